What follows belongs to an exercise in optimizing a design on an open flow for small area, a short achievable clock period and few clock cycles per item; a production flow would make more cautious choices.
RTL that was checked went through simulation tests only; none was proved equivalent to the original.
The runs stand in the order in which they began. Some may have run side by side, so a run need not build on the results above it, and the first need not be the original design.
Some runs may be left out. An edit can pass the tests and still lose a function that they never use.
Function not checked in runs 2 to 9, 13, 17, 22, 34 and 35: the RTL went through the layout flow alone.
Power figures rest on the tool's default switching activity, not on a simulated workload.

[design/flow/design.v]
module seq_multiplier #(parameter N = 32) (
    input  logic clk, rst_n, start,
    input  logic [N-1:0] a, b,
    output logic [(2*N)-1:0] prod,
    output logic ready
);
    logic [(2*N)-1:0] multiplicand;
    logic [N-1:0] multiplier;
    logic [$clog2(N):0] count;
    always_ff @(posedge clk or negedge rst_n) begin
        if (!rst_n) begin
            prod <= '0; ready <= 0; count <= '0;
        end else if (start) begin
            multiplicand <= { {N{1'b0}}, a };
            multiplier <= b;
            prod <= '0;
            count <= N;
            ready <= 0;
        end else if (count > 0) begin
            if (multiplier[0]) prod <= prod + multiplicand;
            multiplicand <= multiplicand << 1;
            multiplier <= multiplier >> 1;
            count <= count - 1;
        end else begin
            ready <= 1;
        end
    end
endmodule
[design/flow/run.sh]
#!/bin/bash
# synth_recipe.tcl (not shown) runs the flow's synth.tcl, then flattens the netlist and writes it again
# the make line also repeats each setting of config.mk as NAME=value (left out here)
make -C /OpenROAD-flow-scripts/flow DESIGN_CONFIG=/design/flow/config.mk WORK_HOME=/design/flow/orfs CLKGATE_MAP_FILE= SYNTH_SCRIPT=/design/flow/synth_recipe.tcl finish
[design/flow/config.mk]
export PLATFORM = sky130hd
export DESIGN_NAME = seq_multiplier
export DESIGN_NICKNAME = seq_multiplier
export VERILOG_FILES = /design/flow/design.v
export SDC_FILE = /design/flow/constraint.sdc
export NUM_CORES = 4
export LEC_CHECK = 0
export CAP_MARGIN = 20
export CORE_MARGIN = 2
export CORE_UTILIZATION = 40
export SLEW_MARGIN = 20
[design/flow/constraint.sdc]
create_clock -name core_clock -period 4.5 [get_ports {clk}]
set_input_delay 0.9000 -clock core_clock [delete_from_list [all_inputs] [get_ports {clk}]]
set_output_delay 0.9000 -clock core_clock [all_outputs]
set_load 0.01 [all_outputs]
==> results of run 1 <==
[through the flow]
| stage | cells | setup WS, ps |
|---|---|---|
| 2_1_floorplan | 1050 | 761.2 |
| 3_3_place_gp | 1465 | 868.8 |
| 3_5_place_dp | 1465 | 735.8 |
| 4_1_cts | 1497 | 641.9 |
| 5_1_grt | 1497 | 394.9 |
| 6_report | 1497 | 653.1 |
[power by group]
part	switching [mW]	total (mW)	leakage (nW)	internal [mW]
Combinational	1.66	2.95	2.93	1.29
Sequential	0.240	2.18	1.90	1.94
Clock	0.764	1.53	0.301	0.764
Total	2.66	6.66	5.13	4.00
[routing by layer]
| metal | global-route usage, % | vias up |
|---|---|---|
| met5 | 0 | - |
| met4 | 5.547 | 2 |
| met3 | 3.850 | 37 |
| li1 | - | 4059 |
| met2 | 30.51 | 193 |
| met1 | 27.39 | 3982 |
[final timing paths]
check	start	to	slack [ps]	cells past startpoint
setup / recovery	prod[0]$_DFFE_PN0P_	prod[60]$_DFFE_PN0P_	650	13
hold / removal	rst_n	prod[42]$_DFFE_PN0P_	380	1
setup reg to reg	prod[0]$_DFFE_PN0P_	prod[60]$_DFFE_PN0P_	650	13
hold reg to reg	ready$_DFFE_PN0P_	ready$_DFFE_PN0P_	520	2
max in group asynchronous	rst_n	count[3]$_DFFE_PN0P_	3100	2
min in group core_clock	ready$_DFFE_PN0P_	ready$_DFFE_PN0P_	520	2
[critical path, cell delays in order, from the launching register on]
cell       delay, ps
dfrtp_1          390
ha_1             190
inv_1             60
fa_1             380
and2b_1          260
o2111ai_2        180
a311oi_1         440
o21ai_1          180
a2111oi_4        430
o21ai_2          170
o31ai_4          320
a21oi_1          140
and4b_1          230
or3_1            350
[Yosys cell counts, drive strengths merged, types with 4 or more instances]
cell type    n  share of area (%)
edfxtp      96                 27
ha          64                7.5
and2         7               0.41
o211ai       4               0.28
a211o        4               0.33
o21a         6               0.42
nand4       22                1.3
nor2        59                2.1
nand3       12               0.57
or3          4               0.24
dfrtp       71                 17
a31oi       10               0.73
xnor2       28                2.3
inv         20               0.71
a21o        37                2.7
nor2b       36                2.1
a211oi      10               0.75
o21bai      21                1.5
xor2        24                2.0
nand3b       8               0.57
a21oi      127                6.0
mux2        62                6.6
o21ai       40                1.9
buf         25                1.8
nand2      134                4.7
nor3        15               0.71
and3         7               0.48
nand2b       8               0.47
nor4         6               0.35
clkbuf      31                1.3
[cells by family (layout without fill, tap and decap cells)]
| kind of cell | count (synthesis) | count (layout) |
|---|---|---|
| XOR/XNOR | 52 | 52 |
| buffers and inverters | 78 | 190 |
| AO/OA/AOI/OAI | 293 | 293 |
| AND/OR/NAND/NOR | 333 | 333 |
| multiplexers | 62 | 62 |
| adder cells (fa/ha/maj) | 65 | 65 |
| flip-flops | 167 | 167 |
[cell usage in the layout (no fill, tap or decap), types with 9 or more instances in the layout]
master	Yosys	final
mux2_2	62	62
a211oi_1	9	9
nor2_1	59	59
nand4_1	22	22
nand3_1	12	12
a31oi_1	9	9
ha_1	64	64
inv_1	20	20
nor3_1	15	15
nand2_1	134	133
a21o_1	34	34
o21bai_1	21	21
xnor2_1	28	28
nor2b_1	36	36
clkbuf_16	0	17
dfrtp_1	71	71
a21oi_1	126	126
o21ai_0	37	37
clkdlybuf4s50_1	0	129
xor2_1	24	24
edfxtp_1	96	96
[flip-flops by register name, summed over array words and instances (netlist names)]
| register | cells |
|---|---|
| count | 6 |
| multiplicand | 64 |
| multiplier | 32 |
| prod | 64 |
| ready | 1 |
[layout make-up]
| type | instances | area, sq um | area share (%) |
|---|---|---|---|
| clock inverter | 15 | 198.9 | 1.568 |
| sequential | 167 | 4659 | 36.73 |
| tap | 335 | 419.2 | 3.304 |
| clock buffer | 17 | 425.4 | 3.353 |
| inverter | 20 | 75.07 | 0.5918 |
| multi-input combinational | 805 | 5545 | 43.71 |
| timing repair buffer | 138 | 1363 | 10.74 |
==> results.ini, run 1 <==
[outcome]
status=complete, no violations

[timing]
maxSlewHeadroom_pct=33.57
setup-tns-final_ps=0
whs_ps=383.9
fmax_ghz=0.2599
drv_slew=0
worstMarginPinSlew_ps=996.4
finalSetupViolCount=0
rsz0062_at_grt=false
fin_crit_ps=3847
post-route-period-util_pct=85.49
fin_skew_ps=17.73
finalHoldViolCount=0

[synth]
ys_warn_count=1
avgSynthCellArea_sq_um=10.11
ys.flop_type=edfxtp_1
synth_area_sq_um=10610
synthSimpleGateAreaFrac_pct=15.21
synth-compound-area-share_pct=18.33
async_flop_share_pct=42.51
synth_mux_area_share_pct=6.578
netlist_instances=1050
ys_seq_area_share_pct=43.90
ys_ff_latch=167
synth_top_family_by_area=compound AO/OA/AOI/OAI gates
synth_xor_area_share_pct=4.291
syn-num-nets=1182
ys_types=78
synth-edff-count=96
synthAdderAreaFrac_pct=7.733

[clock_network]
clock-root-buffer=clkbuf_16
cts.sinks=167
cts_resized=0
cts_buffer_depth=2
insertion_delay_ps=450
cts_buffers=17
post_cts_buffers=0
ctsHoldBuffers=0
htree_levels=4
cts_tree=yes
path_clk_slew_ps=80

[final_layout]
final_area_sq_um=12690
fill_cells=2458
final_util_pct=48.68
drive_gt1_share_pct=11.27
area_growth_pct=19.52
fin_nets=1281
antenna_cells=0

[route]
drt_wl_total_microns=26610
vias=8273
drt_iter0_drc=755
drc=0
met2_wirelength_microns=12030
firstDrtPassIters=5
routedWlPerCell_microns=17.78
highest_layer=met5
wl_met3_microns=1252
met1_length_microns=12770
avgViaCountPerCell=5.526
postRouteAntennaNets=0

[pwr]
powerDensity_nw_per_um2=525.0
peakVddDrop_mv=0.2507
p_leak_nw=5.127
fin_total_pwr_mw=6.660

[place]
gp_congestion=0.8671
port_buffers=131
hpwl_microns=19020
placed_cell_area_sq_um=12060

[flow_run]
drv_cap=0

[critical_path]
critPathCaptureType=flip-flop
path_class=flip-flop to flip-flop
cp_max_fo=3
worstPathArrival_ps=4160
critPathLaunchType=flip-flop
required_ps=4810

[floorplanning]
die_area_sq_um=27850
num_rows=59
core-area_sq_um=26060
io_pins=132
die_x_microns=166.9
start_util_pct=40.73
die-height_microns=166.9

[worst_hold_path]
hp-class=input pin to asynchronous set/reset pin

[grt]
grt_pass1_wl_microns=43970
grt_pass1_vias=8309
grt_overflow=0
grt_start_max_net_pins=83
antenna_found_initial=1
grt_use_total_pct=19.46

Testbench counts, summed over its fixed seeds: cycles 81,600, items 2,400.
==> run 2: changes to the inputs <==
==> design/flow/design.v (replaced) <==
module seq_multiplier #(parameter N = 32) (
    input  logic clk, rst_n, start,
    input  logic [N-1:0] a, b,
    output logic [(2*N)-1:0] prod,
    output logic ready
);
    localparam int K  = 4;             
    localparam int ND = N / K;         
    localparam int IW = $clog2(ND);    
    logic [N-1:0]     mcand;           
    logic [N-1:0]     mplier;          
    logic [2*N-1:0]   acc;
    logic [IW-1:0]    idx;             
    logic             busy;
    logic [IW:0] nda, ndb;
    always_comb begin
        nda = '0;
        ndb = '0;
        for (int i = 0; i < ND; i++) begin
            if (|a[i*K +: K]) nda = (IW+1)'(i + 1);
            if (|b[i*K +: K]) ndb = (IW+1)'(i + 1);
        end
    end
    logic        swap;
    logic [IW:0] nd;
    assign swap = ndb > nda;
    assign nd   = swap ? nda : ndb;
    logic [K-1:0] dig;
    assign dig = mplier[idx*K +: K];
    always_ff @(posedge clk or negedge rst_n) begin
        if (!rst_n) begin
            busy  <= 1'b0;
            ready <= 1'b0;
        end else if (start) begin
            busy  <= nd != 0;
            ready <= nd == 0;
        end else if (busy && idx == 0) begin
            busy  <= 1'b0;
            ready <= 1'b1;
        end
    end
    always_ff @(posedge clk) begin
        if (start) begin
            mcand  <= swap ? b : a;
            mplier <= swap ? a : b;
            acc    <= '0;
            idx    <= IW'(nd - 1);
        end else if (busy) begin
            acc <= (acc << K) + mcand * dig;
            idx <= idx - 1'b1;
        end
    end
    assign prod = acc;
endmodule
==> run 2 against run 1 <==
Now fails the layout checks on setup timing. Highest routed layer is now met4. Critical endpoint is now acc[33]$_SDFFE_PP0P_. Worst hold slack better by 110 ps. First-iteration DRC count is 6.6% lower. Sequential cell count shrank 34. Clock skew down 6.5 ps. Largest cell class unchanged. Utilization is 5.6 points higher. Via count increased by 28%. Area after synthesis rose by 12%. Fmax down 28%. Count of clock-buffer cells in the layout unchanged. Global-route usage is 2.2 points higher.
==> results.ini, run 2 <==
[outcome]
status=failed layout checks
so_faults=setup timing

[route]
drc=0
drt_iter0_drc=705
drt_wl_total_microns=33060
avgViaCountPerCell=5.176
routedWlPerCell_microns=16.16
firstDrtPassIters=7
vias=10590
postRouteAntennaNets=0

[final_layout]
top_register=acc
final_cells=2046
final_util_pct=54.31
area_growth_pct=34.18
largestRegisters=acc (64), mcand (32), mplier (32)
fin_nets=1850
layout_common_cells=nand2_1 (253), buf_4 (162), inv_1 (153)
final_common_cell=nand2_1
antenna_cells=0
largest_reg_flops=64
drive_gt1_share_pct=18.90

[clock_network]
insertion_delay_ps=430
cts_buffers=17
htree_levels=4
cts_buffer_depth=2
cts_tree=yes
path_clk_slew_ps=60
clock-root-buffer=clkbuf_16
cts.sinks=133

[timing]
fin_crit_ps=5349
fmax_ghz=0.1869
finalHoldViolCount=0
fin_skew_ps=11.20
drv_slew=0
worstMarginPinSlew_ps=761.8
maxSlewHeadroom_pct=49.22
setup_ws_ps=-849.2
rsz0062_at_grt=true
whs_ps=494.2
finalSetupViolCount=54
post-route-period-util_pct=118.9

[critical_path]
critPathLaunchType=flip-flop
worstPathArrival_ps=5660
cp_max_fo=9
critPathCaptureType=flip-flop
path_class=flip-flop to flip-flop
required_ps=4810

[synth]
ys_types=84
netlist_instances=1389
yosys-top-cells-count=nand2_1 (254), inv_1 (157), nor2b_1 (127)
ys_ff_latch=133
syn-num-nets=1596
synth-edff-count=67
yosysMostFrequentCell=nand2_1
netlist.area_leader.share_pct=16.86
yosysTopAreaCell=edfxtp_1
ys_warn_count=1
synth_area_sq_um=11930
async_flop_share_pct=1.504
synth_area_leaders=edfxtp_1 (17%), fa_1 (15%), dfxtp_1 (11%)
avgSynthCellArea_sq_um=8.591
ys.flop_type=edfxtp_1
ys_seq_area_share_pct=28.02

[place]
port_buffers=131
place_inst=2001
dpl_worst_slack_ps=-986.8
gp_congestion=0.9263
hpwl_microns=25990

[floorplanning]
num_rows=63
die_x_microns=176.7
start_util_pct=40.48
io_pins=132
core-area_sq_um=29480
die_area_sq_um=31230
die-height_microns=176.7

[grt]
grt_pass1_vias=10270
antenna_found_initial=0
grt_start_max_net_pins=63
grt_use_total_pct=21.70
grt_overflow=0
grt_pass1_wl_microns=53580

[flow_run]
drv_cap=0

[worst_hold_path]
hp-class=flip-flop to flip-flop

-- run 2: logic make-up after synthesis --
group                      count (synthesis)  synth area share [%]
and+or+nand+nor                          606                 25.25
buffers and inverters                    228                 7.466
AOI/OAI and AO/OA                        213                 12.54
adders and majority gates                140                 20.40
DFF                                      133                 28.02
muxes                                     40                 4.194
xor gates and xnor gates                  29                 2.129
-- run 2: cell type report --
type	count	area (sq um)
Timing Repair Buffer	306	2735
Fill cell	2690	13470
Clock buffer	17	425.4
Sequential cell	133	3344
Inverter	157	589.3
Multi-Input combinational cell	1028	8273
Clock inverter	15	156.4
Tap cell	390	488.0
-- run 2: critical path: stages, from the launching register on --
cell and delay, ps:
edfxtp_1 350, buf_6 150, mux4_2 530, mux2i_4 180, buf_12 150, nor2b_1 60, fa_1 500, fa_1 540
inv_1 50, fa_1 480, fa_2 380, nand2b_4 150, a21o_1 220, a211oi_4 290, a311oi_4 170, o311ai_4 410
nor2_2 100, o2111a_1 250, a221o_1 250
-- run 2: path summary, 6_finish.rpt --
check	from	to	slack [ps]	depth (start not counted)
min	acc[4]$_SDFFE_PP0P_	acc[4]$_SDFFE_PP0P_	490	2
max in group asynchronous	rst_n	busy$_DFFE_PN0P_	3740	1
min in group asynchronous	rst_n	ready$_DFFE_PN0P_	630	1
max reg2reg	idx[0]$_DFFE_PP_	acc[33]$_SDFFE_PP0P_	-850	18
min reg2reg	acc[4]$_SDFFE_PP0P_	acc[4]$_SDFFE_PP0P_	490	2
max	idx[0]$_DFFE_PP_	acc[33]$_SDFFE_PP0P_	-850	18
-- run 2: per-layer routing --
| layer | vias up | share of wire, % | track usage, % |
|---|---|---|---|
| met1 | 5016 | 49 | 31.86 |
| met4 | 0 | 1.9 | 6.543 |
| met5 | - | 0 | 0 |
| li1 | 5191 | - | - |
| met2 | 340 | 44 | 33.28 |
| met3 | 43 | 5.1 | 2.878 |
-- run 2: what timing repair did --
item                                   4_1_cts  5_1_grt
endpoints found under the hold margin        0        0
setup endpoints to repair                   56       56
pin swaps                                   23        7
hold buffers                                 0        0
buffers inserted                            11        2
gates resized for setup                     50       20
-- run 2: through the flow --
step	TNS, ps	area (sq um)
final	-33780	16010
after global placement	-36440	14970
after floorplan	-19740	12240
after detailed placement	-40610	14970
after global routing	-46130	16010
after CTS	-34770	15890
Power of run 2 is left out: the tool's default activity adds up to more than one toggle a clock period on the data nets, which glitch-free logic cannot reach.
==> run 3: changes to the inputs <==
==> design/flow/design.v (replaced) <==
module seq_multiplier #(parameter N = 32) (
    input  logic clk, rst_n, start,
    input  logic [N-1:0] a, b,
    output logic [(2*N)-1:0] prod,
    output logic ready
);
    localparam int K  = 2;             
    localparam int ND = N / K;         
    localparam int IW = $clog2(ND);    
    logic [N-1:0]     mcand;           
    logic [N-1:0]     mplier;          
    logic [2*N-1:0]   acc;
    logic [K-1:0]     dig;             
    logic [IW-1:0]    idx;             
    logic             busy;
    logic [IW:0] nda, ndb;
    always_comb begin
        nda = '0;
        ndb = '0;
        for (int i = 0; i < ND; i++) begin
            if (|a[i*K +: K]) nda = (IW+1)'(i + 1);
            if (|b[i*K +: K]) ndb = (IW+1)'(i + 1);
        end
    end
    logic          swap;
    logic [IW:0]   nd;
    logic [N-1:0]  ld_mcand, ld_mplier;
    assign swap      = ndb > nda;
    assign nd        = swap ? nda : ndb;
    assign ld_mcand  = swap ? b : a;
    assign ld_mplier = swap ? a : b;
    logic [K-1:0] ld_dig;
    always_comb begin
        ld_dig = '0;
        for (int i = 0; i < ND; i++)
            if (nd == (IW+1)'(i + 1)) ld_dig = ld_mplier[i*K +: K];
    end
    logic [N+K-1:0]   win;
    logic [N+K:0]     wsum;
    logic [N-K-1:0]   up, up_inc;
    assign win    = mcand * dig;
    assign wsum   = {1'b0, acc[N-1:0], {K{1'b0}}} + {1'b0, win};
    assign up     = acc[2*N-K-1:N];
    assign up_inc = up + 1'b1;
    logic [2*N-1:0] nxt;
    assign nxt = {wsum[N+K] ? up_inc : up, wsum[N+K-1:0]};
    always_ff @(posedge clk or negedge rst_n) begin
        if (!rst_n) begin
            busy  <= 1'b0;
            ready <= 1'b0;
        end else if (start) begin
            busy  <= nd != 0;
            ready <= nd == 0;
        end else if (busy && idx == 0) begin
            busy  <= 1'b0;
            ready <= 1'b1;
        end
    end
    always_ff @(posedge clk) begin
        if (start) begin
            mcand  <= ld_mcand;
            mplier <= ld_mplier;
            acc    <= '0;
            dig    <= ld_dig;
            idx    <= IW'(nd - 1);
        end else if (busy) begin
            acc    <= nxt;
            dig    <= mplier[(idx - 1'b1)*K +: K];
            idx    <= idx - 1'b1;
        end
    end
    assign prod = acc;
endmodule
==> run 3 against run 2 <==
Die area is 16% lower. Setup slack improved by 790 ps. Utilization is 2.7 points higher. Register-to-register slack improved by 1200 ps. The layout still fails its checks (setup timing). Cell area decreased by 13%. Area after synthesis decreased by 16%. Sequential cell count is 3 higher. Highest routed layer unchanged. Critical path type is now input pin to flip-flop. Critical path depth down 1. Clock skew is 2.0 ps lower.
==> results.ini, run 3 <==
[grt]
grt_start_max_net_pins=69
grt_pass1_vias=8648
global_route.peak_usage_layer=met2
use_met1_pct=28.94
grt_overflow=0
antenna_found_initial=0
grtUsageMet2_pct=36.02
grt_pass1_wl_microns=45200
grt_use_total_pct=21.79
met3_usage_pct=3.728

[floorplanning]
die_area_sq_um=26220
die_x_microns=161.9
io_pins=132
die-height_microns=161.9
num_rows=57
core-area_sq_um=24390
start_util_pct=40.91

[timing]
drv_slew=0
setup_ws_ps=-54.82
setup-tns-final_ps=-101.0
maxSlewHeadroom_pct=43.76
fin_crit_ps=4555
worstMarginPinSlew_ps=843.6
fmax_ghz=0.2195
whs_ps=473.8
fin_skew_ps=9.176
post-route-period-util_pct=101.2
rsz0062_at_grt=true
finalHoldViolCount=0
finalSetupViolCount=2

[worst_hold_path]
min_from=acc[0]$_SDFFE_PP0P_
min_to=acc[0]$_SDFFE_PP0P_
hp-class=flip-flop to flip-flop
hold_path_depth=2

[critical_path]
path_class=input pin to flip-flop
cp_max_fo=11
ff2ff_path_depth=15
reg2reg_from=dig[1]$_DFFE_PP_
worstPathArrival_ps=4700
required_ps=4650
critPathCaptureType=flip-flop
r2r_slack_ps=310
critPathLaunchType=input pin
r2r-end=acc[31]$_SDFFE_PP0P_

[route]
firstDrtPassIters=5
avgViaCountPerCell=5.279
vias=8885
postRouteAntennaNets=0
drt_iter0_drc=716
drt_wl_total_microns=28830
drc=0
routedWlPerCell_microns=17.13

[final_layout]
top_register=acc
fill_cells=2149
antenna_cells=0
final_common_cell=buf_4
area_growth_pct=39.46
layout_common_cells=buf_4 (154), inv_1 (113), nand2_1 (104)
largestRegisters=acc (64), mcand (32), mplier (32)
final_cells=1683
fin_nets=1486
largest_reg_flops=64
final_util_pct=57.05
drive_gt1_share_pct=25.09
final_area_sq_um=13920

[synth]
yosys-top-cells-count=inv_1 (115), nand2_1 (106), nor2_1 (97)
netlist_instances=1076
ys.flop_type=edfxtp_1
yosysMostFrequentCell=inv_1
netlist.area_leader.share_pct=21.07
syn-num-nets=1216
yosysTopAreaCell=edfxtp_1
avgSynthCellArea_sq_um=9.274
synth_area_leaders=edfxtp_1 (21%), dfxtp_1 (13%), mux2_2 (7.3%)
ys_ff_latch=136
synth-edff-count=70
ys_types=73
synth_area_sq_um=9978
ys_seq_area_share_pct=34.41
async_flop_share_pct=1.471
ys_warn_count=1

[clock_network]
cts_buffers=17
clock-root-buffer=clkbuf_16
cts.sinks=136
path_clk_slew_ps=60
cts_tree=yes
insertion_delay_ps=420
cts_buffer_depth=2
htree_levels=4

[pwr]
internal_power_mw=4.097
peakVddDrop_mv=0.2841
p_comb_share_pct=51.4
netSwitchingPower_mw=2.552
fin_total_pwr_mw=6.649
p_clk_share_pct=21.8
powerDensity_nw_per_um2=477.8
swShare_pct=38.38
p_leak_nw=5.871
share_seq_of_total_power_pct=26.8

[place]
dpl_worst_slack_ps=-717.1
gp_congestion=0.9257
place_inst=1628
placed_cell_area_sq_um=12650
port_buffers=131
hpwl_microns=21760

[outcome]
so_faults=setup timing
status=failed layout checks

[flow_run]
drv_cap=0

==> run 3: layer usage <==
metal,up-vias,wire length [microns],part of all wire [%]
met1,4205,13190,46
met3,44,1301,4.5
met5,-,0,0
met4,0,796,2.8
met2,243,13540,47
li1,4393,-,-
==> run 3: power groups by stage <==
stage,clock network (mW),registers [mW],logic (mW)
6_report,1.45,1.78,3.42
5_1_grt,1.53,1.81,3.80
4_1_cts,1.47,1.78,3.36
3_5_place_dp,0,1.81,3.28
3_3_place_gp,0,1.80,3.25
2_1_floorplan,0,1.78,2.21
==> run 3: worst max path at each step <==
stage	to	start	slack (ps)
floorplan	dig[1]$_DFFE_PP_	b[20]	30
global placement	dig[1]$_DFFE_PP_	b[12]	-710
detailed placement	dig[1]$_DFFE_PP_	b[12]	-720
CTS	dig[0]$_DFFE_PP_	a[20]	2
global route	dig[0]$_DFFE_PP_	b[7]	-140
finish	dig[0]$_DFFE_PP_	a[18]	-50
==> run 3: kinds of logic (layout without fill, tap and decap cells) <==
logic type,after synthesis,after routing,share of synthesized area [%]
muxes,101,102,12.13
DFF,136,136,34.41
buffers and inverters,161,443,6.232
xor gates and xnor gates,52,52,4.564
adders and majority gates,73,73,11.49
AOI/OAI and AO/OA,214,214,14.98
and+or+nand+nor,339,339,16.20
==> run 3: worst max-delay path, cell delays in order <==
cell and delay, ps:
clkdlybuf4s50_1 420, or4_4 520, o21ai_0 290, o21ai_1 150, nand2_2 120, ha_4 230, nand2b_4 70, a21oi_2 70
o31ai_4 280, buf_12 160, buf_12 130, mux2_2 350, a211oi_2 210, a211oi_1 90, or4_1 510, o21ai_1 100
o22ai_1 100
==> run 3: cell type report <==
type / instances / area (sq um) / area share [%]
multi-input combinational: 780 / 6299 / 45.26
sequential: 136 / 3435 / 24.68
timing repair buffer: 295 / 2714 / 19.50
clock buffer: 22 / 528.0 / 3.794
inverter: 116 / 435.4 / 3.129
tap: 324 / 405.4 / 2.913
clock inverter: 10 / 100.1 / 0.7193
==> run 3: what timing repair did <==
action / in CTS / in global routing
buffers inserted: 15 / 8
pin swaps: 19 / 17
hold buffers: 0 / 0
setup endpoints to repair: 5 / 23
gates resized for setup: 49 / 62
cloned: 1 / 1
==> run 4: changes to the inputs <==
--- a/design/flow/design.v
+++ b/design/flow/design.v
@@ -4,7 +4,7 @@
     output logic [(2*N)-1:0] prod,
     output logic ready
 );
-    localparam int K  = 2;             
+    localparam int K  = 4;             
     localparam int ND = N / K;         
     localparam int IW = $clog2(ND);    
     logic [N-1:0]     mcand;           
==> run 4 against run 3 <==
The layout still fails its checks (setup timing). Clock skew is 12 ps higher. Synthesized cell count is 8.6% higher. Register-to-register slack worse by 750 ps. Sequential power is 7% higher. Power is 91% higher. Sequential share of layout area is 3.2 points lower. Cell count is 12% higher. Critical endpoint is now acc[54]$_SDFFE_PP0P_.
==> results.ini, run 4 <==
[place]
placed_cell_area_sq_um=15000
gp_congestion=0.8554
place_inst=1848
port_buffers=131
hpwl_microns=25850

[final_layout]
final_cells=1893
final_common_cell=buf_4
layout_common_cells=buf_4 (215), nand2_1 (130), clkdlybuf4s50_1 (128)
area_growth_pct=41.86
top_register=acc
largestRegisters=acc (64), mcand (32), mplier (32)
antenna_cells=0
largest_reg_flops=64
final_area_sq_um=16130
drive_gt1_share_pct=29.90
fin_nets=1711
final_util_pct=57.89

[critical_path]
r2r_slack_ps=-440
path_class=flip-flop to flip-flop
crit_end=acc[54]$_SDFFE_PP0P_
critPathLaunchType=flip-flop
ff2ff_path_depth=17
cp_max_fo=13
r2r-end=acc[54]$_SDFFE_PP0P_
critPathCaptureType=flip-flop
required_ps=4840
worstPathArrival_ps=5290
reg2reg_from=dig[3]$_DFFE_PP_
crit_path_start=dig[3]$_DFFE_PP_

[synth]
avgSynthCellArea_sq_um=9.733
synth-edff-count=71
synth-compound-area-share_pct=11.83
ys_warn_count=1
netlist_instances=1168
ys.flop_type=edfxtp_1
synth_xor_area_share_pct=2.388
synth_area_leaders=edfxtp_1 (19%), fa_1 (16%), dfxtp_1 (11%)
synth_mux_area_share_pct=11.24
synthSimpleGateAreaFrac_pct=17.25
synth_top_family_by_area=adder cells
yosysMostFrequentCell=nand2_1
yosys-top-cells-count=nand2_1 (142), inv_1 (99), fa_1 (91)
async_flop_share_pct=1.460
synthAdderAreaFrac_pct=21.64
yosysTopAreaCell=edfxtp_1
ys_seq_area_share_pct=30.46
ys_ff_latch=137
syn-num-nets=1377
ys_types=70
synth_area_sq_um=11370
netlist.area_leader.share_pct=18.75

[grt]
grt_overflow=0
grt_start_max_net_pins=46
use_met1_pct=32.38
global_route.peak_usage_layer=met2
met3_usage_pct=2.968
grt_pass1_vias=10060
antenna_found_initial=0
grt_use_total_pct=22.63
grtUsageMet2_pct=36.23
grt_pass1_wl_microns=53760

[floorplanning]
io_pins=132
core-area_sq_um=27860
die_area_sq_um=29790
die_x_microns=172.6
die-height_microns=172.6
start_util_pct=40.81
num_rows=61

[timing]
drv_slew=0
fin_skew_ps=21.43
rsz0062_at_grt=true
worstMarginPinSlew_ps=854.3
maxSlewHeadroom_pct=42.91
post-route-period-util_pct=109.8
fmax_ghz=0.2023
finalHoldViolCount=0
setup_ws_ps=-442.3
setup-tns-final_ps=-9712
fin_crit_ps=4942
finalSetupViolCount=29

[flow_run]
drv_cap=0

[clock_network]
clock-root-buffer=clkbuf_16
cts.sinks=137
htree_levels=4
cts_buffers=17
path_clk_slew_ps=60
insertion_delay_ps=440
cts_tree=yes
cts_buffer_depth=2

[pwr]
p_leak_nw=6.939
powerDensity_nw_per_um2=786.0
peakVddDrop_mv=0.4078

[route]
vias=10060
drt_iter0_drc=819
drc=0
firstDrtPassIters=5
avgViaCountPerCell=5.315
routedWlPerCell_microns=17.78
postRouteAntennaNets=0
drt_wl_total_microns=33660

[outcome]
so_faults=setup timing
status=failed layout checks

[worst_hold_path]
hp-class=flip-flop to flip-flop

==> run 4: cell type report <==
type                       count  area (sq um)
tap                          378         473.0
clock inverter                13         117.6
fill                        2396         11730
clock buffer                  19         444.2
sequential                   137          3465
multi-input combinational    880          7953
timing repair buffer         367          3303
inverter                      99         371.6
==> run 4: worst min path at each step <==
stage,startpoint,end,slack (ps),cells after the start
2_1_floorplan,acc[0]$_SDFFE_PP0P_,acc[0]$_SDFFE_PP0P_,500,2
3_3_place_gp,acc[0]$_SDFFE_PP0P_,acc[0]$_SDFFE_PP0P_,470,2
3_5_place_dp,acc[62]$_SDFFE_PP0P_,acc[62]$_SDFFE_PP0P_,480,2
4_1_cts,acc[0]$_SDFFE_PP0P_,acc[0]$_SDFFE_PP0P_,490,2
5_1_grt,acc[0]$_SDFFE_PP0P_,acc[0]$_SDFFE_PP0P_,510,2
6_report,acc[62]$_SDFFE_PP0P_,acc[62]$_SDFFE_PP0P_,490,2
==> run 4: timing repair <==
action,in CTS,in global routing
buffers inserted,5,4
cloned,2,2
hold endpoints to repair,0,0
endpoints found under the setup margin,37,48
hold buffers,0,0
resized for setup,39,59
pin swaps,11,28
==> run 4: kinds of logic after synthesis <==
| group | count (synthesis) |
|---|---|
| buffers and inverters | 152 |
| xor gates and xnor gates | 31 |
| DFF | 137 |
| AOI/OAI and AO/OA | 198 |
| and+or+nand+nor | 399 |
| muxes | 109 |
| adders and majority gates | 142 |
==> run 4: critical path, stage by stage (launching register included) <==
cell and delay [ps]:
edfxtp_1 450, buf_12 190, buf_8 120, and2_4 130
fa_1 560, fa_1 450, fa_1 560, ha_4 210
a21o_1 150, a21o_1 180, a21oi_2 180, and2_4 170
or3b_4 390, a31oi_4 250, buf_12 150, o211ai_4 120
or3_1 360, a311oi_2 240
==> run 4: routing by layer <==
metal	wire, microns	part of all wire (%)
met5	0	0
met3	1582	4.7
met1	16100	48
met4	553	1.6
met2	15420	46
==> run 4: power by group <==
part           internal (mW)  switching (mW)  leakage, nW  total (mW)
sequential              1.60           0.301         1.25        1.90
combinational           4.89            4.49         5.41        9.38
clock                  0.783           0.613        0.282        1.40
total                   7.27            5.40         6.94        12.7
==> run 4: per-stage QoR <==
stage / setup slack (ps) / hold WS [ps] / power (mW)
4_1_cts: -416.1 / 486.7 / 12.31
3_3_place_gp: -740.6 / 473.0 / 10.53
3_5_place_dp: -655.1 / 477.4 / 10.66
6_report: -442.3 / 486.4 / 12.68
2_1_floorplan: -163.9 / 502.0 / 7.506
5_1_grt: -603.6 / 506.0 / 13.76
==> run 5: changes to the inputs <==
==> design/flow/design.v (replaced) <==
module seq_multiplier #(parameter N = 32) (
    input  logic clk, rst_n, start,
    input  logic [N-1:0] a, b,
    output logic [(2*N)-1:0] prod,
    output logic ready
);
    logic [63:0] r;
    logic [31:0] mcand;
    logic [2:0]  top;        
    logic [2:0]  cnt;        
    logic        busy;
    logic        one0, two0, neg0, one1, two1, neg1;
    logic [3:0] nda, ndb;    
    logic [3:0] tna, tnb;    
    logic       tla, tlb;    
    always_comb begin
        nda = '0; ndb = '0;
        tna = '0; tnb = '0;
        tla = 1'b0; tlb = 1'b0;
        for (int i = 0; i < 8; i++) begin
            if (|a[i*4 +: 4]) begin
                nda = 4'(i + 1);
                tna = a[i*4 +: 4];
                tla = (i == 0) ? 1'b0 : a[i*4 - 1];
            end
            if (|b[i*4 +: 4]) begin
                ndb = 4'(i + 1);
                tnb = b[i*4 +: 4];
                tlb = (i == 0) ? 1'b0 : b[i*4 - 1];
            end
        end
    end
    logic        swap;
    logic [3:0]  nd;
    logic [3:0]  tn;
    logic        tl;
    logic [31:0] ld_mcand, ld_mpl;
    assign swap     = ndb > nda;
    assign nd       = swap ? nda : ndb;
    assign tn       = swap ? tna : tnb;
    assign tl       = swap ? tla : tlb;
    assign ld_mcand = swap ? b : a;
    assign ld_mpl   = swap ? a : b;
    logic [3:0] en;
    logic       el;
    logic [5:0] enc;
    assign en  = start ? tn : nn;
    assign el  = start ? tl : nl;
    assign enc = {en[2] ^ en[1],
                  (en[3] & ~en[2] & ~en[1]) | (~en[3] & en[2] & en[1]),
                  en[3],
                  en[0] ^ el,
                  (en[1] & ~en[0] & ~el) | (~en[1] & en[0] & el),
                  en[1]};
    logic [3:0] nn;
    logic       nl;
    always_comb begin
        nn = '0;
        nl = 1'b0;
        for (int i = 1; i < 8; i++)
            if (top == 3'(i)) begin
                nn = r[28 + 4*i +: 4];
                nl = r[27 + 4*i];
            end
        if (cnt == 3'd1) nl = 1'b0;
    end
    logic [33:0] row0, row1;
    always_comb begin
        for (int k = 0; k < 33; k++) begin
            row0[k] = ((one0 & (k < 32 ? mcand[k] : 1'b0)) |
                       (two0 & (k > 0 ? mcand[k-1] : 1'b0))) ^ neg0;
            row1[k] = ((one1 & (k < 32 ? mcand[k] : 1'b0)) |
                       (two1 & (k > 0 ? mcand[k-1] : 1'b0))) ^ neg1;
        end
        row0[33] = neg0;
        row1[33] = neg1;
    end
    logic [37:0] u0, u1, u2, cs_s, cs_c;
    assign u0 = {{4{neg0}}, row0};
    assign u1 = {{2{neg1}}, row1, 1'b0, neg0};
    assign u2 = {2'b0, r[31:0], 1'b0, neg1, 2'b0};
    assign cs_s = u0 ^ u1 ^ u2;
    assign cs_c = ((u0 & u1) | (u0 & u2) | (u1 & u2)) << 1;
    logic [37:0] w;
    assign w = cs_s + cs_c;
    logic [31:0] hm;
    always_comb begin
        hm = r[63:32];
        for (int i = 0; i < 8; i++)
            if (top == 3'(i)) hm[4*i +: 4] = 4'b0;
    end
    logic [27:0] up, up_inc, up_dec, up_nxt;
    assign up     = hm[27:0];
    assign up_inc = up + 1'b1;
    assign up_dec = up - 1'b1;
    assign up_nxt = (w[37:36] == 2'b01) ? up_inc :
                    (w[37]            ) ? up_dec : up;
    always_ff @(posedge clk or negedge rst_n) begin
        if (!rst_n) begin
            busy  <= 1'b0;
            ready <= 1'b0;
        end else if (start) begin
            busy  <= nd != 0;
            ready <= nd == 0;
        end else if (busy && cnt == 0) begin
            busy  <= 1'b0;
            ready <= 1'b1;
        end
    end
    always_ff @(posedge clk) begin
        if (start) begin
            mcand <= ld_mcand;
            r     <= {ld_mpl, ld_mcand & {32{tn[3]}}};
            top   <= 3'(nd - 1'b1);
            cnt   <= 3'(nd - 1'b1);
            {one1, two1, neg1, one0, two0, neg0} <= enc;
        end else if (busy) begin
            r     <= {up_nxt, w[35:0]};
            cnt   <= cnt - 1'b1;
            {one1, two1, neg1, one0, two0, neg0} <= enc;
        end
    end
    assign prod = r;
endmodule
==> run 5 against run 4 <==
Still fails the layout checks on setup timing. Non-clock buffer count rose by 46. Fmax increased by 7.9%. Area after synthesis is 6.4% higher. Sequential cell count fell by 27. Synthesized cell count is 19% higher. Via count rose by 27%. Cell area is 4.1% higher. Utilization down 1.4 points. Clock skew shrank 2.7 ps. Count of clock-buffer cells in the layout is 10 lower. Register-to-register slack improved by 360 ps. Highest routed layer unchanged. Global-route usage up 7.0 points.
==> results.ini, run 5 <==
[timing]
post-route-period-util_pct=101.8
finalHoldViolCount=0
setup-tns-final_ps=-354.6
drv_slew=0
fin_skew_ps=18.70
worstMarginPinSlew_ps=975.7
fmax_ghz=0.2182
setup_ws_ps=-82.49
fin_crit_ps=4582
maxSlewHeadroom_pct=34.95
rsz0062_at_grt=true
finalSetupViolCount=10

[flow_run]
drv_cap=0

[critical_path]
critical-path-top-delay-family=compound AO/OA/AOI/OAI gates
cp_slowest_cell=fa_1
critPathBufInv=5
required_ps=4620
critPathMaxStageDelay_ps=520
path_class=flip-flop to flip-flop
critPathCaptureType=flip-flop
cp_max_fo=18
path_cells=buf_12, a22oi_1, xnor2_1, fa_1, inv_1, ha_1, buf_4, nand2_1, o211ai_1, a41o_1, a41o_1, o2111a_2, buf_4, o311a_4, buf_6, a2111o_1, o221a_2
worstPathArrival_ps=4700
critPathLaunchType=flip-flop

[route]
drt_iter0_drc=1323
avgViaCountPerCell=6.010
drc=0
vias=12750
firstDrtPassIters=7
drt_wl_total_microns=47230
postRouteAntennaNets=0
routedWlPerCell_microns=22.27

[grt]
antenna_found_initial=0
grt_use_total_pct=29.59
grt_pass1_wl_microns=72070
grt_overflow=0
grt_pass1_vias=12490
grt_start_max_net_pins=102

[final_layout]
area_growth_pct=38.90
antenna_cells=0
layout_common_cells=buf_4 (260), clkdlybuf4s50_1 (130), inv_1 (120)
fill_cells=2642
seq_area_sq_um=3293
top_register=r
final_common_cell=buf_4
multi_input_area_sq_um=8623
drive_gt1_share_pct=26.86
final_util_pct=56.52
largest_reg_flops=64
final_area_sq_um=16790
largestRegisters=r (64), mcand (32)
fin_nets=1876

[synth]
avgSynthCellArea_sq_um=8.718
yosysTopAreaCell=edfxtp_1
netlist.area_leader.share_pct=26.82
netlist_instances=1387
ys_warn_count=1
synth_area_leaders=edfxtp_1 (27%), xnor2_1 (6.7%), fa_1 (5.5%)
ys_seq_area_share_pct=27.24
yosysMostFrequentCell=inv_1
syn-num-nets=1536
ys_ff_latch=110
async_flop_share_pct=1.818
ys.flop_type=edfxtp_1
synth_area_sq_um=12090
yosys-top-cells-count=inv_1 (122), nand2_1 (109), edfxtp_1 (108)
ys_types=87
synth-edff-count=108

[outcome]
status=failed layout checks
so_faults=setup timing

[place]
gp_congestion=0.9628
hpwl_microns=36670
placed_cell_area_sq_um=15810
port_buffers=131

[clock_network]
cts_tree=yes
htree_levels=3
clock-root-buffer=clkbuf_16
path_clk_slew_ps=80
cts_buffer_depth=2
cts_buffers=9
cts.sinks=110
insertion_delay_ps=370
ctsHoldBuffers=0

[floorplanning]
start_util_pct=40.69
die_area_sq_um=31640
io_pins=132
die-height_microns=177.9
die_x_microns=177.9
num_rows=63
core-area_sq_um=29720

[worst_hold_path]
hp-class=flip-flop to flip-flop

[run 5: final cells by class]
class / instances / area share [%]
clock buffer: 9 / 1.341
clock inverter: 6 / 0.3352
multi-input combinational: 1068 / 51.34
timing repair buffer: 413 / 21.64
inverter: 125 / 2.824
sequential: 110 / 19.61
tap: 390 / 2.905
[run 5: final timing paths]
| path | to | from | slack, ps | cells past startpoint |
|---|---|---|---|---|
| setup / recovery | r[61]$_DFFE_PP_ | one0$_DFFE_PP_ | -80 | 17 |
| hold / removal | ready$_DFFE_PN0P_ | ready$_DFFE_PN0P_ | 550 | 2 |
| setup reg to reg | r[61]$_DFFE_PP_ | one0$_DFFE_PP_ | -80 | 17 |
| hold reg to reg | ready$_DFFE_PN0P_ | ready$_DFFE_PN0P_ | 550 | 2 |
| max in group asynchronous | busy$_DFFE_PN0P_ | rst_n | 3670 | 1 |
| min in group asynchronous | ready$_DFFE_PN0P_ | rst_n | 700 | 1 |
[run 5: logic make-up (layout without fill, tap and decap cells)]
group,Yosys count,count (layout),synth area share [%]
buf+inv,209,553,6.674
compound gates,446,446,26.30
mux,79,79,7.067
fa+ha+maj,82,82,10.53
flops,110,110,27.24
simple gates,354,354,14.31
xor+xnor,107,107,7.875
[run 5: repair_timing]
action,in CTS,in global routing
pin swaps,23,20
gates resized for setup,44,69
buffers inserted,6,4
endpoints found under the setup margin,21,53
[run 5: stage by stage]
step,instances,hold slack [ps],worst slack [ps]
after floorplan,1387,503.9,-2.029
after global placement,2096,528.9,-343.2
after detailed placement,2096,538.7,-322.6
after CTS,2117,559.6,-31.67
after global routing,2121,579.6,-200.8
final,2121,550.0,-82.49
[run 5: per-layer routing]
metal	track usage, %	vias to the layer above	wire length, microns
met5	0	-	0
met4	8.607	0	1431
met3	2.913	95	3156
met2	49.89	570	22520
met1	40.18	6224	20120
li1	-	5859	-
[run 5: tightest hold or removal path, cell delays in order (launching register included)]
cell	delay (ps)
dfrtp_1	370
a311oi_1	60
nor2_1	80
Power of run 5 is not shown: the default activity estimate is doubtful for this run.
==> run 6: changes to the inputs <==
==> design/flow/flow/run.sh (new file) <==
#!/bin/bash
# The standard layout, with the port buffers made of the smallest buffer
# cell instead of the default delay buffer.
set -euo pipefail
export BUFFER_PORTS_ARGS="-buffer_cell sky130_fd_sc_hd__buf_1"
bash standard.sh > standard_flow.log 2>&1
==> design/flow/standard.sh (new file) <==
#!/bin/bash
# synth_recipe.tcl (not shown) runs the flow's synth.tcl, then flattens the netlist and writes it again
# the make line also repeats each setting of config.mk as NAME=value (left out here)
make -C /OpenROAD-flow-scripts/flow DESIGN_CONFIG=/design/flow/config.mk WORK_HOME=/design/flow/orfs CLKGATE_MAP_FILE= SYNTH_SCRIPT=/design/flow/synth_recipe.tcl "${@:-finish}"
--- a/design/flow/config.mk
+++ b/design/flow/config.mk
@@ -8,4 +8,5 @@
 export CAP_MARGIN = 20
 export CORE_MARGIN = 2
 export CORE_UTILIZATION = 40
+export GPL_TIMING_DRIVEN = 0
 export SLEW_MARGIN = 20
removed: design/flow/run.sh
==> run 6 against run 5 <==
Still fails the layout checks on setup timing. Register-to-register slack worse by 160 ps. Count of clock-buffer cells in the layout unchanged. Die area unchanged. Fmax down 3.5%. Clock skew down 1.1 ps. Worst hold slack worse by 240 ps. Routed wire length up 9.4%.
==> results.ini, run 6 <==
[synth]
ys_seq_area_share_pct=27.24
ys.flop_type=edfxtp_1
async_flop_share_pct=1.818
yosysTopAreaCell=edfxtp_1
ys_ff_latch=110
netlist.area_leader.share_pct=26.82
synth_area_sq_um=12090
synth_area_leaders=edfxtp_1 (27%), xnor2_1 (6.7%), fa_1 (5.5%)
yosys-top-cells-count=inv_1 (122), nand2_1 (109), edfxtp_1 (108)
avgSynthCellArea_sq_um=8.718
ys_warn_count=1
ys_types=87
synth-edff-count=108
netlist_instances=1387
syn-num-nets=1536
yosysMostFrequentCell=inv_1

[final_layout]
final_common_cell=buf_1
largest_reg_flops=64
seq_area_sq_um=3293
layout_common_cells=buf_1 (138), inv_1 (116), edfxtp_1 (108)
drive_gt1_share_pct=21.63
largestRegisters=r (64), mcand (32)
fin_nets=1742
antenna_cells=0
multi_input_area_sq_um=9080
top_register=r
final_area_sq_um=15390
area_growth_pct=27.30
fill_cells=2790
final_cells=1985

[critical_path]
critPathLaunchType=flip-flop
crit_path_frequent_cell=buf_6
critPathBufInv=5
required_ps=4710
cp_max_fo=5
cp_slowest_cell=fa_1
critPathCaptureType=flip-flop
path_cells=buf_6, clkbuf_16, a22oi_2, xnor2_2, fa_1, inv_2, ha_4, a21o_1, a211o_1, o211ai_1, o2111ai_4, buf_6, o21ai_4, o311ai_4, buf_4, or4_4, o2111a_1, a211oi_2
critPathMaxStageDelay_ps=550
worstPathArrival_ps=4960
critical-path-top-delay-family=compound AO/OA/AOI/OAI gates
path_class=flip-flop to flip-flop

[floorplanning]
die_area_sq_um=31640
start_util_pct=40.69
die-height_microns=177.9
core-area_sq_um=29720
die_x_microns=177.9
io_pins=132
num_rows=63

[flow_run]
drv_cap=0

[clock_network]
insertion_delay_ps=380
path_clk_slew_ps=80
cts.sinks=110
cts_buffer_depth=2
clock-root-buffer=clkbuf_16
cts_buffers=9
htree_levels=3
cts_tree=yes

[place]
hpwl_microns=37890
dpl_worst_slack_ps=-1422
placed_cell_area_sq_um=13170
gp_congestion=0.9374
place_inst=1910
port_buffers=131

[timing]
finalHoldViolCount=0
fin_crit_ps=4747
maxSlewHeadroom_pct=22.69
finalSetupViolCount=22
worstMarginPinSlew_ps=1160
fmax_ghz=0.2107
setup_ws_ps=-246.8
drv_slew=0
post-route-period-util_pct=105.5
rsz0062_at_grt=true
fin_skew_ps=17.57

[grt]
antenna_found_initial=0
grt_pass1_vias=12330
grt_overflow=0
grt_use_total_pct=32.17
grt_pass1_wl_microns=75040
grt_start_max_net_pins=44

[outcome]
so_faults=setup timing
status=failed layout checks

[route]
vias=12450
avgViaCountPerCell=6.273
firstDrtPassIters=7
postRouteAntennaNets=0
routedWlPerCell_microns=26.02
drt_iter0_drc=1174
drt_wl_total_microns=51650
drc=0

[worst_hold_path]
hp-class=input pin to asynchronous set/reset pin

run 6: cell type report:
cell class | instances | area share (%)
timing repair buffer | 208 | 7.934
inverter | 125 | 3.178
tap | 390 | 3.170
buffer | 71 | 3.536
sequential | 110 | 21.39
clock buffer | 9 | 1.463
clock inverter | 4 | 0.3333
multi-input combinational | 1068 | 58.99
run 6: path summary, 6_finish.rpt:
kind,from,to,slack [ps],depth (start not counted)
worst min-delay path,rst_n,busy$_DFFE_PN0P_,310,1
max in group asynchronous,rst_n,ready$_DFFE_PN0P_,4060,1
min in group core_clock,ready$_DFFE_PN0P_,ready$_DFFE_PN0P_,540,2
worst min register to register,ready$_DFFE_PN0P_,ready$_DFFE_PN0P_,540,2
worst max register to register,one0$_DFFE_PP_,r[50]$_DFFE_PP_,-250,18
worst max-delay path,one0$_DFFE_PP_,r[50]$_DFFE_PP_,-250,18
run 6: worst reg2reg max path, delay by kind of cell (launching register included):
family          cells  cell delay [ps]
compound gates      9             2050
xor+xnor            1              110
fa+ha+maj           2              760
simple gates        1              450
flops               1              430
buf+inv             5              780
run 6: per-stage QoR:
| stage | TNS, ps | hold WS [ps] | util, % |
|---|---|---|---|
| 6_report | -2339 | 308.5 | 51.80 |
| 4_1_cts | -829.9 | 308.9 | 49.91 |
| 3_5_place_dp | -86920 | 537.9 | 44.30 |
| 2_1_floorplan | -2.029 | 503.9 | - |
| 5_1_grt | -6372 | 323.7 | 51.80 |
| 3_3_place_gp | -222380 | 523.1 | 44.10 |
run 6: repair_timing:
item                       4_1_cts  5_1_grt
gates cloned                     7        1
setup endpoints to repair      100       61
resized for setup              215       75
buffers inserted                43       25
pin swaps                       36       44
hold buffers                     0        0
run 6: kinds of logic after synthesis:
logic type / after synthesis / share of synthesized area (%)
AND/OR/NAND/NOR: 354 / 14.31
buffers and inverters: 209 / 6.674
AO/OA/AOI/OAI: 446 / 26.30
flip-flops: 110 / 27.24
adder cells (fa/ha/maj): 82 / 10.53
XOR/XNOR: 107 / 7.875
multiplexers: 79 / 7.067
run 6: per-layer routing:
| metal | vias up | global-route usage (%) | part of all wire [%] |
|---|---|---|---|
| met3 | 153 | 4.049 | 6.8 |
| met1 | 6118 | 39.37 | 39 |
| li1 | 5591 | - | - |
| met2 | 590 | 55.59 | 48 |
| met5 | - | 0 | 0 |
| met4 | 0 | 15.98 | 5.3 |
Power of run 6 is not shown: the default activity estimate is doubtful for this run.
==> run 7: changes to the inputs <==
==> design/flow/run.sh (new file) <==
#!/bin/bash
# synth_recipe.tcl (not shown) runs the flow's synth.tcl, then flattens the netlist and writes it again
# the make line also repeats each setting of config.mk as NAME=value (left out here)
make -C /OpenROAD-flow-scripts/flow DESIGN_CONFIG=/design/flow/config.mk WORK_HOME=/design/flow/orfs CLKGATE_MAP_FILE= SYNTH_SCRIPT=/design/flow/synth_recipe.tcl finish
removed: design/flow/flow/run.sh
removed: design/flow/standard.sh
==> run 7 against run 6 <==
The layout still fails its checks (setup timing). First-iteration DRC count shrank 7.2%. Count of clock-buffer cells in the layout is 1 higher. Critical path depth decreased by 2. Global-route usage down 0.29 points. Sequential share of layout area decreased by 1.7 points. Worst hold slack better by 220 ps. Utilization grew 4.6 points. Cell area grew 8.9%.
==> results.ini, run 7 <==
[timing]
rsz0062_at_grt=true
fin_crit_ps=4660
maxSlewHeadroom_pct=16.80
worstMarginPinSlew_ps=1248
drv_slew=0
finalHoldViolCount=0
post-route-period-util_pct=103.6
finalSetupViolCount=19
fin_skew_ps=23.77
setup_ws_ps=-160.2
fmax_ghz=0.2146

[floorplanning]
num_rows=63
die-height_microns=177.9
die_area_sq_um=31640
die_x_microns=177.9
start_util_pct=40.69
io_pins=132
core-area_sq_um=29720

[route]
firstDrtPassIters=8
routedWlPerCell_microns=25.93
drc=0
avgViaCountPerCell=6.369
postRouteAntennaNets=0
vias=12770
drt_iter0_drc=1090
drt_wl_total_microns=51990

[final_layout]
largest_reg_flops=64
layout_common_cells=inv_1 (113), edfxtp_1 (108), clkdlybuf4s50_1 (107)
area_growth_pct=38.59
final_cells=2005
drive_gt1_share_pct=24.89
largestRegisters=r (64), mcand (32)
antenna_cells=0
top_register=r
final_common_cell=inv_1
fin_nets=1759

[clock_network]
cts_tree=yes
insertion_delay_ps=390
cts.sinks=110
cts_buffers=9
clock-root-buffer=clkbuf_16
cts_buffer_depth=2
htree_levels=3
path_clk_slew_ps=90

[synth]
async_flop_share_pct=1.818
ys_warn_count=1
ys_ff_latch=110
ys_types=87
netlist.area_leader.share_pct=26.82
yosys-top-cells-count=inv_1 (122), nand2_1 (109), edfxtp_1 (108)
synth_area_sq_um=12090
syn-num-nets=1536
yosysTopAreaCell=edfxtp_1
ys.flop_type=edfxtp_1
synth-edff-count=108
ys_seq_area_share_pct=27.24
yosysMostFrequentCell=inv_1
netlist_instances=1387
avgSynthCellArea_sq_um=8.718
synth_area_leaders=edfxtp_1 (27%), xnor2_1 (6.7%), fa_1 (5.5%)

[grt]
antenna_found_initial=0
grt_overflow=0
grt_pass1_vias=12590
grt_start_max_net_pins=40
grt_pass1_wl_microns=75220
grt_use_total_pct=31.89

[place]
hpwl_microns=36990
port_buffers=131
gp_congestion=0.9907
place_inst=1910

[outcome]
status=failed layout checks
so_faults=setup timing

[worst_hold_path]
hp-class=flip-flop to flip-flop

[flow_run]
drv_cap=0

[critical_path]
worstPathArrival_ps=4760
required_ps=4600
cp_max_fo=10
path_class=flip-flop to flip-flop
critPathCaptureType=flip-flop
critPathLaunchType=flip-flop

-- run 7: cell types whose count changed in the layout (fill, tap and decap cells not counted), sizes merged --
cell           previous run  this run
inv                     124       126
clkdlybuf4s15             1         0
buf                     223       112
dlymetal6s2s              0        12
dlygate4sd2               0        11
clkdlybuf4s50             0       107
bufinv                    1         0
clkinvlp                  1         2
-- run 7: final timing paths --
check                                  start                 to  slack (ps)  cells past startpoint
min reg2reg                ready$_DFFE_PN0P_  ready$_DFFE_PN0P_         530                      2
max reg2reg                   two1$_DFFE_PP_    r[50]$_DFFE_PP_        -160                     16
max                           two1$_DFFE_PP_    r[50]$_DFFE_PP_        -160                     16
min in group asynchronous              rst_n  ready$_DFFE_PN0P_         670                      1
min                        ready$_DFFE_PN0P_  ready$_DFFE_PN0P_         530                      2
max in group asynchronous              rst_n   busy$_DFFE_PN0P_        3710                      1
-- run 7: layout make-up --
| cell class | count | area (sq um) |
|---|---|---|
| flip-flops and latches | 110 | 3293 |
| clock buffers | 10 | 229.0 |
| plain buffers | 71 | 615.6 |
| multi-input cells | 1068 | 9363 |
| clock inverters | 6 | 45.04 |
| well taps | 390 | 488.0 |
| repair buffers | 225 | 2230 |
| inverters | 125 | 494.2 |
| fillers | 2644 | 12960 |
-- run 7: cells by family (layout without fill, tap and decap cells) --
family | Yosys count | count (layout) | share of synthesized area [%]
AOI/OAI and AO/OA | 446 | 446 | 26.30
xor gates and xnor gates | 107 | 107 | 7.875
adders and majority gates | 82 | 82 | 10.53
buffers and inverters | 209 | 437 | 6.674
DFF | 110 | 110 | 27.24
muxes | 79 | 79 | 7.067
and+or+nand+nor | 354 | 354 | 14.31
-- run 7: layer usage --
metal	track usage, %	vias up	routed length [microns]
met5	0	-	0
met4	16.60	0	3449
met3	4.156	218	3887
met2	54.60	725	25030
met1	39.05	6199	19610
li1	-	5628	-
-- run 7: worst max-delay path, stage by stage (launching register included) --
cell	delay (ps)
edfxtp_1	530
buf_8	220
a22oi_2	200
xnor2_2	90
fa_1	470
inv_1	70
ha_4	290
nand4_1	250
nor2_2	240
a32oi_4	160
a2111oi_4	430
o2111a_2	350
o311ai_4	200
buf_6	190
or3_4	370
a211oi_2	240
a211oi_2	70
-- run 7: timing repair --
| action | in CTS | in global routing |
|---|---|---|
| setup buffers | 53 | 32 |
| setup endpoints to repair | 110 | 67 |
| pin swaps | 53 | 70 |
| resized for setup | 248 | 136 |
| hold buffers | 0 | 0 |
| cloned | 5 | 4 |
-- run 7: stage by stage --
step / worst slack, ps / TNS, ps / utilization [%] / hold slack, ps / cell area (sq um)
after floorplan: -2.029 / -2.029 / - / 503.9 / 12130
after global placement: -1894 / -252910 / 46.86 / 511.3 / 13930
after detailed placement: -1877 / -124000 / 47.01 / 515.4 / 13970
after CTS: -91.11 / -290.1 / 53.15 / 536.3 / 15800
after global routing: -367.4 / -7207 / 56.39 / 554.3 / 16760
final: -160.2 / -1829 / 56.39 / 526.7 / 16760
Power of run 7 is not shown: the default activity estimate is doubtful for this run.
==> run 8: changes to the inputs <==
==> design/flow/design.v (replaced) <==
module seq_multiplier #(parameter N = 32) (
    input  logic clk, rst_n, start,
    input  logic [N-1:0] a, b,
    output logic [(2*N)-1:0] prod,
    output logic ready
);
    logic [63:0] r;
    logic [31:0] mcand;
    logic [1:0]  dlt;        
    logic [2:0]  top;        
    logic [2:0]  cnt;        
    logic        busy;
    logic        one0, two0, neg0, one1, two1, neg1;
    function automatic logic [5:0] benc(input logic [3:0] n, input logic l);
        benc = {n[2] ^ n[1],
                (n[3] & ~n[2] & ~n[1]) | (~n[3] & n[2] & n[1]),
                n[3],
                n[0] ^ l,
                (n[1] & ~n[0] & ~l) | (~n[1] & n[0] & l),
                n[1]};
    endfunction
    logic [7:0] fa, fb;      
    logic [7:0] ta, tb;      
    logic [7:0] ha, hb;      
    always_comb begin
        for (int i = 0; i < 8; i++) begin
            fa[i] = |a[4*i +: 4];
            fb[i] = |b[4*i +: 4];
        end
        ta[7] = fa[7];
        tb[7] = fb[7];
        for (int i = 6; i >= 0; i--) begin
            ta[i] = ta[i+1] | fa[i];
            tb[i] = tb[i+1] | fb[i];
        end
        ha = ta & ~{1'b0, ta[7:1]};
        hb = tb & ~{1'b0, tb[7:1]};
    end
    logic [2:0] pa, pb;
    logic [3:0] na, nb;
    logic       la, lb;
    always_comb begin
        pa = '0; pb = '0;
        na = '0; nb = '0;
        la = 1'b0; lb = 1'b0;
        for (int i = 0; i < 8; i++) begin
            pa = pa | ({3{ha[i]}} & 3'(i));
            pb = pb | ({3{hb[i]}} & 3'(i));
            na = na | ({4{ha[i]}} & a[4*i +: 4]);
            nb = nb | ({4{hb[i]}} & b[4*i +: 4]);
            if (i > 0) begin
                la = la | (ha[i] & a[4*i - 1]);
                lb = lb | (hb[i] & b[4*i - 1]);
            end
        end
    end
    logic       swap;        
    assign swap = |(tb & ~ta);
    logic [5:0] enc_a, enc_b;
    assign enc_a = benc(na, la);
    assign enc_b = benc(nb, lb);
    logic [3:0] nn;
    logic       nl;
    always_comb begin
        nn = '0;
        nl = 1'b0;
        for (int i = 1; i < 8; i++)
            if (top == 3'(i)) begin
                nn = r[28 + 4*i +: 4];
                nl = r[27 + 4*i];
            end
        if (cnt == 3'd1) nl = 1'b0;
    end
    logic [33:0] row0, row1;
    always_comb begin
        for (int k = 0; k < 33; k++) begin
            row0[k] = ((one0 & (k < 32 ? mcand[k] : 1'b0)) |
                       (two0 & (k > 0 ? mcand[k-1] : 1'b0))) ^ neg0;
            row1[k] = ((one1 & (k < 32 ? mcand[k] : 1'b0)) |
                       (two1 & (k > 0 ? mcand[k-1] : 1'b0))) ^ neg1;
        end
        row0[33] = neg0;
        row1[33] = neg1;
    end
    logic [37:0] u0, u1, u2, cs_s, cs_c, w;
    assign u0   = {{4{neg0}}, row0};
    assign u1   = {{2{neg1}}, row1, 1'b0, neg0};
    assign u2   = {2'b0, r[31:0], 1'b0, neg1, 2'b0};
    assign cs_s = u0 ^ u1 ^ u2;
    assign cs_c = ((u0 & u1) | (u0 & u2) | (u1 & u2)) << 1;
    assign w    = cs_s + cs_c;
    logic [31:0] hm;
    always_comb begin
        hm = r[63:32];
        for (int i = 0; i < 8; i++)
            if (top == 3'(i)) hm[4*i +: 4] = 4'b0;
    end
    logic [27:0] up_nxt;
    assign up_nxt = {hm[27:4] + {{23{dlt[1]}}, dlt[0]}, hm[3:0]};
    always_ff @(posedge clk or negedge rst_n) begin
        if (!rst_n) begin
            busy  <= 1'b0;
            ready <= 1'b0;
        end else if (start) begin
            busy  <= ta[0] & tb[0];
            ready <= ~(ta[0] & tb[0]);
        end else if (busy && cnt == 0) begin
            busy  <= 1'b0;
            ready <= 1'b1;
        end
    end
    always_ff @(posedge clk) begin
        if (start) begin
            mcand <= swap ? b : a;
            r     <= swap ? {a, b & {32{na[3]}}} : {b, a & {32{nb[3]}}};
            dlt   <= 2'b00;
            top   <= swap ? pa : pb;
            cnt   <= swap ? pa : pb;
            {one1, two1, neg1, one0, two0, neg0} <= swap ? enc_a : enc_b;
        end else if (busy) begin
            r     <= {up_nxt, w[35:0]};
            dlt   <= w[37:36];
            cnt   <= cnt - 1'b1;
            {one1, two1, neg1, one0, two0, neg0} <= benc(nn, nl);
        end
    end
    assign prod = {r[63:36] + {{27{dlt[1]}}, dlt[0]}, r[35:0]};
endmodule
==> design/flow/flow/run.sh (new file) <==
#!/bin/bash
# The standard layout, with the port buffers made of the smallest buffer
# cell instead of the default delay buffer.
set -euo pipefail
export BUFFER_PORTS_ARGS="-buffer_cell sky130_fd_sc_hd__buf_1"
bash standard.sh > standard_flow.log 2>&1
==> design/flow/standard.sh (new file) <==
#!/bin/bash
# synth_recipe.tcl (not shown) runs the flow's synth.tcl, then flattens the netlist and writes it again
# the make line also repeats each setting of config.mk as NAME=value (left out here)
make -C /OpenROAD-flow-scripts/flow DESIGN_CONFIG=/design/flow/config.mk WORK_HOME=/design/flow/orfs CLKGATE_MAP_FILE= SYNTH_SCRIPT=/design/flow/synth_recipe.tcl "${@:-finish}"
--- a/design/flow/config.mk
+++ b/design/flow/config.mk
@@ -8,5 +8,4 @@
 export CAP_MARGIN = 20
 export CORE_MARGIN = 2
 export CORE_UTILIZATION = 40
-export GPL_TIMING_DRIVEN = 0
 export SLEW_MARGIN = 20
removed: design/flow/run.sh
==> run 8 against run 7 <==
Still fails the layout checks on setup timing. Setup slack improved by 46 ps. Synthesized cell count is 11% higher. Non-clock buffer count fell by 44. Routed wire length is 12% lower. Worst hold slack worse by 220 ps. Sequential share of layout area rose by 2.6 points. Via count is 0.99% lower. Sequential cell count is 2 higher. Critical path type is now flip-flop to output pin. Critical endpoint is now prod[62].
==> results.ini, run 8 <==
[route]
drt_iter0_drc=1367
routedWlPerCell_microns=21.39
vias=12640
drc=0
firstDrtPassIters=6
postRouteAntennaNets=0
drt_wl_total_microns=45870
avgViaCountPerCell=5.894

[synth]
synth_area_sq_um=13250
syn-num-nets=1734
ys.flop_type=edfxtp_1
ys_ff_latch=112
netlist.area_leader.share_pct=24.48
yosysMostFrequentCell=nand2_1
yosys-top-cells-count=nand2_1 (190), a21oi_1 (134), edfxtp_1 (108)
synth_area_leaders=edfxtp_1 (24%), ha_1 (8.7%), xnor2_1 (6.9%)
avgSynthCellArea_sq_um=8.602
yosysTopAreaCell=edfxtp_1
netlist_instances=1540
ys_seq_area_share_pct=25.16
synth-edff-count=108
async_flop_share_pct=1.786
ys_types=89
ys_warn_count=1

[grt]
antenna_found_initial=2
grt_pass1_vias=11910
grt_start_max_net_pins=70
grt_overflow=0
grt_use_total_pct=26.63
grt_pass1_wl_microns=69550

[timing]
post-route-period-util_pct=102.5
worstMarginPinSlew_ps=883.1
fmax_ghz=0.2167
rsz0062_at_grt=true
finalSetupViolCount=1
drv_slew=0
fin_skew_ps=10.77
maxSlewHeadroom_pct=41.04
finalHoldViolCount=0
setup_ws_ps=-113.7
fin_crit_ps=4614

[clock_network]
cts_buffer_depth=2
cts.sinks=112
insertion_delay_ps=370
htree_levels=3
cts_tree=yes
ctsHoldBuffers=0
path_clk_slew_ps=90
cts_buffers=9
clock-root-buffer=clkbuf_16

[worst_hold_path]
hp-class=input pin to asynchronous set/reset pin

[critical_path]
critPathLaunchType=flip-flop
r2r_slack_ps=240
critPathMaxStageDelay_ps=510
required_ps=3600
ff2ff_path_depth=16
worstPathArrival_ps=3710
reg2reg_from=one0$_DFFE_PP_
critPathCaptureType=output pin
cp_max_fo=2
critPathBufInv=3
r2r-end=r[34]$_DFFE_PP_
path_cells=ha_2, inv_2, fa_2, nor2b_2, o31a_1, o31a_1, o211ai_1, buf_4, a21oi_2, or3b_4, a41oi_2, a21oi_2, or4b_1, o211ai_1, buf_2
critical-path-top-delay-family=compound AO/OA/AOI/OAI gates
path_class=flip-flop to output pin
cp_slowest_cell=or4b_1

[final_layout]
fin_nets=1891
fill_cells=3225
drive_gt1_share_pct=12.28
final_common_cell=nand2_1
area_growth_pct=13.29
largest_reg_flops=64
top_register=r
largestRegisters=r (64), mcand (32)
layout_common_cells=nand2_1 (190), a21oi_1 (131), buf_1 (128)

[place]
dpl_worst_slack_ps=45.75
port_buffers=131
gp_congestion=0.9307
hpwl_microns=35550

[floorplanning]
start_util_pct=40.71
io_pins=132
die-height_microns=186.0
core-area_sq_um=32540
num_rows=66
die_area_sq_um=34590
die_x_microns=186.0

[outcome]
so_faults=setup timing
status=failed layout checks

[flow_run]
drv_cap=0

-- run 8: cell types whose count changed after synthesis, sizes merged, moves of 27 or more --
cell	previous run	this run
a21oi	89	134
a41o	27	0
inv	124	95
nand2	109	191
buf	18	61
mux2	51	6
ha	49	92
-- run 8: cell families (layout without fill, tap and decap cells) --
| logic type | Yosys count | in the layout | synth area share [%] |
|---|---|---|---|
| compound gates | 483 | 483 | 24.98 |
| other cells | 0 | 1 | 0 |
| fa+ha+maj | 127 | 127 | 13.98 |
| xor+xnor | 136 | 136 | 9.096 |
| simple gates | 452 | 452 | 16.41 |
| flops | 112 | 112 | 25.16 |
| buf+inv | 202 | 364 | 7.821 |
| mux | 28 | 28 | 2.550 |
-- run 8: per-stage QoR --
step	setup TNS, ps	std cells	utilization, %	cell area [sq um]	hold WS, ps
final	-113.7	2145	46.12	15010	305.3
after global routing	-314.6	2144	46.12	15000	301.3
after CTS	-71.11	2140	45.78	14890	302.9
after detailed placement	0	2117	44.65	14530	502.4
after global placement	0	2117	44.65	14530	524.2
after floorplan	0	1540	-	13250	498.3
-- run 8: layer usage --
layer | global-route usage [%] | routed length [microns]
met1 | 39.54 | 21560
met2 | 38.66 | 19100
met3 | 4.422 | 3752
met4 | 9.417 | 1451
met5 | 0 | 12
-- run 8: worst register-to-register path: cells and delay by family (launching register included) --
family	cells	cell delay, ps
AOI/OAI and AO/OA	7	1440
xor gates and xnor gates	2	410
adders and majority gates	2	800
buffers and inverters	3	470
DFF	1	420
and+or+nand+nor	2	440
-- run 8: worst max-delay path by stage --
stage / end / cells past startpoint / slack (ps) / startpoint
finish: prod[62] / 15 / -110 / r[36]$_DFFE_PP_
global route: prod[62] / 15 / -280 / r[36]$_DFFE_PP_
CTS: prod[62] / 15 / -70 / r[36]$_DFFE_PP_
detailed placement: prod[62] / 14 / 50 / r[36]$_DFFE_PP_
global placement: r[33]$_DFFE_PP_ / 16 / 70 / one0$_DFFE_PP_
floorplan: prod[62] / 11 / 100 / dlt[1]$_SDFFE_PP0P_
-- run 8: cell type report --
| type | instances | area (sq um) | area share (%) |
|---|---|---|---|
| tap | 442 | 553.0 | 3.685 |
| multi-input combinational | 1226 | 8952 | 59.65 |
| antenna | 1 | 2.502 | 0.01667 |
| sequential | 112 | 3337 | 22.24 |
| timing repair buffer | 252 | 1515 | 10.10 |
| clock buffer | 9 | 225.2 | 1.501 |
| inverter | 96 | 360.3 | 2.401 |
| clock inverter | 7 | 61.31 | 0.4085 |
-- run 8: repair_timing --
item / in CTS / in global routing
resized for setup: 10 / 12
pin swaps: 9 / 11
endpoints found under the setup margin: 5 / 20
setup buffers: 7 / 3
cloned: 0 / 1
Power of run 8 is not shown: the default activity estimate is doubtful for this run.
==> run 9: changes to the inputs <==
==> design/flow/run.sh (new file) <==
#!/bin/bash
# synth_recipe.tcl (not shown) runs the flow's synth.tcl, then flattens the netlist and writes it again
# the make line also repeats each setting of config.mk as NAME=value (left out here)
make -C /OpenROAD-flow-scripts/flow DESIGN_CONFIG=/design/flow/config.mk WORK_HOME=/design/flow/orfs CLKGATE_MAP_FILE= SYNTH_SCRIPT=/design/flow/synth_recipe.tcl finish
removed: design/flow/flow/run.sh
removed: design/flow/standard.sh
==> run 9 against run 8 <==
Still fails the layout checks on setup timing. Worst hold slack better by 240 ps. Count of clock-buffer cells in the layout unchanged. Cell area grew 11%. Sequential cell count unchanged. Sequential share of layout area decreased by 2.3 points. Cell count up 5.0%. Routed wire length grew 1.2%. Critical path type unchanged. Critical endpoint unchanged.
==> results.ini, run 9 <==
[place]
hpwl_microns=36740
gp_congestion=0.9909
placed_cell_area_sq_um=16180
place_inst=2227
port_buffers=131

[timing]
setup_ws_ps=-19.92
fin_skew_ps=17.41
finalHoldViolCount=0
worstMarginPinSlew_ps=1065
drv_slew=0
rsz0062_at_grt=true
fmax_ghz=0.2212
maxSlewHeadroom_pct=28.87
finalSetupViolCount=1
post-route-period-util_pct=100.4
fin_crit_ps=4520

[floorplanning]
die_x_microns=186.0
die_area_sq_um=34590
num_rows=66
start_util_pct=40.71
die-height_microns=186.0
io_pins=132
core-area_sq_um=32540

[outcome]
status=failed layout checks
so_faults=setup timing

[synth]
ys_ff_latch=112
ys.flop_type=edfxtp_1
synth_area_leaders=edfxtp_1 (24%), ha_1 (8.7%), xnor2_1 (6.9%)
ys_types=89
yosys-top-cells-count=nand2_1 (190), a21oi_1 (134), edfxtp_1 (108)
synth_area_sq_um=13250
yosysMostFrequentCell=nand2_1
async_flop_share_pct=1.786
netlist.area_leader.share_pct=24.48
avgSynthCellArea_sq_um=8.602
syn-num-nets=1734
netlist_instances=1540
ys_warn_count=1
yosysTopAreaCell=edfxtp_1
ys_seq_area_share_pct=25.16
synth-edff-count=108

[final_layout]
multi_input_area_sq_um=9069
drive_gt1_share_pct=18.29
layout_common_cells=buf_4 (222), nand2_1 (189), a21oi_1 (127)
final_common_cell=buf_4
top_register=r
fin_nets=1999
seq_area_sq_um=3337
final_cells=2252
antenna_cells=0
area_growth_pct=26.25
final_area_sq_um=16720
largestRegisters=r (64), mcand (32)
largest_reg_flops=64
fill_cells=3183

[critical_path]
cp_max_fo=2
required_ps=3600
path_class=flip-flop to output pin
reg2reg_from=one0$_DFFE_PP_
critPathBufInv=3
path_cells=ha_2, inv_2, fa_2, nor2b_4, o31a_1, o31a_1, o211ai_1, buf_4, a21oi_2, or3b_4, a41oi_4, a21oi_2, or4b_1, o211ai_1, buf_2
worstPathArrival_ps=3620
critPathCaptureType=output pin
critPathLaunchType=flip-flop
crit_path_start=r[36]$_DFFE_PP_
critical-path-top-delay-family=compound AO/OA/AOI/OAI gates
cp_slowest_cell=or4b_1
critPathMaxStageDelay_ps=460

[route]
postRouteAntennaNets=0
routedWlPerCell_microns=20.61
firstDrtPassIters=8
vias=12900
avgViaCountPerCell=5.730
drt_wl_total_microns=46420
drc=0
drt_iter0_drc=1399

[clock_network]
cts.sinks=112
htree_levels=3
ctsHoldBuffers=0
cts_tree=yes
cts_buffer_depth=2
clock-root-buffer=clkbuf_16
path_clk_slew_ps=80
insertion_delay_ps=370
cts_buffers=9

[grt]
grt_use_total_pct=27.09
grt_start_max_net_pins=54
grt_pass1_wl_microns=71280
grt_pass1_vias=12310
grt_overflow=0
antenna_found_initial=0

[worst_hold_path]
hp-class=flip-flop to flip-flop
min_from=ready$_DFFE_PN0P_

[flow_run]
drv_cap=0

-- run 9: cell counts after synthesis --
No cell type changed its count.
-- run 9: through the flow --
stage                     hold slack [ps]  utilization [%]  TNS [ps]  setup slack (ps)
after floorplan                     498.3                -         0             95.74
after global placement              530.2            49.73    -311.9            -267.3
after detailed placement            527.7            49.73    -439.3            -277.2
after CTS                           553.1            50.81    -146.2            -146.2
after global routing                607.0            51.40    -280.4            -129.9
final                               543.4            51.40    -19.92            -19.92
-- run 9: path summary, 6_finish.rpt --
| kind | to | slack [ps] | depth (start not counted) |
|---|---|---|---|
| setup reg to reg | r[32]$_DFFE_PP_ | 150 | 19 |
| setup / recovery | prod[62] | -20 | 15 |
| min in group asynchronous | ready$_DFFE_PN0P_ | 700 | 1 |
| hold / removal | ready$_DFFE_PN0P_ | 540 | 2 |
| hold reg to reg | ready$_DFFE_PN0P_ | 540 | 2 |
| max in group asynchronous | busy$_DFFE_PN0P_ | 3670 | 1 |
-- run 9: cells by family (layout without fill, tap and decap cells) --
family | count (synthesis) | count (layout) | synth area share (%)
flip-flops | 112 | 112 | 25.16
AO/OA/AOI/OAI | 483 | 483 | 24.98
XOR/XNOR | 136 | 136 | 9.096
AND/OR/NAND/NOR | 452 | 452 | 16.41
buffers and inverters | 202 | 472 | 7.821
multiplexers | 28 | 28 | 2.550
adder cells (fa/ha/maj) | 127 | 127 | 13.98
-- run 9: per-layer routing --
| metal | vias up | part of all wire, % | track usage [%] |
|---|---|---|---|
| li1 | 6127 | - | - |
| met2 | 486 | 43 | 40.92 |
| met5 | - | 0 | 0 |
| met1 | 6233 | 47 | 39.77 |
| met3 | 57 | 7.1 | 4.754 |
| met4 | 0 | 2.6 | 6.898 |
-- run 9: area by class of cell --
type	instances	share of cell area [%]
Tap cell	442	3.307
Clock inverter	7	0.4713
Multi-Input combinational cell	1226	54.23
Clock buffer	9	1.347
Sequential cell	112	19.95
Timing Repair Buffer	360	18.54
Inverter	96	2.155
-- run 9: worst register-to-register path: stages, from the launching register on --
cell and delay [ps]:
edfxtp_1 390, buf_4 160, buf_12 130, a22oi_1 200
xnor2_1 120, fa_1 530, inv_1 60, ha_1 340
a21o_1 210, a21oi_1 220, nand2_1 120, o31ai_4 260
o31ai_4 100, o21ai_1 160, buf_4 170, o31ai_2 80
a21boi_0 310, xor2_1 260, o21ai_0 110, buf_4 180
-- run 9: what timing repair did --
action                     CTS  global route
pin swaps                    3             7
hold endpoints to repair     0             0
setup buffers                3             6
setup endpoints to repair   12            16
resized for setup           18            40
Power of run 9 is not shown: the default activity estimate is doubtful for this run.
==> run 10: changes to the inputs <==
--- a/design/flow/design.v
+++ b/design/flow/design.v
@@ -88,7 +88,22 @@
     assign u2   = {2'b0, r[31:0], 1'b0, neg1, 2'b0};
     assign cs_s = u0 ^ u1 ^ u2;
     assign cs_c = ((u0 & u1) | (u0 & u2) | (u1 & u2)) << 1;
-    assign w    = cs_s + cs_c;
+    logic [37:0] kg [0:6];
+    logic [37:0] kp [0:6];
+    always_comb begin
+        kg[0] = cs_s & cs_c;
+        kp[0] = cs_s ^ cs_c;
+        for (int l = 0; l < 6; l++)
+            for (int i = 0; i < 38; i++)
+                if (i >= (1 << l)) begin
+                    kg[l+1][i] = kg[l][i] | (kp[l][i] & kg[l][i - (1 << l)]);
+                    kp[l+1][i] = kp[l][i] & kp[l][i - (1 << l)];
+                end else begin
+                    kg[l+1][i] = kg[l][i];
+                    kp[l+1][i] = kp[l][i];
+                end
+    end
+    assign w = kp[0] ^ {kg[6][36:0], 1'b0};
     logic [31:0] hm;
     always_comb begin
         hm = r[63:32];
@@ -124,5 +139,21 @@
             {one1, two1, neg1, one0, two0, neg0} <= benc(nn, nl);
         end
     end
-    assign prod = {r[63:36] + {{27{dlt[1]}}, dlt[0]}, r[35:0]};
+    logic [27:0] oa [0:5];   
+    logic [27:0] oz [0:5];   
+    always_comb begin
+        oa[0] = {r[62:36], 1'b1};
+        oz[0] = {~r[62:36], 1'b1};
+        for (int l = 0; l < 5; l++)
+            for (int i = 0; i < 28; i++)
+                if (i >= (1 << l)) begin
+                    oa[l+1][i] = oa[l][i] & oa[l][i - (1 << l)];
+                    oz[l+1][i] = oz[l][i] & oz[l][i - (1 << l)];
+                end else begin
+                    oa[l+1][i] = oa[l][i];
+                    oz[l+1][i] = oz[l][i];
+                end
+    end
+    assign prod = {r[63:36] ^ (({28{dlt == 2'b01}} & oa[5]) |
+                               ({28{dlt == 2'b11}} & oz[5])), r[35:0]};
 endmodule
==> run 10 against run 9 <==
The run now finishes clean. Clock skew decreased by 3.1 ps. Global-route usage increased by 0.57 points. Utilization decreased by 1.9 points. Synthesized cell count decreased by 9.4%. Via count decreased by 4.8%. Fmax increased by 4.3%. Cell area decreased by 7.1%. Register-to-register slack improved by 40 ps. Area after synthesis decreased by 4.2%. Highest routed layer unchanged. First-iteration DRC count decreased by 5.2%.
==> results.ini, run 10 <==
[synth]
synth_area_leaders=edfxtp_1 (26%), xnor2_1 (7.4%), ha_1 (6.4%)
ys_types=85
synth-edff-count=108
syn-num-nets=1561
ys_ff_latch=112
avgSynthCellArea_sq_um=9.097
ys_seq_area_share_pct=26.27
ys.flop_type=edfxtp_1
synth_area_sq_um=12690
netlist.area_leader.share_pct=25.56
yosysTopAreaCell=edfxtp_1
async_flop_share_pct=1.786
ys_warn_count=5
netlist_instances=1395
yosys-top-cells-count=edfxtp_1 (108), a21oi_1 (107), xnor2_1 (107)
yosysMostFrequentCell=edfxtp_1

[timing]
finalSetupViolCount=0
fin_skew_ps=14.33
fin_crit_ps=4333
post-route-period-util_pct=96.29
setup-tns-final_ps=0
whs_ps=645.2
finalHoldViolCount=0
drv_slew=0
maxSlewHeadroom_pct=45.56
fmax_ghz=0.2308
setup_ws_ps=166.8
worstMarginPinSlew_ps=809.2

[final_layout]
area_growth_pct=22.38
largestRegisters=r (64), mcand (32)
fin_nets=1745
fill_cells=3023
top_register=r
final_cells=1987
layout_common_cells=buf_4 (148), clkdlybuf4s50_1 (129), edfxtp_1 (108)
largest_reg_flops=64
drive_gt1_share_pct=15.59
final_common_cell=buf_4

[route]
postRouteAntennaNets=0
firstDrtPassIters=6
avgViaCountPerCell=6.181
drt_iter0_drc=1326
drc=0
drt_wl_total_microns=46620
vias=12280
routedWlPerCell_microns=23.46

[floorplanning]
io_pins=132
die-height_microns=182.1
die_area_sq_um=33160
core-area_sq_um=31390
start_util_pct=40.42
die_x_microns=182.1
num_rows=65

[critical_path]
worstPathArrival_ps=3430
required_ps=3600
reg2reg_from=one1$_DFFE_PP_
path_class=flip-flop to output pin
r2r_slack_ps=190
cp_max_fo=5
ff2ff_path_depth=15
critPathCaptureType=output pin
critPathLaunchType=flip-flop
r2r-end=r[28]$_DFFE_PP_

[clock_network]
path_clk_slew_ps=80
cts_tree=yes
cts.sinks=112
clock-root-buffer=clkbuf_16
cts_buffer_depth=2
ctsHoldBuffers=0
htree_levels=3
insertion_delay_ps=370
cts_buffers=9

[place]
gp_congestion=0.9617
place_inst=1957
dpl_worst_slack_ps=-180.5
port_buffers=131
hpwl_microns=36480

[grt]
grt_pass1_wl_microns=69860
use_met1_pct=39.83
grt_overflow=0
global_route.peak_usage_layer=met2
met3_usage_pct=2.455
grtUsageMet2_pct=44.32
grt_pass1_vias=11660
antenna_found_initial=1
grt_start_max_net_pins=74
grt_use_total_pct=27.66

[worst_hold_path]
hp-class=flip-flop to flip-flop
min_from=ready$_DFFE_PN0P_
hold_path_depth=2
min_to=ready$_DFFE_PN0P_

[flow_run]
drv_cap=0

[outcome]
status=complete, no violations

==> run 10: routing by layer <==
metal	vias to the layer above	wire length, microns
met3	87	2947
met5	-	0
met1	5987	20890
met4	0	1447
li1	5608	-
met2	599	21340
==> run 10: worst max-delay path, stage by stage (launching register included) <==
cell	delay [ps]
edfxtp_1	430
nor4b_4	330
nor4b_4	310
nor4b_4	280
or3b_4	470
nor3_4	210
nand2b_4	100
o32ai_2	220
xnor2_1	150
clkdlybuf4s50_1	550
==> run 10: worst max path at each step <==
stage,start,end,depth (start not counted)
floorplan,neg0$_DFFE_PP_,r[35]$_DFFE_PP_,15
global placement,one1$_DFFE_PP_,dlt[1]$_SDFFE_PP0P_,16
detailed placement,one0$_DFFE_PP_,dlt[1]$_SDFFE_PP0P_,16
CTS,r[38]$_DFFE_PP_,prod[53],9
global route,r[38]$_DFFE_PP_,prod[54],9
finish,r[38]$_DFFE_PP_,prod[53],9
==> run 10: cells by family after synthesis <==
| kind of cell | after synthesis | share of synthesized area [%] |
|---|---|---|
| DFF | 112 | 26.27 |
| xor gates and xnor gates | 137 | 9.564 |
| AOI/OAI and AO/OA | 446 | 23.80 |
| buffers and inverters | 165 | 6.448 |
| muxes | 75 | 6.685 |
| and+or+nand+nor | 361 | 15.46 |
| adders and majority gates | 99 | 11.77 |
==> run 10: timing repair <==
item / CTS / global route
endpoints found under the setup margin: 10 / 13
gates resized for setup: 5 / 16
buffers inserted: 1 / 12
pin swaps: 0 / 3
==> run 10: final cells by class <==
class,instances,area (sq um),share of cell area (%)
Antenna cell,1,2.502,0.01611
Inverter,52,195.2,1.257
Multi-Input combinational cell,1118,8648,55.69
Clock inverter,7,47.55,0.3062
Tap cell,402,503.0,3.239
Timing Repair Buffer,286,2575,16.58
Clock buffer,9,225.2,1.450
Sequential cell,112,3333,21.46
==> run 10: per-stage QoR <==
stage               util (%)  area, sq um
detailed placement     47.96        15050
global route           49.47        15530
global placement       47.96        15050
finish                 49.47        15530
CTS                    48.96        15370
floorplan                  -        12690
Testbench counts for the RTL of run 10, summed over its fixed seeds: cycles 10,280, items 2,400.
Power of run 10 is not shown: the default activity estimate is doubtful for this run.
==> run 11: changes to the inputs <==
==> design/flow/flow/run.sh (new file) <==
#!/bin/bash
# The standard layout, with the port buffers made of the smallest buffer
# cell instead of the default delay buffer.
set -euo pipefail
export BUFFER_PORTS_ARGS="-buffer_cell sky130_fd_sc_hd__buf_1"
bash standard.sh > standard_flow.log 2>&1
==> design/flow/standard.sh (new file) <==
#!/bin/bash
# synth_recipe.tcl (not shown) runs the flow's synth.tcl, then flattens the netlist and writes it again
# the make line also repeats each setting of config.mk as NAME=value (left out here)
make -C /OpenROAD-flow-scripts/flow DESIGN_CONFIG=/design/flow/config.mk WORK_HOME=/design/flow/orfs CLKGATE_MAP_FILE= SYNTH_SCRIPT=/design/flow/synth_recipe.tcl "${@:-finish}"
removed: design/flow/run.sh
==> run 11 against run 10 <==
Clock skew fell by 1.3 ps. Register-to-register slack improved by 40 ps. Highest routed layer unchanged. Critical endpoint unchanged. Global-route usage is 0.98 points lower. Worst hold slack got worse by 310 ps. Utilization fell by 4.3 points. Count of clock-buffer cells in the layout grew 1. Cell area down 8.7%.
==> results.ini, run 11 <==
[outcome]
status=complete, no violations

[timing]
finalHoldViolCount=0
rsz0062_at_grt=false
maxSlewHeadroom_pct=46.12
fin_crit_ps=4307
finalSetupViolCount=0
worstMarginPinSlew_ps=799.8
fin_skew_ps=13.00
drv_slew=0
setup_ws_ps=193.5
post-route-period-util_pct=95.70
fmax_ghz=0.2322

[final_layout]
largest_reg_flops=64
multi_input_area_sq_um=8605
largestRegisters=r (64), mcand (32)
drive_gt1_share_pct=11.41
fill_cells=3132
fin_nets=1677
final_cells=1922
final_common_cell=buf_1
area_growth_pct=11.75
top_register=r
seq_area_sq_um=3333
layout_common_cells=buf_1 (130), edfxtp_1 (108), a21oi_1 (107)
final_util_pct=45.17

[floorplanning]
die_area_sq_um=33160
start_util_pct=40.42
die-height_microns=182.1
die_x_microns=182.1
core-area_sq_um=31390
io_pins=132
num_rows=65

[grt]
grt_overflow=0
grt_use_total_pct=26.68
antenna_found_initial=0
grt_pass1_vias=11210
grt_start_max_net_pins=74
grt_pass1_wl_microns=67880

[place]
hpwl_microns=34920
place_inst=1894
port_buffers=131
dpl_worst_slack_ps=-100.3
gp_congestion=1.014

[clock_network]
htree_levels=3
cts_buffer_depth=2
cts_tree=yes
clock-root-buffer=clkbuf_16
cts.sinks=112
cts_buffers=9
ctsHoldBuffers=0
insertion_delay_ps=370
path_clk_slew_ps=80

[route]
vias=11860
postRouteAntennaNets=0
avgViaCountPerCell=6.173
drc=0
routedWlPerCell_microns=23.26
firstDrtPassIters=5
drt_iter0_drc=1042
drt_wl_total_microns=44710

[synth]
async_flop_share_pct=1.786
avgSynthCellArea_sq_um=9.097
synth_area_sq_um=12690
yosysMostFrequentCell=edfxtp_1
ys.flop_type=edfxtp_1
ys_warn_count=5
ys_ff_latch=112
netlist.area_leader.share_pct=25.56
synth-edff-count=108
ys_seq_area_share_pct=26.27
yosysTopAreaCell=edfxtp_1
yosys-top-cells-count=edfxtp_1 (108), a21oi_1 (107), xnor2_1 (107)
netlist_instances=1395
ys_types=85
syn-num-nets=1561
synth_area_leaders=edfxtp_1 (26%), xnor2_1 (7.4%), ha_1 (6.4%)

[critical_path]
path_class=flip-flop to output pin
worstPathArrival_ps=3410
cp_slowest_cell=edfxtp_1
critical-path-top-delay-family=simple AND/OR/NAND/NOR gates
path_cells=nor4b_4, nor4b_4, nor4b_4, or3b_4, nor3_2, nand2b_1, o32ai_1, xnor2_1, buf_1
critPathCaptureType=output pin
critPathBufInv=1
critPathMaxStageDelay_ps=520
required_ps=3600
path_depth=9
critPathLaunchType=flip-flop
cp_max_fo=7
ff2ff_path_depth=13
crit_path_frequent_cell=nor4b_4

[worst_hold_path]
hp-class=input pin to asynchronous set/reset pin

[flow_run]
drv_cap=0

==> run 11: cell types whose count changed in the layout (fill, tap and decap cells not counted), sizes merged, moves of 2 or more <==
cell / delta
clkbuf: +2
diode: +3
clkdlybuf4s50: -129
buf: +61
clkinvlp: -3
==> run 11: cells by family (layout without fill, tap and decap cells) <==
family | after synthesis | in the layout | share of synthesized area [%]
multiplexers | 75 | 75 | 6.685
flip-flops | 112 | 112 | 26.27
buffers and inverters | 165 | 286 | 6.448
AND/OR/NAND/NOR | 361 | 361 | 15.46
AO/OA/AOI/OAI | 446 | 446 | 23.80
other | 0 | 4 | 0
XOR/XNOR | 137 | 137 | 9.564
adder cells (fa/ha/maj) | 99 | 99 | 11.77
==> run 11: repair_timing <==
action / CTS / global route
buffers inserted: 0 / 8
pin swaps: 0 / 1
setup endpoints to repair: 2 / 17
gates resized for setup: 3 / 8
==> run 11: worst paths after layout <==
check	endpoint	start	slack [ps]
worst max-delay path	prod[53]	r[38]$_DFFE_PP_	190
worst max register to register	r[35]$_DFFE_PP_	two0$_DFFE_PP_	230
min in group core_clock	ready$_DFFE_PN0P_	ready$_DFFE_PN0P_	660
worst min-delay path	busy$_DFFE_PN0P_	rst_n	340
max in group asynchronous	ready$_DFFE_PN0P_	rst_n	3980
worst min register to register	ready$_DFFE_PN0P_	ready$_DFFE_PN0P_	660
==> run 11: final cells by class <==
cell class | count | area share, %
Clock inverter | 6 | 0.4676
Inverter | 52 | 1.376
Antenna cell | 4 | 0.07058
Multi-Input combinational cell | 1118 | 60.68
Timing Repair Buffer | 218 | 8.744
Clock buffer | 10 | 1.615
Tap cell | 402 | 3.547
Sequential cell | 112 | 23.50
==> run 11: through the flow <==
step                      hold WS, ps  area (sq um)  TNS (ps)
after floorplan                 548.6         12690         0
after global placement          623.9         13760    -81.37
after detailed placement        626.9         13760    -100.3
after CTS                       330.3         14070         0
after global routing            326.2         14170         0
final                           336.5         14180         0
==> run 11: routing by layer <==
metal	GRT usage [%]	routed length, microns
met4	8.387	1246
met3	3.173	2843
met1	37.85	20290
met2	42.53	20340
met5	0	0
==> run 11: worst reg2reg max path, cell delays in order, from the launching register on <==
cell and delay [ps]:
edfxtp_1 560, buf_12 230, a22oi_1 240, xnor2_1 170
fa_1 440, ha_1 410, and3_1 250, and3_1 240
nand2_1 90, nor3_1 250, a21oi_1 200, o211a_1 320
or4_1 460, and3_1 180
Power of run 11 is not shown: the default activity estimate is doubtful for this run.
==> run 12: changes to the inputs <==
--- a/design/flow/config.mk
+++ b/design/flow/config.mk
@@ -8,4 +8,5 @@
 export CAP_MARGIN = 20
 export CORE_MARGIN = 2
 export CORE_UTILIZATION = 40
+export SETUP_SLACK_MARGIN = 0.6
 export SLEW_MARGIN = 20
==> run 12 against run 11 <==
Register-to-register slack improved by 210 ps. Utilization rose by 4.1 points. Cell area rose by 9.1%. Cell count rose by 2.2%. Die area did not move. Fmax rose by 6.1%. Sequential cell count did not move. Setup slack improved by 250 ps.
==> results.ini, run 12 <==
[outcome]
status=complete, no violations

[route]
drt_iter0_drc=1428
vias=12260
drt_wl_total_microns=47310
firstDrtPassIters=6
postRouteAntennaNets=0
drc=0
avgViaCountPerCell=6.243
routedWlPerCell_microns=24.09

[clock_network]
clock-root-buffer=clkbuf_16
cts_buffers=9
htree_levels=3
insertion_delay_ps=380
cts.sinks=112
cts_buffer_depth=2
path_clk_slew_ps=80
cts_tree=yes

[final_layout]
multi_input_area_sq_um=9414
final_common_cell=buf_1
fin_nets=1719
final_cells=1964
layout_common_cells=buf_1 (116), edfxtp_1 (108), buf_4 (102)
area_growth_pct=21.94
largest_reg_flops=64
fill_cells=2940
top_register=r
largestRegisters=r (64), mcand (32)
seq_area_sq_um=3334
drive_gt1_share_pct=22.40

[flow_run]
drv_cap=0

[synth]
netlist_instances=1395
synth-edff-count=108
ys_warn_count=5
netlist.area_leader.share_pct=25.56
yosysTopAreaCell=edfxtp_1
ys_ff_latch=112
ys_types=85
async_flop_share_pct=1.786
yosys-top-cells-count=edfxtp_1 (108), a21oi_1 (107), xnor2_1 (107)
synth_area_leaders=edfxtp_1 (26%), xnor2_1 (7.4%), ha_1 (6.4%)
avgSynthCellArea_sq_um=9.097
synth_area_sq_um=12690
syn-num-nets=1561
ys_seq_area_share_pct=26.27
yosysMostFrequentCell=edfxtp_1
ys.flop_type=edfxtp_1

[critical_path]
critPathMaxStageDelay_ps=570
path_cells=buf_6, clkbuf_16, a22oi_2, xnor2_2, fa_1, ha_1, and3_4, and3_4, nand2_1, nor3_4, a21oi_4, o211a_1, or4_1, and3_1
worstPathArrival_ps=4190
path_class=flip-flop to flip-flop
required_ps=4630
r2r_slack_ps=440
cp_max_fo=7
crit_path_frequent_cell=and3_4
cp_slowest_cell=edfxtp_1
critPathCaptureType=flip-flop
critPathLaunchType=flip-flop

[place]
place_inst=1892
dpl_worst_slack_ps=165.3
hpwl_microns=35490
gp_congestion=0.9543
port_buffers=131

[timing]
rsz0062_at_grt=true
setup_ws_ps=442.2
worstMarginPinSlew_ps=831.3
fin_crit_ps=4058
finalHoldViolCount=0
maxSlewHeadroom_pct=44.12
fmax_ghz=0.2464
fin_skew_ps=9.954
drv_slew=0
finalSetupViolCount=0
post-route-period-util_pct=90.17
setup-tns-final_ps=0
whs_ps=337.8

[floorplanning]
num_rows=65
die_x_microns=182.1
die_area_sq_um=33160
start_util_pct=40.42
die-height_microns=182.1
io_pins=132
core-area_sq_um=31390

[grt]
antenna_found_initial=2
grt_pass1_vias=11000
grt_start_max_net_pins=47
grt_pass1_wl_microns=67700
grt_use_total_pct=26.86
grt_overflow=0

[worst_hold_path]
hp-class=input pin to asynchronous set/reset pin

run 12: logic make-up after synthesis:
logic type                 Yosys count  share of synthesized area, %
DFF                                112                         26.27
muxes                               75                         6.685
adders and majority gates           99                         11.77
AOI/OAI and AO/OA                  446                         23.80
xor gates and xnor gates           137                         9.564
and+or+nand+nor                    361                         15.46
buffers and inverters              165                         6.448
run 12: worst paths after layout:
check                      depth (start not counted)             start           endpoint
max in group asynchronous                          1             rst_n  ready$_DFFE_PN0P_
setup reg to reg                                  14    two1$_DFFE_PP_    r[35]$_DFFE_PP_
hold / removal                                     1             rst_n   busy$_DFFE_PN0P_
min in group core_clock                            2  cnt[2]$_DFFE_PP_   busy$_DFFE_PN0P_
hold reg to reg                                    2  cnt[2]$_DFFE_PP_   busy$_DFFE_PN0P_
setup / recovery                                  14    two1$_DFFE_PP_    r[35]$_DFFE_PP_
run 12: repair_timing:
action | CTS | global route
gates resized for setup | 41 | 156
setup buffers | 20 | 27
hold buffers | 0 | 0
endpoints found under the setup margin | 35 | 44
pin swaps | 19 | 78
gates cloned | 0 | 5
run 12: area by class of cell:
cell class	count	area share (%)
inverter	52	1.270
clock buffer	12	1.593
tap	402	3.251
multi-input combinational	1118	60.84
sequential	112	21.55
timing repair buffer	260	11.23
antenna	4	0.06469
clock inverter	4	0.2022
run 12: per-layer routing:
metal | global-route usage [%] | vias to the layer above | share of wire [%]
met5 | 0 | - | 0
met4 | 6.968 | 0 | 2.6
met3 | 4.311 | 78 | 7.8
met2 | 42.26 | 577 | 45
met1 | 38.45 | 6033 | 44
li1 | - | 5574 | -
run 12: metrics by stage:
| step | utilization, % | area [sq um] |
|---|---|---|
| 2_1_floorplan | - | 12740 |
| 3_3_place_gp | 43.91 | 13790 |
| 3_5_place_dp | 43.93 | 13790 |
| 4_1_cts | 45.89 | 14410 |
| 5_1_grt | 49.27 | 15470 |
| 6_report | 49.29 | 15470 |
run 12: worst max-delay path: cells and delay by family (launching register included):
kind	cells	cell delay [ps]
adder cells (fa/ha/maj)	2	760
flip-flops	1	570
XOR/XNOR	1	110
buffers and inverters	2	360
AND/OR/NAND/NOR	6	1460
AO/OA/AOI/OAI	3	560
Power of run 12 is not shown: the default activity estimate is doubtful for this run.
==> run 13: changes to the inputs <==
==> design/flow/design.v (replaced) <==
module seq_multiplier #(parameter N = 32) (
    input  logic clk, rst_n, start,
    input  logic [N-1:0] a, b,
    output logic [(2*N)-1:0] prod,
    output logic ready
);
    logic [63:0] s, c;
    logic [31:0] mcand;
    logic [23:0] mpl;        
    logic [1:0]  cnt;        
    logic        busy;
    logic [3:0]  one, two, neg;
    function automatic logic [11:0] benc(input logic [7:0] n, input logic l);
        logic [8:0] x;
        x = {n, l};
        for (int k = 0; k < 4; k++) begin
            benc[k]     = x[2*k+1] ^ x[2*k];                        
            benc[4 + k] = (x[2*k+2] & ~x[2*k+1] & ~x[2*k]) |
                          (~x[2*k+2] & x[2*k+1] & x[2*k]);          
            benc[8 + k] = x[2*k+2];                                 
        end
    endfunction
    logic [3:0] fa, fb;      
    logic [3:0] ta, tb;      
    logic [3:0] ha, hb;      
    always_comb begin
        for (int i = 0; i < 4; i++) begin
            fa[i] = |a[8*i +: 8];
            fb[i] = |b[8*i +: 8];
        end
        ta[3] = fa[3];
        tb[3] = fb[3];
        for (int i = 2; i >= 0; i--) begin
            ta[i] = ta[i+1] | fa[i];
            tb[i] = tb[i+1] | fb[i];
        end
        ha = ta & ~{1'b0, ta[3:1]};
        hb = tb & ~{1'b0, tb[3:1]};
    end
    logic [1:0] pa, pb;
    logic [7:0] na, nb;
    logic       la, lb;
    always_comb begin
        pa = '0; pb = '0;
        na = '0; nb = '0;
        la = 1'b0; lb = 1'b0;
        for (int i = 0; i < 4; i++) begin
            pa = pa | ({2{ha[i]}} & 2'(i));
            pb = pb | ({2{hb[i]}} & 2'(i));
            na = na | ({8{ha[i]}} & a[8*i +: 8]);
            nb = nb | ({8{hb[i]}} & b[8*i +: 8]);
            if (i > 0) begin
                la = la | (ha[i] & a[8*i - 1]);
                lb = lb | (hb[i] & b[8*i - 1]);
            end
        end
    end
    function automatic logic [63:0] cinit(input logic [3:0] h);
        cinit = ({64{h[0]}} & 64'h00ffffff56000000) |
                ({64{h[1]}} & 64'h0000ffff55560000) |
                ({64{h[2]}} & 64'h000000ff55555600) |
                ({64{h[3]}} & 64'h0000000055555556);
    endfunction
    logic swap;              
    assign swap = |(tb & ~ta);
    logic [7:0] nn;
    logic       nl;
    always_comb begin
        case (cnt)
            2'd3:    begin nn = mpl[23:16]; nl = mpl[15]; end
            2'd2:    begin nn = mpl[15:8];  nl = mpl[7];  end
            default: begin nn = mpl[7:0];   nl = 1'b0;    end
        endcase
    end
    logic [32:0] mag [0:3];   
    logic [63:0] pp  [0:3];
    for (genvar k = 0; k < 4; k++) begin : g_row
        assign mag[k] = ({33{one[k]}} & {1'b0, mcand}) |
                        ({33{two[k]}} & {mcand, 1'b0});
        assign pp[k]  = 64'({~neg[k], mag[k] ^ {33{neg[k]}}}) << (2*k);
    end
    logic [63:0] r0, r1;
    assign r0 = {s[55:0], 1'b0, neg[3], 1'b0, neg[2], 1'b0, neg[1], 1'b0, neg[0]};
    assign r1 = {c[55:0], 8'b0};
    logic [63:0] p_s, p_c, u_s, u_c, v_s, v_c, s_nx, c_nx;
    assign p_s  = pp[0] ^ pp[1] ^ pp[2];
    assign p_c  = ((pp[0] & pp[1]) | (pp[0] & pp[2]) | (pp[1] & pp[2])) << 1;
    assign u_s  = pp[3] ^ r0 ^ r1;
    assign u_c  = ((pp[3] & r0) | (pp[3] & r1) | (r0 & r1)) << 1;
    assign v_s  = p_s ^ p_c ^ u_s;
    assign v_c  = ((p_s & p_c) | (p_s & u_s) | (p_c & u_s)) << 1;
    assign s_nx = v_s ^ v_c ^ u_c;
    assign c_nx = ((v_s & v_c) | (v_s & u_c) | (v_c & u_c)) << 1;
    always_ff @(posedge clk or negedge rst_n) begin
        if (!rst_n) begin
            busy  <= 1'b0;
            ready <= 1'b0;
        end else if (start) begin
            busy  <= ta[0] & tb[0];
            ready <= ~(ta[0] & tb[0]);
        end else if (busy && cnt == 2'd0) begin
            busy  <= 1'b0;
            ready <= 1'b1;
        end
    end
    always_ff @(posedge clk) begin
        if (start) begin
            mcand <= swap ? b : a;
            mpl   <= swap ? a[23:0] : b[23:0];
            cnt   <= swap ? pa : pb;
            s     <= {32'b0, swap ? (b & {32{na[7]}}) : (a & {32{nb[7]}})};
            c     <= swap ? cinit(ha) : cinit(hb);
            {neg, two, one} <= swap ? benc(na, la) : benc(nb, lb);
        end else if (busy) begin
            s     <= s_nx;
            c     <= c_nx;
            cnt   <= cnt - 1'b1;
            {neg, two, one} <= benc(nn, nl);
        end
    end
    logic [63:0] og [0:6];
    logic [63:0] op [0:6];
    assign og[0] = s & c;
    assign op[0] = s ^ c;
    for (genvar l = 0; l < 6; l++) begin : g_ks
        assign og[l+1] = og[l] | (op[l] & (og[l] << (1 << l)));
        assign op[l+1] = op[l] & ((op[l] << (1 << l)) | {64'((1 << (1 << l)) - 1)});
    end
    assign prod = op[0] ^ {og[6][62:0], 1'b0};
endmodule
--- a/design/flow/config.mk
+++ b/design/flow/config.mk
@@ -8,5 +8,4 @@
 export CAP_MARGIN = 20
 export CORE_MARGIN = 2
 export CORE_UTILIZATION = 40
-export SETUP_SLACK_MARGIN = 0.6
 export SLEW_MARGIN = 20
==> run 13 against run 12 <==
Count of clock-buffer cells in the layout grew 5. Sequential share of layout area grew 4.2 points. First-iteration DRC count grew 3.4%. Die area grew 52%. Utilization shrank 3.9 points. Setup slack lost 400 ps. Synthesized cell count grew 51%. Fmax shrank 9.0%. Critical path type is now flip-flop to output pin. Critical endpoint is now prod[58]. Highest routed layer unchanged.
==> results.ini, run 13 <==
[floorplanning]
start_util_pct=40.69
die_x_microns=224.9
io_pins=132
die_area_sq_um=50560
num_rows=80
die-height_microns=224.9
core-area_sq_um=47950

[synth]
ys_ff_latch=198
synth-edff-count=164
syn-num-nets=2433
async_flop_share_pct=1.010
ys.flop_type=edfxtp_1
ys_warn_count=5
yosys-top-cells-count=inv_1 (266), nand2_1 (220), edfxtp_1 (164)
ys_types=91
netlist.area_leader.share_pct=25.24
avgSynthCellArea_sq_um=9.234
synth_area_sq_um=19510
netlist_instances=2113
synth_area_leaders=edfxtp_1 (25%), fa_1 (15%), ha_1 (6.8%)
yosysMostFrequentCell=inv_1
ys_seq_area_share_pct=28.78
yosysTopAreaCell=edfxtp_1

[timing]
finalHoldViolCount=0
fin_skew_ps=15.42
fmax_ghz=0.2242
worstMarginPinSlew_ps=785.2
rsz0062_at_grt=true
drv_slew=0
fin_crit_ps=4461
post-route-period-util_pct=99.13
maxSlewHeadroom_pct=47.34
finalSetupViolCount=0

[clock_network]
ctsHoldBuffers=0
htree_levels=4
insertion_delay_ps=480
cts_tree=yes
path_clk_slew_ps=80
cts.sinks=198
cts_buffers=17
clock-root-buffer=clkbuf_16
cts_buffer_depth=2

[route]
vias=15990
postRouteAntennaNets=0
avgViaCountPerCell=5.650
drt_wl_total_microns=62250
firstDrtPassIters=6
drc=0
drt_iter0_drc=1477
routedWlPerCell_microns=22.00

[place]
port_buffers=131
place_inst=2771
gp_congestion=0.9909
hpwl_microns=48030
placed_cell_area_sq_um=20600

[final_layout]
fill_cells=4635
final_cells=2830
antenna_cells=0
area_growth_pct=11.61
final_util_pct=45.42
largestRegisters=s (64), c (62), mcand (32)
largest_reg_flops=64
top_register=s
final_common_cell=inv_1
fin_nets=2522
final_area_sq_um=21780
drive_gt1_share_pct=9.707
layout_common_cells=inv_1 (265), nand2_1 (220), edfxtp_1 (164)

[grt]
grt_start_max_net_pins=102
grt_pass1_vias=15860
grt_overflow=0
grt_pass1_wl_microns=95170
antenna_found_initial=0
grt_use_total_pct=24.82

[critical_path]
critPathCaptureType=output pin
worstPathArrival_ps=3560
ff2ff_path_depth=9
reg2reg_from=one[3]$_DFFE_PP_
critPathLaunchType=flip-flop
required_ps=3600
path_class=flip-flop to output pin
cp_max_fo=4
r2r_slack_ps=1110
r2r-end=s[9]$_DFFE_PP_

[pwr]
p_comb_share_pct=71.0
swShare_pct=50.06
p_leak_nw=9.361
peakVddDrop_mv=0.4175
share_seq_of_total_power_pct=19.1
netSwitchingPower_mw=8.242
internal_power_mw=8.223
powerDensity_nw_per_um2=756.1
p_clk_share_pct=9.9

[worst_hold_path]
hp-class=input pin to asynchronous set/reset pin

[outcome]
status=complete, no violations

[flow_run]
drv_cap=0

run 13: cell count changes in the layout (fill, tap and decap cells not counted), sizes merged, moves of 29 or more:
cell	before	now
a22oi	75	158
buf	254	211
dfxtp	2	32
edfxtp	108	164
fa	34	147
ha	65	106
inv	51	271
mux2	38	0
nand2	82	220
nor2	73	119
xnor2	107	144
xor2	29	58
run 13: critical path, cell delays in order, from the launching register on:
cell and delay [ps]:
edfxtp_1 450, ha_4 310, nand4_1 140, or3_4 360, o211a_1 250, o211a_1 260
o21ba_4 240, o31ai_4 380, and2_4 220, a41o_1 180, xor2_1 130, buf_2 150
run 13: metal layers:
| layer | track usage, % | wire length (microns) |
|---|---|---|
| met1 | 34.18 | 27480 |
| met2 | 40.21 | 29120 |
| met3 | 4.076 | 3946 |
| met4 | 7.306 | 1704 |
| met5 | 0 | 0 |
run 13: cells by family (layout without fill, tap and decap cells):
| family | count (synthesis) | in the layout | share of synthesized area [%] |
|---|---|---|---|
| buffers and inverters | 412 | 514 | 8.465 |
| adder cells (fa/ha/maj) | 253 | 253 | 21.88 |
| flip-flops | 198 | 198 | 28.78 |
| AND/OR/NAND/NOR | 479 | 479 | 11.13 |
| multiplexers | 32 | 32 | 1.642 |
| XOR/XNOR | 202 | 202 | 9.068 |
| AO/OA/AOI/OAI | 537 | 537 | 19.04 |
run 13: timing repair:
item                       in CTS  in global routing
buffers inserted               11                 15
resized for setup              36                 48
setup endpoints to repair      24                 18
pin swaps                      16                 18
run 13: power groups by stage:
| stage | Sequential [mW] | Clock [mW] | Combinational [mW] |
|---|---|---|---|
| finish | 3.15 | 1.62 | 11.7 |
| global route | 3.21 | 1.71 | 13.2 |
| CTS | 3.15 | 1.64 | 11.3 |
| detailed placement | 3.15 | 0 | 11.1 |
| global placement | 3.13 | 0 | 10.9 |
| floorplan | 2.94 | 0 | 7.72 |
run 13: how the worst max path moves through the flow:
stage	slack, ps	depth (start not counted)	start	to
final	40	11	c[10]$_DFFE_PP_	prod[58]
after global routing	-160	13	s[1]$_DFFE_PP_	prod[59]
after CTS	6	11	c[8]$_DFFE_PP_	prod[60]
after detailed placement	60	12	c[1]$_SDFFCE_PN0P_	prod[47]
after global placement	100	12	c[1]$_SDFFCE_PN0P_	prod[59]
after floorplan	510	11	c[1]$_SDFFCE_PN0P_	prod[59]
run 13: final cells by class:
type | count | area, sq um | area share [%]
Timing Repair Buffer | 216 | 1200 | 5.510
Inverter | 266 | 998.5 | 4.585
Clock inverter | 15 | 167.7 | 0.7699
Clock buffer | 17 | 425.4 | 1.953
Tap cell | 615 | 769.5 | 3.533
Multi-Input combinational cell | 1503 | 12600 | 57.86
Sequential cell | 198 | 5617 | 25.79
run 13: metrics by stage:
step	total power [mW]	setup slack (ps)	hold WS [ps]	TNS, ps
3_5_place_dp	14.21	62.66	485.9	0
4_1_cts	16.11	5.839	256.5	0
6_report	16.47	39.18	294.3	0
3_3_place_gp	13.99	103.7	481.3	0
2_1_floorplan	10.66	513.3	464.7	0
5_1_grt	18.11	-159.9	269.0	-547.5
==> run 14: changes to the inputs <==
==> design/flow/design.v (replaced) <==
module seq_multiplier #(parameter N = 32) (
    input  logic clk, rst_n, start,
    input  logic [N-1:0] a, b,
    output logic [(2*N)-1:0] prod,
    output logic ready
);
    logic [63:0] r;
    logic [31:0] mcand;
    logic [1:0]  dlt;        
    logic [2:0]  top;        
    logic [2:0]  cnt;        
    logic        busy;
    logic        one0, two0, neg0, one1, two1, neg1;
    function automatic logic [5:0] benc(input logic [3:0] n, input logic l);
        benc = {n[2] ^ n[1],
                (n[3] & ~n[2] & ~n[1]) | (~n[3] & n[2] & n[1]),
                n[3],
                n[0] ^ l,
                (n[1] & ~n[0] & ~l) | (~n[1] & n[0] & l),
                n[1]};
    endfunction
    logic [7:0] fa, fb;      
    logic [7:0] ta, tb;      
    logic [7:0] ha, hb;      
    always_comb begin
        for (int i = 0; i < 8; i++) begin
            fa[i] = |a[4*i +: 4];
            fb[i] = |b[4*i +: 4];
        end
        ta[7] = fa[7];
        tb[7] = fb[7];
        for (int i = 6; i >= 0; i--) begin
            ta[i] = ta[i+1] | fa[i];
            tb[i] = tb[i+1] | fb[i];
        end
        ha = ta & ~{1'b0, ta[7:1]};
        hb = tb & ~{1'b0, tb[7:1]};
    end
    logic [2:0] pa, pb;
    logic [3:0] na, nb;
    logic       la, lb;
    always_comb begin
        pa = '0; pb = '0;
        na = '0; nb = '0;
        la = 1'b0; lb = 1'b0;
        for (int i = 0; i < 8; i++) begin
            pa = pa | ({3{ha[i]}} & 3'(i));
            pb = pb | ({3{hb[i]}} & 3'(i));
            na = na | ({4{ha[i]}} & a[4*i +: 4]);
            nb = nb | ({4{hb[i]}} & b[4*i +: 4]);
            if (i > 0) begin
                la = la | (ha[i] & a[4*i - 1]);
                lb = lb | (hb[i] & b[4*i - 1]);
            end
        end
    end
    logic       swap;        
    assign swap = |(tb & ~ta);
    logic [5:0] enc_a, enc_b;
    assign enc_a = benc(na, la);
    assign enc_b = benc(nb, lb);
    logic [3:0] nn;
    logic       nl;
    always_comb begin
        nn = '0;
        nl = 1'b0;
        for (int i = 1; i < 8; i++)
            if (top == 3'(i)) begin
                nn = r[28 + 4*i +: 4];
                nl = r[27 + 4*i];
            end
        if (cnt == 3'd1) nl = 1'b0;
    end
    logic [33:0] row0, row1;
    always_comb begin
        for (int k = 0; k < 33; k++) begin
            row0[k] = ((one0 & (k < 32 ? mcand[k] : 1'b0)) |
                       (two0 & (k > 0 ? mcand[k-1] : 1'b0))) ^ neg0;
            row1[k] = ((one1 & (k < 32 ? mcand[k] : 1'b0)) |
                       (two1 & (k > 0 ? mcand[k-1] : 1'b0))) ^ neg1;
        end
        row0[33] = neg0;
        row1[33] = neg1;
    end
    logic [37:0] u0, u1, u2, cs_s, cs_c, w;
    assign u0   = {{4{neg0}}, row0};
    assign u1   = {{2{neg1}}, row1, 1'b0, neg0};
    assign u2   = {2'b0, r[31:0], 1'b0, neg1, 2'b0};
    assign cs_s = u0 ^ u1 ^ u2;
    assign cs_c = ((u0 & u1) | (u0 & u2) | (u1 & u2)) << 1;
    logic [37:0] kg [0:6];
    logic [37:0] kp [0:6];
    always_comb begin
        kg[0] = cs_s & cs_c;
        kp[0] = cs_s ^ cs_c;
        for (int l = 0; l < 6; l++)
            for (int i = 0; i < 38; i++)
                if (i >= (1 << l)) begin
                    kg[l+1][i] = kg[l][i] | (kp[l][i] & kg[l][i - (1 << l)]);
                    kp[l+1][i] = kp[l][i] & kp[l][i - (1 << l)];
                end else begin
                    kg[l+1][i] = kg[l][i];
                    kp[l+1][i] = kp[l][i];
                end
    end
    assign w = kp[0] ^ {kg[6][36:0], 1'b0};
    logic [27:0] up_sum;
    logic [31:0] hm;
    always_comb begin
        hm = {up_sum, r[35:32]};
        for (int i = 0; i < 8; i++)
            if (top == 3'(i)) hm[4*i +: 4] = 4'b0;
    end
    logic [27:0] up_nxt;
    assign up_nxt = hm[27:0];
    always_ff @(posedge clk or negedge rst_n) begin
        if (!rst_n) begin
            busy  <= 1'b0;
            ready <= 1'b0;
        end else if (start) begin
            busy  <= ta[0] & tb[0];
            ready <= ~(ta[0] & tb[0]);
        end else if (busy && cnt == 0) begin
            busy  <= 1'b0;
            ready <= 1'b1;
        end
    end
    always_ff @(posedge clk) begin
        if (start) begin
            mcand <= swap ? b : a;
            r     <= swap ? {a, b & {32{na[3]}}} : {b, a & {32{nb[3]}}};
            dlt   <= 2'b00;
            top   <= swap ? pa : pb;
            cnt   <= swap ? pa : pb;
            {one1, two1, neg1, one0, two0, neg0} <= swap ? enc_a : enc_b;
        end else if (busy) begin
            r     <= {up_nxt, w[35:0]};
            dlt   <= w[37:36];
            cnt   <= cnt - 1'b1;
            {one1, two1, neg1, one0, two0, neg0} <= benc(nn, nl);
        end
    end
    logic [27:0] oa [0:5];   
    logic [27:0] oz [0:5];   
    always_comb begin
        oa[0] = {r[62:36], 1'b1};
        oz[0] = {~r[62:36], 1'b1};
        for (int l = 0; l < 5; l++)
            for (int i = 0; i < 28; i++)
                if (i >= (1 << l)) begin
                    oa[l+1][i] = oa[l][i] & oa[l][i - (1 << l)];
                    oz[l+1][i] = oz[l][i] & oz[l][i - (1 << l)];
                end else begin
                    oa[l+1][i] = oa[l][i];
                    oz[l+1][i] = oz[l][i];
                end
    end
    assign up_sum = r[63:36] ^ (({28{dlt == 2'b01}} & oa[5]) |
                                ({28{dlt == 2'b11}} & oz[5]));
    assign prod   = {up_sum, r[35:0]};
endmodule
--- a/design/flow/config.mk
+++ b/design/flow/config.mk
@@ -7,5 +7,5 @@
 export LEC_CHECK = 0
 export CAP_MARGIN = 20
 export CORE_MARGIN = 2
-export CORE_UTILIZATION = 40
+export CORE_UTILIZATION = 60
 export SLEW_MARGIN = 20
==> run 14 against run 13 <==
Critical path depth rose by 3. Non-clock buffer count fell by 23. Setup slack improved by 170 ps. Sequential cell count fell by 86. Combinational power fell by about 40%. Clock power fell by 49%. Sequential share of layout area rose by 0.61 points. Fmax rose by 3.9%. Critical path type is now flip-flop to flip-flop. Critical endpoint is now r[35]$_DFFE_PP_. Largest cell class unchanged. Highest routed layer is now met5.
==> results.ini, run 14 <==
[grt]
antenna_found_initial=1
grt_use_total_pct=37.42
grt_overflow=0
grt_start_max_net_pins=75
grt_pass1_vias=9599
grt_pass1_wl_microns=57090

[critical_path]
r2r-end=r[35]$_DFFE_PP_
ff2ff_path_depth=14
reg2reg_from=one1$_DFFE_PP_
path_class=flip-flop to flip-flop
r2r_slack_ps=210
critPathCaptureType=flip-flop
cp_max_fo=32
worstPathArrival_ps=4490
required_ps=4700
critPathLaunchType=flip-flop

[final_layout]
top_register=r
drive_gt1_share_pct=11.68
final_util_pct=67.27
final_common_cell=buf_1
area_growth_pct=9.840
largestRegisters=r (64), mcand (32)
layout_common_cells=buf_1 (130), edfxtp_1 (108), xnor2_1 (100)
fin_nets=1464
largest_reg_flops=64
antenna_cells=0

[clock_network]
clock-root-buffer=clkbuf_16
cts_buffer_depth=2
htree_levels=3
cts_buffers=9
insertion_delay_ps=380
cts_tree=yes
ctsHoldBuffers=0
cts.sinks=112
path_clk_slew_ps=90

[place]
port_buffers=131
dpl_worst_slack_ps=163.8
gp_congestion=0.9808
hpwl_microns=29430

[synth]
ys_seq_area_share_pct=29.00
netlist.area_leader.share_pct=28.21
netlist_instances=1213
ys.flop_type=edfxtp_1
synth_mux_area_share_pct=7.456
yosysMostFrequentCell=edfxtp_1
synth_area_leaders=edfxtp_1 (28%), xnor2_1 (7.6%), fa_1 (5.7%)
synthSimpleGateAreaFrac_pct=13.15
yosysTopAreaCell=edfxtp_1
synth-compound-area-share_pct=24.09
ys_types=81
synth_xor_area_share_pct=9.568
ys_warn_count=5
ys_ff_latch=112
async_flop_share_pct=1.786
synth_area_sq_um=11490
yosys-top-cells-count=edfxtp_1 (108), xnor2_1 (100), a21oi_1 (97)
avgSynthCellArea_sq_um=9.476
synthAdderAreaFrac_pct=10.32
synth_top_family_by_area=compound AO/OA/AOI/OAI gates
synth-edff-count=108
syn-num-nets=1355

[timing]
maxSlewHeadroom_pct=47.98
fmax_ghz=0.2330
worstMarginPinSlew_ps=773.2
fin_skew_ps=16.74
drv_slew=0
whs_ps=289.6
setup_ws_ps=208.6
fin_crit_ps=4291
finalHoldViolCount=0
finalSetupViolCount=0
post-route-period-util_pct=95.37

[pwr]
netSwitchingPower_mw=4.918
p_comb_share_pct=72.3
powerDensity_nw_per_um2=770.6
swShare_pct=50.55
p_clk_share_pct=8.4
internal_power_mw=4.811
p_leak_nw=4.790
peakVddDrop_mv=0.4961
share_seq_of_total_power_pct=19.3

[route]
drt_wl_total_microns=38110
postRouteAntennaNets=0
firstDrtPassIters=6
drc=0
vias=10610
avgViaCountPerCell=6.796
routedWlPerCell_microns=24.42
drt_iter0_drc=1193

[floorplanning]
core-area_sq_um=18770
die-height_microns=142.4
start_util_pct=61.25
die_x_microns=142.4
io_pins=132
num_rows=50
die_area_sq_um=20280

[flow_run]
drv_cap=0

[worst_hold_path]
hp-class=input pin to asynchronous set/reset pin

[outcome]
status=complete, no violations

-- run 14: changes by cell type after synthesis, sizes merged, moves of 35 or more --
cell	delta
xor2	-35
fa	-114
clkbuf	-76
a221oi	+36
ha	-64
a22oi	-89
edfxtp	-56
mux2	+36
nor2	-49
inv	-220
nand2	-136
xnor2	-44
-- run 14: logic make-up (layout without fill, tap and decap cells) --
kind of cell,count (synthesis),in the layout
AOI/OAI and AO/OA,398,398
xor gates and xnor gates,124,124
adders and majority gates,75,75
buffers and inverters,143,257
DFF,112,112
muxes,77,77
and+or+nand+nor,284,284
-- run 14: area by class of cell --
class	count	area (sq um)
inverter	48	180.2
multi-input combinational	958	7460
clock buffer	9	225.2
tap	234	292.8
sequential	112	3333
clock inverter	7	63.81
fill	1591	6142
timing repair buffer	193	1071
-- run 14: how the worst max path moves through the flow --
stage | startpoint | end | slack, ps | cells after the start
after CTS | one0$_DFFE_PP_ | r[35]$_DFFE_PP_ | 140 | 13
after global routing | one1$_DFFE_PP_ | r[31]$_DFFE_PP_ | -40 | 14
final | one1$_DFFE_PP_ | r[35]$_DFFE_PP_ | 210 | 14
after detailed placement | one0$_DFFE_PP_ | r[35]$_DFFE_PP_ | 160 | 13
after global placement | one0$_DFFE_PP_ | dlt[0]$_SDFFE_PP0P_ | 210 | 14
after floorplan | neg0$_DFFE_PP_ | dlt[0]$_SDFFE_PP0P_ | 30 | 15
-- run 14: critical path, stage by stage, from the launching register on --
cell	delay [ps]
edfxtp_1	330
buf_4	360
a22oi_1	180
xnor2_1	180
fa_1	510
inv_1	40
ha_1	220
a211oi_1	300
o21ai_0	210
and2_1	240
a221o_1	380
o211ai_1	400
nand3_1	260
and2_1	230
o311ai_1	260
-- run 14: through the flow --
step,TNS (ps),power [mW],std cells,cell area [sq um]
after floorplan,0,6.982,1213,11490
after global placement,0,8.584,1539,12220
after detailed placement,0,8.632,1539,12220
after CTS,0,9.495,1555,12510
after global routing,-44.63,10.49,1561,12630
final,0,9.729,1561,12630
-- run 14: timing repair --
action,in CTS,in global routing
buffers inserted,0,5
gates resized for setup,0,4
endpoints found under the setup margin,0,21
-- run 14: power groups by stage --
| stage | Clock [mW] | Sequential [mW] | Combinational [mW] |
|---|---|---|---|
| after floorplan | 0 | 1.76 | 5.22 |
| after global placement | 0 | 1.90 | 6.68 |
| after detailed placement | 0 | 1.90 | 6.73 |
| after CTS | 0.828 | 1.88 | 6.78 |
| after global routing | 0.864 | 1.91 | 7.71 |
| final | 0.821 | 1.88 | 7.03 |
-- run 14: metal layers --
metal	GRT usage [%]	wire (microns)	vias to the layer above
li1	-	-	4784
met1	56.19	16340	5087
met2	53.24	16160	669
met3	8.143	4336	66
met4	12.77	1264	2
met5	0	13	-
Testbench counts for the RTL of run 14, summed over its fixed seeds: cycles 10,280, items 2,400.
==> run 15: changes to the inputs <==
--- a/design/flow/config.mk
+++ b/design/flow/config.mk
@@ -7,5 +7,6 @@
 export LEC_CHECK = 0
 export CAP_MARGIN = 20
 export CORE_MARGIN = 2
-export CORE_UTILIZATION = 60
+export CORE_UTILIZATION = 40
+export GPL_TIMING_DRIVEN = 0
 export SLEW_MARGIN = 20
==> run 15 against run 14 <==
Register-to-register slack lost 100 ps. Cell count grew 12%. Fmax shrank 2.3%. Clock power grew 6.3%. Area after synthesis is the same. Sequential cell count is the same. First-iteration DRC count shrank 9.0%. Critical path depth is the same. Cell area grew 3.1%. Die area grew 48%.
==> results.ini, run 15 <==
[outcome]
status=complete, no violations

[final_layout]
final_common_cell=buf_1
area_growth_pct=13.24
top_register=r
drive_gt1_share_pct=13.44
largest_reg_flops=64
largestRegisters=r (64), mcand (32)
fin_nets=1506
fill_cells=2821
final_area_sq_um=13020
final_cells=1754
final_util_pct=45.72
layout_common_cells=buf_1 (133), edfxtp_1 (108), xnor2_1 (98)

[grt]
grt_overflow=0
grt_use_total_pct=29.18
grt_start_max_net_pins=42
antenna_found_initial=2
grt_pass1_wl_microns=65480
grt_pass1_vias=10370

[critical_path]
cp_max_fo=10
r2r_slack_ps=110
crit_path_start=one1$_DFFE_PP_
critPathCaptureType=flip-flop
critPathLaunchType=flip-flop
path_cells=clkbuf_2, a22oi_1, xnor2_1, fa_1, ha_1, a21oi_1, o211ai_1, a21oi_1, o21ai_1, o31ai_4, buf_4, o21bai_1, xnor2_1, a21oi_1
path_class=flip-flop to flip-flop
ff2ff_path_depth=14
reg2reg_from=one1$_DFFE_PP_
worstPathArrival_ps=4490
critPathMaxStageDelay_ps=580
cp_slowest_cell=edfxtp_1
crit_path_frequent_cell=a21oi_1
required_ps=4600
r2r-end=r[28]$_DFFE_PP_

[flow_run]
drv_cap=0

[pwr]
peakVddDrop_mv=0.3273
fin_total_pwr_mw=10.22
p_leak_nw=4.902
powerDensity_nw_per_um2=785.2

[synth]
syn-num-nets=1355
async_flop_share_pct=1.786
ys.flop_type=edfxtp_1
ys_types=81
yosys-top-cells-count=edfxtp_1 (108), xnor2_1 (100), a21oi_1 (97)
netlist.area_leader.share_pct=28.21
ys_warn_count=5
avgSynthCellArea_sq_um=9.476
synth_area_sq_um=11490
ys_seq_area_share_pct=29.00
yosysMostFrequentCell=edfxtp_1
yosysTopAreaCell=edfxtp_1
synth_area_leaders=edfxtp_1 (28%), xnor2_1 (7.6%), fa_1 (5.7%)
synth-edff-count=108
ys_ff_latch=112
netlist_instances=1213

[route]
routedWlPerCell_microns=25.20
firstDrtPassIters=5
avgViaCountPerCell=6.148
drt_iter0_drc=1086
drt_wl_total_microns=44190
postRouteAntennaNets=0
vias=10780
drc=0

[timing]
finalHoldViolCount=0
rsz0062_at_grt=false
fin_crit_ps=4392
finalSetupViolCount=0
drv_slew=0
whs_ps=298.1
setup_ws_ps=107.6
setup-tns-final_ps=0
post-route-period-util_pct=97.61
worstMarginPinSlew_ps=1120
maxSlewHeadroom_pct=25.36
fin_skew_ps=14.55
fmax_ghz=0.2277

[clock_network]
insertion_delay_ps=380
cts.sinks=112
htree_levels=3
path_clk_slew_ps=80
cts_tree=yes
cts_buffer_depth=2
clock-root-buffer=clkbuf_16
cts_buffers=9

[floorplanning]
die-height_microns=173.5
start_util_pct=40.38
io_pins=132
die_area_sq_um=30110
num_rows=62
die_x_microns=173.5
core-area_sq_um=28470

[place]
gp_congestion=0.9540
placed_cell_area_sq_um=12530
place_inst=1730
hpwl_microns=34980
port_buffers=131
dpl_worst_slack_ps=-1890

[worst_hold_path]
hp-class=input pin to asynchronous set/reset pin

## run 15: cell count changes in the layout (fill, tap and decap cells not counted), sizes merged
| cell | delta |
|---|---|
| clkinvlp | -1 |
| clkinv | +1 |
| buf | +9 |
| inv | -2 |
| diode | +1 |
| bufinv | +1 |
| clkbuf | +34 |
## run 15: how the worst max path moves through the flow
stage	to	slack, ps	cells past startpoint
after floorplan	dlt[0]$_SDFFE_PP0P_	30	15
after global placement	dlt[0]$_SDFFE_PP0P_	-1990	15
after detailed placement	r[32]$_DFFE_PP_	-1890	15
after CTS	r[23]$_DFFE_PP_	9	13
after global routing	prod[62]	2	9
final	r[28]$_DFFE_PP_	110	14
## run 15: kinds of logic after synthesis
family                   count (synthesis)  synth area share [%]
AO/OA/AOI/OAI                          398                 24.09
AND/OR/NAND/NOR                        284                 13.15
buffers and inverters                  143                 6.422
XOR/XNOR                               124                 9.568
flip-flops                             112                 29.00
multiplexers                            77                 7.456
adder cells (fa/ha/maj)                 75                 10.32
## run 15: where the power goes
part / switching (mW) / internal, mW
logic: 4.39 / 3.08
registers: 0.325 / 1.55
clock network: 0.437 / 0.436
total: 5.15 / 5.07
## run 15: cell type report
cell class / count / area (sq um) / share of cell area, %
flip-flops and latches: 112 / 3333 / 25.61
inverters: 48 / 183.9 / 1.413
plain buffers: 93 / 591.8 / 4.547
well taps: 384 / 480.5 / 3.691
clock buffers: 10 / 229.0 / 1.759
diodes: 1 / 2.502 / 0.01923
multi-input cells: 958 / 7520 / 57.77
repair buffers: 142 / 608.1 / 4.672
clock inverters: 6 / 67.56 / 0.5191
## run 15: worst max-delay path: cells and delay by family, from the launching register on
family                     cells  cell delay [ps]
AOI/OAI and AO/OA              8             1720
xor gates and xnor gates       2              470
adders and majority gates      2              800
buffers and inverters          2              550
DFF                            1              580
## run 15: metal layers
metal | GRT usage, % | part of all wire (%)
met5 | 0 | 0
met4 | 13.17 | 4.3
met3 | 3.860 | 6.9
met2 | 48.25 | 47
met1 | 38.15 | 42
## run 15: repair_timing
item / CTS / global route
pin swaps: 2 / 2
resized for setup: 32 / 23
gates cloned: 0 / 0
hold buffers: 0 / 0
setup endpoints to repair: 28 / 22
buffers inserted: 2 / 7
==> run 16: changes to the inputs <==
--- a/design/flow/config.mk
+++ b/design/flow/config.mk
@@ -8,5 +8,4 @@
 export CAP_MARGIN = 20
 export CORE_MARGIN = 2
 export CORE_UTILIZATION = 40
-export GPL_TIMING_DRIVEN = 0
 export SLEW_MARGIN = 20
==> run 16 against run 15 <==
Clock skew up 0.85 ps. Power down 5.6%. Sequential cell count unchanged. Combinational power down 8.4%. Still clean on timing, DRC and antenna. Critical path type is now flip-flop to output pin. Highest routed layer unchanged.
==> results.ini, run 16 <==
[clock_network]
insertion_delay_ps=370
cts_tree=yes
cts_buffers=9
cts_buffer_depth=2
htree_levels=3
path_clk_slew_ps=80
cts.sinks=112
clock-root-buffer=clkbuf_16
post_cts_buffers=0

[critical_path]
reg2reg_from=neg1$_DFFE_PP_
r2r-end=dlt[0]$_SDFFE_PP0P_
critPathMaxStageDelay_ps=610
critPathCaptureType=output pin
required_ps=3600
cp_slowest_cell=or4_1
path_depth=9
ff2ff_path_depth=15
r2r_slack_ps=270
cp_max_fo=6
critPathLaunchType=flip-flop
worstPathArrival_ps=3400
critPathBufInv=1
path_class=flip-flop to output pin
path_cells=or4_1, nor4b_4, and4_1, and4b_1, nand2_1, or2_1, o22ai_1, xor2_1, buf_1
critical-path-top-delay-family=simple AND/OR/NAND/NOR gates

[final_layout]
fill_cells=2841
antenna_cells=0
final_util_pct=45.06
seq_area_sq_um=3333
fin_nets=1471
area_growth_pct=11.60
largest_reg_flops=64
layout_common_cells=buf_1 (130), edfxtp_1 (108), xnor2_1 (100)
drive_gt1_share_pct=11.85
final_common_cell=buf_1
multi_input_area_sq_um=7450
largestRegisters=r (64), mcand (32)
final_area_sq_um=12830
top_register=r

[floorplanning]
num_rows=62
die_area_sq_um=30110
start_util_pct=40.38
io_pins=132
core-area_sq_um=28470
die-height_microns=173.5
die_x_microns=173.5

[place]
hpwl_microns=31120
gp_congestion=0.9387
placed_cell_area_sq_um=12510
port_buffers=131

[timing]
post-route-period-util_pct=95.56
setup-tns-final_ps=0
fin_crit_ps=4300
finalSetupViolCount=0
finalHoldViolCount=0
drv_slew=0
fin_skew_ps=15.40
fmax_ghz=0.2326
worstMarginPinSlew_ps=1043
maxSlewHeadroom_pct=29.83
rsz0062_at_grt=false

[synth]
synthAdderAreaFrac_pct=10.32
synth-edff-count=108
netlist_instances=1213
synth_xor_area_share_pct=9.568
syn-num-nets=1355
ys_ff_latch=112
synth_area_leaders=edfxtp_1 (28%), xnor2_1 (7.6%), fa_1 (5.7%)
avgSynthCellArea_sq_um=9.476
synthSimpleGateAreaFrac_pct=13.15
ys_seq_area_share_pct=29.00
netlist.area_leader.share_pct=28.21
synth-compound-area-share_pct=24.09
yosysMostFrequentCell=edfxtp_1
ys_warn_count=5
async_flop_share_pct=1.786
ys.flop_type=edfxtp_1
ys_types=81
synth_top_family_by_area=compound AO/OA/AOI/OAI gates
yosysTopAreaCell=edfxtp_1
yosys-top-cells-count=edfxtp_1 (108), xnor2_1 (100), a21oi_1 (97)
synth_area_sq_um=11490
synth_mux_area_share_pct=7.456

[grt]
grt_start_max_net_pins=51
grt_use_total_pct=25.94
grt_pass1_vias=9819
antenna_found_initial=0
grt_pass1_wl_microns=59390
grt_overflow=0

[route]
firstDrtPassIters=6
routedWlPerCell_microns=23.07
vias=10410
drt_iter0_drc=1036
drt_wl_total_microns=39610
drc=0
postRouteAntennaNets=0
avgViaCountPerCell=6.063

[worst_hold_path]
hp-class=input pin to asynchronous set/reset pin

[flow_run]
drv_cap=0

[pwr]
p_leak_nw=4.802
fin_total_pwr_mw=9.652
powerDensity_nw_per_um2=752.4
peakVddDrop_mv=0.3490

[outcome]
status=complete, no violations

run 16: how the worst max path moves through the flow:
| stage | startpoint | end | slack [ps] |
|---|---|---|---|
| CTS | r[42]$_DFFE_PP_ | prod[63] | 180 |
| global placement | b[21] | r[6]$_DFFE_PP_ | 0.4 |
| floorplan | neg0$_DFFE_PP_ | dlt[0]$_SDFFE_PP0P_ | 30 |
| finish | r[42]$_DFFE_PP_ | prod[63] | 200 |
| detailed placement | neg1$_DFFE_PP_ | dlt[0]$_SDFFE_PP0P_ | 240 |
| global route | r[42]$_DFFE_PP_ | prod[63] | 40 |
run 16: layout make-up:
| cell class | instances | area share (%) |
|---|---|---|
| Timing Repair Buffer | 200 | 8.388 |
| Sequential cell | 112 | 25.98 |
| Multi-Input combinational cell | 958 | 58.07 |
| Clock buffer | 10 | 1.785 |
| Inverter | 48 | 1.404 |
| Tap cell | 384 | 3.745 |
| Clock inverter | 5 | 0.6242 |
run 16: stage by stage:
step           setup slack, ps  hold slack, ps  cells
2_1_floorplan            29.06           545.9   1213
3_3_place_gp            0.4006           605.9   1702
3_5_place_dp             242.1           614.7   1702
4_1_cts                  176.7           309.2   1717
5_1_grt                  44.25           323.9   1717
6_report                 199.9           310.1   1717
run 16: cells by family after synthesis:
family | count (synthesis)
flops | 112
mux | 77
buf+inv | 143
fa+ha+maj | 75
xor+xnor | 124
simple gates | 284
compound gates | 398
run 16: per-layer routing:
metal	up-vias	share of wire, %	track usage (%)
li1	4792	-	-
met1	5071	43	35.56
met2	471	46	41.45
met3	77	7.1	3.904
met4	0	3.6	9.816
met5	-	0	0
run 16: what timing repair did:
action / 4_1_cts / 5_1_grt
hold endpoints to repair: 0 / 0
resized for setup: 0 / 1
hold buffers: 0 / 0
endpoints found under the setup margin: 0 / 2
run 16: power by group:
group | leakage, nW | switching, mW | total [mW] | internal, mW
sequential | 1.15 | 0.345 | 1.90 | 1.55
combinational | 3.51 | 4.00 | 6.84 | 2.85
clock | 0.147 | 0.423 | 0.911 | 0.488
==> run 17: changes to the inputs <==
--- a/design/flow/design.v
+++ b/design/flow/design.v
@@ -88,22 +88,7 @@
     assign u2   = {2'b0, r[31:0], 1'b0, neg1, 2'b0};
     assign cs_s = u0 ^ u1 ^ u2;
     assign cs_c = ((u0 & u1) | (u0 & u2) | (u1 & u2)) << 1;
-    logic [37:0] kg [0:6];
-    logic [37:0] kp [0:6];
-    always_comb begin
-        kg[0] = cs_s & cs_c;
-        kp[0] = cs_s ^ cs_c;
-        for (int l = 0; l < 6; l++)
-            for (int i = 0; i < 38; i++)
-                if (i >= (1 << l)) begin
-                    kg[l+1][i] = kg[l][i] | (kp[l][i] & kg[l][i - (1 << l)]);
-                    kp[l+1][i] = kp[l][i] & kp[l][i - (1 << l)];
-                end else begin
-                    kg[l+1][i] = kg[l][i];
-                    kp[l+1][i] = kp[l][i];
-                end
-    end
-    assign w = kp[0] ^ {kg[6][36:0], 1'b0};
+    assign w = cs_s + cs_c;
     logic [27:0] up_sum;
     logic [31:0] hm;
     always_comb begin
==> run 17 against run 16 <==
Setup slack worse by 11 ps. Sequential cell count unchanged. Highest routed layer unchanged. Non-clock buffer count down 19. Fmax down 0.25%.
==> results.ini, run 17 <==
[clock_network]
clock-root-buffer=clkbuf_16
htree_levels=3
path_clk_slew_ps=90
cts_tree=yes
cts_buffers=9
cts.sinks=112
insertion_delay_ps=380
cts_buffer_depth=2

[synth]
ys_seq_area_share_pct=28.50
netlist_instances=1272
yosysMostFrequentCell=edfxtp_1
async_flop_share_pct=1.786
netlist.area_leader.share_pct=27.73
ys_ff_latch=112
synth-edff-count=108
ys_types=84
ys.flop_type=edfxtp_1
syn-num-nets=1414
ys_warn_count=3
synth_area_leaders=edfxtp_1 (28%), xnor2_1 (7.7%), fa_1 (5.6%)
yosys-top-cells-count=edfxtp_1 (108), xnor2_1 (103), a21oi_1 (102)
synth_area_sq_um=11690
avgSynthCellArea_sq_um=9.193
yosysTopAreaCell=edfxtp_1

[place]
gp_congestion=0.9539
dpl_worst_slack_ps=188.9
hpwl_microns=31270
port_buffers=131

[timing]
rsz0062_at_grt=false
post-route-period-util_pct=95.79
maxSlewHeadroom_pct=32.64
worstMarginPinSlew_ps=1009
finalHoldViolCount=0
finalSetupViolCount=0
fin_skew_ps=11.23
drv_slew=0
fmax_ghz=0.2320
setup_ws_ps=189.3
setup-tns-final_ps=0
fin_crit_ps=4311

[grt]
antenna_found_initial=2
grt_use_total_pct=25.59
grt_overflow=0
grt_pass1_vias=10020
grt_start_max_net_pins=55
grt_pass1_wl_microns=59770

[route]
postRouteAntennaNets=0
routedWlPerCell_microns=22.78
drt_iter0_drc=1284
avgViaCountPerCell=6.021
drt_wl_total_microns=39630
vias=10480
drc=0
firstDrtPassIters=5

[critical_path]
critPathCaptureType=flip-flop
path_class=flip-flop to flip-flop
critPathLaunchType=flip-flop
critPathMaxStageDelay_ps=550
worstPathArrival_ps=4630
critical-path-top-delay-family=compound AO/OA/AOI/OAI gates
required_ps=4820
r2r_slack_ps=190
crit_path_frequent_cell=a31o_2
r2r-end=dlt[0]$_SDFFE_PP0P_
ff2ff_path_depth=14
crit_path_start=one0$_DFFE_PP_
cp_max_fo=22
path_cells=buf_4, a22oi_1, xnor2_1, fa_1, inv_1, ha_1, a21o_1, a31o_2, a221o_1, a31o_2, a21boi_2, o211ai_1, a2111oi_0, nand3b_1
critPathBufInv=2
reg2reg_from=one0$_DFFE_PP_
cp_slowest_cell=edfxtp_1

[floorplanning]
die_x_microns=175.0
die_area_sq_um=30620
io_pins=132
start_util_pct=40.63
num_rows=62
core-area_sq_um=28780
die-height_microns=175.0

[outcome]
status=complete, no violations

[final_layout]
largest_reg_flops=64
top_register=r
final_common_cell=buf_1
seq_area_sq_um=3333
area_growth_pct=9.769
multi_input_area_sq_um=7465
largestRegisters=r (64), mcand (32)
drive_gt1_share_pct=9.889
layout_common_cells=buf_1 (130), edfxtp_1 (108), xnor2_1 (103)
fill_cells=2866
fin_nets=1492

[worst_hold_path]
hp-class=input pin to asynchronous set/reset pin

[flow_run]
drv_cap=0

run 17: cell count changes after synthesis, moves of 11 or more:
| cell | delta |
|---|---|
| nor2_1 | -11 |
| clkbuf_1 | +20 |
| o21bai_1 | -12 |
| a221oi_2 | -11 |
| inv_1 | +35 |
| o21ai_0 | -18 |
| o21ai_1 | +24 |
run 17: routing by layer:
layer | vias up | track usage [%] | wire length [microns]
met5 | - | 0 | 0
met4 | 0 | 7.917 | 1108
met3 | 66 | 3.655 | 2819
met2 | 469 | 40.96 | 18190
met1 | 5077 | 35.85 | 17510
li1 | 4864 | - | -
run 17: cell type report:
cell class	instances	area share (%)
inverters	82	2.408
flip-flops and latches	112	25.97
multi-input cells	964	58.15
clock buffers	9	1.755
repair buffers	181	7.174
clock inverters	7	0.7798
diodes	1	0.01950
well taps	384	3.743
run 17: kinds of logic (layout without fill, tap and decap cells):
logic type | count (synthesis) | count (layout) | synth area share (%)
simple gates | 285 | 285 | 13.56
flops | 112 | 112 | 28.50
mux | 76 | 76 | 7.212
other cells | 0 | 1 | 0
xor+xnor | 130 | 130 | 9.919
compound gates | 398 | 398 | 22.84
buf+inv | 196 | 279 | 7.821
fa+ha+maj | 75 | 75 | 10.14
run 17: stage by stage:
stage,instances,area [sq um],util (%),hold slack [ps]
after floorplan,1272,11690,-,549.3
after global routing,1740,12840,44.60,303.9
final,1740,12840,44.60,296.3
after CTS,1738,12810,44.53,291.1
after global placement,1722,12490,43.40,579.4
after detailed placement,1722,12490,43.40,572.0
run 17: how the worst max path moves through the flow:
stage                                      to  cells after the start
final                     dlt[0]$_SDFFE_PP0P_                     14
after global routing      dlt[0]$_SDFFE_PP0P_                     14
after CTS                            prod[62]                      9
after detailed placement      r[34]$_DFFE_PP_                     13
after global placement        r[34]$_DFFE_PP_                     13
after floorplan               r[30]$_DFFE_PP_                     16
run 17: worst register-to-register path: stages, from the launching register on:
cell       delay (ps)
edfxtp_1          550
buf_4             320
a22oi_1           150
xnor2_1           170
fa_1              490
inv_1              40
ha_1              370
a21o_1            230
a31o_2            230
a221o_1           340
a31o_2            250
a21boi_2          360
o211ai_1          220
a2111oi_0         400
nand3b_1          150
run 17: what timing repair did:
item / CTS / global route
setup buffers: 0 / 1
hold buffers: 0 / 0
gates resized for setup: 0 / 2
setup endpoints to repair: 0 / 7
Power of run 17 is not shown: the default activity estimate is doubtful for this run.
==> run 18: changes to the inputs <==
--- a/design/flow/design.v
+++ b/design/flow/design.v
@@ -88,7 +88,22 @@
     assign u2   = {2'b0, r[31:0], 1'b0, neg1, 2'b0};
     assign cs_s = u0 ^ u1 ^ u2;
     assign cs_c = ((u0 & u1) | (u0 & u2) | (u1 & u2)) << 1;
-    assign w = cs_s + cs_c;
+    logic [37:0] kg [0:6];
+    logic [37:0] kp [0:6];
+    always_comb begin
+        kg[0] = cs_s & cs_c;
+        kp[0] = cs_s ^ cs_c;
+        for (int l = 0; l < 6; l++)
+            for (int i = 0; i < 38; i++)
+                if (i >= (1 << l)) begin
+                    kg[l+1][i] = kg[l][i] | (kp[l][i] & kg[l][i - (1 << l)]);
+                    kp[l+1][i] = kp[l][i] & kp[l][i - (1 << l)];
+                end else begin
+                    kg[l+1][i] = kg[l][i];
+                    kp[l+1][i] = kp[l][i];
+                end
+    end
+    assign w = kp[0] ^ {kg[6][36:0], 1'b0};
     logic [27:0] up_sum;
     logic [31:0] hm;
     always_comb begin
--- a/design/flow/config.mk
+++ b/design/flow/config.mk
@@ -8,4 +8,5 @@
 export CAP_MARGIN = 20
 export CORE_MARGIN = 2
 export CORE_UTILIZATION = 40
+export SETUP_SLACK_MARGIN = 0.8
 export SLEW_MARGIN = 20
==> run 18 against run 17 <==
Cell count is 0.46% higher. Routed wire length is 3.2% higher. Non-clock buffer count is 48 higher. Sequential cell count stayed put. Global-route usage is 0.68 points higher. Via count is 1.1% higher. Sequential share of layout area is 1.9 points lower. Register-to-register slack better by 510 ps. Area after synthesis is 1.7% lower. Setup slack better by 420 ps. Synthesized cell count is 4.6% lower.
==> results.ini, run 18 <==
[final_layout]
largest_reg_flops=64
drive_gt1_share_pct=22.30
layout_common_cells=buf_1 (123), edfxtp_1 (108), xnor2_1 (95)
area_growth_pct=20.50
multi_input_area_sq_um=8222
seq_area_sq_um=3336
top_register=r
largestRegisters=r (64), mcand (32)
fin_nets=1500
fill_cells=2708
final_common_cell=buf_1

[place]
port_buffers=131
gp_congestion=0.9534
hpwl_microns=30680

[route]
drt_iter0_drc=934
drt_wl_total_microns=40900
avgViaCountPerCell=6.061
routedWlPerCell_microns=23.40
met2_wirelength_microns=19490
wl_met3_microns=2593
met1_length_microns=17720
drc=0
vias=10600
highest_layer=met4
firstDrtPassIters=5
postRouteAntennaNets=0

[synth]
yosysTopAreaCell=edfxtp_1
ys_warn_count=5
netlist.area_leader.share_pct=28.21
syn-num-nets=1355
yosys-top-cells-count=edfxtp_1 (108), xnor2_1 (100), a21oi_1 (97)
avgSynthCellArea_sq_um=9.476
ys.flop_type=edfxtp_1
synth_area_leaders=edfxtp_1 (28%), xnor2_1 (7.6%), fa_1 (5.7%)
yosysMostFrequentCell=edfxtp_1
synth-edff-count=108
ys_types=81
ys_seq_area_share_pct=29.00
async_flop_share_pct=1.786
netlist_instances=1213
ys_ff_latch=112
synth_area_sq_um=11490

[pwr]
fin_total_pwr_mw=11.42
p_leak_nw=5.117
peakVddDrop_mv=0.3898
powerDensity_nw_per_um2=824.9

[floorplanning]
io_pins=132
die_x_microns=173.5
start_util_pct=40.38
die_area_sq_um=30110
die-height_microns=173.5
num_rows=62
core-area_sq_um=28470

[critical_path]
critPathLaunchType=flip-flop
crit_path_frequent_cell=nand2_2
ff2ff_path_depth=16
crit_path_start=r[43]$_DFFE_PP_
reg2reg_from=one1$_DFFE_PP_
cp_slowest_cell=or4_4
cp_max_fo=3
worstPathArrival_ps=2990
crit_end=prod[61]
path_cells=or4_4, nor4b_4, and4_4, and4b_1, nand2_2, or2_4, buf_4, nand2_2, xor2_1, buf_2
r2r-end=r[35]$_DFFE_PP_
path_class=flip-flop to output pin
critPathCaptureType=output pin
required_ps=3600
critPathMaxStageDelay_ps=550
r2r_slack_ps=700

[timing]
fin_skew_ps=9.057
fin_crit_ps=3888
maxSlewHeadroom_pct=41.90
finalSetupViolCount=0
rsz0062_at_grt=true
worstMarginPinSlew_ps=871.6
post-route-period-util_pct=86.39
setup-tns-final_ps=0
finalHoldViolCount=0
drv_slew=0
fmax_ghz=0.2572
whs_ps=297.9

[worst_hold_path]
hp-class=input pin to asynchronous set/reset pin

[clock_network]
cts_buffers=9
cts.sinks=112
insertion_delay_ps=370
cts_buffer_depth=2
htree_levels=3
clock-root-buffer=clkbuf_16
path_clk_slew_ps=80
cts_tree=yes
ctsHoldBuffers=0

[grt]
grt_start_max_net_pins=75
grt_pass1_wl_microns=60430
grt_pass1_vias=9901
grt_overflow=0
grt_use_total_pct=26.28
antenna_found_initial=0

[outcome]
status=complete, no violations

[flow_run]
drv_cap=0

[run 18: cell types whose count changed in the layout (fill, tap and decap cells not counted), moves of 18 or more]
cell     previous run  this run
o21ai_1            26         5
buf_4              46        90
inv_1              78        44
a22oi_2             0        20
ha_4                0        18
a22oi_1            71        49
ha_1               42        19
[run 18: cells by family (layout without fill, tap and decap cells)]
family	Yosys count	after routing	synth area share, %
compound gates	398	398	24.09
simple gates	284	284	13.15
buf+inv	143	293	6.422
xor+xnor	124	124	9.568
flops	112	112	29.00
mux	77	77	7.456
fa+ha+maj	75	75	10.32
other cells	0	1	0
[run 18: area by class of cell]
cell class | count | share of cell area [%]
multi-input cells | 958 | 59.36
well taps | 384 | 3.469
clock buffers | 9 | 1.626
inverters | 48 | 1.301
clock inverters | 7 | 0.5149
diodes | 1 | 0.01807
repair buffers | 229 | 9.630
flip-flops and latches | 112 | 24.08
[run 18: through the flow]
step | area, sq um | utilization [%] | instances | setup WS (ps)
2_1_floorplan | 11560 | - | 1213 | 819.3
3_3_place_gp | 12390 | 43.52 | 1685 | 334.6
3_5_place_dp | 12390 | 43.52 | 1685 | 306.5
4_1_cts | 13170 | 46.27 | 1730 | 610.9
5_1_grt | 13850 | 48.64 | 1747 | 517.4
6_report | 13850 | 48.65 | 1748 | 612.4
[run 18: where the power goes]
group          switching, mW  total (mW)  internal (mW)
registers              0.353        1.91           1.56
logic                   4.67        8.65           3.98
clock network          0.436       0.870          0.434
[run 18: layer usage]
| metal | GRT usage (%) | vias up |
|---|---|---|
| met5 | 0 | - |
| met4 | 7.662 | 0 |
| met3 | 2.851 | 65 |
| met2 | 43.82 | 449 |
| met1 | 36.10 | 5218 |
| li1 | - | 4863 |
[run 18: repair_timing]
action                                  CTS  global route
gates cloned                              0             0
pin swaps                                27            65
resized for setup                        54           102
buffers inserted                         29            16
endpoints found under the setup margin   31            35
[run 18: worst min-delay path by stage]
stage | slack (ps) | depth (start not counted) | end
2_1_floorplan | 550 | 2 | r[36]$_DFFE_PP_
3_3_place_gp | 570 | 2 | ready$_DFFE_PN0P_
3_5_place_dp | 580 | 2 | ready$_DFFE_PN0P_
4_1_cts | 290 | 1 | ready$_DFFE_PN0P_
5_1_grt | 300 | 1 | busy$_DFFE_PN0P_
6_report | 300 | 1 | ready$_DFFE_PN0P_
[run 18: critical path: cells and delay by family, from the launching register on]
kind	cells	cell delay [ps]
XOR/XNOR	1	140
buffers and inverters	2	290
flip-flops	1	440
AND/OR/NAND/NOR	7	1760
Testbench counts for the RTL of run 18, summed over its fixed seeds: cycles 10,280, items 2,400.
==> run 19: changes to the inputs <==
--- a/design/flow/config.mk
+++ b/design/flow/config.mk
@@ -8,5 +8,5 @@
 export CAP_MARGIN = 20
 export CORE_MARGIN = 2
 export CORE_UTILIZATION = 40
-export SETUP_SLACK_MARGIN = 0.8
+export SETUP_SLACK_MARGIN = 0.5
 export SLEW_MARGIN = 20
==> run 19 against run 18 <==
Routed wire length decreased by 2.6%. Critical path depth increased by 1. Via count fell by 1.5%. Still clean on timing, DRC and antenna. Largest cell class unchanged. Combinational power shrank 11%.
==> results.ini, run 19 <==
[final_layout]
area_growth_pct=15.14
seq_area_sq_um=3333
layout_common_cells=buf_1 (128), edfxtp_1 (108), xnor2_1 (100)
multi_input_area_sq_um=7749
largest_reg_flops=64
final_area_sq_um=13240
drive_gt1_share_pct=16.80
largestRegisters=r (64), mcand (32)
fin_nets=1488
final_common_cell=buf_1
top_register=r
fill_cells=2794

[clock_network]
path_clk_slew_ps=90
clock-root-buffer=clkbuf_16
cts_buffers=9
cts_buffer_depth=2
cts.sinks=112
cts_tree=yes
insertion_delay_ps=380
htree_levels=3

[route]
drt_iter0_drc=1024
routedWlPerCell_microns=22.96
firstDrtPassIters=5
drt_wl_total_microns=39850
postRouteAntennaNets=0
avgViaCountPerCell=6.014
drc=0
vias=10440

[synth]
yosys-top-cells-count=edfxtp_1 (108), xnor2_1 (100), a21oi_1 (97)
synthAdderAreaFrac_pct=10.32
avgSynthCellArea_sq_um=9.476
synth_area_sq_um=11490
synth_xor_area_share_pct=9.568
ys_ff_latch=112
netlist.area_leader.share_pct=28.21
synth-edff-count=108
ys_warn_count=5
yosysTopAreaCell=edfxtp_1
ys_seq_area_share_pct=29.00
synth-compound-area-share_pct=24.09
synthSimpleGateAreaFrac_pct=13.15
syn-num-nets=1355
ys.flop_type=edfxtp_1
synth_top_family_by_area=compound AO/OA/AOI/OAI gates
synth_area_leaders=edfxtp_1 (28%), xnor2_1 (7.6%), fa_1 (5.7%)
ys_types=81
yosysMostFrequentCell=edfxtp_1
netlist_instances=1213
async_flop_share_pct=1.786
synth_mux_area_share_pct=7.456

[place]
gp_congestion=0.9989
placed_cell_area_sq_um=12510
hpwl_microns=30970
port_buffers=131

[timing]
finalSetupViolCount=0
rsz0062_at_grt=true
finalHoldViolCount=0
fin_crit_ps=3923
setup-tns-final_ps=0
fmax_ghz=0.2549
post-route-period-util_pct=87.18
worstMarginPinSlew_ps=947.5
fin_skew_ps=20.36
drv_slew=0
maxSlewHeadroom_pct=36.25

[floorplanning]
num_rows=62
start_util_pct=40.38
die_area_sq_um=30110
io_pins=132
core-area_sq_um=28470
die-height_microns=173.5
die_x_microns=173.5

[critical_path]
crit_path_frequent_cell=buf_4
reg2reg_from=one0$_DFFE_PP_
crit_path_start=a[19]
path_cells=buf_1, or4_1, nor4_4, nand3_2, o21ai_2, a21o_1, buf_4, buf_4, nor2_1, or3_1, o31ai_2
critPathCaptureType=flip-flop
cp_max_fo=26
cp_slowest_cell=or4_1
worstPathArrival_ps=4100
path_class=input pin to flip-flop
critPathLaunchType=input pin
critPathMaxStageDelay_ps=730
required_ps=4680

[pwr]
p_comb_share_pct=73.9
netSwitchingPower_mw=5.148
powerDensity_nw_per_um2=786.1
p_leak_nw=4.927
share_seq_of_total_power_pct=18.1
internal_power_mw=5.256
peakVddDrop_mv=0.3192
swShare_pct=49.48
p_clk_share_pct=8.0

[worst_hold_path]
hp-class=input pin to asynchronous set/reset pin

[outcome]
status=complete, no violations

[grt]
grt_pass1_vias=10110
grt_start_max_net_pins=55
antenna_found_initial=1
grt_overflow=0
grt_use_total_pct=26.00
grt_pass1_wl_microns=60010

[flow_run]
drv_cap=0

## run 19: cell type report
| cell class | count | area share, % |
|---|---|---|
| Multi-Input combinational cell | 958 | 58.55 |
| Clock inverter | 7 | 0.4821 |
| Antenna cell | 1 | 0.01891 |
| Timing Repair Buffer | 217 | 9.075 |
| Clock buffer | 9 | 1.702 |
| Sequential cell | 112 | 25.18 |
| Inverter | 48 | 1.361 |
| Tap cell | 384 | 3.630 |
## run 19: power by group through the flow
stage,Clock [mW],Sequential [mW],Combinational [mW]
detailed placement,0,1.91,6.73
finish,0.837,1.88,7.69
global placement,0,1.92,6.68
CTS,0.845,1.89,6.93
global route,0.888,1.93,8.38
floorplan,0,1.76,5.25
## run 19: path summary, 6_finish.rpt
path | end | slack (ps) | depth (start not counted)
hold / removal | ready$_DFFE_PN0P_ | 300 | 1
setup reg to reg | r[30]$_DFFE_PP_ | 600 | 16
hold reg to reg | ready$_DFFE_PN0P_ | 630 | 2
max in group asynchronous | busy$_DFFE_PN0P_ | 4070 | 1
min in group core_clock | ready$_DFFE_PN0P_ | 630 | 2
setup / recovery | r[33]$_DFFE_PP_ | 580 | 11
## run 19: through the flow
stage	setup WS [ps]	utilization [%]	hold WS, ps	instances	power, mW
CTS	476.2	45.46	302.2	1726	9.658
global placement	101.5	43.91	603.3	1702	8.595
detailed placement	288.9	43.94	612.0	1702	8.644
finish	576.8	46.49	304.7	1736	10.40
floorplan	551.5	-	545.9	1213	7.009
global route	461.0	46.49	300.3	1736	11.20
## run 19: critical path: cells and delay by family
family / cells / cell delay (ps)
AOI/OAI and AO/OA: 3 / 550
buffers and inverters: 3 / 770
and+or+nand+nor: 5 / 1860
## run 19: cells by family after synthesis
family / count (synthesis)
compound gates: 398
simple gates: 284
buf+inv: 143
xor+xnor: 124
flops: 112
mux: 77
fa+ha+maj: 75
## run 19: what timing repair did
item	4_1_cts	5_1_grt
buffers inserted	8	9
resized for setup	18	51
setup endpoints to repair	18	30
pin swaps	5	18
hold buffers	0	0
## run 19: metal layers
layer / GRT usage, % / vias to the layer above / share of wire (%)
li1: - / 4837 / -
met1: 36.01 / 5132 / 44
met2: 42.12 / 402 / 46
met3: 3.092 / 70 / 6.3
met4: 9.075 / 0 / 3.3
met5: 0 / - / 0
==> run 20: changes to the inputs <==
--- a/design/flow/config.mk
+++ b/design/flow/config.mk
@@ -8,5 +8,5 @@
 export CAP_MARGIN = 20
 export CORE_MARGIN = 2
 export CORE_UTILIZATION = 40
-export SETUP_SLACK_MARGIN = 0.5
+export SETUP_SLACK_MARGIN = 0.25
 export SLEW_MARGIN = 20
==> run 20 against run 19 <==
Still clean. Cell count is 1.6% lower. Sequential cell count stayed put. Register-to-register slack got worse by 150 ps. Area after synthesis stayed put. Power shrank 6.9%. Global-route usage is 0.074 points higher.
==> results.ini, run 20 <==
[outcome]
status=complete, no violations

[final_layout]
final_cells=1708
top_register=r
multi_input_area_sq_um=7490
fill_cells=2817
largest_reg_flops=64
largestRegisters=r (64), mcand (32)
fin_nets=1461
layout_common_cells=buf_1 (129), edfxtp_1 (108), xnor2_1 (100)
area_growth_pct=11.06
final_common_cell=buf_1
seq_area_sq_um=3333
drive_gt1_share_pct=12.01
final_util_pct=44.84
antenna_cells=0

[floorplanning]
die_x_microns=173.5
die_area_sq_um=30110
die-height_microns=173.5
start_util_pct=40.38
num_rows=62
core-area_sq_um=28470
io_pins=132

[timing]
worstMarginPinSlew_ps=869.7
fin_crit_ps=4086
whs_ps=287.0
setup-tns-final_ps=0
maxSlewHeadroom_pct=42.02
post-route-period-util_pct=90.80
fmax_ghz=0.2447
finalHoldViolCount=0
drv_slew=0
fin_skew_ps=22.99
rsz0062_at_grt=true
finalSetupViolCount=0

[route]
drc=0
routedWlPerCell_microns=23.06
postRouteAntennaNets=0
vias=10350
drt_iter0_drc=1060
drt_wl_total_microns=39380
firstDrtPassIters=6
avgViaCountPerCell=6.061

[synth]
synth_area_sq_um=11490
netlist.area_leader.share_pct=28.21
synth-compound-area-share_pct=24.09
ys_ff_latch=112
ys_warn_count=5
ys_types=81
synth_xor_area_share_pct=9.568
synth_top_family_by_area=compound AO/OA/AOI/OAI gates
synth-edff-count=108
ys.flop_type=edfxtp_1
synth_mux_area_share_pct=7.456
synth_area_leaders=edfxtp_1 (28%), xnor2_1 (7.6%), fa_1 (5.7%)
avgSynthCellArea_sq_um=9.476
syn-num-nets=1355
yosysMostFrequentCell=edfxtp_1
synthAdderAreaFrac_pct=10.32
yosysTopAreaCell=edfxtp_1
netlist_instances=1213
async_flop_share_pct=1.786
synthSimpleGateAreaFrac_pct=13.15
yosys-top-cells-count=edfxtp_1 (108), xnor2_1 (100), a21oi_1 (97)
ys_seq_area_share_pct=29.00

[critical_path]
required_ps=3600
critPathLaunchType=flip-flop
critPathCaptureType=output pin
cp_max_fo=5
worstPathArrival_ps=3190
path_class=flip-flop to output pin

[pwr]
peakVddDrop_mv=0.3655
powerDensity_nw_per_um2=758.7
p_leak_nw=4.773
fin_total_pwr_mw=9.685

[grt]
grt_pass1_wl_microns=60050
antenna_found_initial=2
grt_start_max_net_pins=53
grt_overflow=0
grt_pass1_vias=9997
grt_use_total_pct=26.08

[flow_run]
drv_cap=0

[place]
gp_congestion=0.9549
place_inst=1681
port_buffers=131
hpwl_microns=30890

[worst_hold_path]
hp-class=input pin to asynchronous set/reset pin

[clock_network]
ctsHoldBuffers=0
clock-root-buffer=clkbuf_16
cts_buffers=9
insertion_delay_ps=390
cts_tree=yes
htree_levels=3
cts.sinks=112
path_clk_slew_ps=80
cts_buffer_depth=2

-- run 20: where the power goes --
group	internal, mW	total, mW	switching [mW]
combinational	2.84	6.95	4.11
sequential	1.55	1.89	0.341
clock	0.401	0.843	0.442
-- run 20: cell families after synthesis --
logic type	after synthesis
flip-flops	112
XOR/XNOR	124
AO/OA/AOI/OAI	398
AND/OR/NAND/NOR	284
multiplexers	77
adder cells (fa/ha/maj)	75
buffers and inverters	143
-- run 20: layout make-up --
class                      count  area share, %
clock buffer                  10          1.872
clock inverter                 6         0.3920
inverter                      48          1.411
multi-input combinational    958          58.67
sequential                   112          26.11
tap                          384          3.764
timing repair buffer         190          7.782
-- run 20: worst max-delay path: stages (launching register included) --
cell and delay [ps]:
edfxtp_1 480, or4_4 530, nor4b_4 270, buf_4 170, and4_4 260, and4b_1 260, nand2_1 80, or2_1 240
o22ai_1 210, xor2_1 160, buf_1 160
-- run 20: worst paths after layout --
check,startpoint,end,slack [ps],cells after the start
hold / removal,rst_n,ready$_DFFE_PN0P_,290,1
max in group asynchronous,rst_n,busy$_DFFE_PN0P_,4080,1
hold reg to reg,ready$_DFFE_PN0P_,ready$_DFFE_PN0P_,620,2
min in group core_clock,ready$_DFFE_PN0P_,ready$_DFFE_PN0P_,620,2
setup reg to reg,one1$_DFFE_PP_,r[23]$_DFFE_PP_,450,14
setup / recovery,r[40]$_DFFE_PP_,prod[63],410,10
-- run 20: metrics by stage --
step	setup slack [ps]	cell area [sq um]
2_1_floorplan	278.7	11500
3_3_place_gp	319.6	12340
3_5_place_dp	271.6	12340
4_1_cts	270.2	12660
5_1_grt	183.6	12770
6_report	413.9	12770
-- run 20: layer usage --
layer	up-vias	share of wire [%]	global-route usage [%]	wire length [microns]
met5	-	0.033	0	13
met4	2	2.7	7.804	1070
met3	55	6.4	2.939	2517
met2	437	47	42.85	18390
met1	5068	44	36.21	17390
li1	4790	-	-	-
-- run 20: repair_timing --
action | 4_1_cts | 5_1_grt
setup endpoints to repair | 3 | 16
pin swaps | 1 | 2
setup buffers | 3 | 8
resized for setup | 2 | 12
==> run 21: changes to the inputs <==
--- a/design/flow/design.v
+++ b/design/flow/design.v
@@ -90,18 +90,19 @@
     assign cs_c = ((u0 & u1) | (u0 & u2) | (u1 & u2)) << 1;
     logic [37:0] kg [0:6];
     logic [37:0] kp [0:6];
-    always_comb begin
-        kg[0] = cs_s & cs_c;
-        kp[0] = cs_s ^ cs_c;
-        for (int l = 0; l < 6; l++)
-            for (int i = 0; i < 38; i++)
-                if (i >= (1 << l)) begin
-                    kg[l+1][i] = kg[l][i] | (kp[l][i] & kg[l][i - (1 << l)]);
-                    kp[l+1][i] = kp[l][i] & kp[l][i - (1 << l)];
-                end else begin
-                    kg[l+1][i] = kg[l][i];
-                    kp[l+1][i] = kp[l][i];
-                end
+    assign kg[0] = cs_s & cs_c;
+    assign kp[0] = cs_s ^ cs_c;
+    for (genvar l = 0; l < 6; l++) begin : g_sk
+        for (genvar i = 0; i < 38; i++) begin : g_bit
+            if ((i >> l) & 1) begin : g_node
+                localparam int J = ((i >> l) << l) - 1;
+                assign kg[l+1][i] = kg[l][i] | (kp[l][i] & kg[l][J]);
+                assign kp[l+1][i] = kp[l][i] & kp[l][J];
+            end else begin : g_pass
+                assign kg[l+1][i] = kg[l][i];
+                assign kp[l+1][i] = kp[l][i];
+            end
+        end
     end
     assign w = kp[0] ^ {kg[6][36:0], 1'b0};
     logic [27:0] up_sum;
@@ -142,18 +143,19 @@
     end
     logic [27:0] oa [0:5];   
     logic [27:0] oz [0:5];   
-    always_comb begin
-        oa[0] = {r[62:36], 1'b1};
-        oz[0] = {~r[62:36], 1'b1};
-        for (int l = 0; l < 5; l++)
-            for (int i = 0; i < 28; i++)
-                if (i >= (1 << l)) begin
-                    oa[l+1][i] = oa[l][i] & oa[l][i - (1 << l)];
-                    oz[l+1][i] = oz[l][i] & oz[l][i - (1 << l)];
-                end else begin
-                    oa[l+1][i] = oa[l][i];
-                    oz[l+1][i] = oz[l][i];
-                end
+    assign oa[0] = {r[62:36], 1'b1};
+    assign oz[0] = {~r[62:36], 1'b1};
+    for (genvar l = 0; l < 5; l++) begin : g_oz
+        for (genvar i = 0; i < 28; i++) begin : g_bit
+            if ((i >> l) & 1) begin : g_node
+                localparam int J = ((i >> l) << l) - 1;
+                assign oa[l+1][i] = oa[l][i] & oa[l][J];
+                assign oz[l+1][i] = oz[l][i] & oz[l][J];
+            end else begin : g_pass
+                assign oa[l+1][i] = oa[l][i];
+                assign oz[l+1][i] = oz[l][i];
+            end
+        end
     end
     assign up_sum = r[63:36] ^ (({28{dlt == 2'b01}} & oa[5]) |
                                 ({28{dlt == 2'b11}} & oz[5]));
==> run 21 against run 20 <==
Register-to-register slack got worse by 110 ps. Largest cell class unchanged. Worst hold slack improved by 58 ps. Non-clock buffer count up 12. First-iteration DRC count shrank 6.7%. Die area shrank 4.7%. Power fell by 12%.
==> results.ini, run 21 <==
[route]
firstDrtPassIters=5
vias=9643
drc=0
drt_iter0_drc=989
drt_wl_total_microns=37270
avgViaCountPerCell=6.099
postRouteAntennaNets=0
routedWlPerCell_microns=23.57

[critical_path]
reg2reg_from=one1$_DFFE_PP_
r2r-end=r[32]$_DFFE_PP_
path_class=flip-flop to flip-flop
required_ps=4600
critPathLaunchType=flip-flop
r2r_slack_ps=340
cp_max_fo=6
ff2ff_path_depth=14
critPathCaptureType=flip-flop
worstPathArrival_ps=4260

[grt]
grt_pass1_wl_microns=55680
grt_pass1_vias=9101
grt_overflow=0
grt_start_max_net_pins=46
grt_use_total_pct=25.72
antenna_found_initial=2

[clock_network]
htree_levels=3
ctsHoldBuffers=0
path_clk_slew_ps=80
cts_buffers=9
cts_tree=yes
clock-root-buffer=clkbuf_16
cts_buffer_depth=2
cts.sinks=112
insertion_delay_ps=370

[final_layout]
layout_common_cells=buf_1 (130), edfxtp_1 (108), xnor2_1 (98)
final_area_sq_um=12340
area_growth_pct=12.71
fin_nets=1379
final_util_pct=45.90
drive_gt1_share_pct=14.38
largest_reg_flops=64
final_common_cell=buf_1
top_register=r
fill_cells=2606
final_cells=1581
largestRegisters=r (64), mcand (32)

[timing]
fin_skew_ps=12.48
finalSetupViolCount=0
fmax_ghz=0.2405
worstMarginPinSlew_ps=947.3
maxSlewHeadroom_pct=36.26
drv_slew=0
whs_ps=344.9
finalHoldViolCount=0
post-route-period-util_pct=92.42
rsz0062_at_grt=true
setup_ws_ps=341.2
fin_crit_ps=4159
setup-tns-final_ps=0

[flow_run]
drv_cap=0

[synth]
synth_top_family_by_area=compound AO/OA/AOI/OAI gates
yosysTopAreaCell=edfxtp_1
synth_mux_area_share_pct=7.087
yosysMostFrequentCell=edfxtp_1
netlist.area_leader.share_pct=29.63
synthSimpleGateAreaFrac_pct=12.14
ys_seq_area_share_pct=30.45
avgSynthCellArea_sq_um=9.790
ys_ff_latch=112
netlist_instances=1118
synth-edff-count=108
async_flop_share_pct=1.786
synth_xor_area_share_pct=10.29
synth-compound-area-share_pct=22.05
syn-num-nets=1264
synthAdderAreaFrac_pct=11.57
ys.flop_type=edfxtp_1
ys_types=78
synth_area_leaders=edfxtp_1 (30%), xnor2_1 (8.0%), fa_1 (6.8%)
synth_area_sq_um=10950
ys_warn_count=5
yosys-top-cells-count=edfxtp_1 (108), xnor2_1 (100), a21oi_1 (91)

[place]
placed_cell_area_sq_um=11830
port_buffers=131
place_inst=1548
gp_congestion=0.9827
dpl_worst_slack_ps=192.7
hpwl_microns=29200

[floorplanning]
die_area_sq_um=28700
num_rows=60
die_x_microns=169.4
die-height_microns=169.4
io_pins=132
start_util_pct=40.73
core-area_sq_um=26880

[worst_hold_path]
hp-class=input pin to asynchronous set/reset pin

[pwr]
fin_total_pwr_mw=8.507
powerDensity_nw_per_um2=689.6
peakVddDrop_mv=0.3609
p_leak_nw=4.479

[outcome]
status=complete, no violations

-- run 21: layer usage --
metal	vias to the layer above	global-route usage [%]	routed length, microns
met1	4723	37.49	16760
met5	-	0	0
met2	443	40.07	16990
met4	0	7.469	763
li1	4445	-	-
met3	32	3.242	2753
-- run 21: worst max-delay path by stage --
stage / start / end / slack (ps) / depth (start not counted)
floorplan: neg1$_DFFE_PP_ / r[30]$_DFFE_PP_ / 340 / 14
global route: one0$_DFFE_PP_ / r[28]$_DFFE_PP_ / 210 / 15
CTS: one1$_DFFE_PP_ / dlt[1]$_SDFFE_PP0P_ / 260 / 13
finish: one1$_DFFE_PP_ / r[32]$_DFFE_PP_ / 340 / 14
detailed placement: b[26] / r[8]$_DFFE_PP_ / 190 / 10
global placement: b[26] / r[8]$_DFFE_PP_ / 100 / 10
-- run 21: layout make-up --
| type | count | area, sq um | share of cell area, % |
|---|---|---|---|
| clock inverters | 7 | 77.57 | 0.6288 |
| inverters | 32 | 121.4 | 0.9838 |
| clock buffers | 9 | 225.2 | 1.826 |
| multi-input cells | 876 | 7009 | 56.82 |
| diodes | 2 | 5.005 | 0.04057 |
| flip-flops and latches | 112 | 3333 | 27.02 |
| well taps | 341 | 426.7 | 3.458 |
| repair buffers | 202 | 1139 | 9.229 |
-- run 21: repair_timing --
| action | CTS | global route |
|---|---|---|
| buffers inserted | 0 | 15 |
| gates resized for setup | 0 | 17 |
| endpoints found under the setup margin | 0 | 15 |
| endpoints found under the hold margin | 0 | 0 |
-- run 21: cells by family (layout without fill, tap and decap cells) --
family / Yosys count / after routing
AOI/OAI and AO/OA: 348 / 348
other: 0 / 2
xor gates and xnor gates: 127 / 127
and+or+nand+nor: 253 / 253
buffers and inverters: 130 / 250
muxes: 69 / 69
adders and majority gates: 79 / 79
DFF: 112 / 112
-- run 21: power breakdown --
group	internal (mW)	total [mW]	switching, mW
logic	2.50	5.76	3.26
clock network	0.442	0.878	0.435
registers	1.55	1.87	0.325
total	4.49	8.51	4.02
-- run 21: worst max-delay path, cell delays in order (launching register included) --
cell      delay (ps)
edfxtp_1         500
buf_4            200
a22oi_1          210
xnor2_1          160
fa_1             500
ha_1             360
and3_1           170
and4_1           240
a31oi_1          310
nor2_2           100
o21ai_1          270
nand2_1          110
fa_1             570
nor2_1           130
a21oi_1           50
Testbench counts for the RTL of run 21, summed over its fixed seeds: cycles 10,280, items 2,400.
==> run 22: changes to the inputs <==
--- a/design/flow/design.v
+++ b/design/flow/design.v
@@ -36,29 +36,26 @@
         ha = ta & ~{1'b0, ta[7:1]};
         hb = tb & ~{1'b0, tb[7:1]};
     end
-    logic [2:0] pa, pb;
-    logic [3:0] na, nb;
-    logic       la, lb;
+    logic        swap;       
+    assign swap = |(tb & ~ta);
+    logic [31:0] ld_mcand, ld_mpl;
+    logic [7:0]  hm1;
+    logic [2:0]  tp;
+    logic [3:0]  tn;
+    logic        tl;
+    assign ld_mcand = swap ? b : a;
+    assign ld_mpl   = swap ? a : b;
+    assign hm1      = swap ? ha : hb;
     always_comb begin
-        pa = '0; pb = '0;
-        na = '0; nb = '0;
-        la = 1'b0; lb = 1'b0;
+        tp = '0;
+        tn = '0;
+        tl = 1'b0;
         for (int i = 0; i < 8; i++) begin
-            pa = pa | ({3{ha[i]}} & 3'(i));
-            pb = pb | ({3{hb[i]}} & 3'(i));
-            na = na | ({4{ha[i]}} & a[4*i +: 4]);
-            nb = nb | ({4{hb[i]}} & b[4*i +: 4]);
-            if (i > 0) begin
-                la = la | (ha[i] & a[4*i - 1]);
-                lb = lb | (hb[i] & b[4*i - 1]);
-            end
+            tp = tp | ({3{hm1[i]}} & 3'(i));
+            tn = tn | ({4{hm1[i]}} & ld_mpl[4*i +: 4]);
+            if (i > 0) tl = tl | (hm1[i] & ld_mpl[4*i - 1]);
         end
     end
-    logic       swap;        
-    assign swap = |(tb & ~ta);
-    logic [5:0] enc_a, enc_b;
-    assign enc_a = benc(na, la);
-    assign enc_b = benc(nb, lb);
     logic [3:0] nn;
     logic       nl;
     always_comb begin
@@ -71,6 +68,10 @@
             end
         if (cnt == 3'd1) nl = 1'b0;
     end
+    logic [3:0] en;
+    logic       el;
+    assign en = start ? tn : nn;
+    assign el = start ? tl : nl;
     logic [33:0] row0, row1;
     always_comb begin
         for (int k = 0; k < 33; k++) begin
@@ -128,17 +129,17 @@
     end
     always_ff @(posedge clk) begin
         if (start) begin
-            mcand <= swap ? b : a;
-            r     <= swap ? {a, b & {32{na[3]}}} : {b, a & {32{nb[3]}}};
+            mcand <= ld_mcand;
+            r     <= {ld_mpl, ld_mcand & {32{tn[3]}}};
             dlt   <= 2'b00;
-            top   <= swap ? pa : pb;
-            cnt   <= swap ? pa : pb;
-            {one1, two1, neg1, one0, two0, neg0} <= swap ? enc_a : enc_b;
+            top   <= tp;
+            cnt   <= tp;
+            {one1, two1, neg1, one0, two0, neg0} <= benc(en, el);
         end else if (busy) begin
             r     <= {up_nxt, w[35:0]};
             dlt   <= w[37:36];
             cnt   <= cnt - 1'b1;
-            {one1, two1, neg1, one0, two0, neg0} <= benc(nn, nl);
+            {one1, two1, neg1, one0, two0, neg0} <= benc(en, el);
         end
     end
     logic [27:0] oa [0:5];   
==> run 22 against run 21 <==
Critical path depth shrank 4. Combinational power grew about 20%. Largest power group unchanged. Power grew 14%. Largest cell class unchanged. Via count grew 3.1%. Clock power shrank 0.9%. Global-route usage grew 0.21 points. Cell count grew 5.5%. Register-to-register slack lost 100 ps.
==> results.ini, run 22 <==
[grt]
grt_start_max_net_pins=59
antenna_found_initial=0
grt_overflow=0
grt_pass1_vias=9497
grt_pass1_wl_microns=55940
grt_use_total_pct=25.94

[synth]
avgSynthCellArea_sq_um=9.183
ys_seq_area_share_pct=31.48
async_flop_share_pct=1.786
ys_ff_latch=112
netlist_instances=1153
synth_area_leaders=edfxtp_1 (31%), xnor2_1 (7.8%), fa_1 (7.0%)
ys_warn_count=5
syn-num-nets=1299
synth-edff-count=108
ys.flop_type=edfxtp_1
ys_types=74
synth_area_sq_um=10590
yosysTopAreaCell=edfxtp_1
netlist.area_leader.share_pct=30.63
yosysMostFrequentCell=nand2_1
yosys-top-cells-count=nand2_1 (151), edfxtp_1 (108), xnor2_1 (94)

[critical_path]
ff2ff_path_depth=21
path_class=flip-flop to output pin
critPathCaptureType=output pin
r2r-end=r[32]$_DFFE_PP_
critPathLaunchType=flip-flop
worstPathArrival_ps=3380
required_ps=3600
reg2reg_from=two0$_DFFE_PP_
r2r_slack_ps=240
cp_max_fo=2

[floorplanning]
io_pins=132
num_rows=59
core-area_sq_um=26060
die_area_sq_um=27790
die-height_microns=166.7
die_x_microns=166.7
start_util_pct=40.63

[route]
drt_iter0_drc=949
avgViaCountPerCell=5.960
firstDrtPassIters=5
vias=9942
drc=0
postRouteAntennaNets=0
drt_wl_total_microns=37300
routedWlPerCell_microns=22.36

[final_layout]
final_cells=1668
top_register=r
largestRegisters=r (64), mcand (32)
final_area_sq_um=13000
area_growth_pct=22.78
final_common_cell=nand2_1
antenna_cells=0
drive_gt1_share_pct=18.75
fin_nets=1474
largest_reg_flops=64
layout_common_cells=nand2_1 (149), buf_1 (126), buf_4 (113)

[pwr]
netSwitchingPower_mw=4.373
share_seq_of_total_power_pct=19.7
internal_power_mw=5.315
p_comb_share_pct=71.4
peakVddDrop_mv=0.4561
powerDensity_nw_per_um2=745.3
swShare_pct=45.14
fin_total_pwr_mw=9.688
p_leak_nw=5.047
p_clk_share_pct=9.0

[clock_network]
path_clk_slew_ps=90
cts.sinks=112
cts_buffer_depth=2
insertion_delay_ps=380
cts_buffers=9
clock-root-buffer=clkbuf_16
cts_tree=yes
ctsHoldBuffers=0
htree_levels=3

[timing]
worstMarginPinSlew_ps=991.0
finalSetupViolCount=0
setup-tns-final_ps=0
whs_ps=314.6
fin_skew_ps=20.61
finalHoldViolCount=0
post-route-period-util_pct=95.20
maxSlewHeadroom_pct=33.93
drv_slew=0
fin_crit_ps=4284
fmax_ghz=0.2334
rsz0062_at_grt=true

[place]
hpwl_microns=27880
placed_cell_area_sq_um=11860
gp_congestion=0.9793
place_inst=1625
port_buffers=131

[outcome]
status=complete, no violations

[flow_run]
drv_cap=0

[worst_hold_path]
hp-class=input pin to asynchronous set/reset pin

-- run 22: stage by stage --
step / utilization, % / worst slack (ps)
2_1_floorplan: - / 239.3
5_1_grt: 49.89 / 20.37
3_5_place_dp: 45.50 / -78.59
3_3_place_gp: 45.50 / -96.60
6_report: 49.89 / 216.0
4_1_cts: 48.22 / 228.0
-- run 22: area by class of cell --
| class | instances | area (sq um) |
|---|---|---|
| sequential | 112 | 3333 |
| multi-input combinational | 897 | 7091 |
| tap | 335 | 419.2 |
| fill | 2463 | 13060 |
| clock inverter | 6 | 76.32 |
| inverter | 46 | 172.7 |
| clock buffer | 10 | 229.0 |
| timing repair buffer | 262 | 1679 |
-- run 22: cell families after synthesis --
family	share of synthesized area [%]
buffers and inverters	6.571
adder cells (fa/ha/maj)	11.96
flip-flops	31.48
AO/OA/AOI/OAI	18.72
multiplexers	4.160
XOR/XNOR	10.30
AND/OR/NAND/NOR	16.80
-- run 22: worst max path at each step --
stage                            to            start  cells past startpoint  slack (ps)
floorplan           r[33]$_DFFE_PP_   neg0$_DFFE_PP_                     16         240
global placement    r[33]$_DFFE_PP_   two0$_DFFE_PP_                     18        -100
detailed placement  r[33]$_DFFE_PP_   two0$_DFFE_PP_                     18         -80
CTS                        prod[63]  r[44]$_DFFE_PP_                     10         230
global route        r[32]$_DFFE_PP_   two0$_DFFE_PP_                     21          20
finish                     prod[63]  r[36]$_DFFE_PP_                     10         220
-- run 22: critical path, stage by stage (launching register included) --
cell and delay [ps]:
edfxtp_1 440, nor4b_4 330, nand4_1 220, nor3_4 240
nand3_2 110, or3_4 350, or4_4 430, or4_4 450
o21ai_2 160, xor2_1 140, buf_2 150
-- run 22: metal layers --
metal,part of all wire (%),vias up,track usage (%)
li1,-,4548,-
met1,45,4885,37.74
met2,45,440,39.22
met3,7.2,69,3.470
met4,3.2,0,9.970
met5,0,-,0
-- run 22: repair_timing --
item | 4_1_cts | 5_1_grt
gates cloned | 2 | 2
endpoints found under the setup margin | 14 | 20
resized for setup | 43 | 55
pin swaps | 33 | 45
buffers inserted | 11 | 12
-- run 22: power by group through the flow --
stage / clock network, mW / logic [mW] / registers (mW)
floorplan: 0 / 4.30 / 1.78
global placement: 0 / 5.65 / 1.93
detailed placement: 0 / 5.71 / 1.92
CTS: 0.871 / 6.32 / 1.89
global route: 0.900 / 7.59 / 1.94
finish: 0.870 / 6.91 / 1.91
==> run 23: changes to the inputs <==
==> design/flow/design.v: back to that of run 21 <==
--- a/design/flow/config.mk
+++ b/design/flow/config.mk
@@ -7,6 +7,6 @@
 export LEC_CHECK = 0
 export CAP_MARGIN = 20
 export CORE_MARGIN = 2
-export CORE_UTILIZATION = 40
-export SETUP_SLACK_MARGIN = 0.25
+export CORE_UTILIZATION = 55
+export SETUP_SLACK_MARGIN = 0.3
 export SLEW_MARGIN = 20
==> run 23 against run 22 <==
Clock skew down 12 ps. Critical path depth unchanged. Routed wire length down 4.1%. Area after synthesis up 3.4%. Count of clock-buffer cells in the layout unchanged. Power down 11%. Die area down 24%. Sequential cell count unchanged. First-iteration DRC count up 8.2%. Utilization up 13 points. Sequential share of layout area up 1.6 points. Combinational power down 17%. Critical path type is now input pin to flip-flop. Critical endpoint is now r[11]$_DFFE_PP_.
==> results.ini, run 23 <==
[pwr]
fin_total_pwr_mw=8.594
peakVddDrop_mv=0.4369
p_leak_nw=4.447
powerDensity_nw_per_um2=702.3

[critical_path]
worstPathArrival_ps=4200
reg2reg_from=two1$_DFFE_PP_
path_class=input pin to flip-flop
cp_slowest_cell=nor4_1
critPathMaxStageDelay_ps=770
crit_path_start=b[13]
critPathLaunchType=input pin
path_cells=buf_1, nor4_1, nand2_1, a2111oi_2, a2bb2oi_2, o21ai_4, and2_1, buf_4, a221oi_1, a21oi_1
critPathBufInv=2
critPathCaptureType=flip-flop
required_ps=4570
critical-path-top-delay-family=compound AO/OA/AOI/OAI gates
cp_max_fo=33

[floorplanning]
num_rows=51
die_x_microns=145.1
io_pins=132
die_area_sq_um=21050
start_util_pct=56.06
die-height_microns=145.1
core-area_sq_um=19530

[synth]
avgSynthCellArea_sq_um=9.790
yosys-top-cells-count=edfxtp_1 (108), xnor2_1 (100), a21oi_1 (91)
synthSimpleGateAreaFrac_pct=12.14
async_flop_share_pct=1.786
yosysMostFrequentCell=edfxtp_1
ys_ff_latch=112
syn-num-nets=1264
netlist_instances=1118
synth_area_leaders=edfxtp_1 (30%), xnor2_1 (8.0%), fa_1 (6.8%)
synth-compound-area-share_pct=22.05
synth_area_sq_um=10950
netlist.area_leader.share_pct=29.63
synth_mux_area_share_pct=7.087
yosysTopAreaCell=edfxtp_1
synth-edff-count=108
ys_types=78
synthAdderAreaFrac_pct=11.57
ys_seq_area_share_pct=30.45
ys.flop_type=edfxtp_1
synth_xor_area_share_pct=10.29
synth_top_family_by_area=compound AO/OA/AOI/OAI gates
ys_warn_count=5

[timing]
worstMarginPinSlew_ps=952.0
rsz0062_at_grt=true
fmax_ghz=0.2423
maxSlewHeadroom_pct=35.95
setup-tns-final_ps=0
fin_skew_ps=8.246
post-route-period-util_pct=91.72
finalHoldViolCount=0
whs_ps=325.7
finalSetupViolCount=0
drv_slew=0
fin_crit_ps=4127

[place]
place_inst=1471
hpwl_microns=27230
port_buffers=131
placed_cell_area_sq_um=11700
gp_congestion=0.9826

[grt]
grt_use_total_pct=33.53
grt_overflow=0
grt_pass1_wl_microns=53860
grt_start_max_net_pins=74
antenna_found_initial=2
grt_pass1_vias=8995

[clock_network]
ctsHoldBuffers=0
cts.sinks=112
cts_tree=yes
insertion_delay_ps=360
cts_buffers=9
path_clk_slew_ps=80
clock-root-buffer=clkbuf_16
htree_levels=3
cts_buffer_depth=2

[final_layout]
top_register=r
area_growth_pct=11.80
largestRegisters=r (64), mcand (32)
final_area_sq_um=12240
drive_gt1_share_pct=14.51
final_common_cell=buf_1
final_cells=1501
largest_reg_flops=64
layout_common_cells=buf_1 (130), edfxtp_1 (108), xnor2_1 (100)
fill_cells=1730
fin_nets=1375

[route]
firstDrtPassIters=6
drt_iter0_drc=1027
postRouteAntennaNets=0
vias=9680
drt_wl_total_microns=35770
drc=0
avgViaCountPerCell=6.449
routedWlPerCell_microns=23.83

[outcome]
status=complete, no violations

[worst_hold_path]
hp-class=input pin to asynchronous set/reset pin

[flow_run]
drv_cap=0

run 23: changes by cell type after synthesis, moves of 19 or more:
cell	change
nand2_1	-85
a21oi_1	+42
nand2b_1	-32
mux2_2	+21
o21ai_1	-20
nor2_1	+19
run 23: worst paths after layout:
kind	depth (start not counted)	slack [ps]	to
max	10	370	r[11]$_DFFE_PP_
min reg2reg	2	610	ready$_DFFE_PN0P_
min in group core_clock	2	610	ready$_DFFE_PN0P_
max in group asynchronous	1	4020	ready$_DFFE_PN0P_
max reg2reg	14	440	r[33]$_DFFE_PP_
min	1	330	busy$_DFFE_PN0P_
run 23: logic make-up after synthesis:
family          count (synthesis)
flops                         112
xor+xnor                      127
simple gates                  253
compound gates                348
mux                            69
fa+ha+maj                      79
buf+inv                       130
run 23: per-layer routing:
layer  track usage [%]  vias up  routed length [microns]
met3             7.107       47                     3697
met2             51.10      526                    15990
met5                 0        -                        0
met4             9.020        0                      840
li1                  -     4440                        -
met1             48.70     4667                    15240
run 23: cell type report:
type / count / area, sq um / share of cell area, %
Inverter: 32 / 125.1 / 1.022
Tap cell: 265 / 331.6 / 2.710
Clock buffer: 10 / 239.0 / 1.953
Multi-Input combinational cell: 876 / 7020 / 57.37
Timing Repair Buffer: 198 / 1084 / 8.855
Sequential cell: 112 / 3333 / 27.24
Clock inverter: 6 / 98.84 / 0.8078
Antenna cell: 2 / 5.005 / 0.04090
run 23: worst register-to-register path, cell delays in order, from the launching register on:
cell and delay, ps:
edfxtp_1 500, buf_4 230, a22oi_1 190, xnor2_1 170, fa_1 450, ha_1 350, and3_1 250, a221oi_2 390
o22ai_2 140, nor3b_2 260, nand2_1 110, fa_1 380, xor2_1 170, nand2_1 80, o21ai_0 110
run 23: power breakdown:
group | internal (mW) | switching [mW]
combinational | 2.51 | 3.26
clock | 0.515 | 0.428
sequential | 1.55 | 0.339
total | 4.57 | 4.02
run 23: stage by stage:
stage                     setup WS [ps]  utilization (%)
after floorplan                   335.0                -
after global placement            184.9            59.91
after detailed placement          167.4            59.91
after CTS                         320.5            61.83
after global routing              236.1            62.64
final                             372.8            62.67
run 23: what timing repair did:
action                     CTS  global route
setup buffers                5             7
setup endpoints to repair    5            15
pin swaps                    1             3
gates resized for setup      0            23
Testbench counts for the RTL of run 23, summed over its fixed seeds: cycles 10,280, items 2,400.
==> run 24: changes to the inputs <==
--- a/design/flow/design.v
+++ b/design/flow/design.v
@@ -36,29 +36,26 @@
         ha = ta & ~{1'b0, ta[7:1]};
         hb = tb & ~{1'b0, tb[7:1]};
     end
-    logic [2:0] pa, pb;
-    logic [3:0] na, nb;
-    logic       la, lb;
+    logic        swap;       
+    assign swap = |(tb & ~ta);
+    logic [31:0] ld_mcand, ld_mpl;
+    logic [7:0]  hm1;
+    logic [2:0]  tp;
+    logic [3:0]  tn;
+    logic        tl;
+    assign ld_mcand = swap ? b : a;
+    assign ld_mpl   = swap ? a : b;
+    assign hm1      = swap ? ha : hb;
     always_comb begin
-        pa = '0; pb = '0;
-        na = '0; nb = '0;
-        la = 1'b0; lb = 1'b0;
+        tp = '0;
+        tn = '0;
+        tl = 1'b0;
         for (int i = 0; i < 8; i++) begin
-            pa = pa | ({3{ha[i]}} & 3'(i));
-            pb = pb | ({3{hb[i]}} & 3'(i));
-            na = na | ({4{ha[i]}} & a[4*i +: 4]);
-            nb = nb | ({4{hb[i]}} & b[4*i +: 4]);
-            if (i > 0) begin
-                la = la | (ha[i] & a[4*i - 1]);
-                lb = lb | (hb[i] & b[4*i - 1]);
-            end
+            tp = tp | ({3{hm1[i]}} & 3'(i));
+            tn = tn | ({4{hm1[i]}} & ld_mpl[4*i +: 4]);
+            if (i > 0) tl = tl | (hm1[i] & ld_mpl[4*i - 1]);
         end
     end
-    logic       swap;        
-    assign swap = |(tb & ~ta);
-    logic [5:0] enc_a, enc_b;
-    assign enc_a = benc(na, la);
-    assign enc_b = benc(nb, lb);
     logic [3:0] nn;
     logic       nl;
     always_comb begin
@@ -71,6 +68,10 @@
             end
         if (cnt == 3'd1) nl = 1'b0;
     end
+    logic [3:0] en;
+    logic       el;
+    assign en = start ? tn : nn;
+    assign el = start ? tl : nl;
     logic [33:0] row0, row1;
     always_comb begin
         for (int k = 0; k < 33; k++) begin
@@ -128,18 +129,18 @@
     end
     always_ff @(posedge clk) begin
         if (start) begin
-            mcand <= swap ? b : a;
-            r     <= swap ? {a, b & {32{na[3]}}} : {b, a & {32{nb[3]}}};
+            mcand <= ld_mcand;
+            r     <= {ld_mpl, ld_mcand & {32{tn[3]}}};
             dlt   <= 2'b00;
-            top   <= swap ? pa : pb;
-            cnt   <= swap ? pa : pb;
-            {one1, two1, neg1, one0, two0, neg0} <= swap ? enc_a : enc_b;
+            top   <= tp;
         end else if (busy) begin
             r     <= {up_nxt, w[35:0]};
             dlt   <= w[37:36];
-            cnt   <= cnt - 1'b1;
-            {one1, two1, neg1, one0, two0, neg0} <= benc(nn, nl);
         end
+    end
+    always_ff @(posedge clk) begin
+        cnt <= start ? tp : cnt - 1'b1;
+        {one1, two1, neg1, one0, two0, neg0} <= benc(en, el);
     end
     logic [27:0] oa [0:5];   
     logic [27:0] oz [0:5];   
--- a/design/flow/config.mk
+++ b/design/flow/config.mk
@@ -7,6 +7,6 @@
 export LEC_CHECK = 0
 export CAP_MARGIN = 20
 export CORE_MARGIN = 2
-export CORE_UTILIZATION = 55
-export SETUP_SLACK_MARGIN = 0.3
+export CORE_UTILIZATION = 40
+export SETUP_SLACK_MARGIN = 0.4
 export SLEW_MARGIN = 20
==> run 24 against run 23 <==
Critical path depth did not move. Worst hold slack lost 20 ps. Still clean on timing, DRC and antenna. Highest routed layer unchanged. Largest cell class unchanged. Synthesized cell count decreased by 2.5%. Sequential power is essentially flat. Via count is 5.5% lower. Routed wire length down 3.8%. Cell count increased by 3.3%. Fmax fell by 4.8%. Cell area decreased by 2.3%. Critical path type is now flip-flop to output pin. Non-clock buffer count grew 4. Global-route usage shrank 8.2 points.
==> results.ini, run 24 <==
[timing]
fin_skew_ps=11.80
worstMarginPinSlew_ps=828.9
rsz0062_at_grt=true
post-route-period-util_pct=96.30
finalSetupViolCount=0
setup-tns-final_ps=0
fmax_ghz=0.2308
maxSlewHeadroom_pct=44.74
drv_slew=0
fin_crit_ps=4334
finalHoldViolCount=0

[clock_network]
htree_levels=3
ctsHoldBuffers=0
clock-root-buffer=clkbuf_16
cts_tree=yes
cts.sinks=112
cts_buffers=9
path_clk_slew_ps=80
cts_buffer_depth=2
insertion_delay_ps=370

[grt]
grtUsageMet2_pct=43.13
met3_usage_pct=3.546
use_met1_pct=33.89
grt_start_max_net_pins=68
antenna_found_initial=0
grt_use_total_pct=25.35
global_route.peak_usage_layer=met2
grt_pass1_vias=8860
grt_pass1_wl_microns=51710
grt_overflow=0

[final_layout]
layout_common_cells=buf_1 (127), edfxtp_1 (99), xnor2_1 (94)
fin_nets=1356
top_register=r
drive_gt1_share_pct=12.26
antenna_cells=0
largest_reg_flops=64
area_growth_pct=14.64
final_util_pct=46.26
largestRegisters=r (64), mcand (32)
fill_cells=2533
final_common_cell=buf_1

[floorplanning]
die_x_microns=165.4
core-area_sq_um=25840
num_rows=59
io_pins=132
start_util_pct=40.35
die_area_sq_um=27370
die-height_microns=165.4

[critical_path]
path_depth=10
cp_slowest_cell=or4_4
path_class=flip-flop to output pin
critical-path-top-delay-family=simple AND/OR/NAND/NOR gates
ff2ff_path_depth=16
cp_max_fo=3
worstPathArrival_ps=3430
critPathBufInv=1
path_cells=or4_4, nor4_4, nand3b_4, or4_4, nor3_4, nand2b_2, or4_4, o31ai_2, xor2_1, buf_2
crit_path_frequent_cell=or4_4
critPathCaptureType=output pin
required_ps=3600
critPathLaunchType=flip-flop
critPathMaxStageDelay_ps=560

[route]
routedWlPerCell_microns=22.20
drt_wl_total_microns=34410
postRouteAntennaNets=0
firstDrtPassIters=5
drt_iter0_drc=949
avgViaCountPerCell=5.903
vias=9150
drc=0

[synth]
synth-edff-count=99
ys_ff_latch=112
synth_area_leaders=edfxtp_1 (29%), xnor2_1 (8.1%), fa_1 (7.1%)
netlist.area_leader.share_pct=28.52
ys_warn_count=5
ys_seq_area_share_pct=31.11
syn-num-nets=1236
ys_types=74
synth_area_sq_um=10420
yosysTopAreaCell=edfxtp_1
yosysMostFrequentCell=edfxtp_1
yosys-top-cells-count=edfxtp_1 (99), xnor2_1 (96), o21ai_0 (69)
netlist_instances=1090
avgSynthCellArea_sq_um=9.564
async_flop_share_pct=1.786
ys.flop_type=edfxtp_1

[place]
gp_congestion=0.9909
port_buffers=131
hpwl_microns=26810

[outcome]
status=complete, no violations

[pwr]
fin_total_pwr_mw=8.921
powerDensity_nw_per_um2=746.5
peakVddDrop_mv=0.7287
p_leak_nw=4.403

[worst_hold_path]
hp-class=input pin to asynchronous set/reset pin

[flow_run]
drv_cap=0

==> run 24: cell count changes after synthesis, sizes merged, moves of 23 or more <==
cell and delta:
a21oi -44, o22ai +28, inv +31, a221oi -30, mux2i +27, mux2 -23
==> run 24: area by class of cell <==
type / count / area, sq um / area share, %
inverter: 62 / 232.7 / 1.947
sequential: 112 / 3256 / 27.24
timing repair buffer: 202 / 1135 / 9.495
clock inverter: 6 / 40.04 / 0.3350
clock buffer: 10 / 229.0 / 1.916
multi-input combinational: 823 / 6640 / 55.56
tap: 335 / 419.2 / 3.507
==> run 24: cell families after synthesis <==
group	share of synthesized area, %
AO/OA/AOI/OAI	19.97
AND/OR/NAND/NOR	12.24
buffers and inverters	7.129
XOR/XNOR	10.72
flip-flops	31.11
adder cells (fa/ha/maj)	12.15
multiplexers	6.685
==> run 24: what timing repair did <==
action / in CTS / in global routing
setup buffers: 12 / 9
pin swaps: 18 / 8
resized for setup: 24 / 17
setup endpoints to repair: 8 / 17
==> run 24: through the flow <==
stage	std cells	setup slack, ps	instance area (sq um)	hold slack (ps)
2_1_floorplan	1090	267.0	10540	440.1
3_3_place_gp	1513	240.3	11350	459.1
3_5_place_dp	1513	173.4	11350	471.0
4_1_cts	1541	128.3	11820	302.3
5_1_grt	1550	9.629	11950	308.5
6_report	1550	166.4	11950	305.5
==> run 24: per-layer routing <==
metal | share of wire [%] | up-vias | wire (microns)
met4 | 2.3 | 0 | 790
met5 | 0 | - | 0
met2 | 48 | 358 | 16520
li1 | - | 4252 | -
met3 | 6.2 | 56 | 2146
met1 | 43 | 4484 | 14960
==> run 24: path summary, 6_finish.rpt <==
path	start	to	slack [ps]
max	r[43]$_DFFE_PP_	prod[63]	170
min	rst_n	ready$_DFFE_PN0P_	310
max reg2reg	one1$_DFF_P_	r[33]$_DFFE_PP_	340
min reg2reg	cnt[0]$_DFF_P_	cnt[0]$_DFF_P_	480
max in group asynchronous	rst_n	busy$_DFFE_PN0P_	4060
min in group core_clock	cnt[0]$_DFF_P_	cnt[0]$_DFF_P_	480
==> run 24: power breakdown <==
group | internal [mW] | switching [mW] | leakage, nW
Combinational | 2.87 | 3.33 | 3.13
Clock | 0.381 | 0.419 | 0.132
Sequential | 1.58 | 0.344 | 1.14
Testbench counts for the RTL of run 24, summed over its fixed seeds: cycles 10,280, items 2,400.
==> run 25: changes to the inputs <==
--- a/design/flow/config.mk
+++ b/design/flow/config.mk
@@ -8,5 +8,5 @@
 export CAP_MARGIN = 20
 export CORE_MARGIN = 2
 export CORE_UTILIZATION = 40
-export SETUP_SLACK_MARGIN = 0.4
+export SETUP_SLACK_MARGIN = 0.25
 export SLEW_MARGIN = 20
==> run 25 against run 24 <==
Clock skew about the same. Cell area shrank 0.51%. Non-clock buffer count shrank 2. Sequential power about the same. First-iteration DRC count down 25%. Sequential cell count did not move. Via count hardly changed. Global-route usage increased by 0.063 points. Area after synthesis unchanged. Cell count down 0.13%. Largest cell class unchanged.
==> results.ini, run 25 <==
[outcome]
status=complete, no violations

[clock_network]
cts_tree=yes
cts.sinks=112
htree_levels=3
path_clk_slew_ps=80
insertion_delay_ps=370
cts_buffer_depth=2
cts_buffers=9
clock-root-buffer=clkbuf_16
ctsHoldBuffers=0

[synth]
async_flop_share_pct=1.786
ys_types=74
yosysMostFrequentCell=edfxtp_1
ys_warn_count=5
netlist_instances=1090
ys_ff_latch=112
synth-edff-count=99
netlist.area_leader.share_pct=28.52
avgSynthCellArea_sq_um=9.564
syn-num-nets=1236
yosys-top-cells-count=edfxtp_1 (99), xnor2_1 (96), o21ai_0 (69)
yosysTopAreaCell=edfxtp_1
ys_seq_area_share_pct=31.11
synth_area_sq_um=10420
ys.flop_type=edfxtp_1
synth_area_leaders=edfxtp_1 (29%), xnor2_1 (8.1%), fa_1 (7.1%)

[floorplanning]
die-height_microns=165.4
die_x_microns=165.4
num_rows=59
io_pins=132
die_area_sq_um=27370
start_util_pct=40.35
core-area_sq_um=25840

[timing]
worstMarginPinSlew_ps=848.8
finalHoldViolCount=0
whs_ps=298.3
post-route-period-util_pct=94.57
rsz0062_at_grt=true
setup-tns-final_ps=0
finalSetupViolCount=0
maxSlewHeadroom_pct=43.41
fin_skew_ps=11.46
fmax_ghz=0.2350
fin_crit_ps=4256
drv_slew=0
setup_ws_ps=244.3

[final_layout]
fin_nets=1354
drive_gt1_share_pct=11.46
final_area_sq_um=11890
antenna_cells=0
fill_cells=2535
area_growth_pct=14.05
final_util_pct=46.02
largestRegisters=r (64), mcand (32)
final_common_cell=buf_1
layout_common_cells=buf_1 (127), edfxtp_1 (99), xnor2_1 (94)
final_cells=1548
largest_reg_flops=64
top_register=r

[critical_path]
worstPathArrival_ps=3360
path_cells=or4_4, nor4_4, nand3b_4, or4_4, nor3_4, nand2b_2, or4_4, o31ai_4, xor2_1, buf_2
r2r_slack_ps=330
critPathLaunchType=flip-flop
cp_max_fo=3
required_ps=3600
critPathCaptureType=output pin
path_class=flip-flop to output pin
crit_path_frequent_cell=or4_4
critPathMaxStageDelay_ps=570
cp_slowest_cell=or4_4

[grt]
grtUsageMet2_pct=42.87
grt_use_total_pct=25.41
grt_pass1_wl_microns=51740
antenna_found_initial=0
grt_pass1_vias=8871
global_route.peak_usage_layer=met2
use_met1_pct=34.03
met3_usage_pct=3.072
grt_start_max_net_pins=72
grt_overflow=0

[place]
hpwl_microns=26910
place_inst=1518
placed_cell_area_sq_um=11350
port_buffers=131
dpl_worst_slack_ps=241.7
gp_congestion=0.9614

[worst_hold_path]
hp-class=input pin to asynchronous set/reset pin

[pwr]
fin_total_pwr_mw=8.690
powerDensity_nw_per_um2=730.9
p_leak_nw=4.403
peakVddDrop_mv=0.6529

[route]
drt_iter0_drc=712
firstDrtPassIters=6
routedWlPerCell_microns=22.22
vias=9152
drt_wl_total_microns=34400
drc=0
avgViaCountPerCell=5.912
postRouteAntennaNets=0

[flow_run]
drv_cap=0

-- run 25: routing by layer --
layer | wire (microns) | up-vias | share of wire, %
met3 | 1958 | 61 | 5.7
met1 | 14990 | 4515 | 44
li1 | - | 4247 | -
met2 | 16490 | 329 | 48
met4 | 960 | 0 | 2.8
met5 | 0 | - | 0
-- run 25: final timing paths --
path                                         start                end  cells after the start
worst max register to register  mcand[2]$_DFFE_PP_    r[32]$_DFFE_PP_                     15
worst max-delay path               r[44]$_DFFE_PP_           prod[63]                     10
worst min register to register      cnt[0]$_DFF_P_     cnt[0]$_DFF_P_                      1
min in group core_clock             cnt[0]$_DFF_P_     cnt[0]$_DFF_P_                      1
worst min-delay path                         rst_n  ready$_DFFE_PN0P_                      1
max in group asynchronous                    rst_n   busy$_DFFE_PN0P_                      1
-- run 25: cells by family (layout without fill, tap and decap cells) --
group | count (synthesis) | after routing | share of synthesized area (%)
xor gates and xnor gates | 126 | 126 | 10.72
AOI/OAI and AO/OA | 313 | 313 | 19.97
DFF | 112 | 112 | 31.11
adders and majority gates | 79 | 79 | 12.15
muxes | 69 | 69 | 6.685
and+or+nand+nor | 236 | 236 | 12.24
buffers and inverters | 155 | 278 | 7.129
-- run 25: final cells by class --
class                           count  area (sq um)  share of cell area [%]
Multi-Input combinational cell    823          6575                   55.30
Inverter                           62         232.7                   1.957
Clock inverter                      5         71.32                  0.5998
Clock buffer                       11         254.0                   2.136
Sequential cell                   112          3254                   27.37
Timing Repair Buffer              200          1084                   9.113
Tap cell                          335         419.2                   3.525
-- run 25: timing repair --
item                                    4_1_cts  5_1_grt
setup buffers                                 7        7
pin swaps                                     7       16
resized for setup                             8       22
endpoints found under the setup margin        7       13
endpoints found under the hold margin         0        0
-- run 25: power by group --
group / total (mW) / internal, mW / switching (mW)
sequential: 1.92 / 1.58 / 0.344
clock: 0.915 / 0.477 / 0.438
combinational: 5.85 / 2.66 / 3.19
-- run 25: critical path: cells and delay by family, from the launching register on --
kind / cells / cell delay, ps
flops: 1 / 390
simple gates: 7 / 2090
compound gates: 1 / 190
xor+xnor: 1 / 170
buf+inv: 1 / 150
==> run 26: changes to the inputs <==
==> design/flow/design.v: back to that of run 21 <==
--- a/design/flow/config.mk
+++ b/design/flow/config.mk
@@ -8,5 +8,5 @@
 export CAP_MARGIN = 20
 export CORE_MARGIN = 2
 export CORE_UTILIZATION = 40
-export SETUP_SLACK_MARGIN = 0.25
+export SETUP_SLACK_MARGIN = 0.4
 export SLEW_MARGIN = 20
==> run 26 against run 25 <==
Sequential cell count unchanged. Largest power group unchanged. Largest cell class unchanged. Highest routed layer is now met5. Setup slack improved by 300 ps. Sequential share of layout area decreased by 0.76 points. Worst hold slack improved by 35 ps. Via count increased by 6.4%. Count of clock-buffer cells in the layout decreased by 1. Synthesized cell count increased by 2.6%. Combinational power increased by 9.9%. Clock skew about the same.
==> results.ini, run 26 <==
[floorplanning]
core-area_sq_um=26880
start_util_pct=40.73
die-height_microns=169.4
die_x_microns=169.4
num_rows=60
die_area_sq_um=28700
io_pins=132

[grt]
grt_overflow=0
antenna_found_initial=2
grt_start_max_net_pins=59
grt_pass1_vias=9294
grt_pass1_wl_microns=55050
grt_use_total_pct=25.37

[route]
drc=0
postRouteAntennaNets=0
vias=9736
routedWlPerCell_microns=23.70
avgViaCountPerCell=6.182
firstDrtPassIters=5
drt_wl_total_microns=37330
drt_iter0_drc=1053

[final_layout]
fin_nets=1375
area_growth_pct=14.48
final_common_cell=buf_1
fill_cells=2616
final_util_pct=46.62
top_register=r
multi_input_area_sq_um=7256
largestRegisters=r (64), mcand (32)
antenna_cells=0
largest_reg_flops=64
layout_common_cells=buf_1 (128), edfxtp_1 (108), xnor2_1 (100)
drive_gt1_share_pct=16.77
final_cells=1575
seq_area_sq_um=3334

[timing]
setup-tns-final_ps=0
fin_crit_ps=3960
drv_slew=0
finalSetupViolCount=0
post-route-period-util_pct=88.01
fin_skew_ps=11.48
worstMarginPinSlew_ps=923.5
rsz0062_at_grt=true
fmax_ghz=0.2525
maxSlewHeadroom_pct=37.86
finalHoldViolCount=0

[synth]
ys.flop_type=edfxtp_1
netlist_instances=1118
ys_ff_latch=112
syn-num-nets=1264
synth_area_sq_um=10950
ys_seq_area_share_pct=30.45
ys_warn_count=5
yosysTopAreaCell=edfxtp_1
synth-edff-count=108
ys_types=78
netlist.area_leader.share_pct=29.63
async_flop_share_pct=1.786
yosys-top-cells-count=edfxtp_1 (108), xnor2_1 (100), a21oi_1 (91)
synth_area_leaders=edfxtp_1 (30%), xnor2_1 (8.0%), fa_1 (6.8%)
avgSynthCellArea_sq_um=9.790
yosysMostFrequentCell=edfxtp_1

[place]
place_inst=1543
gp_congestion=0.9656
hpwl_microns=28320
port_buffers=131

[critical_path]
required_ps=3600
critPathCaptureType=output pin
cp_max_fo=6
path_class=flip-flop to output pin
critPathLaunchType=flip-flop
worstPathArrival_ps=3060

[clock_network]
cts_buffer_depth=2
htree_levels=3
cts_buffers=9
cts.sinks=112
path_clk_slew_ps=80
insertion_delay_ps=370
cts_tree=yes
clock-root-buffer=clkbuf_16

[flow_run]
drv_cap=0

[outcome]
status=complete, no violations

[pwr]
powerDensity_nw_per_um2=726.1
p_leak_nw=4.451
peakVddDrop_mv=0.4228

[worst_hold_path]
hp-class=input pin to asynchronous set/reset pin

## run 26: cell count changes after synthesis, moves of 18 or more
cell | before | now
a21oi_1 | 55 | 91
inv_1 | 62 | 30
o22ai_1 | 33 | 5
mux2i_1 | 64 | 37
mux2_2 | 5 | 28
a221oi_1 | 6 | 24
## run 26: area by class of cell
class | count | share of cell area [%]
inverter | 32 | 1.018
sequential | 112 | 26.61
clock inverter | 6 | 0.3295
timing repair buffer | 198 | 8.907
clock buffer | 10 | 1.827
tap | 341 | 3.405
multi-input combinational | 876 | 57.90
## run 26: path summary, 6_finish.rpt
| kind | startpoint | end | slack, ps | depth (start not counted) |
|---|---|---|---|---|
| max in group asynchronous | rst_n | ready$_DFFE_PN0P_ | 4000 | 1 |
| min reg2reg | busy$_DFFE_PN0P_ | busy$_DFFE_PN0P_ | 610 | 2 |
| min in group core_clock | busy$_DFFE_PN0P_ | busy$_DFFE_PN0P_ | 610 | 2 |
| max reg2reg | one1$_DFFE_PP_ | r[32]$_DFFE_PP_ | 550 | 15 |
| max | r[46]$_DFFE_PP_ | prod[63] | 540 | 10 |
| min | rst_n | busy$_DFFE_PN0P_ | 330 | 1 |
## run 26: through the flow
step	power [mW]	hold slack, ps	area, sq um	worst slack [ps]
floorplan	6.080	525.5	10950	481.5
global placement	7.449	595.4	11780	449.6
detailed placement	7.497	595.0	11780	395.0
CTS	8.350	328.6	12080	380.5
global route	9.811	332.4	12530	346.9
finish	9.099	333.1	12530	539.8
## run 26: metal layers
metal	wire, microns	GRT usage (%)	up-vias	share of wire, %
met3	3108	4.478	66	8.3
li1	-	-	4432	-
met4	1208	8.919	2	3.2
met1	16260	35.82	4771	44
met5	11	0	-	0.029
met2	16750	39.20	465	45
## run 26: timing repair
action / in CTS / in global routing
pin swaps: 1 / 16
buffers inserted: 4 / 11
setup endpoints to repair: 7 / 21
endpoints found under the hold margin: 0 / 0
cloned: 0 / 1
hold buffers: 0 / 0
gates resized for setup: 3 / 59
## run 26: cells by family (layout without fill, tap and decap cells)
kind of cell	after synthesis	count (layout)	share of synthesized area, %
AO/OA/AOI/OAI	348	348	22.05
XOR/XNOR	127	127	10.29
adder cells (fa/ha/maj)	79	79	11.57
buffers and inverters	130	246	6.413
flip-flops	112	112	30.45
multiplexers	69	69	7.087
AND/OR/NAND/NOR	253	253	12.14
## run 26: power breakdown
group,switching [mW],total [mW],internal [mW]
combinational,3.52,6.43,2.91
clock,0.419,0.799,0.380
sequential,0.320,1.87,1.55
total,4.26,9.10,4.84
## run 26: critical path: stages (launching register included)
cell      delay [ps]
edfxtp_1         470
or3_4            380
nor4b_4          300
and4_4           290
nand3_4           90
or3_4            340
or3_4            350
nor3_2           100
a31oi_1           70
xnor2_1          160
buf_2            150
Testbench counts for the RTL of run 26, summed over its fixed seeds: cycles 10,280, items 2,400.
==> run 27: changes to the inputs <==
==> design/flow/design.v: back to that of run 24 <==
--- a/design/flow/config.mk
+++ b/design/flow/config.mk
@@ -8,5 +8,7 @@
 export CAP_MARGIN = 20
 export CORE_MARGIN = 2
 export CORE_UTILIZATION = 40
-export SETUP_SLACK_MARGIN = 0.4
+export CTS_CLUSTER_DIAMETER = 100
+export CTS_CLUSTER_SIZE = 40
+export SETUP_SLACK_MARGIN = 0.25
 export SLEW_MARGIN = 20
==> run 27 against run 26 <==
Still clean. Synthesized cell count decreased by 2.5%. Via count shrank 6.0%. Cell area shrank 5.1%. Power decreased by 4.5%. Largest cell class unchanged. Largest power group unchanged. Highest routed layer is now met4.
==> results.ini, run 27 <==
[timing]
drv_slew=0
post-route-period-util_pct=94.57
finalHoldViolCount=0
fin_crit_ps=4256
finalSetupViolCount=0
whs_ps=298.3
rsz0062_at_grt=true
fin_skew_ps=11.46
maxSlewHeadroom_pct=43.41
setup-tns-final_ps=0
fmax_ghz=0.2350
setup_ws_ps=244.3
worstMarginPinSlew_ps=848.8

[route]
firstDrtPassIters=6
drt_wl_total_microns=34400
vias=9152
drt_iter0_drc=712
postRouteAntennaNets=0
drc=0
avgViaCountPerCell=5.912
routedWlPerCell_microns=22.22

[floorplanning]
core-area_sq_um=25840
num_rows=59
start_util_pct=40.35
die_area_sq_um=27370
die-height_microns=165.4
die_x_microns=165.4
io_pins=132

[clock_network]
path_clk_slew_ps=80
insertion_delay_ps=370
ctsHoldBuffers=0
cts_buffer_depth=2
htree_levels=3
clock-root-buffer=clkbuf_16
cts.sinks=112
cts_tree=yes
cts_buffers=9

[grt]
grt_pass1_wl_microns=51740
grtUsageMet2_pct=42.87
use_met1_pct=34.03
grt_pass1_vias=8871
grt_use_total_pct=25.41
antenna_found_initial=0
global_route.peak_usage_layer=met2
met3_usage_pct=3.072
grt_start_max_net_pins=72
grt_overflow=0

[final_layout]
largest_reg_flops=64
fin_nets=1354
final_common_cell=buf_1
multi_input_area_sq_um=6575
largestRegisters=r (64), mcand (32)
fill_cells=2535
drive_gt1_share_pct=11.46
layout_common_cells=buf_1 (127), edfxtp_1 (99), xnor2_1 (94)
seq_area_sq_um=3254
antenna_cells=0
top_register=r
area_growth_pct=14.05

[synth]
yosys-top-cells-count=edfxtp_1 (99), xnor2_1 (96), o21ai_0 (69)
ys_types=74
synth_area_leaders=edfxtp_1 (29%), xnor2_1 (8.1%), fa_1 (7.1%)
avgSynthCellArea_sq_um=9.564
synth-edff-count=99
yosysMostFrequentCell=edfxtp_1
synth_area_sq_um=10420
ys_warn_count=5
yosysTopAreaCell=edfxtp_1
ys_ff_latch=112
ys_seq_area_share_pct=31.11
netlist_instances=1090
ys.flop_type=edfxtp_1
syn-num-nets=1236
netlist.area_leader.share_pct=28.52
async_flop_share_pct=1.786

[critical_path]
reg2reg_from=mcand[2]$_DFFE_PP_
r2r_slack_ps=330
ff2ff_path_depth=15
worstPathArrival_ps=3360
path_class=flip-flop to output pin
r2r-end=r[32]$_DFFE_PP_
critPathLaunchType=flip-flop
critPathCaptureType=output pin
cp_max_fo=3
required_ps=3600

[pwr]
swShare_pct=45.74
powerDensity_nw_per_um2=730.9
netSwitchingPower_mw=3.975
share_seq_of_total_power_pct=22.1
p_comb_share_pct=67.4
internal_power_mw=4.715
p_clk_share_pct=10.5
p_leak_nw=4.403
peakVddDrop_mv=0.6529

[place]
hpwl_microns=26910
dpl_worst_slack_ps=241.7
gp_congestion=0.9614
port_buffers=131

[outcome]
status=complete, no violations

[worst_hold_path]
hp-class=input pin to asynchronous set/reset pin

[flow_run]
drv_cap=0

==> run 27: cell count changes after synthesis, moves of 8 or more <==
cell,change
a221oi_2,-12
a21oi_1,-36
o21ai_0,+15
inv_1,+32
nor2_1,-14
mux2_2,-23
o22ai_1,+28
edfxtp_1,-9
mux2i_1,+27
dfxtp_1,+9
a221oi_1,-18
a21oi_2,-8
==> run 27: what timing repair did <==
| action | 4_1_cts | 5_1_grt |
|---|---|---|
| resized for setup | 8 | 22 |
| pin swaps | 7 | 16 |
| hold endpoints to repair | 0 | 0 |
| setup endpoints to repair | 7 | 13 |
| setup buffers | 7 | 7 |
==> run 27: how the worst max path moves through the flow <==
stage,from,end,slack [ps]
2_1_floorplan,one0$_DFF_P_,r[33]$_DFFE_PP_,270
3_3_place_gp,a[22],two0$_DFF_P_,240
3_5_place_dp,r[37]$_DFFE_PP_,prod[63],240
4_1_cts,r[44]$_DFFE_PP_,prod[63],110
5_1_grt,r[44]$_DFFE_PP_,prod[63],100
6_report,r[44]$_DFFE_PP_,prod[63],240
==> run 27: cell type report <==
| type | count | share of cell area (%) |
|---|---|---|
| Sequential cell | 112 | 27.37 |
| Multi-Input combinational cell | 823 | 55.30 |
| Inverter | 62 | 1.957 |
| Clock buffer | 11 | 2.136 |
| Timing Repair Buffer | 200 | 9.113 |
| Tap cell | 335 | 3.525 |
| Clock inverter | 5 | 0.5998 |
==> run 27: kinds of logic after synthesis <==
family | Yosys count | share of synthesized area (%)
AO/OA/AOI/OAI | 313 | 19.97
AND/OR/NAND/NOR | 236 | 12.24
buffers and inverters | 155 | 7.129
XOR/XNOR | 126 | 10.72
flip-flops | 112 | 31.11
adder cells (fa/ha/maj) | 79 | 12.15
multiplexers | 69 | 6.685
==> run 27: power by group through the flow <==
stage               clock network [mW]  logic [mW]  registers, mW
global route                     0.959        6.53           1.96
global placement                     0        5.62           1.96
detailed placement                   0        5.63           1.95
CTS                              0.922        5.73           1.93
finish                           0.915        5.85           1.92
floorplan                            0        4.51           1.78
==> run 27: stage by stage <==
step           util [%]  power (mW)  instances  cell area (sq um)
2_1_floorplan         -       6.290       1090              10540
3_3_place_gp      43.91       7.574       1518              11350
3_5_place_dp      43.91       7.586       1518              11350
4_1_cts           45.51       8.576       1541              11760
5_1_grt           46.02       9.452       1548              11890
6_report          46.02       8.690       1548              11890
==> run 27: worst max-delay path, stage by stage (launching register included) <==
cell,delay (ps)
edfxtp_1,390
or4_4,570
nor4_4,220
nand3b_4,130
or4_4,460
nor3_4,160
nand2b_2,90
or4_4,460
o31ai_4,190
xor2_1,170
buf_2,150
==> run 27: routing by layer <==
layer | vias up | share of wire (%)
met5 | - | 0
met4 | 0 | 2.8
met3 | 61 | 5.7
met2 | 329 | 48
met1 | 4515 | 44
li1 | 4247 | -
Testbench counts for the RTL of run 27, summed over its fixed seeds: cycles 10,280, items 2,400.
==> run 28: changes to the inputs <==
==> design/flow/config.mk (replaced) <==
export PLATFORM = sky130hd
export DESIGN_NAME = seq_multiplier
export DESIGN_NICKNAME = seq_multiplier
export VERILOG_FILES = /design/flow/design.v
export SDC_FILE = /design/flow/constraint.sdc
export NUM_CORES = 4
export LEC_CHECK = 0
export CAP_MARGIN = 5
export CORE_MARGIN = 2
export CORE_UTILIZATION = 40
export SETUP_SLACK_MARGIN = 0.25
export SLEW_MARGIN = 5
==> run 28 against run 27 <==
Still clean on timing, DRC and antenna. Non-clock buffer count is the same. Routed wire length is the same. Power unchanged. Cell count did not move. Die area did not move. Setup slack unchanged. Largest cell class unchanged.
==> results.ini, run 28 <==
[critical_path]
required_ps=3600
worstPathArrival_ps=3360
path_cells=or4_4, nor4_4, nand3b_4, or4_4, nor3_4, nand2b_2, or4_4, o31ai_4, xor2_1, buf_2
cp_max_fo=3
critPathMaxStageDelay_ps=570
crit_path_frequent_cell=or4_4
critPathLaunchType=flip-flop
path_class=flip-flop to output pin
critPathCaptureType=output pin
cp_slowest_cell=or4_4

[synth]
yosys-top-cells-count=edfxtp_1 (99), xnor2_1 (96), o21ai_0 (69)
netlist.area_leader.share_pct=28.52
yosysMostFrequentCell=edfxtp_1
async_flop_share_pct=1.786
ys_warn_count=5
synth_area_sq_um=10420
yosysTopAreaCell=edfxtp_1
netlist_instances=1090
synth-edff-count=99
ys.flop_type=edfxtp_1
ys_seq_area_share_pct=31.11
syn-num-nets=1236
ys_ff_latch=112
ys_types=74
synth_area_leaders=edfxtp_1 (29%), xnor2_1 (8.1%), fa_1 (7.1%)
avgSynthCellArea_sq_um=9.564

[timing]
drv_slew=0
setup-tns-final_ps=0
fin_skew_ps=11.46
rsz0062_at_grt=true
fmax_ghz=0.2350
post-route-period-util_pct=94.57
maxSlewHeadroom_pct=43.41
finalSetupViolCount=0
finalHoldViolCount=0
worstMarginPinSlew_ps=848.8
fin_crit_ps=4256

[final_layout]
largestRegisters=r (64), mcand (32)
largest_reg_flops=64
top_register=r
drive_gt1_share_pct=11.46
area_growth_pct=14.05
final_common_cell=buf_1
multi_input_area_sq_um=6575
final_area_sq_um=11890
seq_area_sq_um=3254
fin_nets=1354
layout_common_cells=buf_1 (127), edfxtp_1 (99), xnor2_1 (94)
antenna_cells=0
fill_cells=2535

[outcome]
status=complete, no violations

[route]
avgViaCountPerCell=5.912
firstDrtPassIters=6
routedWlPerCell_microns=22.22
postRouteAntennaNets=0
drt_wl_total_microns=34400
drt_iter0_drc=712
vias=9152
drc=0

[grt]
grt_pass1_wl_microns=51740
grt_overflow=0
grt_use_total_pct=25.41
grt_pass1_vias=8871
antenna_found_initial=0
grt_start_max_net_pins=72

[floorplanning]
die-height_microns=165.4
core-area_sq_um=25840
start_util_pct=40.35
die_x_microns=165.4
die_area_sq_um=27370
num_rows=59
io_pins=132

[pwr]
p_leak_nw=4.403
powerDensity_nw_per_um2=730.9
peakVddDrop_mv=0.6529

[clock_network]
cts_buffer_depth=2
insertion_delay_ps=370
cts.sinks=112
clock-root-buffer=clkbuf_16
htree_levels=3
cts_buffers=9
ctsHoldBuffers=0
path_clk_slew_ps=80
cts_tree=yes

[place]
placed_cell_area_sq_um=11350
gp_congestion=0.9614
port_buffers=131
hpwl_microns=26910

[flow_run]
drv_cap=0

[worst_hold_path]
hp-class=input pin to asynchronous set/reset pin

## run 28: critical path, delay by kind of cell, from the launching register on
family | cells | cell delay, ps
buf+inv | 1 | 150
flops | 1 | 390
simple gates | 7 | 2090
compound gates | 1 | 190
xor+xnor | 1 | 170
## run 28: cells by family (layout without fill, tap and decap cells)
family                   Yosys count  count (layout)  synth area share, %
AO/OA/AOI/OAI                    313             313                19.97
XOR/XNOR                         126             126                10.72
adder cells (fa/ha/maj)           79              79                12.15
buffers and inverters            155             278                7.129
flip-flops                       112             112                31.11
multiplexers                      69              69                6.685
AND/OR/NAND/NOR                  236             236                12.24
## run 28: timing repair
action | CTS | global route
setup endpoints to repair | 7 | 13
pin swaps | 7 | 16
gates resized for setup | 8 | 22
setup buffers | 7 | 7
## run 28: metal layers
metal | wire length, microns | track usage [%] | vias up | share of wire, %
li1 | - | - | 4247 | -
met1 | 14990 | 34.03 | 4515 | 44
met2 | 16490 | 42.87 | 329 | 48
met3 | 1958 | 3.072 | 61 | 5.7
met4 | 960 | 7.955 | 0 | 2.8
met5 | 0 | 0 | - | 0
## run 28: cell type report
type,instances,share of cell area [%]
Sequential cell,112,27.37
Timing Repair Buffer,200,9.113
Inverter,62,1.957
Clock buffer,11,2.136
Multi-Input combinational cell,823,55.30
Tap cell,335,3.525
Clock inverter,5,0.5998
## run 28: power breakdown
group | internal [mW] | total (mW) | switching, mW | leakage, nW
combinational | 2.66 | 5.85 | 3.19 | 3.10
clock | 0.477 | 0.915 | 0.438 | 0.155
sequential | 1.58 | 1.92 | 0.344 | 1.14
## run 28: metrics by stage
stage          std cells  util, %  worst slack (ps)  hold WS, ps  total power, mW
2_1_floorplan       1090        -             267.0        440.1            6.290
3_3_place_gp        1518    43.91             237.0        464.9            7.574
3_5_place_dp        1518    43.91             241.7        493.5            7.586
4_1_cts             1541    45.51             108.5        292.0            8.576
5_1_grt             1548    46.02             101.4        300.2            9.452
6_report            1548    46.02             244.3        298.3            8.690
## run 28: final timing paths
check	startpoint	end	slack [ps]	depth (start not counted)
worst min register to register	cnt[0]$_DFF_P_	cnt[0]$_DFF_P_	510	1
worst max-delay path	r[44]$_DFFE_PP_	prod[63]	240	10
max in group asynchronous	rst_n	busy$_DFFE_PN0P_	4080	1
worst max register to register	mcand[2]$_DFFE_PP_	r[32]$_DFFE_PP_	330	15
worst min-delay path	rst_n	ready$_DFFE_PN0P_	300	1
min in group core_clock	cnt[0]$_DFF_P_	cnt[0]$_DFF_P_	510	1
==> run 29: changes to the inputs <==
==> design/flow/config.mk (replaced) <==
export PLATFORM = sky130hd
export DESIGN_NAME = seq_multiplier
export DESIGN_NICKNAME = seq_multiplier
export VERILOG_FILES = /design/flow/design.v
export SDC_FILE = /design/flow/constraint.sdc
export NUM_CORES = 4
export LEC_CHECK = 0
export CAP_MARGIN = 20
export CORE_MARGIN = 2
export CORE_UTILIZATION = 45
export SETUP_SLACK_MARGIN = 0.3
export SLEW_MARGIN = 20
==> run 29 against run 28 <==
Largest power group unchanged. Critical path depth stayed put. Die area is 11% lower. Fmax shrank 1.1%. Power grew 2.5%. Sequential share of layout area down 0.21 points. Non-clock buffer count is 21 higher. Combinational power increased by 3%. Worst hold slack got worse by 7.9 ps. Sequential cell count did not move. Cell area is 0.98% higher. Register-to-register slack worse by 50 ps.
==> results.ini, run 29 <==
[pwr]
peakVddDrop_mv=0.3492
fin_total_pwr_mw=8.909
p_leak_nw=4.504
powerDensity_nw_per_um2=742.0

[final_layout]
drive_gt1_share_pct=13.21
layout_common_cells=buf_1 (127), edfxtp_1 (99), xnor2_1 (95)
area_growth_pct=15.17
top_register=r
final_common_cell=buf_1
largestRegisters=r (64), mcand (32)
antenna_cells=0
final_area_sq_um=12010
fin_nets=1375
largest_reg_flops=64

[timing]
worstMarginPinSlew_ps=797.8
fin_skew_ps=11.98
setup-tns-final_ps=0
fin_crit_ps=4303
finalSetupViolCount=0
fmax_ghz=0.2324
whs_ps=290.4
finalHoldViolCount=0
maxSlewHeadroom_pct=46.82
post-route-period-util_pct=95.62
drv_slew=0
rsz0062_at_grt=true

[critical_path]
path_class=flip-flop to output pin
cp_max_fo=3
cp_slowest_cell=or4_4
critPathBufInv=1
critPathLaunchType=flip-flop
critPathCaptureType=output pin
path_cells=or4_4, nor4_4, nand3b_4, or4_4, nor3_4, nand2b_2, or4_4, o31ai_4, xor2_1, buf_2
critical-path-top-delay-family=simple AND/OR/NAND/NOR gates
worstPathArrival_ps=3400
crit_path_frequent_cell=or4_4
required_ps=3600
critPathMaxStageDelay_ps=560

[grt]
grt_start_max_net_pins=68
antenna_found_initial=0
grt_pass1_vias=8985
grt_use_total_pct=28.67
grt_pass1_wl_microns=52500
grt_overflow=0

[route]
avgViaCountPerCell=6.063
drt_iter0_drc=882
routedWlPerCell_microns=22.82
met1_length_microns=14530
postRouteAntennaNets=0
met2_wirelength_microns=16720
wl_met3_microns=2411
drt_wl_total_microns=34660
firstDrtPassIters=5
vias=9210
highest_layer=met4
drc=0

[clock_network]
htree_levels=3
cts_buffers=9
cts.sinks=112
cts_buffer_depth=2
path_clk_slew_ps=80
insertion_delay_ps=380
clock-root-buffer=clkbuf_16
ctsHoldBuffers=0
cts_tree=yes

[synth]
synth_area_sq_um=10420
ys_seq_area_share_pct=31.11
yosysTopAreaCell=edfxtp_1
synth-edff-count=99
ys_types=74
ys_warn_count=5
syn-num-nets=1236
yosys-top-cells-count=edfxtp_1 (99), xnor2_1 (96), o21ai_0 (69)
async_flop_share_pct=1.786
netlist_instances=1090
yosysMostFrequentCell=edfxtp_1
avgSynthCellArea_sq_um=9.564
synth_area_leaders=edfxtp_1 (29%), xnor2_1 (8.1%), fa_1 (7.1%)
netlist.area_leader.share_pct=28.52
ys_ff_latch=112
ys.flop_type=edfxtp_1

[worst_hold_path]
hp-class=input pin to asynchronous set/reset pin

[floorplanning]
io_pins=132
core-area_sq_um=22710
num_rows=55
die_area_sq_um=24400
start_util_pct=45.91
die_x_microns=156.2
die-height_microns=156.2

[flow_run]
drv_cap=0

[outcome]
status=complete, no violations

[place]
gp_congestion=1.018
placed_cell_area_sq_um=11420
hpwl_microns=27050
port_buffers=131

run 29: cell counts after synthesis:
Identical to the previous run, type by type.
run 29: routing by layer:
metal  vias up  GRT usage (%)
met4         0          10.66
met3        60          3.861
li1       4300              -
met5         -              0
met2       375          47.98
met1      4475          37.95
run 29: final timing paths:
path | to | slack (ps) | cells past startpoint | from
hold / removal | ready$_DFFE_PN0P_ | 290 | 1 | rst_n
hold reg to reg | cnt[0]$_DFF_P_ | 470 | 1 | cnt[0]$_DFF_P_
min in group core_clock | cnt[0]$_DFF_P_ | 470 | 1 | cnt[0]$_DFF_P_
max in group asynchronous | busy$_DFFE_PN0P_ | 4080 | 1 | rst_n
setup reg to reg | r[33]$_DFFE_PP_ | 280 | 16 | mcand[5]$_DFFE_PP_
setup / recovery | prod[63] | 200 | 10 | r[43]$_DFFE_PP_
run 29: worst reg2reg max path: cells and delay by family (launching register included):
family	cells	cell delay (ps)
AO/OA/AOI/OAI	8	1720
XOR/XNOR	2	350
adder cells (fa/ha/maj)	3	1070
flip-flops	1	470
AND/OR/NAND/NOR	3	340
run 29: layout make-up:
type | instances | area [sq um]
sequential | 112 | 3261
inverter | 62 | 232.7
multi-input combinational | 823 | 6589
clock inverter | 7 | 102.6
timing repair buffer | 221 | 1240
tap | 285 | 356.6
clock buffer | 9 | 225.2
fill | 2157 | 10700
run 29: cell families after synthesis:
logic type	after synthesis	share of synthesized area (%)
AO/OA/AOI/OAI	313	19.97
AND/OR/NAND/NOR	236	12.24
buffers and inverters	155	7.129
XOR/XNOR	126	10.72
flip-flops	112	31.11
adder cells (fa/ha/maj)	79	12.15
multiplexers	69	6.685
run 29: report_power, final:
part           internal [mW]  switching (mW)
Sequential              1.58           0.360
Clock                  0.497           0.439
Combinational           2.74            3.29
run 29: through the flow:
stage	setup WS (ps)	utilization, %	cells
3_5_place_dp	115.1	50.28	1486
5_1_grt	79.92	52.87	1519
2_1_floorplan	267.0	-	1090
6_report	197.0	52.87	1519
4_1_cts	54.09	52.41	1515
3_3_place_gp	192.4	50.28	1486
run 29: repair_timing:
action                     CTS  global route
hold endpoints to repair     0             0
buffers inserted            13             4
pin swaps                    8            12
gates resized for setup     11            21
setup endpoints to repair    7            11
==> run 30: changes to the inputs <==
--- a/design/flow/config.mk
+++ b/design/flow/config.mk
@@ -7,6 +7,6 @@
 export LEC_CHECK = 0
 export CAP_MARGIN = 20
 export CORE_MARGIN = 2
-export CORE_UTILIZATION = 45
-export SETUP_SLACK_MARGIN = 0.3
+export CORE_UTILIZATION = 40
+export SETUP_SLACK_MARGIN = 0.35
 export SLEW_MARGIN = 20
==> run 30 against run 29 <==
Fmax down 0.86%. Largest power group unchanged. Highest routed layer unchanged. Synthesized cell count unchanged. Via count down 1.6%.
==> results.ini, run 30 <==
[route]
avgViaCountPerCell=5.856
drc=0
drt_iter0_drc=815
vias=9065
drt_wl_total_microns=34270
firstDrtPassIters=5
postRouteAntennaNets=0
routedWlPerCell_microns=22.14

[floorplanning]
num_rows=59
start_util_pct=40.35
die_x_microns=165.4
die-height_microns=165.4
die_area_sq_um=27370
core-area_sq_um=25840
io_pins=132

[synth]
ys.flop_type=edfxtp_1
synth_area_sq_um=10420
yosysTopAreaCell=edfxtp_1
netlist_instances=1090
ys_warn_count=5
syn-num-nets=1236
ys_seq_area_share_pct=31.11
async_flop_share_pct=1.786
ys_types=74
avgSynthCellArea_sq_um=9.564
synth-edff-count=99
yosysMostFrequentCell=edfxtp_1
netlist.area_leader.share_pct=28.52
ys_ff_latch=112
yosys-top-cells-count=edfxtp_1 (99), xnor2_1 (96), o21ai_0 (69)
synth_area_leaders=edfxtp_1 (29%), xnor2_1 (8.1%), fa_1 (7.1%)

[critical_path]
r2r_slack_ps=320
critPathMaxStageDelay_ps=560
path_class=flip-flop to output pin
cp_max_fo=3
required_ps=3600
critPathCaptureType=output pin
path_cells=or4_4, nor4_4, nand3b_4, or4_4, nor3_4, nand2b_2, or4_4, o31ai_2, xor2_1, buf_2
crit_path_frequent_cell=or4_4
critPathLaunchType=flip-flop
worstPathArrival_ps=3440
cp_slowest_cell=or4_4

[timing]
finalHoldViolCount=0
fin_crit_ps=4340
post-route-period-util_pct=96.45
setup-tns-final_ps=0
fin_skew_ps=15.97
rsz0062_at_grt=true
finalSetupViolCount=0
worstMarginPinSlew_ps=810.9
fmax_ghz=0.2304
drv_slew=0
maxSlewHeadroom_pct=45.94

[clock_network]
clock-root-buffer=clkbuf_16
cts_buffers=9
cts_buffer_depth=2
cts_tree=yes
insertion_delay_ps=370
cts.sinks=112
path_clk_slew_ps=80
htree_levels=3

[final_layout]
drive_gt1_share_pct=11.71
largest_reg_flops=64
top_register=r
final_common_cell=buf_1
antenna_cells=0
area_growth_pct=14.28
largestRegisters=r (64), mcand (32)
fin_nets=1354
final_area_sq_um=11910
layout_common_cells=buf_1 (127), edfxtp_1 (99), xnor2_1 (94)

[grt]
antenna_found_initial=0
grt_pass1_vias=8854
use_met1_pct=33.88
grt_pass1_wl_microns=51670
grt_overflow=0
met3_usage_pct=3.546
global_route.peak_usage_layer=met2
grt_start_max_net_pins=68
grtUsageMet2_pct=43.06
grt_use_total_pct=25.32

[flow_run]
drv_cap=0

[place]
port_buffers=131
hpwl_microns=26810
gp_congestion=0.9909
placed_cell_area_sq_um=11350

[outcome]
status=complete, no violations

[pwr]
p_leak_nw=4.392
powerDensity_nw_per_um2=740.5
peakVddDrop_mv=0.7327
fin_total_pwr_mw=8.822

[worst_hold_path]
hp-class=input pin to asynchronous set/reset pin

## run 30: cell counts after synthesis
Identical to the previous run, type by type.
## run 30: kinds of logic after synthesis
logic type	after synthesis	share of synthesized area, %
flops	112	31.11
mux	69	6.685
simple gates	236	12.24
fa+ha+maj	79	12.15
compound gates	313	19.97
buf+inv	155	7.129
xor+xnor	126	10.72
## run 30: final cells by class
cell class | count | area (sq um)
Fill cell | 2537 | 13920
Clock inverter | 6 | 40.04
Sequential cell | 112 | 3256
Tap cell | 335 | 419.2
Timing Repair Buffer | 200 | 1120
Inverter | 62 | 232.7
Multi-Input combinational cell | 823 | 6618
Clock buffer | 10 | 229.0
## run 30: final timing paths
kind                                      to  cells past startpoint       startpoint
max                                 prod[63]                     10  r[43]$_DFFE_PP_
min                        ready$_DFFE_PN0P_                      1            rst_n
max reg2reg                  r[33]$_DFFE_PP_                     16     one1$_DFF_P_
min reg2reg                   cnt[0]$_DFF_P_                      1   cnt[0]$_DFF_P_
max in group asynchronous   busy$_DFFE_PN0P_                      1            rst_n
min in group core_clock       cnt[0]$_DFF_P_                      1   cnt[0]$_DFF_P_
## run 30: metal layers
metal	wire (microns)	part of all wire, %
met5	0	0
met1	14780	43
met2	16480	48
met3	2257	6.6
met4	757	2.2
## run 30: power by group
part | total [mW] | internal, mW | switching, mW
sequential | 1.92 | 1.58 | 0.342
clock | 0.801 | 0.381 | 0.420
combinational | 6.10 | 2.82 | 3.28
total | 8.82 | 4.77 | 4.05
## run 30: repair_timing
item,4_1_cts,5_1_grt
hold endpoints to repair,0,0
gates cloned,0,0
pin swaps,18,7
hold buffers,0,0
gates resized for setup,23,12
endpoints found under the setup margin,7,15
setup buffers,11,8
## run 30: per-stage QoR
step | setup WS, ps | std cells | util [%] | hold WS, ps
detailed placement | 173.4 | 1513 | 43.91 | 471.0
global placement | 240.3 | 1513 | 43.91 | 459.1
finish | 159.6 | 1548 | 46.11 | 305.9
floorplan | 267.0 | 1090 | - | 440.1
global route | 9.638 | 1548 | 46.11 | 308.5
CTS | 128.3 | 1540 | 45.70 | 302.3
## run 30: worst max-delay path, delay by kind of cell (launching register included)
kind	cells	cell delay (ps)
and+or+nand+nor	7	2140
DFF	1	410
AOI/OAI and AO/OA	1	210
xor gates and xnor gates	1	170
buffers and inverters	1	150
==> run 31: changes to the inputs <==
==> design/flow/design.v: back to that of run 21 <==
--- a/design/flow/config.mk
+++ b/design/flow/config.mk
@@ -8,5 +8,6 @@
 export CAP_MARGIN = 20
 export CORE_MARGIN = 2
 export CORE_UTILIZATION = 40
-export SETUP_SLACK_MARGIN = 0.35
+export PLACE_DENSITY = 0.75
+export SETUP_SLACK_MARGIN = 0.4
 export SLEW_MARGIN = 20
==> run 31 against run 30 <==
Sequential share of layout area decreased by 0.41 points. Cell count increased by 1.8%. Power decreased by 2.6%. Clock skew decreased by 1.4 ps. First-iteration DRC count increased by 56%. Global-route usage about the same. Utilization about the same. Routed wire length increased by 8.3%.
==> results.ini, run 31 <==
[grt]
grt_use_total_pct=25.35
grt_pass1_vias=9294
grt_overflow=0
grt_pass1_wl_microns=55110
grt_start_max_net_pins=70
antenna_found_initial=5

[floorplanning]
start_util_pct=40.73
die-height_microns=169.4
core-area_sq_um=26880
die_area_sq_um=28700
die_x_microns=169.4
io_pins=132
num_rows=60

[critical_path]
crit_path_start=one0$_DFFE_PP_
critPathMaxStageDelay_ps=450
path_cells=buf_12, a22oi_1, xnor2_1, fa_1, ha_1, and3_1, a221oi_2, o22ai_1, nor3b_4, nand2_1, fa_1, xor2_1, nand2_1, o21ai_0
cp_max_fo=32
cp_slowest_cell=fa_1
critPathCaptureType=flip-flop
worstPathArrival_ps=4180
reg2reg_from=one0$_DFFE_PP_
path_class=flip-flop to flip-flop
required_ps=4610
ff2ff_path_depth=14
critPathLaunchType=flip-flop

[clock_network]
cts.sinks=112
cts_tree=yes
cts_buffer_depth=2
cts_buffers=9
insertion_delay_ps=370
htree_levels=3
path_clk_slew_ps=90
clock-root-buffer=clkbuf_16
ctsHoldBuffers=0

[final_layout]
final_common_cell=buf_1
multi_input_area_sq_um=7087
layout_common_cells=buf_1 (128), edfxtp_1 (108), xnor2_1 (100)
drive_gt1_share_pct=14.94
fin_nets=1373
area_growth_pct=13.16
fill_cells=2588
largest_reg_flops=64
largestRegisters=r (64), mcand (32)
seq_area_sq_um=3333
top_register=r
final_cells=1576

[timing]
fin_skew_ps=14.59
maxSlewHeadroom_pct=31.93
drv_slew=0
fin_crit_ps=4070
finalHoldViolCount=0
whs_ps=318.0
fmax_ghz=0.2457
finalSetupViolCount=0
rsz0062_at_grt=true
setup_ws_ps=430.2
post-route-period-util_pct=90.44
setup-tns-final_ps=0
worstMarginPinSlew_ps=1012

[synth]
synth_area_leaders=edfxtp_1 (30%), xnor2_1 (8.0%), fa_1 (6.8%)
syn-num-nets=1264
avgSynthCellArea_sq_um=9.790
synth-edff-count=108
synth_area_sq_um=10950
ys_types=78
yosysTopAreaCell=edfxtp_1
ys.flop_type=edfxtp_1
netlist.area_leader.share_pct=29.63
netlist_instances=1118
async_flop_share_pct=1.786
yosysMostFrequentCell=edfxtp_1
ys_seq_area_share_pct=30.45
ys_warn_count=5
yosys-top-cells-count=edfxtp_1 (108), xnor2_1 (100), a21oi_1 (91)
ys_ff_latch=112

[route]
drt_iter0_drc=1274
drt_wl_total_microns=37110
met1_length_microns=15550
highest_layer=met5
avgViaCountPerCell=6.297
firstDrtPassIters=6
routedWlPerCell_microns=23.54
met2_wirelength_microns=16630
postRouteAntennaNets=0
drc=0
wl_met3_microns=3787
vias=9924

[pwr]
p_leak_nw=4.468
powerDensity_nw_per_um2=693.8
peakVddDrop_mv=0.3716
fin_total_pwr_mw=8.593

[place]
port_buffers=131
dpl_worst_slack_ps=220.6
place_inst=1542
hpwl_microns=28160
gp_congestion=0.9570

[outcome]
status=complete, no violations

[worst_hold_path]
hp-class=input pin to asynchronous set/reset pin

[flow_run]
drv_cap=0

run 31: changes by cell type in the layout (fill, tap and decap cells not counted), sizes merged, moves of 7 or more:
cell / previous run / this run
a21oi: 55 / 99
a221oi: 6 / 36
and3: 7 / 14
dfxtp: 11 / 2
edfxtp: 99 / 108
inv: 65 / 35
mux2: 5 / 28
mux2i: 64 / 37
nor2: 47 / 61
o21ai: 72 / 59
o21bai: 3 / 10
o22ai: 33 / 5
run 31: metal layers:
metal | track usage [%] | vias to the layer above
met5 | 0 | -
met4 | 9.253 | 4
met3 | 3.475 | 64
met2 | 38.53 | 619
met1 | 36.82 | 4804
li1 | - | 4433
run 31: final cells by class:
class | instances | area share [%]
Antenna cell | 3 | 0.06061
Clock buffer | 10 | 1.849
Clock inverter | 6 | 0.3940
Inverter | 32 | 0.9698
Multi-Input combinational cell | 876 | 57.22
Sequential cell | 112 | 26.91
Tap cell | 341 | 3.445
Timing Repair Buffer | 196 | 9.152
run 31: path summary, 6_finish.rpt:
kind	slack (ps)	to
min in group core_clock	590	ready$_DFFE_PN0P_
worst min-delay path	320	ready$_DFFE_PN0P_
worst max-delay path	430	r[33]$_DFFE_PP_
max in group asynchronous	4040	busy$_DFFE_PN0P_
worst min register to register	590	ready$_DFFE_PN0P_
worst max register to register	430	r[33]$_DFFE_PP_
run 31: timing repair:
action | in CTS | in global routing
setup endpoints to repair | 7 | 24
endpoints found under the hold margin | 0 | 0
pin swaps | 0 | 9
setup buffers | 6 | 8
gates cloned | 1 | 0
resized for setup | 3 | 36
run 31: cell families (layout without fill, tap and decap cells):
family	count (synthesis)	count (layout)	synth area share, %
flip-flops	112	112	30.45
buffers and inverters	130	244	6.413
XOR/XNOR	127	127	10.29
AND/OR/NAND/NOR	253	253	12.14
other	0	3	0
AO/OA/AOI/OAI	348	348	22.05
adder cells (fa/ha/maj)	79	79	11.57
multiplexers	69	69	7.087
run 31: report_power, final:
part | switching, mW | internal, mW | leakage, nW
combinational | 3.35 | 2.54 | 3.18
clock | 0.434 | 0.386 | 0.138
sequential | 0.332 | 1.55 | 1.15
total | 4.12 | 4.47 | 4.47
run 31: worst max-delay path: cells and delay by family, from the launching register on:
kind	cells	cell delay, ps
fa+ha+maj	3	1220
compound gates	4	840
simple gates	4	770
flops	1	430
xor+xnor	2	350
buf+inv	1	200
run 31: metrics by stage:
step | area (sq um) | util (%)
final | 12390 | 46.08
after CTS | 12160 | 45.23
after global routing | 12380 | 46.08
after floorplan | 10950 | -
after global placement | 11790 | 43.87
after detailed placement | 11790 | 43.87
Testbench counts for the RTL of run 31, summed over its fixed seeds: cycles 10,280, items 2,400.
==> run 32: changes to the inputs <==
==> design/flow/design.v: back to that of run 24 <==
==> run 32 against run 31 <==
Utilization up 0.84 points. Routed wire length down 7.4%. Register-to-register slack worse by 210 ps. Setup slack worse by 230 ps. Global-route usage down 0.13 points. Clock power up 2.7%. Fmax down 5.4%. Largest power group unchanged.
==> results.ini, run 32 <==
[final_layout]
final_common_cell=buf_1
multi_input_area_sq_um=6750
seq_area_sq_um=3253
fill_cells=2480
top_register=r
fin_nets=1365
largestRegisters=r (64), mcand (32)
area_growth_pct=16.29
layout_common_cells=buf_1 (127), edfxtp_1 (99), xnor2_1 (92)
antenna_cells=0
drive_gt1_share_pct=14.38
largest_reg_flops=64

[timing]
rsz0062_at_grt=true
finalHoldViolCount=0
maxSlewHeadroom_pct=50.40
worstMarginPinSlew_ps=744.0
fin_crit_ps=4304
finalSetupViolCount=0
post-route-period-util_pct=95.65
drv_slew=0
fin_skew_ps=15.98
fmax_ghz=0.2323
setup-tns-final_ps=0

[route]
drc=0
drt_wl_total_microns=34350
firstDrtPassIters=5
drt_iter0_drc=693
postRouteAntennaNets=0
routedWlPerCell_microns=22.03
vias=9433
avgViaCountPerCell=6.051

[synth]
netlist.area_leader.share_pct=28.52
ys_warn_count=5
yosysTopAreaCell=edfxtp_1
syn-num-nets=1236
synth-edff-count=99
yosysMostFrequentCell=edfxtp_1
ys_ff_latch=112
yosys-top-cells-count=edfxtp_1 (99), xnor2_1 (96), o21ai_0 (69)
avgSynthCellArea_sq_um=9.564
ys_types=74
ys_seq_area_share_pct=31.11
synth_area_leaders=edfxtp_1 (29%), xnor2_1 (8.1%), fa_1 (7.1%)
netlist_instances=1090
ys.flop_type=edfxtp_1
synth_area_sq_um=10420
async_flop_share_pct=1.786

[clock_network]
clock-root-buffer=clkbuf_16
cts_buffer_depth=2
cts_tree=yes
htree_levels=3
ctsHoldBuffers=0
cts_buffers=9
insertion_delay_ps=380
cts.sinks=112
path_clk_slew_ps=90

[flow_run]
drv_cap=0

[floorplanning]
io_pins=132
die_x_microns=165.4
start_util_pct=40.35
die-height_microns=165.4
num_rows=59
die_area_sq_um=27370
core-area_sq_um=25840

[critical_path]
crit_path_frequent_cell=or4_4
critPathBufInv=1
critical-path-top-delay-family=simple AND/OR/NAND/NOR gates
worstPathArrival_ps=3400
cp_max_fo=6
critPathMaxStageDelay_ps=510
critPathLaunchType=flip-flop
path_cells=or4_4, nor4_4, nand3b_4, or4_4, nor3_4, nand2b_2, or4_4, o31ai_4, xor2_1, buf_2
path_class=flip-flop to output pin
cp_slowest_cell=edfxtp_1
required_ps=3600
critPathCaptureType=output pin

[grt]
grt_use_total_pct=25.22
grt_start_max_net_pins=65
grt_pass1_vias=9022
grt_overflow=0
grt_pass1_wl_microns=51610
antenna_found_initial=1

[place]
hpwl_microns=26820
port_buffers=131
gp_congestion=1.021

[pwr]
fin_total_pwr_mw=9.271
peakVddDrop_mv=0.7898
powerDensity_nw_per_um2=764.7
p_leak_nw=4.482

[outcome]
status=complete, no violations

[worst_hold_path]
hp-class=input pin to asynchronous set/reset pin

==> run 32: what timing repair did <==
item                       in CTS  in global routing
cloned                          0                  0
gates resized for setup        20                 47
setup buffers                  16                 10
pin swaps                      15                 25
setup endpoints to repair      13                 31
==> run 32: cells by family after synthesis <==
kind of cell | count (synthesis) | synth area share, %
mux | 69 | 6.685
simple gates | 236 | 12.24
buf+inv | 155 | 7.129
xor+xnor | 126 | 10.72
compound gates | 313 | 19.97
flops | 112 | 31.11
fa+ha+maj | 79 | 12.15
==> run 32: stage by stage <==
step	std cells	hold slack, ps	area [sq um]	setup slack (ps)	util, %
after CTS	1549	296.8	11820	38.07	45.73
after detailed placement	1517	480.6	11310	91.57	43.79
final	1559	299.8	12120	195.7	46.92
after global routing	1559	303.7	12120	83.66	46.92
after floorplan	1090	440.1	10540	267.0	-
after global placement	1517	466.6	11310	174.6	43.79
==> run 32: final cells by class <==
type / instances / area share (%)
Multi-Input combinational cell: 823 / 55.68
Sequential cell: 112 / 26.83
Timing Repair Buffer: 211 / 9.691
Tap cell: 335 / 3.458
Clock buffer: 11 / 2.002
Inverter: 62 / 1.920
Clock inverter: 5 / 0.4128
==> run 32: worst paths after layout <==
| check | slack (ps) | cells after the start | start | end |
|---|---|---|---|---|
| min in group core_clock | 500 | 1 | cnt[0]$_DFF_P_ | cnt[0]$_DFF_P_ |
| hold reg to reg | 500 | 1 | cnt[0]$_DFF_P_ | cnt[0]$_DFF_P_ |
| max in group asynchronous | 4080 | 1 | rst_n | ready$_DFFE_PN0P_ |
| setup / recovery | 200 | 10 | r[42]$_DFFE_PP_ | prod[63] |
| hold / removal | 300 | 1 | rst_n | busy$_DFFE_PN0P_ |
| setup reg to reg | 220 | 17 | mcand[3]$_DFFE_PP_ | r[33]$_DFFE_PP_ |
==> run 32: per-layer routing <==
layer | vias to the layer above | wire (microns) | global-route usage (%) | part of all wire, %
met3 | 96 | 3215 | 4.920 | 9.4
li1 | 4268 | - | - | -
met4 | 2 | 1340 | 8.582 | 3.9
met2 | 517 | 15780 | 40.95 | 46
met5 | - | 13 | 0 | 0.038
met1 | 4550 | 14000 | 33.67 | 41
==> run 32: report_power, final <==
group / switching (mW) / leakage [nW] / internal, mW
Combinational: 3.52 / 3.19 / 2.99
Clock: 0.438 / 0.145 / 0.404
Sequential: 0.345 / 1.14 / 1.58
Testbench counts for the RTL of run 32, summed over its fixed seeds: cycles 10,280, items 2,400.
==> run 33: changes to the inputs <==
==> design/flow/design.v: back to that of run 21 <==
==> design/flow/run.sh (new file) <==
#!/bin/bash
# synth_recipe.tcl (not shown) runs the flow's synth.tcl, then flattens the netlist and writes it again
# the make line also repeats each setting of config.mk as NAME=value (left out here)
make -C /OpenROAD-flow-scripts/flow DESIGN_CONFIG=/design/flow/config.mk WORK_HOME=/design/flow/orfs CLKGATE_MAP_FILE= SYNTH_SCRIPT=/design/flow/synth_recipe.tcl finish
--- a/design/flow/config.mk
+++ b/design/flow/config.mk
@@ -8,6 +8,5 @@
 export CAP_MARGIN = 20
 export CORE_MARGIN = 2
 export CORE_UTILIZATION = 40
-export PLACE_DENSITY = 0.75
 export SETUP_SLACK_MARGIN = 0.4
 export SLEW_MARGIN = 20
removed: design/flow/flow/run.sh
removed: design/flow/standard.sh
==> run 33 against run 32 <==
Still clean. Global-route usage grew 1.8 points. Cell count up 3.7%. Die area is 4.9% higher. Setup slack better by 210 ps. Count of clock-buffer cells in the layout is the same. Fmax grew 5.2%. Sequential cell count stayed put. Area after synthesis up 5.0%. Register-to-register slack gained 190 ps.
==> results.ini, run 33 <==
[timing]
finalSetupViolCount=0
rsz0062_at_grt=true
maxSlewHeadroom_pct=28.99
setup-tns-final_ps=0
setup_ws_ps=408.9
fin_skew_ps=13.06
fmax_ghz=0.2444
whs_ps=636.5
fin_crit_ps=4091
finalHoldViolCount=0
worstMarginPinSlew_ps=1065
drv_slew=0
post-route-period-util_pct=90.91

[floorplanning]
core-area_sq_um=26880
die_area_sq_um=28700
io_pins=132
num_rows=60
die_x_microns=169.4
die-height_microns=169.4
start_util_pct=40.73

[final_layout]
final_cells=1616
top_register=r
largestRegisters=r (64), mcand (32)
area_growth_pct=24.71
layout_common_cells=clkdlybuf4s50_1 (124), edfxtp_1 (108), buf_4 (98)
final_common_cell=clkdlybuf4s50_1
final_area_sq_um=13650
drive_gt1_share_pct=19.61
fin_nets=1416
final_util_pct=50.79
largest_reg_flops=64
antenna_cells=0
fill_cells=2511

[grt]
grtUsageMet2_pct=42.59
grt_pass1_wl_microns=58280
grt_overflow=0
grt_start_max_net_pins=74
use_met1_pct=39.11
global_route.peak_usage_layer=met2
antenna_found_initial=0
met3_usage_pct=3.708
grt_use_total_pct=27.06
grt_pass1_vias=9579

[synth]
netlist.area_leader.share_pct=29.63
yosysMostFrequentCell=edfxtp_1
ys_types=78
ys_seq_area_share_pct=30.45
netlist_instances=1118
yosysTopAreaCell=edfxtp_1
synth-edff-count=108
synth_area_sq_um=10950
yosys-top-cells-count=edfxtp_1 (108), xnor2_1 (100), a21oi_1 (91)
ys.flop_type=edfxtp_1
ys_ff_latch=112
avgSynthCellArea_sq_um=9.790
async_flop_share_pct=1.786
syn-num-nets=1264
synth_area_leaders=edfxtp_1 (30%), xnor2_1 (8.0%), fa_1 (6.8%)
ys_warn_count=5

[worst_hold_path]
min_to=ready$_DFFE_PN0P_
min_from=ready$_DFFE_PN0P_
hold_path_depth=2
hp-class=flip-flop to flip-flop

[clock_network]
insertion_delay_ps=370
htree_levels=3
cts.sinks=112
clock-root-buffer=clkbuf_16
cts_buffers=9
ctsHoldBuffers=0
cts_tree=yes
path_clk_slew_ps=90
cts_buffer_depth=2

[critical_path]
r2r-end=r[33]$_DFFE_PP_
worstPathArrival_ps=4200
ff2ff_path_depth=17
reg2reg_from=one1$_DFFE_PP_
cp_max_fo=8
critPathLaunchType=flip-flop
r2r_slack_ps=410
required_ps=4610
critPathCaptureType=flip-flop
path_class=flip-flop to flip-flop

[pwr]
powerDensity_nw_per_um2=685.6
p_leak_nw=5.071
peakVddDrop_mv=0.5352
fin_total_pwr_mw=9.358

[route]
drt_wl_total_microns=40030
drt_iter0_drc=935
avgViaCountPerCell=6.164
routedWlPerCell_microns=24.77
firstDrtPassIters=5
drc=0
postRouteAntennaNets=0
vias=9961

[place]
placed_cell_area_sq_um=12870
place_inst=1582
hpwl_microns=29670
dpl_worst_slack_ps=218.3
port_buffers=131
gp_congestion=0.9439

[flow_run]
drv_cap=0

[outcome]
status=complete, no violations

[run 33: changes by cell type after synthesis, sizes merged, moves of 7 or more]
cell / change
a221oi: +30
inv: -31
mux2: +23
mux2i: -27
dfxtp: -9
nor2: +14
o22ai: -28
o21bai: +7
and3: +7
o21ai: -13
a21oi: +44
edfxtp: +9
[run 33: area by class of cell]
cell class	count	area (sq um)	area share (%)
Multi-Input combinational cell	876	7219	52.89
Sequential cell	112	3333	24.42
Timing Repair Buffer	239	2260	16.55
Tap cell	341	426.7	3.126
Clock buffer	11	252.7	1.852
Inverter	32	120.1	0.8799
Clock inverter	5	38.79	0.2841
[run 33: cell families after synthesis]
group	count (synthesis)	share of synthesized area, %
buffers and inverters	130	6.413
DFF	112	30.45
and+or+nand+nor	253	12.14
adders and majority gates	79	11.57
xor gates and xnor gates	127	10.29
muxes	69	7.087
AOI/OAI and AO/OA	348	22.05
[run 33: what timing repair did]
action / in CTS / in global routing
cloned: 0 / 3
endpoints found under the setup margin: 11 / 24
buffers inserted: 7 / 8
resized for setup: 11 / 60
endpoints found under the hold margin: 0 / 0
pin swaps: 1 / 18
[run 33: worst max-delay path: stages (launching register included)]
cell and delay, ps:
edfxtp_1 390, buf_4 160, buf_12 140, a22oi_2 220, xnor2_2 100, fa_1 600, ha_4 240, a21oi_2 150
nand2_1 100, a31oi_2 220, buf_4 190, nand3b_1 170, nor3b_4 290, nand2_1 110, fa_2 370, xor2_2 170
nand2_1 120, o21ai_1 90
[run 33: per-layer routing]
metal | routed length, microns | share of wire, %
met3 | 2856 | 7.1
met2 | 18110 | 45
met5 | 0 | 0
met4 | 1122 | 2.8
met1 | 17940 | 45
[run 33: how the worst max path moves through the flow]
stage / from / to
2_1_floorplan: neg1$_DFFE_PP_ / r[30]$_DFFE_PP_
3_3_place_gp: a[28] / r[41]$_DFFE_PP_
3_5_place_dp: b[11] / r[8]$_DFFE_PP_
4_1_cts: r[47]$_DFFE_PP_ / prod[63]
5_1_grt: one1$_DFFE_PP_ / r[33]$_DFFE_PP_
6_report: one1$_DFFE_PP_ / r[33]$_DFFE_PP_
[run 33: report_power, final]
| part | switching, mW | total, mW | internal [mW] | leakage [nW] |
|---|---|---|---|---|
| Clock | 0.433 | 0.845 | 0.412 | 0.143 |
| Combinational | 3.58 | 6.64 | 3.06 | 3.78 |
| Sequential | 0.325 | 1.87 | 1.55 | 1.15 |
Testbench counts for the RTL of run 33, summed over its fixed seeds: cycles 10,280, items 2,400.
==> run 34: changes to the inputs <==
==> design/flow/design.v (replaced) <==
module seq_multiplier #(parameter N = 32) (
    input  logic clk, rst_n, start,
    input  logic [N-1:0] a, b,
    output logic [(2*N)-1:0] prod,
    output logic ready
);
    logic [63:0] r;
    logic [31:0] mcand;
    logic [1:0]  dlt;        
    logic [2:0]  top;        
    logic [2:0]  cnt;        
    logic        busy;
    logic [2:0]  one, two, neg;
    function automatic logic [8:0] benc(input logic [5:0] n, input logic l);
        logic [6:0] x;
        x = {n, l};
        for (int k = 0; k < 3; k++) begin
            benc[k]     = x[2*k+1] ^ x[2*k];
            benc[3 + k] = (x[2*k+2] & ~x[2*k+1] & ~x[2*k]) |
                          (~x[2*k+2] & x[2*k+1] & x[2*k]);
            benc[6 + k] = x[2*k+2];
        end
    endfunction
    logic [35:0] ax, bx;     
    assign ax = {4'b0, a};
    assign bx = {4'b0, b};
    logic [5:0] fa, fb;      
    logic [5:0] ta, tb;      
    logic [5:0] ha, hb;      
    always_comb begin
        for (int i = 0; i < 6; i++) begin
            fa[i] = |ax[6*i +: 6];
            fb[i] = |bx[6*i +: 6];
        end
        ta[5] = fa[5];
        tb[5] = fb[5];
        for (int i = 4; i >= 0; i--) begin
            ta[i] = ta[i+1] | fa[i];
            tb[i] = tb[i+1] | fb[i];
        end
        ha = ta & ~{1'b0, ta[5:1]};
        hb = tb & ~{1'b0, tb[5:1]};
    end
    logic        swap;       
    assign swap = |(tb & ~ta);
    logic [31:0] ld_mcand, ld_mpl;
    logic [35:0] mx;
    logic [5:0]  hm1;
    logic [2:0]  tp;
    logic [5:0]  tn;
    logic        tl;
    assign ld_mcand = swap ? b : a;
    assign ld_mpl   = swap ? a : b;
    assign mx       = {4'b0, ld_mpl};
    assign hm1      = swap ? ha : hb;
    always_comb begin
        tp = '0;
        tn = '0;
        tl = 1'b0;
        for (int i = 0; i < 6; i++) begin
            tp = tp | ({3{hm1[i]}} & 3'(i));
            tn = tn | ({6{hm1[i]}} & mx[6*i +: 6]);
            if (i > 0) tl = tl | (hm1[i] & mx[6*i - 1]);
        end
    end
    logic [69:0] rx;
    assign rx = {6'b0, r};
    logic [5:0] nn;
    logic       nl;
    always_comb begin
        nn = '0;
        nl = 1'b0;
        for (int i = 1; i < 6; i++)
            if (top == 3'(i)) begin
                nn = rx[26 + 6*i +: 6];
                nl = rx[25 + 6*i];
            end
        if (cnt == 3'd1) nl = 1'b0;
    end
    logic [5:0] en;
    logic       el;
    assign en = start ? tn : nn;
    assign el = start ? tl : nl;
    logic [39:0] pp [0:2];
    for (genvar k = 0; k < 3; k++) begin : g_row
        logic [32:0] mag;
        assign mag   = ({33{one[k]}} & {1'b0, mcand}) |
                       ({33{two[k]}} & {mcand, 1'b0});
        assign pp[k] = 40'({{(6 - 2*k){neg[k]}}, neg[k], mag ^ {33{neg[k]}}}) << (2*k);
    end
    logic [39:0] acc, s1, c1, s2, c2, w;
    assign acc = {2'b0, r[31:0], 1'b0, neg[2], 1'b0, neg[1], 1'b0, neg[0]};
    assign s1  = pp[0] ^ pp[1] ^ pp[2];
    assign c1  = ((pp[0] & pp[1]) | (pp[0] & pp[2]) | (pp[1] & pp[2])) << 1;
    assign s2  = s1 ^ c1 ^ acc;
    assign c2  = ((s1 & c1) | (s1 & acc) | (c1 & acc)) << 1;
    logic [39:0] kg [0:6];
    logic [39:0] kp [0:6];
    assign kg[0] = s2 & c2;
    assign kp[0] = s2 ^ c2;
    for (genvar l = 0; l < 6; l++) begin : g_sk
        for (genvar i = 0; i < 40; i++) begin : g_bit
            if ((i >> l) & 1) begin : g_node
                localparam int J = ((i >> l) << l) - 1;
                assign kg[l+1][i] = kg[l][i] | (kp[l][i] & kg[l][J]);
                assign kp[l+1][i] = kp[l][i] & kp[l][J];
            end else begin : g_pass
                assign kg[l+1][i] = kg[l][i];
                assign kp[l+1][i] = kp[l][i];
            end
        end
    end
    assign w = kp[0] ^ {kg[6][38:0], 1'b0};
    logic [25:0] oa [0:5];
    logic [25:0] oz [0:5];
    assign oa[0] = {r[62:38], 1'b1};
    assign oz[0] = {~r[62:38], 1'b1};
    for (genvar l = 0; l < 5; l++) begin : g_oz
        for (genvar i = 0; i < 26; i++) begin : g_bit
            if ((i >> l) & 1) begin : g_node
                localparam int J = ((i >> l) << l) - 1;
                assign oa[l+1][i] = oa[l][i] & oa[l][J];
                assign oz[l+1][i] = oz[l][i] & oz[l][J];
            end else begin : g_pass
                assign oa[l+1][i] = oa[l][i];
                assign oz[l+1][i] = oz[l][i];
            end
        end
    end
    logic [25:0] up_sum;
    assign up_sum = r[63:38] ^ (({26{dlt == 2'b01}} & oa[5]) |
                                ({26{dlt == 2'b11}} & oz[5]));
    logic [37:0] hm;
    always_comb begin
        hm = {6'b0, up_sum, r[37:32]};
        for (int i = 0; i < 6; i++)
            if (top == 3'(i)) hm[6*i +: 6] = 6'b0;
    end
    always_ff @(posedge clk or negedge rst_n) begin
        if (!rst_n) begin
            busy  <= 1'b0;
            ready <= 1'b0;
        end else if (start) begin
            busy  <= ta[0] & tb[0];
            ready <= ~(ta[0] & tb[0]);
        end else if (busy && cnt == 0) begin
            busy  <= 1'b0;
            ready <= 1'b1;
        end
    end
    always_ff @(posedge clk) begin
        if (start) begin
            mcand <= ld_mcand;
            r     <= {ld_mpl, ld_mcand & {32{tn[5]}}};
            dlt   <= 2'b00;
            top   <= tp;
        end else if (busy) begin
            r     <= {hm[25:0], w[37:0]};
            dlt   <= w[39:38];
        end
    end
    always_ff @(posedge clk) begin
        cnt <= start ? tp : cnt - 1'b1;
        {neg, two, one} <= benc(en, el);
    end
    assign prod = {up_sum, r[37:0]};
endmodule
==> design/flow/flow/run.sh (new file) <==
#!/bin/bash
# The standard layout, with the port buffers made of the smallest buffer
# cell instead of the default delay buffer.
set -euo pipefail
export BUFFER_PORTS_ARGS="-buffer_cell sky130_fd_sc_hd__buf_1"
bash standard.sh > standard_flow.log 2>&1
==> design/flow/standard.sh (new file) <==
#!/bin/bash
# synth_recipe.tcl (not shown) runs the flow's synth.tcl, then flattens the netlist and writes it again
# the make line also repeats each setting of config.mk as NAME=value (left out here)
make -C /OpenROAD-flow-scripts/flow DESIGN_CONFIG=/design/flow/config.mk WORK_HOME=/design/flow/orfs CLKGATE_MAP_FILE= SYNTH_SCRIPT=/design/flow/synth_recipe.tcl "${@:-finish}"
removed: design/flow/run.sh
==> run 34 against run 33 <==
Die area rose by 8.3%. Synthesized cell count is 15% higher. Fmax decreased by 9.7%. Cell count up 16%. Global-route usage down 0.66 points. Setup slack worse by 440 ps. Non-clock buffer count is 43 higher. Cell area increased by 9.0%. Count of clock-buffer cells in the layout rose by 8. Critical path type unchanged. Highest routed layer unchanged. First-iteration DRC count rose by 26%. Via count up 9.1%. Now fails the layout checks on setup timing. Area after synthesis grew 8.6%.
==> results.ini, run 34 <==
[outcome]
status=failed layout checks
so_faults=setup timing

[critical_path]
critPathCaptureType=flip-flop
required_ps=4790
cp_max_fo=6
crit_path_start=mcand[11]$_DFFE_PP_
worstPathArrival_ps=4820
critPathLaunchType=flip-flop
path_class=flip-flop to flip-flop
reg2reg_from=mcand[11]$_DFFE_PP_

[synth]
yosysMostFrequentCell=nand2_1
synth_area_sq_um=11880
async_flop_share_pct=1.739
yosysTopAreaCell=edfxtp_1
avgSynthCellArea_sq_um=9.253
synth-edff-count=99
yosys-top-cells-count=nand2_1 (164), xnor2_1 (107), edfxtp_1 (99)
ys.flop_type=edfxtp_1
netlist.area_leader.share_pct=25.02
synth_area_leaders=edfxtp_1 (25%), fa_1 (12%), xnor2_1 (7.9%)
ys_warn_count=6
syn-num-nets=1470
ys_seq_area_share_pct=27.80
ys_types=78
ys_ff_latch=115
netlist_instances=1284

[route]
vias=10870
drt_wl_total_microns=41150
firstDrtPassIters=6
avgViaCountPerCell=5.776
routedWlPerCell_microns=21.86
postRouteAntennaNets=0
drt_iter0_drc=1175
drc=0

[clock_network]
cts_tree=yes
htree_levels=4
insertion_delay_ps=430
clock-root-buffer=clkbuf_16
cts_buffer_depth=2
ctsHoldBuffers=0
cts.sinks=115
path_clk_slew_ps=60
cts_buffers=17

[grt]
grt_pass1_vias=10780
grt_start_max_net_pins=65
grt_overflow=0
grt_use_total_pct=26.40
antenna_found_initial=0
grt_pass1_wl_microns=62250

[floorplanning]
core-area_sq_um=29480
io_pins=132
start_util_pct=40.30
die_area_sq_um=31100
die_x_microns=176.3
num_rows=63
die-height_microns=176.3

[timing]
drv_slew=0
fin_skew_ps=17.81
fmax_ghz=0.2207
fin_crit_ps=4531
finalSetupViolCount=2
finalHoldViolCount=0
setup_ws_ps=-30.68
maxSlewHeadroom_pct=36.13
worstMarginPinSlew_ps=958.0
rsz0062_at_grt=true
post-route-period-util_pct=100.7
whs_ps=242.0

[final_layout]
area_growth_pct=25.21
fin_nets=1665
final_common_cell=nand2_1
final_util_pct=50.46
top_register=r
final_area_sq_um=14880
antenna_cells=0
largestRegisters=r (64), mcand (32)
layout_common_cells=nand2_1 (160), buf_4 (134), buf_1 (121)
largest_reg_flops=64
drive_gt1_share_pct=23.12
final_cells=1882

[place]
placed_cell_area_sq_um=13330
gp_congestion=0.9628
hpwl_microns=30900
place_inst=1810
port_buffers=131

[flow_run]
drv_cap=0

[worst_hold_path]
hp-class=input pin to asynchronous set/reset pin

## run 34: critical path, stage by stage, from the launching register on
cell      delay (ps)
edfxtp_1         540
buf_4            210
a22oi_2          140
xnor2_1          110
fa_1             510
fa_1             490
inv_1             40
ha_1             300
and3_4           170
a22o_1           260
o21ai_4          220
a21oi_2           90
a211o_4          320
o21ai_4          150
nand2b_1         100
a21oi_2          170
fa_2             460
a21oi_2          120
## run 34: path summary, 6_finish.rpt
kind                                endpoint  slack, ps  depth (start not counted)
min                         busy$_DFFE_PN0P_        240                          1
max in group asynchronous  ready$_DFFE_PN0P_       4130                          1
max                          r[32]$_DFFE_PP_        -30                         17
min reg2reg                ready$_DFFE_PN0P_        540                          2
max reg2reg                  r[32]$_DFFE_PP_        -30                         17
min in group core_clock    ready$_DFFE_PN0P_        540                          2
## run 34: cell families after synthesis
family	after synthesis	share of synthesized area, %
AO/OA/AOI/OAI	302	18.42
adder cells (fa/ha/maj)	119	17.02
flip-flops	115	27.80
multiplexers	38	3.412
AND/OR/NAND/NOR	353	14.16
XOR/XNOR	155	11.43
buffers and inverters	202	7.761
## run 34: area by class of cell
type / instances / area, sq um
multi-input combinational: 967 / 8308
sequential: 115 / 3316
clock inverter: 13 / 148.9
tap: 390 / 488.0
fill: 2811 / 14600
clock buffer: 19 / 452.9
timing repair buffer: 282 / 1790
inverter: 96 / 372.9
## run 34: through the flow
stage	setup TNS [ps]	setup slack, ps
2_1_floorplan	0	247.3
3_3_place_gp	-65.32	-26.63
3_5_place_dp	-377.3	-144.9
4_1_cts	0	21.66
5_1_grt	-1651	-208.7
6_report	-49.33	-30.68
## run 34: timing repair
action,CTS,global route
gates cloned,1,0
gates resized for setup,82,52
buffers inserted,27,12
pin swaps,47,20
endpoints found under the setup margin,30,36
## run 34: routing by layer
metal / global-route usage [%] / vias up / part of all wire [%] / wire length (microns)
li1: - / 4943 / - / -
met1: 34.65 / 5326 / 42 / 17160
met2: 43.46 / 492 / 47 / 19470
met3: 3.876 / 109 / 6.7 / 2752
met4: 11.43 / 0 / 4.3 / 1761
met5: 0 / - / 0 / 0
Power of run 34 is not shown: the default activity estimate is doubtful for this run.
==> run 35: changes to the inputs <==
--- a/design/flow/config.mk
+++ b/design/flow/config.mk
@@ -8,5 +8,5 @@
 export CAP_MARGIN = 20
 export CORE_MARGIN = 2
 export CORE_UTILIZATION = 40
-export SETUP_SLACK_MARGIN = 0.4
+export SETUP_SLACK_MARGIN = 0.25
 export SLEW_MARGIN = 20
==> run 35 against run 34 <==
Still fails the layout checks on setup timing. Cell count is 1.7% higher. Global-route usage is 0.073 points lower. Via count hardly changed. Utilization is 1.4 points higher. Clock skew is 4.5 ps lower.
==> results.ini, run 35 <==
[timing]
maxSlewHeadroom_pct=46.69
worstMarginPinSlew_ps=799.6
post-route-period-util_pct=102.2
whs_ps=250.2
fin_crit_ps=4601
fin_skew_ps=13.35
rsz0062_at_grt=true
finalSetupViolCount=13
fmax_ghz=0.2173
setup_ws_ps=-101.0
drv_slew=0
finalHoldViolCount=0

[synth]
netlist_instances=1284
ys_warn_count=6
synthAdderAreaFrac_pct=17.02
synth_area_sq_um=11880
synth-edff-count=99
avgSynthCellArea_sq_um=9.253
ys_types=78
ys_ff_latch=115
synth_mux_area_share_pct=3.412
synthSimpleGateAreaFrac_pct=14.16
yosysTopAreaCell=edfxtp_1
yosysMostFrequentCell=nand2_1
synth-compound-area-share_pct=18.42
async_flop_share_pct=1.739
yosys-top-cells-count=nand2_1 (164), xnor2_1 (107), edfxtp_1 (99)
ys.flop_type=edfxtp_1
synth_top_family_by_area=compound AO/OA/AOI/OAI gates
synth_xor_area_share_pct=11.43
netlist.area_leader.share_pct=25.02
ys_seq_area_share_pct=27.80
syn-num-nets=1470
synth_area_leaders=edfxtp_1 (25%), fa_1 (12%), xnor2_1 (7.9%)

[grt]
use_met1_pct=34.69
met3_usage_pct=4.802
grt_start_max_net_pins=70
global_route.peak_usage_layer=met2
grtUsageMet2_pct=43.61
antenna_found_initial=0
grt_pass1_wl_microns=62210
grt_overflow=0
grt_use_total_pct=26.33
grt_pass1_vias=10670

[route]
vias=10870
firstDrtPassIters=6
drt_iter0_drc=942
postRouteAntennaNets=0
routedWlPerCell_microns=21.43
avgViaCountPerCell=5.681
drc=0
drt_wl_total_microns=41020

[critical_path]
critPathLaunchType=flip-flop
ff2ff_path_depth=19
cp_max_fo=4
path_class=flip-flop to flip-flop
r2r_slack_ps=-100
path_cells=buf_4, a22oi_1, xnor2_1, fa_1, inv_1, fa_1, ha_1, and3_1, a22o_1, o21ai_4, a21oi_4, a211o_1, o21ai_2, nand2b_1, a21oi_2, fa_2, xnor2_2, nor2_1, a31oi_1
critPathCaptureType=flip-flop
worstPathArrival_ps=4730
required_ps=4620
crit_path_frequent_cell=fa_1
crit_path_start=mcand[8]$_DFFE_PP_
r2r-end=r[33]$_DFFE_PP_
critPathMaxStageDelay_ps=510
critical-path-top-delay-family=compound AO/OA/AOI/OAI gates
reg2reg_from=mcand[8]$_DFFE_PP_
critPathBufInv=2
cp_slowest_cell=fa_1

[flow_run]
drv_cap=0

[clock_network]
cts.sinks=115
cts_buffer_depth=2
path_clk_slew_ps=60
htree_levels=4
cts_buffers=17
insertion_delay_ps=420
clock-root-buffer=clkbuf_16
cts_tree=yes

[floorplanning]
core-area_sq_um=29480
start_util_pct=40.30
die_area_sq_um=31100
io_pins=132
die_x_microns=176.3
die-height_microns=176.3
num_rows=63

[final_layout]
final_area_sq_um=15290
drive_gt1_share_pct=25.07
final_common_cell=nand2_1
largest_reg_flops=64
area_growth_pct=28.69
fin_nets=1697
final_util_pct=51.86
top_register=r
largestRegisters=r (64), mcand (32)
layout_common_cells=nand2_1 (160), buf_4 (138), buf_1 (120)
antenna_cells=0

[place]
placed_cell_area_sq_um=13490
port_buffers=131
hpwl_microns=31040
gp_congestion=0.9631

[worst_hold_path]
hp-class=input pin to asynchronous set/reset pin

[outcome]
status=failed layout checks
so_faults=setup timing

run 35: cell counts after synthesis:
No cell type changed its count.
run 35: what timing repair did:
item,4_1_cts,5_1_grt
resized for setup,105,75
buffers inserted,35,15
pin swaps,44,55
hold buffers,0,0
endpoints found under the setup margin,25,30
gates cloned,0,0
run 35: cell type report:
class	instances	area, sq um
flip-flops and latches	115	3316
clock inverters	14	163.9
well taps	390	488.0
inverters	96	365.4
repair buffers	314	2156
clock buffers	18	429.2
multi-input cells	967	8372
fillers	2745	14190
run 35: worst register-to-register path, stage by stage, from the launching register on:
cell and delay (ps):
edfxtp_1 470, buf_4 190, a22oi_1 230, xnor2_1 120
fa_1 510, inv_1 50, fa_1 430, ha_1 300
and3_1 190, a22o_1 280, o21ai_4 240, a21oi_4 90
a211o_1 330, o21ai_2 150, nand2b_1 110, a21oi_2 160
fa_2 240, xnor2_2 60, nor2_1 120, a31oi_1 50
run 35: kinds of logic after synthesis:
family,count (synthesis)
AOI/OAI and AO/OA,302
and+or+nand+nor,353
buffers and inverters,202
adders and majority gates,119
muxes,38
xor gates and xnor gates,155
DFF,115
run 35: how the worst max path moves through the flow:
stage,endpoint,slack (ps),cells past startpoint
floorplan,r[33]$_DFFE_PP_,230,21
global placement,r[33]$_DFFE_PP_,-120,19
detailed placement,dlt[1]$_SDFFE_PP0P_,-160,17
CTS,r[32]$_DFFE_PP_,-50,17
global route,r[33]$_DFFE_PP_,-300,19
finish,r[33]$_DFFE_PP_,-100,19
run 35: stage by stage:
stage	TNS (ps)	instances	setup slack (ps)
floorplan	0	1284	228.3
global placement	-288.6	1832	-121.3
detailed placement	-884.6	1832	-155.7
CTS	-145.7	1899	-46.66
global route	-3834	1914	-297.3
finish	-684.7	1914	-101.0
run 35: routing by layer:
metal	share of wire, %	vias to the layer above
li1	-	5001
met1	42	5334
met2	48	467
met3	6.8	72
met4	3.4	0
met5	0	-
Power of run 35 is not shown: the default activity estimate is doubtful for this run.
==> run 36: changes to the inputs <==
==> design/flow/design.v: back to that of run 21 <==
--- a/design/flow/config.mk
+++ b/design/flow/config.mk
@@ -8,5 +8,6 @@
 export CAP_MARGIN = 20
 export CORE_MARGIN = 2
 export CORE_UTILIZATION = 40
-export SETUP_SLACK_MARGIN = 0.25
+export CTS_BUF_LIST = sky130_fd_sc_hd__clkbuf_4 sky130_fd_sc_hd__clkbuf_8
+export SETUP_SLACK_MARGIN = 0.4
 export SLEW_MARGIN = 20
==> run 36 against run 35 <==
The run now finishes clean. Synthesized cell count shrank 13%. Critical path type is now flip-flop to output pin. Cell area is 19% lower. Global-route usage down 0.95 points. Register-to-register slack gained 650 ps. First-iteration DRC count grew 12%. Critical path depth decreased by 9. Highest routed layer is now met5. Routed wire length down 9.1%. Via count down 11%. Worst hold slack gained 38 ps.
==> results.ini, run 36 <==
[clock_network]
cts_tree=yes
path_clk_slew_ps=120
clock-root-buffer=clkbuf_8
cts_buffer_depth=2
ctsHoldBuffers=0
cts.sinks=112
cts_buffers=9
insertion_delay_ps=410
htree_levels=3

[timing]
drv_slew=0
fmax_ghz=0.2502
rsz0062_at_grt=true
fin_crit_ps=3997
post-route-period-util_pct=88.83
finalSetupViolCount=0
finalHoldViolCount=0
worstMarginPinSlew_ps=967.6
maxSlewHeadroom_pct=34.90
setup-tns-final_ps=0
fin_skew_ps=18.89

[final_layout]
antenna_cells=0
largest_reg_flops=64
largestRegisters=r (64), mcand (32)
area_growth_pct=13.66
layout_common_cells=buf_1 (128), edfxtp_1 (108), xnor2_1 (97)
top_register=r
final_util_pct=46.29
final_common_cell=buf_1
fin_nets=1374
drive_gt1_share_pct=17.03
final_area_sq_um=12440

[critical_path]
r2r_slack_ps=550
required_ps=3600
critPathLaunchType=flip-flop
ff2ff_path_depth=14
critPathCaptureType=output pin
worstPathArrival_ps=3100
cp_max_fo=5
path_class=flip-flop to output pin

[route]
avgViaCountPerCell=6.140
drc=0
vias=9665
postRouteAntennaNets=0
drt_iter0_drc=1053
routedWlPerCell_microns=23.69
firstDrtPassIters=5
drt_wl_total_microns=37290

[synth]
synth_xor_area_share_pct=10.29
async_flop_share_pct=1.786
avgSynthCellArea_sq_um=9.790
synthSimpleGateAreaFrac_pct=12.14
netlist.area_leader.share_pct=29.63
yosys-top-cells-count=edfxtp_1 (108), xnor2_1 (100), a21oi_1 (91)
synth_top_family_by_area=compound AO/OA/AOI/OAI gates
synth_area_sq_um=10950
yosysMostFrequentCell=edfxtp_1
ys_ff_latch=112
syn-num-nets=1264
ys.flop_type=edfxtp_1
synth_mux_area_share_pct=7.087
ys_seq_area_share_pct=30.45
synth-edff-count=108
netlist_instances=1118
ys_warn_count=5
synth_area_leaders=edfxtp_1 (30%), xnor2_1 (8.0%), fa_1 (6.8%)
ys_types=78
synthAdderAreaFrac_pct=11.57
yosysTopAreaCell=edfxtp_1
synth-compound-area-share_pct=22.05

[floorplanning]
die_x_microns=169.4
start_util_pct=40.73
die-height_microns=169.4
core-area_sq_um=26880
io_pins=132
die_area_sq_um=28700
num_rows=60

[flow_run]
drv_cap=0

[grt]
grt_pass1_wl_microns=55020
grt_use_total_pct=25.38
grt_overflow=0
grt_start_max_net_pins=59
grt_pass1_vias=9275
antenna_found_initial=2

[place]
gp_congestion=0.9656
port_buffers=131
placed_cell_area_sq_um=11780
hpwl_microns=28320

[pwr]
p_leak_nw=4.417
peakVddDrop_mv=0.4146
powerDensity_nw_per_um2=714.8

[worst_hold_path]
hp-class=input pin to asynchronous set/reset pin

[outcome]
status=complete, no violations

## run 36: cell types whose count changed after synthesis, sizes merged, moves of 16 or more
cell,previous run,this run
fa,71,37
inv,96,31
nand2,165,66
a22oi,97,63
a22o,24,4
xor2,48,26
a221oi,13,36
nand3,39,17
mux2i,21,37
a21oi,34,99
## run 36: worst paths after layout
| check | from | to |
|---|---|---|
| min in group core_clock | busy$_DFFE_PN0P_ | busy$_DFFE_PN0P_ |
| min reg2reg | busy$_DFFE_PN0P_ | busy$_DFFE_PN0P_ |
| max | r[38]$_DFFE_PP_ | prod[63] |
| max in group asynchronous | rst_n | ready$_DFFE_PN0P_ |
| min | rst_n | busy$_DFFE_PN0P_ |
| max reg2reg | one1$_DFFE_PP_ | r[32]$_DFFE_PP_ |
## run 36: kinds of logic (layout without fill, tap and decap cells)
family / Yosys count / count (layout)
xor+xnor: 127 / 127
buf+inv: 130 / 245
fa+ha+maj: 79 / 79
mux: 69 / 69
compound gates: 348 / 348
flops: 112 / 112
simple gates: 253 / 253
## run 36: final cells by class
| class | instances | area (sq um) |
|---|---|---|
| fillers | 2628 | 14440 |
| multi-input cells | 876 | 7273 |
| flip-flops and latches | 112 | 3334 |
| repair buffers | 197 | 1109 |
| well taps | 341 | 426.7 |
| clock buffers | 10 | 131.4 |
| inverters | 32 | 125.1 |
| clock inverters | 6 | 41.29 |
## run 36: through the flow
stage	hold WS (ps)	std cells	setup slack (ps)	total power, mW
floorplan	525.5	1118	481.5	6.080
global route	271.7	1574	316.9	9.627
finish	288.7	1574	502.5	8.892
detailed placement	595.0	1543	395.0	7.497
CTS	275.2	1564	386.4	8.168
global placement	595.4	1543	449.6	7.449
## run 36: worst max-delay path: stages (launching register included)
cell	delay, ps
edfxtp_1	480
nor4b_4	340
and4bb_2	350
and4_4	260
nand3_4	80
or3_4	340
or3_4	350
nor3_2	100
a31oi_1	70
xnor2_1	160
buf_2	150
## run 36: routing by layer
metal,track usage [%],part of all wire [%]
met1,35.71,44
met2,39.40,45
met3,4.594,7.7
met4,8.621,3.1
met5,0,0.029
## run 36: what timing repair did
| action | CTS | global route |
|---|---|---|
| pin swaps | 1 | 18 |
| gates resized for setup | 7 | 56 |
| hold endpoints to repair | 0 | 0 |
| cloned | 0 | 1 |
| endpoints found under the setup margin | 8 | 22 |
| buffers inserted | 5 | 9 |
## run 36: power breakdown
group          total, mW  internal (mW)  switching (mW)
Sequential          1.87           1.55           0.317
Clock              0.606          0.211           0.395
Combinational       6.42           2.90            3.52
Total               8.89           4.66            4.23
Testbench counts for the RTL of run 36, summed over its fixed seeds: cycles 10,280, items 2,400.
==> run 37: changes to the inputs <==
--- a/design/flow/config.mk
+++ b/design/flow/config.mk
@@ -8,6 +8,6 @@
 export CAP_MARGIN = 20
 export CORE_MARGIN = 2
 export CORE_UTILIZATION = 40
-export CTS_BUF_LIST = sky130_fd_sc_hd__clkbuf_4 sky130_fd_sc_hd__clkbuf_8
+export CTS_BUF_LIST = sky130_fd_sc_hd__clkbuf_8
 export SETUP_SLACK_MARGIN = 0.4
 export SLEW_MARGIN = 20
==> run 37 against run 36 <==
Setup slack worse by 3.9 ps. Utilization barely moved. Sequential power barely moved. Critical path depth is the same. Power is essentially flat. Area after synthesis stayed put. Synthesized cell count stayed put. Sequential share of layout area hardly changed. Critical endpoint unchanged. Largest power group unchanged. Highest routed layer unchanged.
==> results.ini, run 37 <==
[floorplanning]
num_rows=60
io_pins=132
die_area_sq_um=28700
core-area_sq_um=26880
die_x_microns=169.4
start_util_pct=40.73
die-height_microns=169.4

[grt]
grt_use_total_pct=25.38
grt_pass1_wl_microns=55020
grt_pass1_vias=9275
grt_overflow=0
grt_start_max_net_pins=59
antenna_found_initial=2

[route]
firstDrtPassIters=5
avgViaCountPerCell=6.173
drc=0
drt_wl_total_microns=37420
vias=9716
postRouteAntennaNets=0
routedWlPerCell_microns=23.77
drt_iter0_drc=1048

[pwr]
peakVddDrop_mv=0.4146
p_clk_share_pct=6.8
share_seq_of_total_power_pct=21.0
netSwitchingPower_mw=4.239
p_comb_share_pct=72.3
swShare_pct=47.69
p_leak_nw=4.418
internal_power_mw=4.651
powerDensity_nw_per_um2=714.8
fin_total_pwr_mw=8.890

[final_layout]
top_register=r
final_area_sq_um=12440
final_common_cell=buf_1
largestRegisters=r (64), mcand (32)
final_util_pct=46.28
drive_gt1_share_pct=16.95
largest_reg_flops=64
layout_common_cells=buf_1 (128), edfxtp_1 (108), xnor2_1 (97)
antenna_cells=0
area_growth_pct=13.63
fin_nets=1374
final_cells=1574

[place]
port_buffers=131
place_inst=1543
dpl_worst_slack_ps=395.0
gp_congestion=0.9656
hpwl_microns=28320
placed_cell_area_sq_um=11780

[synth]
avgSynthCellArea_sq_um=9.790
yosysMostFrequentCell=edfxtp_1
ys.flop_type=edfxtp_1
async_flop_share_pct=1.786
synth_area_leaders=edfxtp_1 (30%), xnor2_1 (8.0%), fa_1 (6.8%)
netlist_instances=1118
ys_types=78
synth-edff-count=108
synth_area_sq_um=10950
ys_seq_area_share_pct=30.45
syn-num-nets=1264
ys_warn_count=5
ys_ff_latch=112
netlist.area_leader.share_pct=29.63
yosysTopAreaCell=edfxtp_1
yosys-top-cells-count=edfxtp_1 (108), xnor2_1 (100), a21oi_1 (91)

[critical_path]
critPathCaptureType=output pin
worstPathArrival_ps=3100
required_ps=3600
critPathLaunchType=flip-flop
path_class=flip-flop to output pin
cp_max_fo=5

[clock_network]
cts_buffers=9
clock-root-buffer=clkbuf_8
cts.sinks=112
insertion_delay_ps=420
htree_levels=3
path_clk_slew_ps=120
cts_tree=yes
ctsHoldBuffers=0
cts_buffer_depth=2

[timing]
finalSetupViolCount=0
worstMarginPinSlew_ps=976.4
fin_skew_ps=18.35
rsz0062_at_grt=true
maxSlewHeadroom_pct=34.31
post-route-period-util_pct=88.92
setup_ws_ps=498.7
finalHoldViolCount=0
fin_crit_ps=4001
whs_ps=281.6
setup-tns-final_ps=0
drv_slew=0
fmax_ghz=0.2499

[outcome]
status=complete, no violations

[flow_run]
drv_cap=0

[worst_hold_path]
hp-class=input pin to asynchronous set/reset pin

-- run 37: changes by cell type in the layout (fill, tap and decap cells not counted) --
cell and change:
inv_1 +1, clkbuf_4 -1
-- run 37: logic make-up after synthesis --
family	synth area share, %
AOI/OAI and AO/OA	22.05
xor gates and xnor gates	10.29
adders and majority gates	11.57
buffers and inverters	6.413
DFF	30.45
muxes	7.087
and+or+nand+nor	12.14
-- run 37: power groups by stage --
stage | Combinational (mW) | Sequential [mW] | Clock [mW]
after detailed placement | 5.60 | 1.90 | 0
after floorplan | 4.33 | 1.75 | 0
after global routing | 7.08 | 1.90 | 0.641
after CTS | 5.68 | 1.87 | 0.611
final | 6.42 | 1.87 | 0.602
after global placement | 5.55 | 1.90 | 0
-- run 37: layout make-up --
class | count | area (sq um)
repair buffers | 197 | 1109
flip-flops and latches | 112 | 3334
inverters | 32 | 125.1
fillers | 2630 | 14440
clock buffers | 9 | 123.9
multi-input cells | 876 | 7273
clock inverters | 7 | 45.04
well taps | 341 | 426.7
-- run 37: critical path: stages (launching register included) --
cell	delay (ps)
edfxtp_1	480
nor4b_4	340
and4bb_2	350
and4_4	260
nand3_4	80
or3_4	340
or3_4	350
nor3_2	100
a31oi_1	70
xnor2_1	160
buf_2	150
-- run 37: final timing paths --
kind	slack, ps	to	depth (start not counted)	from
worst max-delay path	500	prod[63]	10	r[38]$_DFFE_PP_
worst min register to register	620	busy$_DFFE_PN0P_	2	busy$_DFFE_PN0P_
worst max register to register	520	r[32]$_DFFE_PP_	14	one1$_DFFE_PP_
worst min-delay path	280	busy$_DFFE_PN0P_	1	rst_n
min in group core_clock	620	busy$_DFFE_PN0P_	2	busy$_DFFE_PN0P_
max in group asynchronous	4060	ready$_DFFE_PN0P_	1	rst_n
-- run 37: repair_timing --
item	4_1_cts	5_1_grt
buffers inserted	5	9
endpoints found under the setup margin	8	22
cloned	0	1
pin swaps	1	18
resized for setup	7	56
-- run 37: metal layers --
metal | up-vias | share of wire, % | routed length (microns) | global-route usage, %
met5 | - | 0.029 | 11 | 0
met4 | 2 | 3.0 | 1129 | 8.621
met3 | 70 | 7.3 | 2735 | 4.594
met2 | 453 | 46 | 17070 | 39.40
met1 | 4753 | 44 | 16480 | 35.71
li1 | 4438 | - | - | -

## re-timing with driven ports
No port has a modelled driver above. Below, the same layouts with a new extraction and two added sets of constraints.
Step 1 sets driving cells, clkbuf_16 on the clock port and buf_2 on the other inputs (assumed; they add their load-dependent delay and slew).
Step 2 times the ports against the registers' clock, not the clock port: input delays grow and output delays shrink by t, the midpoint of the rising clock arrivals with the driver on.
a / b / c = no drivers / after step 1 / after step 2; a / b = the first two.
| run | shift t [ns] | setup slack, ns | slew at the worst register clock pin (ns) | worst slew at a driven data input, ns |
|---|---|---|---|---|
| run 1 | 0.488 | 0.653 / 0.653 / 0.653 | 0.09 / 0.09 | 0.06 |
| run 2 | 0.476 | -0.849 / -0.849 / -0.849 | 0.06 / 0.06 | 0.04 |
| run 3 | 0.461 | -0.055 / -0.031 / -0.491 | 0.06 / 0.06 | 0.04 |
| run 4 | 0.481 | -0.442 / -0.442 / -0.442 | 0.07 / 0.07 | 0.05 |
| run 5 | 0.407 | -0.082 / -0.082 / -0.217 | 0.09 / 0.09 | 0.05 |
| run 6 | 0.427 | -0.247 / -0.247 / -0.307 | 0.08 / 0.08 | 0.07 |
| run 7 | 0.427 | -0.160 / -0.160 / -0.381 | 0.10 / 0.10 | 0.04 |
| run 8 | 0.415 | -0.114 / -0.161 / 0.237 | 0.09 / 0.09 | 0.05 |
| run 9 | 0.414 | -0.020 / -0.070 / -0.146 | 0.09 / 0.09 | 0.06 |
| run 10 | 0.415 | 0.167 / 0.116 / 0.117 | 0.08 / 0.08 | 0.08 |
| run 11 | 0.416 | 0.193 / 0.143 / 0.228 | 0.09 / 0.09 | 0.09 |
| run 12 | 0.418 | 0.442 / 0.442 / 0.311 | 0.08 / 0.08 | 0.09 |
| run 13 | 0.526 | 0.039 / -0.019 / 0.484 | 0.08 / 0.08 | 0.05 |
| run 14 | 0.411 | 0.209 / 0.209 / 0.209 | 0.09 / 0.09 | 0.06 |
| run 15 | 0.423 | 0.108 / 0.108 / -0.139 | 0.09 / 0.09 | 0.08 |
| run 16 | 0.412 | 0.200 / 0.150 / 0.193 | 0.09 / 0.09 | 0.04 |
| run 17 | 0.422 | 0.189 / 0.189 / 0.189 | 0.09 / 0.09 | 0.06 |
| run 18 | 0.415 | 0.612 / 0.565 / 0.501 | 0.09 / 0.09 | 0.06 |
| run 19 | 0.413 | 0.577 / 0.542 / 0.146 | 0.09 / 0.09 | 0.09 |
| run 20 | 0.424 | 0.414 / 0.363 / 0.342 | 0.09 / 0.09 | 0.07 |
| run 21 | 0.411 | 0.341 / 0.319 / 0.009 | 0.09 / 0.09 | 0.09 |
| run 22 | 0.416 | 0.216 / 0.170 / -0.094 | 0.09 / 0.09 | 0.05 |
| run 23 | 0.404 | 0.373 / 0.382 / -0.008 | 0.08 / 0.08 | 0.07 |
| run 24 | 0.410 | 0.166 / 0.120 / 0.233 | 0.09 / 0.09 | 0.07 |
| run 25 | 0.414 | 0.244 / 0.198 / 0.038 | 0.09 / 0.09 | 0.06 |
| run 26 | 0.410 | 0.540 / 0.492 / 0.330 | 0.08 / 0.08 | 0.07 |
| run 27 | 0.414 | 0.244 / 0.198 / 0.038 | 0.09 / 0.09 | 0.06 |
| run 28 | 0.414 | 0.244 / 0.198 / 0.038 | 0.09 / 0.09 | 0.06 |
| run 29 | 0.425 | 0.197 / 0.148 / 0.268 | 0.09 / 0.09 | 0.05 |
| run 30 | 0.412 | 0.160 / 0.114 / 0.241 | 0.09 / 0.09 | 0.07 |
| run 31 | 0.413 | 0.430 / 0.430 / 0.057 | 0.09 / 0.09 | 0.08 |
| run 32 | 0.417 | 0.196 / 0.146 / 0.223 | 0.09 / 0.09 | 0.07 |
| run 33 | 0.415 | 0.409 / 0.409 / 0.283 | 0.09 / 0.09 | 0.05 |
| run 34 | 0.476 | -0.031 / -0.031 / -0.031 | 0.07 / 0.07 | 0.06 |
| run 35 | 0.465 | -0.101 / -0.112 / -0.101 | 0.06 / 0.06 | 0.05 |
| run 36 | 0.449 | 0.503 / 0.457 / 0.339 | 0.12 / 0.12 | 0.07 |
| run 37 | 0.452 | 0.499 / 0.453 / 0.259 | 0.12 / 0.12 | 0.07 |
With both steps, setup timing fails in run 15, run 22 and run 23, where it was met with ideal ports. For run 3, which loses most, drivers alone change the setup slack by +0.024 ns; drivers and shift together by -0.436 ns.
